Context: an optimization exercise on an open-source flow, tuned for small area, a short achievable clock period and few clock cycles per item. The choices shown serve that exercise and are no tape-out recipe.
Where RTL was checked, it was by simulation tests only, not by an equivalence proof against the original.
The runs stand in the order in which they began. Some may have run side by side, so a run need not build on the results above it, and the first need not be the original design.
The series may have gaps, and a smaller design here may also do less where the tests do not look.
For runs 4 to 18, 20, 25 to 31, 33, 38, 42, 48 and 49, only the layout was checked, not whether the RTL still works.
Power and IR drop assume default switching activity.

--- config.mk ---
export PLATFORM = sky130hd
export DESIGN_NAME = dma_top
export DESIGN_NICKNAME = dma_top
export VERILOG_FILES = /design/flow/design.v
export SDC_FILE = /design/flow/constraint.sdc
export NUM_CORES = 4
export LEC_CHECK = 0
export CAP_MARGIN = 20
export CORE_MARGIN = 2
export CORE_UTILIZATION = 40
export SLEW_MARGIN = 20
--- constraint.sdc ---
create_clock -name core_clock -period 3.5 [get_ports {clk}]
set_input_delay 0.7000 -clock core_clock [delete_from_list [all_inputs] [get_ports {clk}]]
set_output_delay 0.7000 -clock core_clock [all_outputs]
set_load 0.01 [all_outputs]
--- design.v ---
module master_dma (
    input  wire        clk,
    input  wire        reset,
    input  wire        trigger,
    input  wire [4:0]  length,
    input  wire [31:0] source_address,
    input  wire [31:0] destination_address,
    output wire        done,
    output wire [31:0] ARADDR,
    output wire        ARVALID,
    input  wire        ARREADY,
    input  wire [31:0] RDATA,
    input  wire        RVALID,
    output wire        RREADY,
    output wire [31:0] AWADDR,
    output wire        AWVALID,
    input  wire        AWREADY,
    output wire [31:0] WDATA,
    output wire        WVALID,
    input  wire        WREADY,
    input  wire        BVALID,
    output wire        BREADY
);
wire [2:0] words = length[4:2];
reg       started;      
reg       done_r;       
reg [2:0] ar_count;     
reg [2:0] aw_count;     
reg [2:0] b_count;      
wire active = started ? ~done_r : trigger;
assign ARVALID = active & (ar_count != words);
assign AWVALID = active & (aw_count != words);
wire [3:0] ar_low = {1'b0, source_address[4:2]} + {1'b0, ar_count};
wire [3:0] aw_low = {1'b0, destination_address[4:2]} + {1'b0, aw_count};
assign ARADDR = {source_address[31:5] + {26'd0, ar_low[3]}, ar_low[2:0], source_address[1:0]};
assign AWADDR = {destination_address[31:5] + {26'd0, aw_low[3]}, aw_low[2:0], destination_address[1:0]};
assign WVALID = RVALID & started;
assign WDATA  = RDATA;
assign RREADY = WREADY;
assign BREADY = 1'b1;
wire b_last = BVALID & started & (b_count + 3'd1 == words);
assign done = done_r | b_last;
always @(posedge clk) begin
    if (reset) begin
        started  <= 1'b0;
        done_r   <= 1'b0;
        ar_count <= 3'd0;
        aw_count <= 3'd0;
        b_count  <= 3'd0;
    end else begin
        if (trigger)
            started <= 1'b1;
        if (b_last)
            done_r <= 1'b1;
        if (ARVALID && ARREADY)
            ar_count <= ar_count + 3'd1;
        if (AWVALID && AWREADY)
            aw_count <= aw_count + 3'd1;
        if (BVALID && started)
            b_count <= b_count + 3'd1;
    end
end
endmodule
module dma_top (
    input  wire        clk,
    input  wire        reset,
    input  wire        trigger,
    input  wire [4:0]  length,
    input  wire [31:0] source_address,
    input  wire [31:0] destination_address,
    output wire        done,
    output wire [31:0] ARADDR,
    output wire        ARVALID,
    input  wire        ARREADY,
    input  wire [31:0] RDATA,
    input  wire        RVALID,
    output wire        RREADY,
    output wire [31:0] AWADDR,
    output wire        AWVALID,
    input  wire        AWREADY,
    output wire [31:0] WDATA,
    output wire        WVALID,
    input  wire        WREADY,
    input  wire        BVALID,
    output wire        BREADY
);
master_dma u_dma (
    .clk(clk),
    .reset(reset),
    .trigger(trigger),
    .length(length),
    .source_address(source_address),
    .destination_address(destination_address),
    .done(done),
    .ARADDR(ARADDR),
    .ARVALID(ARVALID),
    .ARREADY(ARREADY),
    .RDATA(RDATA),
    .RVALID(RVALID),
    .RREADY(RREADY),
    .AWADDR(AWADDR),
    .AWVALID(AWVALID),
    .AWREADY(AWREADY),
    .WDATA(WDATA),
    .WVALID(WVALID),
    .WREADY(WREADY),
    .BVALID(BVALID),
    .BREADY(BREADY)
);
endmodule
--- run.sh ---
#!/bin/bash
# synth_recipe.tcl (not shown) runs the flow's synth.tcl, then flattens the netlist and writes it again
# the make line also repeats each setting of config.mk as NAME=value (left out here)
make -C /OpenROAD-flow-scripts/flow DESIGN_CONFIG=/design/flow/config.mk WORK_HOME=/design/flow/orfs CLKGATE_MAP_FILE= SYNTH_SCRIPT=/design/flow/synth_recipe.tcl finish
==> results of run 1 <==
## layout by cell type, fill, tap and decap left out, drive strengths merged, types with 3 or more instances in the layout
cell type      netlist  layout
clkbuf               2       5
ha                  13      13
nand4               16      16
a21o                 5       5
dfxtp               11      11
and4                 8       8
xnor2               42      42
clkdlybuf4s50        0      81
xor2                22      22
nand2               16      16
mux2i                3       3
nand2b               4       4
nor2b                6       6
nor3                 6       6
nor2                20      20
nor3b                3       3
nand3               22      22
clkdlybuf4s15        0      11
dlymetal6s2s         0       3
and3                 6       6
buf                 40      62
inv                 10      10
and2                 3       3
dlygate4sd2          0      22
mux2                 4       4
## logic make-up (layout without fill, tap and decap cells)
group | count (synthesis) | after routing | share of synthesized area
compound gates | 6 | 6 | 0.0224
xor+xnor | 64 | 64 | 0.264
fa+ha+maj | 15 | 15 | 0.0955
buf+inv | 52 | 194 | 0.160
flops | 11 | 11 | 0.104
mux | 7 | 7 | 0.0354
other cells | 1 | 1 | 0.00177
simple gates | 113 | 113 | 0.317
## worst max-delay path: cells and delay by family
| family | cells | cell delay (ps) |
|---|---|---|
| and+or+nand+nor | 3 | 560 |
| xor gates and xnor gates | 1 | 120 |
| AOI/OAI and AO/OA | 2 | 250 |
| adders and majority gates | 3 | 580 |
| buffers and inverters | 3 | 540 |
## per-stage QoR
stage	setup TNS [ps]	utilization	worst slack, ps	cells	instance area, um^2
CTS	-21.9	0.716	-21.9	478	3660
global route	-60.8	0.726	-60.8	481	3710
detailed placement	-22510	0.687	-639	464	3510
floorplan	0	-	366	269	2120
finish	0	0.726	60.4	481	3710
global placement	-20170	0.687	-583	464	3510
## power groups by stage
stage / sequential, mW / clock, mW / combinational (mW)
after floorplan: 0.141 / 0 / 0.162
after global placement: 0.141 / 0 / 0.353
after detailed placement: 0.141 / 0 / 0.355
after CTS: 0.139 / 0.131 / 0.345
after global routing: 0.139 / 0.138 / 0.373
final: 0.139 / 0.127 / 0.345
## worst min-delay path by stage
stage	to	startpoint	cells past startpoint
floorplan	u_dma.b_count[1]	u_dma.b_count[1]	2
global placement	u_dma.b_count[1]	u_dma.b_count[1]	2
detailed placement	u_dma.b_count[1]	u_dma.b_count[1]	2
CTS	u_dma.b_count[1]	u_dma.b_count[1]	2
global route	u_dma.b_count[1]	u_dma.b_count[1]	2
finish	u_dma.b_count[1]	u_dma.b_count[1]	2
## layer usage
metal,vias up,GRT usage
li1,1168,-
met1,1056,0.249
met2,106,0.409
met3,22,0.0812
met4,0,0.0636
met5,-,0
## area by class of cell
| type | count | area, um^2 |
|---|---|---|
| Fill cell | 436 | 1400 |
| Multi-Input combinational cell | 206 | 1710 |
| Sequential cell | 11 | 220 |
| Timing Repair Buffer | 180 | 1610 |
| Clock buffer | 4 | 45.0 |
| Tap cell | 70 | 87.6 |
| Inverter | 10 | 37.5 |
## state kept, by name (all words and copies together), names as in the netlist
register,flops
u_dma.ar_count,3
u_dma.aw_count,3
u_dma.b_count,3
u_dma.done_r,1
u_dma.started,1
## timing repair
item	in CTS	in global routing
resized for setup	130	13
endpoints found under the setup margin	50	29
cloned	0	0
pin swaps	17	16
setup buffers	10	3
==> flow_metrics.py, run 1 <==
metrics = {
    "power": {
        "swShare": 0.325,
        "clkPwrFrac": 0.208,
        "p_int_uw": 412,
        "power.density_nw_per_um2": 165,
        "comb_power_share": 0.565,
        "power.total_uw": 611,
        "p_switching_uw": 198,
        "seq_power_share": 0.227,
        "ir_drop_mv": 0.246,
        "leakagePower_nw": 1.66,
    },
    "sta": {
        "final-hold-violation-count": 0,
        "clock_skew_ps": 2.27,
        "fmax_ghz": 0.291,
        "finalMaxSlewViolations": 0,
        "min_period_ps": 3440,
        "max_slew.worst_pin.slew_ps": 577,
        "rsz0062_at_grt": "yes",
        "slew_headroom": 0.614,
        "hold_slack_ps": 505,
        "fin_crit_sh": 0.983,
        "setup_viol": 0,
    },
    "floorplanning": {
        "pin_count": 211,
        "coreArea_um2": 5110,
        "fp.dieW_um": 76.9,
        "initial_core_util": 0.416,
        "rows": 26,
        "dieArea_um2": 5910,
        "die_height_um": 76.9,
    },
    "finish": {
        "syn_to_final_growth_pct": 74.7,
        "drive_gt1_frac": 0.238,
        "layout.nets": 536,
        "antenna_cells": 0,
    },
    "clock_network": {
        "numCtsBuffers": 3,
        "cts.htree.levels": 1,
        "cts_tree": "done",
        "clk_latency_ps": 240,
        "clk_pin_slew_ps": 50,
        "cts-root-buf": "clkbuf_8",
        "clock_sinks": 11,
        "cts_hold_buf": 0,
        "clock_path_buffers": 2,
    },
    "hold_path": {
        "min_path_type": "reg -> reg",
    },
    "critical_path": {
        "reg2reg_slack_ps": 1840,
        "path_max_fanout": 4,
        "criticalPathCategory": "in -> out",
        "crit_start": "destination_address[3]",
        "crit_slowest_cell": "ha_1",
        "r2r_cells": 5,
        "critPathArrivalTime_ps": 2740,
        "start_kind": "input pin",
        "cp_cell_sequence": "dlygate4sd2_1, ha_1, a21o_1, a21o_1, ha_4, ha_4, nand3_4, buf_6, nor3b_4, and3_4, xor2_1, buf_2",
        "cp.required_ps": 2800,
        "max_stage_delay_ps": 280,
        "r2r-end": "u_dma.ar_count[0]",
        "crit_end": "AWADDR[19]",
        "r2r-start": "u_dma.ar_count[1]",
        "end_kind": "primary output",
    },
    "place": {
        "hpwl_um": 5620,
        "portBuffers": 133,
        "gp_routability_congestion": 0.867,
    },
    "logic_synthesis": {
        "synth.most_common_cell": "xnor2_1",
        "avgSynthCellArea_um2": 7.89,
        "syn_area_um2": 2120,
        "yosysWarningCount": 1,
        "synth.distinct_cells": 32,
        "syn_inst": 269,
        "synth_top_cells_by_area": "xnor2_1 (17%), buf_4 (13%), dfxtp_1 (10%)",
        "synth_edf_count": 0,
        "synth_top_area_share": 0.173,
        "async_flop_share": 0,
        "syn-num-nets": 393,
        "synth_area_leader_cell": "xnor2_1",
        "yosys_register_bits": 11,
        "ys.flop_type": "dfxtp_1",
        "ys_top_cells_by_count": "xnor2_1 (42), buf_4 (38), xor2_1 (22)",
        "synth_seq_area_share": 0.104,
    },
    "route": {
        "vias_per_cell": 4.89,
        "top_layer": "met4",
        "wl_met1_um": 2550,
        "num_vias": 2352,
        "drtAntennaViolNets": 0,
        "drc": 0,
        "finalWirelength_um": 6850,
        "dr.first_iter.drc_count": 35,
        "routedWlPerCell_um": 14.2,
        "route.met3.wl_um": 680,
        "dr.pass1.iters": 4,
        "wl_met2_um": 3440,
    },
    "global_routing": {
        "antenna_found_initial": 0,
        "grt-ovfl-total": 0,
        "grt_max_degree": 18,
        "grt_usage": 0.227,
        "grt_pass1_wl_um": 11100,
        "first_global_vias": 2381,
    },
    "status": {
        "status": "timing/DRC/antenna clean",
    },
    "run": {
        "cap_violations": 0,
    },
}
Testbench counts, summed over its fixed seeds: cycles 29,253, words 9,566.
==> run 2: changes to the inputs <==
--- a/config.mk
+++ b/config.mk
@@ -5,7 +5,9 @@
 export SDC_FILE = /design/flow/constraint.sdc
 export NUM_CORES = 4
 export LEC_CHECK = 0
+export ABC_CLOCK_PERIOD_IN_PS = 600
 export CAP_MARGIN = 20
 export CORE_MARGIN = 2
 export CORE_UTILIZATION = 40
+export SETUP_SLACK_MARGIN = 1.5
 export SLEW_MARGIN = 20
==> run 2 against run 1 <==
Compared with the run above:
- final cell count increased by 10%
- sequential share of layout area fell by 1.2 points
- die area did not move
- final area rose by 29%
- still clean on timing, DRC and antenna
- critical path depth unchanged
- total power up 20%
- core utilization increased by 21 points
- flip-flop and latch count did not move
- global-route usage up 6.9 points
- sequential power is 5% higher
- non-clock buffer count increased by 50
==> flow_metrics.py, run 2 <==
metrics = {
    "status": {
        "status": "timing/DRC/antenna clean",
    },
    "finish": {
        "fillers": 137,
        "regArea_um2": 226,
        "drive_gt1_frac": 0.659,
        "mostFrequentLayoutCell": "buf_4",
        "stdcell_area_um2": 4800,
        "reg_top3": "u_dma.ar_count: 3 flops, u_dma.aw_count: 3 flops, u_dma.b_count: 3 flops",
        "antenna_cells": 0,
        "final_cell_mix": "buf_4 (65), buf_2 (55), clkdlybuf4s50_1 (53)",
        "multi_input_area_um2": 2470,
        "layout.nets": 586,
        "syn_to_final_growth_pct": 126,
    },
    "route": {
        "dr.first_iter.drc_count": 104,
        "drc": 0,
        "drtAntennaViolNets": 0,
        "num_vias": 2959,
        "routedWlPerCell_um": 22.3,
        "finalWirelength_um": 11800,
        "dr.pass1.iters": 4,
        "vias_per_cell": 5.57,
    },
    "logic_synthesis": {
        "synth_edf_count": 0,
        "async_flop_share": 0,
        "ys_top_cells_by_count": "xnor2_1 (42), buf_4 (38), xor2_1 (22)",
        "syn_area_um2": 2120,
        "yosys_register_bits": 11,
        "syn_inst": 269,
        "avgSynthCellArea_um2": 7.89,
        "synth.most_common_cell": "xnor2_1",
        "synth_seq_area_share": 0.104,
        "ys.flop_type": "dfxtp_1",
        "synth_top_area_share": 0.173,
        "syn-num-nets": 393,
        "yosysWarningCount": 1,
        "synth.distinct_cells": 32,
        "synth_top_cells_by_area": "xnor2_1 (17%), buf_4 (13%), dfxtp_1 (10%)",
        "synth_area_leader_cell": "xnor2_1",
    },
    "clock_network": {
        "cts_tree": "done",
        "cts_hold_buf": 0,
        "clock_path_buffers": 2,
        "cts.htree.levels": 1,
        "clk_pin_slew_ps": 50,
        "clk_latency_ps": 250,
        "cts-root-buf": "clkbuf_8",
        "numCtsBuffers": 3,
        "clock_sinks": 11,
    },
    "hold_path": {
        "min_path_type": "reg -> reg",
        "holdPathStages": 2,
        "min_to": "u_dma.started",
        "min_from": "u_dma.started",
    },
    "floorplanning": {
        "dieArea_um2": 5910,
        "coreArea_um2": 5110,
        "fp.dieW_um": 76.9,
        "pin_count": 211,
        "die_height_um": 76.9,
        "initial_core_util": 0.416,
        "rows": 26,
    },
    "critical_path": {
        "path_max_fanout": 5,
        "end_kind": "primary output",
        "criticalPathCategory": "in -> out",
        "r2r_cells": 9,
        "r2r-end": "u_dma.ar_count[0]",
        "r2r-start": "u_dma.started",
        "critPathArrivalTime_ps": 2670,
        "start_kind": "input pin",
        "cp.required_ps": 2800,
        "reg2reg_slack_ps": 1440,
    },
    "sta": {
        "min_period_ps": 3370,
        "setup_viol": 0,
        "finalMaxSlewViolations": 0,
        "clock_skew_ps": 3.35,
        "rsz0062_at_grt": "yes",
        "final-hold-violation-count": 0,
        "fmax_ghz": 0.297,
        "fin_tns_setup_ps": 0,
        "slew_headroom": 0.574,
        "fin_crit_sh": 0.962,
        "max_slew.worst_pin.slew_ps": 636,
    },
    "global_routing": {
        "first_global_vias": 2805,
        "grt_pass1_wl_um": 13900,
        "antenna_found_initial": 0,
        "grt_max_degree": 18,
        "grt-ovfl-total": 0,
        "grt_usage": 0.296,
    },
    "power": {
        "seq_power_share": 0.199,
        "swShare": 0.377,
        "leakagePower_nw": 2.30,
        "ir_drop_mv": 0.324,
        "comb_power_share": 0.615,
        "power.total_uw": 732,
        "clkPwrFrac": 0.186,
        "p_switching_uw": 276,
        "p_int_uw": 456,
        "power.density_nw_per_um2": 152,
    },
    "place": {
        "gp_routability_congestion": 0.811,
        "portBuffers": 133,
        "hpwl_um": 6240,
        "dpl_cell_area_um2": 4160,
    },
    "run": {
        "cap_violations": 0,
    },
}
-- run 2: cell counts after synthesis --
No cell type changed its count.
-- run 2: cell type report --
type | instances | area share
Sequential cell | 11 | 0.0472
Timing Repair Buffer | 230 | 0.402
Multi-Input combinational cell | 206 | 0.516
Inverter | 10 | 0.00782
Clock buffer | 4 | 0.00938
Tap cell | 70 | 0.0182
-- run 2: power by group through the flow --
stage	Clock (mW)	Sequential (mW)	Combinational (mW)
floorplan	0	0.143	0.191
global placement	0	0.145	0.396
detailed placement	0	0.145	0.404
CTS	0.128	0.143	0.402
global route	0.140	0.146	0.467
finish	0.136	0.146	0.450
-- run 2: logic make-up (layout without fill, tap and decap cells) --
kind of cell / count (synthesis) / in the layout / share of synthesized area
flops: 11 / 11 / 0.104
fa+ha+maj: 15 / 15 / 0.0955
simple gates: 113 / 113 / 0.317
mux: 7 / 7 / 0.0354
buf+inv: 52 / 244 / 0.160
xor+xnor: 64 / 64 / 0.264
compound gates: 6 / 6 / 0.0224
other cells: 1 / 1 / 0.00177
-- run 2: how the worst max path moves through the flow --
stage / to / depth (start not counted) / startpoint
after detailed placement: AWADDR[16] / 11 / destination_address[3]
after CTS: AWADDR[16] / 12 / destination_address[3]
after global placement: AWADDR[16] / 11 / destination_address[3]
after floorplan: ARADDR[19] / 9 / source_address[3]
final: ARADDR[17] / 12 / source_address[3]
after global routing: ARADDR[17] / 12 / source_address[3]
-- run 2: routing by layer --
metal	global-route usage	share of wire	vias up
met5	0	0	-
met3	0.0576	0.066	87
met2	0.570	0.54	191
met4	0.213	0.079	0
li1	-	-	1262
met1	0.273	0.32	1419
-- run 2: critical path: stages --
cell and delay (ps):
buf_8 100, ha_4 250, a21o_1 120, a21o_1 160, ha_4 190, ha_4 140, nand4_1 170, nor3_2 230
buf_6 190, buf_6 100, xor2_1 140, buf_2 160
-- run 2: stage by stage --
stage / instances / setup WS, ps / hold WS, ps / util
floorplan: 269 / 545 / 465 / -
global placement: 483 / -464 / 477 / 0.814
detailed placement: 483 / -491 / 504 / 0.814
CTS: 514 / 296 / 524 / 0.882
global route: 531 / 69.5 / 621 / 0.940
finish: 531 / 132 / 612 / 0.940
-- run 2: timing repair --
item                                    4_1_cts  5_1_grt
resized for setup                           393       40
buffers inserted                             27       17
hold endpoints to repair                      0        0
endpoints found under the setup margin       68       63
pin swaps                                    71       44
==> run 3: changes to the inputs <==
--- a/config.mk
+++ b/config.mk
@@ -8,6 +8,6 @@
 export ABC_CLOCK_PERIOD_IN_PS = 600
 export CAP_MARGIN = 20
 export CORE_MARGIN = 2
-export CORE_UTILIZATION = 40
+export CORE_UTILIZATION = 60
 export SETUP_SLACK_MARGIN = 1.5
 export SLEW_MARGIN = 20
==> run 3 against run 2 <==
Compared with the run above:
- synthesized area is the same
- the run now fails in global placement (3_3_place_gp)
- synthesized cell count is the same
==> flow_metrics.py, run 3 <==
metrics = {
    "logic_synthesis": {
        "synth_area_leader_cell": "xnor2_1",
        "synth_edf_count": 0,
        "avgSynthCellArea_um2": 7.89,
        "ys_top_cells_by_count": "xnor2_1 (42), buf_4 (38), xor2_1 (22)",
        "ys.flop_type": "dfxtp_1",
        "async_flop_share": 0,
        "syn_inst": 269,
        "synth.most_common_cell": "xnor2_1",
        "yosys_register_bits": 11,
        "syn_area_um2": 2120,
        "syn-num-nets": 393,
        "yosysWarningCount": 1,
        "synth_top_area_share": 0.173,
        "synth_seq_area_share": 0.104,
        "synth.distinct_cells": 32,
        "synth_top_cells_by_area": "xnor2_1 (17%), buf_4 (13%), dfxtp_1 (10%)",
    },
    "status": {
        "failing_step": "global placement (3_3_place_gp)",
        "status": "did not finish",
        "firstError": "[ERROR GPL-0301] Utilization 117.887 % exceeds 100%.",
    },
    "floorplanning": {
        "die_height_um": 63.5,
        "fp.dieW_um": 63.5,
        "initial_core_util": 0.631,
        "rows": 21,
        "pin_count": 211,
    },
    "place": {
        "portBuffers": 133,
    },
}
-- run 3: cell counts after synthesis --
No cell type changed its count.
-- run 3: cells by family after synthesis --
family	synth area share
compound gates	0.0224
mux	0.0354
other cells	0.00177
xor+xnor	0.264
flops	0.104
simple gates	0.317
fa+ha+maj	0.0955
buf+inv	0.160
==> run 4: changes to the inputs <==
--- a/design.v
+++ b/design.v
@@ -30,10 +30,8 @@
 wire active = started ? ~done_r : trigger;
 assign ARVALID = active & (ar_count != words);
 assign AWVALID = active & (aw_count != words);
-wire [3:0] ar_low = {1'b0, source_address[4:2]} + {1'b0, ar_count};
-wire [3:0] aw_low = {1'b0, destination_address[4:2]} + {1'b0, aw_count};
-assign ARADDR = {source_address[31:5] + {26'd0, ar_low[3]}, ar_low[2:0], source_address[1:0]};
-assign AWADDR = {destination_address[31:5] + {26'd0, aw_low[3]}, aw_low[2:0], destination_address[1:0]};
+addr_offset u_araddr (.base(source_address), .count(ar_count), .addr(ARADDR));
+addr_offset u_awaddr (.base(destination_address), .count(aw_count), .addr(AWADDR));
 assign WVALID = RVALID & started;
 assign WDATA  = RDATA;
 assign RREADY = WREADY;
@@ -60,6 +58,30 @@
             b_count <= b_count + 3'd1;
     end
 end
+endmodule
+module addr_offset (
+    input  wire [31:0] base,
+    input  wire [2:0]  count,
+    output wire [31:0] addr
+);
+wire [2:0] b = base[4:2];
+wire c0 = b[0] & count[0];
+wire c1 = (b[1] & count[1]) | ((b[1] ^ count[1]) & c0);
+wire c2 = (b[2] & count[2]) | ((b[2] ^ count[2]) & c1);
+assign addr[1:0] = base[1:0];
+assign addr[2] = b[0] ^ count[0];
+assign addr[3] = b[1] ^ count[1] ^ c0;
+assign addr[4] = b[2] ^ count[2] ^ c1;
+genvar k;
+generate
+    for (k = 5; k < 32; k = k + 1) begin : g_inc
+        if (k == 5) begin : g_first
+            assign addr[k] = base[k] ^ c2;
+        end else begin : g_rest
+            assign addr[k] = base[k] ^ (c2 & (&base[k-1:5]));
+        end
+    end
+endgenerate
 endmodule
 module dma_top (
     input  wire        clk,
==> config.mk (replaced) <==
export PLATFORM = sky130hd
export DESIGN_NAME = dma_top
export DESIGN_NICKNAME = dma_top
export VERILOG_FILES = /design/flow/design.v
export SDC_FILE = /design/flow/constraint.sdc
export NUM_CORES = 4
export LEC_CHECK = 0
export CAP_MARGIN = 20
export CORE_MARGIN = 2
export CORE_UTILIZATION = 40
export SLEW_MARGIN = 20
==> run 4 against run 3 <==
Compared with the run above:
- the layout now fails its checks (setup timing)
- synthesized cell count shrank 9.7%
- synthesized area down 9.6%
==> flow_metrics.py, run 4 <==
metrics = {
    "status": {
        "status": "complete, but fails checks",
        "check.faults": "setup timing",
    },
    "power": {
        "leakagePower_nw": 1.58,
        "power.total_uw": 597,
        "clkPwrFrac": 0.210,
        "p_switching_uw": 188,
        "comb_power_share": 0.556,
        "power.density_nw_per_um2": 173,
        "ir_drop_mv": 0.307,
        "p_int_uw": 408,
        "swShare": 0.316,
        "seq_power_share": 0.235,
    },
    "logic_synthesis": {
        "synth_area_leader_cell": "xnor2_1",
        "synth_edf_count": 0,
        "syn-num-nets": 363,
        "async_flop_share": 0,
        "synth_seq_area_share": 0.115,
        "synth_top_area_share": 0.237,
        "synth.most_common_cell": "xnor2_1",
        "yosysWarningCount": 1,
        "ys_top_cells_by_count": "xnor2_1 (52), buf_4 (40), nand3_1 (23)",
        "syn_inst": 243,
        "synth.distinct_cells": 28,
        "yosys_register_bits": 11,
        "avgSynthCellArea_um2": 7.90,
        "synth_top_cells_by_area": "xnor2_1 (24%), buf_4 (16%), dfxtp_1 (11%)",
        "syn_area_um2": 1920,
        "ys.flop_type": "dfxtp_1",
    },
    "hold_path": {
        "min_path_type": "reg -> reg",
    },
    "critical_path": {
        "start_kind": "input pin",
        "crit_end": "ARADDR[29]",
        "criticalPathCategory": "in -> out",
        "critPathArrivalTime_ps": 2810,
        "crit_start": "source_address[2]",
        "r2r_cells": 6,
        "r2r-end": "u_dma.aw_count[2]",
        "r2r-start": "u_dma.aw_count[0]",
        "path_max_fanout": 8,
        "end_kind": "primary output",
        "cp.required_ps": 2800,
        "reg2reg_slack_ps": 2010,
    },
    "global_routing": {
        "grt_usage": 0.211,
        "first_global_vias": 1963,
        "grt-ovfl-total": 0,
        "grt_max_degree": 12,
        "antenna_found_initial": 0,
        "grt_pass1_wl_um": 9080,
    },
    "finish": {
        "layout.nets": 509,
        "syn_to_final_growth_pct": 79.4,
        "final_cell_mix": "clkdlybuf4s50_1 (82), xnor2_1 (48), buf_4 (41)",
        "multi_input_area_um2": 1490,
        "stdcell_area_um2": 3440,
        "fillers": 408,
        "reg_top3": "u_dma.ar_count: 3 flops, u_dma.aw_count: 3 flops, u_dma.b_count: 3 flops",
        "drive_gt1_frac": 0.327,
        "regArea_um2": 220,
        "mostFrequentLayoutCell": "clkdlybuf4s50_1",
        "final_cell_count_no_fill": 442,
        "antenna_cells": 0,
    },
    "sta": {
        "setup_ws_ps": -13.3,
        "finalMaxSlewViolations": 0,
        "fin_crit_sh": 1.00,
        "setup_viol": 1,
        "clock_skew_ps": 2.70,
        "rsz0062_at_grt": "yes",
        "final-hold-violation-count": 0,
        "fmax_ghz": 0.285,
        "min_period_ps": 3510,
    },
    "place": {
        "portBuffers": 133,
        "hpwl_um": 4940,
        "gp_routability_congestion": 0.835,
        "dpl.cell_count": 419,
        "dpl_cell_area_um2": 3250,
    },
    "route": {
        "drtAntennaViolNets": 0,
        "dr.pass1.iters": 4,
        "vias_per_cell": 4.77,
        "finalWirelength_um": 6100,
        "num_vias": 2109,
        "drc": 0,
        "dr.first_iter.drc_count": 52,
        "routedWlPerCell_um": 13.8,
    },
    "floorplanning": {
        "initial_core_util": 0.412,
        "dieArea_um2": 5370,
        "fp.dieW_um": 73.3,
        "rows": 25,
        "die_height_um": 73.3,
        "pin_count": 211,
        "coreArea_um2": 4660,
    },
    "clock_network": {
        "numCtsBuffers": 3,
        "clk_latency_ps": 230,
        "cts-root-buf": "clkbuf_8",
        "cts_tree": "done",
        "clock_path_buffers": 2,
        "cts.htree.levels": 1,
        "clk_pin_slew_ps": 50,
        "clock_sinks": 11,
    },
    "run": {
        "cap_violations": 0,
    },
}
run 4: cell count changes after synthesis, moves of 6 or more:
cell	delta
xnor2_1	+10
nor2_1	-8
ha_1	-6
xor2_1	-6
run 4: per-stage QoR:
stage	TNS, ps	hold slack (ps)	util	setup slack (ps)
2_1_floorplan	0	440	-	134
3_3_place_gp	-32020	451	0.698	-825
3_5_place_dp	-33460	458	0.698	-865
4_1_cts	0	466	0.718	0.635
5_1_grt	-1250	500	0.739	-149
6_report	-13.3	469	0.739	-13.3
run 4: worst min-delay path by stage:
stage	start	endpoint	slack, ps	cells after the start
3_5_place_dp	u_dma.b_count[1]	u_dma.b_count[1]	460	2
4_1_cts	u_dma.b_count[1]	u_dma.b_count[1]	470	2
2_1_floorplan	u_dma.b_count[1]	u_dma.b_count[1]	440	2
6_report	u_dma.b_count[1]	u_dma.b_count[1]	470	2
5_1_grt	u_dma.b_count[1]	u_dma.b_count[1]	500	2
3_3_place_gp	u_dma.b_count[1]	u_dma.b_count[1]	450	2
run 4: layout make-up:
cell class | count | share of cell area
Tap cell | 54 | 0.0196
Sequential cell | 11 | 0.0640
Clock buffer | 4 | 0.0131
Timing Repair Buffer | 183 | 0.457
Inverter | 13 | 0.0142
Multi-Input combinational cell | 177 | 0.432
run 4: power by group through the flow:
stage	clock (mW)	combinational, mW	sequential [mW]
floorplan	0	0.157	0.142
global placement	0	0.342	0.141
detailed placement	0	0.345	0.141
CTS	0.128	0.330	0.140
global route	0.132	0.357	0.141
finish	0.125	0.332	0.140
run 4: logic make-up (layout without fill, tap and decap cells):
kind of cell | after synthesis | in the layout | synth area share
and+or+nand+nor | 91 | 91 | 0.271
xor gates and xnor gates | 68 | 68 | 0.310
buffers and inverters | 55 | 200 | 0.186
adders and majority gates | 11 | 11 | 0.0874
DFF | 11 | 11 | 0.115
AOI/OAI and AO/OA | 6 | 6 | 0.0280
other | 1 | 1 | 0.00195
run 4: worst max-delay path, stage by stage:
cell,delay [ps]
buf_8,70
ha_4,120
fa_2,190
inv_2,40
fa_2,340
and4b_2,320
buf_6,110
nand2_4,50
nor3_4,210
buf_6,170
buf_4,120
nand2_4,40
xnor2_2,170
buf_2,160
run 4: layer usage:
layer	global-route usage	share of wire
met4	0.0226	0.010
met1	0.231	0.36
met3	0.0425	0.059
met2	0.422	0.57
met5	0	0
run 4: timing repair:
| item | CTS | global route |
|---|---|---|
| hold buffers | 0 | 0 |
| gates cloned | 1 | 0 |
| pin swaps | 15 | 32 |
| setup endpoints to repair | 56 | 41 |
| resized for setup | 147 | 59 |
| buffers inserted | 14 | 7 |
==> run 5: changes to the inputs <==
==> flow/run.sh (new file) <==
#!/bin/bash
# Standard ORFS layout, with the port buffers made from the smallest buffer cell.
set -euo pipefail
bash standard.sh 'BUFFER_PORTS_ARGS=-buffer_cell sky130_fd_sc_hd__buf_1' finish > orfs_make.log 2>&1
==> standard.sh (new file) <==
#!/bin/bash
# synth_recipe.tcl (not shown) runs the flow's synth.tcl, then flattens the netlist and writes it again
# the make line also repeats each setting of config.mk as NAME=value (left out here)
make -C /OpenROAD-flow-scripts/flow DESIGN_CONFIG=/design/flow/config.mk WORK_HOME=/design/flow/orfs CLKGATE_MAP_FILE= SYNTH_SCRIPT=/design/flow/synth_recipe.tcl "${@:-finish}"
removed: run.sh
==> run 5 against run 4 <==
Compared with the run above:
- the layout still fails its checks (setup timing)
- sequential share of layout area rose by 2.1 points
- first-iteration DRC count fell by 1.9%
- highest routed layer unchanged
- final area fell by 25%
- core utilization fell by 18 points
- largest cell class is now multi-input gates
- clock skew fell by 1.1 ps
- critical path type unchanged
- largest power group unchanged
==> flow_metrics.py, run 5 <==
metrics = {
    "logic_synthesis": {
        "yosys_register_bits": 11,
        "synth_top_area_share": 0.237,
        "syn_area_um2": 1920,
        "synth.distinct_cells": 28,
        "ys_top_cells_by_count": "xnor2_1 (52), buf_4 (40), nand3_1 (23)",
        "avgSynthCellArea_um2": 7.90,
        "synth_top_cells_by_area": "xnor2_1 (24%), buf_4 (16%), dfxtp_1 (11%)",
        "syn-num-nets": 363,
        "synth_seq_area_share": 0.115,
        "synth.most_common_cell": "xnor2_1",
        "yosysWarningCount": 1,
        "synth_area_leader_cell": "xnor2_1",
        "async_flop_share": 0,
        "synth_edf_count": 0,
        "syn_inst": 243,
        "ys.flop_type": "dfxtp_1",
    },
    "clock_network": {
        "clk_latency_ps": 240,
        "cts-root-buf": "clkbuf_8",
        "clk_pin_slew_ps": 50,
        "clock_sinks": 11,
        "clock_path_buffers": 2,
        "cts_tree": "done",
        "cts_hold_buf": 0,
        "cts.htree.levels": 1,
        "numCtsBuffers": 3,
    },
    "sta": {
        "max_slew.worst_pin.slew_ps": 627,
        "final-hold-violation-count": 0,
        "min_period_ps": 3550,
        "setup_ws_ps": -48.0,
        "setup_viol": 4,
        "rsz0062_at_grt": "yes",
        "slew_headroom": 0.582,
        "fin_crit_sh": 1.01,
        "finalMaxSlewViolations": 0,
        "clock_skew_ps": 1.60,
        "fmax_ghz": 0.282,
    },
    "route": {
        "dr.first_iter.drc_count": 51,
        "finalWirelength_um": 5130,
        "num_vias": 1927,
        "drc": 0,
        "vias_per_cell": 4.75,
        "routedWlPerCell_um": 12.6,
        "drtAntennaViolNets": 0,
        "dr.pass1.iters": 4,
    },
    "global_routing": {
        "grt_max_degree": 16,
        "antenna_found_initial": 0,
        "grt-ovfl-total": 0,
        "first_global_vias": 1667,
        "grt_usage": 0.172,
        "grt_pass1_wl_um": 7400,
    },
    "power": {
        "ir_drop_mv": 0.219,
        "power.total_uw": 489,
        "power.density_nw_per_um2": 189,
        "leakagePower_nw": 1.08,
    },
    "status": {
        "check.faults": "setup timing",
        "status": "complete, but fails checks",
    },
    "finish": {
        "syn_to_final_growth_pct": 34.7,
        "mostFrequentLayoutCell": "buf_1",
        "regArea_um2": 220,
        "antenna_cells": 0,
        "multi_input_area_um2": 1520,
        "layout.nets": 473,
        "stdcell_area_um2": 2590,
        "final_cell_mix": "buf_1 (98), xnor2_1 (47), buf_2 (35)",
        "drive_gt1_frac": 0.264,
        "fillers": 494,
        "reg_top3": "u_dma.ar_count: 3 flops, u_dma.aw_count: 3 flops, u_dma.b_count: 3 flops",
    },
    "critical_path": {
        "max_stage_delay_ps": 350,
        "cp_cell_sequence": "buf_1, ha_2, fa_2, inv_2, fa_2, and4b_2, nand4_1, nor3_4, buf_4, xor2_1, buf_2",
        "start_kind": "input pin",
        "criticalPathCategory": "in -> out",
        "end_kind": "primary output",
        "reg2reg_slack_ps": 2050,
        "r2r-start": "u_dma.aw_count[0]",
        "cpMostUsedCell": "fa_2",
        "path_buf_inv": 4,
        "cp.required_ps": 2800,
        "path_max_fanout": 4,
        "r2r-end": "u_dma.aw_count[2]",
        "cpLargestDelayFamily": "simple AND/OR/NAND/NOR gates",
        "critPathArrivalTime_ps": 2850,
        "crit_slowest_cell": "fa_2",
        "r2r_cells": 6,
    },
    "run": {
        "cap_violations": 0,
    },
    "floorplanning": {
        "rows": 25,
        "dieArea_um2": 5370,
        "die_height_um": 73.3,
        "fp.dieW_um": 73.3,
        "initial_core_util": 0.412,
        "coreArea_um2": 4660,
        "pin_count": 211,
    },
    "place": {
        "gp_routability_congestion": 0.788,
        "hpwl_um": 4280,
        "portBuffers": 133,
        "dpl_cell_area_um2": 2260,
    },
    "hold_path": {
        "min_from": "u_dma.b_count[1]",
        "holdPathStages": 2,
        "min_path_type": "reg -> reg",
        "min_to": "u_dma.b_count[1]",
    },
}
## run 5: cell count changes in the layout (fill, tap and decap cells not counted), moves of 3 or more
cell / previous run / this run
clkdlybuf4s50_1: 82 / 0
buf_6: 10 / 3
nand2_1: 16 / 13
buf_1: 0 / 98
nand2_2: 1 / 4
clkbuf_2: 6 / 0
buf_4: 41 / 9
nand3_4: 0 / 3
dlymetal6s2s_1: 5 / 0
dlygate4sd2_1: 9 / 0
buf_2: 29 / 35
## run 5: repair_timing
| item | in CTS | in global routing |
|---|---|---|
| setup endpoints to repair | 17 | 36 |
| gates resized for setup | 7 | 104 |
| cloned | 0 | 1 |
| pin swaps | 3 | 30 |
| setup buffers | 1 | 3 |
## run 5: cells by family after synthesis
family | synth area share
AOI/OAI and AO/OA | 0.0280
xor gates and xnor gates | 0.310
adders and majority gates | 0.0874
buffers and inverters | 0.186
DFF | 0.115
other | 0.00195
and+or+nand+nor | 0.271
## run 5: cell type report
| class | count | share of cell area |
|---|---|---|
| multi-input cells | 177 | 0.586 |
| repair buffers | 147 | 0.267 |
| flip-flops and latches | 11 | 0.0851 |
| well taps | 54 | 0.0261 |
| inverters | 13 | 0.0189 |
| clock buffers | 4 | 0.0174 |
## run 5: power by group
group	total (mW)	switching, mW	internal, mW
combinational	0.220	0.126	0.0944
clock	0.128	0.0482	0.0800
sequential	0.140	0.00794	0.133
total	0.489	0.182	0.307
## run 5: worst min-delay path, stage by stage, from the launching register on
cell and delay (ps):
dfxtp_1 310, nand2_1 60, a21oi_1 50
## run 5: through the flow
stage / instances / TNS (ps) / setup WS (ps) / hold WS, ps / utilization
global route: 406 / -2940 / -178 / 490 / 0.555
finish: 406 / -106 / -48.0 / 472 / 0.555
CTS: 403 / -52.6 / -45.1 / 474 / 0.499
detailed placement: 398 / -1090 / -135 / 465 / 0.486
global placement: 398 / -777 / -91.4 / 448 / 0.486
floorplan: 243 / 0 / 134 / 440 / -
## run 5: metal layers
layer	wire length, um	vias up	track usage
met1	2010	864	0.209
li1	-	982	-
met3	354	10	0.0439
met5	0	-	0
met4	45	0	0.0391
met2	2720	71	0.303
## run 5: worst max-delay path by stage
stage	cells after the start	end	slack, ps	start
4_1_cts	11	AWADDR[17]	-50	destination_address[2]
3_5_place_dp	11	AWADDR[17]	-130	destination_address[2]
6_report	11	AWADDR[17]	-50	destination_address[2]
5_1_grt	11	AWADDR[18]	-180	destination_address[2]
2_1_floorplan	10	ARADDR[22]	130	source_address[2]
3_3_place_gp	11	AWADDR[31]	-90	destination_address[2]
==> run 6: changes to the inputs <==
==> flow/run.sh (replaced) <==
#!/bin/bash
# Standard ORFS layout, with the port buffers made from the smallest buffer
# cell and the adders left to ABC (no full/half-adder cell extraction).
set -euo pipefail
bash standard.sh 'BUFFER_PORTS_ARGS=-buffer_cell sky130_fd_sc_hd__buf_1' 'ADDER_MAP_FILE=' finish > orfs_make.log 2>&1
==> run 6 against run 5 <==
Compared with the run above:
- the run now finishes clean
- fmax rose by 20%
- worst hold slack improved by 65 ps
- core utilization fell by 7.5 points
- sequential power rose by 4%
- wire length fell by 4.8%
- final area fell by 12%
- total power fell by 1.6%
- die area rose by 3.5%
- synthesized cell count rose by 9.5%
- clock skew rose by 2.3 ps
- critical endpoint is now ARADDR[21]
- largest cell class unchanged
- highest routed layer unchanged
==> flow_metrics.py, run 6 <==
metrics = {
    "place": {
        "gp_routability_congestion": 0.757,
        "dpl_cell_area_um2": 2240,
        "dpl.cell_count": 419,
        "hpwl_um": 4330,
        "portBuffers": 133,
    },
    "sta": {
        "hold_slack_ps": 537,
        "min_period_ps": 2960,
        "fin_tns_setup_ps": 0,
        "finalMaxSlewViolations": 0,
        "slew_headroom": 0.639,
        "final-hold-violation-count": 0,
        "setup_viol": 0,
        "fin_crit_sh": 0.845,
        "rsz0062_at_grt": "no",
        "clock_skew_ps": 3.90,
        "max_slew.worst_pin.slew_ps": 538,
        "fmax_ghz": 0.338,
    },
    "critical_path": {
        "start_kind": "input pin",
        "cpLargestDelayFamily": "simple AND/OR/NAND/NOR gates",
        "criticalPathCategory": "in -> out",
        "critPathArrivalTime_ps": 2260,
        "path_buf_inv": 2,
        "max_stage_delay_ps": 410,
        "crit_slowest_cell": "or3b_4",
        "cp_cell_sequence": "buf_1, nand3_1, or3b_4, nor2_2, nand3_1, xnor2_1, buf_1",
        "cp.required_ps": 2800,
        "end_kind": "primary output",
        "path_max_fanout": 13,
    },
    "clock_network": {
        "cts_tree": "done",
        "clk_latency_ps": 240,
        "clock_path_buffers": 2,
        "clock_sinks": 11,
        "cts_resized": 0,
        "clk_pin_slew_ps": 50,
        "numCtsBuffers": 3,
        "cts-root-buf": "clkbuf_8",
        "cts_hold_buf": 0,
        "cts.htree.levels": 1,
        "post-cts-setup-buffers": 0,
    },
    "route": {
        "num_vias": 2026,
        "dr.first_iter.drc_count": 41,
        "drtAntennaViolNets": 0,
        "finalWirelength_um": 4880,
        "dr.pass1.iters": 4,
        "routedWlPerCell_um": 11.5,
        "vias_per_cell": 4.79,
        "drc": 0,
    },
    "logic_synthesis": {
        "syn_inst": 266,
        "synth_edf_count": 0,
        "avgSynthCellArea_um2": 7.48,
        "async_flop_share": 0,
        "syn-num-nets": 375,
        "synth.most_common_cell": "xnor2_1",
        "yosys_register_bits": 11,
        "synth_top_cells_by_area": "xnor2_1 (24%), buf_4 (15%), xor2_1 (12%)",
        "yosysWarningCount": 1,
        "ys_top_cells_by_count": "xnor2_1 (54), buf_4 (41), xor2_1 (28)",
        "synth.distinct_cells": 34,
        "synth_seq_area_share": 0.111,
        "synth_area_leader_cell": "xnor2_1",
        "syn_area_um2": 1990,
        "ys.flop_type": "dfxtp_1",
        "synth_top_area_share": 0.238,
    },
    "finish": {
        "reg_top3": "u_dma.ar_count: 3 flops, u_dma.aw_count: 3 flops, u_dma.b_count: 3 flops",
        "final_cell_mix": "buf_1 (133), xnor2_1 (54), xor2_1 (28)",
        "stdcell_area_um2": 2280,
        "layout.nets": 466,
        "final_cell_count_no_fill": 423,
        "drive_gt1_frac": 0.0365,
        "multi_input_area_um2": 1430,
        "fillers": 549,
        "regArea_um2": 220,
        "syn_to_final_growth_pct": 14.8,
        "antenna_cells": 0,
        "mostFrequentLayoutCell": "buf_1",
    },
    "power": {
        "p_int_uw": 298,
        "seq_power_share": 0.303,
        "ir_drop_mv": 0.196,
        "swShare": 0.380,
        "comb_power_share": 0.434,
        "leakagePower_nw": 0.750,
        "power.density_nw_per_um2": 211,
        "clkPwrFrac": 0.263,
        "p_switching_uw": 183,
        "power.total_uw": 481,
    },
    "global_routing": {
        "grt_pass1_wl_um": 7250,
        "grt-ovfl-total": 0,
        "grt_max_degree": 14,
        "antenna_found_initial": 0,
        "first_global_vias": 1770,
        "grt_usage": 0.163,
    },
    "status": {
        "status": "timing/DRC/antenna clean",
    },
    "hold_path": {
        "min_path_type": "reg -> reg",
    },
    "floorplanning": {
        "die_height_um": 74.5,
        "initial_core_util": 0.418,
        "rows": 25,
        "pin_count": 211,
        "dieArea_um2": 5550,
        "fp.dieW_um": 74.5,
        "coreArea_um2": 4750,
    },
    "run": {
        "cap_violations": 0,
    },
}
==> run 6: cell count changes after synthesis, sizes merged, moves of 3 or more <==
| cell | before | now |
|---|---|---|
| nor3 | 3 | 6 |
| buf | 41 | 44 |
| nor2 | 12 | 21 |
| ha | 7 | 0 |
| nand2 | 21 | 26 |
| inv | 13 | 0 |
| fa | 4 | 0 |
| xor2 | 16 | 28 |
| and4 | 3 | 8 |
==> run 6: power by group through the flow <==
stage / registers [mW] / clock network [mW] / logic (mW)
3_3_place_gp: 0.148 / 0 / 0.209
6_report: 0.146 / 0.127 / 0.209
3_5_place_dp: 0.148 / 0 / 0.211
4_1_cts: 0.145 / 0.133 / 0.212
5_1_grt: 0.147 / 0.139 / 0.234
2_1_floorplan: 0.138 / 0 / 0.171
==> run 6: stage by stage <==
stage / setup WS [ps] / utilization
5_1_grt: 271 / 0.480
2_1_floorplan: 907 / -
3_5_place_dp: 508 / 0.471
3_3_place_gp: 513 / 0.471
6_report: 541 / 0.480
4_1_cts: 509 / 0.480
==> run 6: worst paths after layout <==
| path | startpoint | to | slack, ps | depth (start not counted) |
|---|---|---|---|---|
| setup reg to reg | u_dma.aw_count[0] | u_dma.aw_count[2] | 1850 | 5 |
| hold reg to reg | u_dma.b_count[2] | u_dma.b_count[2] | 540 | 2 |
| hold / removal | u_dma.b_count[2] | u_dma.b_count[2] | 540 | 2 |
| setup / recovery | source_address[5] | ARADDR[21] | 540 | 7 |
==> run 6: cell type report <==
type                            count  area share
Multi-Input combinational cell    208       0.628
Timing Repair Buffer              133       0.219
Sequential cell                    11      0.0964
Tap cell                           67      0.0367
Clock buffer                        3      0.0181
Clock inverter                      1     0.00219
==> run 6: cell families after synthesis <==
group,synth area share
buffers and inverters,0.169
DFF,0.111
and+or+nand+nor,0.307
AOI/OAI and AO/OA,0.0509
xor gates and xnor gates,0.361
other,0.00188
==> run 6: metal layers <==
layer	global-route usage	wire (um)
met5	0	0
met4	0.0337	23
met3	0.0718	541
met2	0.288	2330
met1	0.182	1980
==> run 6: worst register-to-register path: cells and delay by family, from the launching register on <==
| kind | cells | cell delay, ps |
|---|---|---|
| XOR/XNOR | 2 | 280 |
| flip-flops | 1 | 490 |
| AO/OA/AOI/OAI | 1 | 520 |
| AND/OR/NAND/NOR | 2 | 230 |
==> run 7: changes to the inputs <==
--- a/config.mk
+++ b/config.mk
@@ -5,7 +5,9 @@
 export SDC_FILE = /design/flow/constraint.sdc
 export NUM_CORES = 4
 export LEC_CHECK = 0
+export ABC_CLOCK_PERIOD_IN_PS = 1000
 export CAP_MARGIN = 20
 export CORE_MARGIN = 2
-export CORE_UTILIZATION = 40
+export CORE_UTILIZATION = 60
+export SETUP_SLACK_MARGIN = 1.0
 export SLEW_MARGIN = 20
==> run 7 against run 6 <==
Compared with the run above:
- the flow now stops in global routing (5_1_grt)
- synthesized cell count is the same
- synthesized area is the same
==> flow_metrics.py, run 7 <==
metrics = {
    "status": {
        "status": "did not finish",
        "failing_step": "global routing (5_1_grt)",
        "firstError": "[ERROR DPL-0038] Utilization greater than 100%, impossible to legalize",
    },
    "logic_synthesis": {
        "ys.flop_type": "dfxtp_1",
        "syn_area_um2": 1990,
        "avgSynthCellArea_um2": 7.48,
        "synth_top_area_share": 0.238,
        "synth.most_common_cell": "xnor2_1",
        "synth_fa_ha_area_frac": 0,
        "synth_edf_count": 0,
        "yosys_register_bits": 11,
        "synth.distinct_cells": 34,
        "ys_top_cells_by_count": "xnor2_1 (54), buf_4 (41), xor2_1 (28)",
        "async_flop_share": 0,
        "synth_seq_area_share": 0.111,
        "synth-simple-area-share": 0.307,
        "synth_top_family_by_area": "XOR/XNOR gates",
        "synth-compound-area-share": 0.0509,
        "synth_top_cells_by_area": "xnor2_1 (24%), buf_4 (15%), xor2_1 (12%)",
        "yosysWarningCount": 1,
        "synthMuxAreaShare": 0,
        "synth_area_leader_cell": "xnor2_1",
        "syn-num-nets": 375,
        "synth-xor-area-share": 0.361,
        "syn_inst": 266,
    },
    "floorplanning": {
        "fp.dieW_um": 61.6,
        "initial_core_util": 0.641,
        "rows": 20,
        "die_height_um": 61.6,
        "pin_count": 211,
    },
    "place": {
        "pre_cts_slack_ps": 452,
        "portBuffers": 133,
        "dpl_cell_area_um2": 2330,
        "hpwl_um": 4710,
        "gp_routability_congestion": 0.782,
    },
    "clock_network": {
        "cts.htree.levels": 1,
        "numCtsBuffers": 3,
        "cts-root-buf": "clkbuf_4",
        "clock_sinks": 11,
        "clock_path_buffers": 2,
    },
    "sta": {
        "crit_endpoint": "ARADDR[19]",
        "worst-ep-kind": "output port",
    },
    "global_routing": {
        "grt_max_degree": 12,
    },
}
## run 7: worst min-delay path by stage
stage / start / to / slack [ps]
3_3_place_gp: u_dma.b_count[2] / u_dma.b_count[2] / 530
3_5_place_dp: u_dma.b_count[2] / u_dma.b_count[2] / 540
2_1_floorplan: u_dma.b_count[2] / u_dma.b_count[2] / 500
4_1_cts: u_dma.b_count[2] / u_dma.b_count[2] / 560
## run 7: metrics by stage
stage                     total power, mW  utilization  std cells  hold WS [ps]
after floorplan                     0.315            -        266           500
after global placement              0.363        0.750        396           527
after CTS                           0.510        0.944        422           558
after detailed placement            0.367        0.750        396           537
## run 7: cells by family after synthesis
kind of cell	Yosys count
XOR/XNOR	82
AND/OR/NAND/NOR	114
other	1
AO/OA/AOI/OAI	11
flip-flops	11
buffers and inverters	47
## run 7: power by group through the flow
stage          registers, mW  clock network [mW]  logic [mW]
4_1_cts                0.148              0.0886       0.274
3_5_place_dp           0.148                   0       0.219
3_3_place_gp           0.148                   0       0.215
2_1_floorplan          0.138                   0       0.177
## run 7: repair_timing
action / in CTS
resized for setup: 134
setup endpoints to repair: 54
pin swaps: 34
hold buffers: 0
cloned: 2
buffers inserted: 20
==> run 8: changes to the inputs <==
--- a/config.mk
+++ b/config.mk
@@ -5,9 +5,9 @@
 export SDC_FILE = /design/flow/constraint.sdc
 export NUM_CORES = 4
 export LEC_CHECK = 0
-export ABC_CLOCK_PERIOD_IN_PS = 1000
+export ABC_CLOCK_PERIOD_IN_PS = 700
 export CAP_MARGIN = 20
 export CORE_MARGIN = 2
 export CORE_UTILIZATION = 60
-export SETUP_SLACK_MARGIN = 1.0
+export SETUP_SLACK_MARGIN = 0.3
 export SLEW_MARGIN = 20
==> run 8 against run 7 <==
Compared with the run above:
- now clean on timing, DRC and antenna
- synthesized area stayed put
- synthesized cell count did not move
==> flow_metrics.py, run 8 <==
metrics = {
    "clock_network": {
        "clock_path_buffers": 2,
        "numCtsBuffers": 3,
        "cts.htree.levels": 1,
        "cts_hold_buf": 0,
        "post-cts-setup-buffers": 0,
        "clk_pin_slew_ps": 70,
        "cts-root-buf": "clkbuf_4",
        "cts_tree": "done",
        "clock_sinks": 11,
        "clk_latency_ps": 270,
    },
    "global_routing": {
        "first_global_vias": 1740,
        "grt_pass1_wl_um": 7500,
        "grt_usage": 0.263,
        "grt-ovfl-total": 0,
        "antenna_found_initial": 0,
        "grt_max_degree": 14,
    },
    "logic_synthesis": {
        "avgSynthCellArea_um2": 7.48,
        "async_flop_share": 0,
        "ys_top_cells_by_count": "xnor2_1 (54), buf_4 (41), xor2_1 (28)",
        "synth_top_area_share": 0.238,
        "synth_area_leader_cell": "xnor2_1",
        "synth_edf_count": 0,
        "synth.most_common_cell": "xnor2_1",
        "synth_seq_area_share": 0.111,
        "yosys_register_bits": 11,
        "ys.flop_type": "dfxtp_1",
        "synth_top_cells_by_area": "xnor2_1 (24%), buf_4 (15%), xor2_1 (12%)",
        "syn_inst": 266,
        "synth.distinct_cells": 34,
        "syn_area_um2": 1990,
        "yosysWarningCount": 1,
        "syn-num-nets": 375,
    },
    "finish": {
        "drive_gt1_frac": 0.0337,
        "mostFrequentLayoutCell": "buf_1",
        "utilization": 0.722,
        "syn_to_final_growth_pct": 12.6,
        "layout.nets": 466,
        "antenna_cells": 0,
        "reg_top3": "u_dma.ar_count: 3 flops, u_dma.aw_count: 3 flops, u_dma.b_count: 3 flops",
        "final_cell_mix": "buf_1 (133), xnor2_1 (54), xor2_1 (28)",
    },
    "sta": {
        "finalMaxSlewViolations": 0,
        "fin_tns_setup_ps": 0,
        "max_slew.worst_pin.slew_ps": 548,
        "fin_crit_sh": 0.856,
        "fmax_ghz": 0.334,
        "min_period_ps": 3000,
        "rsz0062_at_grt": "no",
        "clock_skew_ps": 7.31,
        "final-hold-violation-count": 0,
        "setup_viol": 0,
        "slew_headroom": 0.632,
    },
    "power": {
        "comb_power_share": 0.471,
        "p_int_uw": 264,
        "ir_drop_mv": 0.187,
        "clkPwrFrac": 0.201,
        "leakagePower_nw": 0.739,
        "power.density_nw_per_um2": 199,
        "p_switching_uw": 181,
        "seq_power_share": 0.327,
        "swShare": 0.407,
    },
    "critical_path": {
        "start_kind": "input pin",
        "critPathArrivalTime_ps": 2300,
        "path_max_fanout": 10,
        "end_kind": "primary output",
        "cp.required_ps": 2800,
        "criticalPathCategory": "in -> out",
    },
    "route": {
        "vias_per_cell": 5.18,
        "num_vias": 2070,
        "routedWlPerCell_um": 12.9,
        "drtAntennaViolNets": 0,
        "dr.pass1.iters": 4,
        "drc": 0,
        "dr.first_iter.drc_count": 102,
        "finalWirelength_um": 5180,
    },
    "floorplanning": {
        "fp.dieW_um": 61.6,
        "die_height_um": 61.6,
        "pin_count": 211,
        "coreArea_um2": 3100,
        "dieArea_um2": 3790,
        "rows": 20,
        "initial_core_util": 0.641,
    },
    "place": {
        "gp_routability_congestion": 0.878,
        "portBuffers": 133,
        "hpwl_um": 4480,
    },
    "status": {
        "status": "timing/DRC/antenna clean",
    },
    "run": {
        "cap_violations": 0,
    },
    "hold_path": {
        "min_path_type": "reg -> reg",
    },
}
-- run 8: cell counts after synthesis --
Identical to the previous run, type by type.
-- run 8: per-layer routing --
metal  part of all wire  wire length (um)  GRT usage  up-vias
met5                  0                 0          0        -
met4              0.039               202      0.131        0
met3              0.082               425     0.0588       16
met2               0.50              2570      0.460      102
li1                   -                 -          -     1038
met1               0.38              1980      0.299      914
-- run 8: timing repair --
item	CTS	global route
endpoints found under the hold margin	0	0
setup endpoints to repair	0	1
gates resized for setup	0	1
-- run 8: cells by family (layout without fill, tap and decap cells) --
group | count (synthesis) | count (layout) | share of synthesized area
flip-flops | 11 | 11 | 0.111
buffers and inverters | 47 | 137 | 0.169
XOR/XNOR | 82 | 82 | 0.361
AND/OR/NAND/NOR | 114 | 114 | 0.307
AO/OA/AOI/OAI | 11 | 11 | 0.0509
other | 1 | 1 | 0.00188
-- run 8: per-stage QoR --
stage	std cells	area, um^2	setup slack, ps	total power [mW]	hold slack (ps)
6_report	400	2240	505	0.445	542
5_1_grt	400	2240	333	0.479	593
4_1_cts	400	2230	492	0.444	546
3_5_place_dp	396	2210	494	0.357	527
3_3_place_gp	396	2210	511	0.354	517
2_1_floorplan	266	1990	907	0.309	500
-- run 8: power by group through the flow --
stage          sequential, mW  clock [mW]  combinational, mW
4_1_cts                 0.145      0.0883              0.210
6_report                0.146      0.0897              0.210
3_3_place_gp            0.148           0              0.206
2_1_floorplan           0.138           0              0.171
5_1_grt                 0.148      0.0973              0.234
3_5_place_dp            0.148           0              0.209
-- run 8: path summary, 6_finish.rpt --
kind	start	to	slack [ps]	cells after the start
worst max-delay path	source_address[5]	ARADDR[25]	500	7
worst min-delay path	u_dma.b_count[2]	u_dma.b_count[2]	540	2
worst max register to register	u_dma.aw_count[0]	u_dma.aw_count[2]	1870	5
worst min register to register	u_dma.b_count[2]	u_dma.b_count[2]	540	2
-- run 8: critical path, cell delays in order --
cell and delay (ps):
buf_1 160, nand3_1 120, or3b_4 420, nor3_4 370, nand4_1 170, xnor2_1 180, buf_1 180
-- run 8: layout make-up --
| class | count | area, um^2 |
|---|---|---|
| well taps | 44 | 55.1 |
| clock buffers | 4 | 26.3 |
| flip-flops and latches | 11 | 220 |
| fillers | 287 | 863 |
| multi-input cells | 208 | 1440 |
| repair buffers | 133 | 499 |
==> run 9: changes to the inputs <==
--- a/config.mk
+++ b/config.mk
@@ -8,6 +8,5 @@
 export ABC_CLOCK_PERIOD_IN_PS = 700
 export CAP_MARGIN = 20
 export CORE_MARGIN = 2
-export CORE_UTILIZATION = 60
-export SETUP_SLACK_MARGIN = 0.3
+export CORE_UTILIZATION = 40
 export SLEW_MARGIN = 20
==> run 9 against run 8 <==
Compared with the run above:
- synthesized area unchanged
- worst setup slack better by 37 ps
- largest power group unchanged
- critical endpoint is now ARADDR[21]
- non-clock buffer count unchanged
- final area up 2.0%
- sequential share of layout area down 0.19 points
- core utilization down 24 points
- critical path type unchanged
- via count down 2.1%
- still clean on timing, DRC and antenna
- critical path depth unchanged
==> flow_metrics.py, run 9 <==
metrics = {
    "critical_path": {
        "critPathArrivalTime_ps": 2260,
        "criticalPathCategory": "in -> out",
        "cp.required_ps": 2800,
        "start_kind": "input pin",
        "path_max_fanout": 13,
        "end_kind": "primary output",
    },
    "place": {
        "hpwl_um": 4330,
        "dpl_cell_area_um2": 2240,
        "dpl.cell_count": 419,
        "gp_routability_congestion": 0.757,
        "portBuffers": 133,
    },
    "power": {
        "p_int_uw": 298,
        "p_switching_uw": 183,
        "swShare": 0.380,
        "seq_power_share": 0.303,
        "comb_power_share": 0.434,
        "leakagePower_nw": 0.750,
        "clkPwrFrac": 0.263,
        "power.density_nw_per_um2": 211,
        "ir_drop_mv": 0.196,
    },
    "floorplanning": {
        "initial_core_util": 0.418,
        "fp.dieW_um": 74.5,
        "rows": 25,
        "coreArea_um2": 4750,
        "dieArea_um2": 5550,
        "pin_count": 211,
        "die_height_um": 74.5,
    },
    "logic_synthesis": {
        "syn-num-nets": 375,
        "synth_top_cells_by_area": "xnor2_1 (24%), buf_4 (15%), xor2_1 (12%)",
        "synth.most_common_cell": "xnor2_1",
        "yosys_register_bits": 11,
        "ys_top_cells_by_count": "xnor2_1 (54), buf_4 (41), xor2_1 (28)",
        "async_flop_share": 0,
        "synth_area_leader_cell": "xnor2_1",
        "syn_area_um2": 1990,
        "yosysWarningCount": 1,
        "synth_top_area_share": 0.238,
        "synth_edf_count": 0,
        "syn_inst": 266,
        "synth_seq_area_share": 0.111,
        "synth.distinct_cells": 34,
        "ys.flop_type": "dfxtp_1",
        "avgSynthCellArea_um2": 7.48,
    },
    "route": {
        "dr.first_iter.drc_count": 41,
        "wl_met1_um": 1980,
        "top_layer": "met4",
        "drtAntennaViolNets": 0,
        "routedWlPerCell_um": 11.5,
        "drc": 0,
        "num_vias": 2026,
        "dr.pass1.iters": 4,
        "finalWirelength_um": 4880,
        "route.met3.wl_um": 541,
        "vias_per_cell": 4.79,
        "wl_met2_um": 2330,
    },
    "finish": {
        "layout.nets": 466,
        "reg_top3": "u_dma.ar_count: 3 flops, u_dma.aw_count: 3 flops, u_dma.b_count: 3 flops",
        "antenna_cells": 0,
        "drive_gt1_frac": 0.0365,
        "final_cell_count_no_fill": 423,
        "fillers": 549,
        "utilization": 0.480,
        "syn_to_final_growth_pct": 14.8,
        "stdcell_area_um2": 2280,
        "final_cell_mix": "buf_1 (133), xnor2_1 (54), xor2_1 (28)",
        "mostFrequentLayoutCell": "buf_1",
    },
    "global_routing": {
        "grt_usage": 0.163,
        "antenna_found_initial": 0,
        "grt_max_degree": 14,
        "grt_pass1_wl_um": 7250,
        "grt-ovfl-total": 0,
        "first_global_vias": 1770,
    },
    "clock_network": {
        "numCtsBuffers": 3,
        "clock_path_buffers": 2,
        "clk_pin_slew_ps": 50,
        "cts_resized": 0,
        "clk_latency_ps": 240,
        "cts_hold_buf": 0,
        "cts.htree.levels": 1,
        "cts-root-buf": "clkbuf_8",
        "clock_sinks": 11,
        "post-cts-setup-buffers": 0,
        "cts_tree": "done",
    },
    "sta": {
        "clock_skew_ps": 3.90,
        "fin_crit_sh": 0.845,
        "rsz0062_at_grt": "no",
        "slew_headroom": 0.639,
        "min_period_ps": 2960,
        "finalMaxSlewViolations": 0,
        "max_slew.worst_pin.slew_ps": 538,
        "setup_viol": 0,
        "fin_tns_setup_ps": 0,
        "fmax_ghz": 0.338,
        "final-hold-violation-count": 0,
    },
    "status": {
        "status": "timing/DRC/antenna clean",
    },
    "hold_path": {
        "min_path_type": "reg -> reg",
    },
    "run": {
        "cap_violations": 0,
    },
}
[run 9: cell types whose count changed in the layout (fill, tap and decap cells not counted)]
cell	change
clkbuf_1	-1
clkbuf_8	+3
clkinv_2	+1
clkbuf_4	-3
nor2_4	-1
nor2_2	+1
[run 9: worst max-delay path: stages]
cell and delay, ps:
buf_1 150, nand3_1 110, or3b_4 410, nor2_2 380
nand3_1 150, xnor2_1 180, buf_1 170
[run 9: metal layers]
| metal | track usage | vias up |
|---|---|---|
| met5 | 0 | - |
| met4 | 0.0337 | 0 |
| met3 | 0.0718 | 4 |
| met2 | 0.288 | 92 |
| met1 | 0.182 | 892 |
| li1 | - | 1038 |
[run 9: final cells by class]
class	instances	area, um^2	area share
multi-input combinational	208	1430	0.628
timing repair buffer	133	499	0.219
sequential	11	220	0.0964
tap	67	83.8	0.0367
clock buffer	3	41.3	0.0181
clock inverter	1	5.00	0.00219
[run 9: cell families after synthesis]
kind of cell / count (synthesis) / share of synthesized area
and+or+nand+nor: 114 / 0.307
buffers and inverters: 47 / 0.169
DFF: 11 / 0.111
xor gates and xnor gates: 82 / 0.361
other: 1 / 0.00188
AOI/OAI and AO/OA: 11 / 0.0509
[run 9: stage by stage]
step	hold slack [ps]	power, mW	worst slack (ps)
after floorplan	500	0.309	907
after global placement	515	0.357	513
after CTS	543	0.490	509
final	537	0.481	541
after global routing	609	0.521	271
after detailed placement	528	0.359	508
[run 9: power by group through the flow]
stage               Clock, mW  Sequential (mW)  Combinational (mW)
finish                  0.127            0.146               0.209
global route            0.139            0.147               0.234
CTS                     0.133            0.145               0.212
detailed placement          0            0.148               0.211
global placement            0            0.148               0.209
floorplan                   0            0.138               0.171
[run 9: worst paths after layout]
path,from,endpoint,slack [ps],depth (start not counted)
min,u_dma.b_count[2],u_dma.b_count[2],540,2
max reg2reg,u_dma.aw_count[0],u_dma.aw_count[2],1850,5
min reg2reg,u_dma.b_count[2],u_dma.b_count[2],540,2
max,source_address[5],ARADDR[21],540,7
==> run 10: changes to the inputs <==
--- a/config.mk
+++ b/config.mk
@@ -5,8 +5,8 @@
 export SDC_FILE = /design/flow/constraint.sdc
 export NUM_CORES = 4
 export LEC_CHECK = 0
-export ABC_CLOCK_PERIOD_IN_PS = 700
 export CAP_MARGIN = 20
 export CORE_MARGIN = 2
-export CORE_UTILIZATION = 40
+export CORE_UTILIZATION = 45
+export SETUP_SLACK_MARGIN = 0.5
 export SLEW_MARGIN = 20
==> run 10 against run 9 <==
Compared with the run above:
- clock power is essentially flat
- global-route usage grew 3.2 points
- worst hold slack lost 1.5 ps
- worst setup slack gained 91 ps
- non-clock buffer count grew 3
- final cell count shrank 2.8%
- final area grew 2.4%
- synthesized area is the same
- via count grew 2.5%
- critical path depth is the same
- fmax grew 3.2%
- combinational power grew 2%
==> flow_metrics.py, run 10 <==
metrics = {
    "global_routing": {
        "grt_most_used_layer": "met2",
        "use_met3": 0.0491,
        "use_met1": 0.227,
        "grt_pass1_wl_um": 8110,
        "first_global_vias": 1826,
        "grt_max_degree": 14,
        "antenna_found_initial": 0,
        "grtUsageMet2": 0.349,
        "grt_usage": 0.195,
        "grt-ovfl-total": 0,
    },
    "place": {
        "portBuffers": 133,
        "hpwl_um": 4380,
        "dpl.cell_count": 404,
        "gp_routability_congestion": 0.808,
        "pre_cts_slack_ps": 476,
    },
    "clock_network": {
        "cts.htree.levels": 1,
        "clk_pin_slew_ps": 50,
        "cts-root-buf": "clkbuf_8",
        "cts_tree": "done",
        "cts_hold_buf": 0,
        "clock_sinks": 11,
        "clk_latency_ps": 230,
        "clock_path_buffers": 2,
        "numCtsBuffers": 3,
    },
    "sta": {
        "finalMaxSlewViolations": 0,
        "max_slew.worst_pin.slew_ps": 549,
        "clock_skew_ps": 2.90,
        "setup_viol": 0,
        "fmax_ghz": 0.349,
        "rsz0062_at_grt": "no",
        "fin_tns_setup_ps": 0,
        "final-hold-violation-count": 0,
        "fin_crit_sh": 0.819,
        "slew_headroom": 0.631,
        "setup_ws_ps": 632,
        "min_period_ps": 2870,
    },
    "logic_synthesis": {
        "ys_top_cells_by_count": "xnor2_1 (54), buf_4 (41), xor2_1 (28)",
        "avgSynthCellArea_um2": 7.48,
        "synth_top_cells_by_area": "xnor2_1 (24%), buf_4 (15%), xor2_1 (12%)",
        "yosys_register_bits": 11,
        "syn-num-nets": 375,
        "syn_inst": 266,
        "synth_area_leader_cell": "xnor2_1",
        "yosysWarningCount": 1,
        "ys.flop_type": "dfxtp_1",
        "synth_top_area_share": 0.238,
        "synth_seq_area_share": 0.111,
        "syn_area_um2": 1990,
        "synth.most_common_cell": "xnor2_1",
        "async_flop_share": 0,
        "synth_edf_count": 0,
        "synth.distinct_cells": 34,
    },
    "finish": {
        "final_cell_mix": "buf_1 (133), xnor2_1 (54), xor2_1 (28)",
        "final_cell_count_no_fill": 411,
        "syn_to_final_growth_pct": 17.5,
        "layout.nets": 469,
        "reg_top3": "u_dma.ar_count: 3 flops, u_dma.aw_count: 3 flops, u_dma.b_count: 3 flops",
        "antenna_cells": 0,
        "fillers": 482,
        "mostFrequentLayoutCell": "buf_1",
        "drive_gt1_frac": 0.0501,
    },
    "route": {
        "vias_per_cell": 5.05,
        "finalWirelength_um": 5160,
        "drtAntennaViolNets": 0,
        "drc": 0,
        "dr.pass1.iters": 4,
        "dr.first_iter.drc_count": 25,
        "routedWlPerCell_um": 12.6,
        "num_vias": 2076,
    },
    "critical_path": {
        "cp.required_ps": 2800,
        "path_max_fanout": 7,
        "start_kind": "input pin",
        "reg2reg_slack_ps": 1820,
        "end_kind": "primary output",
        "criticalPathCategory": "in -> out",
        "critPathArrivalTime_ps": 2170,
    },
    "run": {
        "cap_violations": 0,
    },
    "floorplanning": {
        "rows": 24,
        "fp.dieW_um": 70.5,
        "die_height_um": 70.5,
        "pin_count": 211,
        "dieArea_um2": 4970,
        "coreArea_um2": 4290,
        "initial_core_util": 0.463,
    },
    "status": {
        "status": "timing/DRC/antenna clean",
    },
    "hold_path": {
        "min_path_type": "reg -> reg",
    },
    "power": {
        "power.density_nw_per_um2": 208,
        "leakagePower_nw": 0.801,
        "ir_drop_mv": 0.277,
    },
}
[run 10: cell types whose count changed in the layout (fill, tap and decap cells not counted), sizes merged]
| cell | before | now |
|---|---|---|
| clkinv | 1 | 0 |
| buf | 133 | 136 |
| clkbuf | 3 | 4 |
[run 10: cell type report]
class	instances	area (um^2)	area share
sequential	11	220	0.0942
multi-input combinational	208	1470	0.630
clock buffer	4	45.0	0.0193
tap	52	65.1	0.0278
timing repair buffer	136	534	0.229
[run 10: logic make-up (layout without fill, tap and decap cells)]
| family | after synthesis | after routing | share of synthesized area |
|---|---|---|---|
| AO/OA/AOI/OAI | 11 | 11 | 0.0509 |
| AND/OR/NAND/NOR | 114 | 114 | 0.307 |
| other | 1 | 1 | 0.00188 |
| flip-flops | 11 | 11 | 0.111 |
| buffers and inverters | 47 | 140 | 0.169 |
| XOR/XNOR | 82 | 82 | 0.361 |
[run 10: timing repair]
action                     CTS  global route
buffers inserted             1             2
resized for setup            1             7
pin swaps                    1             2
setup endpoints to repair    5            15
[run 10: power breakdown]
part | switching, mW | leakage, nW | internal, mW
Clock | 0.0461 | 0.0228 | 0.0799
Combinational | 0.125 | 0.689 | 0.0895
Sequential | 0.0137 | 0.0897 | 0.132
Total | 0.185 | 0.801 | 0.302
[run 10: path summary, 6_finish.rpt]
check | startpoint | endpoint | depth (start not counted)
setup reg to reg | u_dma.aw_count[2] | u_dma.aw_count[2] | 5
hold / removal | u_dma.b_count[2] | u_dma.b_count[2] | 2
hold reg to reg | u_dma.b_count[2] | u_dma.b_count[2] | 2
setup / recovery | destination_address[2] | AWADDR[11] | 7
[run 10: layer usage]
| metal | part of all wire | vias to the layer above |
|---|---|---|
| met2 | 0.50 | 88 |
| met4 | 0.021 | 0 |
| met3 | 0.082 | 20 |
| li1 | - | 1041 |
| met5 | 0 | - |
| met1 | 0.39 | 927 |
[run 10: per-stage QoR]
step	total power, mW	area [um^2]	utilization	hold WS (ps)
2_1_floorplan	0.309	1990	-	500
4_1_cts	0.487	2290	0.533	540
3_5_place_dp	0.359	2220	0.517	526
3_3_place_gp	0.357	2220	0.517	515
5_1_grt	0.525	2340	0.544	618
6_report	0.487	2340	0.544	536
[run 10: worst max-delay path, stage by stage]
cell       delay [ps]
buf_1             120
a31oi_1           340
a2bb2oi_4         320
nor2_2            140
and4_1            230
xor2_1            130
buf_1             180
==> run 11: changes to the inputs <==
--- a/config.mk
+++ b/config.mk
@@ -8,5 +8,5 @@
 export CAP_MARGIN = 20
 export CORE_MARGIN = 2
 export CORE_UTILIZATION = 45
-export SETUP_SLACK_MARGIN = 0.5
+export SETUP_SLACK_MARGIN = 0.8
 export SLEW_MARGIN = 20
==> run 11 against run 10 <==
Compared with the run above:
- clock power about the same
- final cell count increased by 5.8%
- sequential share of layout area shrank 1.9 points
- core utilization grew 15 points
- non-clock buffer count up 24
- critical path depth increased by 2
- fmax up 2.9%
- via count is 6.8% higher
- largest cell class unchanged
- largest power group unchanged
==> flow_metrics.py, run 11 <==
metrics = {
    "status": {
        "status": "timing/DRC/antenna clean",
    },
    "sta": {
        "slew_headroom": 0.625,
        "max_slew.worst_pin.slew_ps": 558,
        "setup_viol": 0,
        "fin_crit_sh": 0.797,
        "fmax_ghz": 0.359,
        "rsz0062_at_grt": "yes",
        "finalMaxSlewViolations": 0,
        "fin_tns_setup_ps": 0,
        "clock_skew_ps": 0.219,
        "min_period_ps": 2790,
        "hold_slack_ps": 547,
        "final-hold-violation-count": 0,
    },
    "logic_synthesis": {
        "syn_area_um2": 1990,
        "synth.distinct_cells": 34,
        "synth_seq_area_share": 0.111,
        "synth_top_cells_by_area": "xnor2_1 (24%), buf_4 (15%), xor2_1 (12%)",
        "async_flop_share": 0,
        "synth.most_common_cell": "xnor2_1",
        "synth_top_area_share": 0.238,
        "avgSynthCellArea_um2": 7.48,
        "synth_edf_count": 0,
        "yosys_register_bits": 11,
        "ys.flop_type": "dfxtp_1",
        "yosysWarningCount": 1,
        "syn-num-nets": 375,
        "synth_area_leader_cell": "xnor2_1",
        "ys_top_cells_by_count": "xnor2_1 (54), buf_4 (41), xor2_1 (28)",
        "syn_inst": 266,
    },
    "critical_path": {
        "crit_slowest_cell": "or3b_4",
        "cpLargestDelayFamily": "simple AND/OR/NAND/NOR gates",
        "path_max_fanout": 5,
        "criticalPathCategory": "in -> out",
        "cp_cell_sequence": "buf_6, nand3_2, or3b_4, nor3_4, buf_6, buf_16, nand3_2, xnor2_1, buf_2",
        "cp.required_ps": 2800,
        "end_kind": "primary output",
        "start_kind": "input pin",
        "max_stage_delay_ps": 400,
        "path_buf_inv": 4,
        "cp.depth": 9,
        "critPathArrivalTime_ps": 2090,
        "r2r_cells": 5,
    },
    "route": {
        "drtAntennaViolNets": 0,
        "finalWirelength_um": 5870,
        "num_vias": 2218,
        "drc": 0,
        "routedWlPerCell_um": 13.5,
        "dr.pass1.iters": 4,
        "vias_per_cell": 5.10,
        "dr.first_iter.drc_count": 33,
    },
    "global_routing": {
        "grt_usage": 0.212,
        "grt-ovfl-total": 0,
        "grt_max_degree": 12,
        "grt_pass1_wl_um": 8840,
        "first_global_vias": 1982,
        "antenna_found_initial": 0,
    },
    "place": {
        "dpl.cell_count": 404,
        "portBuffers": 133,
        "hpwl_um": 4380,
        "gp_routability_congestion": 0.808,
    },
    "floorplanning": {
        "die_height_um": 70.5,
        "initial_core_util": 0.463,
        "fp.dieW_um": 70.5,
        "coreArea_um2": 4290,
        "rows": 24,
        "pin_count": 211,
        "dieArea_um2": 4970,
    },
    "finish": {
        "syn_to_final_growth_pct": 50.0,
        "final_cell_count_no_fill": 435,
        "fillers": 365,
        "final_cell_mix": "buf_1 (68), xnor2_1 (47), buf_2 (42)",
        "antenna_cells": 0,
        "reg_top3": "u_dma.ar_count: 3 flops, u_dma.aw_count: 3 flops, u_dma.b_count: 3 flops",
        "utilization": 0.695,
        "multi_input_area_um2": 1670,
        "layout.nets": 493,
        "regArea_um2": 224,
        "drive_gt1_frac": 0.373,
        "mostFrequentLayoutCell": "buf_1",
    },
    "power": {
        "power.total_uw": 544,
        "leakagePower_nw": 1.25,
        "ir_drop_mv": 0.278,
        "power.density_nw_per_um2": 182,
    },
    "clock_network": {
        "clk_pin_slew_ps": 50,
        "clk_latency_ps": 230,
        "cts_hold_buf": 0,
        "cts-root-buf": "clkbuf_8",
        "clock_path_buffers": 2,
        "clock_sinks": 11,
        "cts.htree.levels": 1,
        "numCtsBuffers": 3,
        "cts_tree": "done",
    },
    "run": {
        "cap_violations": 0,
    },
    "hold_path": {
        "min_path_type": "reg -> reg",
        "holdPathStages": 2,
    },
}
==> run 11: cell counts after synthesis <==
Identical to the previous run, type by type.
==> run 11: power breakdown <==
| part | internal, mW | switching [mW] | leakage, nW |
|---|---|---|---|
| Sequential | 0.133 | 0.0159 | 0.0911 |
| Clock | 0.0799 | 0.0470 | 0.0228 |
| Combinational | 0.133 | 0.136 | 1.14 |
| Total | 0.345 | 0.199 | 1.25 |
==> run 11: timing repair <==
action / 4_1_cts / 5_1_grt
setup buffers: 18 / 8
endpoints found under the hold margin: 0 / 0
gates cloned: 1 / 0
pin swaps: 26 / 45
setup endpoints to repair: 44 / 40
resized for setup: 104 / 65
==> run 11: logic make-up (layout without fill, tap and decap cells) <==
family | after synthesis | count (layout) | synth area share
AND/OR/NAND/NOR | 114 | 114 | 0.307
XOR/XNOR | 82 | 82 | 0.361
buffers and inverters | 47 | 164 | 0.169
AO/OA/AOI/OAI | 11 | 11 | 0.0509
flip-flops | 11 | 11 | 0.111
other | 1 | 1 | 0.00188
==> run 11: layout make-up <==
class                           instances  share of cell area
Sequential cell                        11              0.0751
Tap cell                               52              0.0218
Timing Repair Buffer                  160               0.327
Clock buffer                            4              0.0151
Multi-Input combinational cell        208               0.561
==> run 11: per-stage QoR <==
stage / instance area (um^2) / worst slack, ps
after detailed placement: 2220 / 476
after global placement: 2220 / 483
after CTS: 2700 / 735
after floorplan: 1990 / 907
final: 2980 / 712
after global routing: 2980 / 641
==> run 11: worst paths after layout <==
kind                            end              start  slack (ps)
setup / recovery         ARADDR[30]  source_address[7]         710
hold / removal     u_dma.b_count[2]   u_dma.b_count[2]         550
setup reg to reg  u_dma.aw_count[2]  u_dma.aw_count[0]        1870
hold reg to reg    u_dma.b_count[2]   u_dma.b_count[2]         550
==> run 11: routing by layer <==
layer | up-vias | GRT usage | wire [um]
li1 | 1095 | - | -
met1 | 1011 | 0.242 | 2210
met2 | 92 | 0.398 | 3120
met3 | 20 | 0.0462 | 431
met4 | 0 | 0.0491 | 107
met5 | - | 0 | 0
==> run 11: worst min-delay path: cells and delay by family, from the launching register on <==
kind	cells	cell delay (ps)
flip-flops	1	350
AND/OR/NAND/NOR	1	80
XOR/XNOR	1	80
==> run 12: changes to the inputs <==
--- a/design.v
+++ b/design.v
@@ -30,8 +30,10 @@
 wire active = started ? ~done_r : trigger;
 assign ARVALID = active & (ar_count != words);
 assign AWVALID = active & (aw_count != words);
-addr_offset u_araddr (.base(source_address), .count(ar_count), .addr(ARADDR));
-addr_offset u_awaddr (.base(destination_address), .count(aw_count), .addr(AWADDR));
+addr_offset u_araddr (.clk(clk), .reset(reset), .base(source_address), .count(ar_count),
+                      .accept(ARVALID & ARREADY), .addr(ARADDR));
+addr_offset u_awaddr (.clk(clk), .reset(reset), .base(destination_address), .count(aw_count),
+                      .accept(AWVALID & AWREADY), .addr(AWADDR));
 assign WVALID = RVALID & started;
 assign WDATA  = RDATA;
 assign RREADY = WREADY;
@@ -60,28 +62,32 @@
 end
 endmodule
 module addr_offset (
+    input  wire        clk,
+    input  wire        reset,
     input  wire [31:0] base,
     input  wire [2:0]  count,
+    input  wire        accept,
     output wire [31:0] addr
 );
-wire [2:0] b = base[4:2];
-wire c0 = b[0] & count[0];
-wire c1 = (b[1] & count[1]) | ((b[1] ^ count[1]) & c0);
-wire c2 = (b[2] & count[2]) | ((b[2] ^ count[2]) & c1);
+reg carry;
 assign addr[1:0] = base[1:0];
-assign addr[2] = b[0] ^ count[0];
-assign addr[3] = b[1] ^ count[1] ^ c0;
-assign addr[4] = b[2] ^ count[2] ^ c1;
+assign addr[4:2] = base[4:2] + count;
 genvar k;
 generate
     for (k = 5; k < 32; k = k + 1) begin : g_inc
         if (k == 5) begin : g_first
-            assign addr[k] = base[k] ^ c2;
+            assign addr[k] = base[k] ^ carry;
         end else begin : g_rest
-            assign addr[k] = base[k] ^ (c2 & (&base[k-1:5]));
+            assign addr[k] = base[k] ^ (carry & (&base[k-1:5]));
         end
     end
 endgenerate
+always @(posedge clk) begin
+    if (reset)
+        carry <= 1'b0;
+    else if (accept && (&addr[4:2]))
+        carry <= 1'b1;
+end
 endmodule
 module dma_top (
     input  wire        clk,
--- a/config.mk
+++ b/config.mk
@@ -8,5 +8,5 @@
 export CAP_MARGIN = 20
 export CORE_MARGIN = 2
 export CORE_UTILIZATION = 45
-export SETUP_SLACK_MARGIN = 0.8
+export SETUP_SLACK_MARGIN = 0.5
 export SLEW_MARGIN = 20
==> run 12 against run 11 <==
Compared with the run above:
- critical endpoint is now ARADDR[27]
- clock power grew 7%
- worst hold slack improved by 0.87 ps
- highest routed layer is now met5
- non-clock buffer count fell by 17
- sequential share of layout area is 2.8 points higher
- die area down 0.48%
==> flow_metrics.py, run 12 <==
metrics = {
    "status": {
        "status": "timing/DRC/antenna clean",
    },
    "logic_synthesis": {
        "syn_inst": 264,
        "synth_seq_area_share": 0.131,
        "yosysWarningCount": 2,
        "syn-num-nets": 373,
        "synth_top_area_share": 0.217,
        "synthMuxAreaShare": 0,
        "synth.most_common_cell": "xnor2_1",
        "synth_fa_ha_area_frac": 0.00506,
        "synth_top_family_by_area": "XOR/XNOR gates",
        "synth_top_cells_by_area": "xnor2_1 (22%), xor2_1 (15%), buf_4 (14%)",
        "ys.flop_type": "dfxtp_1",
        "avgSynthCellArea_um2": 7.50,
        "syn_area_um2": 1980,
        "yosys_register_bits": 13,
        "synth-compound-area-share": 0.0310,
        "synth_area_leader_cell": "xnor2_1",
        "synth.distinct_cells": 31,
        "ys_top_cells_by_count": "xnor2_1 (49), buf_4 (38), xor2_1 (33)",
        "synth-simple-area-share": 0.299,
        "synth-xor-area-share": 0.363,
        "async_flop_share": 0,
        "synth_edf_count": 0,
    },
    "sta": {
        "hold_slack_ps": 548,
        "rsz0062_at_grt": "yes",
        "min_period_ps": 2950,
        "fin_tns_setup_ps": 0,
        "max_slew.worst_pin.slew_ps": 567,
        "fin_crit_sh": 0.843,
        "slew_headroom": 0.622,
        "final-hold-violation-count": 0,
        "clock_skew_ps": 4.56,
        "finalMaxSlewViolations": 0,
        "setup_viol": 0,
        "fmax_ghz": 0.339,
    },
    "power": {
        "power.density_nw_per_um2": 212,
        "power.total_uw": 534,
        "p_switching_uw": 203,
        "comb_power_share": 0.423,
        "seq_power_share": 0.321,
        "swShare": 0.379,
        "ir_drop_mv": 0.168,
        "leakagePower_nw": 0.924,
        "clkPwrFrac": 0.256,
        "p_int_uw": 331,
    },
    "route": {
        "dr.pass1.iters": 4,
        "routedWlPerCell_um": 13.0,
        "dr.first_iter.drc_count": 16,
        "drc": 0,
        "vias_per_cell": 4.98,
        "drtAntennaViolNets": 0,
        "num_vias": 2096,
        "finalWirelength_um": 5490,
    },
    "floorplanning": {
        "coreArea_um2": 4290,
        "dieArea_um2": 4940,
        "initial_core_util": 0.461,
        "die_height_um": 70.3,
        "pin_count": 211,
        "fp.dieW_um": 70.3,
        "rows": 24,
    },
    "critical_path": {
        "cp.required_ps": 2800,
        "r2r_cells": 5,
        "end_kind": "primary output",
        "start_kind": "input pin",
        "critPathArrivalTime_ps": 2250,
        "criticalPathCategory": "in -> out",
        "path_max_fanout": 4,
    },
    "finish": {
        "drive_gt1_frac": 0.117,
        "layout.nets": 478,
        "syn_to_final_growth_pct": 27.2,
        "final_cell_mix": "buf_1 (119), xnor2_1 (49), xor2_1 (33)",
        "reg_top3": "u_dma.ar_count: 3 flops, u_dma.aw_count: 3 flops, u_dma.b_count: 3 flops",
        "mostFrequentLayoutCell": "buf_1",
        "stdcell_area_um2": 2520,
    },
    "global_routing": {
        "antenna_found_initial": 3,
        "first_global_vias": 1807,
        "grt_usage": 0.206,
        "grt_pass1_wl_um": 8270,
        "grt_max_degree": 14,
        "grt-ovfl-total": 0,
    },
    "hold_path": {
        "min_path_type": "reg -> reg",
        "holdPathStages": 2,
    },
    "clock_network": {
        "cts.htree.levels": 1,
        "clk_latency_ps": 240,
        "clock_path_buffers": 2,
        "clock_sinks": 13,
        "numCtsBuffers": 3,
        "cts_tree": "done",
        "clk_pin_slew_ps": 60,
        "cts-root-buf": "clkbuf_8",
    },
    "place": {
        "gp_routability_congestion": 0.879,
        "dpl_cell_area_um2": 2250,
        "hpwl_um": 4640,
        "portBuffers": 133,
    },
    "run": {
        "cap_violations": 0,
    },
}
-- run 12: final timing paths --
check                       startpoint                   end  slack [ps]
setup / recovery    source_address[15]            ARADDR[27]         550
hold / removal    u_dma.u_araddr.carry  u_dma.u_araddr.carry         550
setup reg to reg     u_dma.aw_count[0]     u_dma.aw_count[0]        1790
hold reg to reg   u_dma.u_araddr.carry  u_dma.u_araddr.carry         550
-- run 12: per-layer routing --
layer	vias up	track usage	share of wire
met5	-	0	0.0049
met4	4	0.0641	0.012
met3	14	0.120	0.14
met2	96	0.314	0.45
met1	926	0.243	0.39
li1	1056	-	-
-- run 12: cell families (layout without fill, tap and decap cells) --
family	after synthesis	count (layout)
adder cells (fa/ha/maj)	1	1
flip-flops	13	13
AND/OR/NAND/NOR	108	108
buffers and inverters	51	155
XOR/XNOR	82	82
AO/OA/AOI/OAI	8	8
other	1	2
-- run 12: timing repair --
item                                   in CTS  in global routing
gates cloned                                0                  0
pin swaps                                   3                 12
endpoints found under the hold margin       0                  0
setup endpoints to repair                   8                 11
gates resized for setup                     5                 53
setup buffers                               1                  7
hold buffers                                0                  0
-- run 12: power groups by stage --
stage | clock (mW) | combinational [mW] | sequential [mW]
6_report | 0.136 | 0.226 | 0.171
5_1_grt | 0.147 | 0.249 | 0.173
4_1_cts | 0.142 | 0.212 | 0.171
3_5_place_dp | 0 | 0.210 | 0.174
3_3_place_gp | 0 | 0.209 | 0.174
2_1_floorplan | 0 | 0.166 | 0.164
-- run 12: critical path: stages --
cell	delay, ps
buf_8	80
nand3_4	70
or4_4	560
buf_6	140
nor3_4	210
nand4_1	140
xnor2_1	190
buf_2	150
-- run 12: cell type report --
cell class | count | area [um^2]
inverters | 8 | 30.0
multi-input cells | 200 | 1460
flip-flops and latches | 13 | 260
well taps | 52 | 65.1
diodes | 1 | 2.50
clock inverters | 1 | 5.00
repair buffers | 143 | 651
fillers | 431 | 1780
clock buffers | 3 | 41.3
-- run 12: per-stage QoR --
stage,util,setup slack (ps),cells
after CTS,0.540,527,413
after floorplan,-,650,264
after global routing,0.586,470,420
final,0.587,550,421
after global placement,0.525,262,408
after detailed placement,0.525,222,408
==> run 13: changes to the inputs <==
--- a/config.mk
+++ b/config.mk
@@ -8,5 +8,4 @@
 export CAP_MARGIN = 20
 export CORE_MARGIN = 2
 export CORE_UTILIZATION = 45
-export SETUP_SLACK_MARGIN = 0.5
 export SLEW_MARGIN = 20
==> run 13 against run 12 <==
Compared with the run above:
- clock power hardly changed
- critical endpoint is now ARADDR[31]
- total power is 3.2% lower
- global-route usage is 0.18 points lower
- die area stayed put
- combinational power is 7% lower
- worst setup slack worse by 310 ps
- fmax is 9.5% lower
- flip-flop and latch count stayed put
==> flow_metrics.py, run 13 <==
metrics = {
    "place": {
        "hpwl_um": 4640,
        "dpl.cell_count": 408,
        "portBuffers": 133,
        "gp_routability_congestion": 0.879,
    },
    "logic_synthesis": {
        "yosys_register_bits": 13,
        "syn_inst": 264,
        "synth_top_area_share": 0.217,
        "synth_area_leader_cell": "xnor2_1",
        "ys_top_cells_by_count": "xnor2_1 (49), buf_4 (38), xor2_1 (33)",
        "async_flop_share": 0,
        "avgSynthCellArea_um2": 7.50,
        "syn_area_um2": 1980,
        "synth_edf_count": 0,
        "synth_seq_area_share": 0.131,
        "synth.most_common_cell": "xnor2_1",
        "yosysWarningCount": 2,
        "synth.distinct_cells": 31,
        "syn-num-nets": 373,
        "synth_top_cells_by_area": "xnor2_1 (22%), xor2_1 (15%), buf_4 (14%)",
        "ys.flop_type": "dfxtp_1",
    },
    "finish": {
        "multi_input_area_um2": 1390,
        "regArea_um2": 260,
        "fillers": 453,
        "reg_top3": "u_dma.ar_count: 3 flops, u_dma.aw_count: 3 flops, u_dma.b_count: 3 flops",
        "syn_to_final_growth_pct": 16.4,
        "drive_gt1_frac": 0.0333,
        "final_cell_mix": "buf_1 (133), xnor2_1 (49), xor2_1 (33)",
        "mostFrequentLayoutCell": "buf_1",
        "layout.nets": 470,
        "final_cell_count_no_fill": 413,
    },
    "power": {
        "leakagePower_nw": 0.792,
        "seq_power_share": 0.332,
        "swShare": 0.382,
        "clkPwrFrac": 0.263,
        "p_switching_uw": 197,
        "p_int_uw": 320,
        "ir_drop_mv": 0.168,
        "power.density_nw_per_um2": 224,
        "comb_power_share": 0.405,
    },
    "status": {
        "status": "timing/DRC/antenna clean",
    },
    "global_routing": {
        "antenna_found_initial": 3,
        "grt_usage": 0.205,
        "first_global_vias": 1786,
        "grt_pass1_wl_um": 8200,
        "grt-ovfl-total": 0,
        "grt_max_degree": 14,
    },
    "sta": {
        "fin_crit_sh": 0.932,
        "rsz0062_at_grt": "no",
        "setup_viol": 0,
        "finalMaxSlewViolations": 0,
        "clock_skew_ps": 4.18,
        "fmax_ghz": 0.307,
        "fin_tns_setup_ps": 0,
        "slew_headroom": 0.616,
        "final-hold-violation-count": 0,
        "max_slew.worst_pin.slew_ps": 576,
        "min_period_ps": 3260,
    },
    "hold_path": {
        "min_path_type": "reg -> reg",
    },
    "clock_network": {
        "clock_sinks": 13,
        "cts_resized": 0,
        "post-cts-setup-buffers": 0,
        "clk_pin_slew_ps": 60,
        "clock_path_buffers": 2,
        "cts_tree": "done",
        "cts-root-buf": "clkbuf_8",
        "cts_hold_buf": 0,
        "clk_latency_ps": 240,
        "cts.htree.levels": 1,
        "numCtsBuffers": 3,
    },
    "route": {
        "num_vias": 2051,
        "drc": 0,
        "routedWlPerCell_um": 12.8,
        "vias_per_cell": 4.97,
        "finalWirelength_um": 5290,
        "dr.first_iter.drc_count": 29,
        "dr.pass1.iters": 6,
        "drtAntennaViolNets": 0,
    },
    "run": {
        "cap_violations": 0,
    },
    "floorplanning": {
        "pin_count": 211,
        "fp.dieW_um": 70.3,
        "initial_core_util": 0.461,
        "rows": 24,
        "die_height_um": 70.3,
        "dieArea_um2": 4940,
        "coreArea_um2": 4290,
    },
    "critical_path": {
        "path_buf_inv": 2,
        "start_kind": "input pin",
        "cp.required_ps": 2800,
        "cp_cell_sequence": "buf_1, nand4_4, or4_4, nor4_4, nand4_1, xnor2_1, buf_1",
        "criticalPathCategory": "in -> out",
        "max_stage_delay_ps": 600,
        "cpLargestDelayFamily": "simple AND/OR/NAND/NOR gates",
        "path_max_fanout": 6,
        "end_kind": "primary output",
        "critPathArrivalTime_ps": 2560,
        "crit_slowest_cell": "or4_4",
        "cpMostUsedCell": "buf_1",
    },
}
[run 13: cell counts after synthesis]
Identical to the previous run, type by type.
[run 13: through the flow]
step | worst slack (ps) | power, mW | hold slack (ps) | utilization | instance area [um^2]
final | 238 | 0.517 | 543 | 0.536 | 2300
after global routing | 123 | 0.553 | 571 | 0.536 | 2300
after CTS | 223 | 0.525 | 544 | 0.536 | 2300
after detailed placement | 222 | 0.385 | 527 | 0.525 | 2250
after global placement | 262 | 0.383 | 518 | 0.525 | 2250
after floorplan | 650 | 0.330 | 500 | - | 1980
[run 13: final timing paths]
kind	start	slack, ps	endpoint	cells past startpoint
worst max register to register	u_dma.aw_count[0]	1790	u_dma.aw_count[0]	5
worst min register to register	u_dma.u_araddr.carry	540	u_dma.u_araddr.carry	2
worst min-delay path	u_dma.u_araddr.carry	540	u_dma.u_araddr.carry	2
worst max-delay path	source_address[5]	240	ARADDR[31]	7
[run 13: cell type report]
type                    instances  area share
well taps                      52      0.0282
repair buffers                135       0.223
clock buffers                   3      0.0179
inverters                       8      0.0130
flip-flops and latches         13       0.113
multi-input cells             200       0.601
clock inverters                 1     0.00217
diodes                          1     0.00109
[run 13: cells by family after synthesis]
family          after synthesis  share of synthesized area
xor+xnor                     82                      0.363
simple gates                108                      0.299
buf+inv                      51                      0.169
other cells                   1                    0.00189
compound gates                8                     0.0310
flops                        13                      0.131
fa+ha+maj                     1                    0.00506
[run 13: layer usage]
metal	global-route usage	part of all wire	vias to the layer above
li1	-	-	1044
met1	0.242	0.40	889
met2	0.308	0.44	98
met3	0.121	0.14	16
met4	0.0641	0.013	4
met5	0	0.0051	-
[run 13: worst reg2reg max path, stage by stage, from the launching register on]
cell	delay, ps
dfxtp_1	510
xnor2_1	120
a311oi_1	530
and2_1	240
xnor2_1	120
nor2_1	50
[run 13: power by group through the flow]
stage               clock network [mW]  logic, mW  registers, mW
global placement                     0      0.209          0.174
global route                     0.147      0.232          0.173
floorplan                            0      0.166          0.164
detailed placement                   0      0.210          0.174
CTS                              0.142      0.212          0.171
finish                           0.136      0.210          0.171
==> run 14: changes to the inputs <==
--- a/design.v
+++ b/design.v
@@ -69,25 +69,36 @@
     input  wire        accept,
     output wire [31:0] addr
 );
-reg carry;
+localparam GROUP = 9;                   
+localparam NG = (27 + GROUP - 1) / GROUP;
+reg  [NG-1:0] gcarry;                   
+wire          carry_next = gcarry[0] | (accept & (&addr[4:2]));
 assign addr[1:0] = base[1:0];
 assign addr[4:2] = base[4:2] + count;
-genvar k;
+genvar k, g;
 generate
     for (k = 5; k < 32; k = k + 1) begin : g_inc
-        if (k == 5) begin : g_first
-            assign addr[k] = base[k] ^ carry;
+        if ((k - 5) % GROUP == 0) begin : g_first
+            assign addr[k] = base[k] ^ gcarry[(k - 5) / GROUP];
         end else begin : g_rest
-            assign addr[k] = base[k] ^ (carry & (&base[k-1:5]));
+            assign addr[k] = base[k] ^ (gcarry[(k - 5) / GROUP] & (&base[k-1:5 + GROUP * ((k - 5) / GROUP)]));
+        end
+    end
+    for (g = 0; g < NG; g = g + 1) begin : g_carry
+        wire next;
+        if (g == 0) begin : g_low
+            assign next = carry_next;
+        end else begin : g_high
+            assign next = carry_next & (&base[5 + GROUP * g - 1:5]);
+        end
+        always @(posedge clk) begin
+            if (reset)
+                gcarry[g] <= 1'b0;
+            else
+                gcarry[g] <= next;
         end
     end
 endgenerate
-always @(posedge clk) begin
-    if (reset)
-        carry <= 1'b0;
-    else if (accept && (&addr[4:2]))
-        carry <= 1'b1;
-end
 endmodule
 module dma_top (
     input  wire        clk,
--- a/config.mk
+++ b/config.mk
@@ -8,4 +8,5 @@
 export CAP_MARGIN = 20
 export CORE_MARGIN = 2
 export CORE_UTILIZATION = 45
+export SETUP_SLACK_MARGIN = 0.6
 export SLEW_MARGIN = 20
==> run 14 against run 13 <==
Compared with the run above:
- combinational power increased by 2%
- core utilization shrank 0.25 points
- largest cell class unchanged
- via count decreased by 3.3%
- non-clock buffer count is 2 lower
- final area is 0.92% higher
- sequential share of layout area grew 3.3 points
- critical path type unchanged
==> flow_metrics.py, run 14 <==
metrics = {
    "status": {
        "status": "timing/DRC/antenna clean",
    },
    "finish": {
        "mostFrequentLayoutCell": "buf_1",
        "final_cell_count_no_fill": 409,
        "fillers": 450,
        "antenna_cells": 0,
        "final_cell_mix": "buf_1 (133), xnor2_1 (56), nand2_1 (29)",
        "layout.nets": 467,
        "multi_input_area_um2": 1360,
        "stdcell_area_um2": 2320,
        "utilization": 0.534,
        "drive_gt1_frac": 0.0476,
        "regArea_um2": 340,
        "syn_to_final_growth_pct": 14.5,
    },
    "critical_path": {
        "criticalPathCategory": "in -> out",
        "cp.required_ps": 2800,
        "path_max_fanout": 4,
        "end_kind": "primary output",
        "r2r-start": "u_dma.started",
        "r2r-end": "u_dma.u_awaddr.gcarry[2]",
        "r2r_cells": 5,
        "reg2reg_slack_ps": 1910,
        "critPathArrivalTime_ps": 2080,
        "crit_start": "destination_address[23]",
        "start_kind": "input pin",
    },
    "floorplanning": {
        "coreArea_um2": 4350,
        "rows": 24,
        "die_height_um": 71.2,
        "pin_count": 211,
        "initial_core_util": 0.466,
        "dieArea_um2": 5070,
        "fp.dieW_um": 71.2,
    },
    "logic_synthesis": {
        "syn_area_um2": 2030,
        "synth_top_area_share": 0.242,
        "synth_edf_count": 0,
        "synth_top_cells_by_area": "xnor2_1 (24%), dfxtp_1 (17%), buf_4 (14%)",
        "syn-num-nets": 374,
        "async_flop_share": 0,
        "synth.most_common_cell": "xnor2_1",
        "yosysWarningCount": 2,
        "syn_inst": 265,
        "ys_top_cells_by_count": "xnor2_1 (56), buf_4 (38), nand2_1 (29)",
        "synth_seq_area_share": 0.168,
        "avgSynthCellArea_um2": 7.66,
        "synth.distinct_cells": 31,
        "ys.flop_type": "dfxtp_1",
        "synth_area_leader_cell": "xnor2_1",
        "yosys_register_bits": 17,
    },
    "hold_path": {
        "min_to": "u_dma.b_count[2]",
        "min_path_type": "reg -> reg",
        "min_from": "u_dma.b_count[2]",
        "holdPathStages": 2,
    },
    "place": {
        "dpl.cell_count": 405,
        "gp_routability_congestion": 0.835,
        "portBuffers": 133,
        "pre_cts_slack_ps": 721,
        "hpwl_um": 5560,
        "dpl_cell_area_um2": 2280,
    },
    "power": {
        "p_int_uw": 369,
        "power.density_nw_per_um2": 250,
        "seq_power_share": 0.374,
        "leakagePower_nw": 0.767,
        "ir_drop_mv": 0.218,
        "comb_power_share": 0.370,
        "p_switching_uw": 212,
        "swShare": 0.365,
        "clkPwrFrac": 0.256,
        "power.total_uw": 581,
    },
    "clock_network": {
        "cts_hold_buf": 0,
        "clock_path_buffers": 2,
        "clock_sinks": 17,
        "clk_pin_slew_ps": 70,
        "cts-root-buf": "clkbuf_8",
        "cts.htree.levels": 1,
        "cts_tree": "done",
        "numCtsBuffers": 3,
        "cts_resized": 0,
        "clk_latency_ps": 250,
        "post-cts-setup-buffers": 0,
    },
    "sta": {
        "min_period_ps": 2780,
        "final-hold-violation-count": 0,
        "finalMaxSlewViolations": 0,
        "fin_tns_setup_ps": 0,
        "hold_slack_ps": 549,
        "clock_skew_ps": 3.76,
        "rsz0062_at_grt": "no",
        "slew_headroom": 0.557,
        "fmax_ghz": 0.360,
        "setup_viol": 0,
        "max_slew.worst_pin.slew_ps": 665,
        "fin_crit_sh": 0.794,
        "setup_ws_ps": 721,
    },
    "global_routing": {
        "grt_max_degree": 16,
        "antenna_found_initial": 0,
        "first_global_vias": 1718,
        "grt_usage": 0.231,
        "grt-ovfl-total": 0,
        "grt_pass1_wl_um": 9050,
    },
    "route": {
        "num_vias": 1983,
        "routedWlPerCell_um": 15.1,
        "dr.first_iter.drc_count": 66,
        "dr.pass1.iters": 4,
        "vias_per_cell": 4.85,
        "drtAntennaViolNets": 0,
        "finalWirelength_um": 6190,
        "drc": 0,
    },
    "run": {
        "cap_violations": 0,
    },
}
-- run 14: cell count changes after synthesis, moves of 3 or more --
cell     change
xnor2_1      +7
buf_2        +3
nand2_1      +6
dfxtp_1      +4
nor3_1       -3
xor2_1       -7
and2_1       -4
inv_1        -4
-- run 14: how the worst max path moves through the flow --
stage	to	slack, ps	cells after the start
global route	AWADDR[31]	610	7
CTS	AWADDR[31]	720	7
floorplan	ARADDR[31]	1080	5
finish	AWADDR[31]	720	7
detailed placement	AWADDR[31]	720	7
global placement	AWADDR[31]	750	7
-- run 14: final cells by class --
| type | count | share of cell area |
|---|---|---|
| sequential | 17 | 0.146 |
| timing repair buffer | 133 | 0.215 |
| clock buffer | 3 | 0.0178 |
| clock inverter | 1 | 0.00215 |
| multi-input combinational | 199 | 0.584 |
| tap | 52 | 0.0280 |
| inverter | 4 | 0.00646 |
-- run 14: cell families after synthesis --
group | count (synthesis) | share of synthesized area
compound gates | 8 | 0.0407
xor+xnor | 82 | 0.354
buf+inv | 49 | 0.163
flops | 17 | 0.168
other cells | 1 | 0.00185
simple gates | 108 | 0.273
-- run 14: worst max-delay path, stage by stage --
cell and delay, ps:
buf_1 160, nand4_1 160, nor2_1 280, nand4_1 180, or2_2 310, xnor2_1 130
buf_1 160
-- run 14: metal layers --
layer	routed length, um	part of all wire	track usage
met1	2430	0.39	0.289
met4	32	0.0052	0.0377
met5	42	0.0068	0.0606
met3	865	0.14	0.138
met2	2810	0.45	0.343
-- run 14: power groups by stage --
stage / registers [mW] / clock network, mW / logic (mW)
5_1_grt: 0.219 / 0.163 / 0.238
2_1_floorplan: 0.209 / 0 / 0.178
3_3_place_gp: 0.221 / 0 / 0.214
6_report: 0.217 / 0.149 / 0.215
4_1_cts: 0.217 / 0.153 / 0.217
3_5_place_dp: 0.221 / 0 / 0.217
==> run 15: changes to the inputs <==
--- a/config.mk
+++ b/config.mk
@@ -8,5 +8,4 @@
 export CAP_MARGIN = 20
 export CORE_MARGIN = 2
 export CORE_UTILIZATION = 45
-export SETUP_SLACK_MARGIN = 0.6
 export SLEW_MARGIN = 20
==> run 15 against run 14 <==
Compared with the run above:
- clock-buffer cell count unchanged
- synthesized area unchanged
- final area unchanged
- first-iteration DRC count unchanged
- critical path type unchanged
- largest power group unchanged
==> flow_metrics.py, run 15 <==
metrics = {
    "status": {
        "status": "timing/DRC/antenna clean",
    },
    "global_routing": {
        "first_global_vias": 1718,
        "grt_pass1_wl_um": 9050,
        "grt-ovfl-total": 0,
        "grt_max_degree": 16,
        "grt_usage": 0.231,
        "antenna_found_initial": 0,
    },
    "power": {
        "leakagePower_nw": 0.767,
        "ir_drop_mv": 0.218,
        "power.density_nw_per_um2": 250,
    },
    "place": {
        "gp_routability_congestion": 0.835,
        "pre_cts_slack_ps": 721,
        "portBuffers": 133,
        "dpl.cell_count": 405,
        "hpwl_um": 5560,
    },
    "route": {
        "vias_per_cell": 4.85,
        "finalWirelength_um": 6190,
        "drc": 0,
        "drtAntennaViolNets": 0,
        "num_vias": 1983,
        "dr.first_iter.drc_count": 66,
        "dr.pass1.iters": 4,
        "routedWlPerCell_um": 15.1,
    },
    "clock_network": {
        "clk_pin_slew_ps": 70,
        "cts.htree.levels": 1,
        "cts_tree": "done",
        "cts_hold_buf": 0,
        "clock_path_buffers": 2,
        "numCtsBuffers": 3,
        "clock_sinks": 17,
        "post-cts-setup-buffers": 0,
        "cts_resized": 0,
        "cts-root-buf": "clkbuf_8",
        "clk_latency_ps": 250,
    },
    "logic_synthesis": {
        "synth_area_leader_cell": "xnor2_1",
        "synth_seq_area_share": 0.168,
        "synth_top_cells_by_area": "xnor2_1 (24%), dfxtp_1 (17%), buf_4 (14%)",
        "syn-num-nets": 374,
        "synth.distinct_cells": 31,
        "yosys_register_bits": 17,
        "syn_inst": 265,
        "ys.flop_type": "dfxtp_1",
        "ys_top_cells_by_count": "xnor2_1 (56), buf_4 (38), nand2_1 (29)",
        "yosysWarningCount": 2,
        "synth_top_area_share": 0.242,
        "async_flop_share": 0,
        "avgSynthCellArea_um2": 7.66,
        "syn_area_um2": 2030,
        "synth_edf_count": 0,
        "synth.most_common_cell": "xnor2_1",
    },
    "hold_path": {
        "min_path_type": "reg -> reg",
    },
    "floorplanning": {
        "fp.dieW_um": 71.2,
        "dieArea_um2": 5070,
        "pin_count": 211,
        "die_height_um": 71.2,
        "coreArea_um2": 4350,
        "initial_core_util": 0.466,
        "rows": 24,
    },
    "finish": {
        "fillers": 450,
        "multi_input_area_um2": 1360,
        "antenna_cells": 0,
        "layout.nets": 467,
        "final_cell_count_no_fill": 409,
        "mostFrequentLayoutCell": "buf_1",
        "regArea_um2": 340,
        "drive_gt1_frac": 0.0476,
        "syn_to_final_growth_pct": 14.5,
        "final_cell_mix": "buf_1 (133), xnor2_1 (56), nand2_1 (29)",
    },
    "sta": {
        "fin_crit_sh": 0.794,
        "max_slew.worst_pin.slew_ps": 665,
        "clock_skew_ps": 3.76,
        "setup_viol": 0,
        "hold_slack_ps": 549,
        "fmax_ghz": 0.360,
        "rsz0062_at_grt": "no",
        "finalMaxSlewViolations": 0,
        "min_period_ps": 2780,
        "fin_tns_setup_ps": 0,
        "slew_headroom": 0.557,
        "setup_ws_ps": 721,
        "final-hold-violation-count": 0,
    },
    "critical_path": {
        "crit_slowest_cell": "or2_2",
        "cp_cell_sequence": "buf_1, nand4_1, nor2_1, nand4_1, or2_2, xnor2_1, buf_1",
        "critPathArrivalTime_ps": 2080,
        "end_kind": "primary output",
        "cp.required_ps": 2800,
        "start_kind": "input pin",
        "path_max_fanout": 4,
        "criticalPathCategory": "in -> out",
        "max_stage_delay_ps": 310,
    },
    "run": {
        "cap_violations": 0,
    },
}
==> run 15: cell counts after synthesis <==
No cell type changed its count.
==> run 15: kinds of logic (layout without fill, tap and decap cells) <==
kind of cell           Yosys count  count (layout)  share of synthesized area
XOR/XNOR                        82              82                      0.354
flip-flops                      17              17                      0.168
AO/OA/AOI/OAI                    8               8                     0.0407
buffers and inverters           49             141                      0.163
other                            1               1                    0.00185
AND/OR/NAND/NOR                108             108                      0.273
==> run 15: critical path, delay by kind of cell <==
family,cells,cell delay (ps)
buffers and inverters,2,320
XOR/XNOR,1,130
AND/OR/NAND/NOR,4,930
==> run 15: path summary, 6_finish.rpt <==
path	from	endpoint	slack, ps	cells past startpoint
max reg2reg	u_dma.started	u_dma.u_awaddr.gcarry[2]	1910	5
max	destination_address[23]	AWADDR[31]	720	7
min	u_dma.b_count[2]	u_dma.b_count[2]	550	2
min reg2reg	u_dma.b_count[2]	u_dma.b_count[2]	550	2
==> run 15: metal layers <==
metal	vias to the layer above	track usage	part of all wire
met2	96	0.343	0.45
met5	-	0.0606	0.0068
met3	6	0.138	0.14
met4	2	0.0377	0.0052
met1	864	0.289	0.39
li1	1015	-	-
==> run 15: cell type report <==
class / instances / area share
repair buffers: 133 / 0.215
multi-input cells: 199 / 0.584
flip-flops and latches: 17 / 0.146
clock buffers: 3 / 0.0178
well taps: 52 / 0.0280
inverters: 4 / 0.00646
clock inverters: 1 / 0.00215
==> run 15: where the power goes <==
part	internal, mW	switching [mW]	total [mW]
clock network	0.0790	0.0698	0.149
logic	0.0886	0.127	0.215
registers	0.201	0.0160	0.217
==> run 15: metrics by stage <==
step	area, um^2	total power, mW	util
final	2320	0.581	0.534
after global routing	2320	0.620	0.534
after detailed placement	2280	0.438	0.523
after floorplan	2030	0.387	-
after CTS	2320	0.588	0.534
after global placement	2280	0.436	0.523
==> run 16: changes to the inputs <==
--- a/design.v
+++ b/design.v
@@ -69,7 +69,7 @@
     input  wire        accept,
     output wire [31:0] addr
 );
-localparam GROUP = 9;                   
+localparam GROUP = 6;                   
 localparam NG = (27 + GROUP - 1) / GROUP;
 reg  [NG-1:0] gcarry;                   
 wire          carry_next = gcarry[0] | (accept & (&addr[4:2]));
==> run 16 against run 15 <==
Compared with the run above:
- sequential power is 18% higher
- still clean on timing, DRC and antenna
- first-iteration DRC count is 56% lower
- sequential share of layout area grew 2.2 points
- synthesized cell count up 6.4%
- wire length decreased by 18%
- combinational power down 6%
- largest cell class unchanged
- die area grew 6.7%
- final cell count rose by 5.6%
- clock skew decreased by 1.2 ps
- flip-flop and latch count is 4 higher
- register-to-register slack worse by 110 ps
- clock-buffer cell count is the same
==> flow_metrics.py, run 16 <==
metrics = {
    "logic_synthesis": {
        "synth-compound-area-share": 0.0656,
        "synth-simple-area-share": 0.274,
        "synth_edf_count": 0,
        "synth.distinct_cells": 40,
        "synth_fa_ha_area_frac": 0,
        "synth-xor-area-share": 0.302,
        "syn_area_um2": 2180,
        "avgSynthCellArea_um2": 7.72,
        "synth_area_leader_cell": "dfxtp_1",
        "synthMuxAreaShare": 0.0150,
        "synth_top_family_by_area": "XOR/XNOR gates",
        "ys_top_cells_by_count": "xnor2_1 (41), buf_4 (38), nand2_1 (37)",
        "syn_inst": 282,
        "synth.most_common_cell": "xnor2_1",
        "yosysWarningCount": 2,
        "syn-num-nets": 391,
        "yosys_register_bits": 21,
        "synth_top_cells_by_area": "dfxtp_1 (19%), xnor2_1 (17%), xor2_1 (14%)",
        "synth_seq_area_share": 0.193,
        "async_flop_share": 0,
        "synth_top_area_share": 0.193,
        "ys.flop_type": "dfxtp_1",
    },
    "sta": {
        "setup_ws_ps": 1110,
        "min_period_ps": 2390,
        "final-hold-violation-count": 0,
        "fin_crit_sh": 0.683,
        "clock_skew_ps": 2.59,
        "rsz0062_at_grt": "no",
        "fin_tns_setup_ps": 0,
        "fmax_ghz": 0.419,
        "finalMaxSlewViolations": 0,
        "setup_viol": 0,
    },
    "power": {
        "comb_power_share": 0.326,
        "seq_power_share": 0.413,
        "ir_drop_mv": 0.144,
        "power.total_uw": 622,
        "clkPwrFrac": 0.261,
        "p_switching_uw": 215,
        "swShare": 0.345,
        "power.density_nw_per_um2": 249,
        "leakagePower_nw": 0.879,
        "p_int_uw": 408,
    },
    "clock_network": {
        "clock_path_buffers": 2,
        "cts_tree": "done",
        "numCtsBuffers": 3,
        "clk_latency_ps": 260,
        "post-cts-setup-buffers": 0,
        "clk_pin_slew_ps": 80,
        "cts_hold_buf": 0,
        "clock_sinks": 21,
        "cts-root-buf": "clkbuf_8",
        "cts_resized": 0,
        "cts.htree.levels": 1,
    },
    "critical_path": {
        "cpLargestDelayFamily": "compound AO/OA/AOI/OAI gates",
        "criticalPathCategory": "in -> out",
        "cpMostUsedCell": "buf_1",
        "path_max_fanout": 4,
        "path_buf_inv": 3,
        "start_kind": "input pin",
        "cp_cell_sequence": "buf_1, xor2_1, o311ai_1, inv_2, buf_1",
        "end_kind": "primary output",
        "max_stage_delay_ps": 420,
        "cp.required_ps": 2800,
        "critPathArrivalTime_ps": 1690,
        "crit_slowest_cell": "o311ai_1",
    },
    "place": {
        "dpl.cell_count": 428,
        "pre_cts_slack_ps": 1090,
        "hpwl_um": 4390,
        "gp_routability_congestion": 0.797,
        "portBuffers": 133,
    },
    "finish": {
        "drive_gt1_frac": 0.0450,
        "syn_to_final_growth_pct": 14.7,
        "fillers": 498,
        "final_cell_count_no_fill": 432,
        "final_cell_mix": "buf_1 (133), xnor2_1 (41), nand2_1 (37)",
        "layout.nets": 488,
        "reg_top3": "u_dma.u_araddr.gcarry: 5 flops, u_dma.u_awaddr.gcarry: 5 flops",
        "antenna_cells": 0,
        "mostFrequentLayoutCell": "buf_1",
    },
    "route": {
        "finalWirelength_um": 5060,
        "num_vias": 2115,
        "drtAntennaViolNets": 0,
        "dr.pass1.iters": 4,
        "dr.first_iter.drc_count": 29,
        "drc": 0,
        "vias_per_cell": 4.90,
        "routedWlPerCell_um": 11.7,
    },
    "floorplanning": {
        "rows": 25,
        "die_height_um": 73.5,
        "fp.dieW_um": 73.5,
        "pin_count": 211,
        "coreArea_um2": 4690,
        "dieArea_um2": 5410,
        "initial_core_util": 0.464,
    },
    "global_routing": {
        "grt_max_degree": 18,
        "grt_usage": 0.179,
        "first_global_vias": 1839,
        "grt_pass1_wl_um": 7910,
        "antenna_found_initial": 0,
        "grt-ovfl-total": 0,
    },
    "hold_path": {
        "min_path_type": "reg -> reg",
    },
    "run": {
        "cap_violations": 0,
    },
    "status": {
        "status": "timing/DRC/antenna clean",
    },
}
-- run 16: cell types whose count changed in the layout (fill, tap and decap cells not counted), moves of 3 or more --
cell / previous run / this run
a21oi_1: 1 / 5
and2_1: 0 / 3
nand2_1: 29 / 37
nand3_1: 16 / 21
xor2_1: 26 / 34
dfxtp_1: 17 / 21
nor2_1: 25 / 21
o21ai_0: 1 / 5
or3_1: 0 / 4
xnor2_1: 56 / 41
nand4_1: 20 / 10
-- run 16: layer usage --
| layer | GRT usage | vias up | routed length, um |
|---|---|---|---|
| li1 | - | 1090 | - |
| met1 | 0.217 | 933 | 2070 |
| met2 | 0.319 | 76 | 2560 |
| met5 | 0 | - | 0 |
| met3 | 0.0384 | 16 | 351 |
| met4 | 0.0424 | 0 | 78 |
-- run 16: kinds of logic (layout without fill, tap and decap cells) --
kind of cell    Yosys count  in the layout
mux                       3              3
compound gates           17             17
buf+inv                  47            143
flops                    21             21
other cells               1              1
simple gates            118            118
xor+xnor                 75             75
-- run 16: worst reg2reg max path, cell delays in order (launching register included) --
cell	delay, ps
dfxtp_1	510
xor2_1	210
o311ai_2	110
buf_4	170
o41ai_4	390
nor3b_1	230
-- run 16: power by group through the flow --
stage,logic (mW),registers (mW),clock network [mW]
after floorplan,0.159,0.255,0
after global placement,0.203,0.262,0
after detailed placement,0.205,0.262,0
after CTS,0.206,0.257,0.171
after global routing,0.227,0.259,0.181
final,0.203,0.257,0.162
-- run 16: final timing paths --
check | slack (ps) | start | end | depth (start not counted)
setup reg to reg | 1800 | u_dma.aw_count[0] | u_dma.u_awaddr.gcarry[1] | 5
hold reg to reg | 540 | u_dma.aw_count[2] | u_dma.aw_count[2] | 2
hold / removal | 540 | u_dma.aw_count[2] | u_dma.aw_count[2] | 2
setup / recovery | 1110 | length[3] | ARVALID | 5
-- run 16: per-stage QoR --
stage | instance area, um^2 | util | hold slack [ps]
2_1_floorplan | 2180 | - | 494
3_3_place_gp | 2450 | 0.522 | 522
3_5_place_dp | 2450 | 0.522 | 526
4_1_cts | 2490 | 0.532 | 546
5_1_grt | 2490 | 0.532 | 582
6_report | 2490 | 0.532 | 540
-- run 16: final cells by class --
type                    instances  area, um^2  area share
multi-input cells             214        1430       0.574
repair buffers                135         514       0.206
flip-flops and latches         21         420       0.169
well taps                      54        67.6      0.0271
clock buffers                   3        41.3      0.0165
inverters                       4        15.0     0.00602
clock inverters                 1        5.00     0.00201
==> run 17: changes to the inputs <==
--- a/design.v
+++ b/design.v
@@ -69,7 +69,7 @@
     input  wire        accept,
     output wire [31:0] addr
 );
-localparam GROUP = 6;                   
+localparam GROUP = 4;                   
 localparam NG = (27 + GROUP - 1) / GROUP;
 reg  [NG-1:0] gcarry;                   
 wire          carry_next = gcarry[0] | (accept & (&addr[4:2]));
==> run 17 against run 16 <==
Compared with the run above:
- critical path depth did not move
- clock-buffer cell count did not move
- sequential power grew 19%
- final cell count decreased by 0.46%
- critical path type unchanged
- still clean
- largest power group unchanged
- flip-flop and latch count grew 4
==> flow_metrics.py, run 17 <==
metrics = {
    "place": {
        "pre_cts_slack_ps": 1110,
        "dpl.cell_count": 426,
        "hpwl_um": 4680,
        "gp_routability_congestion": 0.745,
        "portBuffers": 133,
    },
    "clock_network": {
        "numCtsBuffers": 3,
        "clock_sinks": 25,
        "clock_path_buffers": 2,
        "cts_resized": 0,
        "cts_tree": "done",
        "post-cts-setup-buffers": 0,
        "cts-root-buf": "clkbuf_8",
        "clk_latency_ps": 270,
        "cts_hold_buf": 0,
        "clk_pin_slew_ps": 90,
        "cts.htree.levels": 1,
    },
    "logic_synthesis": {
        "async_flop_share": 0,
        "synth.most_common_cell": "xnor2_1",
        "syn-num-nets": 378,
        "ys.flop_type": "dfxtp_1",
        "avgSynthCellArea_um2": 8.18,
        "synth_seq_area_share": 0.228,
        "yosys_register_bits": 25,
        "synth_top_cells_by_area": "dfxtp_1 (23%), xnor2_1 (22%), buf_4 (13%)",
        "yosysWarningCount": 2,
        "synth_top_area_share": 0.228,
        "ys_top_cells_by_count": "xnor2_1 (54), buf_4 (38), xor2_1 (28)",
        "synth.distinct_cells": 34,
        "syn_area_um2": 2200,
        "synth_area_leader_cell": "dfxtp_1",
        "syn_inst": 269,
        "synth_edf_count": 0,
    },
    "global_routing": {
        "antenna_found_initial": 0,
        "grt-ovfl-total": 0,
        "grt_most_used_layer": "met2",
        "use_met1": 0.228,
        "first_global_vias": 1969,
        "grt_usage": 0.196,
        "use_met3": 0.0453,
        "grtUsageMet2": 0.355,
        "grt_max_degree": 24,
        "grt_pass1_wl_um": 8430,
    },
    "hold_path": {
        "min_path_type": "reg -> reg",
        "holdPathStages": 2,
    },
    "sta": {
        "clock_skew_ps": 7.90,
        "setup_viol": 0,
        "hold_slack_ps": 565,
        "finalMaxSlewViolations": 0,
        "min_period_ps": 2360,
        "setup_ws_ps": 1140,
        "fin_tns_setup_ps": 0,
        "fmax_ghz": 0.423,
        "rsz0062_at_grt": "no",
        "final-hold-violation-count": 0,
        "fin_crit_sh": 0.675,
    },
    "route": {
        "vias_per_cell": 4.94,
        "dr.first_iter.drc_count": 73,
        "routedWlPerCell_um": 12.7,
        "num_vias": 2124,
        "drc": 0,
        "dr.pass1.iters": 4,
        "drtAntennaViolNets": 0,
        "finalWirelength_um": 5450,
    },
    "finish": {
        "antenna_cells": 0,
        "final_cell_count_no_fill": 430,
        "fillers": 492,
        "reg_top3": "u_dma.u_araddr.gcarry: 7 flops, u_dma.u_awaddr.gcarry: 7 flops",
        "final_cell_mix": "buf_1 (133), xnor2_1 (54), xor2_1 (28)",
        "layout.nets": 473,
        "utilization": 0.535,
        "mostFrequentLayoutCell": "buf_1",
        "syn_to_final_growth_pct": 15.0,
        "drive_gt1_frac": 0.0358,
    },
    "critical_path": {
        "critPathArrivalTime_ps": 1660,
        "cp.required_ps": 2800,
        "criticalPathCategory": "in -> out",
        "end_kind": "primary output",
        "start_kind": "input pin",
        "r2r_cells": 5,
        "path_max_fanout": 4,
    },
    "power": {
        "leakagePower_nw": 0.806,
        "power.density_nw_per_um2": 277,
        "ir_drop_mv": 0.162,
    },
    "floorplanning": {
        "rows": 25,
        "coreArea_um2": 4720,
        "die_height_um": 73.9,
        "dieArea_um2": 5460,
        "initial_core_util": 0.466,
        "fp.dieW_um": 73.9,
        "pin_count": 211,
    },
    "status": {
        "status": "timing/DRC/antenna clean",
    },
    "run": {
        "cap_violations": 0,
    },
}
## run 17: cell count changes in the layout (fill, tap and decap cells not counted), sizes merged, moves of 5 or more
cell | before | now
xnor2 | 41 | 54
xor2 | 34 | 28
nand3 | 22 | 16
nand2 | 37 | 25
nand4 | 10 | 26
nor3 | 3 | 8
## run 17: cell type report
| type | instances | area (um^2) | share of cell area |
|---|---|---|---|
| multi-input cells | 199 | 1390 | 0.548 |
| repair buffers | 134 | 507 | 0.200 |
| flip-flops and latches | 25 | 500 | 0.198 |
| well taps | 67 | 83.8 | 0.0332 |
| clock buffers | 3 | 41.3 | 0.0163 |
| clock inverters | 1 | 7.51 | 0.00297 |
| inverters | 1 | 3.75 | 0.00148 |
## run 17: through the flow
stage | cell area, um^2 | power (mW)
2_1_floorplan | 2200 | 0.477
3_3_place_gp | 2480 | 0.533
3_5_place_dp | 2480 | 0.535
4_1_cts | 2530 | 0.713
5_1_grt | 2530 | 0.757
6_report | 2530 | 0.701
## run 17: cells by family after synthesis
group | share of synthesized area
buffers and inverters | 0.143
AO/OA/AOI/OAI | 0.0421
AND/OR/NAND/NOR | 0.259
XOR/XNOR | 0.327
other | 0.00170
flip-flops | 0.228
## run 17: power breakdown
group          switching [mW]  internal [mW]
clock                  0.0942         0.0806
sequential             0.0148          0.292
combinational           0.131         0.0881
total                   0.240          0.461
## run 17: critical path, stage by stage
cell	delay, ps
buf_1	130
xor2_1	160
nor3_1	440
nor3_1	90
buf_1	140
## run 17: path summary, 6_finish.rpt
kind | slack, ps | endpoint | from
setup reg to reg | 1620 | u_dma.u_araddr.gcarry[4] | u_dma.started
setup / recovery | 1140 | ARVALID | length[3]
hold reg to reg | 560 | u_dma.b_count[2] | u_dma.b_count[2]
hold / removal | 560 | u_dma.b_count[2] | u_dma.b_count[2]
## run 17: layer usage
layer	up-vias	wire (um)	share of wire
li1	1061	-	-
met4	0	60	0.011
met2	89	2760	0.51
met3	10	417	0.077
met1	964	2210	0.41
met5	-	0	0
==> run 18: changes to the inputs <==
--- a/design.v
+++ b/design.v
@@ -24,40 +24,54 @@
 wire [2:0] words = length[4:2];
 reg       started;      
 reg       done_r;       
+reg       ar_left;      
+reg       aw_left;      
+reg       b_is_last;    
 reg [2:0] ar_count;     
 reg [2:0] aw_count;     
 reg [2:0] b_count;      
-wire active = started ? ~done_r : trigger;
-assign ARVALID = active & (ar_count != words);
-assign AWVALID = active & (aw_count != words);
+assign ARVALID = ar_left & (started | trigger);
+assign AWVALID = aw_left & (started | trigger);
+wire ar_accept = ARVALID & ARREADY;
+wire aw_accept = AWVALID & AWREADY;
 addr_offset u_araddr (.clk(clk), .reset(reset), .base(source_address), .count(ar_count),
-                      .accept(ARVALID & ARREADY), .addr(ARADDR));
+                      .accept(ar_accept), .addr(ARADDR));
 addr_offset u_awaddr (.clk(clk), .reset(reset), .base(destination_address), .count(aw_count),
-                      .accept(AWVALID & AWREADY), .addr(AWADDR));
+                      .accept(aw_accept), .addr(AWADDR));
 assign WVALID = RVALID & started;
 assign WDATA  = RDATA;
 assign RREADY = WREADY;
 assign BREADY = 1'b1;
-wire b_last = BVALID & started & (b_count + 3'd1 == words);
+wire b_last = BVALID & b_is_last;
 assign done = done_r | b_last;
+wire [2:0] b_count_next = b_count + {2'd0, BVALID};
 always @(posedge clk) begin
     if (reset) begin
-        started  <= 1'b0;
-        done_r   <= 1'b0;
-        ar_count <= 3'd0;
-        aw_count <= 3'd0;
-        b_count  <= 3'd0;
+        started   <= 1'b0;
+        done_r    <= 1'b0;
+        ar_left   <= 1'b1;
+        aw_left   <= 1'b1;
+        b_is_last <= 1'b0;
+        ar_count  <= 3'd0;
+        aw_count  <= 3'd0;
+        b_count   <= 3'd0;
     end else begin
         if (trigger)
             started <= 1'b1;
         if (b_last)
             done_r <= 1'b1;
-        if (ARVALID && ARREADY)
+        if (ar_accept) begin
             ar_count <= ar_count + 3'd1;
-        if (AWVALID && AWREADY)
+            if (ar_count + 3'd1 == words)
+                ar_left <= 1'b0;
+        end
+        if (aw_accept) begin
             aw_count <= aw_count + 3'd1;
-        if (BVALID && started)
-            b_count <= b_count + 3'd1;
+            if (aw_count + 3'd1 == words)
+                aw_left <= 1'b0;
+        end
+        b_count   <= b_count_next;
+        b_is_last <= (b_count_next + 3'd1 == words);
     end
 end
 endmodule
@@ -69,7 +83,7 @@
     input  wire        accept,
     output wire [31:0] addr
 );
-localparam GROUP = 4;                   
+localparam GROUP = 6;                   
 localparam NG = (27 + GROUP - 1) / GROUP;
 reg  [NG-1:0] gcarry;                   
 wire          carry_next = gcarry[0] | (accept & (&addr[4:2]));
==> run 18 against run 17 <==
Compared with the run above:
- still clean
- first-iteration DRC count decreased by 58%
- sequential share of layout area shrank 1.4 points
- critical path depth unchanged
- via count is 3.2% higher
- highest routed layer unchanged
==> flow_metrics.py, run 18 <==
metrics = {
    "status": {
        "status": "timing/DRC/antenna clean",
    },
    "critical_path": {
        "cp_cell_sequence": "buf_1, a31oi_1, or3_4, and2_2, buf_1",
        "cpMostUsedCell": "buf_1",
        "path_buf_inv": 2,
        "max_stage_delay_ps": 390,
        "end_kind": "primary output",
        "cpLargestDelayFamily": "simple AND/OR/NAND/NOR gates",
        "cp.required_ps": 2800,
        "crit_slowest_cell": "or3_4",
        "path_max_fanout": 4,
        "criticalPathCategory": "in -> out",
        "start_kind": "input pin",
        "critPathArrivalTime_ps": 1730,
    },
    "power": {
        "seq_power_share": 0.426,
        "p_switching_uw": 232,
        "p_int_uw": 478,
        "power.density_nw_per_um2": 271,
        "clkPwrFrac": 0.265,
        "ir_drop_mv": 0.206,
        "leakagePower_nw": 0.949,
        "comb_power_share": 0.309,
        "swShare": 0.327,
    },
    "logic_synthesis": {
        "avgSynthCellArea_um2": 7.72,
        "synth_area_leader_cell": "dfxtp_1",
        "synth_top_cells_by_area": "dfxtp_1 (21%), xnor2_1 (17%), buf_4 (13%)",
        "synth_top_area_share": 0.209,
        "synth_seq_area_share": 0.209,
        "synth.most_common_cell": "xnor2_1",
        "ys_top_cells_by_count": "xnor2_1 (44), buf_4 (39), nand2_1 (38)",
        "synth.distinct_cells": 36,
        "async_flop_share": 0,
        "syn-num-nets": 407,
        "syn_inst": 298,
        "ys.flop_type": "dfxtp_1",
        "yosysWarningCount": 2,
        "syn_area_um2": 2300,
        "synth_edf_count": 0,
        "yosys_register_bits": 24,
    },
    "floorplanning": {
        "rows": 26,
        "coreArea_um2": 5010,
        "dieArea_um2": 5700,
        "fp.dieW_um": 75.5,
        "initial_core_util": 0.459,
        "pin_count": 211,
        "die_height_um": 75.5,
    },
    "route": {
        "drtAntennaViolNets": 0,
        "finalWirelength_um": 5270,
        "vias_per_cell": 4.75,
        "dr.first_iter.drc_count": 31,
        "num_vias": 2191,
        "drc": 0,
        "dr.pass1.iters": 4,
        "routedWlPerCell_um": 11.4,
    },
    "sta": {
        "fin_tns_setup_ps": 0,
        "final-hold-violation-count": 0,
        "clock_skew_ps": 1.05,
        "hold_slack_ps": 511,
        "finalMaxSlewViolations": 0,
        "setup_viol": 0,
        "fmax_ghz": 0.411,
        "rsz0062_at_grt": "no",
        "min_period_ps": 2430,
        "fin_crit_sh": 0.695,
    },
    "global_routing": {
        "grt_usage": 0.166,
        "antenna_found_initial": 0,
        "grt_pass1_wl_um": 7400,
        "grt_max_degree": 15,
        "grt-ovfl-total": 0,
        "first_global_vias": 1755,
    },
    "finish": {
        "final_cell_mix": "buf_1 (133), xnor2_1 (44), nand2_1 (38)",
        "mostFrequentLayoutCell": "buf_1",
        "reg_top3": "u_dma.u_araddr.gcarry: 5 flops, u_dma.u_awaddr.gcarry: 5 flops",
        "fillers": 562,
        "final_cell_count_no_fill": 461,
        "antenna_cells": 0,
        "drive_gt1_frac": 0.0332,
        "layout.nets": 501,
        "utilization": 0.522,
        "stdcell_area_um2": 2620,
        "syn_to_final_growth_pct": 13.8,
    },
    "clock_network": {
        "cts_hold_buf": 0,
        "cts.htree.levels": 1,
        "cts-root-buf": "clkbuf_8",
        "clk_pin_slew_ps": 80,
        "cts_tree": "done",
        "numCtsBuffers": 3,
        "clock_sinks": 24,
        "clk_latency_ps": 260,
        "post-cts-setup-buffers": 0,
        "cts_resized": 0,
        "clock_path_buffers": 2,
    },
    "hold_path": {
        "min_path_type": "reg -> reg",
    },
    "run": {
        "cap_violations": 0,
    },
    "place": {
        "dpl_cell_area_um2": 2560,
        "portBuffers": 133,
        "gp_routability_congestion": 0.697,
        "hpwl_um": 4560,
        "dpl.cell_count": 457,
    },
}
==> run 18: layout make-up <==
class	count	area (um^2)	share of cell area
Timing Repair Buffer	134	507	0.194
Clock buffer	4	55.1	0.0210
Tap cell	70	87.6	0.0335
Sequential cell	24	480	0.184
Inverter	6	22.5	0.00860
Multi-Input combinational cell	223	1470	0.560
==> run 18: final timing paths <==
path              cells past startpoint                       end  slack (ps)               from
setup / recovery                      5                 ARADDR[4]        1070  source_address[2]
hold / removal                        1             u_dma.ar_left         510      u_dma.ar_left
setup reg to reg                      4  u_dma.u_araddr.gcarry[4]        1860  u_dma.ar_count[0]
hold reg to reg                       1             u_dma.ar_left         510      u_dma.ar_left
==> run 18: per-layer routing <==
| layer | global-route usage | vias up | wire [um] |
|---|---|---|---|
| met5 | 0 | - | 0 |
| met4 | 0.0234 | 0 | 32 |
| met3 | 0.0423 | 11 | 357 |
| met2 | 0.327 | 75 | 2840 |
| met1 | 0.179 | 979 | 2050 |
| li1 | - | 1126 | - |
==> run 18: metrics by stage <==
step / setup WS [ps] / power [mW]
after floorplan: 1390 / 0.479
after detailed placement: 1060 / 0.530
final: 1070 / 0.709
after CTS: 1050 / 0.722
after global placement: 1070 / 0.527
after global routing: 973 / 0.763
==> run 18: cells by family after synthesis <==
logic type	share of synthesized area
and+or+nand+nor	0.275
xor gates and xnor gates	0.297
buffers and inverters	0.154
DFF	0.209
AOI/OAI and AO/OA	0.0555
muxes	0.00871
other	0.00163
==> run 18: power groups by stage <==
stage	registers (mW)	clock network (mW)	logic, mW
after floorplan	0.295	0	0.184
after global placement	0.308	0	0.219
after detailed placement	0.308	0	0.221
after CTS	0.302	0.197	0.222
after global routing	0.305	0.211	0.248
final	0.302	0.188	0.219
==> run 19: changes to the inputs <==
--- a/design.v
+++ b/design.v
@@ -83,7 +83,7 @@
     input  wire        accept,
     output wire [31:0] addr
 );
-localparam GROUP = 6;                   
+localparam GROUP = 4;                   
 localparam NG = (27 + GROUP - 1) / GROUP;
 reg  [NG-1:0] gcarry;                   
 wire          carry_next = gcarry[0] | (accept & (&addr[4:2]));
==> run 19 against run 18 <==
Compared with the run above:
- flip-flop and latch count up 4
- critical path depth unchanged
- non-clock buffer count unchanged
- core utilization up 0.74 points
- synthesized area up 2.9%
- fmax up 1.8%
- largest power group unchanged
- highest routed layer unchanged
==> flow_metrics.py, run 19 <==
metrics = {
    "critical_path": {
        "cp_cell_sequence": "buf_1, a31oi_1, o21ai_0, and2_1, buf_1",
        "crit_slowest_cell": "o21ai_0",
        "cp.depth": 5,
        "max_stage_delay_ps": 350,
        "crit_start": "source_address[2]",
        "path_max_fanout": 4,
        "end_kind": "primary output",
        "r2r_cells": 4,
        "cp.required_ps": 2800,
        "r2r-start": "u_dma.ar_count[0]",
        "cpMostUsedCell": "buf_1",
        "criticalPathCategory": "in -> out",
        "cpLargestDelayFamily": "compound AO/OA/AOI/OAI gates",
        "start_kind": "input pin",
        "critPathArrivalTime_ps": 1690,
        "path_buf_inv": 2,
    },
    "sta": {
        "finalMaxSlewViolations": 0,
        "fin_tns_setup_ps": 0,
        "min_period_ps": 2390,
        "setup_ws_ps": 1110,
        "fin_crit_sh": 0.683,
        "fmax_ghz": 0.418,
        "setup_viol": 0,
        "clock_skew_ps": 1.48,
        "rsz0062_at_grt": "no",
        "final-hold-violation-count": 0,
    },
    "logic_synthesis": {
        "async_flop_share": 0,
        "ys_top_cells_by_count": "xnor2_1 (50), buf_4 (42), dfxtp_1 (28)",
        "syn_area_um2": 2370,
        "synth.most_common_cell": "xnor2_1",
        "synth_top_cells_by_area": "dfxtp_1 (24%), xnor2_1 (19%), buf_4 (13%)",
        "ys.flop_type": "dfxtp_1",
        "synth_top_area_share": 0.237,
        "yosys_register_bits": 28,
        "syn-num-nets": 392,
        "synth.distinct_cells": 30,
        "synth_area_leader_cell": "dfxtp_1",
        "syn_inst": 283,
        "synth_seq_area_share": 0.237,
        "synth_edf_count": 0,
        "yosysWarningCount": 2,
        "avgSynthCellArea_um2": 8.36,
    },
    "clock_network": {
        "cts_resized": 0,
        "numCtsBuffers": 3,
        "clk_pin_slew_ps": 90,
        "cts_hold_buf": 0,
        "clock_path_buffers": 2,
        "clock_sinks": 28,
        "cts-root-buf": "clkbuf_8",
        "clk_latency_ps": 270,
        "cts.htree.levels": 1,
        "post-cts-setup-buffers": 0,
        "cts_tree": "done",
    },
    "place": {
        "gp_routability_congestion": 0.736,
        "hpwl_um": 4090,
        "dpl.cell_count": 442,
        "pre_cts_slack_ps": 1090,
        "dpl_cell_area_um2": 2630,
        "portBuffers": 133,
    },
    "route": {
        "routedWlPerCell_um": 11.1,
        "drc": 0,
        "dr.pass1.iters": 4,
        "vias_per_cell": 4.82,
        "dr.first_iter.drc_count": 38,
        "drtAntennaViolNets": 0,
        "num_vias": 2151,
        "finalWirelength_um": 4940,
    },
    "finish": {
        "final_cell_mix": "buf_1 (133), xnor2_1 (50), dfxtp_1 (28)",
        "final_cell_count_no_fill": 446,
        "stdcell_area_um2": 2690,
        "layout.nets": 486,
        "syn_to_final_growth_pct": 13.6,
        "mostFrequentLayoutCell": "buf_1",
        "drive_gt1_frac": 0.0346,
        "reg_top3": "u_dma.u_araddr.gcarry: 7 flops, u_dma.u_awaddr.gcarry: 7 flops",
        "utilization": 0.530,
        "antenna_cells": 0,
    },
    "global_routing": {
        "grt-ovfl-total": 0,
        "grt_usage": 0.162,
        "antenna_found_initial": 0,
        "first_global_vias": 1888,
        "grt_max_degree": 16,
        "grt_pass1_wl_um": 8050,
    },
    "floorplanning": {
        "dieArea_um2": 5850,
        "coreArea_um2": 5070,
        "rows": 26,
        "die_height_um": 76.5,
        "fp.dieW_um": 76.5,
        "initial_core_util": 0.466,
        "pin_count": 211,
    },
    "power": {
        "power.density_nw_per_um2": 283,
        "ir_drop_mv": 0.163,
        "leakagePower_nw": 0.885,
    },
    "status": {
        "status": "timing/DRC/antenna clean",
    },
    "run": {
        "cap_violations": 0,
    },
    "hold_path": {
        "min_path_type": "reg -> reg",
        "holdPathStages": 1,
        "min_from": "u_dma.ar_left",
    },
}
-- run 19: cell count changes after synthesis, sizes merged, moves of 2 or more --
cell	before	now
nand3	20	18
dfxtp	24	28
xor2	33	27
nand4	9	22
and4	2	4
nor2	28	16
nor3	5	7
and3	4	0
inv	6	3
xnor2	44	50
nand2	38	21
-- run 19: power breakdown --
group / internal [mW] / total, mW / switching, mW
Sequential: 0.329 / 0.347 / 0.0178
Combinational: 0.0933 / 0.219 / 0.126
Clock: 0.101 / 0.195 / 0.0949
Total: 0.523 / 0.762 / 0.238
-- run 19: routing by layer --
| metal | global-route usage | up-vias | share of wire |
|---|---|---|---|
| met5 | 0 | - | 0 |
| met4 | 0.0491 | 0 | 0.0069 |
| met3 | 0.0415 | 2 | 0.082 |
| met2 | 0.289 | 91 | 0.48 |
| met1 | 0.188 | 942 | 0.43 |
| li1 | - | 1116 | - |
-- run 19: layout make-up --
cell class / instances / area (um^2)
fillers: 537 / 2390
multi-input cells: 207 / 1470
flip-flops and latches: 28 / 561
repair buffers: 134 / 507
well taps: 70 / 87.6
clock buffers: 4 / 55.1
inverters: 3 / 11.3
-- run 19: final timing paths --
kind,to,slack (ps)
setup / recovery,ARADDR[4],1110
hold / removal,u_dma.ar_left,520
setup reg to reg,u_dma.u_araddr.gcarry[5],1840
hold reg to reg,u_dma.ar_left,520
-- run 19: kinds of logic (layout without fill, tap and decap cells) --
group / Yosys count / after routing / synth area share
mux: 2 / 2 / 0.00846
flops: 28 / 28 / 0.237
xor+xnor: 77 / 77 / 0.285
compound gates: 16 / 16 / 0.0635
buf+inv: 48 / 141 / 0.143
other cells: 1 / 1 / 0.00158
simple gates: 111 / 111 / 0.262
-- run 19: metrics by stage --
stage	hold slack (ps)	total power, mW
floorplan	474	0.525
detailed placement	504	0.576
CTS	527	0.774
global route	557	0.810
global placement	497	0.573
finish	520	0.762
Testbench counts for the RTL of run 19, summed over its fixed seeds: cycles 29,253, words 9,566.
==> run 20: changes to the inputs <==
--- a/design.v
+++ b/design.v
@@ -24,54 +24,40 @@
 wire [2:0] words = length[4:2];
 reg       started;      
 reg       done_r;       
-reg       ar_left;      
-reg       aw_left;      
-reg       b_is_last;    
 reg [2:0] ar_count;     
 reg [2:0] aw_count;     
 reg [2:0] b_count;      
-assign ARVALID = ar_left & (started | trigger);
-assign AWVALID = aw_left & (started | trigger);
-wire ar_accept = ARVALID & ARREADY;
-wire aw_accept = AWVALID & AWREADY;
+wire active = started ? ~done_r : trigger;
+assign ARVALID = active & (ar_count != words);
+assign AWVALID = active & (aw_count != words);
 addr_offset u_araddr (.clk(clk), .reset(reset), .base(source_address), .count(ar_count),
-                      .accept(ar_accept), .addr(ARADDR));
+                      .accept(ARVALID & ARREADY), .addr(ARADDR));
 addr_offset u_awaddr (.clk(clk), .reset(reset), .base(destination_address), .count(aw_count),
-                      .accept(aw_accept), .addr(AWADDR));
+                      .accept(AWVALID & AWREADY), .addr(AWADDR));
 assign WVALID = RVALID & started;
 assign WDATA  = RDATA;
 assign RREADY = WREADY;
 assign BREADY = 1'b1;
-wire b_last = BVALID & b_is_last;
+wire b_last = BVALID & started & (b_count + 3'd1 == words);
 assign done = done_r | b_last;
-wire [2:0] b_count_next = b_count + {2'd0, BVALID};
 always @(posedge clk) begin
     if (reset) begin
-        started   <= 1'b0;
-        done_r    <= 1'b0;
-        ar_left   <= 1'b1;
-        aw_left   <= 1'b1;
-        b_is_last <= 1'b0;
-        ar_count  <= 3'd0;
-        aw_count  <= 3'd0;
-        b_count   <= 3'd0;
+        started  <= 1'b0;
+        done_r   <= 1'b0;
+        ar_count <= 3'd0;
+        aw_count <= 3'd0;
+        b_count  <= 3'd0;
     end else begin
         if (trigger)
             started <= 1'b1;
         if (b_last)
             done_r <= 1'b1;
-        if (ar_accept) begin
+        if (ARVALID && ARREADY)
             ar_count <= ar_count + 3'd1;
-            if (ar_count + 3'd1 == words)
-                ar_left <= 1'b0;
-        end
-        if (aw_accept) begin
+        if (AWVALID && AWREADY)
             aw_count <= aw_count + 3'd1;
-            if (aw_count + 3'd1 == words)
-                aw_left <= 1'b0;
-        end
-        b_count   <= b_count_next;
-        b_is_last <= (b_count_next + 3'd1 == words);
+        if (BVALID && started)
+            b_count <= b_count + 3'd1;
     end
 end
 endmodule
==> flow/run.sh (replaced) <==
#!/bin/bash
# ORFS layout with two changes from the standard one:
#  - synthesis maps the logic with a plain delay-oriented ABC script (no
#    full/half-adder extraction, no ABC buffering or resizing); everything else
#    in synthesis, including the registers, is the standard synthesis;
#  - the port buffers are the smallest buffer cell.
set -euo pipefail
here=$(pwd)
rm -rf "$here/scripts_abc"
cp -r "$FLOW_HOME/scripts" "$here/scripts_abc"
printf '&get -n\n&st\n&dch\n&nf -p\n&put\n' > "$here/scripts_abc/abc_speed.script"
bash standard.sh "SCRIPTS_DIR=$here/scripts_abc" 'ADDER_MAP_FILE=' synth > synth.log 2>&1
bash standard.sh 'BUFFER_PORTS_ARGS=-buffer_cell sky130_fd_sc_hd__buf_1' finish > layout.log 2>&1
==> run 20 against run 19 <==
Compared with the run above:
- via count shrank 2.2%
- worst setup slack lost 140 ps
- combinational power shrank 8%
==> flow_metrics.py, run 20 <==
metrics = {
    "place": {
        "portBuffers": 133,
        "pre_cts_slack_ps": 939,
        "gp_routability_congestion": 0.817,
        "hpwl_um": 4910,
    },
    "floorplanning": {
        "rows": 24,
        "dieArea_um2": 5110,
        "pin_count": 211,
        "fp.dieW_um": 71.5,
        "initial_core_util": 0.468,
        "coreArea_um2": 4380,
        "die_height_um": 71.5,
    },
    "logic_synthesis": {
        "ys_top_cells_by_count": "xnor2_1 (40), buf_4 (38), nand4_1 (26)",
        "synth_top_family_by_area": "simple AND/OR/NAND/NOR gates",
        "synthMuxAreaShare": 0,
        "syn-num-nets": 363,
        "yosysWarningCount": 2,
        "synth.most_common_cell": "xnor2_1",
        "syn_inst": 254,
        "synth_top_cells_by_area": "dfxtp_1 (24%), xnor2_1 (17%), buf_4 (14%)",
        "synth_top_area_share": 0.244,
        "synth_seq_area_share": 0.244,
        "avgSynthCellArea_um2": 8.07,
        "ys.flop_type": "dfxtp_1",
        "synth-simple-area-share": 0.259,
        "synth_edf_count": 0,
        "synth-xor-area-share": 0.256,
        "synth-compound-area-share": 0.0976,
        "yosys_register_bits": 25,
        "synth_fa_ha_area_frac": 0,
        "synth.distinct_cells": 26,
        "synth_area_leader_cell": "dfxtp_1",
        "async_flop_share": 0,
        "syn_area_um2": 2050,
    },
    "critical_path": {
        "path_max_fanout": 6,
        "reg2reg_slack_ps": 1380,
        "critPathArrivalTime_ps": 1830,
        "cpMostUsedCell": "buf_1",
        "start_kind": "input pin",
        "cp.depth": 7,
        "cp_cell_sequence": "buf_1, and2_0, o21ai_0, a221oi_1, o211ai_1, nand2_1, buf_1",
        "criticalPathCategory": "in -> out",
        "cpLargestDelayFamily": "compound AO/OA/AOI/OAI gates",
        "r2r_cells": 5,
        "crit_slowest_cell": "and2_0",
        "end_kind": "primary output",
        "max_stage_delay_ps": 290,
        "path_buf_inv": 2,
        "cp.required_ps": 2800,
    },
    "route": {
        "drtAntennaViolNets": 0,
        "dr.first_iter.drc_count": 52,
        "routedWlPerCell_um": 14.1,
        "vias_per_cell": 5.20,
        "drc": 0,
        "finalWirelength_um": 5700,
        "dr.pass1.iters": 5,
        "num_vias": 2104,
    },
    "global_routing": {
        "grt_max_degree": 26,
        "grt_usage": 0.210,
        "grt_pass1_wl_um": 8700,
        "first_global_vias": 1932,
        "grt-ovfl-total": 0,
        "antenna_found_initial": 0,
    },
    "power": {
        "leakagePower_nw": 0.730,
        "p_switching_uw": 227,
        "ir_drop_mv": 0.156,
        "clkPwrFrac": 0.256,
        "power.density_nw_per_um2": 285,
        "swShare": 0.334,
        "p_int_uw": 451,
        "seq_power_share": 0.448,
        "comb_power_share": 0.297,
    },
    "clock_network": {
        "cts.htree.levels": 1,
        "cts-root-buf": "clkbuf_8",
        "numCtsBuffers": 3,
        "cts_resized": 0,
        "post-cts-setup-buffers": 0,
        "clock_path_buffers": 2,
        "clk_pin_slew_ps": 90,
        "cts_hold_buf": 0,
        "cts_tree": "done",
        "clock_sinks": 25,
        "clk_latency_ps": 270,
    },
    "finish": {
        "antenna_cells": 0,
        "layout.nets": 463,
        "multi_input_area_um2": 1260,
        "final_cell_mix": "buf_1 (132), xnor2_1 (40), nand4_1 (26)",
        "mostFrequentLayoutCell": "buf_1",
        "utilization": 0.542,
        "fillers": 457,
        "syn_to_final_growth_pct": 15.9,
        "reg_top3": "u_dma.u_araddr.gcarry: 7 flops, u_dma.u_awaddr.gcarry: 7 flops",
        "regArea_um2": 500,
        "drive_gt1_frac": 0.0142,
    },
    "run": {
        "cap_violations": 0,
    },
    "sta": {
        "fin_crit_sh": 0.724,
        "min_period_ps": 2530,
        "clock_skew_ps": 3.02,
        "fmax_ghz": 0.395,
        "setup_ws_ps": 968,
        "slew_headroom": 0.561,
        "rsz0062_at_grt": "no",
        "final-hold-violation-count": 0,
        "fin_tns_setup_ps": 0,
        "setup_viol": 0,
        "max_slew.worst_pin.slew_ps": 650,
        "finalMaxSlewViolations": 0,
    },
    "status": {
        "status": "timing/DRC/antenna clean",
    },
    "hold_path": {
        "holdPathStages": 2,
        "min_path_type": "reg -> reg",
    },
}
run 20: worst min-delay path, cell delays in order (launching register included):
cell	delay (ps)
dfxtp_1	320
clkinv_1	50
a21oi_1	50
run 20: through the flow:
step | power [mW] | std cells | hold slack (ps) | cell area [um^2]
2_1_floorplan | 0.455 | 254 | 424 | 2050
3_3_place_gp | 0.510 | 401 | 448 | 2330
3_5_place_dp | 0.512 | 401 | 447 | 2330
4_1_cts | 0.689 | 405 | 466 | 2380
5_1_grt | 0.720 | 405 | 502 | 2380
6_report | 0.678 | 405 | 467 | 2380
run 20: logic make-up after synthesis:
logic type / Yosys count
compound gates: 31
xor+xnor: 60
buf+inv: 39
flops: 25
other cells: 1
simple gates: 98
run 20: layout make-up:
class | count | area share
well taps | 52 | 0.0274
repair buffers | 133 | 0.211
multi-input cells | 190 | 0.531
clock inverters | 1 | 0.00211
clock buffers | 3 | 0.0174
inverters | 1 | 0.00158
flip-flops and latches | 25 | 0.211
run 20: final timing paths:
kind / startpoint / endpoint
worst max register to register: u_dma.ar_count[0] / u_dma.u_araddr.gcarry[6]
worst min register to register: u_dma.done_r / u_dma.done_r
worst min-delay path: u_dma.done_r / u_dma.done_r
worst max-delay path: BVALID / done
run 20: power groups by stage:
stage / sequential, mW / combinational [mW] / clock [mW]
after floorplan: 0.308 / 0.147 / 0
after global placement: 0.310 / 0.200 / 0
after detailed placement: 0.310 / 0.202 / 0
after CTS: 0.304 / 0.202 / 0.182
after global routing: 0.305 / 0.223 / 0.192
final: 0.304 / 0.201 / 0.173
run 20: per-layer routing:
| metal | up-vias | GRT usage | routed length [um] |
|---|---|---|---|
| li1 | 1068 | - | - |
| met1 | 944 | 0.266 | 2320 |
| met2 | 86 | 0.362 | 2880 |
| met3 | 6 | 0.0450 | 468 |
| met4 | 0 | 0.0566 | 31 |
| met5 | - | 0 | 0 |
==> run 21: changes to the inputs <==
--- a/design.v
+++ b/design.v
@@ -24,40 +24,54 @@
 wire [2:0] words = length[4:2];
 reg       started;      
 reg       done_r;       
+reg       ar_left;      
+reg       aw_left;      
+reg       b_is_last;    
 reg [2:0] ar_count;     
 reg [2:0] aw_count;     
 reg [2:0] b_count;      
-wire active = started ? ~done_r : trigger;
-assign ARVALID = active & (ar_count != words);
-assign AWVALID = active & (aw_count != words);
+assign ARVALID = ar_left & (started | trigger);
+assign AWVALID = aw_left & (started | trigger);
+wire ar_accept = ARVALID & ARREADY;
+wire aw_accept = AWVALID & AWREADY;
 addr_offset u_araddr (.clk(clk), .reset(reset), .base(source_address), .count(ar_count),
-                      .accept(ARVALID & ARREADY), .addr(ARADDR));
+                      .accept(ar_accept), .addr(ARADDR));
 addr_offset u_awaddr (.clk(clk), .reset(reset), .base(destination_address), .count(aw_count),
-                      .accept(AWVALID & AWREADY), .addr(AWADDR));
+                      .accept(aw_accept), .addr(AWADDR));
 assign WVALID = RVALID & started;
 assign WDATA  = RDATA;
 assign RREADY = WREADY;
 assign BREADY = 1'b1;
-wire b_last = BVALID & started & (b_count + 3'd1 == words);
+wire b_last = BVALID & b_is_last;
 assign done = done_r | b_last;
+wire [2:0] b_count_next = b_count + {2'd0, BVALID};
 always @(posedge clk) begin
     if (reset) begin
-        started  <= 1'b0;
-        done_r   <= 1'b0;
-        ar_count <= 3'd0;
-        aw_count <= 3'd0;
-        b_count  <= 3'd0;
+        started   <= 1'b0;
+        done_r    <= 1'b0;
+        ar_left   <= 1'b1;
+        aw_left   <= 1'b1;
+        b_is_last <= 1'b0;
+        ar_count  <= 3'd0;
+        aw_count  <= 3'd0;
+        b_count   <= 3'd0;
     end else begin
         if (trigger)
             started <= 1'b1;
         if (b_last)
             done_r <= 1'b1;
-        if (ARVALID && ARREADY)
+        if (ar_accept) begin
             ar_count <= ar_count + 3'd1;
-        if (AWVALID && AWREADY)
+            if (ar_count + 3'd1 == words)
+                ar_left <= 1'b0;
+        end
+        if (aw_accept) begin
             aw_count <= aw_count + 3'd1;
-        if (BVALID && started)
-            b_count <= b_count + 3'd1;
+            if (aw_count + 3'd1 == words)
+                aw_left <= 1'b0;
+        end
+        b_count   <= b_count_next;
+        b_is_last <= (b_count_next + 3'd1 == words);
     end
 end
 endmodule
==> run 21 against run 20 <==
Compared with the run above:
- final area up 5.3%
- core utilization down 0.51 points
- wire length up 6.7%
- fmax up 14%
- synthesized cell count up 4.3%
- sequential power up 16%
- still clean on timing, DRC and antenna
- worst hold slack better by 28 ps
- clock power up 14%
==> flow_metrics.py, run 21 <==
metrics = {
    "status": {
        "status": "timing/DRC/antenna clean",
    },
    "sta": {
        "final-hold-violation-count": 0,
        "min_period_ps": 2210,
        "fin_tns_setup_ps": 0,
        "fmax_ghz": 0.452,
        "rsz0062_at_grt": "no",
        "max_slew.worst_pin.slew_ps": 634,
        "slew_headroom": 0.572,
        "finalMaxSlewViolations": 0,
        "setup_viol": 0,
        "clock_skew_ps": 3.10,
        "setup_ws_ps": 1290,
        "fin_crit_sh": 0.633,
    },
    "critical_path": {
        "end_kind": "primary output",
        "crit_slowest_cell": "dfxtp_1",
        "max_stage_delay_ps": 510,
        "start_kind": "flop",
        "critPathArrivalTime_ps": 1510,
        "path_max_fanout": 6,
        "cp_cell_sequence": "nand2_1, o21ai_0, xnor2_1, buf_1",
        "criticalPathCategory": "reg -> out",
        "cp.required_ps": 2800,
    },
    "place": {
        "gp_routability_congestion": 0.753,
        "dpl.cell_count": 415,
        "hpwl_um": 5230,
        "portBuffers": 133,
        "pre_cts_slack_ps": 1210,
        "dpl_cell_area_um2": 2450,
    },
    "logic_synthesis": {
        "synth_edf_count": 0,
        "async_flop_share": 0,
        "synth_top_area_share": 0.260,
        "synth.most_common_cell": "buf_4",
        "syn_area_um2": 2160,
        "syn_inst": 265,
        "synth.distinct_cells": 23,
        "ys.flop_type": "dfxtp_1",
        "syn-num-nets": 374,
        "synth_area_leader_cell": "dfxtp_1",
        "synth_top_cells_by_area": "dfxtp_1 (26%), xnor2_1 (15%), buf_4 (13%)",
        "yosysWarningCount": 2,
        "ys_top_cells_by_count": "buf_4 (38), xnor2_1 (37), dfxtp_1 (28)",
        "yosys_register_bits": 28,
        "synth_seq_area_share": 0.260,
        "avgSynthCellArea_um2": 8.15,
    },
    "global_routing": {
        "grt_pass1_wl_um": 8890,
        "use_met3": 0.0713,
        "first_global_vias": 1803,
        "grt_usage": 0.214,
        "use_met1": 0.268,
        "grt_max_degree": 29,
        "grt_most_used_layer": "met2",
        "antenna_found_initial": 0,
        "grtUsageMet2": 0.361,
        "grt-ovfl-total": 0,
    },
    "clock_network": {
        "cts.htree.levels": 1,
        "clock_path_buffers": 2,
        "clk_pin_slew_ps": 90,
        "cts_resized": 0,
        "clk_latency_ps": 270,
        "clock_sinks": 28,
        "numCtsBuffers": 3,
        "cts_tree": "done",
        "post-cts-setup-buffers": 0,
        "cts-root-buf": "clkbuf_8",
        "cts_hold_buf": 0,
    },
    "floorplanning": {
        "rows": 25,
        "fp.dieW_um": 73.3,
        "die_height_um": 73.3,
        "dieArea_um2": 5370,
        "pin_count": 211,
        "coreArea_um2": 4660,
        "initial_core_util": 0.463,
    },
    "power": {
        "power.density_nw_per_um2": 317,
        "leakagePower_nw": 0.818,
        "seq_power_share": 0.444,
        "p_int_uw": 533,
        "comb_power_share": 0.307,
        "ir_drop_mv": 0.277,
        "p_switching_uw": 260,
        "clkPwrFrac": 0.250,
        "swShare": 0.328,
    },
    "finish": {
        "regArea_um2": 561,
        "layout.nets": 475,
        "mostFrequentLayoutCell": "buf_1",
        "antenna_cells": 0,
        "final_cell_count_no_fill": 419,
        "syn_to_final_growth_pct": 15.9,
        "final_cell_mix": "buf_1 (133), xnor2_1 (37), dfxtp_1 (28)",
        "drive_gt1_frac": 0.0137,
        "fillers": 491,
        "stdcell_area_um2": 2500,
        "reg_top3": "u_dma.u_araddr.gcarry: 7 flops, u_dma.u_awaddr.gcarry: 7 flops",
        "multi_input_area_um2": 1310,
    },
    "route": {
        "dr.pass1.iters": 4,
        "finalWirelength_um": 6080,
        "dr.first_iter.drc_count": 85,
        "drc": 0,
        "vias_per_cell": 5.04,
        "num_vias": 2113,
        "routedWlPerCell_um": 14.5,
        "drtAntennaViolNets": 0,
    },
    "run": {
        "cap_violations": 0,
    },
    "hold_path": {
        "min_path_type": "reg -> reg",
    },
}
-- run 21: layer usage --
layer / part of all wire / up-vias
li1: - / 1091
met2: 0.49 / 86
met1: 0.40 / 926
met3: 0.092 / 10
met4: 0.0089 / 0
met5: 0 / -
-- run 21: worst max-delay path, delay by kind of cell (launching register included) --
| family | cells | cell delay [ps] |
|---|---|---|
| AO/OA/AOI/OAI | 1 | 230 |
| XOR/XNOR | 1 | 170 |
| buffers and inverters | 1 | 190 |
| flip-flops | 1 | 510 |
| AND/OR/NAND/NOR | 1 | 140 |
-- run 21: cell families after synthesis --
kind of cell / after synthesis / share of synthesized area
compound gates: 29 / 0.0869
xor+xnor: 64 / 0.260
buf+inv: 38 / 0.132
flops: 28 / 0.260
mux: 1 / 0.00464
other cells: 1 / 0.00174
simple gates: 104 / 0.256
-- run 21: final timing paths --
| kind | end | cells past startpoint | slack (ps) | startpoint |
|---|---|---|---|---|
| setup / recovery | ARADDR[4] | 4 | 1290 | u_dma.ar_count[0] |
| hold / removal | u_dma.ar_left | 1 | 490 | u_dma.ar_left |
| hold reg to reg | u_dma.ar_left | 1 | 490 | u_dma.ar_left |
| setup reg to reg | u_dma.u_awaddr.gcarry[6] | 5 | 1660 | u_dma.aw_count[0] |
-- run 21: power by group through the flow --
stage	sequential [mW]	combinational, mW	clock, mW
final	0.352	0.243	0.198
after global routing	0.354	0.271	0.218
after CTS	0.351	0.245	0.205
after detailed placement	0.359	0.244	0
after global placement	0.359	0.241	0
after floorplan	0.354	0.181	0
-- run 21: metrics by stage --
stage / total power [mW] / utilization / hold WS, ps
after CTS: 0.801 / 0.537 / 489
after floorplan: 0.535 / - / 433
after global placement: 0.600 / 0.525 / 462
final: 0.793 / 0.537 / 495
after detailed placement: 0.603 / 0.525 / 460
after global routing: 0.843 / 0.537 / 503
-- run 21: cell type report --
cell class,instances,share of cell area
Tap cell,54,0.0270
Multi-Input combinational cell,199,0.525
Timing Repair Buffer,134,0.202
Clock buffer,4,0.0220
Sequential cell,28,0.224
Testbench counts for the RTL of run 21, summed over its fixed seeds: cycles 29,253, words 9,566.
==> run 22: changes to the inputs <==
--- a/config.mk
+++ b/config.mk
@@ -8,4 +8,5 @@
 export CAP_MARGIN = 20
 export CORE_MARGIN = 2
 export CORE_UTILIZATION = 45
+export SETUP_SLACK_MARGIN = 1.4
 export SLEW_MARGIN = 20
==> run 22 against run 21 <==
Compared with the run above:
- total power up 3.1%
- die area did not move
- final cell count is 0.24% higher
- global-route usage is 0.14 points higher
- sequential power hardly changed
==> flow_metrics.py, run 22 <==
metrics = {
    "status": {
        "status": "timing/DRC/antenna clean",
    },
    "floorplanning": {
        "coreArea_um2": 4660,
        "rows": 25,
        "fp.dieW_um": 73.3,
        "dieArea_um2": 5370,
        "pin_count": 211,
        "initial_core_util": 0.463,
        "die_height_um": 73.3,
    },
    "global_routing": {
        "grt_max_degree": 29,
        "grt_pass1_wl_um": 8930,
        "first_global_vias": 1806,
        "grt-ovfl-total": 0,
        "grt_usage": 0.215,
        "antenna_found_initial": 0,
    },
    "critical_path": {
        "path_max_fanout": 2,
        "critPathArrivalTime_ps": 1400,
        "cp.required_ps": 2800,
        "criticalPathCategory": "in -> out",
        "start_kind": "input pin",
        "end_kind": "primary output",
    },
    "logic_synthesis": {
        "synth.most_common_cell": "buf_4",
        "ys_top_cells_by_count": "buf_4 (38), xnor2_1 (37), dfxtp_1 (28)",
        "syn_area_um2": 2160,
        "synth.distinct_cells": 23,
        "syn_inst": 265,
        "yosysWarningCount": 2,
        "synth_edf_count": 0,
        "yosys_register_bits": 28,
        "avgSynthCellArea_um2": 8.15,
        "synth_seq_area_share": 0.260,
        "synth_area_leader_cell": "dfxtp_1",
        "async_flop_share": 0,
        "ys.flop_type": "dfxtp_1",
        "syn-num-nets": 374,
        "synth_top_cells_by_area": "dfxtp_1 (26%), xnor2_1 (15%), buf_4 (13%)",
        "synth_top_area_share": 0.260,
    },
    "sta": {
        "min_period_ps": 2100,
        "final-hold-violation-count": 0,
        "hold_slack_ps": 492,
        "fin_tns_setup_ps": 0,
        "clock_skew_ps": 2.36,
        "rsz0062_at_grt": "yes",
        "slew_headroom": 0.567,
        "fmax_ghz": 0.476,
        "fin_crit_sh": 0.601,
        "setup_viol": 0,
        "max_slew.worst_pin.slew_ps": 642,
        "finalMaxSlewViolations": 0,
    },
    "power": {
        "ir_drop_mv": 0.281,
        "seq_power_share": 0.433,
        "clkPwrFrac": 0.243,
        "swShare": 0.327,
        "comb_power_share": 0.324,
        "p_switching_uw": 267,
        "power.density_nw_per_um2": 312,
        "power.total_uw": 817,
        "p_int_uw": 550,
        "leakagePower_nw": 0.954,
    },
    "finish": {
        "stdcell_area_um2": 2620,
        "mostFrequentLayoutCell": "buf_1",
        "antenna_cells": 0,
        "final_cell_mix": "buf_1 (100), xnor2_1 (34), xor2_1 (27)",
        "reg_top3": "u_dma.u_araddr.gcarry: 7 flops, u_dma.u_awaddr.gcarry: 7 flops",
        "layout.nets": 476,
        "drive_gt1_frac": 0.150,
        "syn_to_final_growth_pct": 21.3,
        "fillers": 477,
        "final_cell_count_no_fill": 420,
    },
    "route": {
        "drtAntennaViolNets": 0,
        "vias_per_cell": 5.10,
        "dr.pass1.iters": 4,
        "finalWirelength_um": 6200,
        "drc": 0,
        "dr.first_iter.drc_count": 70,
        "num_vias": 2141,
        "routedWlPerCell_um": 14.8,
    },
    "clock_network": {
        "cts-root-buf": "clkbuf_8",
        "cts.htree.levels": 1,
        "cts_tree": "done",
        "numCtsBuffers": 3,
        "clock_sinks": 28,
        "clock_path_buffers": 2,
        "clk_pin_slew_ps": 90,
        "clk_latency_ps": 270,
    },
    "place": {
        "dpl.cell_count": 415,
        "dpl_cell_area_um2": 2450,
        "gp_routability_congestion": 0.753,
        "hpwl_um": 5230,
        "portBuffers": 133,
    },
    "hold_path": {
        "min_path_type": "reg -> reg",
    },
    "run": {
        "cap_violations": 0,
    },
}
[run 22: cell counts after synthesis]
No cell type changed its count.
[run 22: power groups by stage]
| stage | combinational, mW | sequential [mW] | clock (mW) |
|---|---|---|---|
| 2_1_floorplan | 0.181 | 0.354 | 0 |
| 3_3_place_gp | 0.241 | 0.359 | 0 |
| 3_5_place_dp | 0.244 | 0.359 | 0 |
| 6_report | 0.265 | 0.354 | 0.199 |
| 4_1_cts | 0.248 | 0.352 | 0.205 |
| 5_1_grt | 0.292 | 0.356 | 0.218 |
[run 22: worst paths after layout]
kind	slack, ps	end	from	cells past startpoint
worst max-delay path	1400	ARADDR[4]	source_address[2]	5
worst min-delay path	490	u_dma.ar_left	u_dma.ar_left	1
worst max register to register	1750	u_dma.u_araddr.gcarry[4]	u_dma.started	4
worst min register to register	490	u_dma.ar_left	u_dma.ar_left	1
[run 22: kinds of logic (layout without fill, tap and decap cells)]
family | after synthesis | in the layout | synth area share
AND/OR/NAND/NOR | 104 | 104 | 0.256
buffers and inverters | 38 | 139 | 0.132
flip-flops | 28 | 28 | 0.260
other | 1 | 1 | 0.00174
multiplexers | 1 | 1 | 0.00464
AO/OA/AOI/OAI | 29 | 29 | 0.0869
XOR/XNOR | 64 | 64 | 0.260
[run 22: area by class of cell]
type,instances,area (um^2),area share
clock buffer,4,55.1,0.0210
tap,54,67.6,0.0258
multi-input combinational,199,1380,0.526
timing repair buffer,135,556,0.212
sequential,28,564,0.215
[run 22: layer usage]
layer / part of all wire / routed length (um) / global-route usage / vias up
li1: - / - / - / 1093
met4: 0.0098 / 61 / 0.0370 / 0
met1: 0.40 / 2470 / 0.268 / 941
met5: 0 / 0 / 0 / -
met3: 0.097 / 601 / 0.0713 / 12
met2: 0.49 / 3070 / 0.366 / 95
[run 22: worst max-delay path, stage by stage]
cell	delay, ps
buf_1	130
nand2_2	100
o21ai_2	180
xnor2_2	130
buf_2	160
[run 22: repair_timing]
action	4_1_cts	5_1_grt
endpoints found under the hold margin	0	0
endpoints found under the setup margin	5	23
resized for setup	10	45
pin swaps	0	10
buffers inserted	0	1
gates cloned	0	0
hold buffers	0	0
[run 22: stage by stage]
| step | setup slack [ps] | util |
|---|---|---|
| 6_report | 1400 | 0.562 |
| 3_3_place_gp | 1210 | 0.525 |
| 2_1_floorplan | 1610 | - |
| 4_1_cts | 1400 | 0.540 |
| 3_5_place_dp | 1210 | 0.525 |
| 5_1_grt | 1350 | 0.562 |
==> run 23: changes to the inputs <==
--- a/design.v
+++ b/design.v
@@ -24,20 +24,15 @@
 wire [2:0] words = length[4:2];
 reg       started;      
 reg       done_r;       
-reg       ar_left;      
-reg       aw_left;      
 reg       b_is_last;    
-reg [2:0] ar_count;     
-reg [2:0] aw_count;     
 reg [2:0] b_count;      
-assign ARVALID = ar_left & (started | trigger);
-assign AWVALID = aw_left & (started | trigger);
-wire ar_accept = ARVALID & ARREADY;
-wire aw_accept = AWVALID & AWREADY;
-addr_offset u_araddr (.clk(clk), .reset(reset), .base(source_address), .count(ar_count),
-                      .accept(ar_accept), .addr(ARADDR));
-addr_offset u_awaddr (.clk(clk), .reset(reset), .base(destination_address), .count(aw_count),
-                      .accept(aw_accept), .addr(AWADDR));
+wire active = started | trigger;
+addr_channel u_ar (.clk(clk), .reset(reset), .base(source_address), .words(words),
+                   .active(active), .started(started), .ready(ARREADY),
+                   .valid(ARVALID), .addr(ARADDR));
+addr_channel u_aw (.clk(clk), .reset(reset), .base(destination_address), .words(words),
+                   .active(active), .started(started), .ready(AWREADY),
+                   .valid(AWVALID), .addr(AWADDR));
 assign WVALID = RVALID & started;
 assign WDATA  = RDATA;
 assign RREADY = WREADY;
@@ -49,46 +44,41 @@
     if (reset) begin
         started   <= 1'b0;
         done_r    <= 1'b0;
-        ar_left   <= 1'b1;
-        aw_left   <= 1'b1;
-        b_is_last <= 1'b0;
-        ar_count  <= 3'd0;
-        aw_count  <= 3'd0;
         b_count   <= 3'd0;
     end else begin
         if (trigger)
             started <= 1'b1;
         if (b_last)
             done_r <= 1'b1;
-        if (ar_accept) begin
-            ar_count <= ar_count + 3'd1;
-            if (ar_count + 3'd1 == words)
-                ar_left <= 1'b0;
-        end
-        if (aw_accept) begin
-            aw_count <= aw_count + 3'd1;
-            if (aw_count + 3'd1 == words)
-                aw_left <= 1'b0;
-        end
         b_count   <= b_count_next;
-        b_is_last <= (b_count_next + 3'd1 == words);
     end
 end
+always @(posedge clk)
+    b_is_last <= (b_count_next + 3'd1 == words);
 endmodule
-module addr_offset (
+module addr_channel (
     input  wire        clk,
     input  wire        reset,
     input  wire [31:0] base,
-    input  wire [2:0]  count,
-    input  wire        accept,
+    input  wire [2:0]  words,
+    input  wire        active,
+    input  wire        started,
+    input  wire        ready,
+    output wire        valid,
     output wire [31:0] addr
 );
 localparam GROUP = 4;                   
 localparam NG = (27 + GROUP - 1) / GROUP;
+reg           left;                     
+reg  [2:0]    low;                      
 reg  [NG-1:0] gcarry;                   
-wire          carry_next = gcarry[0] | (accept & (&addr[4:2]));
+assign valid = left & active;
+wire   accept = valid & ready;
 assign addr[1:0] = base[1:0];
-assign addr[4:2] = base[4:2] + count;
+assign addr[4:2] = started ? low : base[4:2];
+wire [2:0] low_next = addr[4:2] + {2'd0, accept};
+wire [2:0] low_end  = base[4:2] + words;
+wire       carry_next = gcarry[0] | (accept & (&addr[4:2]));
 genvar k, g;
 generate
     for (k = 5; k < 32; k = k + 1) begin : g_inc
@@ -113,6 +103,14 @@
         end
     end
 endgenerate
+always @(posedge clk)
+    low <= low_next;
+always @(posedge clk) begin
+    if (reset)
+        left <= 1'b1;
+    else if (accept && low_next == low_end)
+        left <= 1'b0;
+end
 endmodule
 module dma_top (
     input  wire        clk,
--- a/config.mk
+++ b/config.mk
@@ -8,5 +8,4 @@
 export CAP_MARGIN = 20
 export CORE_MARGIN = 2
 export CORE_UTILIZATION = 45
-export SETUP_SLACK_MARGIN = 1.4
 export SLEW_MARGIN = 20
==> run 23 against run 22 <==
Compared with the run above:
- still clean
- total power down 3.5%
- final cell count down 1.2%
- synthesized area increased by 0.12%
- sequential power is essentially flat
- via count decreased by 3.4%
- sequential share of layout area increased by 1.0 points
- first-iteration DRC count shrank 39%
==> flow_metrics.py, run 23 <==
metrics = {
    "sta": {
        "final-hold-violation-count": 0,
        "rsz0062_at_grt": "no",
        "fin_crit_sh": 0.678,
        "fin_tns_setup_ps": 0,
        "clock_skew_ps": 1.81,
        "min_period_ps": 2370,
        "finalMaxSlewViolations": 0,
        "setup_viol": 0,
        "fmax_ghz": 0.422,
    },
    "route": {
        "drtAntennaViolNets": 0,
        "wl_met1_um": 2180,
        "drc": 0,
        "top_layer": "met4",
        "routedWlPerCell_um": 12.6,
        "vias_per_cell": 4.98,
        "dr.pass1.iters": 4,
        "wl_met2_um": 2640,
        "num_vias": 2068,
        "route.met3.wl_um": 375,
        "finalWirelength_um": 5220,
        "dr.first_iter.drc_count": 43,
    },
    "floorplanning": {
        "initial_core_util": 0.461,
        "pin_count": 211,
        "dieArea_um2": 5380,
        "fp.dieW_um": 73.3,
        "coreArea_um2": 4690,
        "die_height_um": 73.3,
        "rows": 25,
    },
    "finish": {
        "drive_gt1_frac": 0.00831,
        "final_cell_count_no_fill": 415,
        "stdcell_area_um2": 2480,
        "syn_to_final_growth_pct": 14.9,
        "utilization": 0.530,
        "final_cell_mix": "buf_1 (133), xnor2_1 (41), dfxtp_1 (28)",
        "multi_input_area_um2": 1290,
        "fillers": 482,
        "antenna_cells": 0,
        "reg_top3": "u_dma.u_ar.gcarry: 7 flops, u_dma.u_aw.gcarry: 7 flops",
        "mostFrequentLayoutCell": "buf_1",
        "regArea_um2": 561,
        "layout.nets": 472,
    },
    "critical_path": {
        "criticalPathCategory": "reg -> out",
        "end_kind": "primary output",
        "reg2reg_slack_ps": 1260,
        "r2r-end": "u_dma.u_aw.gcarry[6]",
        "path_max_fanout": 10,
        "crit_end": "AWADDR[2]",
        "r2r-start": "u_dma.started",
        "critPathArrivalTime_ps": 1670,
        "start_kind": "flop",
        "crit_start": "u_dma.started",
        "cp.required_ps": 2800,
        "r2r_cells": 6,
    },
    "logic_synthesis": {
        "ys.flop_type": "dfxtp_1",
        "syn_inst": 263,
        "yosysWarningCount": 2,
        "yosys_register_bits": 28,
        "syn_area_um2": 2160,
        "synth_top_cells_by_area": "dfxtp_1 (26%), xnor2_1 (17%), buf_4 (13%)",
        "synth.most_common_cell": "xnor2_1",
        "async_flop_share": 0,
        "synth_seq_area_share": 0.259,
        "syn-num-nets": 372,
        "synth_top_area_share": 0.259,
        "ys_top_cells_by_count": "xnor2_1 (41), buf_4 (38), dfxtp_1 (28)",
        "synth.distinct_cells": 29,
        "avgSynthCellArea_um2": 8.22,
        "synth_edf_count": 0,
        "synth_area_leader_cell": "dfxtp_1",
    },
    "clock_network": {
        "clk_pin_slew_ps": 90,
        "clock_path_buffers": 2,
        "cts_hold_buf": 0,
        "clk_latency_ps": 270,
        "cts_resized": 0,
        "cts_tree": "done",
        "post-cts-setup-buffers": 0,
        "cts.htree.levels": 1,
        "clock_sinks": 28,
        "numCtsBuffers": 3,
        "cts-root-buf": "clkbuf_8",
    },
    "global_routing": {
        "grt_max_degree": 15,
        "antenna_found_initial": 0,
        "grt-ovfl-total": 0,
        "grt_pass1_wl_um": 7670,
        "first_global_vias": 1731,
        "grt_usage": 0.178,
    },
    "place": {
        "portBuffers": 133,
        "gp_routability_congestion": 0.776,
        "dpl.cell_count": 412,
        "dpl_cell_area_um2": 2440,
        "hpwl_um": 4520,
    },
    "power": {
        "leakagePower_nw": 0.842,
        "ir_drop_mv": 0.240,
        "power.density_nw_per_um2": 317,
    },
    "status": {
        "status": "timing/DRC/antenna clean",
    },
    "run": {
        "cap_violations": 0,
    },
    "hold_path": {
        "min_path_type": "reg -> reg",
    },
}
-- run 23: final cells by class --
type | instances | share of cell area
clock buffers | 3 | 0.0166
inverters | 7 | 0.0106
multi-input cells | 190 | 0.519
flip-flops and latches | 28 | 0.226
well taps | 54 | 0.0272
repair buffers | 133 | 0.201
-- run 23: metrics by stage --
stage          setup slack, ps  total power, mW  hold slack (ps)
2_1_floorplan             1420            0.563              441
3_3_place_gp              1100            0.624              471
3_5_place_dp              1110            0.627              473
4_1_cts                   1100            0.802              487
5_1_grt                    923            0.844              534
6_report                  1130            0.788              488
-- run 23: how the worst min path moves through the flow --
stage / cells after the start / startpoint / end
after floorplan: 2 / u_dma.u_ar.left / u_dma.u_ar.left
final: 2 / u_dma.u_aw.left / u_dma.u_aw.left
after global routing: 2 / u_dma.u_aw.left / u_dma.u_aw.left
after global placement: 2 / u_dma.u_ar.left / u_dma.u_ar.left
after detailed placement: 2 / u_dma.u_ar.left / u_dma.u_ar.left
after CTS: 2 / u_dma.u_ar.left / u_dma.u_ar.left
-- run 23: critical path, stage by stage (launching register included) --
cell	delay [ps]
dfxtp_1	630
mux2i_1	390
clkinv_1	220
buf_1	170
-- run 23: layer usage --
| layer | vias to the layer above | GRT usage |
|---|---|---|
| met2 | 82 | 0.308 |
| met4 | 0 | 0.0202 |
| met1 | 918 | 0.229 |
| li1 | 1062 | - |
| met5 | - | 0 |
| met3 | 6 | 0.0466 |
-- run 23: report_power, final --
| part | switching [mW] | internal, mW | total [mW] | leakage (nW) |
|---|---|---|---|---|
| clock network | 0.0933 | 0.0772 | 0.170 | 0.0216 |
| logic | 0.151 | 0.110 | 0.261 | 0.592 |
| registers | 0.0133 | 0.343 | 0.356 | 0.229 |
-- run 23: cells by family after synthesis --
group	synth area share
other	0.00173
AO/OA/AOI/OAI	0.0874
flip-flops	0.259
multiplexers	0.0295
XOR/XNOR	0.259
buffers and inverters	0.144
AND/OR/NAND/NOR	0.219
Testbench counts for the RTL of run 23, summed over its fixed seeds: cycles 29,253, words 9,566.
==> run 24: changes to the inputs <==
--- a/config.mk
+++ b/config.mk
@@ -8,4 +8,5 @@
 export CAP_MARGIN = 20
 export CORE_MARGIN = 2
 export CORE_UTILIZATION = 45
+export SETUP_SLACK_MARGIN = 1.45
 export SLEW_MARGIN = 20
==> run 24 against run 23 <==
Compared with the run above:
- still clean on timing, DRC and antenna
- core utilization increased by 5.0 points
- sequential share of layout area fell by 1.8 points
- final area rose by 9.5%
- largest power group unchanged
- highest routed layer unchanged
==> flow_metrics.py, run 24 <==
metrics = {
    "logic_synthesis": {
        "syn_inst": 263,
        "synth_top_area_share": 0.259,
        "synth_edf_count": 0,
        "ys.flop_type": "dfxtp_1",
        "synth.distinct_cells": 29,
        "syn_area_um2": 2160,
        "avgSynthCellArea_um2": 8.22,
        "ys_top_cells_by_count": "xnor2_1 (41), buf_4 (38), dfxtp_1 (28)",
        "async_flop_share": 0,
        "synth_area_leader_cell": "dfxtp_1",
        "synth.most_common_cell": "xnor2_1",
        "synth_seq_area_share": 0.259,
        "syn-num-nets": 372,
        "synth_top_cells_by_area": "dfxtp_1 (26%), xnor2_1 (17%), buf_4 (13%)",
        "yosys_register_bits": 28,
        "yosysWarningCount": 2,
    },
    "sta": {
        "setup_ws_ps": 1470,
        "setup_viol": 0,
        "finalMaxSlewViolations": 0,
        "rsz0062_at_grt": "yes",
        "fin_crit_sh": 0.581,
        "final-hold-violation-count": 0,
        "fmax_ghz": 0.492,
        "fin_tns_setup_ps": 0,
        "clock_skew_ps": 2.37,
        "min_period_ps": 2030,
    },
    "finish": {
        "layout.nets": 479,
        "drive_gt1_frac": 0.179,
        "final_cell_mix": "buf_1 (93), xnor2_1 (40), dfxtp_1 (27)",
        "fillers": 478,
        "multi_input_area_um2": 1360,
        "mostFrequentLayoutCell": "buf_1",
        "utilization": 0.580,
        "reg_top3": "u_dma.u_ar.gcarry: 7 flops, u_dma.u_aw.gcarry: 7 flops",
        "syn_to_final_growth_pct": 25.9,
        "antenna_cells": 0,
        "regArea_um2": 564,
    },
    "clock_network": {
        "cts.htree.levels": 1,
        "numCtsBuffers": 3,
        "cts_hold_buf": 0,
        "clk_latency_ps": 270,
        "clock_path_buffers": 2,
        "clk_pin_slew_ps": 100,
        "clock_sinks": 28,
        "cts-root-buf": "clkbuf_8",
        "cts_tree": "done",
    },
    "global_routing": {
        "antenna_found_initial": 0,
        "first_global_vias": 1778,
        "grt-ovfl-total": 0,
        "grt_usage": 0.184,
        "grt_pass1_wl_um": 7910,
        "grt_max_degree": 17,
    },
    "route": {
        "dr.pass1.iters": 4,
        "route.met3.wl_um": 426,
        "vias_per_cell": 5.01,
        "wl_met1_um": 2280,
        "dr.first_iter.drc_count": 45,
        "drtAntennaViolNets": 0,
        "finalWirelength_um": 5590,
        "routedWlPerCell_um": 13.2,
        "wl_met2_um": 2810,
        "top_layer": "met4",
        "num_vias": 2120,
        "drc": 0,
    },
    "critical_path": {
        "end_kind": "primary output",
        "cp_cell_sequence": "buf_1, and2_4, nand3_4, xnor2_2, buf_2",
        "path_max_fanout": 4,
        "critPathArrivalTime_ps": 1330,
        "max_stage_delay_ps": 180,
        "r2r_cells": 7,
        "crit_slowest_cell": "and2_4",
        "path_buf_inv": 2,
        "reg2reg_slack_ps": 1610,
        "cp.depth": 5,
        "cpLargestDelayFamily": "simple AND/OR/NAND/NOR gates",
        "criticalPathCategory": "in -> out",
        "cp.required_ps": 2800,
        "start_kind": "input pin",
    },
    "floorplanning": {
        "initial_core_util": 0.461,
        "dieArea_um2": 5380,
        "fp.dieW_um": 73.3,
        "coreArea_um2": 4690,
        "rows": 25,
        "die_height_um": 73.3,
        "pin_count": 211,
    },
    "run": {
        "cap_violations": 0,
    },
    "status": {
        "status": "timing/DRC/antenna clean",
    },
    "power": {
        "power.density_nw_per_um2": 333,
        "ir_drop_mv": 0.362,
        "power.total_uw": 906,
        "leakagePower_nw": 1.03,
    },
    "place": {
        "hpwl_um": 4640,
        "pre_cts_slack_ps": 1090,
        "gp_routability_congestion": 0.819,
        "portBuffers": 133,
    },
    "hold_path": {
        "holdPathStages": 2,
        "min_path_type": "reg -> reg",
    },
}
-- run 24: repair_timing --
action | in CTS | in global routing
pin swaps | 4 | 19
resized for setup | 27 | 43
gates cloned | 0 | 0
endpoints found under the setup margin | 31 | 29
setup buffers | 2 | 5
-- run 24: kinds of logic (layout without fill, tap and decap cells) --
family | Yosys count | count (layout) | share of synthesized area
DFF | 28 | 28 | 0.259
AOI/OAI and AO/OA | 30 | 30 | 0.0874
xor gates and xnor gates | 64 | 64 | 0.259
other | 1 | 1 | 0.00173
buffers and inverters | 45 | 151 | 0.144
and+or+nand+nor | 89 | 89 | 0.219
muxes | 6 | 6 | 0.0295
-- run 24: worst paths after layout --
check / startpoint / end
worst min-delay path: u_dma.u_aw.left / u_dma.u_aw.left
worst min register to register: u_dma.u_aw.left / u_dma.u_aw.left
worst max register to register: u_dma.started / u_dma.u_ar.gcarry[6]
worst max-delay path: source_address[18] / ARADDR[20]
-- run 24: per-stage QoR --
stage                     hold slack (ps)  area [um^2]  cells
after CTS                             492         2590    418
after detailed placement              474         2440    412
after global routing                  527         2720    423
after global placement                472         2440    412
final                                 489         2720    423
after floorplan                       441         2160    263
-- run 24: cell type report --
| cell class | instances | share of cell area |
|---|---|---|
| Multi-Input combinational cell | 190 | 0.501 |
| Timing Repair Buffer | 140 | 0.230 |
| Sequential cell | 28 | 0.207 |
| Tap cell | 54 | 0.0248 |
| Clock buffer | 3 | 0.0152 |
| Clock inverter | 1 | 0.0110 |
| Inverter | 7 | 0.0101 |
-- run 24: routing by layer --
layer  GRT usage  vias up
li1            -     1082
met1       0.230      932
met2       0.309       96
met3      0.0604       10
met4      0.0404        0
met5           0        -
-- run 24: worst register-to-register path: stages (launching register included) --
cell and delay, ps:
dfxtp_4 460, buf_4 150, o211a_1 210, a41oi_1 120
or2_0 290, nor4_2 200, nand4_1 200, nor3_1 200
-- run 24: power breakdown --
group | internal, mW | leakage, nW | switching, mW
Sequential | 0.343 | 0.230 | 0.0158
Combinational | 0.134 | 0.768 | 0.159
Clock | 0.153 | 0.0357 | 0.102
==> run 25: changes to the inputs <==
--- a/design.v
+++ b/design.v
@@ -67,7 +67,7 @@
     output wire        valid,
     output wire [31:0] addr
 );
-localparam GROUP = 4;                   
+localparam GROUP = 5;                   
 localparam NG = (27 + GROUP - 1) / GROUP;
 reg           left;                     
 reg  [2:0]    low;                      
--- a/config.mk
+++ b/config.mk
@@ -8,5 +8,5 @@
 export CAP_MARGIN = 20
 export CORE_MARGIN = 2
 export CORE_UTILIZATION = 45
-export SETUP_SLACK_MARGIN = 1.45
+export SETUP_SLACK_MARGIN = 1.3
 export SLEW_MARGIN = 20
==> run 25 against run 24 <==
Compared with the run above:
- still clean on timing, DRC and antenna
- global-route usage down 0.59 points
- clock skew down 1.4 ps
- clock power shrank 23%
- die area rose by 0.44%
- via count hardly changed
- synthesized cell count is 1.5% higher
- core utilization grew 0.61 points
- flip-flop and latch count down 2
- critical endpoint is now ARADDR[18]
- largest cell class unchanged
- largest power group unchanged
==> flow_metrics.py, run 25 <==
metrics = {
    "power": {
        "ir_drop_mv": 0.195,
        "p_int_uw": 543,
        "clkPwrFrac": 0.243,
        "comb_power_share": 0.343,
        "leakagePower_nw": 1.09,
        "power.total_uw": 805,
        "power.density_nw_per_um2": 293,
        "swShare": 0.326,
        "seq_power_share": 0.414,
        "p_switching_uw": 263,
    },
    "sta": {
        "finalMaxSlewViolations": 0,
        "min_period_ps": 2130,
        "setup_viol": 0,
        "rsz0062_at_grt": "yes",
        "clock_skew_ps": 0.979,
        "final-hold-violation-count": 0,
        "fmax_ghz": 0.469,
        "fin_tns_setup_ps": 0,
        "fin_crit_sh": 0.609,
    },
    "place": {
        "portBuffers": 133,
        "gp_routability_congestion": 0.782,
        "hpwl_um": 4320,
        "dpl.cell_count": 416,
        "dpl_cell_area_um2": 2450,
    },
    "global_routing": {
        "grt_usage": 0.178,
        "grt-ovfl-total": 0,
        "first_global_vias": 1760,
        "grt_pass1_wl_um": 7710,
        "grt_max_degree": 15,
        "antenna_found_initial": 0,
    },
    "critical_path": {
        "path_max_fanout": 4,
        "r2r_cells": 6,
        "critPathArrivalTime_ps": 1430,
        "start_kind": "input pin",
        "crit_start": "source_address[16]",
        "reg2reg_slack_ps": 1510,
        "cp.required_ps": 2800,
        "criticalPathCategory": "in -> out",
        "crit_end": "ARADDR[18]",
        "end_kind": "primary output",
        "r2r-end": "u_dma.u_aw.gcarry[5]",
        "r2r-start": "u_dma.started",
    },
    "clock_network": {
        "clock_sinks": 26,
        "cts-root-buf": "clkbuf_8",
        "cts_tree": "done",
        "cts.htree.levels": 1,
        "clock_path_buffers": 2,
        "cts_hold_buf": 0,
        "numCtsBuffers": 3,
        "clk_latency_ps": 270,
        "clk_pin_slew_ps": 90,
    },
    "logic_synthesis": {
        "syn_area_um2": 2170,
        "syn-num-nets": 376,
        "synth.distinct_cells": 32,
        "synth_top_area_share": 0.240,
        "ys.flop_type": "dfxtp_1",
        "synth.most_common_cell": "xnor2_1",
        "synth_area_leader_cell": "dfxtp_1",
        "ys_top_cells_by_count": "xnor2_1 (43), buf_4 (38), dfxtp_1 (26)",
        "synth_top_cells_by_area": "dfxtp_1 (24%), xnor2_1 (17%), buf_4 (13%)",
        "yosysWarningCount": 2,
        "syn_inst": 267,
        "yosys_register_bits": 26,
        "synth_edf_count": 0,
        "avgSynthCellArea_um2": 8.14,
        "synth_seq_area_share": 0.240,
        "async_flop_share": 0,
    },
    "finish": {
        "final_cell_count_no_fill": 427,
        "final_cell_mix": "buf_1 (101), xnor2_1 (40), dfxtp_1 (25)",
        "reg_top3": "u_dma.u_ar.gcarry: 6 flops, u_dma.u_aw.gcarry: 6 flops",
        "syn_to_final_growth_pct": 26.6,
        "stdcell_area_um2": 2750,
        "layout.nets": 483,
        "drive_gt1_frac": 0.161,
        "mostFrequentLayoutCell": "buf_1",
        "antenna_cells": 0,
    },
    "floorplanning": {
        "rows": 25,
        "die_height_um": 73.5,
        "pin_count": 211,
        "coreArea_um2": 4690,
        "dieArea_um2": 5400,
        "fp.dieW_um": 73.5,
        "initial_core_util": 0.463,
    },
    "route": {
        "drtAntennaViolNets": 0,
        "drc": 0,
        "num_vias": 2118,
        "dr.pass1.iters": 4,
        "routedWlPerCell_um": 12.3,
        "finalWirelength_um": 5250,
        "vias_per_cell": 4.96,
        "dr.first_iter.drc_count": 41,
    },
    "hold_path": {
        "min_path_type": "reg -> reg",
    },
    "status": {
        "status": "timing/DRC/antenna clean",
    },
    "run": {
        "cap_violations": 0,
    },
}
run 25: stage by stage:
| step | utilization | hold slack (ps) | worst slack [ps] |
|---|---|---|---|
| global route | 0.586 | 500 | 1270 |
| floorplan | - | 441 | 1450 |
| detailed placement | 0.523 | 470 | 993 |
| finish | 0.586 | 488 | 1370 |
| global placement | 0.523 | 465 | 996 |
| CTS | 0.552 | 488 | 1300 |
run 25: cells by family after synthesis:
family          Yosys count  share of synthesized area
mux                       6                     0.0300
other cells               1                    0.00173
simple gates            101                      0.251
xor+xnor                 65                      0.262
compound gates           26                     0.0778
buf+inv                  42                      0.138
flops                    26                      0.240
run 25: worst min path at each step:
stage                     from               to  slack, ps  depth (start not counted)
6_report       u_dma.u_ar.left  u_dma.u_ar.left        490                          2
5_1_grt        u_dma.u_ar.left  u_dma.u_ar.left        500                          2
4_1_cts        u_dma.u_ar.left  u_dma.u_ar.left        490                          2
3_5_place_dp   u_dma.u_ar.left  u_dma.u_ar.left        470                          2
3_3_place_gp   u_dma.u_ar.left  u_dma.u_ar.left        460                          2
2_1_floorplan  u_dma.u_aw.left  u_dma.u_aw.left        440                          2
run 25: what timing repair did:
item	CTS	global route
pin swaps	8	8
gates resized for setup	15	47
buffers inserted	7	0
setup endpoints to repair	15	22
run 25: layout make-up:
type | instances | area (um^2)
fill | 471 | 1940
multi-input combinational | 199 | 1470
timing repair buffer | 140 | 621
sequential | 26 | 522
tap | 54 | 67.6
clock buffer | 4 | 55.1
inverter | 4 | 15.0
run 25: metal layers:
metal  global-route usage  up-vias  part of all wire
met5                    0        -                 0
met4               0.0202        0             0.010
met3               0.0398        6             0.066
met2                0.317       87              0.51
met1                0.225      946              0.41
li1                     -     1079                 -
run 25: worst max-delay path, stage by stage:
cell      delay, ps
clkbuf_2        120
nand4_1         130
buf_4           170
xnor2_1         140
buf_1           170
run 25: power groups by stage:
stage / sequential (mW) / clock (mW) / combinational [mW]
floorplan: 0.334 / 0 / 0.201
global placement: 0.337 / 0 / 0.257
detailed placement: 0.338 / 0 / 0.259
CTS: 0.332 / 0.206 / 0.264
global route: 0.336 / 0.215 / 0.307
finish: 0.333 / 0.196 / 0.276
==> run 26: changes to the inputs <==
--- a/design.v
+++ b/design.v
@@ -67,7 +67,7 @@
     output wire        valid,
     output wire [31:0] addr
 );
-localparam GROUP = 5;                   
+localparam GROUP = 7;                   
 localparam NG = (27 + GROUP - 1) / GROUP;
 reg           left;                     
 reg  [2:0]    low;                      
==> run 26 against run 25 <==
Compared with the run above:
- die area fell by 5.4%
- critical path depth rose by 2
- global-route usage rose by 4.2 points
- synthesized area fell by 5.7%
- first-iteration DRC count rose by 7.3%
- synthesized cell count fell by 2.6%
- worst hold slack got worse by 9.3 ps
- clock-buffer cell count fell by 1
- sequential power fell by 12%
- sequential share of layout area fell by 4.5 points
- combinational power rose by 17%
- non-clock buffer count rose by 21
- critical endpoint is now ARADDR[25]
- largest cell class unchanged
==> flow_metrics.py, run 26 <==
metrics = {
    "logic_synthesis": {
        "synthMuxAreaShare": 0.0293,
        "async_flop_share": 0,
        "synth_edf_count": 0,
        "avgSynthCellArea_um2": 7.88,
        "synth_top_family_by_area": "XOR/XNOR gates",
        "syn_inst": 260,
        "synth_top_cells_by_area": "dfxtp_1 (22%), xnor2_1 (18%), buf_4 (14%)",
        "synth.most_common_cell": "xnor2_1",
        "ys.flop_type": "dfxtp_1",
        "synth_seq_area_share": 0.215,
        "synth_area_leader_cell": "dfxtp_1",
        "yosysWarningCount": 2,
        "synth_fa_ha_area_frac": 0,
        "synth-xor-area-share": 0.269,
        "synth_top_area_share": 0.215,
        "synth-simple-area-share": 0.236,
        "synth.distinct_cells": 27,
        "yosys_register_bits": 22,
        "ys_top_cells_by_count": "xnor2_1 (43), buf_4 (38), dfxtp_1 (22)",
        "synth-compound-area-share": 0.0947,
        "syn-num-nets": 369,
        "syn_area_um2": 2050,
    },
    "clock_network": {
        "cts-root-buf": "clkbuf_8",
        "cts_tree": "done",
        "clock_sinks": 22,
        "cts_hold_buf": 0,
        "cts.htree.levels": 1,
        "clock_path_buffers": 2,
        "clk_pin_slew_ps": 80,
        "clk_latency_ps": 260,
        "numCtsBuffers": 3,
    },
    "global_routing": {
        "grt_usage": 0.220,
        "grt_max_degree": 12,
        "grt_most_used_layer": "met2",
        "grt_pass1_wl_um": 9030,
        "use_met3": 0.0759,
        "use_met1": 0.259,
        "grtUsageMet2": 0.376,
        "grt-ovfl-total": 0,
        "antenna_found_initial": 0,
        "first_global_vias": 2011,
    },
    "critical_path": {
        "path_buf_inv": 2,
        "cpLargestDelayFamily": "simple AND/OR/NAND/NOR gates",
        "path_max_fanout": 4,
        "max_stage_delay_ps": 160,
        "reg2reg_slack_ps": 1430,
        "cp_cell_sequence": "buf_8, nand4_1, nand2b_4, nand2b_4, nand2b_4, xnor2_2, buf_2",
        "end_kind": "primary output",
        "cpMostUsedCell": "nand2b_4",
        "critPathArrivalTime_ps": 1600,
        "criticalPathCategory": "in -> out",
        "cp.required_ps": 2800,
        "start_kind": "input pin",
        "crit_slowest_cell": "nand2b_4",
    },
    "power": {
        "comb_power_share": 0.417,
        "swShare": 0.344,
        "clkPwrFrac": 0.203,
        "p_int_uw": 507,
        "seq_power_share": 0.379,
        "leakagePower_nw": 1.25,
        "ir_drop_mv": 0.208,
        "p_switching_uw": 266,
        "power.density_nw_per_um2": 250,
    },
    "route": {
        "dr.first_iter.drc_count": 44,
        "dr.pass1.iters": 4,
        "vias_per_cell": 5.07,
        "drc": 0,
        "finalWirelength_um": 6370,
        "drtAntennaViolNets": 0,
        "num_vias": 2220,
        "routedWlPerCell_um": 14.5,
    },
    "sta": {
        "fin_tns_setup_ps": 0,
        "setup_viol": 0,
        "clock_skew_ps": 1.80,
        "final-hold-violation-count": 0,
        "finalMaxSlewViolations": 0,
        "min_period_ps": 2300,
        "fmax_ghz": 0.435,
        "hold_slack_ps": 478,
        "rsz0062_at_grt": "yes",
        "fin_crit_sh": 0.657,
    },
    "finish": {
        "final_cell_mix": "buf_1 (86), xnor2_1 (39), buf_4 (28)",
        "layout.nets": 497,
        "stdcell_area_um2": 3090,
        "reg_top3": "u_dma.u_ar.gcarry: 4 flops, u_dma.u_aw.gcarry: 4 flops",
        "drive_gt1_frac": 0.311,
        "final_cell_count_no_fill": 438,
        "antenna_cells": 0,
        "mostFrequentLayoutCell": "buf_1",
        "utilization": 0.704,
        "syn_to_final_growth_pct": 50.8,
    },
    "floorplanning": {
        "initial_core_util": 0.467,
        "dieArea_um2": 5110,
        "die_height_um": 71.5,
        "rows": 24,
        "fp.dieW_um": 71.5,
        "coreArea_um2": 4380,
        "pin_count": 211,
    },
    "place": {
        "gp_routability_congestion": 0.876,
        "portBuffers": 133,
        "hpwl_um": 4840,
        "dpl_cell_area_um2": 2350,
        "dpl.cell_count": 407,
    },
    "hold_path": {
        "min_path_type": "reg -> reg",
    },
    "run": {
        "cap_violations": 0,
    },
    "status": {
        "status": "timing/DRC/antenna clean",
    },
}
## run 26: path summary, 6_finish.rpt
kind	end	start	depth (start not counted)
hold reg to reg	u_dma.u_ar.left	u_dma.u_ar.left	2
hold / removal	u_dma.u_ar.left	u_dma.u_ar.left	2
setup reg to reg	u_dma.u_aw.gcarry[3]	u_dma.started	6
setup / recovery	ARADDR[25]	source_address[20]	7
## run 26: metrics by stage
step | worst slack (ps) | total power, mW
2_1_floorplan | 1280 | 0.492
3_3_place_gp | 848 | 0.554
3_5_place_dp | 835 | 0.556
4_1_cts | 1200 | 0.746
5_1_grt | 1150 | 0.819
6_report | 1200 | 0.773
## run 26: timing repair
item                       CTS  global route
setup endpoints to repair   38            26
buffers inserted            15            13
pin swaps                   15            23
hold endpoints to repair     0             0
cloned                       0             0
resized for setup           88            63
## run 26: power by group through the flow
stage	clock network, mW	registers (mW)	logic (mW)
finish	0.157	0.293	0.323
CTS	0.160	0.291	0.296
detailed placement	0	0.293	0.263
global placement	0	0.294	0.261
floorplan	0	0.290	0.202
global route	0.171	0.297	0.352
## run 26: metal layers
metal,part of all wire,vias up
li1,-,1095
met1,0.38,1012
met2,0.51,94
met3,0.083,19
met4,0.024,0
met5,0,-
## run 26: layout make-up
cell class,instances,area (um^2)
multi-input combinational,192,1570
fill,367,1300
timing repair buffer,161,931
sequential,22,447
inverter,8,30.0
clock buffer,3,41.3
tap,52,65.1
## run 26: cell families after synthesis
kind of cell | after synthesis
compound gates | 31
simple gates | 91
other cells | 1
flops | 22
xor+xnor | 63
mux | 6
buf+inv | 46
## run 26: worst register-to-register path: cells and delay by family, from the launching register on
family	cells	cell delay, ps
mux	1	230
simple gates	4	1190
compound gates	1	170
flops	1	420
==> run 27: changes to the inputs <==
--- a/design.v
+++ b/design.v
@@ -67,7 +67,7 @@
     output wire        valid,
     output wire [31:0] addr
 );
-localparam GROUP = 7;                   
+localparam GROUP = 9;                   
 localparam NG = (27 + GROUP - 1) / GROUP;
 reg           left;                     
 reg  [2:0]    low;                      
==> run 27 against run 26 <==
Compared with the run above:
- die area decreased by 1.7%
- wire length rose by 7.0%
- flip-flop and latch count down 2
- sequential share of layout area shrank 1.3 points
- total power down 3.7%
- synthesized area is 1.8% lower
- still clean
- first-iteration DRC count is 98% higher
- critical endpoint is now AWADDR[22]
==> flow_metrics.py, run 27 <==
metrics = {
    "global_routing": {
        "first_global_vias": 2024,
        "grt_max_degree": 11,
        "grt_pass1_wl_um": 9780,
        "use_met3": 0.120,
        "grt_usage": 0.244,
        "grt_most_used_layer": "met2",
        "antenna_found_initial": 0,
        "grtUsageMet2": 0.428,
        "use_met1": 0.277,
        "grt-ovfl-total": 0,
    },
    "route": {
        "num_vias": 2244,
        "vias_per_cell": 5.17,
        "dr.pass1.iters": 4,
        "finalWirelength_um": 6810,
        "dr.first_iter.drc_count": 87,
        "drtAntennaViolNets": 0,
        "routedWlPerCell_um": 15.7,
        "drc": 0,
    },
    "logic_synthesis": {
        "synth_fa_ha_area_frac": 0,
        "synth_top_cells_by_area": "dfxtp_1 (20%), xnor2_1 (19%), buf_4 (14%)",
        "avgSynthCellArea_um2": 7.83,
        "synth_area_leader_cell": "dfxtp_1",
        "synth_top_area_share": 0.199,
        "synth_edf_count": 0,
        "yosysWarningCount": 2,
        "synth.most_common_cell": "xnor2_1",
        "syn_area_um2": 2010,
        "synth-simple-area-share": 0.240,
        "synthMuxAreaShare": 0.0305,
        "syn-num-nets": 366,
        "ys_top_cells_by_count": "xnor2_1 (43), buf_4 (38), dfxtp_1 (20)",
        "async_flop_share": 0,
        "synth_seq_area_share": 0.199,
        "ys.flop_type": "dfxtp_1",
        "syn_inst": 257,
        "synth-compound-area-share": 0.116,
        "synth.distinct_cells": 28,
        "synth_top_family_by_area": "XOR/XNOR gates",
        "yosys_register_bits": 20,
        "synth-xor-area-share": 0.261,
    },
    "floorplanning": {
        "dieArea_um2": 5020,
        "fp.dieW_um": 70.9,
        "rows": 24,
        "coreArea_um2": 4320,
        "initial_core_util": 0.465,
        "die_height_um": 70.9,
        "pin_count": 211,
    },
    "clock_network": {
        "clock_sinks": 20,
        "cts.htree.levels": 1,
        "clk_pin_slew_ps": 80,
        "cts_tree": "done",
        "clk_latency_ps": 250,
        "cts-root-buf": "clkbuf_8",
        "clock_path_buffers": 2,
        "numCtsBuffers": 3,
    },
    "finish": {
        "drive_gt1_frac": 0.309,
        "layout.nets": 493,
        "syn_to_final_growth_pct": 51.6,
        "final_cell_mix": "buf_1 (85), xnor2_1 (30), buf_2 (24)",
        "antenna_cells": 0,
        "mostFrequentLayoutCell": "buf_1",
        "fillers": 389,
    },
    "sta": {
        "rsz0062_at_grt": "yes",
        "final-hold-violation-count": 0,
        "fin_crit_sh": 0.682,
        "fmax_ghz": 0.419,
        "min_period_ps": 2390,
        "fin_tns_setup_ps": 0,
        "clock_skew_ps": 3.14,
        "finalMaxSlewViolations": 0,
        "setup_viol": 0,
    },
    "hold_path": {
        "min_from": "u_dma.u_aw.left",
        "holdPathStages": 2,
        "min_path_type": "reg -> reg",
        "min_to": "u_dma.u_aw.left",
    },
    "place": {
        "hpwl_um": 5050,
        "gp_routability_congestion": 0.823,
        "portBuffers": 133,
    },
    "critical_path": {
        "r2r-end": "u_dma.u_ar.left",
        "start_kind": "input pin",
        "r2r_cells": 6,
        "reg2reg_slack_ps": 1390,
        "cpLargestDelayFamily": "simple AND/OR/NAND/NOR gates",
        "path_buf_inv": 2,
        "crit_slowest_cell": "and3b_2",
        "path_max_fanout": 2,
        "cp_cell_sequence": "buf_8, nand3_4, and3b_2, nand4_1, nand2b_4, xnor2_2, buf_2",
        "end_kind": "primary output",
        "critPathArrivalTime_ps": 1690,
        "cp.required_ps": 2800,
        "max_stage_delay_ps": 260,
        "criticalPathCategory": "in -> out",
        "r2r-start": "u_dma.started",
    },
    "power": {
        "seq_power_share": 0.364,
        "power.density_nw_per_um2": 244,
        "p_switching_uw": 263,
        "power.total_uw": 744,
        "p_int_uw": 481,
        "ir_drop_mv": 0.232,
        "comb_power_share": 0.432,
        "swShare": 0.353,
        "clkPwrFrac": 0.205,
        "leakagePower_nw": 1.28,
    },
    "status": {
        "status": "timing/DRC/antenna clean",
    },
    "run": {
        "cap_violations": 0,
    },
}
run 27: changes by cell type after synthesis, moves of 3 or more:
cell      change
clkinv_1      -3
nor3b_1       -4
a21oi_1       +4
xor2_1        -3
a41oi_1       +3
and3b_1       +3
and4_1        +3
run 27: layout make-up:
| type | instances | area (um^2) | area share |
|---|---|---|---|
| well taps | 52 | 65.1 | 0.0213 |
| flip-flops and latches | 20 | 402 | 0.132 |
| clock buffers | 3 | 41.3 | 0.0135 |
| inverters | 5 | 18.8 | 0.00615 |
| multi-input cells | 194 | 1590 | 0.522 |
| repair buffers | 160 | 931 | 0.305 |
run 27: kinds of logic after synthesis:
logic type | count (synthesis)
AND/OR/NAND/NOR | 90
other | 1
flip-flops | 20
XOR/XNOR | 60
buffers and inverters | 43
AO/OA/AOI/OAI | 37
multiplexers | 6
run 27: power groups by stage:
stage / clock network (mW) / registers, mW / logic (mW)
2_1_floorplan: 0 / 0.267 / 0.201
3_3_place_gp: 0 / 0.271 / 0.263
3_5_place_dp: 0 / 0.272 / 0.264
4_1_cts: 0.155 / 0.268 / 0.302
5_1_grt: 0.167 / 0.273 / 0.348
6_report: 0.152 / 0.271 / 0.321
run 27: worst max-delay path by stage:
stage | startpoint | cells after the start | end
detailed placement | destination_address[14] | 7 | AWADDR[22]
global placement | destination_address[14] | 7 | AWADDR[22]
global route | destination_address[14] | 7 | AWADDR[22]
CTS | source_address[17] | 6 | ARADDR[21]
floorplan | source_address[24] | 5 | ARADDR[31]
finish | destination_address[14] | 7 | AWADDR[22]
run 27: worst reg2reg max path, stage by stage, from the launching register on:
cell      delay, ps
dfxtp_2         540
o211ai_1        270
nor3_2          360
xor2_1          240
xnor2_1         120
o41ai_1         360
nand2b_1        100
run 27: per-stage QoR:
step	cells	hold WS, ps	area, um^2	util	setup WS (ps)
5_1_grt	434	501	3050	0.705	1060
3_3_place_gp	404	478	2400	0.556	827
6_report	434	486	3050	0.705	1110
2_1_floorplan	257	441	2130	-	1280
4_1_cts	429	488	2880	0.666	1150
3_5_place_dp	404	474	2400	0.556	816
run 27: metal layers:
layer | vias up | part of all wire
met3 | 8 | 0.11
met4 | 0 | 0.0053
li1 | 1106 | -
met5 | - | 0
met2 | 102 | 0.51
met1 | 1028 | 0.38
run 27: timing repair:
action | 4_1_cts | 5_1_grt
gates resized for setup | 96 | 28
setup buffers | 22 | 5
pin swaps | 13 | 11
hold buffers | 0 | 0
setup endpoints to repair | 37 | 38
==> run 28: changes to the inputs <==
--- a/design.v
+++ b/design.v
@@ -67,7 +67,7 @@
     output wire        valid,
     output wire [31:0] addr
 );
-localparam GROUP = 9;                   
+localparam GROUP = 3;                   
 localparam NG = (27 + GROUP - 1) / GROUP;
 reg           left;                     
 reg  [2:0]    low;                      
==> run 28 against run 27 <==
Compared with the run above:
- core utilization is 14 points lower
- die area is 11% higher
- global-route usage is 5.6 points lower
- register-to-register slack better by 50 ps
- first-iteration DRC count is 46% lower
- combinational power is 18% lower
- worst hold slack worse by 4.1 ps
- clock power is 130% higher
- wire length is 22% lower
- non-clock buffer count is 27 lower
- highest routed layer unchanged
==> flow_metrics.py, run 28 <==
metrics = {
    "finish": {
        "layout.nets": 484,
        "drive_gt1_frac": 0.0399,
        "stdcell_area_um2": 2680,
        "final_cell_count_no_fill": 443,
        "syn_to_final_growth_pct": 19.2,
        "fillers": 500,
        "final_cell_mix": "buf_1 (133), xnor2_1 (38), nand3_1 (34)",
        "reg_top3": "u_dma.u_ar.gcarry: 9 flops, u_dma.u_aw.gcarry: 9 flops",
        "antenna_cells": 0,
        "mostFrequentLayoutCell": "buf_1",
    },
    "logic_synthesis": {
        "synth-compound-area-share": 0.0807,
        "synth_area_leader_cell": "dfxtp_1",
        "synth.distinct_cells": 28,
        "synth_top_cells_by_area": "dfxtp_1 (29%), xnor2_1 (15%), buf_4 (13%)",
        "avgSynthCellArea_um2": 8.23,
        "syn_inst": 273,
        "synth_edf_count": 0,
        "synth_fa_ha_area_frac": 0,
        "synth-xor-area-share": 0.242,
        "yosys_register_bits": 32,
        "synth_top_area_share": 0.285,
        "syn-num-nets": 382,
        "syn_area_um2": 2250,
        "yosysWarningCount": 2,
        "synth_top_family_by_area": "XOR/XNOR gates",
        "synthMuxAreaShare": 0.0284,
        "ys.flop_type": "dfxtp_1",
        "synth-simple-area-share": 0.224,
        "ys_top_cells_by_count": "buf_4 (38), xnor2_1 (38), nand3_1 (34)",
        "async_flop_share": 0,
        "synth_seq_area_share": 0.285,
    },
    "floorplanning": {
        "fp.dieW_um": 74.7,
        "coreArea_um2": 4750,
        "rows": 25,
        "pin_count": 211,
        "dieArea_um2": 5570,
        "die_height_um": 74.7,
        "initial_core_util": 0.473,
    },
    "sta": {
        "min_period_ps": 2120,
        "setup_viol": 0,
        "fin_crit_sh": 0.607,
        "hold_slack_ps": 482,
        "setup_ws_ps": 1380,
        "clock_skew_ps": 8.44,
        "final-hold-violation-count": 0,
        "finalMaxSlewViolations": 0,
        "rsz0062_at_grt": "yes",
        "fin_tns_setup_ps": 0,
        "fmax_ghz": 0.471,
    },
    "route": {
        "dr.first_iter.drc_count": 47,
        "finalWirelength_um": 5340,
        "routedWlPerCell_um": 12.1,
        "drc": 0,
        "drtAntennaViolNets": 0,
        "wl_met2_um": 2760,
        "dr.pass1.iters": 4,
        "num_vias": 2141,
        "vias_per_cell": 4.83,
        "route.met3.wl_um": 405,
        "wl_met1_um": 2080,
        "top_layer": "met4",
    },
    "power": {
        "power.density_nw_per_um2": 378,
        "leakagePower_nw": 0.935,
        "ir_drop_mv": 0.335,
    },
    "critical_path": {
        "crit_start": "u_dma.started",
        "path_buf_inv": 2,
        "reg2reg_slack_ps": 1440,
        "cpLargestDelayFamily": "flip-flops",
        "max_stage_delay_ps": 480,
        "crit_slowest_cell": "dfxtp_2",
        "r2r-start": "u_dma.started",
        "critPathArrivalTime_ps": 1420,
        "start_kind": "flop",
        "criticalPathCategory": "reg -> out",
        "end_kind": "primary output",
        "path_max_fanout": 10,
        "cp.required_ps": 2800,
        "cp_cell_sequence": "mux2i_2, clkinv_1, buf_1",
    },
    "place": {
        "hpwl_um": 4600,
        "gp_routability_congestion": 0.780,
        "portBuffers": 133,
        "pre_cts_slack_ps": 977,
        "dpl.cell_count": 435,
        "dpl_cell_area_um2": 2540,
    },
    "clock_network": {
        "clk_pin_slew_ps": 60,
        "clk_latency_ps": 280,
        "cts.htree.levels": 2,
        "cts_hold_buf": 0,
        "cts_tree": "done",
        "numCtsBuffers": 5,
        "cts-root-buf": "clkbuf_8",
        "clock_path_buffers": 2,
        "clock_sinks": 32,
    },
    "global_routing": {
        "grt_usage": 0.188,
        "grt_pass1_wl_um": 8180,
        "grt-ovfl-total": 0,
        "antenna_found_initial": 0,
        "grt_max_degree": 12,
        "first_global_vias": 1934,
    },
    "run": {
        "cap_violations": 0,
    },
    "hold_path": {
        "min_path_type": "reg -> reg",
        "min_from": "u_dma.u_ar.left",
    },
    "status": {
        "status": "timing/DRC/antenna clean",
    },
}
[run 28: cells by family (layout without fill, tap and decap cells)]
group	count (synthesis)	in the layout
compound gates	31	31
xor+xnor	62	62
buf+inv	45	148
flops	32	32
mux	6	6
other cells	1	1
simple gates	96	96
[run 28: what timing repair did]
| action | CTS | global route |
|---|---|---|
| setup endpoints to repair | 6 | 4 |
| gates resized for setup | 2 | 4 |
| buffers inserted | 0 | 0 |
[run 28: worst register-to-register path: cells and delay by family (launching register included)]
kind | cells | cell delay [ps]
buffers and inverters | 1 | 90
DFF | 1 | 480
and+or+nand+nor | 4 | 1040
AOI/OAI and AO/OA | 2 | 410
[run 28: per-stage QoR]
step           power, mW   util
2_1_floorplan      0.613      -
5_1_grt             1.08  0.563
3_3_place_gp       0.672  0.535
4_1_cts             1.03  0.560
3_5_place_dp       0.674  0.535
6_report            1.01  0.563
[run 28: cell type report]
type,count,area (um^2),share of cell area
multi-input combinational,196,1320,0.491
sequential,32,642,0.240
timing repair buffer,133,499,0.186
tap,67,83.8,0.0313
clock buffer,5,68.8,0.0257
clock inverter,3,42.5,0.0159
inverter,7,26.3,0.00981
[run 28: report_power, final]
group / switching (mW) / total (mW) / leakage (nW) / internal (mW)
Sequential: 0.0135 / 0.403 / 0.262 / 0.390
Clock: 0.136 / 0.346 / 0.0541 / 0.210
Combinational: 0.151 / 0.264 / 0.619 / 0.113
[run 28: metal layers]
layer  global-route usage  vias up
met2                0.327       82
met3               0.0562       14
li1                     -     1082
met4               0.0794        0
met5                    0        -
met1                0.213      963
[run 28: worst paths after layout]
| kind | to | cells after the start |
|---|---|---|
| setup / recovery | AWADDR[2] | 3 |
| hold / removal | u_dma.u_ar.left | 2 |
| setup reg to reg | u_dma.u_aw.gcarry[8] | 7 |
| hold reg to reg | u_dma.u_ar.left | 2 |
==> run 29: changes to the inputs <==
--- a/config.mk
+++ b/config.mk
@@ -8,5 +8,4 @@
 export CAP_MARGIN = 20
 export CORE_MARGIN = 2
 export CORE_UTILIZATION = 45
-export SETUP_SLACK_MARGIN = 1.3
 export SLEW_MARGIN = 20
==> run 29 against run 28 <==
Compared with the run above:
- critical endpoint is now u_dma.u_ar.gcarry[8]
- clock skew decreased by 3.2 ps
- still clean
- critical path depth grew 3
- critical path type is now reg -> reg
- synthesized cell count is the same
- combinational power about the same
==> flow_metrics.py, run 29 <==
metrics = {
    "sta": {
        "final-hold-violation-count": 0,
        "finalMaxSlewViolations": 0,
        "fmax_ghz": 0.397,
        "fin_crit_sh": 0.719,
        "min_period_ps": 2520,
        "fin_tns_setup_ps": 0,
        "setup_ws_ps": 983,
        "rsz0062_at_grt": "no",
        "clock_skew_ps": 5.21,
        "setup_viol": 0,
    },
    "critical_path": {
        "reg2reg_slack_ps": 980,
        "critPathArrivalTime_ps": 2740,
        "start_kind": "flop",
        "end_kind": "flop",
        "cp_cell_sequence": "mux2_1, a41oi_1, or2_0, or3_1, nor4_1, and4_1",
        "crit_slowest_cell": "dfxtp_1",
        "r2r-end": "u_dma.u_ar.gcarry[8]",
        "criticalPathCategory": "reg -> reg",
        "max_stage_delay_ps": 620,
        "cp.required_ps": 3720,
        "path_max_fanout": 10,
        "r2r_cells": 6,
        "r2r-start": "u_dma.started",
    },
    "finish": {
        "multi_input_area_um2": 1290,
        "final_cell_mix": "buf_1 (133), xnor2_1 (38), nand3_1 (34)",
        "syn_to_final_growth_pct": 18.0,
        "mostFrequentLayoutCell": "buf_1",
        "regArea_um2": 641,
        "reg_top3": "u_dma.u_ar.gcarry: 9 flops, u_dma.u_aw.gcarry: 9 flops",
        "layout.nets": 484,
        "antenna_cells": 0,
        "drive_gt1_frac": 0.0186,
        "stdcell_area_um2": 2650,
        "fillers": 514,
    },
    "clock_network": {
        "cts_resized": 0,
        "numCtsBuffers": 5,
        "clk_pin_slew_ps": 70,
        "clock_path_buffers": 2,
        "post-cts-setup-buffers": 0,
        "cts-root-buf": "clkbuf_8",
        "clk_latency_ps": 280,
        "cts.htree.levels": 2,
        "cts_hold_buf": 0,
        "clock_sinks": 32,
        "cts_tree": "done",
    },
    "logic_synthesis": {
        "synth_seq_area_share": 0.285,
        "synth_top_cells_by_area": "dfxtp_1 (29%), xnor2_1 (15%), buf_4 (13%)",
        "ys_top_cells_by_count": "buf_4 (38), xnor2_1 (38), nand3_1 (34)",
        "ys.flop_type": "dfxtp_1",
        "synth.distinct_cells": 28,
        "async_flop_share": 0,
        "yosys_register_bits": 32,
        "synth_top_area_share": 0.285,
        "avgSynthCellArea_um2": 8.23,
        "syn-num-nets": 382,
        "syn_area_um2": 2250,
        "synth_edf_count": 0,
        "yosysWarningCount": 2,
        "syn_inst": 273,
        "synth_area_leader_cell": "dfxtp_1",
    },
    "route": {
        "finalWirelength_um": 5490,
        "drtAntennaViolNets": 0,
        "routedWlPerCell_um": 12.4,
        "dr.first_iter.drc_count": 41,
        "dr.pass1.iters": 4,
        "drc": 0,
        "vias_per_cell": 4.77,
        "num_vias": 2113,
    },
    "floorplanning": {
        "pin_count": 211,
        "fp.dieW_um": 74.7,
        "dieArea_um2": 5570,
        "initial_core_util": 0.473,
        "rows": 25,
        "die_height_um": 74.7,
        "coreArea_um2": 4750,
    },
    "power": {
        "p_switching_uw": 292,
        "leakagePower_nw": 0.935,
        "clkPwrFrac": 0.339,
        "power.total_mw": 1.00,
        "power.density_nw_per_um2": 378,
        "seq_power_share": 0.401,
        "ir_drop_mv": 0.286,
        "swShare": 0.291,
        "comb_power_share": 0.260,
        "p_int_uw": 712,
    },
    "hold_path": {
        "min_to": "u_dma.u_ar.left",
        "holdPathStages": 2,
        "min_path_type": "reg -> reg",
        "min_from": "u_dma.u_ar.left",
    },
    "global_routing": {
        "first_global_vias": 1797,
        "antenna_found_initial": 0,
        "grt_usage": 0.186,
        "grt_pass1_wl_um": 7930,
        "grt_max_degree": 11,
        "grt-ovfl-total": 0,
    },
    "place": {
        "portBuffers": 133,
        "hpwl_um": 4710,
        "gp_routability_congestion": 0.771,
        "pre_cts_slack_ps": 837,
        "dpl_cell_area_um2": 2540,
    },
    "run": {
        "cap_violations": 0,
    },
    "status": {
        "status": "timing/DRC/antenna clean",
    },
}
## run 29: cell count changes in the layout (fill, tap and decap cells not counted), sizes merged
cell,previous run,this run
clkinvlp,1,0
clkbuf,5,6
## run 29: power by group through the flow
stage | combinational (mW) | clock [mW] | sequential, mW
finish | 0.261 | 0.340 | 0.403
floorplan | 0.205 | 0 | 0.407
global route | 0.293 | 0.368 | 0.405
global placement | 0.261 | 0 | 0.410
detailed placement | 0.262 | 0 | 0.410
CTS | 0.263 | 0.351 | 0.402
## run 29: final cells by class
type	instances	share of cell area
multi-input combinational	196	0.488
sequential	32	0.242
timing repair buffer	133	0.188
tap	67	0.0316
clock buffer	6	0.0274
clock inverter	2	0.0132
inverter	7	0.00991
## run 29: worst max-delay path by stage
stage / to / start
detailed placement: u_dma.u_ar.gcarry[8] / source_address[2]
CTS: u_dma.u_ar.gcarry[8] / u_dma.started
floorplan: u_dma.u_ar.gcarry[8] / source_address[2]
global placement: u_dma.u_ar.gcarry[8] / source_address[2]
global route: u_dma.u_ar.gcarry[8] / u_dma.started
finish: u_dma.u_ar.gcarry[8] / u_dma.started
## run 29: metal layers
layer | track usage | up-vias | share of wire
met1 | 0.242 | 923 | 0.43
met3 | 0.0535 | 6 | 0.071
met2 | 0.304 | 99 | 0.49
met4 | 0.0496 | 0 | 0.0097
met5 | 0 | - | 0
li1 | - | 1085 | -
## run 29: critical path: cells and delay by family, from the launching register on
| family | cells | cell delay [ps] |
|---|---|---|
| and+or+nand+nor | 4 | 1390 |
| AOI/OAI and AO/OA | 1 | 130 |
| muxes | 1 | 320 |
| DFF | 1 | 620 |
## run 29: per-stage QoR
step	util	cells	hold slack, ps
3_3_place_gp	0.535	435	468
3_5_place_dp	0.535	435	467
2_1_floorplan	-	273	441
4_1_cts	0.558	443	478
6_report	0.558	443	476
5_1_grt	0.558	443	489
## run 29: cells by family after synthesis
family / after synthesis / share of synthesized area
mux: 6 / 0.0284
simple gates: 96 / 0.224
xor+xnor: 62 / 0.242
other cells: 1 / 0.00167
flops: 32 / 0.285
compound gates: 31 / 0.0807
buf+inv: 45 / 0.139
==> run 30: changes to the inputs <==
--- a/design.v
+++ b/design.v
@@ -67,7 +67,7 @@
     output wire        valid,
     output wire [31:0] addr
 );
-localparam GROUP = 3;                   
+localparam GROUP = 27;                  
 localparam NG = (27 + GROUP - 1) / GROUP;
 reg           left;                     
 reg  [2:0]    low;                      
==> run 30 against run 29 <==
Compared with the run above:
- still clean on timing, DRC and antenna
- die area shrank 13%
- synthesized cell count shrank 8.4%
- final cell count shrank 9.3%
- wire length shrank 10%
- final area shrank 14%
- first-iteration DRC count grew 12%
- core utilization grew 0.39 points
- global-route usage grew 1.4 points
- sequential power shrank 45%
==> flow_metrics.py, run 30 <==
metrics = {
    "logic_synthesis": {
        "async_flop_share": 0,
        "synth_fa_ha_area_frac": 0,
        "avgSynthCellArea_um2": 7.72,
        "synthMuxAreaShare": 0.0324,
        "synth_seq_area_share": 0.166,
        "synth_top_cells_by_area": "xnor2_1 (20%), dfxtp_1 (17%), buf_4 (15%)",
        "synth_top_area_share": 0.204,
        "synth-xor-area-share": 0.290,
        "synth_area_leader_cell": "xnor2_1",
        "synth-compound-area-share": 0.0992,
        "yosys_register_bits": 16,
        "synth.most_common_cell": "xnor2_1",
        "ys_top_cells_by_count": "xnor2_1 (45), buf_4 (38), xor2_1 (19)",
        "yosysWarningCount": 2,
        "synth_edf_count": 0,
        "synth.distinct_cells": 29,
        "synth_top_family_by_area": "XOR/XNOR gates",
        "syn-num-nets": 359,
        "syn_inst": 250,
        "ys.flop_type": "dfxtp_1",
        "syn_area_um2": 1930,
        "synth-simple-area-share": 0.255,
    },
    "place": {
        "hpwl_um": 4320,
        "dpl.cell_count": 398,
        "gp_routability_congestion": 0.865,
        "portBuffers": 133,
    },
    "sta": {
        "fin_crit_sh": 0.890,
        "final-hold-violation-count": 0,
        "fmax_ghz": 0.321,
        "fin_tns_setup_ps": 0,
        "clock_skew_ps": 3.71,
        "setup_viol": 0,
        "finalMaxSlewViolations": 0,
        "min_period_ps": 3120,
        "slew_headroom": 0.670,
        "rsz0062_at_grt": "no",
        "max_slew.worst_pin.slew_ps": 481,
    },
    "finish": {
        "mostFrequentLayoutCell": "buf_1",
        "syn_to_final_growth_pct": 18.1,
        "layout.nets": 462,
        "final_cell_count_no_fill": 402,
        "final_cell_mix": "buf_1 (133), xnor2_1 (45), xor2_1 (19)",
        "drive_gt1_frac": 0.0199,
        "reg_top3": "u_dma.b_count: 3 flops, u_dma.u_ar.low: 3 flops, u_dma.u_aw.low: 3 flops",
    },
    "critical_path": {
        "crit_slowest_cell": "nor4b_2",
        "critPathArrivalTime_ps": 2420,
        "cp.required_ps": 2800,
        "path_max_fanout": 5,
        "start_kind": "input pin",
        "max_stage_delay_ps": 370,
        "path_buf_inv": 2,
        "cp_cell_sequence": "buf_1, nand4_1, nor4b_2, nor3b_1, nand4_1, nand2b_1, xnor2_1, buf_1",
        "cpLargestDelayFamily": "simple AND/OR/NAND/NOR gates",
        "criticalPathCategory": "in -> out",
        "end_kind": "primary output",
    },
    "clock_network": {
        "cts_hold_buf": 0,
        "clock_path_buffers": 2,
        "cts_tree": "done",
        "cts.htree.levels": 1,
        "clock_sinks": 16,
        "clk_pin_slew_ps": 60,
        "clk_latency_ps": 250,
        "numCtsBuffers": 3,
        "cts-root-buf": "clkbuf_8",
    },
    "route": {
        "vias_per_cell": 5.04,
        "dr.pass1.iters": 4,
        "num_vias": 2028,
        "dr.first_iter.drc_count": 46,
        "drc": 0,
        "finalWirelength_um": 4920,
        "routedWlPerCell_um": 12.2,
        "drtAntennaViolNets": 0,
    },
    "run": {
        "cap_violations": 0,
    },
    "global_routing": {
        "grt_pass1_wl_um": 8070,
        "antenna_found_initial": 1,
        "grt-ovfl-total": 0,
        "grt_usage": 0.200,
        "grt_max_degree": 12,
        "first_global_vias": 1872,
    },
    "floorplanning": {
        "rows": 23,
        "pin_count": 211,
        "dieArea_um2": 4830,
        "die_height_um": 69.5,
        "coreArea_um2": 4060,
        "initial_core_util": 0.476,
        "fp.dieW_um": 69.5,
    },
    "power": {
        "power.density_nw_per_um2": 269,
        "power.total_uw": 613,
        "leakagePower_nw": 0.746,
        "ir_drop_mv": 0.148,
    },
    "status": {
        "status": "timing/DRC/antenna clean",
    },
    "hold_path": {
        "min_path_type": "reg -> reg",
    },
}
## run 30: where the power goes
part           switching (mW)  internal [mW]
logic                   0.147          0.111
clock network          0.0576         0.0762
registers              0.0137          0.207
## run 30: area by class of cell
| type | instances | area (um^2) |
|---|---|---|
| Timing Repair Buffer | 136 | 522 |
| Sequential cell | 16 | 320 |
| Tap cell | 50 | 62.6 |
| Inverter | 4 | 15.0 |
| Antenna cell | 1 | 2.50 |
| Clock buffer | 3 | 41.3 |
| Fill cell | 446 | 1780 |
| Multi-Input combinational cell | 192 | 1320 |
## run 30: layer usage
layer	vias to the layer above	GRT usage	routed length (um)
met5	-	0	0
met4	0	0.0632	68
met3	8	0.0683	525
met2	106	0.358	2430
met1	880	0.221	1890
li1	1034	-	-
## run 30: worst paths after layout
path / from / end / slack [ps] / depth (start not counted)
worst max-delay path: destination_address[5] / AWADDR[31] / 380 / 8
worst min-delay path: u_dma.u_ar.left / u_dma.u_ar.left / 470 / 2
worst max register to register: u_dma.started / u_dma.u_aw.left / 1340 / 6
worst min register to register: u_dma.u_ar.left / u_dma.u_ar.left / 470 / 2
## run 30: logic make-up after synthesis
family / count (synthesis)
other: 1
and+or+nand+nor: 91
DFF: 16
AOI/OAI and AO/OA: 30
muxes: 6
xor gates and xnor gates: 64
buffers and inverters: 42
## run 30: timing repair
action / in CTS / in global routing
resized for setup: 0 / 1
endpoints found under the setup margin: 0 / 1
buffers inserted: 0 / 0
## run 30: worst reg2reg max path, delay by kind of cell (launching register included)
kind | cells | cell delay (ps)
AOI/OAI and AO/OA | 1 | 330
xor gates and xnor gates | 2 | 360
DFF | 1 | 590
muxes | 1 | 510
and+or+nand+nor | 2 | 260
## run 30: per-stage QoR
stage               cell area [um^2]  setup WS, ps  utilization  hold slack [ps]
floorplan                       1930           105            -              442
global placement                2230           258        0.549              467
detailed placement              2230           270        0.549              469
CTS                             2270           251        0.560              478
global route                    2280          38.9        0.562              490
finish                          2280           383        0.562              472
==> run 31: changes to the inputs <==
--- a/config.mk
+++ b/config.mk
@@ -8,4 +8,5 @@
 export CAP_MARGIN = 20
 export CORE_MARGIN = 2
 export CORE_UTILIZATION = 45
+export SETUP_SLACK_MARGIN = 1.3
 export SLEW_MARGIN = 20
==> run 31 against run 30 <==
Compared with the run above:
- non-clock buffer count is 54 higher
- first-iteration DRC count grew 87%
- final cell count grew 13%
- clock power is 25% higher
- critical path depth increased by 3
- via count increased by 23%
- worst hold slack improved by 9.6 ps
- final area increased by 57%
==> flow_metrics.py, run 31 <==
metrics = {
    "critical_path": {
        "cp_cell_sequence": "buf_8, nand4_1, buf_6, buf_4, nor2_4, buf_4, buf_6, nand4_1, nor2b_1, xor2_1, buf_2",
        "criticalPathCategory": "in -> out",
        "path_max_fanout": 4,
        "cp.required_ps": 2800,
        "max_stage_delay_ps": 250,
        "cpLargestDelayFamily": "buffers and inverters",
        "crit_slowest_cell": "nor2b_1",
        "cp.depth": 11,
        "end_kind": "primary output",
        "path_buf_inv": 6,
        "start_kind": "input pin",
        "critPathArrivalTime_ps": 2230,
        "r2r_cells": 6,
    },
    "run": {
        "cap_violations": 0,
    },
    "sta": {
        "fin_tns_setup_ps": 0,
        "finalMaxSlewViolations": 0,
        "final-hold-violation-count": 0,
        "setup_ws_ps": 568,
        "hold_slack_ps": 482,
        "clock_skew_ps": 0.721,
        "fin_crit_sh": 0.838,
        "rsz0062_at_grt": "yes",
        "min_period_ps": 2930,
        "fmax_ghz": 0.341,
        "setup_viol": 0,
    },
    "route": {
        "drc": 0,
        "drtAntennaViolNets": 0,
        "routedWlPerCell_um": 19.0,
        "dr.first_iter.drc_count": 86,
        "dr.pass1.iters": 4,
        "num_vias": 2494,
        "finalWirelength_um": 8670,
        "vias_per_cell": 5.47,
    },
    "logic_synthesis": {
        "yosysWarningCount": 2,
        "synth_edf_count": 0,
        "synth.distinct_cells": 29,
        "synth_seq_area_share": 0.166,
        "yosys_register_bits": 16,
        "syn_inst": 250,
        "ys_top_cells_by_count": "xnor2_1 (45), buf_4 (38), xor2_1 (19)",
        "syn-num-nets": 359,
        "async_flop_share": 0,
        "synth_top_cells_by_area": "xnor2_1 (20%), dfxtp_1 (17%), buf_4 (15%)",
        "synth.most_common_cell": "xnor2_1",
        "syn_area_um2": 1930,
        "synth_area_leader_cell": "xnor2_1",
        "synth_top_area_share": 0.204,
        "ys.flop_type": "dfxtp_1",
        "avgSynthCellArea_um2": 7.72,
    },
    "global_routing": {
        "antenna_found_initial": 0,
        "grt-ovfl-total": 0,
        "grt_max_degree": 12,
        "grt_pass1_wl_um": 10300,
        "grt_usage": 0.259,
        "first_global_vias": 2265,
    },
    "hold_path": {
        "min_path_type": "reg -> reg",
        "holdPathStages": 2,
    },
    "power": {
        "leakagePower_nw": 1.63,
        "ir_drop_mv": 0.328,
        "power.density_nw_per_um2": 216,
        "power.total_uw": 773,
    },
    "floorplanning": {
        "initial_core_util": 0.476,
        "pin_count": 211,
        "die_height_um": 69.5,
        "rows": 23,
        "coreArea_um2": 4060,
        "dieArea_um2": 4830,
        "fp.dieW_um": 69.5,
    },
    "finish": {
        "mostFrequentLayoutCell": "buf_1",
        "utilization": 0.880,
        "layout.nets": 516,
        "antenna_cells": 0,
        "final_cell_mix": "buf_1 (58), buf_6 (46), buf_2 (40)",
        "syn_to_final_growth_pct": 85.0,
        "drive_gt1_frac": 0.495,
        "reg_top3": "u_dma.b_count: 3 flops, u_dma.u_ar.low: 3 flops, u_dma.u_aw.low: 3 flops",
        "fillers": 210,
    },
    "place": {
        "hpwl_um": 4150,
        "portBuffers": 133,
        "pre_cts_slack_ps": 361,
        "gp_routability_congestion": 0.831,
    },
    "clock_network": {
        "cts.htree.levels": 1,
        "clk_pin_slew_ps": 60,
        "clock_sinks": 16,
        "cts_hold_buf": 0,
        "clock_path_buffers": 2,
        "cts-root-buf": "clkbuf_8",
        "numCtsBuffers": 3,
        "clk_latency_ps": 250,
        "cts_tree": "done",
    },
    "status": {
        "status": "timing/DRC/antenna clean",
    },
}
[run 31: cell count changes in the layout (fill, tap and decap cells not counted), sizes merged]
cell	before	now
buf	136	185
clkbuf	3	9
diode	1	0
[run 31: kinds of logic after synthesis]
group                     count (synthesis)  synth area share
and+or+nand+nor                          91             0.255
xor gates and xnor gates                 64             0.290
buffers and inverters                    42             0.156
AOI/OAI and AO/OA                        30            0.0992
DFF                                      16             0.166
muxes                                     6            0.0324
other                                     1           0.00194
[run 31: path summary, 6_finish.rpt]
kind	slack, ps	startpoint	endpoint
setup / recovery	570	destination_address[5]	AWADDR[16]
hold / removal	480	u_dma.u_aw.left	u_dma.u_aw.left
setup reg to reg	1350	u_dma.started	u_dma.u_aw.left
hold reg to reg	480	u_dma.u_aw.left	u_dma.u_aw.left
[run 31: metrics by stage]
stage          instances  cell area, um^2
2_1_floorplan        250             2180
3_3_place_gp         399             2480
3_5_place_dp         399             2480
4_1_cts              438             3200
5_1_grt              456             3570
6_report             456             3570
[run 31: layout make-up]
type	instances	area, um^2	share of cell area
clock buffer	4	55.1	0.0154
inverter	4	15.0	0.00420
multi-input combinational	192	1780	0.498
sequential	16	323	0.0904
tap	50	62.6	0.0175
timing repair buffer	190	1340	0.374
[run 31: per-layer routing]
layer | GRT usage | vias up | routed length (um) | part of all wire
li1 | - | 1137 | - | -
met3 | 0.0640 | 47 | 601 | 0.069
met4 | 0.133 | 0 | 393 | 0.045
met5 | 0 | - | 0 | 0
met1 | 0.266 | 1166 | 2910 | 0.34
met2 | 0.480 | 144 | 4770 | 0.55
[run 31: timing repair]
| item | CTS | global route |
|---|---|---|
| pin swaps | 35 | 31 |
| gates resized for setup | 133 | 66 |
| setup endpoints to repair | 52 | 53 |
| setup buffers | 35 | 18 |
[run 31: report_power, final]
group	internal, mW	switching, mW	leakage (nW)	total (mW)
logic	0.187	0.191	1.47	0.379
registers	0.207	0.0204	0.133	0.228
clock network	0.0999	0.0667	0.0288	0.167
[run 31: worst register-to-register path, cell delays in order, from the launching register on]
cell and delay [ps]:
dfxtp_2 520, o211ai_1 250, nor3_2 400, xor2_1 310, xnor2_1 130, o41ai_1 350
nand2b_1 80
==> run 32: changes to the inputs <==
--- a/design.v
+++ b/design.v
@@ -67,7 +67,7 @@
     output wire        valid,
     output wire [31:0] addr
 );
-localparam GROUP = 27;                  
+localparam GROUP = 4;                   
 localparam NG = (27 + GROUP - 1) / GROUP;
 reg           left;                     
 reg  [2:0]    low;                      
==> run 32 against run 31 <==
Compared with the run above:
- combinational power down 29%
- final area decreased by 29%
- worst setup slack gained 820 ps
- critical path type unchanged
- critical endpoint is now ARADDR[20]
==> flow_metrics.py, run 32 <==
metrics = {
    "finish": {
        "layout.nets": 474,
        "mostFrequentLayoutCell": "buf_1",
        "utilization": 0.541,
        "regArea_um2": 564,
        "final_cell_count_no_fill": 417,
        "final_cell_mix": "buf_1 (129), xnor2_1 (41), dfxtp_1 (27)",
        "reg_top3": "u_dma.u_ar.gcarry: 7 flops, u_dma.u_aw.gcarry: 7 flops",
        "fillers": 484,
        "stdcell_area_um2": 2540,
        "multi_input_area_um2": 1320,
        "antenna_cells": 0,
        "drive_gt1_frac": 0.0441,
        "syn_to_final_growth_pct": 17.4,
    },
    "sta": {
        "min_period_ps": 2120,
        "rsz0062_at_grt": "no",
        "finalMaxSlewViolations": 0,
        "fin_crit_sh": 0.605,
        "fmax_ghz": 0.472,
        "clock_skew_ps": 1.77,
        "final-hold-violation-count": 0,
        "fin_tns_setup_ps": 0,
        "setup_viol": 0,
        "hold_slack_ps": 487,
        "setup_ws_ps": 1380,
    },
    "hold_path": {
        "min_path_type": "reg -> reg",
    },
    "clock_network": {
        "cts_hold_buf": 0,
        "clk_latency_ps": 270,
        "cts-root-buf": "clkbuf_8",
        "cts_tree": "done",
        "clock_path_buffers": 2,
        "cts.htree.levels": 1,
        "clock_sinks": 28,
        "clk_pin_slew_ps": 90,
        "numCtsBuffers": 3,
    },
    "logic_synthesis": {
        "synth_area_leader_cell": "dfxtp_1",
        "synthMuxAreaShare": 0.0295,
        "synth_fa_ha_area_frac": 0,
        "syn_area_um2": 2160,
        "synth_seq_area_share": 0.259,
        "synth-compound-area-share": 0.0874,
        "syn-num-nets": 372,
        "synth_top_cells_by_area": "dfxtp_1 (26%), xnor2_1 (17%), buf_4 (13%)",
        "syn_inst": 263,
        "async_flop_share": 0,
        "synth_edf_count": 0,
        "synth_top_family_by_area": "XOR/XNOR gates",
        "avgSynthCellArea_um2": 8.22,
        "yosysWarningCount": 2,
        "synth-xor-area-share": 0.259,
        "ys.flop_type": "dfxtp_1",
        "synth_top_area_share": 0.259,
        "synth.distinct_cells": 29,
        "yosys_register_bits": 28,
        "synth-simple-area-share": 0.219,
        "ys_top_cells_by_count": "xnor2_1 (41), buf_4 (38), dfxtp_1 (28)",
        "synth.most_common_cell": "xnor2_1",
    },
    "route": {
        "num_vias": 2084,
        "finalWirelength_um": 5270,
        "dr.pass1.iters": 4,
        "drc": 0,
        "drtAntennaViolNets": 0,
        "vias_per_cell": 5.00,
        "routedWlPerCell_um": 12.6,
        "dr.first_iter.drc_count": 46,
    },
    "power": {
        "ir_drop_mv": 0.243,
        "p_int_uw": 536,
        "swShare": 0.328,
        "p_switching_uw": 261,
        "power.density_nw_per_um2": 314,
        "seq_power_share": 0.449,
        "leakagePower_nw": 0.869,
        "clkPwrFrac": 0.213,
        "comb_power_share": 0.338,
        "power.total_uw": 797,
    },
    "floorplanning": {
        "coreArea_um2": 4690,
        "dieArea_um2": 5380,
        "fp.dieW_um": 73.3,
        "pin_count": 211,
        "die_height_um": 73.3,
        "rows": 25,
        "initial_core_util": 0.461,
    },
    "place": {
        "pre_cts_slack_ps": 1110,
        "portBuffers": 133,
        "gp_routability_congestion": 0.776,
        "dpl_cell_area_um2": 2440,
        "dpl.cell_count": 412,
        "hpwl_um": 4520,
    },
    "global_routing": {
        "grt-ovfl-total": 0,
        "grt_pass1_wl_um": 7670,
        "antenna_found_initial": 0,
        "grt_usage": 0.178,
        "grt_max_degree": 15,
        "first_global_vias": 1731,
    },
    "critical_path": {
        "cp.required_ps": 2800,
        "criticalPathCategory": "in -> out",
        "crit_slowest_cell": "xnor2_1",
        "cp_cell_sequence": "clkbuf_2, and2_4, nand3_1, xnor2_1, clkbuf_2",
        "critPathArrivalTime_ps": 1420,
        "end_kind": "primary output",
        "path_max_fanout": 4,
        "start_kind": "input pin",
        "max_stage_delay_ps": 190,
        "cpMostUsedCell": "clkbuf_2",
    },
    "run": {
        "cap_violations": 0,
    },
    "status": {
        "status": "timing/DRC/antenna clean",
    },
}
==> run 32: cell families (layout without fill, tap and decap cells) <==
group,Yosys count,after routing
other,1,1
DFF,28,28
AOI/OAI and AO/OA,30,30
and+or+nand+nor,89,89
xor gates and xnor gates,64,64
muxes,6,6
buffers and inverters,45,145
==> run 32: worst max-delay path, delay by kind of cell <==
family                    cells  cell delay [ps]
and+or+nand+nor               2              260
xor gates and xnor gates      1              190
buffers and inverters         2              270
==> run 32: routing by layer <==
metal	routed length, um	up-vias	global-route usage
met5	0	-	0
met4	34	0	0.0202
met3	366	6	0.0466
met2	2660	80	0.308
met1	2210	929	0.229
li1	-	1069	-
==> run 32: area by class of cell <==
type	instances	share of cell area
multi-input combinational	190	0.520
sequential	28	0.222
timing repair buffer	135	0.205
tap	54	0.0266
clock buffer	3	0.0163
inverter	7	0.0103
==> run 32: repair_timing <==
action                     4_1_cts  5_1_grt
pin swaps                        0        5
setup endpoints to repair        9       10
resized for setup                4       11
buffers inserted                 0        2
==> run 32: worst paths after layout <==
check | cells after the start | startpoint | end | slack, ps
setup / recovery | 5 | source_address[17] | ARADDR[20] | 1380
hold / removal | 2 | u_dma.u_aw.left | u_dma.u_aw.left | 490
setup reg to reg | 6 | u_dma.started | u_dma.u_ar.left | 1590
hold reg to reg | 2 | u_dma.u_aw.left | u_dma.u_aw.left | 490
==> run 32: power by group through the flow <==
stage	logic (mW)	clock network [mW]	registers (mW)
after floorplan	0.204	0	0.359
after global placement	0.260	0	0.364
after detailed placement	0.263	0	0.364
after CTS	0.265	0.181	0.358
after global routing	0.299	0.193	0.361
final	0.269	0.170	0.358
Testbench counts for the RTL of run 32, summed over its fixed seeds: cycles 29,253, words 9,566.
==> run 33: changes to the inputs <==
--- a/design.v
+++ b/design.v
@@ -24,8 +24,7 @@
 wire [2:0] words = length[4:2];
 reg       started;      
 reg       done_r;       
-reg       b_is_last;    
-reg [2:0] b_count;      
+reg [2:0] b_left;       
 wire active = started | trigger;
 addr_channel u_ar (.clk(clk), .reset(reset), .base(source_address), .words(words),
                    .active(active), .started(started), .ready(ARREADY),
@@ -37,24 +36,21 @@
 assign WDATA  = RDATA;
 assign RREADY = WREADY;
 assign BREADY = 1'b1;
-wire b_last = BVALID & b_is_last;
+wire b_last = BVALID & (b_left == 3'd1);
 assign done = done_r | b_last;
-wire [2:0] b_count_next = b_count + {2'd0, BVALID};
 always @(posedge clk) begin
     if (reset) begin
-        started   <= 1'b0;
-        done_r    <= 1'b0;
-        b_count   <= 3'd0;
+        started <= 1'b0;
+        done_r  <= 1'b0;
     end else begin
         if (trigger)
             started <= 1'b1;
         if (b_last)
             done_r <= 1'b1;
-        b_count   <= b_count_next;
     end
 end
 always @(posedge clk)
-    b_is_last <= (b_count_next + 3'd1 == words);
+    b_left <= started ? b_left - {2'd0, BVALID} : words;
 endmodule
 module addr_channel (
     input  wire        clk,
==> run 33 against run 32 <==
Compared with the run above:
- still clean on timing, DRC and antenna
- first-iteration DRC count increased by 13%
- die area decreased by 1.9%
- via count decreased by 0.14%
- final cell count decreased by 0.72%
- clock skew increased by 9.2 ps
- clock-buffer cell count unchanged
- critical endpoint is now ARADDR[3]
- largest power group unchanged
- highest routed layer unchanged
==> flow_metrics.py, run 33 <==
metrics = {
    "status": {
        "status": "timing/DRC/antenna clean",
    },
    "sta": {
        "setup_ws_ps": 1340,
        "setup_viol": 0,
        "rsz0062_at_grt": "yes",
        "fin_crit_sh": 0.617,
        "fmax_ghz": 0.463,
        "min_period_ps": 2160,
        "finalMaxSlewViolations": 0,
        "clock_skew_ps": 11.0,
        "fin_tns_setup_ps": 0,
        "final-hold-violation-count": 0,
    },
    "clock_network": {
        "clk_pin_slew_ps": 110,
        "clock_path_buffers": 2,
        "clock_sinks": 27,
        "cts_hold_buf": 0,
        "cts.htree.levels": 1,
        "clk_latency_ps": 280,
        "cts_tree": "done",
        "numCtsBuffers": 3,
        "cts-root-buf": "clkbuf_8",
    },
    "floorplanning": {
        "dieArea_um2": 5280,
        "pin_count": 211,
        "fp.dieW_um": 72.6,
        "coreArea_um2": 4440,
        "rows": 24,
        "die_height_um": 72.6,
        "initial_core_util": 0.477,
    },
    "logic_synthesis": {
        "synth_top_cells_by_area": "dfxtp_1 (26%), xnor2_1 (18%), buf_4 (13%)",
        "syn-num-nets": 371,
        "ys.flop_type": "dfxtp_1",
        "syn_inst": 262,
        "synth_top_area_share": 0.255,
        "synth_area_leader_cell": "dfxtp_1",
        "avgSynthCellArea_um2": 8.09,
        "syn_area_um2": 2120,
        "synth.distinct_cells": 23,
        "synth_seq_area_share": 0.255,
        "ys_top_cells_by_count": "xnor2_1 (43), buf_4 (38), dfxtp_1 (27)",
        "synth_edf_count": 0,
        "yosysWarningCount": 2,
        "yosys_register_bits": 27,
        "async_flop_share": 0,
        "synth.most_common_cell": "xnor2_1",
    },
    "route": {
        "drc": 0,
        "vias_per_cell": 5.03,
        "routedWlPerCell_um": 13.2,
        "dr.pass1.iters": 5,
        "num_vias": 2081,
        "drtAntennaViolNets": 0,
        "dr.first_iter.drc_count": 52,
        "finalWirelength_um": 5460,
    },
    "critical_path": {
        "crit_slowest_cell": "dfxtp_2",
        "path_buf_inv": 3,
        "cp_cell_sequence": "buf_6, mux2i_2, clkinv_1, buf_1",
        "end_kind": "primary output",
        "reg2reg_slack_ps": 1450,
        "max_stage_delay_ps": 420,
        "start_kind": "flop",
        "cpLargestDelayFamily": "buffers and inverters",
        "path_max_fanout": 11,
        "criticalPathCategory": "reg -> out",
        "critPathArrivalTime_ps": 1460,
        "cp.required_ps": 2800,
    },
    "power": {
        "leakagePower_nw": 0.837,
        "ir_drop_mv": 0.174,
        "power.density_nw_per_um2": 324,
    },
    "global_routing": {
        "grt_usage": 0.190,
        "grt_max_degree": 18,
        "grt-ovfl-total": 0,
        "antenna_found_initial": 0,
        "grt_pass1_wl_um": 8010,
        "first_global_vias": 1841,
    },
    "finish": {
        "layout.nets": 472,
        "fillers": 450,
        "final_cell_mix": "buf_1 (128), xnor2_1 (42), dfxtp_1 (26)",
        "mostFrequentLayoutCell": "buf_1",
        "multi_input_area_um2": 1310,
        "regArea_um2": 542,
        "syn_to_final_growth_pct": 18.7,
        "reg_top3": "u_dma.u_ar.gcarry: 7 flops, u_dma.u_aw.gcarry: 7 flops",
        "stdcell_area_um2": 2520,
        "drive_gt1_frac": 0.0580,
        "final_cell_count_no_fill": 414,
        "antenna_cells": 0,
    },
    "place": {
        "dpl_cell_area_um2": 2410,
        "dpl.cell_count": 410,
        "gp_routability_congestion": 0.887,
        "pre_cts_slack_ps": 957,
        "portBuffers": 133,
        "hpwl_um": 4700,
    },
    "hold_path": {
        "min_path_type": "reg -> reg",
    },
    "run": {
        "cap_violations": 0,
    },
}
[run 33: report_power, final]
group	switching, mW	total [mW]	internal [mW]
sequential	0.0154	0.349	0.333
combinational	0.156	0.275	0.119
clock	0.108	0.192	0.0837
[run 33: area by class of cell]
type	instances	share of cell area
multi-input combinational	187	0.519
clock buffer	3	0.0164
tap	52	0.0259
clock inverter	1	0.00348
inverter	10	0.0149
sequential	27	0.215
timing repair buffer	134	0.205
[run 33: cell families (layout without fill, tap and decap cells)]
kind of cell,count (synthesis),after routing,share of synthesized area
and+or+nand+nor,88,88,0.221
xor gates and xnor gates,61,61,0.252
buffers and inverters,48,148,0.152
AOI/OAI and AO/OA,31,31,0.0897
DFF,27,27,0.255
muxes,6,6,0.0283
other,1,1,0.00177
[run 33: metrics by stage]
stage                     utilization  hold slack (ps)  total power [mW]
after floorplan                     -              441             0.554
after global placement          0.541              482             0.616
after detailed placement        0.541              472             0.618
after CTS                       0.561              489             0.825
after global routing            0.566              511             0.862
final                           0.566              488             0.816
[run 33: per-layer routing]
| layer | vias to the layer above | part of all wire | GRT usage |
|---|---|---|---|
| met5 | - | 0 | 0 |
| met4 | 0 | 0.010 | 0.0556 |
| met3 | 10 | 0.081 | 0.0580 |
| met2 | 86 | 0.48 | 0.316 |
| met1 | 919 | 0.43 | 0.235 |
| li1 | 1066 | - | - |
[run 33: final timing paths]
kind	from	end	cells after the start
max	u_dma.started	ARADDR[3]	4
min reg2reg	u_dma.u_aw.left	u_dma.u_aw.left	2
min	u_dma.u_aw.left	u_dma.u_aw.left	2
max reg2reg	u_dma.started	u_dma.u_ar.gcarry[6]	7
[run 33: timing repair]
item / 4_1_cts / 5_1_grt
pin swaps: 0 / 4
buffers inserted: 0 / 0
gates resized for setup: 10 / 10
setup endpoints to repair: 9 / 12
[run 33: worst reg2reg max path, stage by stage (launching register included)]
cell and delay [ps]:
dfxtp_2 380, buf_6 170, mux2i_4 200, nor4_1 280, o21bai_1 180, nor4_2 380
nand4_1 200, nor3_1 210
==> run 34: changes to the inputs <==
--- a/design.v
+++ b/design.v
@@ -24,7 +24,8 @@
 wire [2:0] words = length[4:2];
 reg       started;      
 reg       done_r;       
-reg [2:0] b_left;       
+reg       b_is_last;    
+reg [2:0] b_count;      
 wire active = started | trigger;
 addr_channel u_ar (.clk(clk), .reset(reset), .base(source_address), .words(words),
                    .active(active), .started(started), .ready(ARREADY),
@@ -36,21 +37,24 @@
 assign WDATA  = RDATA;
 assign RREADY = WREADY;
 assign BREADY = 1'b1;
-wire b_last = BVALID & (b_left == 3'd1);
+wire b_last = BVALID & b_is_last;
 assign done = done_r | b_last;
+wire [2:0] b_count_next = b_count + {2'd0, BVALID};
 always @(posedge clk) begin
     if (reset) begin
-        started <= 1'b0;
-        done_r  <= 1'b0;
+        started   <= 1'b0;
+        done_r    <= 1'b0;
+        b_count   <= 3'd0;
     end else begin
         if (trigger)
             started <= 1'b1;
         if (b_last)
             done_r <= 1'b1;
+        b_count   <= b_count_next;
     end
 end
 always @(posedge clk)
-    b_left <= started ? b_left - {2'd0, BVALID} : words;
+    b_is_last <= (b_count_next + 3'd1 == words);
 endmodule
 module addr_channel (
     input  wire        clk,
--- a/config.mk
+++ b/config.mk
@@ -7,6 +7,6 @@
 export LEC_CHECK = 0
 export CAP_MARGIN = 20
 export CORE_MARGIN = 2
-export CORE_UTILIZATION = 45
+export CORE_UTILIZATION = 55
 export SETUP_SLACK_MARGIN = 1.3
 export SLEW_MARGIN = 20
==> run 34 against run 33 <==
Compared with the run above:
- total power rose by 7.8%
- clock-buffer cell count did not move
- global-route usage rose by 6.7 points
- synthesized cell count rose by 0.38%
- flip-flop and latch count rose by 1
- clock skew fell by 6.1 ps
- combinational power fell by 3%
==> flow_metrics.py, run 34 <==
metrics = {
    "finish": {
        "final_cell_mix": "buf_1 (127), xnor2_1 (41), dfxtp_1 (27)",
        "reg_top3": "u_dma.u_ar.gcarry: 7 flops, u_dma.u_aw.gcarry: 7 flops",
        "layout.nets": 472,
        "mostFrequentLayoutCell": "buf_1",
        "final_cell_count_no_fill": 410,
        "utilization": 0.684,
        "fillers": 352,
        "antenna_cells": 0,
        "stdcell_area_um2": 2540,
        "drive_gt1_frac": 0.0497,
        "syn_to_final_growth_pct": 17.5,
    },
    "clock_network": {
        "post-cts-setup-buffers": 0,
        "clk_pin_slew_ps": 100,
        "clock_sinks": 28,
        "clock_path_buffers": 2,
        "clk_latency_ps": 280,
        "cts_tree": "done",
        "cts.htree.levels": 1,
        "cts-root-buf": "clkbuf_8",
        "numCtsBuffers": 3,
    },
    "floorplanning": {
        "initial_core_util": 0.582,
        "fp.dieW_um": 66.7,
        "dieArea_um2": 4450,
        "pin_count": 211,
        "rows": 22,
        "coreArea_um2": 3720,
        "die_height_um": 66.7,
    },
    "logic_synthesis": {
        "synth.distinct_cells": 29,
        "ys_top_cells_by_count": "xnor2_1 (41), buf_4 (38), dfxtp_1 (28)",
        "synth_top_area_share": 0.259,
        "synth_top_cells_by_area": "dfxtp_1 (26%), xnor2_1 (17%), buf_4 (13%)",
        "synth.most_common_cell": "xnor2_1",
        "syn_inst": 263,
        "ys.flop_type": "dfxtp_1",
        "yosysWarningCount": 2,
        "synth_area_leader_cell": "dfxtp_1",
        "yosys_register_bits": 28,
        "synth_edf_count": 0,
        "synth_seq_area_share": 0.259,
        "async_flop_share": 0,
        "syn-num-nets": 372,
        "syn_area_um2": 2160,
        "avgSynthCellArea_um2": 8.22,
    },
    "power": {
        "power.density_nw_per_um2": 346,
        "ir_drop_mv": 0.263,
        "leakagePower_nw": 0.882,
        "power.total_uw": 879,
    },
    "critical_path": {
        "reg2reg_slack_ps": 1530,
        "critPathArrivalTime_ps": 1430,
        "path_max_fanout": 4,
        "r2r-start": "u_dma.started",
        "r2r-end": "u_dma.u_ar.gcarry[6]",
        "end_kind": "primary output",
        "r2r_cells": 6,
        "cp.required_ps": 2800,
        "criticalPathCategory": "in -> out",
        "start_kind": "input pin",
    },
    "global_routing": {
        "grt-ovfl-total": 0,
        "grt_max_degree": 17,
        "antenna_found_initial": 0,
        "first_global_vias": 1826,
        "grt_pass1_wl_um": 8470,
        "grt_usage": 0.257,
    },
    "place": {
        "hpwl_um": 5030,
        "gp_routability_congestion": 0.848,
        "portBuffers": 133,
        "dpl_cell_area_um2": 2440,
        "pre_cts_slack_ps": 1010,
        "dpl.cell_count": 406,
    },
    "sta": {
        "fin_crit_sh": 0.610,
        "setup_viol": 0,
        "clock_skew_ps": 4.85,
        "finalMaxSlewViolations": 0,
        "final-hold-violation-count": 0,
        "rsz0062_at_grt": "yes",
        "min_period_ps": 2130,
        "hold_slack_ps": 483,
        "fmax_ghz": 0.469,
        "setup_ws_ps": 1370,
        "fin_tns_setup_ps": 0,
    },
    "route": {
        "dr.pass1.iters": 4,
        "num_vias": 2100,
        "routedWlPerCell_um": 14.2,
        "vias_per_cell": 5.12,
        "drtAntennaViolNets": 0,
        "drc": 0,
        "dr.first_iter.drc_count": 42,
        "finalWirelength_um": 5830,
    },
    "run": {
        "cap_violations": 0,
    },
    "hold_path": {
        "min_to": "u_dma.u_ar.left",
        "holdPathStages": 2,
        "min_from": "u_dma.u_ar.left",
        "min_path_type": "reg -> reg",
    },
    "status": {
        "status": "timing/DRC/antenna clean",
    },
}
run 34: cell count changes after synthesis, moves of 3 or more:
cell,delta
mux2_1,+3
mux2i_1,-3
xor2_1,+5
clkinv_1,-3
run 34: what timing repair did:
item / 4_1_cts / 5_1_grt
gates resized for setup: 4 / 13
hold buffers: 0 / 0
endpoints found under the setup margin: 8 / 13
pin swaps: 0 / 2
run 34: report_power, final:
group          leakage (nW)  internal [mW]  switching [mW]  total (mW)
registers             0.230          0.343          0.0128       0.356
clock network        0.0357          0.153           0.102       0.255
logic                 0.617          0.114           0.155       0.268
total                 0.882          0.610           0.269       0.879
run 34: worst max-delay path by stage:
stage,from,endpoint,slack [ps]
final,source_address[17],ARADDR[20],1370
after global routing,source_address[2],u_dma.u_ar.gcarry[6],1290
after CTS,u_dma.started,AWADDR[2],1290
after detailed placement,source_address[2],u_dma.u_ar.gcarry[6],1010
after global placement,source_address[2],u_dma.u_ar.gcarry[6],1100
after floorplan,source_address[2],u_dma.u_ar.left,1420
run 34: routing by layer:
layer  wire [um]  GRT usage  part of all wire  vias up
met3         757      0.133              0.13       10
met5           0          0                 0        -
met1        2230      0.293              0.38      918
met4         125     0.0893             0.021        0
met2        2720      0.410              0.47      106
li1            -          -                 -     1066
run 34: worst max-delay path: stages:
cell	delay, ps
buf_1	140
and2_4	180
nand3_1	100
xnor2_1	160
clkbuf_2	150
run 34: logic make-up (layout without fill, tap and decap cells):
logic type,after synthesis,after routing,share of synthesized area
AND/OR/NAND/NOR,89,89,0.219
other,1,1,0.00173
multiplexers,6,6,0.0295
AO/OA/AOI/OAI,30,30,0.0874
buffers and inverters,45,144,0.144
flip-flops,28,28,0.259
XOR/XNOR,64,64,0.259
run 34: cell type report:
cell class,count,area [um^2],share of cell area
clock buffers,3,41.3,0.0163
clock inverters,1,30.0,0.0118
inverters,7,26.3,0.0103
multi-input cells,190,1310,0.516
flip-flops and latches,28,564,0.222
well taps,48,60.1,0.0236
repair buffers,133,507,0.200
Testbench counts for the RTL of run 34, summed over its fixed seeds: cycles 29,253, words 9,566.
==> run 35: changes to the inputs <==
--- a/config.mk
+++ b/config.mk
@@ -7,6 +7,6 @@
 export LEC_CHECK = 0
 export CAP_MARGIN = 20
 export CORE_MARGIN = 2
-export CORE_UTILIZATION = 55
+export CORE_UTILIZATION = 50
 export SETUP_SLACK_MARGIN = 1.3
 export SLEW_MARGIN = 20
==> run 35 against run 34 <==
Compared with the run above:
- still clean on timing, DRC and antenna
- global-route usage shrank 3.3 points
- sequential power is essentially flat
- synthesized cell count is the same
- clock-buffer cell count is the same
- fmax grew 0.10%
- synthesized area is the same
- critical endpoint is now AWADDR[12]
==> flow_metrics.py, run 35 <==
metrics = {
    "status": {
        "status": "timing/DRC/antenna clean",
    },
    "floorplanning": {
        "initial_core_util": 0.529,
        "die_height_um": 69.8,
        "fp.dieW_um": 69.8,
        "dieArea_um2": 4870,
        "coreArea_um2": 4090,
        "rows": 23,
        "pin_count": 211,
    },
    "route": {
        "drtAntennaViolNets": 0,
        "num_vias": 2114,
        "vias_per_cell": 5.13,
        "drc": 0,
        "finalWirelength_um": 5930,
        "dr.pass1.iters": 4,
        "dr.first_iter.drc_count": 72,
        "routedWlPerCell_um": 14.4,
    },
    "clock_network": {
        "numCtsBuffers": 3,
        "clock_path_buffers": 2,
        "cts_tree": "done",
        "clk_pin_slew_ps": 90,
        "cts_hold_buf": 0,
        "clock_sinks": 28,
        "post-cts-setup-buffers": 0,
        "cts.htree.levels": 1,
        "clk_latency_ps": 270,
        "cts-root-buf": "clkbuf_8",
    },
    "critical_path": {
        "reg2reg_slack_ps": 1560,
        "cpMostUsedCell": "buf_1",
        "r2r_cells": 6,
        "crit_start": "destination_address[9]",
        "criticalPathCategory": "in -> out",
        "crit_slowest_cell": "xnor2_1",
        "crit_end": "AWADDR[12]",
        "r2r-start": "u_dma.started",
        "critPathArrivalTime_ps": 1430,
        "start_kind": "input pin",
        "cp.required_ps": 2800,
        "max_stage_delay_ps": 200,
        "path_max_fanout": 5,
        "cp_cell_sequence": "buf_1, nand4_1, xnor2_1, buf_1",
        "end_kind": "primary output",
        "r2r-end": "u_dma.u_aw.gcarry[6]",
    },
    "hold_path": {
        "min_path_type": "reg -> reg",
    },
    "logic_synthesis": {
        "synthMuxAreaShare": 0.0295,
        "synth_seq_area_share": 0.259,
        "synth-xor-area-share": 0.259,
        "yosysWarningCount": 2,
        "syn_area_um2": 2160,
        "synth_top_area_share": 0.259,
        "synth.most_common_cell": "xnor2_1",
        "synth.distinct_cells": 29,
        "syn_inst": 263,
        "avgSynthCellArea_um2": 8.22,
        "synth_fa_ha_area_frac": 0,
        "synth-compound-area-share": 0.0874,
        "ys.flop_type": "dfxtp_1",
        "synth_top_cells_by_area": "dfxtp_1 (26%), xnor2_1 (17%), buf_4 (13%)",
        "yosys_register_bits": 28,
        "synth_top_family_by_area": "XOR/XNOR gates",
        "synth_edf_count": 0,
        "synth-simple-area-share": 0.219,
        "syn-num-nets": 372,
        "synth_area_leader_cell": "dfxtp_1",
        "ys_top_cells_by_count": "xnor2_1 (41), buf_4 (38), dfxtp_1 (28)",
        "async_flop_share": 0,
    },
    "sta": {
        "fin_tns_setup_ps": 0,
        "fmax_ghz": 0.469,
        "setup_viol": 0,
        "finalMaxSlewViolations": 0,
        "fin_crit_sh": 0.609,
        "rsz0062_at_grt": "no",
        "clock_skew_ps": 2.42,
        "min_period_ps": 2130,
        "setup_ws_ps": 1370,
        "final-hold-violation-count": 0,
    },
    "power": {
        "p_switching_uw": 265,
        "power.density_nw_per_um2": 344,
        "leakagePower_nw": 0.879,
        "p_int_uw": 610,
        "seq_power_share": 0.407,
        "clkPwrFrac": 0.288,
        "swShare": 0.303,
        "comb_power_share": 0.305,
        "ir_drop_mv": 0.389,
    },
    "finish": {
        "mostFrequentLayoutCell": "buf_1",
        "layout.nets": 472,
        "drive_gt1_frac": 0.0470,
        "antenna_cells": 0,
        "syn_to_final_growth_pct": 17.5,
        "reg_top3": "u_dma.u_ar.gcarry: 7 flops, u_dma.u_aw.gcarry: 7 flops",
        "final_cell_mix": "buf_1 (128), xnor2_1 (41), dfxtp_1 (27)",
    },
    "global_routing": {
        "grt_pass1_wl_um": 8930,
        "grt_usage": 0.224,
        "grt_max_degree": 17,
        "first_global_vias": 1955,
        "antenna_found_initial": 0,
        "grt-ovfl-total": 0,
    },
    "run": {
        "cap_violations": 0,
    },
    "place": {
        "portBuffers": 133,
        "pre_cts_slack_ps": 1070,
        "gp_routability_congestion": 0.809,
        "hpwl_um": 5140,
    },
}
## run 35: final cells by class
type                            count  area (um^2)
Fill cell                         402         1550
Multi-Input combinational cell    190         1310
Sequential cell                    28          564
Timing Repair Buffer              133          505
Tap cell                           50         62.6
Clock buffer                        3         41.3
Clock inverter                      1         30.0
Inverter                            7         26.3
## run 35: kinds of logic after synthesis
kind of cell	Yosys count
other	1
XOR/XNOR	64
AO/OA/AOI/OAI	30
buffers and inverters	45
flip-flops	28
multiplexers	6
AND/OR/NAND/NOR	89
## run 35: routing by layer
layer | GRT usage | vias to the layer above | share of wire
met4 | 0.0256 | 0 | 0.0081
met5 | 0 | - | 0
li1 | - | 1069 | -
met2 | 0.377 | 111 | 0.48
met3 | 0.121 | 8 | 0.13
met1 | 0.259 | 926 | 0.38
## run 35: how the worst min path moves through the flow
stage / end / from / depth (start not counted)
after floorplan: u_dma.u_ar.left / u_dma.u_ar.left / 2
after global placement: u_dma.u_ar.left / u_dma.u_ar.left / 2
after detailed placement: u_dma.u_ar.left / u_dma.u_ar.left / 2
after CTS: u_dma.u_ar.left / u_dma.u_ar.left / 2
after global routing: u_dma.u_aw.left / u_dma.u_aw.left / 2
final: u_dma.u_ar.left / u_dma.u_ar.left / 2
## run 35: power groups by stage
stage | registers, mW | logic (mW) | clock network (mW)
after floorplan | 0.359 | 0.204 | 0
after detailed placement | 0.363 | 0.263 | 0
after global routing | 0.358 | 0.295 | 0.268
final | 0.356 | 0.267 | 0.252
after global placement | 0.363 | 0.261 | 0
after CTS | 0.357 | 0.266 | 0.261
## run 35: what timing repair did
item / in CTS / in global routing
pin swaps: 0 / 2
endpoints found under the setup margin: 8 / 10
resized for setup: 4 / 12
cloned: 0 / 0
## run 35: critical path: cells and delay by family
kind,cells,cell delay [ps]
buffers and inverters,2,360
xor gates and xnor gates,1,200
and+or+nand+nor,1,170
## run 35: through the flow
stage | power [mW] | utilization | instances | hold slack (ps) | area, um^2
floorplan | 0.563 | - | 263 | 441 | 2160
global placement | 0.624 | 0.597 | 408 | 472 | 2440
detailed placement | 0.626 | 0.597 | 408 | 465 | 2440
CTS | 0.884 | 0.615 | 412 | 483 | 2510
global route | 0.922 | 0.622 | 412 | 524 | 2540
finish | 0.875 | 0.622 | 412 | 489 | 2540
==> run 36: changes to the inputs <==
--- a/config.mk
+++ b/config.mk
@@ -7,6 +7,7 @@
 export LEC_CHECK = 0
 export CAP_MARGIN = 20
 export CORE_MARGIN = 2
-export CORE_UTILIZATION = 50
+export CORE_UTILIZATION = 45
+export PLACE_DENSITY = 0.8
 export SETUP_SLACK_MARGIN = 1.3
 export SLEW_MARGIN = 20
==> run 36 against run 35 <==
Compared with the run above:
- synthesized area stayed put
- core utilization is 7.9 points lower
- worst setup slack worse by 15 ps
- largest power group unchanged
- clock skew is 1.5 ps higher
==> flow_metrics.py, run 36 <==
metrics = {
    "power": {
        "comb_power_share": 0.307,
        "leakagePower_nw": 0.882,
        "swShare": 0.308,
        "ir_drop_mv": 0.359,
        "p_int_uw": 610,
        "power.density_nw_per_um2": 346,
        "power.total_uw": 882,
        "p_switching_uw": 272,
        "clkPwrFrac": 0.290,
        "seq_power_share": 0.403,
    },
    "clock_network": {
        "clock_path_buffers": 2,
        "clock_sinks": 28,
        "clk_latency_ps": 270,
        "cts.htree.levels": 1,
        "clk_pin_slew_ps": 100,
        "cts_tree": "done",
        "cts-root-buf": "clkbuf_8",
        "cts_hold_buf": 0,
        "post-cts-setup-buffers": 0,
        "numCtsBuffers": 3,
    },
    "logic_synthesis": {
        "synth_top_area_share": 0.259,
        "synth_seq_area_share": 0.259,
        "synth.distinct_cells": 29,
        "yosysWarningCount": 2,
        "yosys_register_bits": 28,
        "synth-xor-area-share": 0.259,
        "async_flop_share": 0,
        "synth_area_leader_cell": "dfxtp_1",
        "synth-simple-area-share": 0.219,
        "synth_fa_ha_area_frac": 0,
        "avgSynthCellArea_um2": 8.22,
        "synth.most_common_cell": "xnor2_1",
        "synth_top_family_by_area": "XOR/XNOR gates",
        "ys.flop_type": "dfxtp_1",
        "syn-num-nets": 372,
        "synth-compound-area-share": 0.0874,
        "synth_top_cells_by_area": "dfxtp_1 (26%), xnor2_1 (17%), buf_4 (13%)",
        "ys_top_cells_by_count": "xnor2_1 (41), buf_4 (38), dfxtp_1 (28)",
        "synthMuxAreaShare": 0.0295,
        "syn_inst": 263,
        "syn_area_um2": 2160,
        "synth_edf_count": 0,
    },
    "route": {
        "vias_per_cell": 5.12,
        "top_layer": "met4",
        "route.met3.wl_um": 675,
        "num_vias": 2128,
        "drtAntennaViolNets": 0,
        "wl_met2_um": 2830,
        "dr.first_iter.drc_count": 34,
        "finalWirelength_um": 5700,
        "dr.pass1.iters": 4,
        "drc": 0,
        "wl_met1_um": 2150,
        "routedWlPerCell_um": 13.7,
    },
    "floorplanning": {
        "pin_count": 211,
        "coreArea_um2": 4690,
        "rows": 25,
        "dieArea_um2": 5380,
        "die_height_um": 73.3,
        "initial_core_util": 0.461,
        "fp.dieW_um": 73.3,
    },
    "sta": {
        "fin_crit_sh": 0.613,
        "setup_viol": 0,
        "hold_slack_ps": 478,
        "fin_tns_setup_ps": 0,
        "clock_skew_ps": 3.89,
        "fmax_ghz": 0.466,
        "min_period_ps": 2150,
        "rsz0062_at_grt": "no",
        "final-hold-violation-count": 0,
        "finalMaxSlewViolations": 0,
    },
    "critical_path": {
        "end_kind": "primary output",
        "criticalPathCategory": "in -> out",
        "path_buf_inv": 2,
        "start_kind": "input pin",
        "max_stage_delay_ps": 190,
        "crit_start": "source_address[17]",
        "cpLargestDelayFamily": "simple AND/OR/NAND/NOR gates",
        "cp_cell_sequence": "buf_1, and2_4, nand3_1, nor2b_1, buf_2",
        "cp.required_ps": 2800,
        "r2r-start": "u_dma.started",
        "path_max_fanout": 4,
        "critPathArrivalTime_ps": 1450,
        "crit_slowest_cell": "nor2b_1",
    },
    "finish": {
        "final_cell_mix": "buf_1 (126), xnor2_1 (41), dfxtp_1 (27)",
        "final_cell_count_no_fill": 416,
        "multi_input_area_um2": 1310,
        "layout.nets": 472,
        "drive_gt1_frac": 0.0497,
        "antenna_cells": 0,
        "regArea_um2": 564,
        "fillers": 471,
        "stdcell_area_um2": 2550,
        "reg_top3": "u_dma.u_ar.gcarry: 7 flops, u_dma.u_aw.gcarry: 7 flops",
        "syn_to_final_growth_pct": 17.9,
        "mostFrequentLayoutCell": "buf_1",
    },
    "global_routing": {
        "grt-ovfl-total": 0,
        "antenna_found_initial": 0,
        "first_global_vias": 1907,
        "grt_max_degree": 17,
        "grt_usage": 0.201,
        "grt_pass1_wl_um": 8440,
    },
    "place": {
        "dpl.cell_count": 412,
        "dpl_cell_area_um2": 2440,
        "gp_routability_congestion": 0.769,
        "hpwl_um": 4990,
        "portBuffers": 133,
    },
    "hold_path": {
        "min_path_type": "reg -> reg",
        "min_from": "u_dma.u_aw.left",
    },
    "status": {
        "status": "timing/DRC/antenna clean",
    },
    "run": {
        "cap_violations": 0,
    },
}
run 36: timing repair:
item / in CTS / in global routing
resized for setup: 5 / 12
endpoints found under the hold margin: 0 / 0
endpoints found under the setup margin: 12 / 14
pin swaps: 0 / 2
run 36: final cells by class:
class / count / area share
multi-input combinational: 190 / 0.514
sequential: 28 / 0.221
timing repair buffer: 133 / 0.199
tap: 54 / 0.0265
clock buffer: 3 / 0.0162
clock inverter: 1 / 0.0118
inverter: 7 / 0.0103
run 36: final timing paths:
path,end,slack (ps),depth (start not counted)
setup reg to reg,u_dma.u_ar.left,1620,6
setup / recovery,ARADDR[19],1350,5
hold / removal,u_dma.u_aw.left,480,2
hold reg to reg,u_dma.u_aw.left,480,2
run 36: kinds of logic after synthesis:
| family | after synthesis |
|---|---|
| AND/OR/NAND/NOR | 89 |
| XOR/XNOR | 64 |
| buffers and inverters | 45 |
| AO/OA/AOI/OAI | 30 |
| flip-flops | 28 |
| multiplexers | 6 |
| other | 1 |
run 36: per-stage QoR:
| stage | worst slack, ps | util |
|---|---|---|
| after floorplan | 1420 | - |
| after global placement | 1050 | 0.521 |
| after detailed placement | 943 | 0.521 |
| after CTS | 1270 | 0.538 |
| after global routing | 1300 | 0.543 |
| final | 1350 | 0.543 |
run 36: power groups by stage:
stage | Combinational (mW) | Clock [mW] | Sequential, mW
after floorplan | 0.204 | 0 | 0.359
after global placement | 0.260 | 0 | 0.363
after detailed placement | 0.267 | 0 | 0.363
after CTS | 0.269 | 0.267 | 0.356
after global routing | 0.301 | 0.281 | 0.360
final | 0.270 | 0.256 | 0.356
run 36: per-layer routing:
layer  up-vias  track usage
met5         -            0
met2        97        0.359
met1       955        0.218
met4         0       0.0343
met3        10       0.0960
li1       1066            -
run 36: worst register-to-register path: stages, from the launching register on:
cell and delay, ps:
dfxtp_4 450, mux2_2 430, and3_1 190, xor2_1 200
xnor2_1 100, o41ai_1 340, nand2b_1 80
==> run 37: changes to the inputs <==
--- a/config.mk
+++ b/config.mk
@@ -8,6 +8,6 @@
 export CAP_MARGIN = 20
 export CORE_MARGIN = 2
 export CORE_UTILIZATION = 45
-export PLACE_DENSITY = 0.8
+export PLACE_DENSITY = 0.35
 export SETUP_SLACK_MARGIN = 1.3
 export SLEW_MARGIN = 20
==> run 37 against run 36 <==
Compared with the run above:
- still clean on timing, DRC and antenna
- non-clock buffer count up 2
- core utilization down 0.19 points
- first-iteration DRC count up 97%
- synthesized area unchanged
- total power down 10%
- final area down 0.34%
- synthesized cell count unchanged
- final cell count up 0.72%
- critical path type unchanged
- critical endpoint unchanged
- largest cell class unchanged
- highest routed layer unchanged
==> flow_metrics.py, run 37 <==
metrics = {
    "status": {
        "status": "timing/DRC/antenna clean",
    },
    "finish": {
        "drive_gt1_frac": 0.0579,
        "mostFrequentLayoutCell": "buf_1",
        "stdcell_area_um2": 2540,
        "regArea_um2": 564,
        "syn_to_final_growth_pct": 17.5,
        "multi_input_area_um2": 1310,
        "fillers": 508,
        "layout.nets": 474,
        "final_cell_mix": "buf_1 (125), xnor2_1 (41), dfxtp_1 (27)",
        "reg_top3": "u_dma.u_ar.gcarry: 7 flops, u_dma.u_aw.gcarry: 7 flops",
    },
    "sta": {
        "hold_slack_ps": 479,
        "setup_ws_ps": 1360,
        "clock_skew_ps": 2.13,
        "final-hold-violation-count": 0,
        "rsz0062_at_grt": "no",
        "fin_crit_sh": 0.611,
        "setup_viol": 0,
        "fmax_ghz": 0.468,
        "min_period_ps": 2140,
        "finalMaxSlewViolations": 0,
        "fin_tns_setup_ps": 0,
    },
    "logic_synthesis": {
        "async_flop_share": 0,
        "synth.most_common_cell": "xnor2_1",
        "synth_area_leader_cell": "dfxtp_1",
        "synth_edf_count": 0,
        "syn_inst": 263,
        "synth_top_area_share": 0.259,
        "synth_seq_area_share": 0.259,
        "synth_top_cells_by_area": "dfxtp_1 (26%), xnor2_1 (17%), buf_4 (13%)",
        "yosysWarningCount": 2,
        "ys_top_cells_by_count": "xnor2_1 (41), buf_4 (38), dfxtp_1 (28)",
        "synth.distinct_cells": 29,
        "syn_area_um2": 2160,
        "ys.flop_type": "dfxtp_1",
        "yosys_register_bits": 28,
        "avgSynthCellArea_um2": 8.22,
        "syn-num-nets": 372,
    },
    "critical_path": {
        "start_kind": "input pin",
        "cp.required_ps": 2800,
        "cp_cell_sequence": "buf_1, and2_4, nand3_1, nor2b_1, buf_1",
        "end_kind": "primary output",
        "max_stage_delay_ps": 180,
        "critPathArrivalTime_ps": 1440,
        "crit_slowest_cell": "and2_4",
        "cpMostUsedCell": "buf_1",
        "path_max_fanout": 4,
        "criticalPathCategory": "in -> out",
    },
    "global_routing": {
        "first_global_vias": 1815,
        "grt_usage": 0.200,
        "grt_max_degree": 15,
        "grt-ovfl-total": 0,
        "grt_pass1_wl_um": 8420,
        "antenna_found_initial": 2,
    },
    "place": {
        "gp_routability_congestion": 0.752,
        "hpwl_um": 4990,
        "dpl_cell_area_um2": 2440,
        "pre_cts_slack_ps": 1100,
        "portBuffers": 133,
    },
    "floorplanning": {
        "die_height_um": 73.3,
        "dieArea_um2": 5380,
        "coreArea_um2": 4690,
        "fp.dieW_um": 73.3,
        "pin_count": 211,
        "initial_core_util": 0.461,
        "rows": 25,
    },
    "clock_network": {
        "clk_pin_slew_ps": 80,
        "cts-root-buf": "clkbuf_8",
        "clock_path_buffers": 2,
        "cts.htree.levels": 1,
        "numCtsBuffers": 3,
        "clk_latency_ps": 260,
        "clock_sinks": 28,
        "cts_tree": "done",
    },
    "power": {
        "leakagePower_nw": 0.882,
        "power.density_nw_per_um2": 311,
        "ir_drop_mv": 0.206,
    },
    "hold_path": {
        "min_path_type": "reg -> reg",
    },
    "route": {
        "dr.first_iter.drc_count": 67,
        "vias_per_cell": 4.95,
        "num_vias": 2073,
        "dr.pass1.iters": 4,
        "drc": 0,
        "finalWirelength_um": 5690,
        "routedWlPerCell_um": 13.6,
        "drtAntennaViolNets": 0,
    },
    "run": {
        "cap_violations": 0,
    },
}
==> run 37: final cells by class <==
class	count	share of cell area
Clock buffer	3	0.0163
Tap cell	54	0.0266
Multi-Input combinational cell	190	0.516
Timing Repair Buffer	135	0.206
Sequential cell	28	0.222
Antenna cell	2	0.00197
Inverter	7	0.0103
==> run 37: worst paths after layout <==
check | from | endpoint | slack [ps] | depth (start not counted)
worst max register to register | u_dma.started | u_dma.u_ar.left | 1580 | 6
worst min-delay path | u_dma.u_ar.left | u_dma.u_ar.left | 480 | 2
worst max-delay path | source_address[17] | ARADDR[19] | 1360 | 5
worst min register to register | u_dma.u_ar.left | u_dma.u_ar.left | 480 | 2
==> run 37: critical path, delay by kind of cell <==
| family | cells | cell delay [ps] |
|---|---|---|
| and+or+nand+nor | 3 | 440 |
| buffers and inverters | 2 | 290 |
==> run 37: cells by family after synthesis <==
kind of cell,after synthesis,share of synthesized area
xor gates and xnor gates,64,0.259
other,1,0.00173
muxes,6,0.0295
DFF,28,0.259
and+or+nand+nor,89,0.219
buffers and inverters,45,0.144
AOI/OAI and AO/OA,30,0.0874
==> run 37: what timing repair did <==
action	4_1_cts	5_1_grt
hold buffers	0	0
buffers inserted	0	2
endpoints found under the hold margin	0	0
endpoints found under the setup margin	10	16
pin swaps	0	5
gates resized for setup	4	16
==> run 37: stage by stage <==
stage          power, mW  instances   util
6_report           0.790        419  0.541
5_1_grt            0.851        417  0.540
4_1_cts            0.800        415  0.531
3_5_place_dp       0.628        412  0.521
3_3_place_gp       0.626        412  0.521
2_1_floorplan      0.563        263      -
==> run 37: report_power, final <==
| group | internal, mW | switching [mW] | total (mW) |
|---|---|---|---|
| clock | 0.0770 | 0.0873 | 0.164 |
| combinational | 0.115 | 0.154 | 0.269 |
| sequential | 0.343 | 0.0132 | 0.356 |
==> run 37: per-layer routing <==
| metal | global-route usage | vias to the layer above | wire [um] |
|---|---|---|---|
| met2 | 0.318 | 100 | 2700 |
| met3 | 0.0974 | 5 | 630 |
| met1 | 0.257 | 898 | 2340 |
| met4 | 0.0182 | 0 | 14 |
| met5 | 0 | - | 0 |
| li1 | - | 1070 | - |
==> run 38: changes to the inputs <==
--- a/design.v
+++ b/design.v
@@ -24,37 +24,33 @@
 wire [2:0] words = length[4:2];
 reg       started;      
 reg       done_r;       
-reg       b_is_last;    
-reg [2:0] b_count;      
+reg [2:0] b_left;       
 wire active = started | trigger;
 addr_channel u_ar (.clk(clk), .reset(reset), .base(source_address), .words(words),
-                   .active(active), .started(started), .ready(ARREADY),
+                   .active(active), .ready(ARREADY),
                    .valid(ARVALID), .addr(ARADDR));
 addr_channel u_aw (.clk(clk), .reset(reset), .base(destination_address), .words(words),
-                   .active(active), .started(started), .ready(AWREADY),
+                   .active(active), .ready(AWREADY),
                    .valid(AWVALID), .addr(AWADDR));
 assign WVALID = RVALID & started;
 assign WDATA  = RDATA;
 assign RREADY = WREADY;
 assign BREADY = 1'b1;
-wire b_last = BVALID & b_is_last;
+wire b_last = BVALID & (b_left == 3'd1);
 assign done = done_r | b_last;
-wire [2:0] b_count_next = b_count + {2'd0, BVALID};
 always @(posedge clk) begin
     if (reset) begin
-        started   <= 1'b0;
-        done_r    <= 1'b0;
-        b_count   <= 3'd0;
+        started <= 1'b0;
+        done_r  <= 1'b0;
     end else begin
         if (trigger)
             started <= 1'b1;
         if (b_last)
             done_r <= 1'b1;
-        b_count   <= b_count_next;
     end
 end
 always @(posedge clk)
-    b_is_last <= (b_count_next + 3'd1 == words);
+    b_left <= started ? b_left - {2'd0, BVALID} : words;
 endmodule
 module addr_channel (
     input  wire        clk,
@@ -62,7 +58,6 @@
     input  wire [31:0] base,
     input  wire [2:0]  words,
     input  wire        active,
-    input  wire        started,
     input  wire        ready,
     output wire        valid,
     output wire [31:0] addr
@@ -70,12 +65,13 @@
 localparam GROUP = 4;                   
 localparam NG = (27 + GROUP - 1) / GROUP;
 reg           left;                     
+reg           issued;                   
 reg  [2:0]    low;                      
 reg  [NG-1:0] gcarry;                   
 assign valid = left & active;
 wire   accept = valid & ready;
 assign addr[1:0] = base[1:0];
-assign addr[4:2] = started ? low : base[4:2];
+assign addr[4:2] = issued ? low : base[4:2];
 wire [2:0] low_next = addr[4:2] + {2'd0, accept};
 wire [2:0] low_end  = base[4:2] + words;
 wire       carry_next = gcarry[0] | (accept & (&addr[4:2]));
@@ -105,6 +101,12 @@
 endgenerate
 always @(posedge clk)
     low <= low_next;
+always @(posedge clk) begin
+    if (reset)
+        issued <= 1'b0;
+    else if (valid)
+        issued <= 1'b1;
+end
 always @(posedge clk) begin
     if (reset)
         left <= 1'b1;
--- a/config.mk
+++ b/config.mk
@@ -8,6 +8,5 @@
 export CAP_MARGIN = 20
 export CORE_MARGIN = 2
 export CORE_UTILIZATION = 45
-export PLACE_DENSITY = 0.35
 export SETUP_SLACK_MARGIN = 1.3
 export SLEW_MARGIN = 20
==> run 38 against run 37 <==
Compared with the run above:
- combinational power up 5%
- global-route usage shrank 1.2 points
- core utilization grew 0.69 points
- flip-flop and latch count rose by 1
- wire length fell by 7.6%
- clock-buffer cell count grew 3
- sequential power is 6.7% higher
- total power up 17%
- critical path type unchanged
==> flow_metrics.py, run 38 <==
metrics = {
    "route": {
        "drc": 0,
        "drtAntennaViolNets": 0,
        "dr.pass1.iters": 6,
        "finalWirelength_um": 5260,
        "vias_per_cell": 5.11,
        "num_vias": 2158,
        "routedWlPerCell_um": 12.5,
        "dr.first_iter.drc_count": 66,
    },
    "finish": {
        "layout.nets": 476,
        "drive_gt1_frac": 0.0543,
        "mostFrequentLayoutCell": "buf_1",
        "final_cell_mix": "buf_1 (128), xnor2_1 (40), dfxtp_1 (28)",
        "reg_top3": "u_dma.u_ar.gcarry: 7 flops, u_dma.u_aw.gcarry: 7 flops",
        "syn_to_final_growth_pct": 18.5,
        "antenna_cells": 0,
    },
    "logic_synthesis": {
        "syn_inst": 264,
        "async_flop_share": 0,
        "syn_area_um2": 2170,
        "synth_top_area_share": 0.267,
        "ys.flop_type": "dfxtp_1",
        "ys_top_cells_by_count": "xnor2_1 (40), buf_4 (38), dfxtp_1 (29)",
        "synth_seq_area_share": 0.267,
        "synth-xor-area-share": 0.246,
        "synthMuxAreaShare": 0.0305,
        "synth_fa_ha_area_frac": 0,
        "synth_top_cells_by_area": "dfxtp_1 (27%), xnor2_1 (16%), buf_4 (13%)",
        "synth_area_leader_cell": "dfxtp_1",
        "synth.most_common_cell": "xnor2_1",
        "synth-simple-area-share": 0.229,
        "yosysWarningCount": 2,
        "yosys_register_bits": 29,
        "avgSynthCellArea_um2": 8.22,
        "synth_edf_count": 0,
        "syn-num-nets": 373,
        "synth_top_family_by_area": "XOR/XNOR gates",
        "synth.distinct_cells": 27,
        "synth-compound-area-share": 0.0865,
    },
    "floorplanning": {
        "initial_core_util": 0.463,
        "pin_count": 211,
        "rows": 25,
        "coreArea_um2": 4690,
        "fp.dieW_um": 73.5,
        "dieArea_um2": 5400,
        "die_height_um": 73.5,
    },
    "critical_path": {
        "end_kind": "primary output",
        "cp.required_ps": 2800,
        "crit_slowest_cell": "mux2i_1",
        "critPathArrivalTime_ps": 1480,
        "path_max_fanout": 3,
        "cpLargestDelayFamily": "buffers and inverters",
        "start_kind": "input pin",
        "reg2reg_slack_ps": 1630,
        "cpMostUsedCell": "buf_1",
        "path_buf_inv": 3,
        "max_stage_delay_ps": 280,
        "criticalPathCategory": "in -> out",
        "cp_cell_sequence": "buf_1, mux2i_1, clkinv_1, buf_1",
    },
    "power": {
        "leakagePower_nw": 0.875,
        "power.total_uw": 925,
        "power.density_nw_per_um2": 360,
        "ir_drop_mv": 0.210,
    },
    "sta": {
        "rsz0062_at_grt": "yes",
        "min_period_ps": 2180,
        "finalMaxSlewViolations": 0,
        "fin_tns_setup_ps": 0,
        "setup_viol": 0,
        "clock_skew_ps": 3.16,
        "fmax_ghz": 0.459,
        "final-hold-violation-count": 0,
        "hold_slack_ps": 480,
        "fin_crit_sh": 0.622,
    },
    "status": {
        "status": "timing/DRC/antenna clean",
    },
    "clock_network": {
        "post-cts-setup-buffers": 0,
        "clk_latency_ps": 280,
        "clock_sinks": 29,
        "cts.htree.levels": 2,
        "cts-root-buf": "clkbuf_8",
        "cts_tree": "done",
        "cts_hold_buf": 0,
        "clock_path_buffers": 2,
        "numCtsBuffers": 5,
        "clk_pin_slew_ps": 60,
    },
    "global_routing": {
        "grt_pass1_wl_um": 8030,
        "antenna_found_initial": 0,
        "grt_max_degree": 11,
        "grt-ovfl-total": 0,
        "first_global_vias": 1925,
        "grt_usage": 0.188,
    },
    "place": {
        "gp_routability_congestion": 0.731,
        "portBuffers": 133,
        "hpwl_um": 4390,
    },
    "run": {
        "cap_violations": 0,
    },
    "hold_path": {
        "min_path_type": "reg -> reg",
    },
}
-- run 38: repair_timing --
action                                  in CTS  in global routing
pin swaps                                    0                  1
endpoints found under the setup margin       4                 10
hold endpoints to repair                     0                  0
resized for setup                            4                  9
-- run 38: layer usage --
| metal | up-vias | GRT usage | share of wire |
|---|---|---|---|
| met2 | 97 | 0.322 | 0.50 |
| met4 | 0 | 0.0768 | 0.021 |
| met5 | - | 0 | 0 |
| li1 | 1079 | - | - |
| met1 | 965 | 0.223 | 0.41 |
| met3 | 17 | 0.0466 | 0.071 |
-- run 38: worst paths after layout --
kind                          start               to  cells past startpoint
max          destination_address[2]        AWADDR[2]                      4
min                 u_dma.u_aw.left  u_dma.u_aw.left                      2
max reg2reg       u_dma.u_aw.issued  u_dma.u_aw.left                      6
min reg2reg         u_dma.u_aw.left  u_dma.u_aw.left                      2
-- run 38: kinds of logic (layout without fill, tap and decap cells) --
family / after synthesis / after routing
other: 1 / 1
buffers and inverters: 42 / 146
AOI/OAI and AO/OA: 30 / 30
DFF: 29 / 29
muxes: 6 / 6
and+or+nand+nor: 95 / 95
xor gates and xnor gates: 61 / 61
-- run 38: worst register-to-register path, stage by stage (launching register included) --
cell and delay [ps]:
dfxtp_1 400, mux2_1 380, nor3b_2 180, xor2_1 250, xnor2_1 110, o41ai_1 340
nand2b_1 80
-- run 38: layout make-up --
| cell class | instances | area, um^2 |
|---|---|---|
| timing repair buffer | 134 | 513 |
| tap | 54 | 67.6 |
| clock inverter | 2 | 10.0 |
| inverter | 4 | 15.0 |
| fill | 466 | 2120 |
| sequential | 29 | 582 |
| clock buffer | 6 | 72.6 |
| multi-input combinational | 193 | 1310 |
-- run 38: where the power goes --
| group | total, mW | internal (mW) | leakage (nW) | switching [mW] |
|---|---|---|---|---|
| sequential | 0.380 | 0.362 | 0.239 | 0.0172 |
| combinational | 0.283 | 0.121 | 0.591 | 0.162 |
| clock | 0.262 | 0.137 | 0.0450 | 0.125 |
-- run 38: metrics by stage --
stage	std cells	util	instance area [um^2]	setup WS, ps
after floorplan	264	-	2170	1410
after global placement	414	0.524	2460	994
after detailed placement	414	0.524	2460	987
after CTS	422	0.545	2560	1310
after global routing	422	0.548	2570	1260
final	422	0.548	2570	1320
==> run 39: changes to the inputs <==
==> design.v: back to that of run 23 <==
--- a/flow/run.sh
+++ b/flow/run.sh
@@ -10,4 +10,4 @@
 cp -r "$FLOW_HOME/scripts" "$here/scripts_abc"
 printf '&get -n\n&st\n&dch\n&nf -p\n&put\n' > "$here/scripts_abc/abc_speed.script"
 bash standard.sh "SCRIPTS_DIR=$here/scripts_abc" 'ADDER_MAP_FILE=' synth > synth.log 2>&1
-bash standard.sh 'BUFFER_PORTS_ARGS=-buffer_cell sky130_fd_sc_hd__buf_1' finish > layout.log 2>&1
+bash standard.sh 'BUFFER_PORTS_ARGS=-buffer_cell sky130_fd_sc_hd__buf_1' 'SETUP_MOVE_SEQUENCE=unbuffer,sizeup,swap' finish > layout.log 2>&1
--- a/config.mk
+++ b/config.mk
@@ -8,5 +8,5 @@
 export CAP_MARGIN = 20
 export CORE_MARGIN = 2
 export CORE_UTILIZATION = 45
-export SETUP_SLACK_MARGIN = 1.3
+export SETUP_SLACK_MARGIN = 1.45
 export SLEW_MARGIN = 20
==> run 39 against run 38 <==
Compared with the run above:
- sequential share of layout area is 1.5 points lower
- clock skew hardly changed
- combinational power hardly changed
- final cell count is 1.4% lower
- flip-flop and latch count is 1 lower
- register-to-register slack hardly changed
- die area is 0.38% lower
- critical endpoint is now AWADDR[4]
==> flow_metrics.py, run 39 <==
metrics = {
    "critical_path": {
        "cp.required_ps": 2800,
        "cp.depth": 3,
        "r2r_cells": 6,
        "end_kind": "primary output",
        "path_max_fanout": 10,
        "max_stage_delay_ps": 460,
        "crit_slowest_cell": "dfxtp_4",
        "criticalPathCategory": "reg -> out",
        "path_buf_inv": 2,
        "cp_cell_sequence": "mux2i_1, clkinv_1, buf_1",
        "cpLargestDelayFamily": "flip-flops",
        "start_kind": "flop",
        "critPathArrivalTime_ps": 1330,
    },
    "route": {
        "num_vias": 2086,
        "dr.pass1.iters": 4,
        "routedWlPerCell_um": 13.3,
        "drtAntennaViolNets": 0,
        "dr.first_iter.drc_count": 46,
        "finalWirelength_um": 5520,
        "vias_per_cell": 5.01,
        "drc": 0,
    },
    "floorplanning": {
        "fp.dieW_um": 73.3,
        "initial_core_util": 0.461,
        "pin_count": 211,
        "rows": 25,
        "die_height_um": 73.3,
        "coreArea_um2": 4690,
        "dieArea_um2": 5380,
    },
    "finish": {
        "reg_top3": "u_dma.u_ar.gcarry: 7 flops, u_dma.u_aw.gcarry: 7 flops",
        "layout.nets": 472,
        "final_cell_count_no_fill": 416,
        "antenna_cells": 0,
        "mostFrequentLayoutCell": "buf_1",
        "final_cell_mix": "buf_1 (92), xnor2_1 (40), dfxtp_1 (27)",
        "drive_gt1_frac": 0.163,
        "syn_to_final_growth_pct": 23.7,
    },
    "clock_network": {
        "cts-root-buf": "clkbuf_8",
        "clock_path_buffers": 2,
        "cts.htree.levels": 1,
        "post-cts-setup-buffers": 0,
        "clock_sinks": 28,
        "clk_latency_ps": 270,
        "cts_tree": "done",
        "numCtsBuffers": 3,
        "clk_pin_slew_ps": 100,
    },
    "place": {
        "hpwl_um": 4640,
        "dpl.cell_count": 412,
        "portBuffers": 133,
        "gp_routability_congestion": 0.819,
    },
    "run": {
        "cap_violations": 0,
    },
    "logic_synthesis": {
        "synth_seq_area_share": 0.259,
        "synth.distinct_cells": 29,
        "synth_top_cells_by_area": "dfxtp_1 (26%), xnor2_1 (17%), buf_4 (13%)",
        "syn_inst": 263,
        "syn_area_um2": 2160,
        "yosys_register_bits": 28,
        "synth.most_common_cell": "xnor2_1",
        "ys_top_cells_by_count": "xnor2_1 (41), buf_4 (38), dfxtp_1 (28)",
        "async_flop_share": 0,
        "synth_edf_count": 0,
        "ys.flop_type": "dfxtp_1",
        "yosysWarningCount": 2,
        "synth_top_area_share": 0.259,
        "synth_area_leader_cell": "dfxtp_1",
        "syn-num-nets": 372,
        "avgSynthCellArea_um2": 8.22,
    },
    "sta": {
        "fmax_ghz": 0.492,
        "min_period_ps": 2030,
        "clock_skew_ps": 2.67,
        "setup_viol": 0,
        "fin_tns_setup_ps": 0,
        "final-hold-violation-count": 0,
        "fin_crit_sh": 0.581,
        "finalMaxSlewViolations": 0,
        "rsz0062_at_grt": "yes",
    },
    "global_routing": {
        "antenna_found_initial": 0,
        "grt_max_degree": 17,
        "first_global_vias": 1775,
        "grt-ovfl-total": 0,
        "grt_pass1_wl_um": 7870,
        "grt_usage": 0.183,
    },
    "power": {
        "leakagePower_nw": 1.01,
        "power.density_nw_per_um2": 336,
        "ir_drop_mv": 0.360,
    },
    "hold_path": {
        "holdPathStages": 2,
        "min_path_type": "reg -> reg",
    },
    "status": {
        "status": "timing/DRC/antenna clean",
    },
}
-- run 39: routing by layer --
metal,global-route usage,part of all wire,up-vias,routed length [um]
li1,-,-,1069,-
met1,0.226,0.41,915,2260
met2,0.307,0.50,94,2760
met3,0.0631,0.080,8,441
met4,0.0404,0.0096,0,53
met5,0,0,-,0
-- run 39: area by class of cell --
type / instances / area, um^2
timing repair buffer: 133 / 582
tap: 54 / 67.6
inverter: 7 / 28.8
clock inverter: 1 / 30.0
sequential: 28 / 564
clock buffer: 3 / 41.3
fill: 482 / 2020
multi-input combinational: 190 / 1360
-- run 39: logic make-up after synthesis --
| kind of cell | count (synthesis) | share of synthesized area |
|---|---|---|
| other | 1 | 0.00173 |
| muxes | 6 | 0.0295 |
| AOI/OAI and AO/OA | 30 | 0.0874 |
| and+or+nand+nor | 89 | 0.219 |
| buffers and inverters | 45 | 0.144 |
| xor gates and xnor gates | 64 | 0.259 |
| DFF | 28 | 0.259 |
-- run 39: final timing paths --
check	slack, ps	endpoint	start
max reg2reg	1620	u_dma.u_ar.left	u_dma.started
min	490	u_dma.u_aw.left	u_dma.u_aw.left
max	1470	AWADDR[4]	u_dma.started
min reg2reg	490	u_dma.u_aw.left	u_dma.u_aw.left
-- run 39: where the power goes --
group / switching (mW) / internal (mW) / total (mW)
Clock: 0.101 / 0.153 / 0.254
Combinational: 0.158 / 0.129 / 0.286
Sequential: 0.0154 / 0.343 / 0.359
-- run 39: worst reg2reg max path, stage by stage (launching register included) --
cell      delay [ps]
dfxtp_4          460
mux2_2           420
and3_1           180
xor2_1           200
xnor2_1          100
o41ai_1          340
nand2b_1          80
-- run 39: per-stage QoR --
| step | power, mW | hold slack, ps | worst slack, ps | utilization | area [um^2] |
|---|---|---|---|---|---|
| 6_report | 0.899 | 489 | 1470 | 0.570 | 2670 |
| 5_1_grt | 0.955 | 527 | 1360 | 0.570 | 2670 |
| 4_1_cts | 0.892 | 492 | 1400 | 0.550 | 2580 |
| 3_5_place_dp | 0.627 | 474 | 1090 | 0.521 | 2440 |
| 3_3_place_gp | 0.624 | 472 | 1110 | 0.521 | 2440 |
| 2_1_floorplan | 0.563 | 441 | 1450 | - | 2160 |
-- run 39: repair_timing --
action / 4_1_cts / 5_1_grt
hold endpoints to repair: 0 / 0
hold buffers: 0 / 0
resized for setup: 28 / 45
endpoints found under the setup margin: 31 / 29
pin swaps: 4 / 20
Testbench counts for the RTL of run 39, summed over its fixed seeds: cycles 29,253, words 9,566.
==> run 40: changes to the inputs <==
--- a/config.mk
+++ b/config.mk
@@ -8,5 +8,5 @@
 export CAP_MARGIN = 20
 export CORE_MARGIN = 2
 export CORE_UTILIZATION = 45
-export SETUP_SLACK_MARGIN = 1.45
+export SETUP_SLACK_MARGIN = 1.3
 export SLEW_MARGIN = 20
==> run 40 against run 39 <==
Compared with the run above:
- final area decreased by 5.6%
- first-iteration DRC count decreased by 4.3%
- wire length decreased by 5.3%
- largest power group unchanged
- total power decreased by 12%
- synthesized cell count unchanged
- largest cell class unchanged
==> flow_metrics.py, run 40 <==
metrics = {
    "finish": {
        "reg_top3": "u_dma.u_ar.gcarry: 7 flops, u_dma.u_aw.gcarry: 7 flops",
        "drive_gt1_frac": 0.0388,
        "antenna_cells": 0,
        "final_cell_mix": "buf_1 (129), xnor2_1 (41), dfxtp_1 (27)",
        "final_cell_count_no_fill": 415,
        "syn_to_final_growth_pct": 16.7,
        "layout.nets": 472,
        "multi_input_area_um2": 1320,
        "regArea_um2": 564,
        "fillers": 483,
        "mostFrequentLayoutCell": "buf_1",
    },
    "global_routing": {
        "antenna_found_initial": 0,
        "grt_usage": 0.178,
        "grt_max_degree": 15,
        "grt-ovfl-total": 0,
        "grt_pass1_wl_um": 7670,
        "first_global_vias": 1731,
    },
    "logic_synthesis": {
        "syn_inst": 263,
        "synth_seq_area_share": 0.259,
        "synth.distinct_cells": 29,
        "syn-num-nets": 372,
        "synth_area_leader_cell": "dfxtp_1",
        "synth_top_cells_by_area": "dfxtp_1 (26%), xnor2_1 (17%), buf_4 (13%)",
        "synth_edf_count": 0,
        "synth_top_area_share": 0.259,
        "async_flop_share": 0,
        "synth.most_common_cell": "xnor2_1",
        "ys.flop_type": "dfxtp_1",
        "syn_area_um2": 2160,
        "ys_top_cells_by_count": "xnor2_1 (41), buf_4 (38), dfxtp_1 (28)",
        "avgSynthCellArea_um2": 8.22,
        "yosys_register_bits": 28,
        "yosysWarningCount": 2,
    },
    "clock_network": {
        "clk_pin_slew_ps": 90,
        "numCtsBuffers": 3,
        "clock_path_buffers": 2,
        "cts.htree.levels": 1,
        "clock_sinks": 28,
        "clk_latency_ps": 270,
        "cts_hold_buf": 0,
        "post-cts-setup-buffers": 0,
        "cts-root-buf": "clkbuf_8",
        "cts_tree": "done",
    },
    "critical_path": {
        "critPathArrivalTime_ps": 1420,
        "path_max_fanout": 4,
        "crit_start": "source_address[17]",
        "criticalPathCategory": "in -> out",
        "r2r-start": "u_dma.started",
        "reg2reg_slack_ps": 1590,
        "cp.required_ps": 2800,
        "r2r_cells": 6,
        "r2r-end": "u_dma.u_ar.gcarry[6]",
        "end_kind": "primary output",
        "start_kind": "input pin",
        "crit_end": "ARADDR[20]",
    },
    "sta": {
        "rsz0062_at_grt": "yes",
        "fmax_ghz": 0.473,
        "clock_skew_ps": 1.82,
        "fin_crit_sh": 0.605,
        "setup_viol": 0,
        "fin_tns_setup_ps": 0,
        "min_period_ps": 2120,
        "final-hold-violation-count": 0,
        "finalMaxSlewViolations": 0,
    },
    "route": {
        "routedWlPerCell_um": 12.6,
        "num_vias": 2078,
        "drc": 0,
        "dr.first_iter.drc_count": 44,
        "dr.pass1.iters": 4,
        "drtAntennaViolNets": 0,
        "vias_per_cell": 5.01,
        "finalWirelength_um": 5230,
    },
    "floorplanning": {
        "dieArea_um2": 5380,
        "rows": 25,
        "pin_count": 211,
        "initial_core_util": 0.461,
        "die_height_um": 73.3,
        "coreArea_um2": 4690,
        "fp.dieW_um": 73.3,
    },
    "power": {
        "swShare": 0.327,
        "comb_power_share": 0.336,
        "ir_drop_mv": 0.243,
        "seq_power_share": 0.450,
        "power.total_uw": 795,
        "power.density_nw_per_um2": 315,
        "leakagePower_nw": 0.860,
        "clkPwrFrac": 0.214,
        "p_int_uw": 535,
        "p_switching_uw": 260,
    },
    "place": {
        "portBuffers": 133,
        "hpwl_um": 4520,
        "dpl.cell_count": 412,
        "gp_routability_congestion": 0.776,
    },
    "status": {
        "status": "timing/DRC/antenna clean",
    },
    "run": {
        "cap_violations": 0,
    },
    "hold_path": {
        "min_path_type": "reg -> reg",
    },
}
run 40: cell types whose count changed in the layout (fill, tap and decap cells not counted), sizes merged:
cell,delta
clkbuf,-17
bufinv,-1
inv,-1
buf,+17
clkinv,+1
run 40: cell families (layout without fill, tap and decap cells):
logic type / after synthesis / count (layout) / synth area share
flip-flops: 28 / 28 / 0.259
AO/OA/AOI/OAI: 30 / 30 / 0.0874
XOR/XNOR: 64 / 64 / 0.259
AND/OR/NAND/NOR: 89 / 89 / 0.219
other: 1 / 1 / 0.00173
multiplexers: 6 / 6 / 0.0295
buffers and inverters: 45 / 143 / 0.144
run 40: power groups by stage:
stage               Clock [mW]  Sequential (mW)  Combinational, mW
floorplan                    0            0.359              0.204
global placement             0            0.364              0.260
detailed placement           0            0.364              0.263
CTS                      0.181            0.358              0.265
global route             0.193            0.361              0.298
finish                   0.170            0.358              0.267
run 40: timing repair:
action / in CTS / in global routing
resized for setup: 4 / 11
hold endpoints to repair: 0 / 0
cloned: 0 / 0
endpoints found under the setup margin: 9 / 10
pin swaps: 0 / 5
run 40: cell type report:
cell class | instances | share of cell area
Timing Repair Buffer | 133 | 0.200
Clock buffer | 3 | 0.0164
Tap cell | 54 | 0.0268
Multi-Input combinational cell | 190 | 0.523
Inverter | 7 | 0.0104
Sequential cell | 28 | 0.224
run 40: per-layer routing:
| layer | vias to the layer above | wire [um] | part of all wire | track usage |
|---|---|---|---|---|
| met1 | 925 | 2190 | 0.42 | 0.229 |
| met3 | 6 | 367 | 0.070 | 0.0466 |
| met4 | 0 | 34 | 0.0065 | 0.0202 |
| li1 | 1065 | - | - | - |
| met5 | - | 0 | 0 | 0 |
| met2 | 82 | 2640 | 0.51 | 0.308 |
run 40: worst max-delay path, cell delays in order:
cell,delay [ps]
clkbuf_2,120
and2_4,160
nand3_1,100
xnor2_1,180
clkbuf_2,150
run 40: worst min path at each step:
stage / from / cells past startpoint / end
detailed placement: u_dma.u_ar.left / 2 / u_dma.u_ar.left
CTS: u_dma.u_ar.left / 2 / u_dma.u_ar.left
global route: u_dma.u_aw.left / 2 / u_dma.u_aw.left
global placement: u_dma.u_ar.left / 2 / u_dma.u_ar.left
finish: u_dma.u_ar.left / 2 / u_dma.u_ar.left
floorplan: u_dma.u_ar.left / 2 / u_dma.u_ar.left
run 40: per-stage QoR:
step           worst slack, ps  utilization  cell area, um^2  hold WS [ps]
4_1_cts                   1310        0.531             2490           487
5_1_grt                   1260        0.538             2520           534
3_5_place_dp              1110        0.521             2440           473
3_3_place_gp              1100        0.521             2440           471
6_report                  1380        0.538             2520           487
2_1_floorplan             1420            -             2160           441
==> run 41: changes to the inputs <==
--- a/design.v
+++ b/design.v
@@ -23,9 +23,7 @@
 );
 wire [2:0] words = length[4:2];
 reg       started;      
-reg       done_r;       
-reg       b_is_last;    
-reg [2:0] b_count;      
+reg [2:0] b_left;       
 wire active = started | trigger;
 addr_channel u_ar (.clk(clk), .reset(reset), .base(source_address), .words(words),
                    .active(active), .started(started), .ready(ARREADY),
@@ -37,24 +35,15 @@
 assign WDATA  = RDATA;
 assign RREADY = WREADY;
 assign BREADY = 1'b1;
-wire b_last = BVALID & b_is_last;
-assign done = done_r | b_last;
-wire [2:0] b_count_next = b_count + {2'd0, BVALID};
+assign done = (started & (b_left == 3'd0)) | (BVALID & (b_left == 3'd1));
 always @(posedge clk) begin
-    if (reset) begin
-        started   <= 1'b0;
-        done_r    <= 1'b0;
-        b_count   <= 3'd0;
-    end else begin
-        if (trigger)
-            started <= 1'b1;
-        if (b_last)
-            done_r <= 1'b1;
-        b_count   <= b_count_next;
-    end
+    if (reset)
+        started <= 1'b0;
+    else if (trigger)
+        started <= 1'b1;
 end
 always @(posedge clk)
-    b_is_last <= (b_count_next + 3'd1 == words);
+    b_left <= started ? b_left - {2'd0, BVALID} : words;
 endmodule
 module addr_channel (
     input  wire        clk,
==> run 41 against run 40 <==
Compared with the run above:
- clock skew about the same
- combinational power is 2% lower
- flip-flop and latch count fell by 2
- final area shrank 1.9%
- first-iteration DRC count shrank 11%
- core utilization up 2.3 points
- clock power increased by 16%
- die area fell by 3.1%
- register-to-register slack got worse by 100 ps
- wire length about the same
- clock-buffer cell count grew 1
- non-clock buffer count is the same
- largest cell class unchanged
==> flow_metrics.py, run 41 <==
metrics = {
    "power": {
        "ir_drop_mv": 0.192,
        "p_int_uw": 533,
        "clkPwrFrac": 0.248,
        "seq_power_share": 0.424,
        "leakagePower_nw": 0.826,
        "comb_power_share": 0.328,
        "power.density_nw_per_um2": 322,
        "swShare": 0.330,
        "p_switching_uw": 263,
    },
    "logic_synthesis": {
        "ys_top_cells_by_count": "xnor2_1 (40), buf_4 (38), dfxtp_1 (26)",
        "synth_area_leader_cell": "dfxtp_1",
        "synth_top_area_share": 0.249,
        "synth.distinct_cells": 28,
        "synth.most_common_cell": "xnor2_1",
        "synth_seq_area_share": 0.249,
        "avgSynthCellArea_um2": 8.08,
        "yosysWarningCount": 2,
        "synth_edf_count": 0,
        "syn-num-nets": 368,
        "ys.flop_type": "dfxtp_1",
        "syn_inst": 259,
        "async_flop_share": 0,
        "yosys_register_bits": 26,
        "syn_area_um2": 2090,
        "synth_top_cells_by_area": "dfxtp_1 (25%), xnor2_1 (17%), buf_4 (14%)",
    },
    "place": {
        "hpwl_um": 4520,
        "dpl_cell_area_um2": 2370,
        "gp_routability_congestion": 0.803,
        "dpl.cell_count": 406,
        "portBuffers": 133,
        "pre_cts_slack_ps": 1050,
    },
    "finish": {
        "regArea_um2": 524,
        "antenna_cells": 0,
        "drive_gt1_frac": 0.0475,
        "mostFrequentLayoutCell": "buf_1",
        "stdcell_area_um2": 2470,
        "syn_to_final_growth_pct": 18.3,
        "fillers": 465,
        "reg_top3": "u_dma.u_ar.gcarry: 7 flops, u_dma.u_aw.gcarry: 7 flops",
        "final_cell_mix": "buf_1 (129), xnor2_1 (40), dfxtp_1 (25)",
        "layout.nets": 468,
        "multi_input_area_um2": 1300,
        "final_cell_count_no_fill": 410,
    },
    "sta": {
        "final-hold-violation-count": 0,
        "rsz0062_at_grt": "yes",
        "setup_ws_ps": 1370,
        "finalMaxSlewViolations": 0,
        "min_period_ps": 2130,
        "clock_skew_ps": 2.28,
        "setup_viol": 0,
        "fmax_ghz": 0.471,
        "fin_tns_setup_ps": 0,
        "fin_crit_sh": 0.607,
    },
    "route": {
        "finalWirelength_um": 5230,
        "dr.first_iter.drc_count": 39,
        "num_vias": 2048,
        "vias_per_cell": 5.00,
        "dr.pass1.iters": 4,
        "routedWlPerCell_um": 12.8,
        "drtAntennaViolNets": 0,
        "drc": 0,
    },
    "clock_network": {
        "numCtsBuffers": 3,
        "cts.htree.levels": 1,
        "clk_pin_slew_ps": 90,
        "clock_path_buffers": 2,
        "cts_hold_buf": 0,
        "cts-root-buf": "clkbuf_8",
        "clk_latency_ps": 270,
        "clock_sinks": 26,
        "post-cts-setup-buffers": 0,
        "cts_tree": "done",
    },
    "critical_path": {
        "cp.depth": 5,
        "max_stage_delay_ps": 180,
        "critPathArrivalTime_ps": 1430,
        "crit_slowest_cell": "and2_4",
        "cp.required_ps": 2800,
        "cpLargestDelayFamily": "buffers and inverters",
        "start_kind": "input pin",
        "criticalPathCategory": "in -> out",
        "end_kind": "primary output",
        "cp_cell_sequence": "buf_1, and2_4, nand3_1, xnor2_1, buf_2",
        "r2r_cells": 6,
        "path_buf_inv": 2,
        "path_max_fanout": 4,
    },
    "floorplanning": {
        "rows": 24,
        "die_height_um": 72.2,
        "fp.dieW_um": 72.2,
        "pin_count": 211,
        "dieArea_um2": 5210,
        "initial_core_util": 0.474,
        "coreArea_um2": 4410,
    },
    "global_routing": {
        "antenna_found_initial": 0,
        "grt_usage": 0.189,
        "grt-ovfl-total": 0,
        "first_global_vias": 1819,
        "grt_max_degree": 18,
        "grt_pass1_wl_um": 8000,
    },
    "run": {
        "cap_violations": 0,
    },
    "hold_path": {
        "min_path_type": "reg -> reg",
        "holdPathStages": 2,
    },
    "status": {
        "status": "timing/DRC/antenna clean",
    },
}
## run 41: changes by cell type in the layout (fill, tap and decap cells not counted), sizes merged, moves of 2 or more
cell / change
nand3: -2
dfxtp: -2
a21o: -2
nor2: +2
buf: +2
xor2: -3
## run 41: tightest hold or removal path: stages (launching register included)
cell      delay [ps]
dfxtp_1          330
o41ai_1           60
nand2b_1          50
## run 41: cell type report
class,instances,share of cell area
Sequential cell,26,0.212
Clock buffer,4,0.0222
Timing Repair Buffer,133,0.204
Multi-Input combinational cell,187,0.524
Tap cell,52,0.0263
Inverter,8,0.0121
## run 41: timing repair
action / in CTS / in global routing
setup endpoints to repair: 19 / 12
pin swaps: 0 / 2
resized for setup: 6 / 13
## run 41: per-layer routing
metal,wire [um],share of wire,track usage
met5,0,0,0
met4,37,0.0071,0.0335
met3,391,0.075,0.0472
met2,2650,0.51,0.327
met1,2150,0.41,0.240
## run 41: through the flow
stage,hold slack (ps),util,power [mW]
2_1_floorplan,441,-,0.534
3_3_place_gp,464,0.537,0.593
3_5_place_dp,463,0.537,0.595
4_1_cts,480,0.551,0.796
5_1_grt,493,0.561,0.850
6_report,478,0.561,0.796
## run 41: worst paths after layout
| check | start | endpoint | slack, ps |
|---|---|---|---|
| worst max-delay path | destination_address[17] | AWADDR[20] | 1370 |
| worst min-delay path | u_dma.u_ar.left | u_dma.u_ar.left | 480 |
| worst max register to register | u_dma.started | u_dma.u_ar.gcarry[6] | 1490 |
| worst min register to register | u_dma.u_ar.left | u_dma.u_ar.left | 480 |
## run 41: power groups by stage
| stage | Sequential (mW) | Combinational [mW] | Clock (mW) |
|---|---|---|---|
| 3_5_place_dp | 0.341 | 0.254 | 0 |
| 2_1_floorplan | 0.337 | 0.197 | 0 |
| 4_1_cts | 0.335 | 0.256 | 0.205 |
| 3_3_place_gp | 0.341 | 0.252 | 0 |
| 5_1_grt | 0.341 | 0.290 | 0.218 |
| 6_report | 0.338 | 0.261 | 0.198 |
## run 41: cells by family after synthesis
logic type                after synthesis  synth area share
other                                   1           0.00179
DFF                                    26             0.249
xor gates and xnor gates               60             0.251
AOI/OAI and AO/OA                      32            0.0951
buffers and inverters                  46             0.151
and+or+nand+nor                        88             0.222
muxes                                   6            0.0305
Testbench counts for the RTL of run 41, summed over its fixed seeds: cycles 29,253, words 9,566.
==> run 42: changes to the inputs <==
--- a/design.v
+++ b/design.v
@@ -67,7 +67,7 @@
 assign addr[4:2] = started ? low : base[4:2];
 wire [2:0] low_next = addr[4:2] + {2'd0, accept};
 wire [2:0] low_end  = base[4:2] + words;
-wire       carry_next = gcarry[0] | (accept & (&addr[4:2]));
+wire       carry_next = ~reset & (gcarry[0] | (accept & (&addr[4:2])));
 genvar k, g;
 generate
     for (k = 5; k < 32; k = k + 1) begin : g_inc
@@ -84,12 +84,8 @@
         end else begin : g_high
             assign next = carry_next & (&base[5 + GROUP * g - 1:5]);
         end
-        always @(posedge clk) begin
-            if (reset)
-                gcarry[g] <= 1'b0;
-            else
-                gcarry[g] <= next;
-        end
+        always @(posedge clk)
+            gcarry[g] <= next;
     end
 endgenerate
 always @(posedge clk)
==> run 42 against run 41 <==
Compared with the run above:
- total power down 4.1%
- sequential power shrank 2%
- final area up 0.45%
- clock-buffer cell count fell by 1
- flip-flop and latch count unchanged
- non-clock buffer count is 1 higher
- critical endpoint unchanged
- largest power group unchanged
- highest routed layer unchanged
==> flow_metrics.py, run 42 <==
metrics = {
    "status": {
        "status": "timing/DRC/antenna clean",
    },
    "global_routing": {
        "grt_max_degree": 18,
        "grt_pass1_wl_um": 8670,
        "antenna_found_initial": 0,
        "grt_usage": 0.210,
        "grt-ovfl-total": 0,
        "first_global_vias": 1984,
    },
    "critical_path": {
        "path_buf_inv": 2,
        "criticalPathCategory": "in -> out",
        "end_kind": "primary output",
        "reg2reg_slack_ps": 1410,
        "cp.depth": 5,
        "cp.required_ps": 2800,
        "critPathArrivalTime_ps": 1420,
        "crit_start": "destination_address[17]",
        "cpLargestDelayFamily": "buffers and inverters",
        "crit_slowest_cell": "and3_1",
        "r2r-start": "u_dma.started",
        "r2r-end": "u_dma.u_ar.gcarry[6]",
        "path_max_fanout": 4,
        "r2r_cells": 7,
        "crit_end": "AWADDR[20]",
        "max_stage_delay_ps": 200,
        "cp_cell_sequence": "buf_1, and3_1, nand2_1, xnor2_1, clkbuf_2",
        "start_kind": "input pin",
    },
    "finish": {
        "utilization": 0.559,
        "antenna_cells": 0,
        "syn_to_final_growth_pct": 17.9,
        "final_cell_count_no_fill": 410,
        "mostFrequentLayoutCell": "buf_1",
        "fillers": 469,
        "drive_gt1_frac": 0.0419,
        "layout.nets": 469,
        "stdcell_area_um2": 2490,
        "final_cell_mix": "buf_1 (126), xnor2_1 (41), dfxtp_1 (26)",
        "reg_top3": "u_dma.u_ar.gcarry: 7 flops, u_dma.u_aw.gcarry: 7 flops",
    },
    "clock_network": {
        "cts_tree": "done",
        "clock_sinks": 26,
        "cts.htree.levels": 1,
        "clk_latency_ps": 270,
        "clk_pin_slew_ps": 90,
        "cts_hold_buf": 0,
        "cts-root-buf": "clkbuf_8",
        "clock_path_buffers": 2,
        "numCtsBuffers": 3,
    },
    "route": {
        "num_vias": 2086,
        "dr.pass1.iters": 4,
        "vias_per_cell": 5.09,
        "drc": 0,
        "dr.first_iter.drc_count": 37,
        "drtAntennaViolNets": 0,
        "routedWlPerCell_um": 13.9,
        "finalWirelength_um": 5690,
    },
    "sta": {
        "setup_viol": 0,
        "rsz0062_at_grt": "yes",
        "min_period_ps": 2120,
        "fmax_ghz": 0.472,
        "final-hold-violation-count": 0,
        "hold_slack_ps": 480,
        "finalMaxSlewViolations": 0,
        "fin_crit_sh": 0.606,
        "fin_tns_setup_ps": 0,
        "setup_ws_ps": 1380,
        "clock_skew_ps": 4.87,
    },
    "power": {
        "power.density_nw_per_um2": 307,
        "swShare": 0.334,
        "comb_power_share": 0.348,
        "p_int_uw": 509,
        "power.total_uw": 764,
        "seq_power_share": 0.434,
        "leakagePower_nw": 0.872,
        "p_switching_uw": 255,
        "ir_drop_mv": 0.138,
        "clkPwrFrac": 0.218,
    },
    "logic_synthesis": {
        "synth_top_cells_by_area": "dfxtp_1 (25%), xnor2_1 (17%), buf_4 (14%)",
        "synth_seq_area_share": 0.247,
        "yosysWarningCount": 2,
        "syn_inst": 259,
        "synth_area_leader_cell": "dfxtp_1",
        "yosys_register_bits": 26,
        "synth_edf_count": 0,
        "avgSynthCellArea_um2": 8.14,
        "syn-num-nets": 368,
        "syn_area_um2": 2110,
        "ys.flop_type": "dfxtp_1",
        "ys_top_cells_by_count": "xnor2_1 (41), buf_4 (38), dfxtp_1 (26)",
        "synth.most_common_cell": "xnor2_1",
        "async_flop_share": 0,
        "synth_top_area_share": 0.247,
        "synth.distinct_cells": 29,
    },
    "place": {
        "dpl_cell_area_um2": 2400,
        "dpl.cell_count": 407,
        "portBuffers": 133,
        "pre_cts_slack_ps": 1010,
        "gp_routability_congestion": 0.868,
        "hpwl_um": 4820,
    },
    "floorplanning": {
        "die_height_um": 72.5,
        "dieArea_um2": 5250,
        "fp.dieW_um": 72.5,
        "rows": 24,
        "pin_count": 211,
        "initial_core_util": 0.475,
        "coreArea_um2": 4440,
    },
    "hold_path": {
        "min_path_type": "reg -> reg",
    },
    "run": {
        "cap_violations": 0,
    },
}
==> run 42: worst register-to-register path, cell delays in order (launching register included) <==
cell and delay, ps:
dfxtp_1 310, buf_4 230, o211ai_1 200, nand4b_1 330, a2111oi_4 420, and3_1 230
and3_1 170, and3_1 140
==> run 42: final cells by class <==
class / instances / area, um^2 / area share
sequential: 26 / 520 / 0.209
clock buffer: 3 / 41.3 / 0.0166
timing repair buffer: 134 / 515 / 0.207
tap: 52 / 65.1 / 0.0262
inverter: 5 / 20.0 / 0.00805
multi-input combinational: 190 / 1320 / 0.532
==> run 42: logic make-up after synthesis <==
| group | after synthesis | share of synthesized area |
|---|---|---|
| simple gates | 93 | 0.237 |
| xor+xnor | 62 | 0.257 |
| buf+inv | 43 | 0.144 |
| compound gates | 28 | 0.0819 |
| flops | 26 | 0.247 |
| mux | 6 | 0.0314 |
| other cells | 1 | 0.00178 |
==> run 42: worst min-delay path by stage <==
stage	cells past startpoint	end	slack, ps	startpoint
6_report	2	u_dma.u_aw.left	480	u_dma.u_aw.left
5_1_grt	2	u_dma.u_aw.left	510	u_dma.u_aw.left
4_1_cts	2	u_dma.u_aw.left	480	u_dma.u_aw.left
3_5_place_dp	2	u_dma.u_aw.left	470	u_dma.u_aw.left
3_3_place_gp	2	u_dma.u_aw.left	470	u_dma.u_aw.left
2_1_floorplan	2	u_dma.u_aw.left	440	u_dma.u_aw.left
==> run 42: repair_timing <==
item                                   CTS  global route
pin swaps                                0             1
setup endpoints to repair                2            14
gates resized for setup                  2            13
endpoints found under the hold margin    0             0
setup buffers                            0             0
==> run 42: power groups by stage <==
stage               Sequential, mW  Clock, mW  Combinational, mW
floorplan                    0.337          0              0.196
global placement             0.336          0              0.259
detailed placement           0.336          0              0.259
CTS                          0.330      0.176              0.262
global route                 0.333      0.182              0.296
finish                       0.331      0.166              0.266
==> run 42: metal layers <==
| layer | wire [um] | part of all wire | GRT usage |
|---|---|---|---|
| met2 | 2780 | 0.49 | 0.340 |
| met4 | 163 | 0.029 | 0.105 |
| met5 | 0 | 0 | 0 |
| met1 | 2280 | 0.40 | 0.259 |
| met3 | 468 | 0.082 | 0.0500 |
==> run 43: changes to the inputs <==
--- a/design.v
+++ b/design.v
@@ -67,7 +67,7 @@
 assign addr[4:2] = started ? low : base[4:2];
 wire [2:0] low_next = addr[4:2] + {2'd0, accept};
 wire [2:0] low_end  = base[4:2] + words;
-wire       carry_next = ~reset & (gcarry[0] | (accept & (&addr[4:2])));
+wire       carry_next = gcarry[0] | (accept & (&addr[4:2]));
 genvar k, g;
 generate
     for (k = 5; k < 32; k = k + 1) begin : g_inc
@@ -84,8 +84,12 @@
         end else begin : g_high
             assign next = carry_next & (&base[5 + GROUP * g - 1:5]);
         end
-        always @(posedge clk)
-            gcarry[g] <= next;
+        always @(posedge clk) begin
+            if (reset)
+                gcarry[g] <= 1'b0;
+            else
+                gcarry[g] <= next;
+        end
     end
 endgenerate
 always @(posedge clk)
--- a/config.mk
+++ b/config.mk
@@ -8,5 +8,5 @@
 export CAP_MARGIN = 20
 export CORE_MARGIN = 2
 export CORE_UTILIZATION = 45
-export SETUP_SLACK_MARGIN = 1.3
+export SETUP_SLACK_MARGIN = 1.25
 export SLEW_MARGIN = 20
==> run 43 against run 42 <==
Compared with the run above:
- wire length fell by 8.2%
- synthesized area is 0.83% lower
- synthesized cell count stayed put
- via count fell by 1.6%
- still clean
- worst hold slack lost 2.6 ps
- final cell count stayed put
- register-to-register slack better by 80 ps
- critical path type unchanged
- critical path depth unchanged
==> flow_metrics.py, run 43 <==
metrics = {
    "clock_network": {
        "cts-root-buf": "clkbuf_8",
        "clock_sinks": 26,
        "clk_latency_ps": 270,
        "numCtsBuffers": 3,
        "clock_path_buffers": 2,
        "post-cts-setup-buffers": 0,
        "clk_pin_slew_ps": 90,
        "cts.htree.levels": 1,
        "cts_tree": "done",
    },
    "route": {
        "vias_per_cell": 5.00,
        "drtAntennaViolNets": 0,
        "finalWirelength_um": 5220,
        "routedWlPerCell_um": 12.7,
        "drc": 0,
        "dr.pass1.iters": 4,
        "dr.first_iter.drc_count": 44,
        "num_vias": 2052,
    },
    "floorplanning": {
        "die_height_um": 72.2,
        "rows": 24,
        "pin_count": 211,
        "dieArea_um2": 5210,
        "fp.dieW_um": 72.2,
        "coreArea_um2": 4410,
        "initial_core_util": 0.474,
    },
    "logic_synthesis": {
        "synth_seq_area_share": 0.249,
        "synth.distinct_cells": 28,
        "synth.most_common_cell": "xnor2_1",
        "avgSynthCellArea_um2": 8.08,
        "synth-compound-area-share": 0.0951,
        "synth_edf_count": 0,
        "syn_inst": 259,
        "syn_area_um2": 2090,
        "ys.flop_type": "dfxtp_1",
        "synthMuxAreaShare": 0.0305,
        "synth_fa_ha_area_frac": 0,
        "synth_top_cells_by_area": "dfxtp_1 (25%), xnor2_1 (17%), buf_4 (14%)",
        "async_flop_share": 0,
        "ys_top_cells_by_count": "xnor2_1 (40), buf_4 (38), dfxtp_1 (26)",
        "yosys_register_bits": 26,
        "synth_top_family_by_area": "XOR/XNOR gates",
        "syn-num-nets": 368,
        "synth_top_area_share": 0.249,
        "yosysWarningCount": 2,
        "synth_area_leader_cell": "dfxtp_1",
        "synth-simple-area-share": 0.222,
        "synth-xor-area-share": 0.251,
    },
    "critical_path": {
        "crit_slowest_cell": "and2_4",
        "start_kind": "input pin",
        "cp.required_ps": 2800,
        "cp_cell_sequence": "buf_1, and2_4, nand3_1, xnor2_1, clkbuf_2",
        "critPathArrivalTime_ps": 1440,
        "reg2reg_slack_ps": 1490,
        "max_stage_delay_ps": 180,
        "cp.depth": 5,
        "cpLargestDelayFamily": "buffers and inverters",
        "r2r-start": "u_dma.started",
        "path_max_fanout": 4,
        "criticalPathCategory": "in -> out",
        "end_kind": "primary output",
        "r2r_cells": 6,
        "r2r-end": "u_dma.u_ar.gcarry[6]",
        "path_buf_inv": 2,
    },
    "hold_path": {
        "min_path_type": "reg -> reg",
        "holdPathStages": 2,
        "min_to": "u_dma.u_ar.left",
        "min_from": "u_dma.u_ar.left",
    },
    "global_routing": {
        "grt_pass1_wl_um": 8000,
        "grt-ovfl-total": 0,
        "grt_usage": 0.189,
        "first_global_vias": 1819,
        "grt_max_degree": 18,
        "antenna_found_initial": 0,
    },
    "finish": {
        "fillers": 464,
        "layout.nets": 468,
        "final_cell_mix": "buf_1 (131), xnor2_1 (40), dfxtp_1 (25)",
        "antenna_cells": 0,
        "final_cell_count_no_fill": 410,
        "multi_input_area_um2": 1300,
        "drive_gt1_frac": 0.0419,
        "utilization": 0.560,
        "regArea_um2": 524,
        "syn_to_final_growth_pct": 18.2,
        "reg_top3": "u_dma.u_ar.gcarry: 7 flops, u_dma.u_aw.gcarry: 7 flops",
        "mostFrequentLayoutCell": "buf_1",
    },
    "status": {
        "status": "timing/DRC/antenna clean",
    },
    "sta": {
        "min_period_ps": 2140,
        "rsz0062_at_grt": "yes",
        "fin_crit_sh": 0.611,
        "fin_tns_setup_ps": 0,
        "finalMaxSlewViolations": 0,
        "hold_slack_ps": 478,
        "final-hold-violation-count": 0,
        "fmax_ghz": 0.468,
        "setup_viol": 0,
        "clock_skew_ps": 2.30,
    },
    "place": {
        "gp_routability_congestion": 0.803,
        "hpwl_um": 4520,
        "dpl.cell_count": 406,
        "portBuffers": 133,
    },
    "power": {
        "power.total_uw": 796,
        "ir_drop_mv": 0.192,
        "power.density_nw_per_um2": 322,
        "leakagePower_nw": 0.819,
    },
    "run": {
        "cap_violations": 0,
    },
}
-- run 43: cell count changes after synthesis, sizes merged, moves of 3 or more --
cell    change
nand2       +3
nor3        +5
nand3       -9
and3        -9
a21oi       -3
nand4       +8
a31oi       +8
clkinv      +3
-- run 43: worst reg2reg max path: cells and delay by family, from the launching register on --
kind	cells	cell delay [ps]
flops	1	500
compound gates	2	390
simple gates	4	1040
-- run 43: area by class of cell --
type / instances / area share
sequential: 26 / 0.212
multi-input combinational: 187 / 0.524
timing repair buffer: 133 / 0.203
tap: 52 / 0.0263
clock buffer: 4 / 0.0223
inverter: 8 / 0.0121
-- run 43: what timing repair did --
action | CTS | global route
hold buffers | 0 | 0
setup endpoints to repair | 17 | 9
gates resized for setup | 3 | 13
-- run 43: logic make-up (layout without fill, tap and decap cells) --
logic type | after synthesis | in the layout
muxes | 6 | 6
other | 1 | 1
AOI/OAI and AO/OA | 32 | 32
and+or+nand+nor | 88 | 88
buffers and inverters | 46 | 145
DFF | 26 | 26
xor gates and xnor gates | 60 | 60
-- run 43: worst max path at each step --
stage / start / endpoint / slack, ps
CTS: BVALID / done / 1290
global route: source_address[2] / u_dma.u_ar.gcarry[6] / 1250
finish: destination_address[17] / AWADDR[20] / 1360
global placement: source_address[2] / u_dma.u_ar.gcarry[6] / 1080
detailed placement: source_address[2] / u_dma.u_ar.gcarry[6] / 1050
floorplan: BVALID / done / 1390
-- run 43: stage by stage --
step                area, um^2  setup WS [ps]
global placement          2370           1080
detailed placement        2370           1050
CTS                       2430           1290
finish                    2470           1360
floorplan                 2090           1390
global route              2470           1250
-- run 43: metal layers --
layer  track usage  vias up  routed length, um
li1              -     1055                  -
met1         0.240      909               2150
met2         0.327       82               2650
met3        0.0472        6                387
met4        0.0335        0                 37
met5             0        -                  0
-- run 43: power breakdown --
| part | switching, mW | leakage (nW) | internal, mW |
|---|---|---|---|
| registers | 0.0178 | 0.214 | 0.320 |
| logic | 0.148 | 0.577 | 0.112 |
| clock network | 0.0971 | 0.0288 | 0.101 |
Testbench counts for the RTL of run 43, summed over its fixed seeds: cycles 29,253, words 9,566.
==> run 44: changes to the inputs <==
--- a/config.mk
+++ b/config.mk
@@ -8,5 +8,5 @@
 export CAP_MARGIN = 20
 export CORE_MARGIN = 2
 export CORE_UTILIZATION = 45
-export SETUP_SLACK_MARGIN = 1.25
+export SETUP_SLACK_MARGIN = 1.4
 export SLEW_MARGIN = 20
==> run 44 against run 43 <==
Compared with the run above:
- largest cell class unchanged
- combinational power is 7% higher
- via count is 1.1% higher
- final area is 4.4% higher
- non-clock buffer count stayed put
==> flow_metrics.py, run 44 <==
metrics = {
    "route": {
        "routedWlPerCell_um": 13.2,
        "dr.pass1.iters": 4,
        "drc": 0,
        "drtAntennaViolNets": 0,
        "vias_per_cell": 5.06,
        "num_vias": 2075,
        "finalWirelength_um": 5400,
        "dr.first_iter.drc_count": 46,
    },
    "logic_synthesis": {
        "synth_top_area_share": 0.249,
        "syn-num-nets": 368,
        "yosysWarningCount": 2,
        "synth_fa_ha_area_frac": 0,
        "synthMuxAreaShare": 0.0305,
        "synth_top_cells_by_area": "dfxtp_1 (25%), xnor2_1 (17%), buf_4 (14%)",
        "synth-xor-area-share": 0.251,
        "synth_area_leader_cell": "dfxtp_1",
        "ys.flop_type": "dfxtp_1",
        "avgSynthCellArea_um2": 8.08,
        "ys_top_cells_by_count": "xnor2_1 (40), buf_4 (38), dfxtp_1 (26)",
        "synth.distinct_cells": 28,
        "synth-simple-area-share": 0.222,
        "yosys_register_bits": 26,
        "synth.most_common_cell": "xnor2_1",
        "synth_top_family_by_area": "XOR/XNOR gates",
        "synth-compound-area-share": 0.0951,
        "syn_inst": 259,
        "synth_seq_area_share": 0.249,
        "async_flop_share": 0,
        "synth_edf_count": 0,
        "syn_area_um2": 2090,
    },
    "place": {
        "pre_cts_slack_ps": 1060,
        "dpl_cell_area_um2": 2370,
        "hpwl_um": 4600,
        "portBuffers": 133,
        "dpl.cell_count": 406,
        "gp_routability_congestion": 0.752,
    },
    "sta": {
        "slew_headroom": 0.647,
        "fin_crit_sh": 0.598,
        "final-hold-violation-count": 0,
        "rsz0062_at_grt": "yes",
        "fmax_ghz": 0.478,
        "clock_skew_ps": 5.56,
        "setup_viol": 0,
        "max_slew.worst_pin.slew_ps": 527,
        "fin_tns_setup_ps": 0,
        "min_period_ps": 2090,
        "finalMaxSlewViolations": 0,
        "setup_ws_ps": 1410,
    },
    "global_routing": {
        "grt_max_degree": 18,
        "grt_pass1_wl_um": 8080,
        "antenna_found_initial": 0,
        "grtUsageMet2": 0.348,
        "grt_usage": 0.191,
        "grt_most_used_layer": "met2",
        "use_met3": 0.0375,
        "grt-ovfl-total": 0,
        "use_met1": 0.240,
        "first_global_vias": 1799,
    },
    "critical_path": {
        "end_kind": "primary output",
        "cp.required_ps": 2800,
        "r2r_cells": 6,
        "crit_end": "AWADDR[4]",
        "r2r-start": "u_dma.started",
        "critPathArrivalTime_ps": 1390,
        "path_max_fanout": 17,
        "r2r-end": "u_dma.u_aw.gcarry[6]",
        "crit_start": "u_dma.started",
        "reg2reg_slack_ps": 1550,
        "start_kind": "flop",
        "criticalPathCategory": "reg -> out",
    },
    "finish": {
        "mostFrequentLayoutCell": "buf_1",
        "syn_to_final_growth_pct": 23.3,
        "multi_input_area_um2": 1360,
        "reg_top3": "u_dma.u_ar.gcarry: 7 flops, u_dma.u_aw.gcarry: 7 flops",
        "layout.nets": 468,
        "antenna_cells": 0,
        "fillers": 466,
        "regArea_um2": 524,
        "drive_gt1_frac": 0.142,
        "final_cell_mix": "buf_1 (105), xnor2_1 (39), dfxtp_1 (25)",
        "final_cell_count_no_fill": 410,
        "stdcell_area_um2": 2580,
    },
    "hold_path": {
        "holdPathStages": 2,
        "min_path_type": "reg -> reg",
    },
    "power": {
        "power.density_nw_per_um2": 316,
        "power.total_uw": 816,
        "ir_drop_mv": 0.180,
        "leakagePower_nw": 0.930,
    },
    "clock_network": {
        "clk_pin_slew_ps": 90,
        "clk_latency_ps": 270,
        "cts_tree": "done",
        "numCtsBuffers": 3,
        "cts.htree.levels": 1,
        "cts-root-buf": "clkbuf_8",
        "post-cts-setup-buffers": 0,
        "clock_sinks": 26,
        "clock_path_buffers": 2,
    },
    "floorplanning": {
        "dieArea_um2": 5210,
        "pin_count": 211,
        "fp.dieW_um": 72.2,
        "rows": 24,
        "initial_core_util": 0.474,
        "coreArea_um2": 4410,
        "die_height_um": 72.2,
    },
    "status": {
        "status": "timing/DRC/antenna clean",
    },
    "run": {
        "cap_violations": 0,
    },
}
run 44: cell counts after synthesis:
No cell type changed its count.
run 44: critical path: stages, from the launching register on:
cell,delay (ps)
dfxtp_4,510
mux2i_2,370
clkinv_1,100
buf_1,140
run 44: metrics by stage:
| step | hold slack [ps] | util |
|---|---|---|
| 6_report | 472 | 0.584 |
| 5_1_grt | 504 | 0.584 |
| 4_1_cts | 479 | 0.559 |
| 3_5_place_dp | 466 | 0.537 |
| 3_3_place_gp | 465 | 0.537 |
| 2_1_floorplan | 441 | - |
run 44: worst min-delay path by stage:
| stage | start | endpoint | slack (ps) |
|---|---|---|---|
| after floorplan | u_dma.u_ar.left | u_dma.u_ar.left | 440 |
| after global placement | u_dma.u_aw.left | u_dma.u_aw.left | 460 |
| after detailed placement | u_dma.u_aw.left | u_dma.u_aw.left | 470 |
| after CTS | u_dma.u_aw.left | u_dma.u_aw.left | 480 |
| after global routing | u_dma.u_aw.left | u_dma.u_aw.left | 500 |
| final | u_dma.u_aw.left | u_dma.u_aw.left | 470 |
run 44: kinds of logic after synthesis:
logic type | count (synthesis)
xor+xnor | 60
buf+inv | 46
simple gates | 88
mux | 6
flops | 26
compound gates | 32
other cells | 1
run 44: layout make-up:
type                       instances  area share
multi-input combinational        187       0.527
timing repair buffer             133       0.212
sequential                        26       0.203
tap                               52      0.0252
clock buffer                       4      0.0213
inverter                           8      0.0116
run 44: what timing repair did:
action | 4_1_cts | 5_1_grt
setup endpoints to repair | 26 | 32
hold buffers | 0 | 0
pin swaps | 0 | 13
gates resized for setup | 17 | 43
run 44: power by group:
group          internal [mW]  total (mW)  leakage (nW)  switching, mW
Sequential             0.320       0.341         0.214         0.0206
Combinational          0.124       0.280         0.687          0.156
Clock                  0.101       0.196        0.0288         0.0953
run 44: layer usage:
metal / part of all wire / vias up / wire, um
li1: - / 1053 / -
met1: 0.40 / 923 / 2140
met2: 0.52 / 95 / 2830
met3: 0.075 / 4 / 405
met4: 0.0039 / 0 / 21
met5: 0 / - / 0
==> run 45: changes to the inputs <==
--- a/config.mk
+++ b/config.mk
@@ -8,5 +8,6 @@
 export CAP_MARGIN = 20
 export CORE_MARGIN = 2
 export CORE_UTILIZATION = 45
-export SETUP_SLACK_MARGIN = 1.4
+export GPL_ROUTABILITY_DRIVEN = 0
+export SETUP_SLACK_MARGIN = 1.3
 export SLEW_MARGIN = 20
==> run 45 against run 44 <==
Compared with the run above:
- still clean
- wire length shrank 3.1%
- synthesized cell count is the same
- clock power is essentially flat
- flip-flop and latch count did not move
- non-clock buffer count is the same
- largest power group unchanged
==> flow_metrics.py, run 45 <==
metrics = {
    "status": {
        "status": "timing/DRC/antenna clean",
    },
    "sta": {
        "clock_skew_ps": 2.28,
        "fin_tns_setup_ps": 0,
        "finalMaxSlewViolations": 0,
        "rsz0062_at_grt": "yes",
        "setup_ws_ps": 1370,
        "final-hold-violation-count": 0,
        "min_period_ps": 2130,
        "setup_viol": 0,
        "fmax_ghz": 0.471,
        "hold_slack_ps": 478,
        "fin_crit_sh": 0.607,
    },
    "finish": {
        "layout.nets": 468,
        "utilization": 0.561,
        "final_cell_mix": "buf_1 (129), xnor2_1 (40), dfxtp_1 (25)",
        "reg_top3": "u_dma.u_ar.gcarry: 7 flops, u_dma.u_aw.gcarry: 7 flops",
        "mostFrequentLayoutCell": "buf_1",
        "antenna_cells": 0,
        "syn_to_final_growth_pct": 18.3,
        "drive_gt1_frac": 0.0475,
        "fillers": 465,
    },
    "logic_synthesis": {
        "synth.most_common_cell": "xnor2_1",
        "avgSynthCellArea_um2": 8.08,
        "synth.distinct_cells": 28,
        "synth_seq_area_share": 0.249,
        "syn_area_um2": 2090,
        "yosys_register_bits": 26,
        "syn_inst": 259,
        "async_flop_share": 0,
        "syn-num-nets": 368,
        "synth_top_cells_by_area": "dfxtp_1 (25%), xnor2_1 (17%), buf_4 (14%)",
        "synth_top_area_share": 0.249,
        "synth_area_leader_cell": "dfxtp_1",
        "synth_edf_count": 0,
        "yosysWarningCount": 2,
        "ys.flop_type": "dfxtp_1",
        "ys_top_cells_by_count": "xnor2_1 (40), buf_4 (38), dfxtp_1 (26)",
    },
    "global_routing": {
        "grt_pass1_wl_um": 8000,
        "grt-ovfl-total": 0,
        "antenna_found_initial": 0,
        "first_global_vias": 1819,
        "grt_max_degree": 18,
        "grt_usage": 0.189,
    },
    "run": {
        "cap_violations": 0,
    },
    "clock_network": {
        "cts-root-buf": "clkbuf_8",
        "clock_path_buffers": 2,
        "cts_tree": "done",
        "clock_sinks": 26,
        "clk_latency_ps": 270,
        "numCtsBuffers": 3,
        "cts.htree.levels": 1,
        "cts_hold_buf": 0,
        "clk_pin_slew_ps": 90,
    },
    "route": {
        "vias_per_cell": 5.00,
        "routedWlPerCell_um": 12.8,
        "drc": 0,
        "dr.first_iter.drc_count": 39,
        "num_vias": 2048,
        "dr.pass1.iters": 4,
        "drtAntennaViolNets": 0,
        "finalWirelength_um": 5230,
    },
    "hold_path": {
        "holdPathStages": 2,
        "min_path_type": "reg -> reg",
    },
    "place": {
        "pre_cts_slack_ps": 1050,
        "portBuffers": 133,
        "hpwl_um": 4520,
    },
    "power": {
        "seq_power_share": 0.424,
        "p_int_uw": 533,
        "power.total_uw": 796,
        "comb_power_share": 0.328,
        "leakagePower_nw": 0.826,
        "swShare": 0.330,
        "p_switching_uw": 263,
        "power.density_nw_per_um2": 322,
        "clkPwrFrac": 0.248,
        "ir_drop_mv": 0.192,
    },
    "critical_path": {
        "start_kind": "input pin",
        "criticalPathCategory": "in -> out",
        "critPathArrivalTime_ps": 1430,
        "path_max_fanout": 4,
        "r2r_cells": 6,
        "end_kind": "primary output",
        "cp.required_ps": 2800,
    },
    "floorplanning": {
        "pin_count": 211,
        "dieArea_um2": 5210,
        "initial_core_util": 0.474,
        "fp.dieW_um": 72.2,
        "die_height_um": 72.2,
        "rows": 24,
        "coreArea_um2": 4410,
    },
}
==> run 45: changes by cell type in the layout (fill, tap and decap cells not counted), sizes merged <==
cell	change
clkbuf	-16
inv	-3
buf	+16
clkinv	+3
==> run 45: worst max-delay path, cell delays in order <==
cell and delay (ps):
buf_1 140, and2_4 180, nand3_1 100, xnor2_1 140, buf_2 150
==> run 45: path summary, 6_finish.rpt <==
check	end	slack (ps)	from
max	AWADDR[20]	1370	destination_address[17]
max reg2reg	u_dma.u_ar.gcarry[6]	1490	u_dma.started
min reg2reg	u_dma.u_ar.left	480	u_dma.u_ar.left
min	u_dma.u_ar.left	480	u_dma.u_ar.left
==> run 45: layer usage <==
| layer | global-route usage | wire [um] | part of all wire | vias to the layer above |
|---|---|---|---|---|
| met5 | 0 | 0 | 0 | - |
| met4 | 0.0335 | 37 | 0.0071 | 0 |
| met3 | 0.0472 | 391 | 0.075 | 6 |
| met2 | 0.327 | 2650 | 0.51 | 82 |
| met1 | 0.240 | 2150 | 0.41 | 902 |
| li1 | - | - | - | 1058 |
==> run 45: logic make-up after synthesis <==
| logic type | share of synthesized area |
|---|---|
| buffers and inverters | 0.151 |
| other | 0.00179 |
| AND/OR/NAND/NOR | 0.222 |
| XOR/XNOR | 0.251 |
| flip-flops | 0.249 |
| AO/OA/AOI/OAI | 0.0951 |
| multiplexers | 0.0305 |
==> run 45: power by group through the flow <==
stage	Sequential, mW	Combinational (mW)	Clock [mW]
2_1_floorplan	0.337	0.197	0
3_3_place_gp	0.341	0.252	0
3_5_place_dp	0.341	0.254	0
4_1_cts	0.335	0.256	0.205
5_1_grt	0.341	0.290	0.218
6_report	0.338	0.261	0.198
==> run 45: final cells by class <==
class | instances | area, um^2 | share of cell area
flip-flops and latches | 26 | 524 | 0.212
repair buffers | 133 | 504 | 0.204
well taps | 52 | 65.1 | 0.0263
multi-input cells | 187 | 1300 | 0.524
clock buffers | 4 | 55.1 | 0.0222
inverters | 8 | 30.0 | 0.0121
==> run 45: per-stage QoR <==
stage | cell area [um^2] | instances
5_1_grt | 2470 | 410
3_5_place_dp | 2370 | 406
2_1_floorplan | 2090 | 259
4_1_cts | 2430 | 410
6_report | 2470 | 410
3_3_place_gp | 2370 | 406
==> run 45: timing repair <==
item	CTS	global route
resized for setup	6	13
endpoints found under the setup margin	19	12
pin swaps	0	2
buffers inserted	0	0
==> run 46: changes to the inputs <==
--- a/config.mk
+++ b/config.mk
@@ -8,6 +8,6 @@
 export CAP_MARGIN = 20
 export CORE_MARGIN = 2
 export CORE_UTILIZATION = 45
-export GPL_ROUTABILITY_DRIVEN = 0
+export GPL_TIMING_DRIVEN = 0
 export SETUP_SLACK_MARGIN = 1.3
 export SLEW_MARGIN = 20
==> run 46 against run 45 <==
Compared with the run above:
- still clean
- final area grew 18%
- clock power is essentially flat
- fmax shrank 2.0%
- flip-flop and latch count is the same
- final cell count grew 18%
- critical path depth shrank 2
- wire length grew 12%
- die area is the same
- sequential power is essentially flat
- via count grew 13%
- worst hold slack gained 1.3 ps
- worst setup slack lost 44 ps
- critical endpoint is now AWADDR[2]
- highest routed layer unchanged
==> flow_metrics.py, run 46 <==
metrics = {
    "critical_path": {
        "criticalPathCategory": "reg -> out",
        "path_max_fanout": 17,
        "reg2reg_slack_ps": 1480,
        "r2r_cells": 6,
        "critPathArrivalTime_ps": 1470,
        "r2r-start": "u_dma.started",
        "end_kind": "primary output",
        "start_kind": "flop",
        "r2r-end": "u_dma.u_ar.left",
        "cp.required_ps": 2800,
    },
    "sta": {
        "rsz0062_at_grt": "yes",
        "final-hold-violation-count": 0,
        "setup_viol": 0,
        "fin_tns_setup_ps": 0,
        "fmax_ghz": 0.461,
        "clock_skew_ps": 2.22,
        "slew_headroom": 0.656,
        "fin_crit_sh": 0.620,
        "max_slew.worst_pin.slew_ps": 514,
        "hold_slack_ps": 479,
        "finalMaxSlewViolations": 0,
        "min_period_ps": 2170,
    },
    "global_routing": {
        "grt_usage": 0.205,
        "grt_max_degree": 18,
        "first_global_vias": 1985,
        "grt-ovfl-total": 0,
        "grt_pass1_wl_um": 8680,
        "antenna_found_initial": 0,
    },
    "power": {
        "power.density_nw_per_um2": 294,
        "ir_drop_mv": 0.307,
        "leakagePower_nw": 1.06,
        "power.total_uw": 856,
    },
    "place": {
        "portBuffers": 170,
        "hpwl_um": 5090,
        "dpl.cell_count": 481,
        "gp_routability_congestion": 0.804,
    },
    "finish": {
        "antenna_cells": 0,
        "reg_top3": "u_dma.u_ar.gcarry: 7 flops, u_dma.u_aw.gcarry: 7 flops",
        "syn_to_final_growth_pct": 39.3,
        "layout.nets": 543,
        "final_cell_mix": "buf_1 (162), xnor2_1 (40), buf_4 (38)",
        "utilization": 0.660,
        "final_cell_count_no_fill": 485,
        "drive_gt1_frac": 0.136,
        "regArea_um2": 524,
        "mostFrequentLayoutCell": "buf_1",
        "multi_input_area_um2": 1310,
        "fillers": 447,
    },
    "clock_network": {
        "cts.htree.levels": 1,
        "clock_sinks": 26,
        "clock_path_buffers": 2,
        "numCtsBuffers": 3,
        "cts_tree": "done",
        "clk_latency_ps": 270,
        "cts_hold_buf": 0,
        "cts-root-buf": "clkbuf_8",
        "post-cts-setup-buffers": 0,
        "clk_pin_slew_ps": 90,
    },
    "route": {
        "routedWlPerCell_um": 12.1,
        "num_vias": 2324,
        "dr.pass1.iters": 4,
        "finalWirelength_um": 5860,
        "dr.first_iter.drc_count": 54,
        "drtAntennaViolNets": 0,
        "vias_per_cell": 4.79,
        "drc": 0,
    },
    "floorplanning": {
        "coreArea_um2": 4410,
        "die_height_um": 72.2,
        "dieArea_um2": 5210,
        "fp.dieW_um": 72.2,
        "initial_core_util": 0.474,
        "pin_count": 211,
        "rows": 24,
    },
    "logic_synthesis": {
        "syn-num-nets": 368,
        "yosysWarningCount": 2,
        "synth_top_area_share": 0.249,
        "synth_top_cells_by_area": "dfxtp_1 (25%), xnor2_1 (17%), buf_4 (14%)",
        "avgSynthCellArea_um2": 8.08,
        "ys.flop_type": "dfxtp_1",
        "syn_inst": 259,
        "synth_edf_count": 0,
        "async_flop_share": 0,
        "ys_top_cells_by_count": "xnor2_1 (40), buf_4 (38), dfxtp_1 (26)",
        "yosys_register_bits": 26,
        "synth_area_leader_cell": "dfxtp_1",
        "synth.distinct_cells": 28,
        "synth.most_common_cell": "xnor2_1",
        "synth_seq_area_share": 0.249,
        "syn_area_um2": 2090,
    },
    "hold_path": {
        "min_to": "u_dma.u_ar.left",
        "min_from": "u_dma.u_ar.left",
        "min_path_type": "reg -> reg",
        "holdPathStages": 2,
    },
    "run": {
        "cap_violations": 0,
    },
    "status": {
        "status": "timing/DRC/antenna clean",
    },
}
## run 46: worst max path at each step
stage          slack (ps)  depth (start not counted)     startpoint                   end
6_report             1330                          3  u_dma.started             AWADDR[2]
5_1_grt              1240                          3  u_dma.started             AWADDR[2]
4_1_cts              1300                          3  u_dma.started             AWADDR[2]
3_5_place_dp         1100                          6  u_dma.started  u_dma.u_aw.gcarry[6]
3_3_place_gp         1070                          6  u_dma.started  u_dma.u_aw.gcarry[6]
2_1_floorplan        1390                          2         BVALID                  done
## run 46: cell type report
type | count | share of cell area
clock buffer | 4 | 0.0189
tap | 52 | 0.0223
multi-input combinational | 187 | 0.448
buffer | 38 | 0.0979
sequential | 26 | 0.180
inverter | 8 | 0.0103
timing repair buffer | 170 | 0.222
## run 46: worst max-delay path: stages, from the launching register on
cell      delay [ps]
dfxtp_4          490
mux2i_2          340
clkinv_1         200
buf_1            160
## run 46: report_power, final
| group | switching (mW) | internal (mW) |
|---|---|---|
| combinational | 0.176 | 0.148 |
| clock | 0.0943 | 0.101 |
| sequential | 0.0177 | 0.320 |
## run 46: what timing repair did
action,CTS,global route
setup endpoints to repair,19,16
cloned,0,0
pin swaps,0,1
gates resized for setup,5,18
## run 46: cell families (layout without fill, tap and decap cells)
kind of cell,after synthesis,in the layout,share of synthesized area
DFF,26,26,0.249
other,1,1,0.00179
xor gates and xnor gates,60,60,0.251
buffers and inverters,46,220,0.151
muxes,6,6,0.0305
AOI/OAI and AO/OA,32,32,0.0951
and+or+nand+nor,88,88,0.222
## run 46: routing by layer
metal	track usage	up-vias	routed length, um
li1	-	1205	-
met1	0.244	1019	2180
met2	0.377	92	3110
met3	0.0417	8	479
met5	0	-	0
met4	0.0461	0	82
## run 46: stage by stage
step / worst slack (ps) / instance area (um^2)
global placement: 1070 / 2800
global route: 1240 / 2910
floorplan: 1390 / 2090
detailed placement: 1100 / 2800
finish: 1330 / 2910
CTS: 1300 / 2860
==> run 47: changes to the inputs <==
--- a/config.mk
+++ b/config.mk
@@ -8,6 +8,6 @@
 export CAP_MARGIN = 20
 export CORE_MARGIN = 2
 export CORE_UTILIZATION = 45
-export GPL_TIMING_DRIVEN = 0
+export CTS_BUF_LIST = sky130_fd_sc_hd__clkbuf_4 sky130_fd_sc_hd__clkbuf_8
 export SETUP_SLACK_MARGIN = 1.3
 export SLEW_MARGIN = 20
==> run 47 against run 46 <==
Compared with the run above:
- total power is 6.9% lower
- core utilization is 9.9 points lower
- final area is 15% lower
- worst setup slack better by 44 ps
- critical path type is now in -> out
- flip-flop and latch count stayed put
- largest cell class unchanged
- first-iteration DRC count is 28% lower
- via count is 12% lower
- still clean
- synthesized cell count stayed put
==> flow_metrics.py, run 47 <==
metrics = {
    "clock_network": {
        "clk_pin_slew_ps": 90,
        "post-cts-setup-buffers": 0,
        "clock_sinks": 26,
        "numCtsBuffers": 3,
        "cts-root-buf": "clkbuf_8",
        "cts.htree.levels": 1,
        "clk_latency_ps": 270,
        "clock_path_buffers": 2,
        "cts_tree": "done",
    },
    "logic_synthesis": {
        "synth-simple-area-share": 0.222,
        "synth_top_area_share": 0.249,
        "yosysWarningCount": 2,
        "ys_top_cells_by_count": "xnor2_1 (40), buf_4 (38), dfxtp_1 (26)",
        "yosys_register_bits": 26,
        "synth_edf_count": 0,
        "syn-num-nets": 368,
        "synth_fa_ha_area_frac": 0,
        "synth_area_leader_cell": "dfxtp_1",
        "syn_area_um2": 2090,
        "synth.most_common_cell": "xnor2_1",
        "synth.distinct_cells": 28,
        "synth_top_cells_by_area": "dfxtp_1 (25%), xnor2_1 (17%), buf_4 (14%)",
        "synth_seq_area_share": 0.249,
        "synth_top_family_by_area": "XOR/XNOR gates",
        "async_flop_share": 0,
        "avgSynthCellArea_um2": 8.08,
        "synthMuxAreaShare": 0.0305,
        "ys.flop_type": "dfxtp_1",
        "syn_inst": 259,
        "synth-compound-area-share": 0.0951,
        "synth-xor-area-share": 0.251,
    },
    "route": {
        "finalWirelength_um": 5230,
        "dr.first_iter.drc_count": 39,
        "drtAntennaViolNets": 0,
        "num_vias": 2048,
        "vias_per_cell": 5.00,
        "drc": 0,
        "routedWlPerCell_um": 12.8,
        "dr.pass1.iters": 4,
    },
    "power": {
        "power.density_nw_per_um2": 322,
        "ir_drop_mv": 0.192,
        "clkPwrFrac": 0.248,
        "p_int_uw": 533,
        "comb_power_share": 0.328,
        "p_switching_uw": 263,
        "swShare": 0.330,
        "leakagePower_nw": 0.826,
        "seq_power_share": 0.424,
    },
    "critical_path": {
        "criticalPathCategory": "in -> out",
        "end_kind": "primary output",
        "path_max_fanout": 4,
        "critPathArrivalTime_ps": 1430,
        "cp.required_ps": 2800,
        "start_kind": "input pin",
    },
    "finish": {
        "syn_to_final_growth_pct": 18.3,
        "antenna_cells": 0,
        "fillers": 465,
        "mostFrequentLayoutCell": "buf_1",
        "drive_gt1_frac": 0.0475,
        "layout.nets": 468,
        "final_cell_mix": "buf_1 (129), xnor2_1 (40), dfxtp_1 (25)",
        "reg_top3": "u_dma.u_ar.gcarry: 7 flops, u_dma.u_aw.gcarry: 7 flops",
    },
    "global_routing": {
        "first_global_vias": 1819,
        "grt-ovfl-total": 0,
        "grt_max_degree": 18,
        "grt_usage": 0.189,
        "grt_pass1_wl_um": 8000,
        "antenna_found_initial": 0,
    },
    "sta": {
        "clock_skew_ps": 2.28,
        "final-hold-violation-count": 0,
        "fmax_ghz": 0.471,
        "finalMaxSlewViolations": 0,
        "rsz0062_at_grt": "yes",
        "setup_viol": 0,
        "fin_crit_sh": 0.607,
        "min_period_ps": 2130,
        "setup_ws_ps": 1370,
        "fin_tns_setup_ps": 0,
    },
    "status": {
        "status": "timing/DRC/antenna clean",
    },
    "floorplanning": {
        "initial_core_util": 0.474,
        "rows": 24,
        "pin_count": 211,
        "coreArea_um2": 4410,
        "fp.dieW_um": 72.2,
        "dieArea_um2": 5210,
        "die_height_um": 72.2,
    },
    "run": {
        "cap_violations": 0,
    },
    "place": {
        "hpwl_um": 4520,
        "portBuffers": 133,
        "pre_cts_slack_ps": 1050,
        "gp_routability_congestion": 0.803,
    },
    "hold_path": {
        "min_path_type": "reg -> reg",
    },
}
## run 47: final timing paths
path | depth (start not counted) | slack [ps] | to | from
max | 5 | 1370 | AWADDR[20] | destination_address[17]
min | 2 | 480 | u_dma.u_ar.left | u_dma.u_ar.left
max reg2reg | 6 | 1490 | u_dma.u_ar.gcarry[6] | u_dma.started
min reg2reg | 2 | 480 | u_dma.u_ar.left | u_dma.u_ar.left
## run 47: power by group through the flow
| stage | clock network (mW) | logic [mW] | registers, mW |
|---|---|---|---|
| 2_1_floorplan | 0 | 0.197 | 0.337 |
| 3_3_place_gp | 0 | 0.252 | 0.341 |
| 3_5_place_dp | 0 | 0.254 | 0.341 |
| 4_1_cts | 0.205 | 0.256 | 0.335 |
| 5_1_grt | 0.218 | 0.290 | 0.341 |
| 6_report | 0.198 | 0.261 | 0.338 |
## run 47: layout make-up
type | count | area, um^2 | area share
Inverter | 8 | 30.0 | 0.0121
Clock buffer | 4 | 55.1 | 0.0222
Sequential cell | 26 | 524 | 0.212
Multi-Input combinational cell | 187 | 1300 | 0.524
Tap cell | 52 | 65.1 | 0.0263
Timing Repair Buffer | 133 | 504 | 0.204
## run 47: stage by stage
stage	hold WS [ps]	total power [mW]	utilization	instances	area (um^2)
6_report	478	0.796	0.561	410	2470
3_3_place_gp	464	0.593	0.537	406	2370
3_5_place_dp	463	0.595	0.537	406	2370
2_1_floorplan	441	0.534	-	259	2090
4_1_cts	480	0.796	0.551	410	2430
5_1_grt	493	0.850	0.561	410	2470
## run 47: layer usage
layer	up-vias	track usage	share of wire
li1	1058	-	-
met1	902	0.240	0.41
met2	82	0.327	0.51
met3	6	0.0472	0.075
met4	0	0.0335	0.0071
met5	-	0	0
## run 47: worst max-delay path: stages
cell and delay, ps:
buf_1 140, and2_4 180, nand3_1 100, xnor2_1 140, buf_2 150
## run 47: timing repair
item / CTS / global route
resized for setup: 6 / 13
endpoints found under the hold margin: 0 / 0
pin swaps: 0 / 2
endpoints found under the setup margin: 19 / 12
gates cloned: 0 / 0
hold buffers: 0 / 0
## run 47: cell families (layout without fill, tap and decap cells)
kind of cell              Yosys count  count (layout)
and+or+nand+nor                    88              88
buffers and inverters              46             145
muxes                               6               6
AOI/OAI and AO/OA                  32              32
xor gates and xnor gates           60              60
DFF                                26              26
other                               1               1
==> run 48: changes to the inputs <==
--- a/design.v
+++ b/design.v
@@ -59,12 +59,12 @@
 localparam GROUP = 4;                   
 localparam NG = (27 + GROUP - 1) / GROUP;
 reg           left;                     
-reg  [2:0]    low;                      
+reg  [2:0]    low_x;                    
 reg  [NG-1:0] gcarry;                   
 assign valid = left & active;
 wire   accept = valid & ready;
 assign addr[1:0] = base[1:0];
-assign addr[4:2] = started ? low : base[4:2];
+assign addr[4:2] = base[4:2] ^ low_x;
 wire [2:0] low_next = addr[4:2] + {2'd0, accept};
 wire [2:0] low_end  = base[4:2] + words;
 wire       carry_next = gcarry[0] | (accept & (&addr[4:2]));
@@ -92,8 +92,12 @@
         end
     end
 endgenerate
-always @(posedge clk)
-    low <= low_next;
+always @(posedge clk) begin
+    if (reset)
+        low_x <= 3'd0;
+    else
+        low_x <= low_next ^ base[4:2];
+end
 always @(posedge clk) begin
     if (reset)
         left <= 1'b1;
--- a/config.mk
+++ b/config.mk
@@ -8,6 +8,5 @@
 export CAP_MARGIN = 20
 export CORE_MARGIN = 2
 export CORE_UTILIZATION = 45
-export CTS_BUF_LIST = sky130_fd_sc_hd__clkbuf_4 sky130_fd_sc_hd__clkbuf_8
 export SETUP_SLACK_MARGIN = 1.3
 export SLEW_MARGIN = 20
==> run 48 against run 47 <==
Compared with the run above:
- flip-flop and latch count unchanged
- sequential power is 1% lower
- core utilization shrank 2.1 points
- synthesized cell count grew 2.3%
- final area rose by 1.0%
- via count rose by 2.6%
- register-to-register slack improved by 110 ps
- final cell count grew 2.4%
- clock-buffer cell count decreased by 1
==> flow_metrics.py, run 48 <==
metrics = {
    "logic_synthesis": {
        "synth_area_leader_cell": "dfxtp_1",
        "syn_inst": 265,
        "synth.distinct_cells": 27,
        "ys.flop_type": "dfxtp_1",
        "synth_top_area_share": 0.244,
        "synth_edf_count": 0,
        "syn_area_um2": 2130,
        "synth-compound-area-share": 0.0964,
        "yosysWarningCount": 2,
        "synth_seq_area_share": 0.244,
        "syn-num-nets": 374,
        "async_flop_share": 0,
        "synth-xor-area-share": 0.278,
        "synth_top_family_by_area": "XOR/XNOR gates",
        "synth_fa_ha_area_frac": 0,
        "yosys_register_bits": 26,
        "synth_top_cells_by_area": "dfxtp_1 (24%), xnor2_1 (18%), buf_4 (13%)",
        "avgSynthCellArea_um2": 8.04,
        "synthMuxAreaShare": 0,
        "ys_top_cells_by_count": "xnor2_1 (43), buf_4 (38), dfxtp_1 (26)",
        "synth-simple-area-share": 0.239,
        "synth.most_common_cell": "xnor2_1",
    },
    "floorplanning": {
        "dieArea_um2": 5300,
        "rows": 25,
        "fp.dieW_um": 72.8,
        "pin_count": 211,
        "coreArea_um2": 4630,
        "initial_core_util": 0.460,
        "die_height_um": 72.8,
    },
    "sta": {
        "hold_slack_ps": 477,
        "setup_ws_ps": 1370,
        "fmax_ghz": 0.470,
        "setup_viol": 0,
        "fin_crit_sh": 0.609,
        "finalMaxSlewViolations": 0,
        "min_period_ps": 2130,
        "fin_tns_setup_ps": 0,
        "rsz0062_at_grt": "no",
        "final-hold-violation-count": 0,
        "clock_skew_ps": 2.85,
    },
    "clock_network": {
        "clk_latency_ps": 260,
        "numCtsBuffers": 3,
        "cts-root-buf": "clkbuf_8",
        "cts_tree": "done",
        "clk_pin_slew_ps": 90,
        "clock_path_buffers": 2,
        "cts.htree.levels": 1,
        "post-cts-setup-buffers": 0,
        "clock_sinks": 26,
    },
    "route": {
        "finalWirelength_um": 5580,
        "dr.pass1.iters": 4,
        "dr.first_iter.drc_count": 54,
        "vias_per_cell": 5.00,
        "num_vias": 2102,
        "drc": 0,
        "routedWlPerCell_um": 13.3,
        "drtAntennaViolNets": 0,
    },
    "critical_path": {
        "cp.required_ps": 2800,
        "start_kind": "input pin",
        "end_kind": "primary output",
        "critPathArrivalTime_ps": 1430,
        "criticalPathCategory": "in -> out",
        "path_max_fanout": 2,
    },
    "global_routing": {
        "grt-ovfl-total": 0,
        "grt_pass1_wl_um": 8370,
        "antenna_found_initial": 3,
        "grt_max_degree": 14,
        "grt_usage": 0.202,
        "first_global_vias": 1849,
    },
    "run": {
        "cap_violations": 0,
    },
    "finish": {
        "regArea_um2": 522,
        "fillers": 491,
        "drive_gt1_frac": 0.0467,
        "syn_to_final_growth_pct": 17.4,
        "stdcell_area_um2": 2500,
        "reg_top3": "u_dma.u_ar.gcarry: 7 flops, u_dma.u_aw.gcarry: 7 flops",
        "final_cell_mix": "buf_1 (126), xnor2_1 (43), dfxtp_1 (25)",
        "mostFrequentLayoutCell": "buf_1",
        "multi_input_area_um2": 1330,
        "layout.nets": 475,
    },
    "power": {
        "power.density_nw_per_um2": 307,
        "leakagePower_nw": 0.863,
        "ir_drop_mv": 0.191,
    },
    "status": {
        "status": "timing/DRC/antenna clean",
    },
    "place": {
        "hpwl_um": 4870,
        "dpl_cell_area_um2": 2430,
        "portBuffers": 133,
        "gp_routability_congestion": 0.788,
        "pre_cts_slack_ps": 1070,
    },
    "hold_path": {
        "min_path_type": "reg -> reg",
    },
}
run 48: cell types whose count changed in the layout (fill, tap and decap cells not counted), moves of 2 or more:
cell,before,now
buf_1,129,126
clkbuf_2,2,5
clkinv_1,8,4
diode_2,0,2
mux2_1,2,0
nand2_1,16,18
nor2_1,14,20
nor2b_1,16,18
xnor2_1,40,43
run 48: worst paths after layout:
kind | startpoint | slack (ps) | depth (start not counted) | end
worst min register to register | u_dma.u_ar.left | 480 | 2 | u_dma.u_ar.left
worst min-delay path | u_dma.u_ar.left | 480 | 2 | u_dma.u_ar.left
worst max-delay path | BVALID | 1370 | 4 | done
worst max register to register | u_dma.started | 1600 | 6 | u_dma.u_ar.left
run 48: cell type report:
type / count / share of cell area
tap: 54 / 0.0270
timing repair buffer: 134 / 0.206
antenna: 2 / 0.00200
clock buffer: 3 / 0.0165
sequential: 26 / 0.209
inverter: 4 / 0.00601
multi-input combinational: 197 / 0.534
run 48: worst max-delay path, cell delays in order:
cell       delay, ps
buf_1             90
clkinv_1         100
a2111oi_2        350
buf_2            180
run 48: metal layers:
layer  track usage  vias up  wire, um
li1              -     1074         -
met1         0.235      913      2150
met2         0.323       97      2630
met3         0.117       16       728
met4        0.0432        2        61
met5             0        -        13
run 48: kinds of logic after synthesis:
| kind of cell | after synthesis |
|---|---|
| flops | 26 |
| compound gates | 32 |
| simple gates | 98 |
| buf+inv | 42 |
| xor+xnor | 66 |
| other cells | 1 |
run 48: what timing repair did:
item	CTS	global route
endpoints found under the setup margin	2	10
pin swaps	0	4
resized for setup	2	16
hold buffers	0	0
run 48: power breakdown:
| part | internal (mW) | total (mW) | switching, mW |
|---|---|---|---|
| Combinational | 0.120 | 0.270 | 0.150 |
| Clock | 0.0769 | 0.166 | 0.0892 |
| Sequential | 0.313 | 0.333 | 0.0198 |
| Total | 0.510 | 0.769 | 0.259 |
run 48: per-stage QoR:
stage          std cells  total power [mW]  utilization
2_1_floorplan        265             0.541            -
3_3_place_gp         415             0.604        0.524
3_5_place_dp         415             0.606        0.524
4_1_cts              418             0.771        0.533
5_1_grt              418             0.821        0.539
6_report             420             0.769        0.540
==> run 49: changes to the inputs <==
--- a/config.mk
+++ b/config.mk
@@ -8,5 +8,5 @@
 export CAP_MARGIN = 20
 export CORE_MARGIN = 2
 export CORE_UTILIZATION = 45
-export SETUP_SLACK_MARGIN = 1.3
+export SETUP_SLACK_MARGIN = 1.42
 export SLEW_MARGIN = 20
==> run 49 against run 48 <==
Compared with the run above:
- final area up 6.8%
- fmax up 4.3%
- core utilization up 3.7 points
- critical path depth up 1
- flip-flop and latch count unchanged
- register-to-register slack better by 40 ps
- die area unchanged
- final cell count up 0.48%
- critical path type unchanged
- largest cell class unchanged
==> flow_metrics.py, run 49 <==
metrics = {
    "route": {
        "num_vias": 2107,
        "vias_per_cell": 4.99,
        "dr.pass1.iters": 4,
        "drc": 0,
        "finalWirelength_um": 5510,
        "dr.first_iter.drc_count": 54,
        "routedWlPerCell_um": 13.1,
        "drtAntennaViolNets": 0,
    },
    "finish": {
        "fillers": 466,
        "layout.nets": 474,
        "drive_gt1_frac": 0.165,
        "utilization": 0.577,
        "mostFrequentLayoutCell": "buf_1",
        "reg_top3": "u_dma.u_ar.gcarry: 7 flops, u_dma.u_aw.gcarry: 7 flops",
        "syn_to_final_growth_pct": 25.4,
        "final_cell_mix": "buf_1 (94), xnor2_1 (42), clkbuf_2 (26)",
        "stdcell_area_um2": 2670,
    },
    "clock_network": {
        "clock_path_buffers": 2,
        "cts-root-buf": "clkbuf_8",
        "clock_sinks": 26,
        "cts.htree.levels": 1,
        "clk_latency_ps": 280,
        "cts_tree": "done",
        "clk_pin_slew_ps": 100,
        "numCtsBuffers": 3,
        "post-cts-setup-buffers": 0,
    },
    "floorplanning": {
        "coreArea_um2": 4630,
        "die_height_um": 72.8,
        "rows": 25,
        "dieArea_um2": 5300,
        "initial_core_util": 0.460,
        "pin_count": 211,
        "fp.dieW_um": 72.8,
    },
    "critical_path": {
        "start_kind": "input pin",
        "cp.required_ps": 2800,
        "criticalPathCategory": "in -> out",
        "end_kind": "primary output",
        "critPathArrivalTime_ps": 1340,
        "path_max_fanout": 4,
    },
    "status": {
        "status": "timing/DRC/antenna clean",
    },
    "hold_path": {
        "min_path_type": "reg -> reg",
    },
    "place": {
        "hpwl_um": 4660,
        "portBuffers": 133,
        "dpl_cell_area_um2": 2430,
        "gp_routability_congestion": 0.828,
    },
    "logic_synthesis": {
        "yosys_register_bits": 26,
        "syn_area_um2": 2130,
        "avgSynthCellArea_um2": 8.04,
        "ys.flop_type": "dfxtp_1",
        "synth_area_leader_cell": "dfxtp_1",
        "synth_seq_area_share": 0.244,
        "syn-num-nets": 374,
        "synth_top_area_share": 0.244,
        "ys_top_cells_by_count": "xnor2_1 (43), buf_4 (38), dfxtp_1 (26)",
        "async_flop_share": 0,
        "synth.most_common_cell": "xnor2_1",
        "synth.distinct_cells": 27,
        "yosysWarningCount": 2,
        "synth_top_cells_by_area": "dfxtp_1 (24%), xnor2_1 (18%), buf_4 (13%)",
        "syn_inst": 265,
        "synth_edf_count": 0,
    },
    "sta": {
        "final-hold-violation-count": 0,
        "slew_headroom": 0.616,
        "clock_skew_ps": 1.18,
        "min_period_ps": 2040,
        "fmax_ghz": 0.490,
        "rsz0062_at_grt": "yes",
        "setup_viol": 0,
        "max_slew.worst_pin.slew_ps": 577,
        "fin_crit_sh": 0.583,
        "finalMaxSlewViolations": 0,
        "fin_tns_setup_ps": 0,
    },
    "global_routing": {
        "grt_pass1_wl_um": 8230,
        "antenna_found_initial": 4,
        "first_global_vias": 1830,
        "grt-ovfl-total": 0,
        "grt_usage": 0.201,
        "grt_max_degree": 16,
    },
    "power": {
        "ir_drop_mv": 0.214,
        "power.density_nw_per_um2": 331,
        "power.total_uw": 883,
        "leakagePower_nw": 0.989,
    },
    "run": {
        "cap_violations": 0,
    },
}
[run 49: cell counts after synthesis]
Identical to the previous run, type by type.
[run 49: timing repair]
action	in CTS	in global routing
resized for setup	18	43
endpoints found under the setup margin	8	31
hold buffers	0	0
pin swaps	2	11
[run 49: worst max-delay path: stages]
cell and delay (ps):
buf_2 120, and2_4 150, nand3_4 90, nor2b_1 140, clkbuf_2 140
[run 49: worst paths after layout]
path | to | from | depth (start not counted) | slack [ps]
hold reg to reg | u_dma.u_ar.left | u_dma.u_ar.left | 2 | 480
setup / recovery | ARADDR[19] | source_address[17] | 5 | 1460
setup reg to reg | u_dma.u_ar.left | u_dma.started | 6 | 1640
hold / removal | u_dma.u_ar.left | u_dma.u_ar.left | 2 | 480
[run 49: layout make-up]
cell class              instances  area, um^2  share of cell area
diodes                          4        10.0             0.00375
clock buffers                   3        41.3              0.0155
clock inverters                 1        30.0              0.0112
inverters                       4        16.3             0.00609
multi-input cells             197        1420               0.533
flip-flops and latches         26         522               0.195
well taps                      54        67.6              0.0253
repair buffers                133         561               0.210
[run 49: per-layer routing]
| metal | global-route usage | share of wire | vias up |
|---|---|---|---|
| met2 | 0.291 | 0.44 | 104 |
| met3 | 0.126 | 0.14 | 8 |
| li1 | - | - | 1073 |
| met5 | 0 | 0 | - |
| met4 | 0.0617 | 0.014 | 0 |
| met1 | 0.246 | 0.41 | 922 |
[run 49: cell families after synthesis]
kind of cell	after synthesis	synth area share
and+or+nand+nor	98	0.239
xor gates and xnor gates	66	0.278
buffers and inverters	42	0.141
AOI/OAI and AO/OA	32	0.0964
DFF	26	0.244
other	1	0.00176
[run 49: where the power goes]
part / internal [mW] / switching (mW)
sequential: 0.313 / 0.0242
clock: 0.153 / 0.106
combinational: 0.131 / 0.155
total: 0.598 / 0.285
[run 49: through the flow]
stage               std cells  hold WS, ps  setup slack [ps]
global placement          414          463              1190
finish                    422          483              1460
floorplan                 265          441              1420
detailed placement        414          470              1170
global route              418          511              1390
CTS                       418          486              1410

==> separate check: timing with driven ports <==
How much do the figures lean on ideal ports? The routed layouts below were timed once more, with nothing changed but the port constraints. Step 1: set_driving_cell puts a clkbuf_16 on clk and a buf_2 on each other input, an assumption about the parent block. Step 2 moves the port delays by t, midway between the first and last clock arrival at a register: inputs arrive t later, outputs are due t later. That takes back most of the time a late clock gives input paths. a / b / c = ideal ports / drivers / drivers and shift; a / b = the first two.
run | shift t [ns] | slack for setup (ns) | hold slack, ns
run 1 | 0.257 | 0.060 / 0.038 / 0.038 | 0.505 / 0.505 / 0.505
run 2 | 0.271 | 0.132 / 0.092 / 0.092 | 0.612 / 0.612 / 0.612
run 4 | 0.253 | -0.013 / -0.062 / -0.062 | 0.469 / 0.469 / 0.469
run 5 | 0.259 | -0.048 / -0.088 / -0.088 | 0.472 / 0.472 / 0.472
run 6 | 0.256 | 0.541 / 0.491 / 0.491 | 0.537 / 0.537 / 0.537
run 8 | 0.294 | 0.505 / 0.482 / 0.482 | 0.542 / 0.542 / 0.542
run 9 | 0.256 | 0.541 / 0.491 / 0.491 | 0.537 / 0.537 / 0.537
run 10 | 0.255 | 0.632 / 0.596 / 0.596 | 0.536 / 0.536 / 0.536
run 11 | 0.255 | 0.712 / 0.649 / 0.649 | 0.547 / 0.547 / 0.547
run 12 | 0.265 | 0.550 / 0.491 / 0.491 | 0.548 / 0.548 / 0.548
run 13 | 0.265 | 0.238 / 0.199 / 0.199 | 0.543 / 0.543 / 0.543
run 14 | 0.276 | 0.721 / 0.687 / 0.687 | 0.549 / 0.549 / 0.549
run 15 | 0.276 | 0.721 / 0.687 / 0.687 | 0.549 / 0.549 / 0.549
run 16 | 0.280 | 1.111 / 1.091 / 1.091 | 0.540 / 0.540 / 0.540
run 17 | 0.293 | 1.137 / 1.116 / 1.116 | 0.565 / 0.565 / 0.565
run 18 | 0.286 | 1.067 / 1.046 / 1.046 | 0.511 / 0.511 / 0.511
run 19 | 0.293 | 1.110 / 1.083 / 1.083 | 0.520 / 0.520 / 0.520
run 20 | 0.291 | 0.968 / 0.939 / 0.939 | 0.467 / 0.467 / 0.467
run 21 | 0.294 | 1.286 / 1.262 / 1.177 | 0.495 / 0.495 / 0.495
run 22 | 0.294 | 1.397 / 1.370 / 1.289 | 0.492 / 0.492 / 0.492
run 23 | 0.289 | 1.128 / 1.105 / 1.100 | 0.488 / 0.488 / 0.488
run 24 | 0.296 | 1.466 / 1.423 / 1.281 | 0.489 / 0.489 / 0.489
run 25 | 0.289 | 1.368 / 1.305 / 1.184 | 0.488 / 0.488 / 0.488
run 26 | 0.284 | 1.201 / 1.147 / 1.091 | 0.478 / 0.478 / 0.478
run 27 | 0.277 | 1.113 / 1.050 / 1.050 | 0.486 / 0.486 / 0.486
run 28 | 0.298 | 1.375 / 1.351 / 1.082 | 0.482 / 0.482 / 0.482
run 29 | 0.303 | 0.983 / 0.983 / 0.822 | 0.476 / 0.476 / 0.476
run 30 | 0.267 | 0.383 / 0.359 / 0.359 | 0.472 / 0.472 / 0.472
run 31 | 0.274 | 0.568 / 0.509 / 0.509 | 0.482 / 0.482 / 0.482
run 32 | 0.289 | 1.383 / 1.349 / 1.194 | 0.487 / 0.487 / 0.487
run 33 | 0.299 | 1.339 / 1.316 / 1.184 | 0.488 / 0.488 / 0.488
run 34 | 0.303 | 1.366 / 1.335 / 1.095 | 0.483 / 0.483 / 0.483
run 35 | 0.292 | 1.368 / 1.339 / 1.133 | 0.489 / 0.489 / 0.489
run 36 | 0.296 | 1.353 / 1.323 / 1.232 | 0.478 / 0.478 / 0.478
run 37 | 0.285 | 1.363 / 1.333 / 1.178 | 0.479 / 0.479 / 0.479
run 38 | 0.302 | 1.323 / 1.297 / 1.203 | 0.480 / 0.480 / 0.480
run 39 | 0.295 | 1.466 / 1.439 / 1.264 | 0.489 / 0.489 / 0.489
run 40 | 0.289 | 1.384 / 1.349 / 1.193 | 0.487 / 0.487 / 0.487
run 41 | 0.291 | 1.375 / 1.343 / 1.171 | 0.478 / 0.478 / 0.478
run 42 | 0.293 | 1.380 / 1.331 / 1.096 | 0.480 / 0.480 / 0.480
run 43 | 0.291 | 1.362 / 1.331 / 1.171 | 0.478 / 0.478 / 0.478
run 44 | 0.288 | 1.408 / 1.387 / 1.272 | 0.472 / 0.472 / 0.472
run 45 | 0.291 | 1.375 / 1.343 / 1.171 | 0.478 / 0.478 / 0.478
run 46 | 0.295 | 1.330 / 1.306 / 1.169 | 0.479 / 0.479 / 0.479
run 47 | 0.291 | 1.375 / 1.343 / 1.171 | 0.478 / 0.478 / 0.478
run 48 | 0.284 | 1.370 / 1.348 / 1.174 | 0.477 / 0.477 / 0.477
run 49 | 0.303 | 1.459 / 1.434 / 1.275 | 0.483 / 0.483 / 0.483
The setup slack of run 28, which loses most, moves by -0.024 ns with the drivers and by -0.293 ns with both steps.
